Context: an optimization exercise on an open-source flow, tuned for small area. The choices shown serve that exercise and are no tape-out recipe. At most, simulation tests tie the RTL to the original design; equivalence was not proved. The runs stand in the order in which they began. Some may have run side by side, so a run need not build on the results above it, and the first need not be the original design. Some runs may be left out. An edit can pass the tests and still lose a function that they never use. Only the layout flow was run in runs 3, 7, 10, 12 and 26; the RTL was not checked for function there.

File: flow/design.v
`timescale 1ns / 100ps
module cordic_cell #(
	parameter	VEC_WIDTH = 16,
	parameter	ANG_WIDTH = 16,
	parameter	THETA = 0,
	parameter	N = 0	)(
	input	wire							clk,
	input  	wire	signed	[VEC_WIDTH  :0] x_i,
	input  	wire	signed	[VEC_WIDTH  :0] y_i,
	input  	wire	signed	[ANG_WIDTH-1:0] z_i,
	output	reg 	signed	[VEC_WIDTH  :0] x_o,
	output	reg 	signed	[VEC_WIDTH  :0] y_o,
	output	reg 	signed	[ANG_WIDTH-1:0] z_o
);
always @ (posedge clk)
begin
	if (z_i[ANG_WIDTH-1] == 1'b0)	 
	begin
		x_o <= x_i - (y_i >>> N);
		y_o <= y_i + (x_i >>> N);
		z_o <= z_i - THETA;
	end
	else begin						 
		x_o <= x_i + (y_i >>> N);
		y_o <= y_i - (x_i >>> N);
		z_o <= z_i + THETA;
	end
end
endmodule
`timescale 1ns / 100ps
module cordic_pipelined #(
	parameter	VEC_WIDTH = 16,
	parameter	ANG_WIDTH = 16 )(
	input	wire							clk,
	input	wire		[ANG_WIDTH-1:0]		z_i,
	output	reg	signed	[VEC_WIDTH-1:0]		cos_o,
	output	reg	signed	[VEC_WIDTH-1:0]		sin_o
);
wire signed [VEC_WIDTH  :0] x [0:16];
wire signed [VEC_WIDTH  :0] y [0:16];
wire signed [ANG_WIDTH-1:0] z [0:16];
assign x[0] = 17'sd19898;
assign y[0] = 17'sd0;
wire [ANG_WIDTH-1:0] z_t = z_i - 16'd16384;
assign z[0] = (z_t[ANG_WIDTH-1])? ($signed(z_t) + 16'sd8192) : ($signed(z_t) - 16'sd8192);
reg		sr	[15:0];
integer n;
always @ (posedge clk)
begin
	for (n = 15; n>0; n = n-1)
	begin
		sr[n] <= sr[n-1];
	end
	sr[0] <= z_t[ANG_WIDTH-1];
end
wire sel = sr[15];
cordic_cell #(.THETA(16'sd4096),.N(0)) cell0
(
	.clk(clk),
	.x_i(x[0]),
	.y_i(y[0]), 
	.z_i(z[0]),
	.x_o(x[1]),
	.y_o(y[1]),
	.z_o(z[1])
);
cordic_cell #(.THETA(16'sd2418),.N(1)) cell1
(
	.clk(clk),
	.x_i(x[1]),
	.y_i(y[1]), 
	.z_i(z[1]),
	.x_o(x[2]),
	.y_o(y[2]),
	.z_o(z[2])
);
cordic_cell #(.THETA(16'sd1278),.N(2)) cell2
(
	.clk(clk),
	.x_i(x[2]),
	.y_i(y[2]), 
	.z_i(z[2]),
	.x_o(x[3]),
	.y_o(y[3]),
	.z_o(z[3])
);
cordic_cell #(.THETA(16'sd649),.N(3)) cell3
(
	.clk(clk),
	.x_i(x[3]),
	.y_i(y[3]), 
	.z_i(z[3]),
	.x_o(x[4]),
	.y_o(y[4]),
	.z_o(z[4])
);
cordic_cell #(.THETA(16'sd326),.N(4)) cell4
(
	.clk(clk),
	.x_i(x[4]),
	.y_i(y[4]), 
	.z_i(z[4]),
	.x_o(x[5]),
	.y_o(y[5]),
	.z_o(z[5])
);
cordic_cell #(.THETA(16'sd163),.N(5)) cell5
(
	.clk(clk),
	.x_i(x[5]),
	.y_i(y[5]), 
	.z_i(z[5]),
	.x_o(x[6]),
	.y_o(y[6]),
	.z_o(z[6])
);
cordic_cell #(.THETA(16'sd81),.N(6)) cell6
(
	.clk(clk),
	.x_i(x[6]),
	.y_i(y[6]), 
	.z_i(z[6]),
	.x_o(x[7]),
	.y_o(y[7]),
	.z_o(z[7])
);
cordic_cell #(.THETA(16'sd41),.N(7)) cell7
(
	.clk(clk),
	.x_i(x[7]),
	.y_i(y[7]), 
	.z_i(z[7]),
	.x_o(x[8]),
	.y_o(y[8]),
	.z_o(z[8])
);
cordic_cell #(.THETA(16'sd20),.N(8)) cell8
(
	.clk(clk),
	.x_i(x[8]),
	.y_i(y[8]), 
	.z_i(z[8]),
	.x_o(x[9]),
	.y_o(y[9]),
	.z_o(z[9])
);
cordic_cell #(.THETA(16'sd10),.N(9)) cell9
(
	.clk(clk),
	.x_i(x[9]),
	.y_i(y[9]), 
	.z_i(z[9]),
	.x_o(x[10]),
	.y_o(y[10]),
	.z_o(z[10])
);
cordic_cell #(.THETA(16'sd5),.N(10)) cell10
(
	.clk(clk),
	.x_i(x[10]),
	.y_i(y[10]), 
	.z_i(z[10]),
	.x_o(x[11]),
	.y_o(y[11]),
	.z_o(z[11])
);
cordic_cell #(.THETA(16'sd3),.N(11)) cell11
(
	.clk(clk),
	.x_i(x[11]),
	.y_i(y[11]), 
	.z_i(z[11]),
	.x_o(x[12]),
	.y_o(y[12]),
	.z_o(z[12])
);
cordic_cell #(.THETA(16'sd1),.N(12)) cell12
(
	.clk(clk),
	.x_i(x[12]),
	.y_i(y[12]), 
	.z_i(z[12]),
	.x_o(x[13]),
	.y_o(y[13]),
	.z_o(z[13])
);
cordic_cell #(.THETA(16'sd1),.N(13)) cell13
(
	.clk(clk),
	.x_i(x[13]),
	.y_i(y[13]), 
	.z_i(z[13]),
	.x_o(x[14]),
	.y_o(y[14]),
	.z_o(z[14])
);
cordic_cell #(.THETA(16'sd0),.N(14)) cell14
(
	.clk(clk),
	.x_i(x[14]),
	.y_i(y[14]), 
	.z_i(z[14]),
	.x_o(x[15]),
	.y_o(y[15]),
	.z_o(z[15])
);
cordic_cell #(.THETA(16'sd0),.N(15)) cell15
(
	.clk(clk),
	.x_i(x[15]),
	.y_i(y[15]), 
	.z_i(z[15]),
	.x_o(x[16]),
	.y_o(y[16]),
	.z_o(z[16])
);
wire signed [VEC_WIDTH:0] x_t = (sel) ? -y[16] : y[16];
wire signed [VEC_WIDTH:0] y_t = (sel) ? x[16] : -x[16];
always @ (posedge clk)
begin
	cos_o <= (x_t[VEC_WIDTH]) ? ((x_t[VEC_WIDTH-1]==1'b1) ? x_t[15:0] : 16'h8001) : ((x_t[VEC_WIDTH-1]==1'b0) ?x_t[15:0] : 16'h7FFF);
	sin_o <= (y_t[VEC_WIDTH]) ? ((y_t[VEC_WIDTH-1]==1'b1) ? y_t[15:0] : 16'h8001) : ((y_t[VEC_WIDTH-1]==1'b0) ?y_t[15:0] : 16'h7FFF);
end
endmodule
`timescale 1ns / 100ps
module nco #(
	parameter	VEC_WIDTH = 16,
	parameter	ANG_WIDTH = 16,
	parameter	ACC_WIDTH = 32	)(
	input	wire						clk_i,
	input	wire						rst_n,
	input	wire	[ACC_WIDTH-1:0]		acc_i,
	output	signed	[VEC_WIDTH-1:0]		cos_o,
	output	signed	[VEC_WIDTH-1:0]		sin_o
	);
reg		[ACC_WIDTH-1:0]		acc;
always @ (posedge clk_i, negedge rst_n)
begin
	if (!rst_n)
		acc <= 'd0;
	else
		acc <= acc + acc_i;
end
wire [ANG_WIDTH-1:0] z_i = acc[ACC_WIDTH-1 : ACC_WIDTH-ANG_WIDTH+1];
cordic_pipelined #(
	.VEC_WIDTH		(VEC_WIDTH),
	.ANG_WIDTH		(ANG_WIDTH)
)	cordic_inst (
	.clk			(clk_i),
	.z_i			(z_i),
	.cos_o			(cos_o), 
	.sin_o			(sin_o)
);
endmodule
File: flow/constraint.sdc
create_clock -name core_clock -period 5.0 [get_ports {clk_i}]
set_input_delay 1.0000 -clock core_clock [delete_from_list [all_inputs] [get_ports {clk_i}]]
set_output_delay 1.0000 -clock core_clock [all_outputs]
set_load 0.01 [all_outputs]
File: flow/run.sh
#!/bin/bash
# synth_recipe.tcl (not shown) runs the flow's synth.tcl, then flattens the netlist and writes it again
# the make line also repeats each setting of config.mk as NAME=value (left out here)
make -C /OpenROAD-flow-scripts/flow DESIGN_CONFIG=/design/flow/config.mk WORK_HOME=/design/flow/orfs CLKGATE_MAP_FILE= SYNTH_SCRIPT=/design/flow/synth_recipe.tcl finish
File: flow/config.mk
export PLATFORM = sky130hd
export DESIGN_NAME = nco
export DESIGN_NICKNAME = nco
export VERILOG_FILES = /design/flow/design.v
export SDC_FILE = /design/flow/constraint.sdc
export NUM_CORES = 4
export LEC_CHECK = 0
export CAP_MARGIN = 20
export CORE_MARGIN = 2
export CORE_UTILIZATION = 40
export SLEW_MARGIN = 20
==> flow_metrics.tcl, run 1 <==
set metrics [dict create \
    r2r_setup_slack_ps 1100 \
    drt-total-wl_um 118800 \
    cts.path.max_buffers 3 \
    drt_pre_antenna_iters 6 \
    path_class "flip-flop to flip-flop" \
    drc 0 \
    hold_violations 0 \
    setup_viol 0 \
    die_area_um2 134100 \
    ant_nets 0 \
    start_util_pct 40.43 \
    clock_skew_ps 53.11 \
    clk_root_buffer_cell "clkbuf_16" \
    synthFlopType "dfxtp_1" \
    post_drt_wl_per_cell_um 15.11 \
    critical_path_required_ps 5590 \
    ys_seq_area_share_pct 30.40 \
    via_count 41760 \
    tightest_slew_ps 1076 \
    post-route-period-util_pct 77.97 \
    setup_tns_ps 0 \
    cts_tree "done" \
    io_pins 66 \
    grt_start_max_net_pins 33 \
    grt_use_total_pct 17.40 \
    crit_fanout 4 \
    clock-sinks 789 \
    relSlewSlack_pct 28.17 \
    post-cts-setup-buffers 0 \
    drive_above_1_share_pct 3.908 \
    die_w_um 366.2 \
    final_core_util_pct 44.87 \
    synth_edf_count 0 \
    syn_inst 5953 \
    clk_latency_ps 720 \
    cp-start-kind "flip-flop" \
    clk_pin_slew_ps 60 \
    worst_ep_arrival_time_ps 4490 \
    syn_area_per_cell_um2 8.817 \
    nNetsFinal 6847 \
    synthesis.area_um2 52490 \
    regMostFlops "acc" \
    drtIter0Drc 2338 \
    avgViaCountPerCell 5.315 \
    die_h_um 366.2 \
    grt_pass1_vias 40510 \
    htreeDepth 3 \
    maxSlewViolCount 0 \
    worst_setup_path_end_kind "flip-flop" \
    io_buffer_count 65 \
    diodes 0 \
    maxCapViolCount 0 \
    grt_pass1_wl_um 198300 \
    cts_buffers 90 \
    syn_nets 6759 \
    synth.distinct_cells 89 \
    num_rows 132 \
    fin_area_um2 58250 \
    period_needed_ps 3899 \
    postCtsHoldBufs 0 \
    async_reset_ff_share_pct 4.056 \
    holdCritPathClass "flip-flop to flip-flop" \
    cts_resized 0 \
    area_delta_synth_final_pct 10.98 \
    dp_hpwl_um 94430 \
    largest_reg_flops 32 \
    core_area_um2 129800 \
    max_freq_mhz 256.5 \
    gr-total-overflow 0 \
    gp_congestion 0.8784 \
    placed_cell_area_um2 55100 \
    grt_antenna_before_repair 0 \
    ys_seq_elements 789 \
    ys_warn_count 20 \
    outcome "complete, no violations" \
    grt_setup_unrepaired "false" \
]
-- Yosys cell counts (21+ instances only) --
cell type / count / area [um2]
nand3_1: 107 / 535.5
o41ai_1: 28 / 245.2
o21bai_1: 84 / 630.6
nand2_1: 240 / 900.9
xnor2_1: 496 / 4344
a21o_1: 205 / 1539
fa_1: 43 / 860.8
or4_1: 23 / 172.7
xor2_1: 236 / 2067
dfxtp_1: 757 / 15150
dfrtp_1: 32 / 800.8
o31a_1: 26 / 227.7
mux2i_1: 35 / 350.3
a21oi_1: 555 / 2778
a31oi_1: 78 / 488.0
clkbuf_1: 69 / 259.0
nor2_1: 474 / 1779
nand2b_1: 53 / 331.6
o21ai_0: 268 / 1341
and3_1: 72 / 450.4
inv_1: 403 / 1513
nor4_1: 45 / 281.5
o31ai_1: 33 / 247.7
ha_1: 729 / 9121
nor3_1: 226 / 1131
a2111oi_0: 27 / 236.5
o21a_1: 66 / 495.5
a21boi_0: 21 / 157.7
or3_1: 31 / 193.9
nor2b_1: 62 / 387.9
a211oi_1: 37 / 277.8
o211ai_1: 26 / 195.2
nand4_1: 53 / 331.6
-- cell usage in the layout (no fill, tap or decap), types with 90 or more instances in the layout --
master | Yosys | routed
ha_1 | 729 | 729
a21o_1 | 205 | 205
nor3_1 | 226 | 226
a21oi_1 | 555 | 555
nor2_1 | 474 | 474
dfxtp_1 | 757 | 757
o21ai_0 | 268 | 268
inv_1 | 403 | 403
clkbuf_16 | 0 | 90
xor2_1 | 236 | 236
nand2_1 | 240 | 240
nand3_1 | 107 | 107
xnor2_1 | 496 | 496
-- per-layer routing --
metal	GRT usage (%)	share of wire, %	up-vias
li1	-	-	21630
met1	21.17	45	19290
met2	31.50	49	631
met3	2.409	3.1	210
met4	5.318	2.7	0
met5	0	0	-
-- area by class of cell --
cell class | instances | area [um2]
Tap cell | 1742 | 2180
Timing Repair Buffer | 83 | 785.8
Multi-Input combinational cell | 4670 | 34650
Sequential cell | 789 | 15960
Clock buffer | 122 | 2562
Fill cell | 12760 | 71560
Clock inverter | 44 | 590.6
Inverter | 407 | 1528
-- metrics by stage --
| step | setup WS (ps) | hold WS, ps | cells |
|---|---|---|---|
| 2_1_floorplan | 1643 | 309.6 | 5953 |
| 3_3_place_gp | 899.3 | 314.4 | 7691 |
| 3_5_place_dp | 1023 | 312.1 | 7691 |
| 4_1_cts | 1167 | 318.7 | 7857 |
| 5_1_grt | 800.0 | 322.3 | 7857 |
| 6_report | 1101 | 319.9 | 7857 |
-- worst paths after layout --
path / end / startpoint / cells after the start
min in group asynchronous: acc[27] / rst_n / 2
worst max-delay path: cordic_inst.cell6.y_o[14] / cordic_inst.cell5.x_o[9] / 11
max in group asynchronous: acc[1] / rst_n / 2
worst min-delay path: cordic_inst.sr[6] / cordic_inst.sr[5] / 0
worst max register to register: cordic_inst.cell6.y_o[14] / cordic_inst.cell5.x_o[9] / 11
worst min register to register: cordic_inst.sr[6] / cordic_inst.sr[5] / 0
-- worst max-delay path, cell delays in order, from the launching register on --
cell,delay [ps]
dfxtp_1,350
nor2_1,250
nor4b_1,620
nor2_1,120
xnor2_1,180
ha_1,210
a2111oi_0,630
o21ai_0,290
nor3b_1,260
o31a_1,310
o31ai_1,340
a21boi_0,260
-- cell families after synthesis --
family / count (synthesis) / share of synthesized area (%)
other cells: 1 / 0.007145
simple gates: 1481 / 13.76
buf+inv: 494 / 3.588
compound gates: 1623 / 19.77
mux: 53 / 1.054
flops: 789 / 30.40
xor+xnor: 735 / 12.31
fa+ha+maj: 777 / 19.11
Power of run 1 is not shown: default switching activity piles up to over one toggle a cycle in this logic, so the estimate is an artifact.
==> run 2, diff against run 1 <==
==> flow/design.v (replaced) <==
module nco (
	input  wire        clk_i,
	input  wire        rst_n,
	input  wire [31:0] acc_i,
	output wire [15:0] cos_o,
	output wire [15:0] sin_o
);
reg [31:0] acc;
always @(posedge clk_i, negedge rst_n)
	if (!rst_n) acc <= 32'd0;
	else acc <= acc + acc_i;
wire [14:0] ph1 = acc[31:17];
wire [12:0] zv1 = {~ph1[12], ph1[11:0]};
wire dv2 = ~ph1[12];
wire [12:0] z3 = dv2 ? (zv1[12:0] + 13'd2418) : (zv1[12:0] - 13'd2418);
reg [0:0] r1_sel;
always @(posedge clk_i) r1_sel <= ~ph1[14];
reg [0:0] r1_d0;
always @(posedge clk_i) r1_d0 <= ~ph1[13];
reg [0:0] r1_d1;
always @(posedge clk_i) r1_d1 <= ~ph1[12];
reg [12:0] r1_z2;
always @(posedge clk_i) r1_z2 <= z3;
reg [0:0] r1_d2;
always @(posedge clk_i) r1_d2 <= z3[12];
wire [12:0] zv4 = r1_z2;
wire dv5 = r1_d2;
wire [11:0] z6 = dv5 ? (zv4[11:0] + 12'd1278) : (zv4[11:0] - 12'd1278);
reg [0:0] r2_sel;
always @(posedge clk_i) r2_sel <= r1_sel;
reg [0:0] r2_d0;
always @(posedge clk_i) r2_d0 <= r1_d0;
reg [0:0] r2_d1;
always @(posedge clk_i) r2_d1 <= r1_d1;
reg [0:0] r2_d2;
always @(posedge clk_i) r2_d2 <= r1_d2;
reg [11:0] r2_z3;
always @(posedge clk_i) r2_z3 <= z6;
reg [0:0] r2_d3;
always @(posedge clk_i) r2_d3 <= z6[11];
wire [11:0] zv7 = r2_z3;
wire dv8 = r2_d3;
wire [10:0] z9 = dv8 ? (zv7[10:0] + 11'd649) : (zv7[10:0] - 11'd649);
reg [0:0] r3_sel;
always @(posedge clk_i) r3_sel <= r2_sel;
reg [0:0] r3_d0;
always @(posedge clk_i) r3_d0 <= r2_d0;
reg [0:0] r3_d1;
always @(posedge clk_i) r3_d1 <= r2_d1;
reg [0:0] r3_d2;
always @(posedge clk_i) r3_d2 <= r2_d2;
reg [0:0] r3_d3;
always @(posedge clk_i) r3_d3 <= r2_d3;
reg [10:0] r3_z4;
always @(posedge clk_i) r3_z4 <= z9;
reg [0:0] r3_d4;
always @(posedge clk_i) r3_d4 <= z9[10];
wire [10:0] zv10 = r3_z4;
wire dv11 = r3_d4;
wire [9:0] z12 = dv11 ? (zv10[9:0] + 10'd326) : (zv10[9:0] - 10'd326);
reg [0:0] r4_sel;
always @(posedge clk_i) r4_sel <= r3_sel;
reg [0:0] r4_d0;
always @(posedge clk_i) r4_d0 <= r3_d0;
reg [0:0] r4_d1;
always @(posedge clk_i) r4_d1 <= r3_d1;
reg [0:0] r4_d2;
always @(posedge clk_i) r4_d2 <= r3_d2;
reg [0:0] r4_d3;
always @(posedge clk_i) r4_d3 <= r3_d3;
reg [0:0] r4_d4;
always @(posedge clk_i) r4_d4 <= r3_d4;
reg [9:0] r4_z5;
always @(posedge clk_i) r4_z5 <= z12;
reg [0:0] r4_d5;
always @(posedge clk_i) r4_d5 <= z12[9];
wire [9:0] zv13 = r4_z5;
wire dv14 = r4_d5;
wire [8:0] z15 = dv14 ? (zv13[8:0] + 9'd163) : (zv13[8:0] - 9'd163);
reg [0:0] r5_sel;
always @(posedge clk_i) r5_sel <= r4_sel;
reg [0:0] r5_d0;
always @(posedge clk_i) r5_d0 <= r4_d0;
reg [0:0] r5_d1;
always @(posedge clk_i) r5_d1 <= r4_d1;
reg [0:0] r5_d2;
always @(posedge clk_i) r5_d2 <= r4_d2;
reg [0:0] r5_d3;
always @(posedge clk_i) r5_d3 <= r4_d3;
reg [0:0] r5_d4;
always @(posedge clk_i) r5_d4 <= r4_d4;
reg [0:0] r5_d5;
always @(posedge clk_i) r5_d5 <= r4_d5;
reg [8:0] r5_z6;
always @(posedge clk_i) r5_z6 <= z15;
reg [0:0] r5_d6;
always @(posedge clk_i) r5_d6 <= z15[8];
wire [8:0] zv16 = r5_z6;
wire dv17 = r5_d6;
wire [7:0] z18 = dv17 ? (zv16[7:0] + 8'd81) : (zv16[7:0] - 8'd81);
reg [0:0] r6_sel;
always @(posedge clk_i) r6_sel <= r5_sel;
reg [0:0] r6_d0;
always @(posedge clk_i) r6_d0 <= r5_d0;
reg [0:0] r6_d1;
always @(posedge clk_i) r6_d1 <= r5_d1;
reg [0:0] r6_d2;
always @(posedge clk_i) r6_d2 <= r5_d2;
reg [0:0] r6_d3;
always @(posedge clk_i) r6_d3 <= r5_d3;
reg [0:0] r6_d4;
always @(posedge clk_i) r6_d4 <= r5_d4;
reg [0:0] r6_d5;
always @(posedge clk_i) r6_d5 <= r5_d5;
reg [0:0] r6_d6;
always @(posedge clk_i) r6_d6 <= r5_d6;
reg [7:0] r6_z7;
always @(posedge clk_i) r6_z7 <= z18;
reg [0:0] r6_d7;
always @(posedge clk_i) r6_d7 <= z18[7];
wire [7:0] zv19 = r6_z7;
wire dv20 = r6_d7;
wire [6:0] z21 = dv20 ? (zv19[6:0] + 7'd41) : (zv19[6:0] - 7'd41);
reg [0:0] r7_sel;
always @(posedge clk_i) r7_sel <= r6_sel;
reg [0:0] r7_d0;
always @(posedge clk_i) r7_d0 <= r6_d0;
reg [0:0] r7_d1;
always @(posedge clk_i) r7_d1 <= r6_d1;
reg [0:0] r7_d2;
always @(posedge clk_i) r7_d2 <= r6_d2;
reg [0:0] r7_d3;
always @(posedge clk_i) r7_d3 <= r6_d3;
reg [0:0] r7_d4;
always @(posedge clk_i) r7_d4 <= r6_d4;
reg [0:0] r7_d5;
always @(posedge clk_i) r7_d5 <= r6_d5;
reg [0:0] r7_d6;
always @(posedge clk_i) r7_d6 <= r6_d6;
reg [0:0] r7_d7;
always @(posedge clk_i) r7_d7 <= r6_d7;
reg [6:0] r7_z8;
always @(posedge clk_i) r7_z8 <= z21;
reg [0:0] r7_d8;
always @(posedge clk_i) r7_d8 <= z21[6];
wire [6:0] zv22 = r7_z8;
wire dv23 = r7_d8;
wire [5:0] z24 = dv23 ? (zv22[5:0] + 6'd20) : (zv22[5:0] - 6'd20);
wire [5:0] tix25 = {r7_d5,r7_d4,r7_d3,r7_d2,r7_d1,r7_d0};
reg [16:0] tx26, ty27;
always @* case (tix25)
  6'd0: begin tx26 = 17'h1edfe; ty27 = 17'h07eb2; end
  6'd1: begin tx26 = 17'h07eb5; ty27 = 17'h01202; end
  6'd2: begin tx26 = 17'h05a8f; ty27 = 17'h05a6e; end
  6'd3: begin tx26 = 17'h05a70; ty27 = 17'h1a571; end
  6'd4: begin tx26 = 17'h02bba; ty27 = 17'h07845; end
  6'd5: begin tx26 = 17'h07847; ty27 = 17'h1d445; end
  6'd6: begin tx26 = 17'h07a75; ty27 = 17'h0252d; end
  6'd7: begin tx26 = 17'h0252f; ty27 = 17'h1858a; end
  6'd8: begin tx26 = 17'h00dbb; ty27 = 17'h07f3c; end
  6'd9: begin tx26 = 17'h07f3f; ty27 = 17'h1f245; end
  6'd10: begin tx26 = 17'h06e08; ty27 = 17'h0415b; end
  6'd11: begin tx26 = 17'h0415d; ty27 = 17'h191f8; end
  6'd12: begin tx26 = 17'h047fd; ty27 = 17'h069ce; end
  6'd13: begin tx26 = 17'h069ce; ty27 = 17'h1b803; end
  6'd14: begin tx26 = 17'h07fd8; ty27 = 17'h005e6; end
  6'd15: begin tx26 = 17'h005e6; ty27 = 17'h18029; end
  6'd16: begin tx26 = 17'h1fde8; ty27 = 17'h07ff6; end
  6'd17: begin tx26 = 17'h07ff7; ty27 = 17'h00218; end
  6'd18: begin tx26 = 17'h0651c; ty27 = 17'h04e73; end
  6'd19: begin tx26 = 17'h04e75; ty27 = 17'h19ae4; end
  6'd20: begin tx26 = 17'h03a5d; ty27 = 17'h071e4; end
  6'd21: begin tx26 = 17'h071e4; ty27 = 17'h1c5a2; end
  6'd22: begin tx26 = 17'h07e22; ty27 = 17'h015a5; end
  6'd23: begin tx26 = 17'h015a5; ty27 = 17'h181dd; end
  6'd24: begin tx26 = 17'h01d77; ty27 = 17'h07c89; end
  6'd25: begin tx26 = 17'h07c8a; ty27 = 17'h1e289; end
  6'd26: begin tx26 = 17'h0754f; ty27 = 17'h03326; end
  6'd27: begin tx26 = 17'h03328; ty27 = 17'h18ab1; end
  6'd28: begin tx26 = 17'h0549a; ty27 = 17'h06007; end
  6'd29: begin tx26 = 17'h06005; ty27 = 17'h1ab68; end
  6'd30: begin tx26 = 17'h07f94; ty27 = 17'h1f5f0; end
  6'd31: begin tx26 = 17'h1f5ee; ty27 = 17'h1806d; end
  6'd32: begin tx26 = 17'h1f5f0; ty27 = 17'h07f94; end
  6'd33: begin tx26 = 17'h07f95; ty27 = 17'h00a10; end
  6'd34: begin tx26 = 17'h06007; ty27 = 17'h0549a; end
  6'd35: begin tx26 = 17'h0549a; ty27 = 17'h19ff9; end
  6'd36: begin tx26 = 17'h03326; ty27 = 17'h0754f; end
  6'd37: begin tx26 = 17'h0754f; ty27 = 17'h1ccd9; end
  6'd38: begin tx26 = 17'h07c89; ty27 = 17'h01d77; end
  6'd39: begin tx26 = 17'h01d77; ty27 = 17'h18376; end
  6'd40: begin tx26 = 17'h015a5; ty27 = 17'h07e22; end
  6'd41: begin tx26 = 17'h07e23; ty27 = 17'h1ea5b; end
  6'd42: begin tx26 = 17'h071e4; ty27 = 17'h03a5d; end
  6'd43: begin tx26 = 17'h03a5d; ty27 = 17'h18e1c; end
  6'd44: begin tx26 = 17'h04e73; ty27 = 17'h0651c; end
  6'd45: begin tx26 = 17'h0651a; ty27 = 17'h1b18d; end
  6'd46: begin tx26 = 17'h07ff6; ty27 = 17'h1fde8; end
  6'd47: begin tx26 = 17'h1fde6; ty27 = 17'h1800b; end
  6'd48: begin tx26 = 17'h005e6; ty27 = 17'h07fd8; end
  6'd49: begin tx26 = 17'h07fd7; ty27 = 17'h1fa1a; end
  6'd50: begin tx26 = 17'h069ce; ty27 = 17'h047fd; end
  6'd51: begin tx26 = 17'h047fd; ty27 = 17'h19632; end
  6'd52: begin tx26 = 17'h0415b; ty27 = 17'h06e08; end
  6'd53: begin tx26 = 17'h06e06; ty27 = 17'h1bea4; end
  6'd54: begin tx26 = 17'h07f3c; ty27 = 17'h00dbb; end
  6'd55: begin tx26 = 17'h00db9; ty27 = 17'h180c3; end
  6'd56: begin tx26 = 17'h0252d; ty27 = 17'h07a75; end
  6'd57: begin tx26 = 17'h07a74; ty27 = 17'h1dad3; end
  6'd58: begin tx26 = 17'h07845; ty27 = 17'h02bba; end
  6'd59: begin tx26 = 17'h02bba; ty27 = 17'h187bb; end
  6'd60: begin tx26 = 17'h05a6e; ty27 = 17'h05a8f; end
  6'd61: begin tx26 = 17'h05a8b; ty27 = 17'h1a594; end
  6'd62: begin tx26 = 17'h07eb2; ty27 = 17'h1edfe; end
  6'd63: begin tx26 = 17'h1edfa; ty27 = 17'h1814f; end
  default: begin tx26 = 17'h0; ty27 = 17'h0; end endcase
wire [16:0] xv28 = tx26; wire [16:0] yv29 = ty27; wire dv30 = r7_d6;
wire nd31 = ~dv30;
wire [16:0] s32;
wire [16:0] a33 = {xv28[16],xv28[15],xv28[14],xv28[13],xv28[12],xv28[11],xv28[10],xv28[9],xv28[8],xv28[7],xv28[6],xv28[5],xv28[4],xv28[3],xv28[2],xv28[1],xv28[0]};
wire [16:0] b34 = {(yv29[16] ^ nd31),(yv29[16] ^ nd31),(yv29[16] ^ nd31),(yv29[16] ^ nd31),(yv29[16] ^ nd31),(yv29[16] ^ nd31),(yv29[16] ^ nd31),(yv29[15] ^ nd31),(yv29[14] ^ nd31),(yv29[13] ^ nd31),(yv29[12] ^ nd31),(yv29[11] ^ nd31),(yv29[10] ^ nd31),(yv29[9] ^ nd31),(yv29[8] ^ nd31),(yv29[7] ^ nd31),(yv29[6] ^ nd31)};
assign s32 = a33 + b34 + nd31;
wire [16:0] s35;
wire [16:0] a36 = {yv29[16],yv29[15],yv29[14],yv29[13],yv29[12],yv29[11],yv29[10],yv29[9],yv29[8],yv29[7],yv29[6],yv29[5],yv29[4],yv29[3],yv29[2],yv29[1],yv29[0]};
wire [16:0] b37 = {(xv28[16] ^ dv30),(xv28[16] ^ dv30),(xv28[16] ^ dv30),(xv28[16] ^ dv30),(xv28[16] ^ dv30),(xv28[16] ^ dv30),(xv28[16] ^ dv30),(xv28[15] ^ dv30),(xv28[14] ^ dv30),(xv28[13] ^ dv30),(xv28[12] ^ dv30),(xv28[11] ^ dv30),(xv28[10] ^ dv30),(xv28[9] ^ dv30),(xv28[8] ^ dv30),(xv28[7] ^ dv30),(xv28[6] ^ dv30)};
assign s35 = a36 + b37 + dv30;
reg [0:0] r8_sel;
always @(posedge clk_i) r8_sel <= r7_sel;
reg [0:0] r8_d7;
always @(posedge clk_i) r8_d7 <= r7_d7;
reg [0:0] r8_d8;
always @(posedge clk_i) r8_d8 <= r7_d8;
reg [5:0] r8_z9;
always @(posedge clk_i) r8_z9 <= z24;
reg [0:0] r8_d9;
always @(posedge clk_i) r8_d9 <= z24[5];
reg [16:0] r8_x;
always @(posedge clk_i) r8_x <= s32;
reg [16:0] r8_y;
always @(posedge clk_i) r8_y <= s35;
wire [5:0] zv38 = r8_z9;
wire dv39 = r8_d9;
wire [4:0] z40 = dv39 ? (zv38[4:0] + 5'd10) : (zv38[4:0] - 5'd10);
wire [16:0] xv41 = r8_x; wire [16:0] yv42 = r8_y; wire dv43 = r8_d7;
wire nd44 = ~dv43;
wire [16:0] s45;
wire [16:0] a46 = {xv41[16],xv41[15],xv41[14],xv41[13],xv41[12],xv41[11],xv41[10],xv41[9],xv41[8],xv41[7],xv41[6],xv41[5],xv41[4],xv41[3],xv41[2],xv41[1],xv41[0]};
wire [16:0] b47 = {(yv42[16] ^ nd44),(yv42[16] ^ nd44),(yv42[16] ^ nd44),(yv42[16] ^ nd44),(yv42[16] ^ nd44),(yv42[16] ^ nd44),(yv42[16] ^ nd44),(yv42[16] ^ nd44),(yv42[15] ^ nd44),(yv42[14] ^ nd44),(yv42[13] ^ nd44),(yv42[12] ^ nd44),(yv42[11] ^ nd44),(yv42[10] ^ nd44),(yv42[9] ^ nd44),(yv42[8] ^ nd44),(yv42[7] ^ nd44)};
assign s45 = a46 + b47 + nd44;
wire [16:0] s48;
wire [16:0] a49 = {yv42[16],yv42[15],yv42[14],yv42[13],yv42[12],yv42[11],yv42[10],yv42[9],yv42[8],yv42[7],yv42[6],yv42[5],yv42[4],yv42[3],yv42[2],yv42[1],yv42[0]};
wire [16:0] b50 = {(xv41[16] ^ dv43),(xv41[16] ^ dv43),(xv41[16] ^ dv43),(xv41[16] ^ dv43),(xv41[16] ^ dv43),(xv41[16] ^ dv43),(xv41[16] ^ dv43),(xv41[16] ^ dv43),(xv41[15] ^ dv43),(xv41[14] ^ dv43),(xv41[13] ^ dv43),(xv41[12] ^ dv43),(xv41[11] ^ dv43),(xv41[10] ^ dv43),(xv41[9] ^ dv43),(xv41[8] ^ dv43),(xv41[7] ^ dv43)};
assign s48 = a49 + b50 + dv43;
reg [0:0] r9_sel;
always @(posedge clk_i) r9_sel <= r8_sel;
reg [0:0] r9_d8;
always @(posedge clk_i) r9_d8 <= r8_d8;
reg [0:0] r9_d9;
always @(posedge clk_i) r9_d9 <= r8_d9;
reg [16:0] r9_x;
always @(posedge clk_i) r9_x <= s45;
reg [16:0] r9_y;
always @(posedge clk_i) r9_y <= s48;
reg [4:0] r9_z10;
always @(posedge clk_i) r9_z10 <= z40;
reg [0:0] r9_d10;
always @(posedge clk_i) r9_d10 <= z40[4];
wire [4:0] zv51 = r9_z10;
wire dv52 = r9_d10;
wire [3:0] z53 = dv52 ? (zv51[3:0] + 4'd5) : (zv51[3:0] - 4'd5);
wire [16:0] xv54 = r9_x; wire [16:0] yv55 = r9_y; wire dv56 = r9_d8;
wire nd57 = ~dv56;
wire [16:0] s58;
wire [16:0] a59 = {xv54[16],xv54[15],xv54[14],xv54[13],xv54[12],xv54[11],xv54[10],xv54[9],xv54[8],xv54[7],xv54[6],xv54[5],xv54[4],xv54[3],xv54[2],xv54[1],xv54[0]};
wire [16:0] b60 = {(yv55[16] ^ nd57),(yv55[16] ^ nd57),(yv55[16] ^ nd57),(yv55[16] ^ nd57),(yv55[16] ^ nd57),(yv55[16] ^ nd57),(yv55[16] ^ nd57),(yv55[16] ^ nd57),(yv55[16] ^ nd57),(yv55[15] ^ nd57),(yv55[14] ^ nd57),(yv55[13] ^ nd57),(yv55[12] ^ nd57),(yv55[11] ^ nd57),(yv55[10] ^ nd57),(yv55[9] ^ nd57),(yv55[8] ^ nd57)};
assign s58 = a59 + b60 + nd57;
wire [16:0] s61;
wire [16:0] a62 = {yv55[16],yv55[15],yv55[14],yv55[13],yv55[12],yv55[11],yv55[10],yv55[9],yv55[8],yv55[7],yv55[6],yv55[5],yv55[4],yv55[3],yv55[2],yv55[1],yv55[0]};
wire [16:0] b63 = {(xv54[16] ^ dv56),(xv54[16] ^ dv56),(xv54[16] ^ dv56),(xv54[16] ^ dv56),(xv54[16] ^ dv56),(xv54[16] ^ dv56),(xv54[16] ^ dv56),(xv54[16] ^ dv56),(xv54[16] ^ dv56),(xv54[15] ^ dv56),(xv54[14] ^ dv56),(xv54[13] ^ dv56),(xv54[12] ^ dv56),(xv54[11] ^ dv56),(xv54[10] ^ dv56),(xv54[9] ^ dv56),(xv54[8] ^ dv56)};
assign s61 = a62 + b63 + dv56;
reg [0:0] r10_sel;
always @(posedge clk_i) r10_sel <= r9_sel;
reg [0:0] r10_d9;
always @(posedge clk_i) r10_d9 <= r9_d9;
reg [16:0] r10_x;
always @(posedge clk_i) r10_x <= s58;
reg [16:0] r10_y;
always @(posedge clk_i) r10_y <= s61;
reg [0:0] r10_d10;
always @(posedge clk_i) r10_d10 <= r9_d10;
reg [3:0] r10_z11;
always @(posedge clk_i) r10_z11 <= z53;
reg [0:0] r10_d11;
always @(posedge clk_i) r10_d11 <= z53[3];
wire [3:0] zv64 = r10_z11;
wire dv65 = r10_d11;
wire [2:0] z66 = dv65 ? (zv64[2:0] + 3'd3) : (zv64[2:0] - 3'd3);
wire [16:0] xv67 = r10_x; wire [16:0] yv68 = r10_y; wire dv69 = r10_d9;
wire nd70 = ~dv69;
wire [16:0] s71;
wire [16:0] a72 = {xv67[16],xv67[15],xv67[14],xv67[13],xv67[12],xv67[11],xv67[10],xv67[9],xv67[8],xv67[7],xv67[6],xv67[5],xv67[4],xv67[3],xv67[2],xv67[1],xv67[0]};
wire [16:0] b73 = {(yv68[16] ^ nd70),(yv68[16] ^ nd70),(yv68[16] ^ nd70),(yv68[16] ^ nd70),(yv68[16] ^ nd70),(yv68[16] ^ nd70),(yv68[16] ^ nd70),(yv68[16] ^ nd70),(yv68[16] ^ nd70),(yv68[16] ^ nd70),(yv68[15] ^ nd70),(yv68[14] ^ nd70),(yv68[13] ^ nd70),(yv68[12] ^ nd70),(yv68[11] ^ nd70),(yv68[10] ^ nd70),(yv68[9] ^ nd70)};
assign s71 = a72 + b73 + nd70;
wire [16:0] s74;
wire [16:0] a75 = {yv68[16],yv68[15],yv68[14],yv68[13],yv68[12],yv68[11],yv68[10],yv68[9],yv68[8],yv68[7],yv68[6],yv68[5],yv68[4],yv68[3],yv68[2],yv68[1],yv68[0]};
wire [16:0] b76 = {(xv67[16] ^ dv69),(xv67[16] ^ dv69),(xv67[16] ^ dv69),(xv67[16] ^ dv69),(xv67[16] ^ dv69),(xv67[16] ^ dv69),(xv67[16] ^ dv69),(xv67[16] ^ dv69),(xv67[16] ^ dv69),(xv67[16] ^ dv69),(xv67[15] ^ dv69),(xv67[14] ^ dv69),(xv67[13] ^ dv69),(xv67[12] ^ dv69),(xv67[11] ^ dv69),(xv67[10] ^ dv69),(xv67[9] ^ dv69)};
assign s74 = a75 + b76 + dv69;
reg [0:0] r11_sel;
always @(posedge clk_i) r11_sel <= r10_sel;
reg [16:0] r11_x;
always @(posedge clk_i) r11_x <= s71;
reg [16:0] r11_y;
always @(posedge clk_i) r11_y <= s74;
reg [0:0] r11_d10;
always @(posedge clk_i) r11_d10 <= r10_d10;
reg [0:0] r11_d11;
always @(posedge clk_i) r11_d11 <= r10_d11;
reg [2:0] r11_z12;
always @(posedge clk_i) r11_z12 <= z66;
reg [0:0] r11_d12;
always @(posedge clk_i) r11_d12 <= z66[2];
wire [2:0] zv77 = r11_z12;
wire dv78 = r11_d12;
wire [1:0] z79 = dv78 ? (zv77[1:0] + 2'd1) : (zv77[1:0] - 2'd1);
wire [16:0] xv80 = r11_x; wire [16:0] yv81 = r11_y; wire dv82 = r11_d10;
wire nd83 = ~dv82;
wire [16:0] s84;
wire [16:0] a85 = {xv80[16],xv80[15],xv80[14],xv80[13],xv80[12],xv80[11],xv80[10],xv80[9],xv80[8],xv80[7],xv80[6],xv80[5],xv80[4],xv80[3],xv80[2],xv80[1],xv80[0]};
wire [16:0] b86 = {(yv81[16] ^ nd83),(yv81[16] ^ nd83),(yv81[16] ^ nd83),(yv81[16] ^ nd83),(yv81[16] ^ nd83),(yv81[16] ^ nd83),(yv81[16] ^ nd83),(yv81[16] ^ nd83),(yv81[16] ^ nd83),(yv81[16] ^ nd83),(yv81[16] ^ nd83),(yv81[15] ^ nd83),(yv81[14] ^ nd83),(yv81[13] ^ nd83),(yv81[12] ^ nd83),(yv81[11] ^ nd83),(yv81[10] ^ nd83)};
assign s84 = a85 + b86 + nd83;
wire [16:0] s87;
wire [16:0] a88 = {yv81[16],yv81[15],yv81[14],yv81[13],yv81[12],yv81[11],yv81[10],yv81[9],yv81[8],yv81[7],yv81[6],yv81[5],yv81[4],yv81[3],yv81[2],yv81[1],yv81[0]};
wire [16:0] b89 = {(xv80[16] ^ dv82),(xv80[16] ^ dv82),(xv80[16] ^ dv82),(xv80[16] ^ dv82),(xv80[16] ^ dv82),(xv80[16] ^ dv82),(xv80[16] ^ dv82),(xv80[16] ^ dv82),(xv80[16] ^ dv82),(xv80[16] ^ dv82),(xv80[16] ^ dv82),(xv80[15] ^ dv82),(xv80[14] ^ dv82),(xv80[13] ^ dv82),(xv80[12] ^ dv82),(xv80[11] ^ dv82),(xv80[10] ^ dv82)};
assign s87 = a88 + b89 + dv82;
reg [0:0] r12_sel;
always @(posedge clk_i) r12_sel <= r11_sel;
reg [16:0] r12_x;
always @(posedge clk_i) r12_x <= s84;
reg [16:0] r12_y;
always @(posedge clk_i) r12_y <= s87;
reg [0:0] r12_d11;
always @(posedge clk_i) r12_d11 <= r11_d11;
reg [0:0] r12_d12;
always @(posedge clk_i) r12_d12 <= r11_d12;
reg [1:0] r12_z13;
always @(posedge clk_i) r12_z13 <= z79;
reg [0:0] r12_d13;
always @(posedge clk_i) r12_d13 <= z79[1];
wire [1:0] zv90 = r12_z13;
wire dv91 = r12_d13;
wire [0:0] z92 = dv91 ? (zv90[0:0] + 1'd1) : (zv90[0:0] - 1'd1);
wire [16:0] xv93 = r12_x; wire [16:0] yv94 = r12_y; wire dv95 = r12_d11;
wire nd96 = ~dv95;
wire [16:0] s97;
wire [16:0] a98 = {xv93[16],xv93[15],xv93[14],xv93[13],xv93[12],xv93[11],xv93[10],xv93[9],xv93[8],xv93[7],xv93[6],xv93[5],xv93[4],xv93[3],xv93[2],xv93[1],xv93[0]};
wire [16:0] b99 = {(yv94[16] ^ nd96),(yv94[16] ^ nd96),(yv94[16] ^ nd96),(yv94[16] ^ nd96),(yv94[16] ^ nd96),(yv94[16] ^ nd96),(yv94[16] ^ nd96),(yv94[16] ^ nd96),(yv94[16] ^ nd96),(yv94[16] ^ nd96),(yv94[16] ^ nd96),(yv94[16] ^ nd96),(yv94[15] ^ nd96),(yv94[14] ^ nd96),(yv94[13] ^ nd96),(yv94[12] ^ nd96),(yv94[11] ^ nd96)};
assign s97 = a98 + b99 + nd96;
wire [16:0] s100;
wire [16:0] a101 = {yv94[16],yv94[15],yv94[14],yv94[13],yv94[12],yv94[11],yv94[10],yv94[9],yv94[8],yv94[7],yv94[6],yv94[5],yv94[4],yv94[3],yv94[2],yv94[1],yv94[0]};
wire [16:0] b102 = {(xv93[16] ^ dv95),(xv93[16] ^ dv95),(xv93[16] ^ dv95),(xv93[16] ^ dv95),(xv93[16] ^ dv95),(xv93[16] ^ dv95),(xv93[16] ^ dv95),(xv93[16] ^ dv95),(xv93[16] ^ dv95),(xv93[16] ^ dv95),(xv93[16] ^ dv95),(xv93[16] ^ dv95),(xv93[15] ^ dv95),(xv93[14] ^ dv95),(xv93[13] ^ dv95),(xv93[12] ^ dv95),(xv93[11] ^ dv95)};
assign s100 = a101 + b102 + dv95;
reg [0:0] r13_sel;
always @(posedge clk_i) r13_sel <= r12_sel;
reg [16:0] r13_x;
always @(posedge clk_i) r13_x <= s97;
reg [16:0] r13_y;
always @(posedge clk_i) r13_y <= s100;
reg [0:0] r13_d12;
always @(posedge clk_i) r13_d12 <= r12_d12;
reg [0:0] r13_d13;
always @(posedge clk_i) r13_d13 <= r12_d13;
reg [0:0] r13_d14;
always @(posedge clk_i) r13_d14 <= z92[0];
reg [0:0] r13_d15;
always @(posedge clk_i) r13_d15 <= z92[0];
wire [16:0] xv103 = r13_x; wire [16:0] yv104 = r13_y; wire dv105 = r13_d12;
wire nd106 = ~dv105;
wire [16:0] s107;
wire [16:0] a108 = {xv103[16],xv103[15],xv103[14],xv103[13],xv103[12],xv103[11],xv103[10],xv103[9],xv103[8],xv103[7],xv103[6],xv103[5],xv103[4],xv103[3],xv103[2],xv103[1],xv103[0]};
wire [16:0] b109 = {(yv104[16] ^ nd106),(yv104[16] ^ nd106),(yv104[16] ^ nd106),(yv104[16] ^ nd106),(yv104[16] ^ nd106),(yv104[16] ^ nd106),(yv104[16] ^ nd106),(yv104[16] ^ nd106),(yv104[16] ^ nd106),(yv104[16] ^ nd106),(yv104[16] ^ nd106),(yv104[16] ^ nd106),(yv104[16] ^ nd106),(yv104[15] ^ nd106),(yv104[14] ^ nd106),(yv104[13] ^ nd106),(yv104[12] ^ nd106)};
assign s107 = a108 + b109 + nd106;
wire [16:0] s110;
wire [16:0] a111 = {yv104[16],yv104[15],yv104[14],yv104[13],yv104[12],yv104[11],yv104[10],yv104[9],yv104[8],yv104[7],yv104[6],yv104[5],yv104[4],yv104[3],yv104[2],yv104[1],yv104[0]};
wire [16:0] b112 = {(xv103[16] ^ dv105),(xv103[16] ^ dv105),(xv103[16] ^ dv105),(xv103[16] ^ dv105),(xv103[16] ^ dv105),(xv103[16] ^ dv105),(xv103[16] ^ dv105),(xv103[16] ^ dv105),(xv103[16] ^ dv105),(xv103[16] ^ dv105),(xv103[16] ^ dv105),(xv103[16] ^ dv105),(xv103[16] ^ dv105),(xv103[15] ^ dv105),(xv103[14] ^ dv105),(xv103[13] ^ dv105),(xv103[12] ^ dv105)};
assign s110 = a111 + b112 + dv105;
reg [0:0] r14_sel;
always @(posedge clk_i) r14_sel <= r13_sel;
reg [16:0] r14_x;
always @(posedge clk_i) r14_x <= s107;
reg [16:0] r14_y;
always @(posedge clk_i) r14_y <= s110;
reg [0:0] r14_d13;
always @(posedge clk_i) r14_d13 <= r13_d13;
reg [0:0] r14_d14;
always @(posedge clk_i) r14_d14 <= r13_d14;
reg [0:0] r14_d15;
always @(posedge clk_i) r14_d15 <= r13_d15;
wire [16:0] xv113 = r14_x; wire [16:0] yv114 = r14_y; wire dv115 = r14_d13;
wire nd116 = ~dv115;
wire [16:0] s117;
wire [16:0] a118 = {xv113[16],xv113[15],xv113[14],xv113[13],xv113[12],xv113[11],xv113[10],xv113[9],xv113[8],xv113[7],xv113[6],xv113[5],xv113[4],xv113[3],xv113[2],xv113[1],xv113[0]};
wire [16:0] b119 = {(yv114[16] ^ nd116),(yv114[16] ^ nd116),(yv114[16] ^ nd116),(yv114[16] ^ nd116),(yv114[16] ^ nd116),(yv114[16] ^ nd116),(yv114[16] ^ nd116),(yv114[16] ^ nd116),(yv114[16] ^ nd116),(yv114[16] ^ nd116),(yv114[16] ^ nd116),(yv114[16] ^ nd116),(yv114[16] ^ nd116),(yv114[16] ^ nd116),(yv114[15] ^ nd116),(yv114[14] ^ nd116),(yv114[13] ^ nd116)};
assign s117 = a118 + b119 + nd116;
wire [16:0] s120;
wire [16:0] a121 = {yv114[16],yv114[15],yv114[14],yv114[13],yv114[12],yv114[11],yv114[10],yv114[9],yv114[8],yv114[7],yv114[6],yv114[5],yv114[4],yv114[3],yv114[2],yv114[1],yv114[0]};
wire [16:0] b122 = {(xv113[16] ^ dv115),(xv113[16] ^ dv115),(xv113[16] ^ dv115),(xv113[16] ^ dv115),(xv113[16] ^ dv115),(xv113[16] ^ dv115),(xv113[16] ^ dv115),(xv113[16] ^ dv115),(xv113[16] ^ dv115),(xv113[16] ^ dv115),(xv113[16] ^ dv115),(xv113[16] ^ dv115),(xv113[16] ^ dv115),(xv113[16] ^ dv115),(xv113[15] ^ dv115),(xv113[14] ^ dv115),(xv113[13] ^ dv115)};
assign s120 = a121 + b122 + dv115;
reg [0:0] r15_sel;
always @(posedge clk_i) r15_sel <= r14_sel;
reg [16:0] r15_x;
always @(posedge clk_i) r15_x <= s117;
reg [16:0] r15_y;
always @(posedge clk_i) r15_y <= s120;
reg [0:0] r15_d14;
always @(posedge clk_i) r15_d14 <= r14_d14;
reg [0:0] r15_d15;
always @(posedge clk_i) r15_d15 <= r14_d15;
wire [16:0] xv123 = r15_x; wire [16:0] yv124 = r15_y; wire dv125 = r15_d14;
wire nd126 = ~dv125;
wire [16:0] s127;
wire [16:0] a128 = {xv123[16],xv123[15],xv123[14],xv123[13],xv123[12],xv123[11],xv123[10],xv123[9],xv123[8],xv123[7],xv123[6],xv123[5],xv123[4],xv123[3],xv123[2],xv123[1],xv123[0]};
wire [16:0] b129 = {(yv124[16] ^ nd126),(yv124[16] ^ nd126),(yv124[16] ^ nd126),(yv124[16] ^ nd126),(yv124[16] ^ nd126),(yv124[16] ^ nd126),(yv124[16] ^ nd126),(yv124[16] ^ nd126),(yv124[16] ^ nd126),(yv124[16] ^ nd126),(yv124[16] ^ nd126),(yv124[16] ^ nd126),(yv124[16] ^ nd126),(yv124[16] ^ nd126),(yv124[16] ^ nd126),(yv124[15] ^ nd126),(yv124[14] ^ nd126)};
assign s127 = a128 + b129 + nd126;
wire [16:0] s130;
wire [16:0] a131 = {yv124[16],yv124[15],yv124[14],yv124[13],yv124[12],yv124[11],yv124[10],yv124[9],yv124[8],yv124[7],yv124[6],yv124[5],yv124[4],yv124[3],yv124[2],yv124[1],yv124[0]};
wire [16:0] b132 = {(xv123[16] ^ dv125),(xv123[16] ^ dv125),(xv123[16] ^ dv125),(xv123[16] ^ dv125),(xv123[16] ^ dv125),(xv123[16] ^ dv125),(xv123[16] ^ dv125),(xv123[16] ^ dv125),(xv123[16] ^ dv125),(xv123[16] ^ dv125),(xv123[16] ^ dv125),(xv123[16] ^ dv125),(xv123[16] ^ dv125),(xv123[16] ^ dv125),(xv123[16] ^ dv125),(xv123[15] ^ dv125),(xv123[14] ^ dv125)};
assign s130 = a131 + b132 + dv125;
reg [0:0] r16_sel;
always @(posedge clk_i) r16_sel <= r15_sel;
reg [16:0] r16_x;
always @(posedge clk_i) r16_x <= s127;
reg [16:0] r16_y;
always @(posedge clk_i) r16_y <= s130;
reg [0:0] r16_d15;
always @(posedge clk_i) r16_d15 <= r15_d15;
wire [16:0] xv133 = r16_x; wire [16:0] yv134 = r16_y; wire dv135 = r16_d15;
wire nd136 = ~dv135;
wire [16:0] s137;
wire [16:0] a138 = {xv133[16],xv133[15],xv133[14],xv133[13],xv133[12],xv133[11],xv133[10],xv133[9],xv133[8],xv133[7],xv133[6],xv133[5],xv133[4],xv133[3],xv133[2],xv133[1],xv133[0]};
wire [16:0] b139 = {(yv134[16] ^ nd136),(yv134[16] ^ nd136),(yv134[16] ^ nd136),(yv134[16] ^ nd136),(yv134[16] ^ nd136),(yv134[16] ^ nd136),(yv134[16] ^ nd136),(yv134[16] ^ nd136),(yv134[16] ^ nd136),(yv134[16] ^ nd136),(yv134[16] ^ nd136),(yv134[16] ^ nd136),(yv134[16] ^ nd136),(yv134[16] ^ nd136),(yv134[16] ^ nd136),(yv134[16] ^ nd136),(yv134[15] ^ nd136)};
assign s137 = a138 + b139 + nd136;
wire [16:0] s140;
wire [16:0] a141 = {yv134[16],yv134[15],yv134[14],yv134[13],yv134[12],yv134[11],yv134[10],yv134[9],yv134[8],yv134[7],yv134[6],yv134[5],yv134[4],yv134[3],yv134[2],yv134[1],yv134[0]};
wire [16:0] b142 = {(xv133[16] ^ dv135),(xv133[16] ^ dv135),(xv133[16] ^ dv135),(xv133[16] ^ dv135),(xv133[16] ^ dv135),(xv133[16] ^ dv135),(xv133[16] ^ dv135),(xv133[16] ^ dv135),(xv133[16] ^ dv135),(xv133[16] ^ dv135),(xv133[16] ^ dv135),(xv133[16] ^ dv135),(xv133[16] ^ dv135),(xv133[16] ^ dv135),(xv133[16] ^ dv135),(xv133[16] ^ dv135),(xv133[15] ^ dv135)};
assign s140 = a141 + b142 + dv135;
wire signed [16:0] xo143 = s137; wire signed [16:0] yo144 = s140; wire so145 = r16_sel;
wire signed [16:0] xt_o = so145 ? -yo144 : yo144;
wire signed [16:0] yt_o = so145 ? xo143 : -xo143;
wire [15:0] cos_n = xt_o[16] ? (xt_o[15] ? xt_o[15:0] : 16'h8001) : (xt_o[15] ? 16'h7FFF : xt_o[15:0]);
wire [15:0] sin_n = yt_o[16] ? (yt_o[15] ? yt_o[15:0] : 16'h8001) : (yt_o[15] ? 16'h7FFF : yt_o[15:0]);
reg [15:0] r17_cos;
always @(posedge clk_i) r17_cos <= cos_n;
reg [15:0] r17_sin;
always @(posedge clk_i) r17_sin <= sin_n;
assign cos_o = r17_cos;
assign sin_o = r17_sin;
endmodule
==> run 2 against run 1 <==
Still clean. Clock-buffer cell count is 31 lower. Sequential share of layout area grew 1.8 points. Utilization up 0.55 points. Wire length shrank 36%. Die area shrank 34%. Critical path type unchanged. Highest routed layer is now met5.
==> flow_metrics.tcl, run 2 <==
set metrics [dict create \
    grt_use_total_pct 17.35 \
    async_reset_ff_share_pct 5.776 \
    syn_nets 4275 \
    fin_area_um2 38620 \
    cp.buffers_inverters 0 \
    tightest_slew_ps 1035 \
    io_pins 66 \
    clock_skew_ps 39.22 \
    die_h_um 296.6 \
    ys_warn_count 1 \
    die_w_um 296.6 \
    setup_viol 0 \
    ant_nets 0 \
    grt_pass1_vias 25560 \
    start_util_pct 40.28 \
    wl_met3_um 3893 \
    nNetsFinal 4346 \
    drc 0 \
    synth_area_leaders "dfxtp_1, ha_1, xnor2_1, a21oi_1, xor2_1" \
    outcome "complete, no violations" \
    cts_buffers 67 \
    clk_latency_ps 610 \
    largest_reg_flops 32 \
    grt_start_max_net_pins 89 \
    ys_seq_area_share_pct 32.86 \
    area_delta_synth_final_pct 12.78 \
    worstPathCellList "xnor2_2 > ha_1 > a21oi_1 > o21bai_4 > o2111a_1 > or4_4 > a32oi_2 > nand4bb_1 > or3_1 > nand3_1 > nand3_1 > o211ai_2" \
    synthesis.area_um2 34240 \
    grt_pass1_wl_um 125700 \
    num_rows 107 \
    grt_setup_unrepaired "false" \
    grt_antenna_before_repair 1 \
    postCtsHoldBufs 0 \
    crit_fanout 12 \
    synthFlopType "dfxtp_1" \
    io_buffer_count 65 \
    gp_congestion 0.9206 \
    dp_hpwl_um 58010 \
    slowest_delay_ps 570 \
    synth.top_cells.by_count "dfxtp_1, ha_1, xnor2_1, a21oi_1, nor2_1" \
    worst_ep_arrival_time_ps 5060 \
    period_needed_ps 4534 \
    core_area_um2 85010 \
    diodes 0 \
    path_class "flip-flop to flip-flop" \
    final_common_cell "dfxtp_1" \
    hold_violations 0 \
    maxCapViolCount 0 \
    seq_area_um2 11260 \
    drive_above_1_share_pct 5.377 \
    post-cts-setup-buffers 0 \
    placed_cell_area_um2 36240 \
    syn_inst 3801 \
    htreeDepth 3 \
    regMostFlops "acc" \
    clk_root_buffer_cell "clkbuf_16" \
    cp-start-kind "flip-flop" \
    clk_pin_slew_ps 60 \
    layout_common_cells "dfxtp_1, ha_1, xnor2_1, a21oi_1, nor2_1" \
    max_freq_mhz 220.5 \
    maxSlewViolCount 0 \
    cts_tree "done" \
    cp_common_cell "nand3_1" \
    fill_cells 8253 \
    drt_pre_antenna_iters 5 \
    ys_seq_elements 554 \
    dr.max_layer_used "met5" \
    relSlewSlack_pct 30.49 \
    yosys.area.top_type "dfxtp_1" \
    cts.path.max_buffers 3 \
    syn_area_per_cell_um2 9.009 \
    die_area_um2 87960 \
    multi_input_area_um2 21940 \
    met1_length_um 32760 \
    yosysTopAreaCellShare_pct 30.52 \
    post_drt_wl_per_cell_um 15.07 \
    crit_family "simple AND/OR/NAND/NOR gates" \
    via_count 26660 \
    drt-total-wl_um 76370 \
    wl_met2_um 37140 \
    clock-sinks 554 \
    holdCritPathClass "flip-flop to flip-flop" \
    drtIter0Drc 1607 \
    synth.distinct_cells 86 \
    worst_setup_path_end_kind "flip-flop" \
    synth_most_common_cell "dfxtp_1" \
    avgViaCountPerCell 5.260 \
    gr-total-overflow 0 \
    slowest_stage "xnor2_2" \
    critical_path_required_ps 5530 \
    synth_edf_count 0 \
    setup_tns_ps 0 \
    post-route-period-util_pct 90.69 \
    cts_resized 0 \
]
run 2: routing by layer:
| metal | track usage, % | up-vias |
|---|---|---|
| li1 | - | 13750 |
| met1 | 20.71 | 12120 |
| met2 | 30.85 | 609 |
| met3 | 3.093 | 173 |
| met4 | 6.640 | 2 |
| met5 | 0 | - |
run 2: logic make-up (layout without fill, tap and decap cells):
family / after synthesis / in the layout / share of synthesized area [%]
AO/OA/AOI/OAI: 1021 / 1021 / 19.39
buffers and inverters: 278 / 401 / 3.091
flip-flops: 554 / 554 / 32.86
AND/OR/NAND/NOR: 961 / 961 / 13.64
adder cells (fa/ha/maj): 441 / 441 / 16.81
XOR/XNOR: 518 / 518 / 13.25
multiplexers: 28 / 28 / 0.9683
run 2: path summary, 6_finish.rpt:
path / from / to / slack [ps] / cells after the start
setup / recovery: r16_y[16] / r17_sin[11] / 470 / 12
hold / removal: r7_sel / r8_sel / 290 / 0
setup reg to reg: r16_y[16] / r17_sin[11] / 470 / 12
hold reg to reg: r7_sel / r8_sel / 290 / 0
max in group asynchronous: rst_n / acc[5] / 3890 / 2
min in group asynchronous: rst_n / acc[31] / 780 / 2
run 2: cell type report:
type	instances	area share, %
multi-input cells	2969	56.82
flip-flops and latches	554	29.15
clock buffers	91	5.032
well taps	1144	3.706
repair buffers	107	2.501
inverters	173	1.682
clock inverters	30	1.115
run 2: worst reg2reg max path, cell delays in order (launching register included):
cell and delay (ps):
dfxtp_1 340, xnor2_2 570, ha_1 440, a21oi_1 290, o21bai_4 100, o2111a_1 280
or4_4 500, a32oi_2 220, nand4bb_1 320, or3_1 550, nand3_1 120, nand3_1 410
o211ai_2 320
run 2: per-stage QoR:
stage	hold WS (ps)	std cells	setup slack [ps]	util, %
5_1_grt	318.9	5068	120.7	45.43
3_3_place_gp	311.1	4947	202.1	42.63
2_1_floorplan	309.6	3801	679.9	-
4_1_cts	304.5	5068	84.53	45.42
3_5_place_dp	312.1	4947	87.50	42.63
6_report	294.6	5068	465.6	45.43
Power of run 2 is left out for the same reason.
## Run 3: large edit since run 2, in outline
flow/design.v: 457 -> 1555 lines; modules unchanged: 0
  nco: edited, 457 -> 1555 lines, shown in part
==> module nco, changes in run 3, first 41 of 1911 lines <==
@@ -5,78 +5,182 @@
 	output wire [15:0] cos_o,
 	output wire [15:0] sin_o
 );
-reg [31:0] acc;
+reg [7:0] L0, L1, L2, L3; reg [7:0] D1a, D2a, D2b, D3a, D3b, D3c; reg c0r, c1r, c2r;
+wire [8:0] s1;
+wire [9:0] c2;
+assign c2[0] = 1'b0;
+assign s1[0] = L0[0] ^ acc_i[0] ^ c2[0];
+assign c2[1] = (L0[0] & acc_i[0]) | (c2[0] & (L0[0] ^ acc_i[0]));
+assign s1[1] = L0[1] ^ acc_i[1] ^ c2[1];
+assign c2[2] = (L0[1] & acc_i[1]) | (c2[1] & (L0[1] ^ acc_i[1]));
+assign s1[2] = L0[2] ^ acc_i[2] ^ c2[2];
+assign c2[3] = (L0[2] & acc_i[2]) | (c2[2] & (L0[2] ^ acc_i[2]));
+assign s1[3] = L0[3] ^ acc_i[3] ^ c2[3];
+assign c2[4] = (L0[3] & acc_i[3]) | (c2[3] & (L0[3] ^ acc_i[3]));
+assign s1[4] = L0[4] ^ acc_i[4] ^ c2[4];
+assign c2[5] = (L0[4] & acc_i[4]) | (c2[4] & (L0[4] ^ acc_i[4]));
+assign s1[5] = L0[5] ^ acc_i[5] ^ c2[5];
+assign c2[6] = (L0[5] & acc_i[5]) | (c2[5] & (L0[5] ^ acc_i[5]));
+assign s1[6] = L0[6] ^ acc_i[6] ^ c2[6];
+assign c2[7] = (L0[6] & acc_i[6]) | (c2[6] & (L0[6] ^ acc_i[6]));
+assign s1[7] = L0[7] ^ acc_i[7] ^ c2[7];
+assign c2[8] = (L0[7] & acc_i[7]) | (c2[7] & (L0[7] ^ acc_i[7]));
+assign s1[8] = 1'b0 ^ 1'b0 ^ c2[8];
+assign c2[9] = (1'b0 & 1'b0) | (c2[8] & (1'b0 ^ 1'b0));
+wire [8:0] ch0 = s1;
+wire [8:0] s3;
+wire [9:0] c4;
+assign c4[0] = c0r;
+assign s3[0] = L1[0] ^ D1a[0] ^ c4[0];
+assign c4[1] = (L1[0] & D1a[0]) | (c4[0] & (L1[0] ^ D1a[0]));
+assign s3[1] = L1[1] ^ D1a[1] ^ c4[1];
+assign c4[2] = (L1[1] & D1a[1]) | (c4[1] & (L1[1] ^ D1a[1]));
+assign s3[2] = L1[2] ^ D1a[2] ^ c4[2];
+assign c4[3] = (L1[2] & D1a[2]) | (c4[2] & (L1[2] ^ D1a[2]));
+assign s3[3] = L1[3] ^ D1a[3] ^ c4[3];
+assign c4[4] = (L1[3] & D1a[3]) | (c4[3] & (L1[3] ^ D1a[3]));
+assign s3[4] = L1[4] ^ D1a[4] ^ c4[4];
+assign c4[5] = (L1[4] & D1a[4]) | (c4[4] & (L1[4] ^ D1a[4]));
==> run 3 against run 2 <==
Clock skew fell by 11 ps. Synthesized cell count fell by 17%. Fmax fell by 5.4%. Die area fell by 16%. Non-clock buffer count rose by 89. Largest cell class unchanged.
==> flow_metrics.tcl, run 3 <==
set metrics [dict create \
    syn_inst 3171 \
    outcome "complete, no violations" \
    async_reset_ff_share_pct 17.66 \
    synth_edf_count 0 \
    relSlewSlack_pct 24.77 \
    avgViaCountPerCell 5.518 \
    synth.top_cells.by_count "dfxtp_1, xnor2_1, nor2_1, nand2_1, a21oi_1" \
    clock_skew_ps 27.80 \
    tightest_slew_ps 1124 \
    die_w_um 272.2 \
    worst_ep_arrival_time_ps 5290 \
    place_ws_ps 15.58 \
    fin_area_um2 33010 \
    clk_pin_slew_ps 60 \
    die_h_um 272.2 \
    drc 0 \
    placedCellCount 4150 \
    post-route-period-util_pct 95.89 \
    critical_path_required_ps 5490 \
    drtIter0Drc 2323 \
    num_rows 98 \
    maxCapViolCount 0 \
    drt-total-wl_um 77430 \
    postLayoutSetupSlackWorst_ps 205.5 \
    period_needed_ps 4794 \
    synthFlopType "dfxtp_1" \
    drive_above_1_share_pct 10.12 \
    start_util_pct 40.33 \
    syn_nets 3440 \
    fin_cells 4250 \
    htreeDepth 2 \
    ys_seq_elements 470 \
    hold_violations 0 \
    grt_pass1_vias 22210 \
    synthMuxAreaShare_pct 2.304 \
    synth_compound_area_share_pct 17.08 \
    ys_warn_count 1 \
    die_area_um2 74110 \
    layout_common_cells "dfxtp_1, xnor2_1, nor2_1, nand2_1, a21oi_1" \
    core_area_um2 71360 \
    grt_antenna_before_repair 1 \
    nNetsFinal 3527 \
    io_pins 66 \
    yosysTopAreaCellShare_pct 26.92 \
    postCtsHoldBufs 0 \
    synth_area_leaders "dfxtp_1, xnor2_1, fa_1, dfrtp_1, ha_1" \
    clk_root_buffer_cell "clkbuf_16" \
    ant_nets 0 \
    final_common_cell "dfxtp_1" \
    synth_fa_ha_area_share_pct 13.35 \
    grt_pass1_wl_um 121700 \
    min-delay-start "r15_sel" \
    post_drt_wl_per_cell_um 18.22 \
    grt_start_max_net_pins 170 \
    worst_setup_path_end_kind "flip-flop" \
    maxSlewViolCount 0 \
    ys_seq_area_share_pct 34.13 \
    path_class "flip-flop to flip-flop" \
    clk_latency_ps 600 \
    cts_buffers 51 \
    diodes 0 \
    yosys.area.top_type "dfxtp_1" \
    synth_most_common_cell "dfxtp_1" \
    r2r_start "r14_y[11]" \
    holdCritPathClass "flip-flop to flip-flop" \
    cp-start-kind "flip-flop" \
    grt_use_total_pct 20.48 \
    io_buffer_count 65 \
    area_delta_synth_final_pct 14.69 \
    cts_tree "done" \
    cts.path.max_buffers 3 \
    hold_path_depth 0 \
    via_count 23450 \
    crit_fanout 6 \
    synthesis.area_um2 28780 \
    synth.distinct_cells 101 \
    crit_start "r14_y[11]" \
    yosys.area_share.simple_pct 14.21 \
    dp_hpwl_um 56540 \
    gp_congestion 1.005 \
    synth-xor-area-share_pct 14.26 \
    placed_cell_area_um2 30970 \
    setup_viol 0 \
    max_freq_mhz 208.6 \
    syn_area_per_cell_um2 9.076 \
    synth_top_family_by_area "compound AO/OA/AOI/OAI gates" \
    drt_pre_antenna_iters 6 \
    rr_worst_depth 19 \
    gr-total-overflow 0 \
    clock-sinks 470 \
]
==> run 3: per-stage QoR <==
stage,setup TNS (ps),hold slack (ps),util (%)
after CTS,0,323.6,45.93
final,0,320.3,46.26
after detailed placement,0,312.1,43.40
after floorplan,0,309.6,-
after global routing,-702.4,323.3,46.26
after global placement,0,309.8,43.40
==> run 3: cell families (layout without fill, tap and decap cells) <==
group / Yosys count / count (layout)
AOI/OAI and AO/OA: 756 / 756
and+or+nand+nor: 835 / 835
DFF: 470 / 470
adders and majority gates: 244 / 244
muxes: 55 / 55
xor gates and xnor gates: 458 / 458
buffers and inverters: 353 / 482
==> run 3: path summary, 6_finish.rpt <==
| check | endpoint | slack (ps) |
|---|---|---|
| hold / removal | r16_sel | 320 |
| setup / recovery | r15_y[13] | 210 |
| setup reg to reg | r15_y[13] | 210 |
| min in group asynchronous | D1a[7] | 420 |
| hold reg to reg | r16_sel | 320 |
| max in group asynchronous | D3a[3] | 4060 |
==> run 3: layout make-up <==
cell class	count	area (um2)
fillers	6913	38350
multi-input cells	2348	17810
flip-flops and latches	470	9836
repair buffers	196	1664
clock buffers	74	1515
well taps	950	1189
inverters	191	716.9
clock inverters	21	281.5
==> run 3: repair_timing <==
| action | CTS | global route |
|---|---|---|
| resized for setup | 2 | 39 |
| endpoints found under the hold margin | 0 | 0 |
| buffers inserted | 0 | 5 |
| pin swaps | 0 | 10 |
| cloned | 0 | 0 |
| setup endpoints to repair | 3 | 59 |
==> run 3: layer usage <==
layer	part of all wire (%)	GRT usage, %	up-vias
met5	0.018	0	-
met4	5.0	9.673	2
met3	7.7	3.950	264
met2	46	32.92	954
met1	42	26.51	11000
li1	-	-	11230
==> run 3: critical path: stages (launching register included) <==
cell	delay, ps
dfxtp_1	310
nand2b_1	150
and2_1	180
fa_2	400
a211oi_2	320
o21bai_2	140
a211oi_2	260
a22oi_1	190
xnor2_1	280
xor2_1	110
ha_1	400
nand2_1	120
or3b_2	470
a211oi_2	220
a21oi_1	120
a31o_4	280
nand4b_1	200
o32a_1	260
buf_4	160
xor2_1	130
Power of run 3 is left out for the same reason.
==> run 4, diff against run 3 <==
==> flow/design.v (replaced) <==
module nco (
	input  wire        clk_i,
	input  wire        rst_n,
	input  wire [31:0] acc_i,
	output wire [15:0] cos_o,
	output wire [15:0] sin_o
);
reg [7:0] L0, L1, L2, L3; reg [7:0] D1a, D2a, D2b, D3a, D3b, D3c; reg c0r, c1r, c2r;
wire [8:0] s1;
wire [9:0] c2;
assign c2[0] = 1'b0;
assign s1[0] = L0[0] ^ acc_i[0] ^ c2[0];
assign c2[1] = (L0[0] & acc_i[0]) | (c2[0] & (L0[0] ^ acc_i[0]));
assign s1[1] = L0[1] ^ acc_i[1] ^ c2[1];
assign c2[2] = (L0[1] & acc_i[1]) | (c2[1] & (L0[1] ^ acc_i[1]));
assign s1[2] = L0[2] ^ acc_i[2] ^ c2[2];
assign c2[3] = (L0[2] & acc_i[2]) | (c2[2] & (L0[2] ^ acc_i[2]));
assign s1[3] = L0[3] ^ acc_i[3] ^ c2[3];
assign c2[4] = (L0[3] & acc_i[3]) | (c2[3] & (L0[3] ^ acc_i[3]));
assign s1[4] = L0[4] ^ acc_i[4] ^ c2[4];
assign c2[5] = (L0[4] & acc_i[4]) | (c2[4] & (L0[4] ^ acc_i[4]));
assign s1[5] = L0[5] ^ acc_i[5] ^ c2[5];
assign c2[6] = (L0[5] & acc_i[5]) | (c2[5] & (L0[5] ^ acc_i[5]));
assign s1[6] = L0[6] ^ acc_i[6] ^ c2[6];
assign c2[7] = (L0[6] & acc_i[6]) | (c2[6] & (L0[6] ^ acc_i[6]));
assign s1[7] = L0[7] ^ acc_i[7] ^ c2[7];
assign c2[8] = (L0[7] & acc_i[7]) | (c2[7] & (L0[7] ^ acc_i[7]));
assign s1[8] = 1'b0 ^ 1'b0 ^ c2[8];
assign c2[9] = (1'b0 & 1'b0) | (c2[8] & (1'b0 ^ 1'b0));
wire [8:0] ch0 = s1;
wire [8:0] s3;
wire [9:0] c4;
assign c4[0] = c0r;
assign s3[0] = L1[0] ^ D1a[0] ^ c4[0];
assign c4[1] = (L1[0] & D1a[0]) | (c4[0] & (L1[0] ^ D1a[0]));
assign s3[1] = L1[1] ^ D1a[1] ^ c4[1];
assign c4[2] = (L1[1] & D1a[1]) | (c4[1] & (L1[1] ^ D1a[1]));
assign s3[2] = L1[2] ^ D1a[2] ^ c4[2];
assign c4[3] = (L1[2] & D1a[2]) | (c4[2] & (L1[2] ^ D1a[2]));
assign s3[3] = L1[3] ^ D1a[3] ^ c4[3];
assign c4[4] = (L1[3] & D1a[3]) | (c4[3] & (L1[3] ^ D1a[3]));
assign s3[4] = L1[4] ^ D1a[4] ^ c4[4];
assign c4[5] = (L1[4] & D1a[4]) | (c4[4] & (L1[4] ^ D1a[4]));
assign s3[5] = L1[5] ^ D1a[5] ^ c4[5];
assign c4[6] = (L1[5] & D1a[5]) | (c4[5] & (L1[5] ^ D1a[5]));
assign s3[6] = L1[6] ^ D1a[6] ^ c4[6];
assign c4[7] = (L1[6] & D1a[6]) | (c4[6] & (L1[6] ^ D1a[6]));
assign s3[7] = L1[7] ^ D1a[7] ^ c4[7];
assign c4[8] = (L1[7] & D1a[7]) | (c4[7] & (L1[7] ^ D1a[7]));
assign s3[8] = 1'b0 ^ 1'b0 ^ c4[8];
assign c4[9] = (1'b0 & 1'b0) | (c4[8] & (1'b0 ^ 1'b0));
wire [8:0] ch1 = s3;
wire [8:0] s5;
wire [9:0] c6;
assign c6[0] = c1r;
assign s5[0] = L2[0] ^ D2b[0] ^ c6[0];
assign c6[1] = (L2[0] & D2b[0]) | (c6[0] & (L2[0] ^ D2b[0]));
assign s5[1] = L2[1] ^ D2b[1] ^ c6[1];
assign c6[2] = (L2[1] & D2b[1]) | (c6[1] & (L2[1] ^ D2b[1]));
assign s5[2] = L2[2] ^ D2b[2] ^ c6[2];
assign c6[3] = (L2[2] & D2b[2]) | (c6[2] & (L2[2] ^ D2b[2]));
assign s5[3] = L2[3] ^ D2b[3] ^ c6[3];
assign c6[4] = (L2[3] & D2b[3]) | (c6[3] & (L2[3] ^ D2b[3]));
assign s5[4] = L2[4] ^ D2b[4] ^ c6[4];
assign c6[5] = (L2[4] & D2b[4]) | (c6[4] & (L2[4] ^ D2b[4]));
assign s5[5] = L2[5] ^ D2b[5] ^ c6[5];
assign c6[6] = (L2[5] & D2b[5]) | (c6[5] & (L2[5] ^ D2b[5]));
assign s5[6] = L2[6] ^ D2b[6] ^ c6[6];
assign c6[7] = (L2[6] & D2b[6]) | (c6[6] & (L2[6] ^ D2b[6]));
assign s5[7] = L2[7] ^ D2b[7] ^ c6[7];
assign c6[8] = (L2[7] & D2b[7]) | (c6[7] & (L2[7] ^ D2b[7]));
assign s5[8] = 1'b0 ^ 1'b0 ^ c6[8];
assign c6[9] = (1'b0 & 1'b0) | (c6[8] & (1'b0 ^ 1'b0));
wire [8:0] ch2 = s5;
wire [8:0] s7;
wire [9:0] c8;
assign c8[0] = c2r;
assign s7[0] = L3[0] ^ D3c[0] ^ c8[0];
assign c8[1] = (L3[0] & D3c[0]) | (c8[0] & (L3[0] ^ D3c[0]));
assign s7[1] = L3[1] ^ D3c[1] ^ c8[1];
assign c8[2] = (L3[1] & D3c[1]) | (c8[1] & (L3[1] ^ D3c[1]));
assign s7[2] = L3[2] ^ D3c[2] ^ c8[2];
assign c8[3] = (L3[2] & D3c[2]) | (c8[2] & (L3[2] ^ D3c[2]));
assign s7[3] = L3[3] ^ D3c[3] ^ c8[3];
assign c8[4] = (L3[3] & D3c[3]) | (c8[3] & (L3[3] ^ D3c[3]));
assign s7[4] = L3[4] ^ D3c[4] ^ c8[4];
assign c8[5] = (L3[4] & D3c[4]) | (c8[4] & (L3[4] ^ D3c[4]));
assign s7[5] = L3[5] ^ D3c[5] ^ c8[5];
assign c8[6] = (L3[5] & D3c[5]) | (c8[5] & (L3[5] ^ D3c[5]));
assign s7[6] = L3[6] ^ D3c[6] ^ c8[6];
assign c8[7] = (L3[6] & D3c[6]) | (c8[6] & (L3[6] ^ D3c[6]));
assign s7[7] = L3[7] ^ D3c[7] ^ c8[7];
assign c8[8] = (L3[7] & D3c[7]) | (c8[7] & (L3[7] ^ D3c[7]));
assign s7[8] = 1'b0 ^ 1'b0 ^ c8[8];
assign c8[9] = (1'b0 & 1'b0) | (c8[8] & (1'b0 ^ 1'b0));
wire [8:0] ch3 = s7;
always @(posedge clk_i, negedge rst_n)
	if (!rst_n) begin
		L0 <= 8'd0; L1 <= 8'd0; L2 <= 8'd0; L3 <= 8'd0; c0r <= 1'b0; c1r <= 1'b0; c2r <= 1'b0;
		D1a <= 8'd0; D2a <= 8'd0; D2b <= 8'd0; D3a <= 8'd0; D3b <= 8'd0; D3c <= 8'd0;
	end else begin
		L0 <= ch0[7:0]; c0r <= ch0[8];
		L1 <= ch1[7:0]; c1r <= ch1[8];
		L2 <= ch2[7:0]; c2r <= ch2[8];
		L3 <= ch3[7:0];
		D1a <= acc_i[15:8];
		D2a <= acc_i[23:16]; D2b <= D2a;
		D3a <= acc_i[31:24]; D3b <= D3a; D3c <= D3b;
	end
reg [6:0] L2d; always @(posedge clk_i) L2d <= L2[7:1];
wire [14:0] ph4 = {L3, L2d};
wire [12:0] zv9 = {~ph4[12], ph4[11:0]};
wire dv10 = ~ph4[12];
wire [12:0] s12;
wire [13:0] c13;
assign c13[0] = 1'b0;
assign s12[0] = zv9[0] ^ 1'b0 ^ c13[0];
assign c13[1] = (zv9[0] & 1'b0) | (c13[0] & (zv9[0] ^ 1'b0));
assign s12[1] = zv9[1] ^ 1'b1 ^ c13[1];
assign c13[2] = (zv9[1] & 1'b1) | (c13[1] & (zv9[1] ^ 1'b1));
assign s12[2] = zv9[2] ^ ~dv10 ^ c13[2];
assign c13[3] = (zv9[2] & ~dv10) | (c13[2] & (zv9[2] ^ ~dv10));
assign s12[3] = zv9[3] ^ ~dv10 ^ c13[3];
assign c13[4] = (zv9[3] & ~dv10) | (c13[3] & (zv9[3] ^ ~dv10));
assign s12[4] = zv9[4] ^ dv10 ^ c13[4];
assign c13[5] = (zv9[4] & dv10) | (c13[4] & (zv9[4] ^ dv10));
assign s12[5] = zv9[5] ^ dv10 ^ c13[5];
assign c13[6] = (zv9[5] & dv10) | (c13[5] & (zv9[5] ^ dv10));
assign s12[6] = zv9[6] ^ dv10 ^ c13[6];
assign c13[7] = (zv9[6] & dv10) | (c13[6] & (zv9[6] ^ dv10));
assign s12[7] = zv9[7] ^ ~dv10 ^ c13[7];
assign c13[8] = (zv9[7] & ~dv10) | (c13[7] & (zv9[7] ^ ~dv10));
assign s12[8] = zv9[8] ^ dv10 ^ c13[8];
assign c13[9] = (zv9[8] & dv10) | (c13[8] & (zv9[8] ^ dv10));
assign s12[9] = zv9[9] ^ ~dv10 ^ c13[9];
assign c13[10] = (zv9[9] & ~dv10) | (c13[9] & (zv9[9] ^ ~dv10));
assign s12[10] = zv9[10] ^ ~dv10 ^ c13[10];
assign c13[11] = (zv9[10] & ~dv10) | (c13[10] & (zv9[10] ^ ~dv10));
assign s12[11] = zv9[11] ^ dv10 ^ c13[11];
assign c13[12] = (zv9[11] & dv10) | (c13[11] & (zv9[11] ^ dv10));
assign s12[12] = zv9[12] ^ ~dv10 ^ c13[12];
assign c13[13] = (zv9[12] & ~dv10) | (c13[12] & (zv9[12] ^ ~dv10));
wire [12:0] z11 = s12;
reg [0:0] r4_sel;
always @(posedge clk_i) r4_sel <= ~ph4[14];
reg [0:0] r4_d0;
always @(posedge clk_i) r4_d0 <= ~ph4[13];
reg [0:0] r4_d1;
always @(posedge clk_i) r4_d1 <= ~ph4[12];
reg [12:0] r4_z2;
always @(posedge clk_i) r4_z2 <= z11;
reg [0:0] r4_d2;
always @(posedge clk_i) r4_d2 <= z11[12];
wire [12:0] zv14 = r4_z2;
wire dv15 = r4_d2;
wire [11:0] s17;
wire [12:0] c18;
assign c18[0] = 1'b0;
assign s17[0] = zv14[0] ^ 1'b0 ^ c18[0];
assign c18[1] = (zv14[0] & 1'b0) | (c18[0] & (zv14[0] ^ 1'b0));
assign s17[1] = zv14[1] ^ 1'b1 ^ c18[1];
assign c18[2] = (zv14[1] & 1'b1) | (c18[1] & (zv14[1] ^ 1'b1));
assign s17[2] = zv14[2] ^ dv15 ^ c18[2];
assign c18[3] = (zv14[2] & dv15) | (c18[2] & (zv14[2] ^ dv15));
assign s17[3] = zv14[3] ^ dv15 ^ c18[3];
assign c18[4] = (zv14[3] & dv15) | (c18[3] & (zv14[3] ^ dv15));
assign s17[4] = zv14[4] ^ dv15 ^ c18[4];
assign c18[5] = (zv14[4] & dv15) | (c18[4] & (zv14[4] ^ dv15));
assign s17[5] = zv14[5] ^ dv15 ^ c18[5];
assign c18[6] = (zv14[5] & dv15) | (c18[5] & (zv14[5] ^ dv15));
assign s17[6] = zv14[6] ^ dv15 ^ c18[6];
assign c18[7] = (zv14[6] & dv15) | (c18[6] & (zv14[6] ^ dv15));
assign s17[7] = zv14[7] ^ dv15 ^ c18[7];
assign c18[8] = (zv14[7] & dv15) | (c18[7] & (zv14[7] ^ dv15));
assign s17[8] = zv14[8] ^ ~dv15 ^ c18[8];
assign c18[9] = (zv14[8] & ~dv15) | (c18[8] & (zv14[8] ^ ~dv15));
assign s17[9] = zv14[9] ^ ~dv15 ^ c18[9];
assign c18[10] = (zv14[9] & ~dv15) | (c18[9] & (zv14[9] ^ ~dv15));
assign s17[10] = zv14[10] ^ dv15 ^ c18[10];
assign c18[11] = (zv14[10] & dv15) | (c18[10] & (zv14[10] ^ dv15));
assign s17[11] = zv14[11] ^ ~dv15 ^ c18[11];
assign c18[12] = (zv14[11] & ~dv15) | (c18[11] & (zv14[11] ^ ~dv15));
wire [11:0] z16 = s17;
reg [0:0] r5_sel;
always @(posedge clk_i) r5_sel <= r4_sel;
reg [0:0] r5_d0;
always @(posedge clk_i) r5_d0 <= r4_d0;
reg [0:0] r5_d1;
always @(posedge clk_i) r5_d1 <= r4_d1;
reg [0:0] r5_d2;
always @(posedge clk_i) r5_d2 <= r4_d2;
reg [11:0] r5_z3;
always @(posedge clk_i) r5_z3 <= z16;
reg [0:0] r5_d3;
always @(posedge clk_i) r5_d3 <= z16[11];
wire [11:0] zv19 = r5_z3;
wire dv20 = r5_d3;
wire [10:0] s22;
wire [11:0] c23;
assign c23[0] = 1'b0;
assign s22[0] = zv19[0] ^ 1'b1 ^ c23[0];
assign c23[1] = (zv19[0] & 1'b1) | (c23[0] & (zv19[0] ^ 1'b1));
assign s22[1] = zv19[1] ^ ~dv20 ^ c23[1];
assign c23[2] = (zv19[1] & ~dv20) | (c23[1] & (zv19[1] ^ ~dv20));
assign s22[2] = zv19[2] ^ ~dv20 ^ c23[2];
assign c23[3] = (zv19[2] & ~dv20) | (c23[2] & (zv19[2] ^ ~dv20));
assign s22[3] = zv19[3] ^ dv20 ^ c23[3];
assign c23[4] = (zv19[3] & dv20) | (c23[3] & (zv19[3] ^ dv20));
assign s22[4] = zv19[4] ^ ~dv20 ^ c23[4];
assign c23[5] = (zv19[4] & ~dv20) | (c23[4] & (zv19[4] ^ ~dv20));
assign s22[5] = zv19[5] ^ ~dv20 ^ c23[5];
assign c23[6] = (zv19[5] & ~dv20) | (c23[5] & (zv19[5] ^ ~dv20));
assign s22[6] = zv19[6] ^ ~dv20 ^ c23[6];
assign c23[7] = (zv19[6] & ~dv20) | (c23[6] & (zv19[6] ^ ~dv20));
assign s22[7] = zv19[7] ^ dv20 ^ c23[7];
assign c23[8] = (zv19[7] & dv20) | (c23[7] & (zv19[7] ^ dv20));
assign s22[8] = zv19[8] ^ ~dv20 ^ c23[8];
assign c23[9] = (zv19[8] & ~dv20) | (c23[8] & (zv19[8] ^ ~dv20));
assign s22[9] = zv19[9] ^ dv20 ^ c23[9];
assign c23[10] = (zv19[9] & dv20) | (c23[9] & (zv19[9] ^ dv20));
assign s22[10] = zv19[10] ^ ~dv20 ^ c23[10];
assign c23[11] = (zv19[10] & ~dv20) | (c23[10] & (zv19[10] ^ ~dv20));
wire [10:0] z21 = s22;
reg [0:0] r6_sel;
always @(posedge clk_i) r6_sel <= r5_sel;
reg [0:0] r6_d0;
always @(posedge clk_i) r6_d0 <= r5_d0;
reg [0:0] r6_d1;
always @(posedge clk_i) r6_d1 <= r5_d1;
reg [0:0] r6_d2;
always @(posedge clk_i) r6_d2 <= r5_d2;
reg [0:0] r6_d3;
always @(posedge clk_i) r6_d3 <= r5_d3;
reg [10:0] r6_z4;
always @(posedge clk_i) r6_z4 <= z21;
reg [0:0] r6_d4;
always @(posedge clk_i) r6_d4 <= z21[10];
wire [10:0] zv24 = r6_z4;
wire dv25 = r6_d4;
wire [9:0] s27;
wire [10:0] c28;
assign c28[0] = 1'b0;
assign s27[0] = zv24[0] ^ 1'b0 ^ c28[0];
assign c28[1] = (zv24[0] & 1'b0) | (c28[0] & (zv24[0] ^ 1'b0));
assign s27[1] = zv24[1] ^ 1'b1 ^ c28[1];
assign c28[2] = (zv24[1] & 1'b1) | (c28[1] & (zv24[1] ^ 1'b1));
assign s27[2] = zv24[2] ^ dv25 ^ c28[2];
assign c28[3] = (zv24[2] & dv25) | (c28[2] & (zv24[2] ^ dv25));
assign s27[3] = zv24[3] ^ ~dv25 ^ c28[3];
assign c28[4] = (zv24[3] & ~dv25) | (c28[3] & (zv24[3] ^ ~dv25));
assign s27[4] = zv24[4] ^ ~dv25 ^ c28[4];
assign c28[5] = (zv24[4] & ~dv25) | (c28[4] & (zv24[4] ^ ~dv25));
assign s27[5] = zv24[5] ^ ~dv25 ^ c28[5];
assign c28[6] = (zv24[5] & ~dv25) | (c28[5] & (zv24[5] ^ ~dv25));
assign s27[6] = zv24[6] ^ dv25 ^ c28[6];
assign c28[7] = (zv24[6] & dv25) | (c28[6] & (zv24[6] ^ dv25));
assign s27[7] = zv24[7] ^ ~dv25 ^ c28[7];
assign c28[8] = (zv24[7] & ~dv25) | (c28[7] & (zv24[7] ^ ~dv25));
assign s27[8] = zv24[8] ^ dv25 ^ c28[8];
assign c28[9] = (zv24[8] & dv25) | (c28[8] & (zv24[8] ^ dv25));
assign s27[9] = zv24[9] ^ ~dv25 ^ c28[9];
assign c28[10] = (zv24[9] & ~dv25) | (c28[9] & (zv24[9] ^ ~dv25));
wire [9:0] z26 = s27;
reg [0:0] r7_sel;
always @(posedge clk_i) r7_sel <= r6_sel;
reg [0:0] r7_d0;
always @(posedge clk_i) r7_d0 <= r6_d0;
reg [0:0] r7_d1;
always @(posedge clk_i) r7_d1 <= r6_d1;
reg [0:0] r7_d2;
always @(posedge clk_i) r7_d2 <= r6_d2;
reg [0:0] r7_d3;
always @(posedge clk_i) r7_d3 <= r6_d3;
reg [0:0] r7_d4;
always @(posedge clk_i) r7_d4 <= r6_d4;
reg [9:0] r7_z5;
always @(posedge clk_i) r7_z5 <= z26;
reg [0:0] r7_d5;
always @(posedge clk_i) r7_d5 <= z26[9];
wire [9:0] zv29 = r7_z5;
wire dv30 = r7_d5;
wire [8:0] s32;
wire [9:0] c33;
assign c33[0] = 1'b0;
assign s32[0] = zv29[0] ^ 1'b1 ^ c33[0];
assign c33[1] = (zv29[0] & 1'b1) | (c33[0] & (zv29[0] ^ 1'b1));
assign s32[1] = zv29[1] ^ dv30 ^ c33[1];
assign c33[2] = (zv29[1] & dv30) | (c33[1] & (zv29[1] ^ dv30));
assign s32[2] = zv29[2] ^ ~dv30 ^ c33[2];
assign c33[3] = (zv29[2] & ~dv30) | (c33[2] & (zv29[2] ^ ~dv30));
assign s32[3] = zv29[3] ^ ~dv30 ^ c33[3];
assign c33[4] = (zv29[3] & ~dv30) | (c33[3] & (zv29[3] ^ ~dv30));
assign s32[4] = zv29[4] ^ ~dv30 ^ c33[4];
assign c33[5] = (zv29[4] & ~dv30) | (c33[4] & (zv29[4] ^ ~dv30));
assign s32[5] = zv29[5] ^ dv30 ^ c33[5];
assign c33[6] = (zv29[5] & dv30) | (c33[5] & (zv29[5] ^ dv30));
assign s32[6] = zv29[6] ^ ~dv30 ^ c33[6];
assign c33[7] = (zv29[6] & ~dv30) | (c33[6] & (zv29[6] ^ ~dv30));
assign s32[7] = zv29[7] ^ dv30 ^ c33[7];
assign c33[8] = (zv29[7] & dv30) | (c33[7] & (zv29[7] ^ dv30));
assign s32[8] = zv29[8] ^ ~dv30 ^ c33[8];
assign c33[9] = (zv29[8] & ~dv30) | (c33[8] & (zv29[8] ^ ~dv30));
wire [8:0] z31 = s32;
reg [0:0] r8_sel;
always @(posedge clk_i) r8_sel <= r7_sel;
reg [0:0] r8_d0;
always @(posedge clk_i) r8_d0 <= r7_d0;
reg [0:0] r8_d1;
always @(posedge clk_i) r8_d1 <= r7_d1;
reg [0:0] r8_d2;
always @(posedge clk_i) r8_d2 <= r7_d2;
reg [0:0] r8_d3;
always @(posedge clk_i) r8_d3 <= r7_d3;
reg [0:0] r8_d4;
always @(posedge clk_i) r8_d4 <= r7_d4;
reg [0:0] r8_d5;
always @(posedge clk_i) r8_d5 <= r7_d5;
reg [8:0] r8_z6;
always @(posedge clk_i) r8_z6 <= z31;
reg [0:0] r8_d6;
always @(posedge clk_i) r8_d6 <= z31[8];
wire [8:0] zv34 = r8_z6;
wire dv35 = r8_d6;
wire [7:0] s37;
wire [8:0] c38;
assign c38[0] = 1'b0;
assign s37[0] = zv34[0] ^ 1'b1 ^ c38[0];
assign c38[1] = (zv34[0] & 1'b1) | (c38[0] & (zv34[0] ^ 1'b1));
assign s37[1] = zv34[1] ^ ~dv35 ^ c38[1];
assign c38[2] = (zv34[1] & ~dv35) | (c38[1] & (zv34[1] ^ ~dv35));
assign s37[2] = zv34[2] ^ ~dv35 ^ c38[2];
assign c38[3] = (zv34[2] & ~dv35) | (c38[2] & (zv34[2] ^ ~dv35));
assign s37[3] = zv34[3] ^ ~dv35 ^ c38[3];
assign c38[4] = (zv34[3] & ~dv35) | (c38[3] & (zv34[3] ^ ~dv35));
assign s37[4] = zv34[4] ^ dv35 ^ c38[4];
assign c38[5] = (zv34[4] & dv35) | (c38[4] & (zv34[4] ^ dv35));
assign s37[5] = zv34[5] ^ ~dv35 ^ c38[5];
assign c38[6] = (zv34[5] & ~dv35) | (c38[5] & (zv34[5] ^ ~dv35));
assign s37[6] = zv34[6] ^ dv35 ^ c38[6];
assign c38[7] = (zv34[6] & dv35) | (c38[6] & (zv34[6] ^ dv35));
assign s37[7] = zv34[7] ^ ~dv35 ^ c38[7];
assign c38[8] = (zv34[7] & ~dv35) | (c38[7] & (zv34[7] ^ ~dv35));
wire [7:0] z36 = s37;
reg [0:0] r9_sel;
always @(posedge clk_i) r9_sel <= r8_sel;
reg [0:0] r9_d0;
always @(posedge clk_i) r9_d0 <= r8_d0;
reg [0:0] r9_d1;
always @(posedge clk_i) r9_d1 <= r8_d1;
reg [0:0] r9_d2;
always @(posedge clk_i) r9_d2 <= r8_d2;
reg [0:0] r9_d3;
always @(posedge clk_i) r9_d3 <= r8_d3;
reg [0:0] r9_d4;
always @(posedge clk_i) r9_d4 <= r8_d4;
reg [0:0] r9_d5;
always @(posedge clk_i) r9_d5 <= r8_d5;
reg [0:0] r9_d6;
always @(posedge clk_i) r9_d6 <= r8_d6;
reg [7:0] r9_z7;
always @(posedge clk_i) r9_z7 <= z36;
reg [0:0] r9_d7;
always @(posedge clk_i) r9_d7 <= z36[7];
wire [7:0] zv39 = r9_z7;
wire dv40 = r9_d7;
wire [6:0] s42;
wire [7:0] c43;
assign c43[0] = 1'b0;
assign s42[0] = zv39[0] ^ 1'b1 ^ c43[0];
assign c43[1] = (zv39[0] & 1'b1) | (c43[0] & (zv39[0] ^ 1'b1));
assign s42[1] = zv39[1] ^ ~dv40 ^ c43[1];
assign c43[2] = (zv39[1] & ~dv40) | (c43[1] & (zv39[1] ^ ~dv40));
assign s42[2] = zv39[2] ^ ~dv40 ^ c43[2];
assign c43[3] = (zv39[2] & ~dv40) | (c43[2] & (zv39[2] ^ ~dv40));
assign s42[3] = zv39[3] ^ dv40 ^ c43[3];
assign c43[4] = (zv39[3] & dv40) | (c43[3] & (zv39[3] ^ dv40));
assign s42[4] = zv39[4] ^ ~dv40 ^ c43[4];
assign c43[5] = (zv39[4] & ~dv40) | (c43[4] & (zv39[4] ^ ~dv40));
assign s42[5] = zv39[5] ^ dv40 ^ c43[5];
assign c43[6] = (zv39[5] & dv40) | (c43[5] & (zv39[5] ^ dv40));
assign s42[6] = zv39[6] ^ ~dv40 ^ c43[6];
assign c43[7] = (zv39[6] & ~dv40) | (c43[6] & (zv39[6] ^ ~dv40));
wire [6:0] z41 = s42;
reg [0:0] r10_sel;
always @(posedge clk_i) r10_sel <= r9_sel;
reg [0:0] r10_d0;
always @(posedge clk_i) r10_d0 <= r9_d0;
reg [0:0] r10_d1;
always @(posedge clk_i) r10_d1 <= r9_d1;
reg [0:0] r10_d2;
always @(posedge clk_i) r10_d2 <= r9_d2;
reg [0:0] r10_d3;
always @(posedge clk_i) r10_d3 <= r9_d3;
reg [0:0] r10_d4;
always @(posedge clk_i) r10_d4 <= r9_d4;
reg [0:0] r10_d5;
always @(posedge clk_i) r10_d5 <= r9_d5;
reg [0:0] r10_d6;
always @(posedge clk_i) r10_d6 <= r9_d6;
reg [0:0] r10_d7;
always @(posedge clk_i) r10_d7 <= r9_d7;
reg [6:0] r10_z8;
always @(posedge clk_i) r10_z8 <= z41;
reg [0:0] r10_d8;
always @(posedge clk_i) r10_d8 <= z41[6];
wire [6:0] zv44 = r10_z8;
wire dv45 = r10_d8;
wire [5:0] s47;
wire [6:0] c48;
assign c48[0] = 1'b0;
assign s47[0] = zv44[0] ^ 1'b0 ^ c48[0];
assign c48[1] = (zv44[0] & 1'b0) | (c48[0] & (zv44[0] ^ 1'b0));
assign s47[1] = zv44[1] ^ 1'b0 ^ c48[1];
assign c48[2] = (zv44[1] & 1'b0) | (c48[1] & (zv44[1] ^ 1'b0));
assign s47[2] = zv44[2] ^ 1'b1 ^ c48[2];
assign c48[3] = (zv44[2] & 1'b1) | (c48[2] & (zv44[2] ^ 1'b1));
assign s47[3] = zv44[3] ^ ~dv45 ^ c48[3];
assign c48[4] = (zv44[3] & ~dv45) | (c48[3] & (zv44[3] ^ ~dv45));
assign s47[4] = zv44[4] ^ dv45 ^ c48[4];
assign c48[5] = (zv44[4] & dv45) | (c48[4] & (zv44[4] ^ dv45));
assign s47[5] = zv44[5] ^ ~dv45 ^ c48[5];
assign c48[6] = (zv44[5] & ~dv45) | (c48[5] & (zv44[5] ^ ~dv45));
wire [5:0] z46 = s47;
wire [5:0] tix49 = {r10_d5,r10_d4,r10_d3,r10_d2,r10_d1,r10_d0};
reg [16:0] tx50, ty51;
wire [63:0] dec52 = 64'd1 << tix49;
wire [16:0] tx50_w, ty51_w;
assign tx50_w[0] = |(dec52 & 64'h259a1be6259a1be6);
assign tx50_w[1] = |(dec52 & 64'hf837f2bc9742a3b5);
assign tx50_w[2] = |(dec52 & 64'h176fcdb6e5bebae7);
assign tx50_w[3] = |(dec52 & 64'hb9dc28689e157f95);
assign tx50_w[4] = |(dec52 & 64'hcada788b511e5b5b);
assign tx50_w[5] = |(dec52 & 64'hdbc9d79189eb93db);
assign tx50_w[6] = |(dec52 & 64'h961fdca1853bf869);
assign tx50_w[7] = |(dec52 & 64'he88fc54bd2a3f117);
assign tx50_w[8] = |(dec52 & 64'h89dfe5b3cda7fb91);
assign tx50_w[9] = |(dec52 & 64'h7a6a5a12485a565e);
assign tx50_w[10] = |(dec52 & 64'hc1ebf3ebd7cfd783);
assign tx50_w[11] = |(dec52 & 64'hfee6dac2435b677f);
assign tx50_w[12] = |(dec52 & 64'h7642cffbdff3426e);
assign tx50_w[13] = |(dec52 & 64'hcf66ee77ee7766f3);
assign tx50_w[14] = |(dec52 & 64'hf67ef66ff66f7e6f);
assign tx50_w[15] = |(dec52 & 64'h8000800180010001);
assign tx50_w[16] = |(dec52 & 64'h8000800180010001);
always @* tx50 = tx50_w;
assign ty51_w[0] = |(dec52 & 64'h9bc4a6789bc4a678);
assign ty51_w[1] = |(dec52 & 64'hdeca83d414257487);
assign ty51_w[2] = |(dec52 & 64'hf1243cd194d95374);
assign ty51_w[3] = |(dec52 & 64'hdc57fe3ca3829dc4);
assign ty51_w[4] = |(dec52 & 64'h6f4f1eef48870d09);
assign ty51_w[5] = |(dec52 & 64'h4d6c41c8ec7dc94d);
assign ty51_w[6] = |(dec52 & 64'hc38546f8e09d5e3c);
assign ty51_w[7] = |(dec52 & 64'h7ee5602d4bf95881);
assign ty51_w[8] = |(dec52 & 64'hec4570d964f15dc8);
assign ty51_w[9] = |(dec52 & 64'h1f3f0f8b2e0f0307);
assign ty51_w[10] = |(dec52 & 64'h687d597d416541e9);
assign ty51_w[11] = |(dec52 & 64'h57734f6b290d3115);
assign ty51_w[12] = |(dec52 & 64'h132b655d45592b37);
assign ty51_w[13] = |(dec52 & 64'h6533771177113359);
assign ty51_w[14] = |(dec52 & 64'h5317533553351735);
assign ty51_w[15] = |(dec52 & 64'heaaaeaa8eaa8aaa8);
assign ty51_w[16] = |(dec52 & 64'heaaaeaa8eaa8aaa8);
always @* ty51 = ty51_w;
wire [16:0] xv53 = tx50; wire [16:0] yv54 = ty51; wire dv55 = r10_d6;
wire nd56 = ~dv55;
wire [16:0] s57;
wire [16:0] a58 = {xv53[16],xv53[15],xv53[14],xv53[13],xv53[12],xv53[11],xv53[10],xv53[9],xv53[8],xv53[7],xv53[6],xv53[5],xv53[4],xv53[3],xv53[2],xv53[1],xv53[0]};
wire [16:0] b59 = {(yv54[16] ^ nd56),(yv54[16] ^ nd56),(yv54[16] ^ nd56),(yv54[16] ^ nd56),(yv54[16] ^ nd56),(yv54[16] ^ nd56),(yv54[16] ^ nd56),(yv54[15] ^ nd56),(yv54[14] ^ nd56),(yv54[13] ^ nd56),(yv54[12] ^ nd56),(yv54[11] ^ nd56),(yv54[10] ^ nd56),(yv54[9] ^ nd56),(yv54[8] ^ nd56),(yv54[7] ^ nd56),(yv54[6] ^ nd56)};
assign s57 = a58 + b59 + nd56;
wire [16:0] s60;
wire [16:0] a61 = {yv54[16],yv54[15],yv54[14],yv54[13],yv54[12],yv54[11],yv54[10],yv54[9],yv54[8],yv54[7],yv54[6],yv54[5],yv54[4],yv54[3],yv54[2],yv54[1],yv54[0]};
wire [16:0] b62 = {(xv53[16] ^ dv55),(xv53[16] ^ dv55),(xv53[16] ^ dv55),(xv53[16] ^ dv55),(xv53[16] ^ dv55),(xv53[16] ^ dv55),(xv53[16] ^ dv55),(xv53[15] ^ dv55),(xv53[14] ^ dv55),(xv53[13] ^ dv55),(xv53[12] ^ dv55),(xv53[11] ^ dv55),(xv53[10] ^ dv55),(xv53[9] ^ dv55),(xv53[8] ^ dv55),(xv53[7] ^ dv55),(xv53[6] ^ dv55)};
assign s60 = a61 + b62 + dv55;
reg [0:0] r11_sel;
always @(posedge clk_i) r11_sel <= r10_sel;
reg [0:0] r11_d7;
always @(posedge clk_i) r11_d7 <= r10_d7;
reg [0:0] r11_d8;
always @(posedge clk_i) r11_d8 <= r10_d8;
reg [5:0] r11_z9;
always @(posedge clk_i) r11_z9 <= z46;
reg [0:0] r11_d9;
always @(posedge clk_i) r11_d9 <= z46[5];
reg [16:0] r11_x;
always @(posedge clk_i) r11_x <= s57;
reg [16:0] r11_y;
always @(posedge clk_i) r11_y <= s60;
wire [5:0] zv63 = r11_z9;
wire dv64 = r11_d9;
wire [4:0] s66;
wire [5:0] c67;
assign c67[0] = 1'b0;
assign s66[0] = zv63[0] ^ 1'b0 ^ c67[0];
assign c67[1] = (zv63[0] & 1'b0) | (c67[0] & (zv63[0] ^ 1'b0));
assign s66[1] = zv63[1] ^ 1'b1 ^ c67[1];
assign c67[2] = (zv63[1] & 1'b1) | (c67[1] & (zv63[1] ^ 1'b1));
assign s66[2] = zv63[2] ^ ~dv64 ^ c67[2];
assign c67[3] = (zv63[2] & ~dv64) | (c67[2] & (zv63[2] ^ ~dv64));
assign s66[3] = zv63[3] ^ dv64 ^ c67[3];
assign c67[4] = (zv63[3] & dv64) | (c67[3] & (zv63[3] ^ dv64));
assign s66[4] = zv63[4] ^ ~dv64 ^ c67[4];
assign c67[5] = (zv63[4] & ~dv64) | (c67[4] & (zv63[4] ^ ~dv64));
wire [4:0] z65 = s66;
wire [16:0] xv68 = r11_x; wire [16:0] yv69 = r11_y; wire dv70 = r11_d7;
wire nd71 = ~dv70;
wire [9:0] la72 = {xv68[9],xv68[8],xv68[7],xv68[6],xv68[5],xv68[4],xv68[3],xv68[2],xv68[1],xv68[0]};
wire [9:0] lb73 = {(yv69[16] ^ nd71),(yv69[15] ^ nd71),(yv69[14] ^ nd71),(yv69[13] ^ nd71),(yv69[12] ^ nd71),(yv69[11] ^ nd71),(yv69[10] ^ nd71),(yv69[9] ^ nd71),(yv69[8] ^ nd71),(yv69[7] ^ nd71)};
wire [10:0] lo74 = la72 + lb73 + nd71;
wire bb75 = (yv69[16] ^ nd71);
wire e76 = lo74[10] ^ bb75;
wire [6:0] al77;
assign al77[0] = 1'b1;
wire [6:0] tq78;
assign tq78[0] = xv68[10] ^ bb75;
assign tq78[1] = xv68[11] ^ bb75;
assign tq78[2] = xv68[12] ^ bb75;
assign tq78[3] = xv68[13] ^ bb75;
assign tq78[4] = xv68[14] ^ bb75;
assign tq78[5] = xv68[15] ^ bb75;
assign tq78[6] = xv68[16] ^ bb75;
assign al77[1] = &tq78[0:0];
assign al77[2] = &tq78[1:0];
assign al77[3] = &tq78[2:0];
assign al77[4] = &tq78[3:0];
assign al77[5] = &tq78[4:0];
assign al77[6] = &tq78[5:0];
wire [16:0] sp79;
assign sp79[9:0] = lo74[9:0];
assign sp79[10] = xv68[10] ^ (e76 & al77[0]);
assign sp79[11] = xv68[11] ^ (e76 & al77[1]);
assign sp79[12] = xv68[12] ^ (e76 & al77[2]);
assign sp79[13] = xv68[13] ^ (e76 & al77[3]);
assign sp79[14] = xv68[14] ^ (e76 & al77[4]);
assign sp79[15] = xv68[15] ^ (e76 & al77[5]);
assign sp79[16] = xv68[16] ^ (e76 & al77[6]);
wire [9:0] la80 = {yv69[9],yv69[8],yv69[7],yv69[6],yv69[5],yv69[4],yv69[3],yv69[2],yv69[1],yv69[0]};
wire [9:0] lb81 = {(xv68[16] ^ dv70),(xv68[15] ^ dv70),(xv68[14] ^ dv70),(xv68[13] ^ dv70),(xv68[12] ^ dv70),(xv68[11] ^ dv70),(xv68[10] ^ dv70),(xv68[9] ^ dv70),(xv68[8] ^ dv70),(xv68[7] ^ dv70)};
wire [10:0] lo82 = la80 + lb81 + dv70;
wire bb83 = (xv68[16] ^ dv70);
wire e84 = lo82[10] ^ bb83;
wire [6:0] al85;
assign al85[0] = 1'b1;
wire [6:0] tq86;
assign tq86[0] = yv69[10] ^ bb83;
assign tq86[1] = yv69[11] ^ bb83;
assign tq86[2] = yv69[12] ^ bb83;
assign tq86[3] = yv69[13] ^ bb83;
assign tq86[4] = yv69[14] ^ bb83;
assign tq86[5] = yv69[15] ^ bb83;
assign tq86[6] = yv69[16] ^ bb83;
assign al85[1] = &tq86[0:0];
assign al85[2] = &tq86[1:0];
assign al85[3] = &tq86[2:0];
assign al85[4] = &tq86[3:0];
assign al85[5] = &tq86[4:0];
assign al85[6] = &tq86[5:0];
wire [16:0] sp87;
assign sp87[9:0] = lo82[9:0];
assign sp87[10] = yv69[10] ^ (e84 & al85[0]);
assign sp87[11] = yv69[11] ^ (e84 & al85[1]);
assign sp87[12] = yv69[12] ^ (e84 & al85[2]);
assign sp87[13] = yv69[13] ^ (e84 & al85[3]);
assign sp87[14] = yv69[14] ^ (e84 & al85[4]);
assign sp87[15] = yv69[15] ^ (e84 & al85[5]);
assign sp87[16] = yv69[16] ^ (e84 & al85[6]);
reg [0:0] r12_sel;
always @(posedge clk_i) r12_sel <= r11_sel;
reg [0:0] r12_d8;
always @(posedge clk_i) r12_d8 <= r11_d8;
reg [0:0] r12_d9;
always @(posedge clk_i) r12_d9 <= r11_d9;
reg [16:0] r12_x;
always @(posedge clk_i) r12_x <= sp79;
reg [16:0] r12_y;
always @(posedge clk_i) r12_y <= sp87;
reg [4:0] r12_z10;
always @(posedge clk_i) r12_z10 <= z65;
reg [0:0] r12_d10;
always @(posedge clk_i) r12_d10 <= z65[4];
wire [4:0] zv88 = r12_z10;
wire dv89 = r12_d10;
wire [3:0] s91;
wire [4:0] c92;
assign c92[0] = 1'b0;
assign s91[0] = zv88[0] ^ 1'b1 ^ c92[0];
assign c92[1] = (zv88[0] & 1'b1) | (c92[0] & (zv88[0] ^ 1'b1));
assign s91[1] = zv88[1] ^ ~dv89 ^ c92[1];
assign c92[2] = (zv88[1] & ~dv89) | (c92[1] & (zv88[1] ^ ~dv89));
assign s91[2] = zv88[2] ^ dv89 ^ c92[2];
assign c92[3] = (zv88[2] & dv89) | (c92[2] & (zv88[2] ^ dv89));
assign s91[3] = zv88[3] ^ ~dv89 ^ c92[3];
assign c92[4] = (zv88[3] & ~dv89) | (c92[3] & (zv88[3] ^ ~dv89));
wire [3:0] z90 = s91;
wire [16:0] xv93 = r12_x; wire [16:0] yv94 = r12_y; wire dv95 = r12_d8;
wire nd96 = ~dv95;
wire [8:0] la97 = {xv93[8],xv93[7],xv93[6],xv93[5],xv93[4],xv93[3],xv93[2],xv93[1],xv93[0]};
wire [8:0] lb98 = {(yv94[16] ^ nd96),(yv94[15] ^ nd96),(yv94[14] ^ nd96),(yv94[13] ^ nd96),(yv94[12] ^ nd96),(yv94[11] ^ nd96),(yv94[10] ^ nd96),(yv94[9] ^ nd96),(yv94[8] ^ nd96)};
wire [9:0] lo99 = la97 + lb98 + nd96;
wire bb100 = (yv94[16] ^ nd96);
wire e101 = lo99[9] ^ bb100;
wire [7:0] al102;
assign al102[0] = 1'b1;
wire [7:0] tq103;
assign tq103[0] = xv93[9] ^ bb100;
assign tq103[1] = xv93[10] ^ bb100;
assign tq103[2] = xv93[11] ^ bb100;
assign tq103[3] = xv93[12] ^ bb100;
assign tq103[4] = xv93[13] ^ bb100;
assign tq103[5] = xv93[14] ^ bb100;
assign tq103[6] = xv93[15] ^ bb100;
assign tq103[7] = xv93[16] ^ bb100;
assign al102[1] = &tq103[0:0];
assign al102[2] = &tq103[1:0];
assign al102[3] = &tq103[2:0];
assign al102[4] = &tq103[3:0];
assign al102[5] = &tq103[4:0];
assign al102[6] = &tq103[5:0];
assign al102[7] = &tq103[6:0];
wire [16:0] sp104;
assign sp104[8:0] = lo99[8:0];
assign sp104[9] = xv93[9] ^ (e101 & al102[0]);
assign sp104[10] = xv93[10] ^ (e101 & al102[1]);
assign sp104[11] = xv93[11] ^ (e101 & al102[2]);
assign sp104[12] = xv93[12] ^ (e101 & al102[3]);
assign sp104[13] = xv93[13] ^ (e101 & al102[4]);
assign sp104[14] = xv93[14] ^ (e101 & al102[5]);
assign sp104[15] = xv93[15] ^ (e101 & al102[6]);
assign sp104[16] = xv93[16] ^ (e101 & al102[7]);
wire [8:0] la105 = {yv94[8],yv94[7],yv94[6],yv94[5],yv94[4],yv94[3],yv94[2],yv94[1],yv94[0]};
wire [8:0] lb106 = {(xv93[16] ^ dv95),(xv93[15] ^ dv95),(xv93[14] ^ dv95),(xv93[13] ^ dv95),(xv93[12] ^ dv95),(xv93[11] ^ dv95),(xv93[10] ^ dv95),(xv93[9] ^ dv95),(xv93[8] ^ dv95)};
wire [9:0] lo107 = la105 + lb106 + dv95;
wire bb108 = (xv93[16] ^ dv95);
wire e109 = lo107[9] ^ bb108;
wire [7:0] al110;
assign al110[0] = 1'b1;
wire [7:0] tq111;
assign tq111[0] = yv94[9] ^ bb108;
assign tq111[1] = yv94[10] ^ bb108;
assign tq111[2] = yv94[11] ^ bb108;
assign tq111[3] = yv94[12] ^ bb108;
assign tq111[4] = yv94[13] ^ bb108;
assign tq111[5] = yv94[14] ^ bb108;
assign tq111[6] = yv94[15] ^ bb108;
assign tq111[7] = yv94[16] ^ bb108;
assign al110[1] = &tq111[0:0];
assign al110[2] = &tq111[1:0];
assign al110[3] = &tq111[2:0];
assign al110[4] = &tq111[3:0];
assign al110[5] = &tq111[4:0];
assign al110[6] = &tq111[5:0];
assign al110[7] = &tq111[6:0];
wire [16:0] sp112;
assign sp112[8:0] = lo107[8:0];
assign sp112[9] = yv94[9] ^ (e109 & al110[0]);
assign sp112[10] = yv94[10] ^ (e109 & al110[1]);
assign sp112[11] = yv94[11] ^ (e109 & al110[2]);
assign sp112[12] = yv94[12] ^ (e109 & al110[3]);
assign sp112[13] = yv94[13] ^ (e109 & al110[4]);
assign sp112[14] = yv94[14] ^ (e109 & al110[5]);
assign sp112[15] = yv94[15] ^ (e109 & al110[6]);
assign sp112[16] = yv94[16] ^ (e109 & al110[7]);
reg [0:0] r13_sel;
always @(posedge clk_i) r13_sel <= r12_sel;
reg [0:0] r13_d9;
always @(posedge clk_i) r13_d9 <= r12_d9;
reg [16:0] r13_x;
always @(posedge clk_i) r13_x <= sp104;
reg [16:0] r13_y;
always @(posedge clk_i) r13_y <= sp112;
reg [0:0] r13_d10;
always @(posedge clk_i) r13_d10 <= r12_d10;
reg [3:0] r13_z11;
always @(posedge clk_i) r13_z11 <= z90;
reg [0:0] r13_d11;
always @(posedge clk_i) r13_d11 <= z90[3];
wire [3:0] zv113 = r13_z11;
wire dv114 = r13_d11;
wire [2:0] s116;
wire [3:0] c117;
assign c117[0] = 1'b0;
assign s116[0] = zv113[0] ^ 1'b1 ^ c117[0];
assign c117[1] = (zv113[0] & 1'b1) | (c117[0] & (zv113[0] ^ 1'b1));
assign s116[1] = zv113[1] ^ dv114 ^ c117[1];
assign c117[2] = (zv113[1] & dv114) | (c117[1] & (zv113[1] ^ dv114));
assign s116[2] = zv113[2] ^ ~dv114 ^ c117[2];
assign c117[3] = (zv113[2] & ~dv114) | (c117[2] & (zv113[2] ^ ~dv114));
wire [2:0] z115 = s116;
wire [16:0] xv118 = r13_x; wire [16:0] yv119 = r13_y; wire dv120 = r13_d9;
wire nd121 = ~dv120;
wire [7:0] la122 = {xv118[7],xv118[6],xv118[5],xv118[4],xv118[3],xv118[2],xv118[1],xv118[0]};
wire [7:0] lb123 = {(yv119[16] ^ nd121),(yv119[15] ^ nd121),(yv119[14] ^ nd121),(yv119[13] ^ nd121),(yv119[12] ^ nd121),(yv119[11] ^ nd121),(yv119[10] ^ nd121),(yv119[9] ^ nd121)};
wire [8:0] lo124 = la122 + lb123 + nd121;
wire bb125 = (yv119[16] ^ nd121);
wire e126 = lo124[8] ^ bb125;
wire [8:0] al127;
assign al127[0] = 1'b1;
wire [8:0] tq128;
assign tq128[0] = xv118[8] ^ bb125;
assign tq128[1] = xv118[9] ^ bb125;
assign tq128[2] = xv118[10] ^ bb125;
assign tq128[3] = xv118[11] ^ bb125;
assign tq128[4] = xv118[12] ^ bb125;
assign tq128[5] = xv118[13] ^ bb125;
assign tq128[6] = xv118[14] ^ bb125;
assign tq128[7] = xv118[15] ^ bb125;
assign tq128[8] = xv118[16] ^ bb125;
assign al127[1] = &tq128[0:0];
assign al127[2] = &tq128[1:0];
assign al127[3] = &tq128[2:0];
assign al127[4] = &tq128[3:0];
assign al127[5] = &tq128[4:0];
assign al127[6] = &tq128[5:0];
assign al127[7] = &tq128[6:0];
assign al127[8] = &tq128[7:0];
wire [16:0] sp129;
assign sp129[7:0] = lo124[7:0];
assign sp129[8] = xv118[8] ^ (e126 & al127[0]);
assign sp129[9] = xv118[9] ^ (e126 & al127[1]);
assign sp129[10] = xv118[10] ^ (e126 & al127[2]);
assign sp129[11] = xv118[11] ^ (e126 & al127[3]);
assign sp129[12] = xv118[12] ^ (e126 & al127[4]);
assign sp129[13] = xv118[13] ^ (e126 & al127[5]);
assign sp129[14] = xv118[14] ^ (e126 & al127[6]);
assign sp129[15] = xv118[15] ^ (e126 & al127[7]);
assign sp129[16] = xv118[16] ^ (e126 & al127[8]);
wire [7:0] la130 = {yv119[7],yv119[6],yv119[5],yv119[4],yv119[3],yv119[2],yv119[1],yv119[0]};
wire [7:0] lb131 = {(xv118[16] ^ dv120),(xv118[15] ^ dv120),(xv118[14] ^ dv120),(xv118[13] ^ dv120),(xv118[12] ^ dv120),(xv118[11] ^ dv120),(xv118[10] ^ dv120),(xv118[9] ^ dv120)};
wire [8:0] lo132 = la130 + lb131 + dv120;
wire bb133 = (xv118[16] ^ dv120);
wire e134 = lo132[8] ^ bb133;
wire [8:0] al135;
assign al135[0] = 1'b1;
wire [8:0] tq136;
assign tq136[0] = yv119[8] ^ bb133;
assign tq136[1] = yv119[9] ^ bb133;
assign tq136[2] = yv119[10] ^ bb133;
assign tq136[3] = yv119[11] ^ bb133;
assign tq136[4] = yv119[12] ^ bb133;
assign tq136[5] = yv119[13] ^ bb133;
assign tq136[6] = yv119[14] ^ bb133;
assign tq136[7] = yv119[15] ^ bb133;
assign tq136[8] = yv119[16] ^ bb133;
assign al135[1] = &tq136[0:0];
assign al135[2] = &tq136[1:0];
assign al135[3] = &tq136[2:0];
assign al135[4] = &tq136[3:0];
assign al135[5] = &tq136[4:0];
assign al135[6] = &tq136[5:0];
assign al135[7] = &tq136[6:0];
assign al135[8] = &tq136[7:0];
wire [16:0] sp137;
assign sp137[7:0] = lo132[7:0];
assign sp137[8] = yv119[8] ^ (e134 & al135[0]);
assign sp137[9] = yv119[9] ^ (e134 & al135[1]);
assign sp137[10] = yv119[10] ^ (e134 & al135[2]);
assign sp137[11] = yv119[11] ^ (e134 & al135[3]);
assign sp137[12] = yv119[12] ^ (e134 & al135[4]);
assign sp137[13] = yv119[13] ^ (e134 & al135[5]);
assign sp137[14] = yv119[14] ^ (e134 & al135[6]);
assign sp137[15] = yv119[15] ^ (e134 & al135[7]);
assign sp137[16] = yv119[16] ^ (e134 & al135[8]);
wire [16:0] xv138 = sp129; wire [16:0] yv139 = sp137; wire dv140 = r13_d10;
wire nd141 = ~dv140;
wire [6:0] la142 = {xv138[6],xv138[5],xv138[4],xv138[3],xv138[2],xv138[1],xv138[0]};
wire [6:0] lb143 = {(yv139[16] ^ nd141),(yv139[15] ^ nd141),(yv139[14] ^ nd141),(yv139[13] ^ nd141),(yv139[12] ^ nd141),(yv139[11] ^ nd141),(yv139[10] ^ nd141)};
wire [7:0] lo144 = la142 + lb143 + nd141;
wire bb145 = (yv139[16] ^ nd141);
wire e146 = lo144[7] ^ bb145;
wire [9:0] al147;
assign al147[0] = 1'b1;
wire [9:0] tq148;
assign tq148[0] = xv138[7] ^ bb145;
assign tq148[1] = xv138[8] ^ bb145;
assign tq148[2] = xv138[9] ^ bb145;
assign tq148[3] = xv138[10] ^ bb145;
assign tq148[4] = xv138[11] ^ bb145;
assign tq148[5] = xv138[12] ^ bb145;
assign tq148[6] = xv138[13] ^ bb145;
assign tq148[7] = xv138[14] ^ bb145;
assign tq148[8] = xv138[15] ^ bb145;
assign tq148[9] = xv138[16] ^ bb145;
assign al147[1] = &tq148[0:0];
assign al147[2] = &tq148[1:0];
assign al147[3] = &tq148[2:0];
assign al147[4] = &tq148[3:0];
assign al147[5] = &tq148[4:0];
assign al147[6] = &tq148[5:0];
assign al147[7] = &tq148[6:0];
assign al147[8] = &tq148[7:0];
assign al147[9] = &tq148[8:0];
wire [16:0] sp149;
assign sp149[6:0] = lo144[6:0];
assign sp149[7] = xv138[7] ^ (e146 & al147[0]);
assign sp149[8] = xv138[8] ^ (e146 & al147[1]);
assign sp149[9] = xv138[9] ^ (e146 & al147[2]);
assign sp149[10] = xv138[10] ^ (e146 & al147[3]);
assign sp149[11] = xv138[11] ^ (e146 & al147[4]);
assign sp149[12] = xv138[12] ^ (e146 & al147[5]);
assign sp149[13] = xv138[13] ^ (e146 & al147[6]);
assign sp149[14] = xv138[14] ^ (e146 & al147[7]);
assign sp149[15] = xv138[15] ^ (e146 & al147[8]);
assign sp149[16] = xv138[16] ^ (e146 & al147[9]);
wire [6:0] la150 = {yv139[6],yv139[5],yv139[4],yv139[3],yv139[2],yv139[1],yv139[0]};
wire [6:0] lb151 = {(xv138[16] ^ dv140),(xv138[15] ^ dv140),(xv138[14] ^ dv140),(xv138[13] ^ dv140),(xv138[12] ^ dv140),(xv138[11] ^ dv140),(xv138[10] ^ dv140)};
wire [7:0] lo152 = la150 + lb151 + dv140;
wire bb153 = (xv138[16] ^ dv140);
wire e154 = lo152[7] ^ bb153;
wire [9:0] al155;
assign al155[0] = 1'b1;
wire [9:0] tq156;
assign tq156[0] = yv139[7] ^ bb153;
assign tq156[1] = yv139[8] ^ bb153;
assign tq156[2] = yv139[9] ^ bb153;
assign tq156[3] = yv139[10] ^ bb153;
assign tq156[4] = yv139[11] ^ bb153;
assign tq156[5] = yv139[12] ^ bb153;
assign tq156[6] = yv139[13] ^ bb153;
assign tq156[7] = yv139[14] ^ bb153;
assign tq156[8] = yv139[15] ^ bb153;
assign tq156[9] = yv139[16] ^ bb153;
assign al155[1] = &tq156[0:0];
assign al155[2] = &tq156[1:0];
assign al155[3] = &tq156[2:0];
assign al155[4] = &tq156[3:0];
assign al155[5] = &tq156[4:0];
assign al155[6] = &tq156[5:0];
assign al155[7] = &tq156[6:0];
assign al155[8] = &tq156[7:0];
assign al155[9] = &tq156[8:0];
wire [16:0] sp157;
assign sp157[6:0] = lo152[6:0];
assign sp157[7] = yv139[7] ^ (e154 & al155[0]);
assign sp157[8] = yv139[8] ^ (e154 & al155[1]);
assign sp157[9] = yv139[9] ^ (e154 & al155[2]);
assign sp157[10] = yv139[10] ^ (e154 & al155[3]);
assign sp157[11] = yv139[11] ^ (e154 & al155[4]);
assign sp157[12] = yv139[12] ^ (e154 & al155[5]);
assign sp157[13] = yv139[13] ^ (e154 & al155[6]);
assign sp157[14] = yv139[14] ^ (e154 & al155[7]);
assign sp157[15] = yv139[15] ^ (e154 & al155[8]);
assign sp157[16] = yv139[16] ^ (e154 & al155[9]);
reg [0:0] r14_sel;
always @(posedge clk_i) r14_sel <= r13_sel;
reg [16:0] r14_x;
always @(posedge clk_i) r14_x <= sp149;
reg [16:0] r14_y;
always @(posedge clk_i) r14_y <= sp157;
reg [0:0] r14_d11;
always @(posedge clk_i) r14_d11 <= r13_d11;
reg [2:0] r14_z12;
always @(posedge clk_i) r14_z12 <= z115;
reg [0:0] r14_d12;
always @(posedge clk_i) r14_d12 <= z115[2];
wire [2:0] zv158 = r14_z12;
wire dv159 = r14_d12;
wire [1:0] s161;
wire [2:0] c162;
assign c162[0] = 1'b0;
assign s161[0] = zv158[0] ^ 1'b1 ^ c162[0];
assign c162[1] = (zv158[0] & 1'b1) | (c162[0] & (zv158[0] ^ 1'b1));
assign s161[1] = zv158[1] ^ ~dv159 ^ c162[1];
assign c162[2] = (zv158[1] & ~dv159) | (c162[1] & (zv158[1] ^ ~dv159));
wire [1:0] z160 = s161;
wire [16:0] xv163 = r14_x; wire [16:0] yv164 = r14_y; wire dv165 = r14_d11;
wire nd166 = ~dv165;
wire [5:0] la167 = {xv163[5],xv163[4],xv163[3],xv163[2],xv163[1],xv163[0]};
wire [5:0] lb168 = {(yv164[16] ^ nd166),(yv164[15] ^ nd166),(yv164[14] ^ nd166),(yv164[13] ^ nd166),(yv164[12] ^ nd166),(yv164[11] ^ nd166)};
wire [6:0] lo169 = la167 + lb168 + nd166;
wire bb170 = (yv164[16] ^ nd166);
wire e171 = lo169[6] ^ bb170;
wire [10:0] al172;
assign al172[0] = 1'b1;
wire [10:0] tq173;
assign tq173[0] = xv163[6] ^ bb170;
assign tq173[1] = xv163[7] ^ bb170;
assign tq173[2] = xv163[8] ^ bb170;
assign tq173[3] = xv163[9] ^ bb170;
assign tq173[4] = xv163[10] ^ bb170;
assign tq173[5] = xv163[11] ^ bb170;
assign tq173[6] = xv163[12] ^ bb170;
assign tq173[7] = xv163[13] ^ bb170;
assign tq173[8] = xv163[14] ^ bb170;
assign tq173[9] = xv163[15] ^ bb170;
assign tq173[10] = xv163[16] ^ bb170;
assign al172[1] = &tq173[0:0];
assign al172[2] = &tq173[1:0];
assign al172[3] = &tq173[2:0];
assign al172[4] = &tq173[3:0];
assign al172[5] = &tq173[4:0];
assign al172[6] = &tq173[5:0];
assign al172[7] = &tq173[6:0];
assign al172[8] = &tq173[7:0];
assign al172[9] = &tq173[8:0];
assign al172[10] = &tq173[9:0];
wire [16:0] sp174;
assign sp174[5:0] = lo169[5:0];
assign sp174[6] = xv163[6] ^ (e171 & al172[0]);
assign sp174[7] = xv163[7] ^ (e171 & al172[1]);
assign sp174[8] = xv163[8] ^ (e171 & al172[2]);
assign sp174[9] = xv163[9] ^ (e171 & al172[3]);
assign sp174[10] = xv163[10] ^ (e171 & al172[4]);
assign sp174[11] = xv163[11] ^ (e171 & al172[5]);
assign sp174[12] = xv163[12] ^ (e171 & al172[6]);
assign sp174[13] = xv163[13] ^ (e171 & al172[7]);
assign sp174[14] = xv163[14] ^ (e171 & al172[8]);
assign sp174[15] = xv163[15] ^ (e171 & al172[9]);
assign sp174[16] = xv163[16] ^ (e171 & al172[10]);
wire [5:0] la175 = {yv164[5],yv164[4],yv164[3],yv164[2],yv164[1],yv164[0]};
wire [5:0] lb176 = {(xv163[16] ^ dv165),(xv163[15] ^ dv165),(xv163[14] ^ dv165),(xv163[13] ^ dv165),(xv163[12] ^ dv165),(xv163[11] ^ dv165)};
wire [6:0] lo177 = la175 + lb176 + dv165;
wire bb178 = (xv163[16] ^ dv165);
wire e179 = lo177[6] ^ bb178;
wire [10:0] al180;
assign al180[0] = 1'b1;
wire [10:0] tq181;
assign tq181[0] = yv164[6] ^ bb178;
assign tq181[1] = yv164[7] ^ bb178;
assign tq181[2] = yv164[8] ^ bb178;
assign tq181[3] = yv164[9] ^ bb178;
assign tq181[4] = yv164[10] ^ bb178;
assign tq181[5] = yv164[11] ^ bb178;
assign tq181[6] = yv164[12] ^ bb178;
assign tq181[7] = yv164[13] ^ bb178;
assign tq181[8] = yv164[14] ^ bb178;
assign tq181[9] = yv164[15] ^ bb178;
assign tq181[10] = yv164[16] ^ bb178;
assign al180[1] = &tq181[0:0];
assign al180[2] = &tq181[1:0];
assign al180[3] = &tq181[2:0];
assign al180[4] = &tq181[3:0];
assign al180[5] = &tq181[4:0];
assign al180[6] = &tq181[5:0];
assign al180[7] = &tq181[6:0];
assign al180[8] = &tq181[7:0];
assign al180[9] = &tq181[8:0];
assign al180[10] = &tq181[9:0];
wire [16:0] sp182;
assign sp182[5:0] = lo177[5:0];
assign sp182[6] = yv164[6] ^ (e179 & al180[0]);
assign sp182[7] = yv164[7] ^ (e179 & al180[1]);
assign sp182[8] = yv164[8] ^ (e179 & al180[2]);
assign sp182[9] = yv164[9] ^ (e179 & al180[3]);
assign sp182[10] = yv164[10] ^ (e179 & al180[4]);
assign sp182[11] = yv164[11] ^ (e179 & al180[5]);
assign sp182[12] = yv164[12] ^ (e179 & al180[6]);
assign sp182[13] = yv164[13] ^ (e179 & al180[7]);
assign sp182[14] = yv164[14] ^ (e179 & al180[8]);
assign sp182[15] = yv164[15] ^ (e179 & al180[9]);
assign sp182[16] = yv164[16] ^ (e179 & al180[10]);
wire [16:0] xv183 = sp174; wire [16:0] yv184 = sp182; wire dv185 = r14_d12;
wire nd186 = ~dv185;
wire [4:0] la187 = {xv183[4],xv183[3],xv183[2],xv183[1],xv183[0]};
wire [4:0] lb188 = {(yv184[16] ^ nd186),(yv184[15] ^ nd186),(yv184[14] ^ nd186),(yv184[13] ^ nd186),(yv184[12] ^ nd186)};
wire [5:0] lo189 = la187 + lb188 + nd186;
wire bb190 = (yv184[16] ^ nd186);
wire e191 = lo189[5] ^ bb190;
wire [11:0] al192;
assign al192[0] = 1'b1;
wire [11:0] tq193;
assign tq193[0] = xv183[5] ^ bb190;
assign tq193[1] = xv183[6] ^ bb190;
assign tq193[2] = xv183[7] ^ bb190;
assign tq193[3] = xv183[8] ^ bb190;
assign tq193[4] = xv183[9] ^ bb190;
assign tq193[5] = xv183[10] ^ bb190;
assign tq193[6] = xv183[11] ^ bb190;
assign tq193[7] = xv183[12] ^ bb190;
assign tq193[8] = xv183[13] ^ bb190;
assign tq193[9] = xv183[14] ^ bb190;
assign tq193[10] = xv183[15] ^ bb190;
assign tq193[11] = xv183[16] ^ bb190;
assign al192[1] = &tq193[0:0];
assign al192[2] = &tq193[1:0];
assign al192[3] = &tq193[2:0];
assign al192[4] = &tq193[3:0];
assign al192[5] = &tq193[4:0];
assign al192[6] = &tq193[5:0];
assign al192[7] = &tq193[6:0];
assign al192[8] = &tq193[7:0];
assign al192[9] = &tq193[8:0];
assign al192[10] = &tq193[9:0];
assign al192[11] = &tq193[10:0];
wire [16:0] sp194;
assign sp194[4:0] = lo189[4:0];
assign sp194[5] = xv183[5] ^ (e191 & al192[0]);
assign sp194[6] = xv183[6] ^ (e191 & al192[1]);
assign sp194[7] = xv183[7] ^ (e191 & al192[2]);
assign sp194[8] = xv183[8] ^ (e191 & al192[3]);
assign sp194[9] = xv183[9] ^ (e191 & al192[4]);
assign sp194[10] = xv183[10] ^ (e191 & al192[5]);
assign sp194[11] = xv183[11] ^ (e191 & al192[6]);
assign sp194[12] = xv183[12] ^ (e191 & al192[7]);
assign sp194[13] = xv183[13] ^ (e191 & al192[8]);
assign sp194[14] = xv183[14] ^ (e191 & al192[9]);
assign sp194[15] = xv183[15] ^ (e191 & al192[10]);
assign sp194[16] = xv183[16] ^ (e191 & al192[11]);
wire [4:0] la195 = {yv184[4],yv184[3],yv184[2],yv184[1],yv184[0]};
wire [4:0] lb196 = {(xv183[16] ^ dv185),(xv183[15] ^ dv185),(xv183[14] ^ dv185),(xv183[13] ^ dv185),(xv183[12] ^ dv185)};
wire [5:0] lo197 = la195 + lb196 + dv185;
wire bb198 = (xv183[16] ^ dv185);
wire e199 = lo197[5] ^ bb198;
wire [11:0] al200;
assign al200[0] = 1'b1;
wire [11:0] tq201;
assign tq201[0] = yv184[5] ^ bb198;
assign tq201[1] = yv184[6] ^ bb198;
assign tq201[2] = yv184[7] ^ bb198;
assign tq201[3] = yv184[8] ^ bb198;
assign tq201[4] = yv184[9] ^ bb198;
assign tq201[5] = yv184[10] ^ bb198;
assign tq201[6] = yv184[11] ^ bb198;
assign tq201[7] = yv184[12] ^ bb198;
assign tq201[8] = yv184[13] ^ bb198;
assign tq201[9] = yv184[14] ^ bb198;
assign tq201[10] = yv184[15] ^ bb198;
assign tq201[11] = yv184[16] ^ bb198;
assign al200[1] = &tq201[0:0];
assign al200[2] = &tq201[1:0];
assign al200[3] = &tq201[2:0];
assign al200[4] = &tq201[3:0];
assign al200[5] = &tq201[4:0];
assign al200[6] = &tq201[5:0];
assign al200[7] = &tq201[6:0];
assign al200[8] = &tq201[7:0];
assign al200[9] = &tq201[8:0];
assign al200[10] = &tq201[9:0];
assign al200[11] = &tq201[10:0];
wire [16:0] sp202;
assign sp202[4:0] = lo197[4:0];
assign sp202[5] = yv184[5] ^ (e199 & al200[0]);
assign sp202[6] = yv184[6] ^ (e199 & al200[1]);
assign sp202[7] = yv184[7] ^ (e199 & al200[2]);
assign sp202[8] = yv184[8] ^ (e199 & al200[3]);
assign sp202[9] = yv184[9] ^ (e199 & al200[4]);
assign sp202[10] = yv184[10] ^ (e199 & al200[5]);
assign sp202[11] = yv184[11] ^ (e199 & al200[6]);
assign sp202[12] = yv184[12] ^ (e199 & al200[7]);
assign sp202[13] = yv184[13] ^ (e199 & al200[8]);
assign sp202[14] = yv184[14] ^ (e199 & al200[9]);
assign sp202[15] = yv184[15] ^ (e199 & al200[10]);
assign sp202[16] = yv184[16] ^ (e199 & al200[11]);
reg [0:0] r15_sel;
always @(posedge clk_i) r15_sel <= r14_sel;
reg [16:0] r15_x;
always @(posedge clk_i) r15_x <= sp194;
reg [16:0] r15_y;
always @(posedge clk_i) r15_y <= sp202;
reg [1:0] r15_z13;
always @(posedge clk_i) r15_z13 <= z160;
reg [0:0] r15_d13;
always @(posedge clk_i) r15_d13 <= z160[1];
wire [1:0] zv203 = r15_z13;
wire dv204 = r15_d13;
wire [0:0] s206;
wire [1:0] c207;
assign c207[0] = 1'b0;
assign s206[0] = zv203[0] ^ 1'b1 ^ c207[0];
assign c207[1] = (zv203[0] & 1'b1) | (c207[0] & (zv203[0] ^ 1'b1));
wire [0:0] z205 = s206;
wire [16:0] xv208 = r15_x; wire [16:0] yv209 = r15_y; wire dv210 = r15_d13;
wire nd211 = ~dv210;
wire [3:0] la212 = {xv208[3],xv208[2],xv208[1],xv208[0]};
wire [3:0] lb213 = {(yv209[16] ^ nd211),(yv209[15] ^ nd211),(yv209[14] ^ nd211),(yv209[13] ^ nd211)};
wire [4:0] lo214 = la212 + lb213 + nd211;
wire bb215 = (yv209[16] ^ nd211);
wire e216 = lo214[4] ^ bb215;
wire [12:0] al217;
assign al217[0] = 1'b1;
wire [12:0] tq218;
assign tq218[0] = xv208[4] ^ bb215;
assign tq218[1] = xv208[5] ^ bb215;
assign tq218[2] = xv208[6] ^ bb215;
assign tq218[3] = xv208[7] ^ bb215;
assign tq218[4] = xv208[8] ^ bb215;
assign tq218[5] = xv208[9] ^ bb215;
assign tq218[6] = xv208[10] ^ bb215;
assign tq218[7] = xv208[11] ^ bb215;
assign tq218[8] = xv208[12] ^ bb215;
assign tq218[9] = xv208[13] ^ bb215;
assign tq218[10] = xv208[14] ^ bb215;
assign tq218[11] = xv208[15] ^ bb215;
assign tq218[12] = xv208[16] ^ bb215;
assign al217[1] = &tq218[0:0];
assign al217[2] = &tq218[1:0];
assign al217[3] = &tq218[2:0];
assign al217[4] = &tq218[3:0];
assign al217[5] = &tq218[4:0];
assign al217[6] = &tq218[5:0];
assign al217[7] = &tq218[6:0];
assign al217[8] = &tq218[7:0];
assign al217[9] = &tq218[8:0];
assign al217[10] = &tq218[9:0];
assign al217[11] = &tq218[10:0];
assign al217[12] = &tq218[11:0];
wire [16:0] sp219;
assign sp219[3:0] = lo214[3:0];
assign sp219[4] = xv208[4] ^ (e216 & al217[0]);
assign sp219[5] = xv208[5] ^ (e216 & al217[1]);
assign sp219[6] = xv208[6] ^ (e216 & al217[2]);
assign sp219[7] = xv208[7] ^ (e216 & al217[3]);
assign sp219[8] = xv208[8] ^ (e216 & al217[4]);
assign sp219[9] = xv208[9] ^ (e216 & al217[5]);
assign sp219[10] = xv208[10] ^ (e216 & al217[6]);
assign sp219[11] = xv208[11] ^ (e216 & al217[7]);
assign sp219[12] = xv208[12] ^ (e216 & al217[8]);
assign sp219[13] = xv208[13] ^ (e216 & al217[9]);
assign sp219[14] = xv208[14] ^ (e216 & al217[10]);
assign sp219[15] = xv208[15] ^ (e216 & al217[11]);
assign sp219[16] = xv208[16] ^ (e216 & al217[12]);
wire [3:0] la220 = {yv209[3],yv209[2],yv209[1],yv209[0]};
wire [3:0] lb221 = {(xv208[16] ^ dv210),(xv208[15] ^ dv210),(xv208[14] ^ dv210),(xv208[13] ^ dv210)};
wire [4:0] lo222 = la220 + lb221 + dv210;
wire bb223 = (xv208[16] ^ dv210);
wire e224 = lo222[4] ^ bb223;
wire [12:0] al225;
assign al225[0] = 1'b1;
wire [12:0] tq226;
assign tq226[0] = yv209[4] ^ bb223;
assign tq226[1] = yv209[5] ^ bb223;
assign tq226[2] = yv209[6] ^ bb223;
assign tq226[3] = yv209[7] ^ bb223;
assign tq226[4] = yv209[8] ^ bb223;
assign tq226[5] = yv209[9] ^ bb223;
assign tq226[6] = yv209[10] ^ bb223;
assign tq226[7] = yv209[11] ^ bb223;
assign tq226[8] = yv209[12] ^ bb223;
assign tq226[9] = yv209[13] ^ bb223;
assign tq226[10] = yv209[14] ^ bb223;
assign tq226[11] = yv209[15] ^ bb223;
assign tq226[12] = yv209[16] ^ bb223;
assign al225[1] = &tq226[0:0];
assign al225[2] = &tq226[1:0];
assign al225[3] = &tq226[2:0];
assign al225[4] = &tq226[3:0];
assign al225[5] = &tq226[4:0];
assign al225[6] = &tq226[5:0];
assign al225[7] = &tq226[6:0];
assign al225[8] = &tq226[7:0];
assign al225[9] = &tq226[8:0];
assign al225[10] = &tq226[9:0];
assign al225[11] = &tq226[10:0];
assign al225[12] = &tq226[11:0];
wire [16:0] sp227;
assign sp227[3:0] = lo222[3:0];
assign sp227[4] = yv209[4] ^ (e224 & al225[0]);
assign sp227[5] = yv209[5] ^ (e224 & al225[1]);
assign sp227[6] = yv209[6] ^ (e224 & al225[2]);
assign sp227[7] = yv209[7] ^ (e224 & al225[3]);
assign sp227[8] = yv209[8] ^ (e224 & al225[4]);
assign sp227[9] = yv209[9] ^ (e224 & al225[5]);
assign sp227[10] = yv209[10] ^ (e224 & al225[6]);
assign sp227[11] = yv209[11] ^ (e224 & al225[7]);
assign sp227[12] = yv209[12] ^ (e224 & al225[8]);
assign sp227[13] = yv209[13] ^ (e224 & al225[9]);
assign sp227[14] = yv209[14] ^ (e224 & al225[10]);
assign sp227[15] = yv209[15] ^ (e224 & al225[11]);
assign sp227[16] = yv209[16] ^ (e224 & al225[12]);
wire [16:0] xv228 = sp219; wire [16:0] yv229 = sp227; wire dv230 = z205[0];
wire nd231 = ~dv230;
wire [2:0] la232 = {xv228[2],xv228[1],xv228[0]};
wire [2:0] lb233 = {(yv229[16] ^ nd231),(yv229[15] ^ nd231),(yv229[14] ^ nd231)};
wire [3:0] lo234 = la232 + lb233 + nd231;
wire bb235 = (yv229[16] ^ nd231);
wire e236 = lo234[3] ^ bb235;
wire [13:0] al237;
assign al237[0] = 1'b1;
wire [13:0] tq238;
assign tq238[0] = xv228[3] ^ bb235;
assign tq238[1] = xv228[4] ^ bb235;
assign tq238[2] = xv228[5] ^ bb235;
assign tq238[3] = xv228[6] ^ bb235;
assign tq238[4] = xv228[7] ^ bb235;
assign tq238[5] = xv228[8] ^ bb235;
assign tq238[6] = xv228[9] ^ bb235;
assign tq238[7] = xv228[10] ^ bb235;
assign tq238[8] = xv228[11] ^ bb235;
assign tq238[9] = xv228[12] ^ bb235;
assign tq238[10] = xv228[13] ^ bb235;
assign tq238[11] = xv228[14] ^ bb235;
assign tq238[12] = xv228[15] ^ bb235;
assign tq238[13] = xv228[16] ^ bb235;
assign al237[1] = &tq238[0:0];
assign al237[2] = &tq238[1:0];
assign al237[3] = &tq238[2:0];
assign al237[4] = &tq238[3:0];
assign al237[5] = &tq238[4:0];
assign al237[6] = &tq238[5:0];
assign al237[7] = &tq238[6:0];
assign al237[8] = &tq238[7:0];
assign al237[9] = &tq238[8:0];
assign al237[10] = &tq238[9:0];
assign al237[11] = &tq238[10:0];
assign al237[12] = &tq238[11:0];
assign al237[13] = &tq238[12:0];
wire [16:0] sp239;
assign sp239[2:0] = lo234[2:0];
assign sp239[3] = xv228[3] ^ (e236 & al237[0]);
assign sp239[4] = xv228[4] ^ (e236 & al237[1]);
assign sp239[5] = xv228[5] ^ (e236 & al237[2]);
assign sp239[6] = xv228[6] ^ (e236 & al237[3]);
assign sp239[7] = xv228[7] ^ (e236 & al237[4]);
assign sp239[8] = xv228[8] ^ (e236 & al237[5]);
assign sp239[9] = xv228[9] ^ (e236 & al237[6]);
assign sp239[10] = xv228[10] ^ (e236 & al237[7]);
assign sp239[11] = xv228[11] ^ (e236 & al237[8]);
assign sp239[12] = xv228[12] ^ (e236 & al237[9]);
assign sp239[13] = xv228[13] ^ (e236 & al237[10]);
assign sp239[14] = xv228[14] ^ (e236 & al237[11]);
assign sp239[15] = xv228[15] ^ (e236 & al237[12]);
assign sp239[16] = xv228[16] ^ (e236 & al237[13]);
wire [2:0] la240 = {yv229[2],yv229[1],yv229[0]};
wire [2:0] lb241 = {(xv228[16] ^ dv230),(xv228[15] ^ dv230),(xv228[14] ^ dv230)};
wire [3:0] lo242 = la240 + lb241 + dv230;
wire bb243 = (xv228[16] ^ dv230);
wire e244 = lo242[3] ^ bb243;
wire [13:0] al245;
assign al245[0] = 1'b1;
wire [13:0] tq246;
assign tq246[0] = yv229[3] ^ bb243;
assign tq246[1] = yv229[4] ^ bb243;
assign tq246[2] = yv229[5] ^ bb243;
assign tq246[3] = yv229[6] ^ bb243;
assign tq246[4] = yv229[7] ^ bb243;
assign tq246[5] = yv229[8] ^ bb243;
assign tq246[6] = yv229[9] ^ bb243;
assign tq246[7] = yv229[10] ^ bb243;
assign tq246[8] = yv229[11] ^ bb243;
assign tq246[9] = yv229[12] ^ bb243;
assign tq246[10] = yv229[13] ^ bb243;
assign tq246[11] = yv229[14] ^ bb243;
assign tq246[12] = yv229[15] ^ bb243;
assign tq246[13] = yv229[16] ^ bb243;
assign al245[1] = &tq246[0:0];
assign al245[2] = &tq246[1:0];
assign al245[3] = &tq246[2:0];
assign al245[4] = &tq246[3:0];
assign al245[5] = &tq246[4:0];
assign al245[6] = &tq246[5:0];
assign al245[7] = &tq246[6:0];
assign al245[8] = &tq246[7:0];
assign al245[9] = &tq246[8:0];
assign al245[10] = &tq246[9:0];
assign al245[11] = &tq246[10:0];
assign al245[12] = &tq246[11:0];
assign al245[13] = &tq246[12:0];
wire [16:0] sp247;
assign sp247[2:0] = lo242[2:0];
assign sp247[3] = yv229[3] ^ (e244 & al245[0]);
assign sp247[4] = yv229[4] ^ (e244 & al245[1]);
assign sp247[5] = yv229[5] ^ (e244 & al245[2]);
assign sp247[6] = yv229[6] ^ (e244 & al245[3]);
assign sp247[7] = yv229[7] ^ (e244 & al245[4]);
assign sp247[8] = yv229[8] ^ (e244 & al245[5]);
assign sp247[9] = yv229[9] ^ (e244 & al245[6]);
assign sp247[10] = yv229[10] ^ (e244 & al245[7]);
assign sp247[11] = yv229[11] ^ (e244 & al245[8]);
assign sp247[12] = yv229[12] ^ (e244 & al245[9]);
assign sp247[13] = yv229[13] ^ (e244 & al245[10]);
assign sp247[14] = yv229[14] ^ (e244 & al245[11]);
assign sp247[15] = yv229[15] ^ (e244 & al245[12]);
assign sp247[16] = yv229[16] ^ (e244 & al245[13]);
reg [0:0] r16_sel;
always @(posedge clk_i) r16_sel <= r15_sel;
reg [16:0] r16_x;
always @(posedge clk_i) r16_x <= sp239;
reg [16:0] r16_y;
always @(posedge clk_i) r16_y <= sp247;
reg [0:0] r16_d15;
always @(posedge clk_i) r16_d15 <= z205[0];
wire [16:0] xo248 = r16_x; wire [16:0] yo249 = r16_y; wire so250 = r16_sel; wire dv251 = r16_d15;
wire signed [2:0] xs252 = {1'b0, xo248[16:15]};
wire signed [2:0] ys253 = {yo249[16], yo249[16:15]};
wire signed [2:0] m254 = so250 ? (dv251 ? 3'sd1 + xs252 : 3'sd1 - xs252) : (dv251 ? -xs252 : xs252);
wire signed [3:0] m255 = so250 ? (dv251 ? {ys253[2],ys253} : -{ys253[2],ys253}) : (dv251 ? 4'sd1 - {ys253[2],ys253} : 4'sd1 + {ys253[2],ys253});
wire [2:0] la256 = {(yo249[2] ^ so250),(yo249[1] ^ so250),(yo249[0] ^ so250)};
wire [2:0] lb257 = {m254[2],m254[1],m254[0]};
wire [3:0] lo258 = la256 + lb257 + 1'b0;
wire bb259 = m254[2];
wire e260 = lo258[3] ^ bb259;
wire [13:0] al261;
assign al261[0] = 1'b1;
wire [13:0] tq262;
assign tq262[0] = (yo249[3] ^ so250) ^ bb259;
assign tq262[1] = (yo249[4] ^ so250) ^ bb259;
assign tq262[2] = (yo249[5] ^ so250) ^ bb259;
assign tq262[3] = (yo249[6] ^ so250) ^ bb259;
assign tq262[4] = (yo249[7] ^ so250) ^ bb259;
assign tq262[5] = (yo249[8] ^ so250) ^ bb259;
assign tq262[6] = (yo249[9] ^ so250) ^ bb259;
assign tq262[7] = (yo249[10] ^ so250) ^ bb259;
assign tq262[8] = (yo249[11] ^ so250) ^ bb259;
assign tq262[9] = (yo249[12] ^ so250) ^ bb259;
assign tq262[10] = (yo249[13] ^ so250) ^ bb259;
assign tq262[11] = (yo249[14] ^ so250) ^ bb259;
assign tq262[12] = (yo249[15] ^ so250) ^ bb259;
assign tq262[13] = (yo249[16] ^ so250) ^ bb259;
assign al261[1] = &tq262[0:0];
assign al261[2] = &tq262[1:0];
assign al261[3] = &tq262[2:0];
assign al261[4] = &tq262[3:0];
assign al261[5] = &tq262[4:0];
assign al261[6] = &tq262[5:0];
assign al261[7] = &tq262[6:0];
assign al261[8] = &tq262[7:0];
assign al261[9] = &tq262[8:0];
assign al261[10] = &tq262[9:0];
assign al261[11] = &tq262[10:0];
assign al261[12] = &tq262[11:0];
assign al261[13] = &tq262[12:0];
wire [16:0] sp263;
assign sp263[2:0] = lo258[2:0];
assign sp263[3] = (yo249[3] ^ so250) ^ (e260 & al261[0]);
assign sp263[4] = (yo249[4] ^ so250) ^ (e260 & al261[1]);
assign sp263[5] = (yo249[5] ^ so250) ^ (e260 & al261[2]);
assign sp263[6] = (yo249[6] ^ so250) ^ (e260 & al261[3]);
assign sp263[7] = (yo249[7] ^ so250) ^ (e260 & al261[4]);
assign sp263[8] = (yo249[8] ^ so250) ^ (e260 & al261[5]);
assign sp263[9] = (yo249[9] ^ so250) ^ (e260 & al261[6]);
assign sp263[10] = (yo249[10] ^ so250) ^ (e260 & al261[7]);
assign sp263[11] = (yo249[11] ^ so250) ^ (e260 & al261[8]);
assign sp263[12] = (yo249[12] ^ so250) ^ (e260 & al261[9]);
assign sp263[13] = (yo249[13] ^ so250) ^ (e260 & al261[10]);
assign sp263[14] = (yo249[14] ^ so250) ^ (e260 & al261[11]);
assign sp263[15] = (yo249[15] ^ so250) ^ (e260 & al261[12]);
assign sp263[16] = (yo249[16] ^ so250) ^ (e260 & al261[13]);
wire [3:0] la264 = {(xo248[3] ^ ~so250),(xo248[2] ^ ~so250),(xo248[1] ^ ~so250),(xo248[0] ^ ~so250)};
wire [3:0] lb265 = {m255[3],m255[2],m255[1],m255[0]};
wire [4:0] lo266 = la264 + lb265 + 1'b0;
wire bb267 = m255[3];
wire e268 = lo266[4] ^ bb267;
wire [12:0] al269;
assign al269[0] = 1'b1;
wire [12:0] tq270;
assign tq270[0] = (xo248[4] ^ ~so250) ^ bb267;
assign tq270[1] = (xo248[5] ^ ~so250) ^ bb267;
assign tq270[2] = (xo248[6] ^ ~so250) ^ bb267;
assign tq270[3] = (xo248[7] ^ ~so250) ^ bb267;
assign tq270[4] = (xo248[8] ^ ~so250) ^ bb267;
assign tq270[5] = (xo248[9] ^ ~so250) ^ bb267;
assign tq270[6] = (xo248[10] ^ ~so250) ^ bb267;
assign tq270[7] = (xo248[11] ^ ~so250) ^ bb267;
assign tq270[8] = (xo248[12] ^ ~so250) ^ bb267;
assign tq270[9] = (xo248[13] ^ ~so250) ^ bb267;
assign tq270[10] = (xo248[14] ^ ~so250) ^ bb267;
assign tq270[11] = (xo248[15] ^ ~so250) ^ bb267;
assign tq270[12] = (xo248[16] ^ ~so250) ^ bb267;
assign al269[1] = &tq270[0:0];
assign al269[2] = &tq270[1:0];
assign al269[3] = &tq270[2:0];
assign al269[4] = &tq270[3:0];
assign al269[5] = &tq270[4:0];
assign al269[6] = &tq270[5:0];
assign al269[7] = &tq270[6:0];
assign al269[8] = &tq270[7:0];
assign al269[9] = &tq270[8:0];
assign al269[10] = &tq270[9:0];
assign al269[11] = &tq270[10:0];
assign al269[12] = &tq270[11:0];
wire [16:0] sp271;
assign sp271[3:0] = lo266[3:0];
assign sp271[4] = (xo248[4] ^ ~so250) ^ (e268 & al269[0]);
assign sp271[5] = (xo248[5] ^ ~so250) ^ (e268 & al269[1]);
assign sp271[6] = (xo248[6] ^ ~so250) ^ (e268 & al269[2]);
assign sp271[7] = (xo248[7] ^ ~so250) ^ (e268 & al269[3]);
assign sp271[8] = (xo248[8] ^ ~so250) ^ (e268 & al269[4]);
assign sp271[9] = (xo248[9] ^ ~so250) ^ (e268 & al269[5]);
assign sp271[10] = (xo248[10] ^ ~so250) ^ (e268 & al269[6]);
assign sp271[11] = (xo248[11] ^ ~so250) ^ (e268 & al269[7]);
assign sp271[12] = (xo248[12] ^ ~so250) ^ (e268 & al269[8]);
assign sp271[13] = (xo248[13] ^ ~so250) ^ (e268 & al269[9]);
assign sp271[14] = (xo248[14] ^ ~so250) ^ (e268 & al269[10]);
assign sp271[15] = (xo248[15] ^ ~so250) ^ (e268 & al269[11]);
assign sp271[16] = (xo248[16] ^ ~so250) ^ (e268 & al269[12]);
wire [16:0] xt_o = sp263; wire [16:0] yt_o = sp271;
wire [15:0] cos_n = xt_o[16] ? (xt_o[15] ? xt_o[15:0] : 16'h8001) : (xt_o[15] ? 16'h7FFF : xt_o[15:0]);
wire [15:0] sin_n = yt_o[16] ? (yt_o[15] ? yt_o[15:0] : 16'h8001) : (yt_o[15] ? 16'h7FFF : yt_o[15:0]);
reg [15:0] r17_cos;
always @(posedge clk_i) r17_cos <= cos_n;
reg [15:0] r17_sin;
always @(posedge clk_i) r17_sin <= sin_n;
assign cos_o = r17_cos;
assign sin_o = r17_sin;
endmodule
--- a/flow/config.mk
+++ b/flow/config.mk
@@ -8,4 +8,7 @@
 export CAP_MARGIN = 20
 export CORE_MARGIN = 2
 export CORE_UTILIZATION = 40
+export CTS_BUF_LIST = sky130_fd_sc_hd__clkbuf_8
+export CTS_CLUSTER_DIAMETER = 60
+export CTS_CLUSTER_SIZE = 16
 export SLEW_MARGIN = 20
==> run 4 against run 3 <==
Die area shrank 2.4%. Still clean on timing, DRC and antenna. Clock skew grew 18 ps. Sequential share of layout area grew 1.4 points. Synthesized cell count shrank 3.2%. Final area shrank 4.1%. Non-clock buffer count grew 31. Wire length shrank 18%. Critical path depth grew 1. Fmax grew 2.2%. Register-to-register slack gained 100 ps. Via count shrank 9.7%. Synthesized area shrank 2.5%.
==> flow_metrics.tcl, run 4 <==
set metrics [dict create \
    start_util_pct 40.23 \
    io_pins 66 \
    die_h_um 268.9 \
    slowest_delay_ps 520 \
    grt_setup_unrepaired "false" \
    synth_area_leaders "dfxtp_1, xnor2_1, fa_1, dfrtp_1, ha_1" \
    gr-total-overflow 0 \
    crit_family "compound AO/OA/AOI/OAI gates" \
    drt-total-wl_um 63430 \
    fin_cells 4180 \
    outcome "complete, no violations" \
    drtIter0Drc 1277 \
    relSlewSlack_pct 32.19 \
    yosysTopAreaCellShare_pct 27.74 \
    yosys.area.top_type "dfxtp_1" \
    htreeDepth 2 \
    dp_hpwl_um 49180 \
    slowest_stage "or4b_4" \
    clock_skew_ps 46.03 \
    via_count 21180 \
    post-route-period-util_pct 93.83 \
    clk_latency_ps 650 \
    cts_tree "done" \
    syn_nets 3345 \
    worst_ep_arrival_time_ps 5220 \
    clk_pin_slew_ps 100 \
    max_freq_mhz 213.1 \
    holdCritPathClass "flip-flop to flip-flop" \
    syn_area_per_cell_um2 9.141 \
    core_area_um2 69790 \
    path_class "flip-flop to flip-flop" \
    maxCapViolCount 0 \
    die_area_um2 72320 \
    worst_setup_path_end_kind "flip-flop" \
    clock-sinks 472 \
    grt_pass1_wl_um 103000 \
    hold_violations 0 \
    cts.path.max_buffers 3 \
    maxSlewViolCount 0 \
    area_delta_synth_final_pct 12.80 \
    place_ws_ps -2.049 \
    synth.distinct_cells 94 \
    hold_path_depth 0 \
    post_drt_wl_per_cell_um 15.17 \
    crit_cells 20 \
    ys_seq_elements 472 \
    postLayoutSetupSlackWorst_ps 308.4 \
    worstPathCellList "buf_4 > xor2_1 > ha_1 > nor2b_1 > o21a_1 > or4b_4 > a211oi_4 > xnor2_1 > xnor2_2 > inv_2 > ha_1 > a21oi_1 > nand3_1 > o31ai_2 > a21oi_2 > o311a_1 > a21oi_2 > and2_2 > o21ai_0 > xor2_1" \
    grt_use_total_pct 17.54 \
    syn_inst 3071 \
    ys_seq_area_share_pct 35.14 \
    drt_pre_antenna_iters 6 \
    cp.buffers_inverters 2 \
    grt_start_max_net_pins 93 \
    io_buffer_count 65 \
    postCtsHoldBufs 0 \
    layout_common_cells "dfxtp_1, xnor2_1, inv_1, nor2_1, nand2_1" \
    cts_buffers 41 \
    setup_tns_ps 0 \
    critical_path_required_ps 5530 \
    period_needed_ps 4692 \
    async_reset_ff_share_pct 17.58 \
    ys_warn_count 1 \
    final_common_cell "dfxtp_1" \
    die_w_um 268.9 \
    clk_root_buffer_cell "clkbuf_8" \
    fill_cells 6743 \
    synth_edf_count 0 \
    cp-start-kind "flip-flop" \
    setup_viol 0 \
    placedCellCount 4104 \
    grt_pass1_vias 20050 \
    nNetsFinal 3482 \
    synthFlopType "dfxtp_1" \
    rr_worst_depth 20 \
    gp_congestion 0.9212 \
    synth_most_common_cell "dfxtp_1" \
    grt_antenna_before_repair 1 \
    tightest_slew_ps 1001 \
    crit_fanout 6 \
    drc 0 \
    synth.top_cells.by_count "dfxtp_1, xnor2_1, inv_1, nor2_1" \
    drive_above_1_share_pct 9.914 \
    synthesis.area_um2 28070 \
    num_rows 97 \
    ant_nets 0 \
    avgViaCountPerCell 5.067 \
]
-- run 4: metrics by stage --
stage               hold WS [ps]  util, %  area (um2)
finish                     312.0    45.38       31670
global route               306.4    45.38       31670
CTS                        316.8    45.20       31540
detailed placement         312.1    43.97       30690
global placement           309.6    43.97       30690
floorplan                  309.6        -       28130
-- run 4: final timing paths --
| kind | from | to | slack [ps] |
|---|---|---|---|
| setup / recovery | r15_d13 | r16_x[13] | 310 |
| hold / removal | r9_d0 | r10_d0 | 310 |
| setup reg to reg | r15_d13 | r16_x[13] | 310 |
| hold reg to reg | r9_d0 | r10_d0 | 310 |
| max in group asynchronous | rst_n | D3a[0] | 4150 |
| min in group asynchronous | rst_n | D1a[4] | 370 |
-- run 4: area by class of cell --
class | count | area [um2] | area share [%]
inverters | 241 | 904.6 | 2.857
repair buffers | 227 | 1918 | 6.057
clock buffers | 46 | 633.1 | 1.999
diodes | 2 | 5.005 | 0.01581
flip-flops and latches | 472 | 9883 | 31.21
well taps | 940 | 1176 | 3.714
multi-input cells | 2225 | 16930 | 53.45
clock inverters | 27 | 220.2 | 0.6954
-- run 4: repair_timing --
action | 4_1_cts | 5_1_grt
pin swaps | 0 | 2
gates resized for setup | 1 | 28
buffers inserted | 0 | 1
endpoints found under the setup margin | 2 | 45
-- run 4: kinds of logic after synthesis --
| kind of cell | Yosys count | share of synthesized area, % |
|---|---|---|
| and+or+nand+nor | 770 | 13.48 |
| AOI/OAI and AO/OA | 657 | 14.86 |
| xor gates and xnor gates | 506 | 15.79 |
| DFF | 472 | 35.14 |
| buffers and inverters | 374 | 5.076 |
| adders and majority gates | 240 | 13.64 |
| muxes | 52 | 2.023 |
-- run 4: layer usage --
metal,share of wire [%],GRT usage (%),up-vias
met5,0,0,-
met4,2.9,5.646,0
met1,45,22.72,9959
met3,3.9,2.064,102
met2,49,30.41,421
li1,-,-,10700
Power of run 4 is left out for the same reason.
==> run 5, diff against run 4 <==
--- a/flow/config.mk
+++ b/flow/config.mk
@@ -8,7 +8,7 @@
 export CAP_MARGIN = 20
 export CORE_MARGIN = 2
 export CORE_UTILIZATION = 40
-export CTS_BUF_LIST = sky130_fd_sc_hd__clkbuf_8
-export CTS_CLUSTER_DIAMETER = 60
-export CTS_CLUSTER_SIZE = 16
+export CTS_BUF_LIST = sky130_fd_sc_hd__clkbuf_16
+export CTS_CLUSTER_DIAMETER = 100
+export CTS_CLUSTER_SIZE = 30
 export SLEW_MARGIN = 20
==> run 5 against run 4 <==
Wire length down 0.53%. Clock skew down 17 ps. Clock-buffer cell count shrank 22. Via count fell by 0.25%. Worst hold slack worse by 17 ps. Register-to-register slack got worse by 60 ps. First-iteration DRC count shrank 1.9%. Critical path depth shrank 2. Synthesized cell count did not move. Synthesized area is the same. Fmax decreased by 1.3%. Critical path type unchanged. Largest cell class unchanged. Highest routed layer unchanged.
==> flow_metrics.tcl, run 5 <==
set metrics [dict create \
    die_area_um2 72320 \
    drt-total-wl_um 63090 \
    synth_area_leaders "dfxtp_1, xnor2_1, fa_1, dfrtp_1, ha_1" \
    clk_root_buffer_cell "clkbuf_16" \
    slowest_delay_ps 620 \
    grt_pass1_wl_um 102400 \
    rr_worst_depth 18 \
    clk_pin_slew_ps 100 \
    synth.top_cells.by_count "dfxtp_1, xnor2_1, inv_1, nor2_1" \
    synth_most_common_cell "dfxtp_1" \
    yosys.area.top_type "dfxtp_1" \
    via_count 21130 \
    drive_above_1_share_pct 9.167 \
    worst_setup_path_end_kind "flip-flop" \
    setup_viol 0 \
    fin_cells 4147 \
    outcome "complete, no violations" \
    ant_nets 0 \
    area_delta_synth_final_pct 12.62 \
    multi_input_area_um2 16910 \
    slowest_stage "or4b_2" \
    cp-endpoint "r14_y[10]" \
    nNetsFinal 3465 \
    clk_latency_ps 600 \
    crit_fanout 6 \
    ys_seq_elements 472 \
    clock-sinks 472 \
    tightest_slew_ps 1001 \
    avgViaCountPerCell 5.094 \
    grt_use_total_pct 17.35 \
    timing.rr.end "r14_y[10]" \
    gr-total-overflow 0 \
    critical_path_required_ps 5460 \
    dp_hpwl_um 49180 \
    syn_area_per_cell_um2 9.141 \
    yosysTopAreaCellShare_pct 27.74 \
    grt_start_max_net_pins 93 \
    synth.distinct_cells 94 \
    fill_cells 6734 \
    top_usage_layer "met2" \
    max_freq_mhz 210.4 \
    io_buffer_count 65 \
    core_area_um2 69790 \
    async_reset_ff_share_pct 17.58 \
    final_common_cell "dfxtp_1" \
    cts_tree "done" \
    crit_family "simple AND/OR/NAND/NOR gates" \
    period_needed_ps 4752 \
    path_class "flip-flop to flip-flop" \
    cp-start-kind "flip-flop" \
    final_core_util_pct 45.30 \
    placedCellCount 4104 \
    crit_start "r13_d9" \
    num_rows 97 \
    gp_congestion 0.9212 \
    io_pins 66 \
    diodes 0 \
    die_w_um 268.9 \
    r2r_setup_slack_ps 250 \
    ys_warn_count 1 \
    r2r_start "r13_d9" \
    worst_ep_arrival_time_ps 5210 \
    drtIter0Drc 1253 \
    synthFlopType "dfxtp_1" \
    synthesis.area_um2 28070 \
    drc 0 \
    htreeDepth 1 \
    syn_inst 3071 \
    grt_pass1_vias 19810 \
    seq_area_um2 9883 \
    maxCapViolCount 0 \
    ys_seq_area_share_pct 35.14 \
    grt_antenna_before_repair 0 \
    syn_nets 3345 \
    start_util_pct 40.23 \
    drt_pre_antenna_iters 6 \
    post-route-period-util_pct 95.04 \
    crit_cells 18 \
    grt_util_met1_pct 22.82 \
    synth_edf_count 0 \
    clock_skew_ps 28.59 \
    holdCritPathClass "flip-flop to flip-flop" \
    grtUsageMet3_pct 1.580 \
    min-delay-start "r15_sel" \
    cp.buffers_inverters 0 \
    grt_use_met2_pct 30.42 \
    cts_buffers 24 \
    die_h_um 268.9 \
    cts.path.max_buffers 3 \
    layout_common_cells "dfxtp_1, xnor2_1, inv_1, nor2_1, nand2_1" \
    worstPathCellList "nor2_1 > or2_2 > fa_1 > a21oi_2 > o21bai_1 > nor4_2 > or2_2 > mux2i_2 > a21oi_1 > xnor2_1 > xnor2_1 > ha_1 > a21o_1 > a21o_1 > a221o_1 > or4b_2 > o21ai_0 > xor2_1" \
    hold_violations 0 \
    maxSlewViolCount 0 \
    postCtsHoldBufs 0 \
    relSlewSlack_pct 32.19 \
    post_drt_wl_per_cell_um 15.21 \
]
run 5: cell counts after synthesis:
No cell type changed its count.
run 5: metal layers:
| layer | part of all wire, % | wire, um |
|---|---|---|
| met4 | 2.7 | 1721 |
| met2 | 49 | 30810 |
| met1 | 45 | 28210 |
| met3 | 3.7 | 2345 |
| met5 | 0 | 0 |
run 5: stage by stage:
stage / instance area (um2) / setup slack [ps] / TNS, ps / hold slack, ps
global route: 31620 / -57.74 / -64.59 / 298.2
global placement: 30690 / 151.3 / 0 / 309.6
finish: 31620 / 248.2 / 0 / 295.2
detailed placement: 30690 / -2.049 / -2.049 / 312.1
CTS: 31520 / 75.58 / 0 / 294.1
floorplan: 28130 / -10.15 / -10.15 / 309.6
run 5: layout make-up:
type	count	share of cell area (%)
repair buffers	227	6.067
flip-flops and latches	472	31.26
clock inverters	18	0.7084
multi-input cells	2225	53.48
well taps	940	3.720
inverters	241	2.861
clock buffers	24	1.900
run 5: timing repair:
item,CTS,global route
resized for setup,2,25
pin swaps,0,2
setup endpoints to repair,1,46
endpoints found under the hold margin,0,0
buffers inserted,0,1
run 5: cells by family after synthesis:
kind of cell               count (synthesis)  synth area share, %
AOI/OAI and AO/OA                        657                14.86
xor gates and xnor gates                 506                15.79
adders and majority gates                240                13.64
buffers and inverters                    374                5.076
DFF                                      472                35.14
muxes                                     52                2.023
and+or+nand+nor                          770                13.48
run 5: worst min path at each step:
stage / cells after the start / endpoint
after floorplan: 0 / r10_d0
after global placement: 0 / r7_sel
after detailed placement: 0 / r14_sel
after CTS: 0 / r16_sel
after global routing: 0 / r16_sel
final: 0 / r16_sel
Power of run 5 is left out for the same reason.
==> run 6, diff against run 5 <==
--- a/flow/config.mk
+++ b/flow/config.mk
@@ -7,8 +7,9 @@
 export LEC_CHECK = 0
 export CAP_MARGIN = 20
 export CORE_MARGIN = 2
-export CORE_UTILIZATION = 40
+export CORE_UTILIZATION = 65
 export CTS_BUF_LIST = sky130_fd_sc_hd__clkbuf_16
 export CTS_CLUSTER_DIAMETER = 100
 export CTS_CLUSTER_SIZE = 30
+export GPL_TIMING_DRIVEN = 0
 export SLEW_MARGIN = 20
==> run 6 against run 5 <==
The layout now fails its checks (setup timing). Non-clock buffer count increased by 16. Worst setup slack worse by 250 ps. Clock skew shrank 9.0 ps. Worst hold slack better by 25 ps. Clock-buffer cell count fell by 5.
==> flow_metrics.tcl, run 6 <==
set metrics [dict create \
    outcome "failed layout checks" \
    so_faults "setup timing" \
    clock-sinks 472 \
    cp-start-kind "flip-flop" \
    slowest_delay_ps 460 \
    die_w_um 211.8 \
    async_reset_ff_share_pct 17.58 \
    worst_ep_arrival_time_ps 5440 \
    drt_pre_antenna_iters 12 \
    worstPathCellList "buf_4 > xnor2_1 > buf_2 > inv_1 > ha_1 > nand2_1 > o21ai_4 > mux2i_2 > xor2_2 > xor2_2 > inv_1 > ha_1 > nand2_1 > nor3_1 > o21a_1 > o31a_1 > a221o_2 > o22ai_2 > nand3_2 > xor2_2" \
    grt_antenna_before_repair 0 \
    fill_cells 2839 \
    die_h_um 211.8 \
    cts_tree "done" \
    clk_pin_slew_ps 120 \
    avgViaCountPerCell 6.109 \
    setup_tns_ps -0.1177 \
    synthFlopType "dfxtp_1" \
    clk_root_buffer_cell "clkbuf_16" \
    ant_nets 0 \
    gr-total-overflow 0 \
    r2r_setup_slack_ps -0.1 \
    syn_area_per_cell_um2 9.141 \
    layout_common_cells "dfxtp_1, xnor2_1, inv_1, nand2_1, nor2_1" \
    drive_above_1_share_pct 11.65 \
    multi_input_area_um2 17750 \
    drc 0 \
    cts.path.max_buffers 3 \
    clk_latency_ps 570 \
    timing.rr.end "r14_x[16]" \
    yosys.area.top_type "dfxtp_1" \
    diodes 0 \
    area_delta_synth_final_pct 12.61 \
    post-route-period-util_pct 100.0 \
    core_area_um2 42890 \
    via_count 23180 \
    grt_use_total_pct 34.50 \
    synth_most_common_cell "dfxtp_1" \
    io_buffer_count 65 \
    path_class "flip-flop to flip-flop" \
    worst_setup_path_end_kind "flip-flop" \
    nNetsFinal 3477 \
    io_pins 66 \
    postLayoutSetupSlackWorst_ps -0.1177 \
    fin_cells 3795 \
    post_drt_wl_per_cell_um 20.91 \
    cp_common_cell "xor2_2" \
    num_rows 76 \
    synthesis.area_um2 28070 \
    syn_inst 3071 \
    crit_fanout 10 \
    hold_violations 0 \
    syn_nets 3345 \
    synth_edf_count 0 \
    rr_worst_depth 20 \
    dp_hpwl_um 56800 \
    r2r_start "r13_d9" \
    holdCritPathClass "flip-flop to flip-flop" \
    tightest_slew_ps 977.8 \
    seq_area_um2 9894 \
    synth.distinct_cells 94 \
    critical_path_required_ps 5440 \
    gp_congestion 1.020 \
    grt_start_max_net_pins 58 \
    die_area_um2 44870 \
    final_common_cell "dfxtp_1" \
    setup_viol 1 \
    ys_seq_area_share_pct 35.14 \
    relSlewSlack_pct 34.57 \
    ys_warn_count 1 \
    start_util_pct 65.46 \
    htreeDepth 1 \
    grt_pass1_wl_um 122200 \
    grt_pass1_vias 23600 \
    slowest_stage "a221o_2" \
    max_freq_mhz 200.0 \
    cts_buffers 19 \
    yosysTopAreaCellShare_pct 27.74 \
    drtIter0Drc 2147 \
    synth_area_leaders "dfxtp_1, xnor2_1, fa_1, dfrtp_1, ha_1" \
    placedCellCount 3722 \
    grt_setup_unrepaired "true" \
    hold_path_depth 0 \
    place_ws_ps -1254 \
    synth.top_cells.by_count "dfxtp_1, xnor2_1, inv_1, nor2_1" \
    ys_seq_elements 472 \
    maxSlewViolCount 0 \
    hold_slack_ps 320.2 \
    period_needed_ps 5000 \
    clock_skew_ps 19.64 \
    drt-total-wl_um 79370 \
    min-delay-start "r8_d4" \
    maxCapViolCount 0 \
    holdPathEnd "r9_d4" \
]
==> run 6: cell types whose count changed in the layout (fill, tap and decap cells not counted), sizes merged <==
cell and change:
clkinvlp +1, buf -67, bufinv +1, clkbuf +78, clkinv -5, inv -5
==> run 6: what timing repair did <==
item / in CTS / in global routing
cloned: 0 / 1
setup endpoints to repair: 125 / 88
resized for setup: 181 / 134
buffers inserted: 23 / 39
pin swaps: 23 / 34
hold buffers: 0 / 0
==> run 6: through the flow <==
step                      util (%)  area (um2)
after floorplan                  -       28130
after global placement       68.81       29510
after detailed placement     68.88       29540
after CTS                    72.17       30950
after global routing         73.71       31610
final                        73.71       31610
==> run 6: worst max path at each step <==
stage                         start    endpoint  cells after the start
after global placement       r10_d2   r11_x[16]                     21
after CTS                    r10_d3   r11_x[16]                     22
after global routing      r13_y[16]   r14_y[12]                     19
after floorplan             r16_sel  r17_sin[0]                     20
final                        r13_d9   r14_x[16]                     20
after detailed placement     r10_d2   r11_x[16]                     21
==> run 6: area by class of cell <==
cell class	instances	area share, %
repair buffers	128	3.610
repair inverters	1	0.02375
clock inverters	9	0.2098
flip-flops and latches	472	31.30
clock buffers	19	1.504
plain buffers	115	2.019
multi-input cells	2225	56.15
inverters	241	2.873
well taps	585	2.315
==> run 6: metal layers <==
layer	routed length (um)	part of all wire (%)	up-vias	global-route usage (%)
li1	-	-	10640	-
met2	39540	50	1022	61.79
met4	4397	5.5	0	17.24
met3	5147	6.5	283	4.272
met1	30280	38	11240	40.80
met5	0	0	-	0
==> run 6: worst max-delay path: cells and delay by family, from the launching register on <==
family | cells | cell delay (ps)
AOI/OAI and AO/OA | 5 | 1540
xor gates and xnor gates | 4 | 880
adders and majority gates | 2 | 640
buffers and inverters | 4 | 580
and+or+nand+nor | 4 | 460
DFF | 1 | 400
muxes | 1 | 330
==> run 6: cell families (layout without fill, tap and decap cells) <==
| logic type | Yosys count | in the layout | synth area share, % |
|---|---|---|---|
| muxes | 52 | 52 | 2.023 |
| and+or+nand+nor | 770 | 770 | 13.48 |
| AOI/OAI and AO/OA | 657 | 657 | 14.86 |
| adders and majority gates | 240 | 240 | 13.64 |
| DFF | 472 | 472 | 35.14 |
| buffers and inverters | 374 | 513 | 5.076 |
| xor gates and xnor gates | 506 | 506 | 15.79 |
Power of run 6 is left out for the same reason.
==> run 7: too many edits to list; what changed since run 6 <==
flow/design.v: 1383 -> 1498 lines; modules unchanged: 0
  nco: edited, 1383 -> 1498 lines, shown in part
==> module nco, changes in run 7, first 37 of 2654 lines <==
@@ -5,182 +5,309 @@
 	output wire [15:0] cos_o,
 	output wire [15:0] sin_o
 );
-reg [7:0] L0, L1, L2, L3; reg [7:0] D1a, D2a, D2b, D3a, D3b, D3c; reg c0r, c1r, c2r;
+reg [31:0] acc; reg c0r, c1r, c2r;
 wire [8:0] s1;
 wire [9:0] c2;
 assign c2[0] = 1'b0;
-assign s1[0] = L0[0] ^ acc_i[0] ^ c2[0];
-assign c2[1] = (L0[0] & acc_i[0]) | (c2[0] & (L0[0] ^ acc_i[0]));
-assign s1[1] = L0[1] ^ acc_i[1] ^ c2[1];
-assign c2[2] = (L0[1] & acc_i[1]) | (c2[1] & (L0[1] ^ acc_i[1]));
-assign s1[2] = L0[2] ^ acc_i[2] ^ c2[2];
-assign c2[3] = (L0[2] & acc_i[2]) | (c2[2] & (L0[2] ^ acc_i[2]));
-assign s1[3] = L0[3] ^ acc_i[3] ^ c2[3];
-assign c2[4] = (L0[3] & acc_i[3]) | (c2[3] & (L0[3] ^ acc_i[3]));
-assign s1[4] = L0[4] ^ acc_i[4] ^ c2[4];
-assign c2[5] = (L0[4] & acc_i[4]) | (c2[4] & (L0[4] ^ acc_i[4]));
-assign s1[5] = L0[5] ^ acc_i[5] ^ c2[5];
-assign c2[6] = (L0[5] & acc_i[5]) | (c2[5] & (L0[5] ^ acc_i[5]));
-assign s1[6] = L0[6] ^ acc_i[6] ^ c2[6];
-assign c2[7] = (L0[6] & acc_i[6]) | (c2[6] & (L0[6] ^ acc_i[6]));
-assign s1[7] = L0[7] ^ acc_i[7] ^ c2[7];
-assign c2[8] = (L0[7] & acc_i[7]) | (c2[7] & (L0[7] ^ acc_i[7]));
+assign s1[0] = acc[0] ^ acc_i[0] ^ c2[0];
+assign c2[1] = (acc[0] & acc_i[0]) | (c2[0] & (acc[0] ^ acc_i[0]));
+assign s1[1] = acc[1] ^ acc_i[1] ^ c2[1];
+assign c2[2] = (acc[1] & acc_i[1]) | (c2[1] & (acc[1] ^ acc_i[1]));
+assign s1[2] = acc[2] ^ acc_i[2] ^ c2[2];
+assign c2[3] = (acc[2] & acc_i[2]) | (c2[2] & (acc[2] ^ acc_i[2]));
+assign s1[3] = acc[3] ^ acc_i[3] ^ c2[3];
+assign c2[4] = (acc[3] & acc_i[3]) | (c2[3] & (acc[3] ^ acc_i[3]));
+assign s1[4] = acc[4] ^ acc_i[4] ^ c2[4];
+assign c2[5] = (acc[4] & acc_i[4]) | (c2[4] & (acc[4] ^ acc_i[4]));
+assign s1[5] = acc[5] ^ acc_i[5] ^ c2[5];
+assign c2[6] = (acc[5] & acc_i[5]) | (c2[5] & (acc[5] ^ acc_i[5]));
--- a/flow/config.mk
+++ b/flow/config.mk
@@ -7,9 +7,8 @@
 export LEC_CHECK = 0
 export CAP_MARGIN = 20
 export CORE_MARGIN = 2
-export CORE_UTILIZATION = 65
+export CORE_UTILIZATION = 40
 export CTS_BUF_LIST = sky130_fd_sc_hd__clkbuf_16
 export CTS_CLUSTER_DIAMETER = 100
 export CTS_CLUSTER_SIZE = 30
-export GPL_TIMING_DRIVEN = 0
 export SLEW_MARGIN = 20
==> run 7 against run 6 <==
The run now finishes clean. Synthesized area grew 1.3%. Final cell count rose by 11%. Non-clock buffer count is 44 lower. Sequential share of layout area shrank 1.3 points. Critical path depth rose by 1. Die area is 63% higher.
==> flow_metrics.tcl, run 7 <==
set metrics [dict create \
    drt_pre_antenna_iters 6 \
    worstPathCellList "buf_4 > buf_4 > nand2b_1 > nand2_1 > fa_1 > nor2b_1 > o2111ai_1 > buf_4 > a211o_1 > a21oi_1 > o21ai_0 > xor2_1 > xnor2_1 > ha_1 > nand3_1 > nor4_4 > nor3_2 > nor2_2 > o2111a_2 > a31oi_1 > xor2_1" \
    gr-total-overflow 0 \
    maxCapViolCount 0 \
    drtIter0Drc 1374 \
    place_ws_ps 73.18 \
    syn_nets 3463 \
    area_delta_synth_final_pct 11.05 \
    fin_area_um2 31590 \
    grt_pass1_vias 20880 \
    synth_edf_count 0 \
    syn_inst 3174 \
    largest_reg_flops 32 \
    start_util_pct 40.48 \
    grt_pass1_wl_um 106000 \
    outcome "complete, no violations" \
    core_area_um2 70270 \
    cp-start-kind "flip-flop" \
    placedCellCount 4180 \
    yosys.area.top_type "dfxtp_1" \
    relSlewSlack_pct 34.95 \
    r2r_start "r13_d9" \
    clock-sinks 464 \
    ys_seq_area_share_pct 33.27 \
    num_rows 97 \
    clk_root_buffer_cell "clkbuf_16" \
    grt_setup_unrepaired "false" \
    dp_hpwl_um 50070 \
    crit_start "r13_d9" \
    grt_start_max_net_pins 94 \
    setup_viol 0 \
    holdCritPathClass "flip-flop to flip-flop" \
    grt_antenna_before_repair 0 \
    maxSlewViolCount 0 \
    synth.top_cells.by_count "dfxtp_1, xnor2_1, inv_1, nor2_1, a21oi_1" \
    cts_buffers 22 \
    clk_latency_ps 600 \
    cp-endpoint "r14_y[14]" \
    final_common_cell "dfxtp_1" \
    fin_cells 4219 \
    clock_skew_ps 33.33 \
    die_area_um2 73260 \
    synth_area_leaders "dfxtp_1, xnor2_1, fa_1, ha_1, xor2_1" \
    post-route-period-util_pct 93.21 \
    htreeDepth 1 \
    period_needed_ps 4660 \
    cts_tree "done" \
    slowest_delay_ps 420 \
    critical_path_required_ps 5500 \
    nNetsFinal 3555 \
    r2r_setup_slack_ps 340 \
    drc 0 \
    slowest_stage "fa_1" \
    placed_cell_area_um2 30760 \
    post_drt_wl_per_cell_um 15.09 \
    synthesis.area_um2 28440 \
    cts.path.max_buffers 3 \
    ys_seq_elements 464 \
    die_w_um 270.7 \
    cp_common_cell "buf_4" \
    async_reset_ff_share_pct 7.543 \
    path_class "flip-flop to flip-flop" \
    postLayoutSetupSlackWorst_ps 339.6 \
    timing.rr.end "r14_y[14]" \
    syn_area_per_cell_um2 8.961 \
    crit_fanout 9 \
    io_pins 66 \
    ant_nets 0 \
    drive_above_1_share_pct 7.749 \
    rr_worst_depth 21 \
    die_h_um 270.7 \
    via_count 21680 \
    synth.distinct_cells 108 \
    layout_common_cells "dfxtp_1, xnor2_1, inv_1, nor2_1, a21oi_1" \
    yosysTopAreaCellShare_pct 30.19 \
    gp_congestion 0.9484 \
    worst_ep_arrival_time_ps 5160 \
    hold_violations 0 \
    max_freq_mhz 214.6 \
    synth_most_common_cell "dfxtp_1" \
    ys_warn_count 1 \
    setup_tns_ps 0 \
    worst_setup_path_end_kind "flip-flop" \
    tightest_slew_ps 968.8 \
    postCtsHoldBufs 0 \
    regMostFlops "acc" \
    io_buffer_count 65 \
    drt-total-wl_um 63680 \
    clk_pin_slew_ps 110 \
    avgViaCountPerCell 5.139 \
    grt_use_total_pct 17.31 \
    synthFlopType "dfxtp_1" \
]
run 7: how the worst min path moves through the flow:
stage | startpoint | to | slack (ps) | cells after the start
2_1_floorplan | r9_d0 | r10_d0 | 310 | 0
3_3_place_gp | r5_d2 | r6_d2 | 310 | 0
3_5_place_dp | r7_d3 | r8_d3 | 310 | 0
4_1_cts | r8_d7 | r9_d7 | 320 | 0
5_1_grt | r8_d7 | r9_d7 | 330 | 0
6_report | r8_d7 | r9_d7 | 320 | 0
run 7: metal layers:
layer	track usage, %	routed length (um)
met1	22.43	28440
met2	30.20	30620
met3	1.704	2378
met4	5.554	2245
met5	0	0
run 7: worst max-delay path, delay by kind of cell (launching register included):
| kind | cells | cell delay [ps] |
|---|---|---|
| AO/OA/AOI/OAI | 6 | 1430 |
| AND/OR/NAND/NOR | 7 | 900 |
| adder cells (fa/ha/maj) | 2 | 720 |
| XOR/XNOR | 3 | 620 |
| buffers and inverters | 3 | 510 |
| flip-flops | 1 | 410 |
run 7: kinds of logic (layout without fill, tap and decap cells):
family / after synthesis / count (layout) / share of synthesized area, %
and+or+nand+nor: 833 / 833 / 14.34
adders and majority gates: 255 / 255 / 14.15
xor gates and xnor gates: 507 / 507 / 15.87
other: 0 / 1 / 0
DFF: 464 / 464 / 33.27
muxes: 39 / 39 / 1.474
AOI/OAI and AO/OA: 682 / 682 / 15.58
buffers and inverters: 394 / 498 / 5.314
run 7: repair_timing:
item / 4_1_cts / 5_1_grt
setup endpoints to repair: 0 / 61
gates resized for setup: 0 / 24
buffers inserted: 0 / 2
hold endpoints to repair: 0 / 0
run 7: final cells by class:
| class | instances | area, um2 |
|---|---|---|
| antenna | 1 | 2.502 |
| clock buffer | 22 | 550.5 |
| clock inverter | 14 | 168.9 |
| fill | 6883 | 38690 |
| inverter | 263 | 987.2 |
| multi-input combinational | 2316 | 17550 |
| sequential | 464 | 9478 |
| tap | 940 | 1176 |
| timing repair buffer | 199 | 1677 |
run 7: through the flow:
stage	hold WS (ps)	utilization, %
detailed placement	312.1	43.78
global route	328.8	44.94
global placement	309.8	43.78
CTS	321.3	44.80
floorplan	309.6	-
finish	317.4	44.95
Power of run 7 is left out for the same reason.
==> run 8, diff against run 7 <==
==> flow/design.v: back to that of run 4 <==
--- a/flow/config.mk
+++ b/flow/config.mk
@@ -7,7 +7,7 @@
 export LEC_CHECK = 0
 export CAP_MARGIN = 20
 export CORE_MARGIN = 2
-export CORE_UTILIZATION = 40
+export CORE_UTILIZATION = 60
 export CTS_BUF_LIST = sky130_fd_sc_hd__clkbuf_16
 export CTS_CLUSTER_DIAMETER = 100
 export CTS_CLUSTER_SIZE = 30
==> run 8 against run 7 <==
Wire length up 7.1%. Final area is 0.79% lower. Clock-buffer cell count down 1. Final cell count shrank 9.2%. Sequential cell count up 8. Register-to-register slack worse by 50 ps. First-iteration DRC count is 18% higher. Synthesized area down 1.3%. Die area down 34%. Worst setup slack worse by 52 ps. Synthesized cell count decreased by 3.2%. Utilization rose by 23 points. Critical path type unchanged.
==> flow_metrics.tcl, run 8 <==
set metrics [dict create \
    outcome "complete, no violations" \
    die_h_um 220.3 \
    drt_pre_antenna_iters 5 \
    htreeDepth 1 \
    worst_ep_arrival_time_ps 5220 \
    relSlewSlack_pct 39.39 \
    clock_skew_ps 16.49 \
    final_common_cell "dfxtp_1" \
    holdCritPathClass "flip-flop to flip-flop" \
    start_util_pct 60.56 \
    post_drt_wl_per_cell_um 17.80 \
    multi_input_area_um2 17050 \
    setup_tns_ps 0 \
    hold_path_depth 0 \
    drc 0 \
    ys_seq_elements 472 \
    cts_tree "done" \
    syn_nets 3345 \
    clk_pin_slew_ps 110 \
    maxCapViolCount 0 \
    die_area_um2 48530 \
    grt_antenna_before_repair 0 \
    synth_area_leaders "dfxtp_1, xnor2_1, fa_1, dfrtp_1, ha_1" \
    clock-sinks 472 \
    num_rows 79 \
    io_pins 66 \
    cp-start-kind "flip-flop" \
    grt_pass1_vias 21680 \
    drt-total-wl_um 68170 \
    dp_hpwl_um 52520 \
    path_class "flip-flop to flip-flop" \
    synth.top_cells.by_count "dfxtp_1, xnor2_1, inv_1, nor2_1" \
    synth.distinct_cells 94 \
    crit_fanout 7 \
    ys_warn_count 1 \
    synth_edf_count 0 \
    rr_worst_depth 18 \
    async_reset_ff_share_pct 17.58 \
    die_w_um 220.3 \
    synthesis.area_um2 28070 \
    min-delay-start "r10_z8[1]" \
    grt_use_total_pct 28.15 \
    core_area_um2 46360 \
    maxSlewViolCount 0 \
    crit_start "r13_y[9]" \
    area_delta_synth_final_pct 11.62 \
    syn_inst 3071 \
    worst_setup_path_end_kind "flip-flop" \
    r2r_start "r13_y[9]" \
    r2r_setup_slack_ps 290 \
    avgViaCountPerCell 5.742 \
    holdPathEnd "r11_z9[1]" \
    drtIter0Drc 1621 \
    ant_nets 0 \
    seq_area_um2 9889 \
    layout_common_cells "dfxtp_1, xnor2_1, inv_1, nor2_1, nand2_1" \
    synth_most_common_cell "dfxtp_1" \
    timing.rr.end "r14_y[10]" \
    grt_start_max_net_pins 74 \
    ys_seq_area_share_pct 35.14 \
    via_count 21990 \
    fill_cells 3657 \
    cts.path.max_buffers 3 \
    clk_latency_ps 580 \
    synthFlopType "dfxtp_1" \
    gp_congestion 0.9798 \
    hold_violations 0 \
    yosys.area.top_type "dfxtp_1" \
    hold_slack_ps 323.5 \
    cts_buffers 21 \
    yosysTopAreaCellShare_pct 27.74 \
    io_buffer_count 65 \
    setup_viol 0 \
    post-route-period-util_pct 94.25 \
    syn_area_per_cell_um2 9.141 \
    tightest_slew_ps 904.9 \
    period_needed_ps 4713 \
    critical_path_required_ps 5510 \
    diodes 0 \
    max_freq_mhz 212.2 \
    nNetsFinal 3486 \
    grt_pass1_wl_um 110400 \
    clk_root_buffer_cell "clkbuf_16" \
    gr-total-overflow 0 \
    drive_above_1_share_pct 10.15 \
]
==> run 8: changes by cell type in the layout (fill, tap and decap cells not counted), sizes merged, moves of 9 or more <==
cell    before  now
o21ai      129  149
a211oi      19   31
buf        135  187
dfrtp       35   83
nor2       234  201
a21oi      214  197
nand3       77   57
inv        268  245
ha         144  130
o21a        24   15
dfxtp      429  389
nor4        27   14
==> run 8: how the worst max path moves through the flow <==
| stage | end | depth (start not counted) | slack [ps] |
|---|---|---|---|
| final | r14_y[10] | 18 | 290 |
| after global routing | r16_x[13] | 21 | -20 |
| after CTS | r14_y[12] | 19 | 30 |
| after detailed placement | r15_x[16] | 17 | -80 |
| after global placement | r16_x[13] | 19 | 100 |
| after floorplan | r17_sin[0] | 20 | -10 |
==> run 8: layer usage <==
metal	track usage [%]	up-vias	part of all wire [%]
met4	7.427	0	2.7
met5	0	-	0
li1	-	10680	-
met1	36.04	10650	43
met3	2.900	124	4.4
met2	50.62	545	50
==> run 8: critical path, stage by stage (launching register included) <==
cell and delay, ps:
dfxtp_1 340, and2_1 160, or2_2 290, fa_2 400, a21oi_2 180, o21bai_2 120, nor4_4 310, buf_4 170
nor2_1 110, xnor2_1 270, nor2_1 80, xnor2_1 320, xnor2_1 120, ha_1 350, a21o_1 180, a221o_1 370
or4b_2 650, o21ai_2 80, xor2_1 150
==> run 8: layout make-up <==
type	count	share of cell area [%]
multi-input combinational	2225	54.41
sequential	472	31.56
timing repair buffer	251	6.684
inverter	241	2.887
tap	607	2.424
clock buffer	21	1.677
clock inverter	13	0.3594
==> run 8: through the flow <==
stage / setup slack (ps) / cell area [um2] / cells / utilization, %
finish: 287.3 / 31340 / 3830 / 67.59
floorplan: -10.15 / 28130 / 3071 / -
CTS: 28.47 / 31060 / 3825 / 67.00
detailed placement: -82.44 / 30420 / 3791 / 65.62
global placement: 100.3 / 30420 / 3791 / 65.62
global route: -16.17 / 31340 / 3830 / 67.59
==> run 8: cell families after synthesis <==
kind of cell               Yosys count  share of synthesized area [%]
and+or+nand+nor                    770                          13.48
AOI/OAI and AO/OA                  657                          14.86
xor gates and xnor gates           506                          15.79
DFF                                472                          35.14
buffers and inverters              374                          5.076
adders and majority gates          240                          13.64
muxes                               52                          2.023
==> run 8: timing repair <==
action                                  4_1_cts  5_1_grt
buffers inserted                              0        5
endpoints found under the setup margin        7       56
hold buffers                                  0        0
pin swaps                                     0        5
resized for setup                             2       51
Power of run 8 is left out for the same reason.
==> run 9, diff against run 8 <==
==> flow/config.mk (replaced) <==
export PLATFORM = sky130hd
export DESIGN_NAME = nco
export DESIGN_NICKNAME = nco
export VERILOG_FILES = /design/flow/design.v
export SDC_FILE = /design/flow/constraint.sdc
export NUM_CORES = 4
export LEC_CHECK = 0
export CAP_MARGIN = 0
export CORE_MARGIN = 2
export CORE_UTILIZATION = 40
export CTS_BUF_LIST = sky130_fd_sc_hd__clkbuf_16
export CTS_CLUSTER_DIAMETER = 100
export CTS_CLUSTER_SIZE = 30
export SLEW_MARGIN = 0
==> run 9 against run 8 <==
Still clean. Final area up 0.88%. Critical path depth unchanged. Final cell count increased by 8.3%. Synthesized area unchanged. Largest cell class unchanged.
==> flow_metrics.tcl, run 9 <==
set metrics [dict create \
    synth.distinct_cells 94 \
    grt_pass1_vias 19810 \
    synthFlopType "dfxtp_1" \
    area_delta_synth_final_pct 12.60 \
    cts.path.max_buffers 3 \
    r2r_start "r13_d9" \
    post-route-period-util_pct 95.08 \
    gp_congestion 0.9212 \
    async_reset_ff_share_pct 17.58 \
    slowest_stage "or4b_2" \
    yosys.area.top_type "dfxtp_1" \
    nNetsFinal 3465 \
    setup_tns_ps 0 \
    synth_area_leaders "dfxtp_1, xnor2_1, fa_1, dfrtp_1, ha_1" \
    maxSlewViolCount 0 \
    diodes 0 \
    cts_buffers 24 \
    gr-total-overflow 0 \
    cp.buffers_inverters 0 \
    yosysTopAreaCellShare_pct 27.74 \
    clk_root_buffer_cell "clkbuf_16" \
    die_w_um 268.9 \
    slowest_delay_ps 620 \
    worst_setup_path_end_kind "flip-flop" \
    path_class "flip-flop to flip-flop" \
    final_core_util_pct 45.30 \
    crit_family "simple AND/OR/NAND/NOR gates" \
    ys_seq_elements 472 \
    cts_tree "done" \
    hold_path_depth 0 \
    rr_worst_depth 18 \
    clock-sinks 472 \
    grt_use_total_pct 17.35 \
    layout_common_cells "dfxtp_1, xnor2_1, inv_1, nor2_1, nand2_1" \
    num_rows 97 \
    io_pins 66 \
    avgViaCountPerCell 5.098 \
    synthesis.area_um2 28070 \
    min-delay-start "r15_sel" \
    hold_slack_ps 295.7 \
    htreeDepth 1 \
    start_util_pct 40.23 \
    grt_pass1_wl_um 102400 \
    core_area_um2 69790 \
    crit_fanout 6 \
    relSlewSlack_pct 32.19 \
    synth.top_cells.by_count "dfxtp_1, xnor2_1, inv_1, nor2_1" \
    syn_area_per_cell_um2 9.141 \
    critical_path_required_ps 5460 \
    drtIter0Drc 1255 \
    dp_hpwl_um 49180 \
    clk_pin_slew_ps 100 \
    drc 0 \
    tightest_slew_ps 1001 \
    io_buffer_count 65 \
    setup_viol 0 \
    grt_start_max_net_pins 93 \
    post_drt_wl_per_cell_um 15.22 \
    clk_latency_ps 600 \
    r2r_setup_slack_ps 250 \
    drt_pre_antenna_iters 8 \
    ys_seq_area_share_pct 35.14 \
    syn_inst 3071 \
    drt-total-wl_um 63100 \
    period_needed_ps 4754 \
    worstPathCellList "nor2_1 > or2_2 > fa_1 > a21oi_2 > o21bai_1 > nor4_2 > or2_2 > mux2i_2 > a21oi_1 > xnor2_1 > xnor2_1 > ha_1 > a21o_1 > a21o_1 > a221o_1 > or4b_2 > o21ai_0 > xor2_1" \
    cp-start-kind "flip-flop" \
    synth_most_common_cell "dfxtp_1" \
    maxCapViolCount 0 \
    holdCritPathClass "flip-flop to flip-flop" \
    grt_antenna_before_repair 0 \
    final_common_cell "dfxtp_1" \
    ys_warn_count 1 \
    outcome "complete, no violations" \
    via_count 21140 \
    clock_skew_ps 28.23 \
    die_h_um 268.9 \
    ant_nets 0 \
    syn_nets 3345 \
    holdPathEnd "r16_sel" \
    timing.rr.end "r14_y[10]" \
    drive_above_1_share_pct 9.167 \
    worst_ep_arrival_time_ps 5210 \
    synth_edf_count 0 \
    max_freq_mhz 210.4 \
    die_area_um2 72320 \
    hold_violations 0 \
]
## run 9: cell counts after synthesis
Identical to the previous run, type by type.
## run 9: what timing repair did
action | CTS | global route
hold buffers | 0 | 0
gates cloned | 0 | 0
buffers inserted | 0 | 1
gates resized for setup | 2 | 25
pin swaps | 0 | 2
setup endpoints to repair | 1 | 46
## run 9: area by class of cell
type / instances / area [um2]
inverter: 241 / 904.6
multi-input combinational: 2225 / 16910
clock inverter: 18 / 224.0
clock buffer: 24 / 600.6
fill: 6734 / 38170
tap: 940 / 1176
sequential: 472 / 9883
timing repair buffer: 227 / 1914
## run 9: per-stage QoR
step           instance area [um2]  instances  setup slack (ps)
6_report                     31610       4147             246.2
5_1_grt                      31610       4147            -57.74
4_1_cts                      31520       4146             75.58
3_5_place_dp                 30690       4104            -2.049
3_3_place_gp                 30690       4104             151.3
2_1_floorplan                28130       3071            -10.15
## run 9: logic make-up after synthesis
| logic type | after synthesis | share of synthesized area (%) |
|---|---|---|
| xor gates and xnor gates | 506 | 15.79 |
| buffers and inverters | 374 | 5.076 |
| and+or+nand+nor | 770 | 13.48 |
| adders and majority gates | 240 | 13.64 |
| AOI/OAI and AO/OA | 657 | 14.86 |
| muxes | 52 | 2.023 |
| DFF | 472 | 35.14 |
## run 9: per-layer routing
metal	GRT usage, %	wire length [um]
met1	22.82	28100
met2	30.42	30820
met3	1.580	2405
met4	4.670	1773
met5	0	0
## run 9: worst max path at each step
stage / from / cells after the start / to
2_1_floorplan: r16_sel / 20 / r17_sin[0]
3_3_place_gp: r15_d13 / 20 / r16_x[13]
3_5_place_dp: r15_d13 / 20 / r16_x[13]
4_1_cts: r15_d13 / 20 / r16_x[13]
5_1_grt: r13_d9 / 18 / r14_y[10]
6_report: r13_d9 / 18 / r14_y[10]
Power of run 9 is left out for the same reason.
## Run 10: large edit since run 9, in outline
flow/design.v: 1383 -> 1504 lines; modules unchanged: 0
  nco: edited, 1383 -> 1504 lines, shown in part
==> module nco, changes in run 10, first 37 of 2652 lines <==
@@ -5,182 +5,309 @@
 	output wire [15:0] cos_o,
 	output wire [15:0] sin_o
 );
-reg [7:0] L0, L1, L2, L3; reg [7:0] D1a, D2a, D2b, D3a, D3b, D3c; reg c0r, c1r, c2r;
+reg [31:0] acc; reg c0r, c1r, c2r;
 wire [8:0] s1;
 wire [9:0] c2;
 assign c2[0] = 1'b0;
-assign s1[0] = L0[0] ^ acc_i[0] ^ c2[0];
-assign c2[1] = (L0[0] & acc_i[0]) | (c2[0] & (L0[0] ^ acc_i[0]));
-assign s1[1] = L0[1] ^ acc_i[1] ^ c2[1];
-assign c2[2] = (L0[1] & acc_i[1]) | (c2[1] & (L0[1] ^ acc_i[1]));
-assign s1[2] = L0[2] ^ acc_i[2] ^ c2[2];
-assign c2[3] = (L0[2] & acc_i[2]) | (c2[2] & (L0[2] ^ acc_i[2]));
-assign s1[3] = L0[3] ^ acc_i[3] ^ c2[3];
-assign c2[4] = (L0[3] & acc_i[3]) | (c2[3] & (L0[3] ^ acc_i[3]));
-assign s1[4] = L0[4] ^ acc_i[4] ^ c2[4];
-assign c2[5] = (L0[4] & acc_i[4]) | (c2[4] & (L0[4] ^ acc_i[4]));
-assign s1[5] = L0[5] ^ acc_i[5] ^ c2[5];
-assign c2[6] = (L0[5] & acc_i[5]) | (c2[5] & (L0[5] ^ acc_i[5]));
-assign s1[6] = L0[6] ^ acc_i[6] ^ c2[6];
-assign c2[7] = (L0[6] & acc_i[6]) | (c2[6] & (L0[6] ^ acc_i[6]));
-assign s1[7] = L0[7] ^ acc_i[7] ^ c2[7];
-assign c2[8] = (L0[7] & acc_i[7]) | (c2[7] & (L0[7] ^ acc_i[7]));
+assign s1[0] = acc[0] ^ acc_i[0] ^ c2[0];
+assign c2[1] = (acc[0] & acc_i[0]) | (c2[0] & (acc[0] ^ acc_i[0]));
+assign s1[1] = acc[1] ^ acc_i[1] ^ c2[1];
+assign c2[2] = (acc[1] & acc_i[1]) | (c2[1] & (acc[1] ^ acc_i[1]));
+assign s1[2] = acc[2] ^ acc_i[2] ^ c2[2];
+assign c2[3] = (acc[2] & acc_i[2]) | (c2[2] & (acc[2] ^ acc_i[2]));
+assign s1[3] = acc[3] ^ acc_i[3] ^ c2[3];
+assign c2[4] = (acc[3] & acc_i[3]) | (c2[3] & (acc[3] ^ acc_i[3]));
+assign s1[4] = acc[4] ^ acc_i[4] ^ c2[4];
+assign c2[5] = (acc[4] & acc_i[4]) | (c2[4] & (acc[4] ^ acc_i[4]));
+assign s1[5] = acc[5] ^ acc_i[5] ^ c2[5];
+assign c2[6] = (acc[5] & acc_i[5]) | (c2[5] & (acc[5] ^ acc_i[5]));
--- a/flow/config.mk
+++ b/flow/config.mk
@@ -5,10 +5,10 @@
 export SDC_FILE = /design/flow/constraint.sdc
 export NUM_CORES = 4
 export LEC_CHECK = 0
-export CAP_MARGIN = 0
+export CAP_MARGIN = 20
 export CORE_MARGIN = 2
 export CORE_UTILIZATION = 40
 export CTS_BUF_LIST = sky130_fd_sc_hd__clkbuf_16
 export CTS_CLUSTER_DIAMETER = 100
 export CTS_CLUSTER_SIZE = 30
-export SLEW_MARGIN = 0
+export SLEW_MARGIN = 20
==> run 10 against run 9 <==
Worst setup slack gained 32 ps. Still clean on timing, DRC and antenna. Utilization grew 0.13 points. Global-route usage grew 0.17 points. Register-to-register slack gained 30 ps. Die area shrank 1.6%. Via count shrank 0.44%. Clock skew is essentially flat. Critical endpoint is now r14_x[12]. Final cell count shrank 1.8%.
==> flow_metrics.tcl, run 10 <==
set metrics [dict create \
    period_needed_ps 4722 \
    cts_buffers 23 \
    post-route-period-util_pct 94.43 \
    yosysTopAreaCellShare_pct 30.82 \
    die_h_um 266.7 \
    cts.path.max_buffers 3 \
    synth_most_common_cell "dfxtp_1" \
    via_count 21050 \
    gp_congestion 0.9453 \
    fill_cells 6668 \
    core_area_um2 68470 \
    synth_edf_count 0 \
    dp_hpwl_um 49600 \
    post_drt_wl_per_cell_um 15.45 \
    slowest_delay_ps 360 \
    grt_use_total_pct 17.51 \
    postLayoutSetupSlackWorst_ps 278.4 \
    clock-sinks 460 \
    syn_inst 3052 \
    avgViaCountPerCell 5.167 \
    postCtsHoldBufs 0 \
    place_ws_ps -42.84 \
    clock_skew_ps 28.41 \
    crit_fanout 8 \
    drc 0 \
    drtIter0Drc 1413 \
    final_common_cell "dfxtp_1" \
    async_reset_ff_share_pct 7.609 \
    maxCapViolCount 0 \
    gr-total-overflow 0 \
    ant_nets 0 \
    hold_violations 0 \
    worst_ep_arrival_time_ps 5220 \
    outcome "complete, no violations" \
    synth.distinct_cells 102 \
    io_buffer_count 65 \
    tightest_slew_ps 953.4 \
    drive_above_1_share_pct 9.245 \
    hold_slack_ps 328.6 \
    yosys.area.top_type "dfxtp_1" \
    grt_antenna_before_repair 0 \
    regMostFlops "acc" \
    setup_tns_ps 0 \
    maxSlewViolCount 0 \
    drt_pre_antenna_iters 8 \
    clk_root_buffer_cell "clkbuf_16" \
    start_util_pct 40.33 \
    synth_area_leaders "dfxtp_1, xnor2_1, fa_1, ha_1, xor2_1" \
    die_area_um2 71140 \
    r2r_setup_slack_ps 280 \
    clk_pin_slew_ps 110 \
    syn_nets 3339 \
    synthesis.area_um2 27610 \
    holdCritPathClass "flip-flop to flip-flop" \
    layout_common_cells "dfxtp_1, xnor2_1, inv_1, nor2_1, a21oi_1" \
    syn_area_per_cell_um2 9.046 \
    synthFlopType "dfxtp_1" \
    cp-start-kind "flip-flop" \
    ys_seq_area_share_pct 33.99 \
    synth.top_cells.by_count "dfxtp_1, xnor2_1, inv_1, nor2_1, a21oi_1" \
    path_class "flip-flop to flip-flop" \
    max_freq_mhz 211.8 \
    largest_reg_flops 32 \
    grt_pass1_wl_um 102000 \
    worst_setup_path_end_kind "flip-flop" \
    ys_seq_elements 460 \
    relSlewSlack_pct 36.35 \
    diodes 0 \
    grt_pass1_vias 19920 \
    htreeDepth 1 \
    drt-total-wl_um 62940 \
    setup_viol 0 \
    critical_path_required_ps 5500 \
    nNetsFinal 3463 \
    die_w_um 266.7 \
    ys_warn_count 1 \
    num_rows 96 \
    grt_start_max_net_pins 39 \
    slowest_stage "ha_1" \
    area_delta_synth_final_pct 12.67 \
    cts_tree "done" \
    clk_latency_ps 580 \
    io_pins 66 \
]
==> run 10: cell count changes in the layout (fill, tap and decap cells not counted), sizes merged, moves of 10 or more <==
cell / previous run / this run
a211oi: 31 / 21
a21o: 45 / 33
dfrtp: 83 / 35
dfxtp: 389 / 425
ha: 130 / 142
mux2i: 35 / 25
nand2: 194 / 178
nor2: 201 / 216
o21a: 15 / 33
o21ai: 149 / 165
xor2: 173 / 148
==> run 10: final cells by class <==
class	instances	area [um2]	area share, %
clock buffer	23	575.6	1.850
clock inverter	17	195.2	0.6275
inverter	249	937.1	3.013
multi-input combinational	2221	17020	54.71
sequential	460	9397	30.21
tap	882	1104	3.548
timing repair buffer	221	1879	6.042
==> run 10: worst max-delay path: cells and delay by family, from the launching register on <==
kind            cells  cell delay (ps)
xor+xnor            4              610
flops               1              350
buf+inv             2              280
compound gates      9             1590
fa+ha+maj           2              680
simple gates        8             1140
==> run 10: logic make-up after synthesis <==
family	Yosys count	synth area share (%)
xor gates and xnor gates	482	15.54
DFF	460	33.99
muxes	36	1.396
and+or+nand+nor	786	14.14
adders and majority gates	254	14.52
buffers and inverters	371	5.148
AOI/OAI and AO/OA	663	15.27
==> run 10: worst paths after layout <==
kind                                from        end  cells after the start
worst max-delay path              r13_d9  r14_x[12]                     25
worst min-delay path            r8_z8[1]   r9_z9[1]                      0
worst max register to register    r13_d9  r14_x[12]                     25
worst min register to register  r8_z8[1]   r9_z9[1]                      0
max in group asynchronous          rst_n    acc[19]                      2
min in group asynchronous          rst_n    acc[25]                      2
==> run 10: metrics by stage <==
step	instance area (um2)	utilization [%]	instances
floorplan	27630	-	3052
global placement	30050	43.89	4025
detailed placement	30050	43.89	4025
CTS	30830	45.04	4065
global route	31110	45.43	4073
finish	31110	45.43	4073
==> run 10: layer usage <==
metal | share of wire (%) | vias up | global-route usage, %
li1 | - | 10590 | -
met1 | 43 | 9848 | 21.59
met2 | 51 | 515 | 32.23
met3 | 4.3 | 94 | 1.725
met4 | 2.7 | 0 | 4.950
met5 | 0 | - | 0
==> run 10: what timing repair did <==
action / 4_1_cts / 5_1_grt
setup buffers: 0 / 8
cloned: 0 / 0
resized for setup: 2 / 47
pin swaps: 0 / 9
endpoints found under the setup margin: 4 / 58
Power of run 10 is left out for the same reason.
## Run 11: large edit since run 10, in outline
flow/design.v: 1504 -> 1534 lines; modules unchanged: 0
  nco: edited, 1504 -> 1534 lines, shown in part
==> module nco as of run 11, first 42 of 1534 lines <==
module nco (
	input  wire        clk_i,
	input  wire        rst_n,
	input  wire [31:0] acc_i,
	output wire [15:0] cos_o,
	output wire [15:0] sin_o
);
reg [31:0] acc; reg c0r, c1r, c2r;
wire [8:0] s1;
wire [9:0] c2;
assign c2[0] = 1'b0;
assign s1[0] = acc[0] ^ acc_i[0] ^ c2[0];
assign c2[1] = (acc[0] & acc_i[0]) | (c2[0] & (acc[0] ^ acc_i[0]));
assign s1[1] = acc[1] ^ acc_i[1] ^ c2[1];
assign c2[2] = (acc[1] & acc_i[1]) | (c2[1] & (acc[1] ^ acc_i[1]));
assign s1[2] = acc[2] ^ acc_i[2] ^ c2[2];
assign c2[3] = (acc[2] & acc_i[2]) | (c2[2] & (acc[2] ^ acc_i[2]));
assign s1[3] = acc[3] ^ acc_i[3] ^ c2[3];
assign c2[4] = (acc[3] & acc_i[3]) | (c2[3] & (acc[3] ^ acc_i[3]));
assign s1[4] = acc[4] ^ acc_i[4] ^ c2[4];
assign c2[5] = (acc[4] & acc_i[4]) | (c2[4] & (acc[4] ^ acc_i[4]));
assign s1[5] = acc[5] ^ acc_i[5] ^ c2[5];
assign c2[6] = (acc[5] & acc_i[5]) | (c2[5] & (acc[5] ^ acc_i[5]));
assign s1[6] = acc[6] ^ acc_i[6] ^ c2[6];
assign c2[7] = (acc[6] & acc_i[6]) | (c2[6] & (acc[6] ^ acc_i[6]));
assign s1[7] = acc[7] ^ acc_i[7] ^ c2[7];
assign c2[8] = (acc[7] & acc_i[7]) | (c2[7] & (acc[7] ^ acc_i[7]));
assign s1[8] = 1'b0 ^ 1'b0 ^ c2[8];
assign c2[9] = (1'b0 & 1'b0) | (c2[8] & (1'b0 ^ 1'b0));
wire [8:0] ch0 = s1;
wire [8:0] s3;
wire [9:0] c4;
assign c4[0] = c0r;
assign s3[0] = acc[8] ^ acc_i[8] ^ c4[0];
assign c4[1] = (acc[8] & acc_i[8]) | (c4[0] & (acc[8] ^ acc_i[8]));
assign s3[1] = acc[9] ^ acc_i[9] ^ c4[1];
assign c4[2] = (acc[9] & acc_i[9]) | (c4[1] & (acc[9] ^ acc_i[9]));
assign s3[2] = acc[10] ^ acc_i[10] ^ c4[2];
assign c4[3] = (acc[10] & acc_i[10]) | (c4[2] & (acc[10] ^ acc_i[10]));
assign s3[3] = acc[11] ^ acc_i[11] ^ c4[3];
assign c4[4] = (acc[11] & acc_i[11]) | (c4[3] & (acc[11] ^ acc_i[11]));
assign s3[4] = acc[12] ^ acc_i[12] ^ c4[4];
==> run 11 against run 10 <==
Non-clock buffer count is 2 lower. Final cell count is 2.7% lower. Clock skew is 13 ps higher. Wire length is 4.8% higher. Utilization is 0.36 points higher. Critical path type unchanged. Critical endpoint is now r14_y[16]. Largest cell class unchanged.
==> flow_metrics.tcl, run 11 <==
set metrics [dict create \
    outcome "complete, no violations" \
    gr-total-overflow 0 \
    synth.top_cells.by_count "dfxtp_1, xnor2_1, inv_1, a21oi_1, nor2_1" \
    fill_cells 6350 \
    ys_warn_count 1 \
    yosysTopAreaCellShare_pct 29.71 \
    clock_skew_ps 41.59 \
    final_core_util_pct 45.79 \
    io_buffer_count 65 \
    synthFlopType "dfxtp_1" \
    cts.path.max_buffers 3 \
    crit_start "r13_y[9]" \
    min-delay-start "r11_sel" \
    io_pins 66 \
    drt_pre_antenna_iters 6 \
    max_freq_mhz 209.9 \
    period_needed_ps 4764 \
    post-route-period-util_pct 95.28 \
    die_w_um 263.6 \
    ys_seq_area_share_pct 32.96 \
    gp_congestion 0.8761 \
    holdCritPathClass "flip-flop to flip-flop" \
    grt_util_met1_pct 23.12 \
    async_reset_ff_share_pct 8.046 \
    cts_buffers 26 \
    start_util_pct 40.27 \
    num_rows 95 \
    rr_worst_depth 20 \
    clk_latency_ps 610 \
    relSlewSlack_pct 35.30 \
    clk_pin_slew_ps 100 \
    yosys.area.top_type "dfxtp_1" \
    drtIter0Drc 1349 \
    post_drt_wl_per_cell_um 16.64 \
    synth_area_leaders "dfxtp_1, xnor2_1, fa_1, ha_1, xor2_1" \
    setup_viol 0 \
    synth.distinct_cells 107 \
    critical_path_required_ps 5490 \
    layout_common_cells "dfxtp_1, xnor2_1, inv_1, a21oi_1, nor2_1" \
    drc 0 \
    clk_root_buffer_cell "clkbuf_16" \
    grt_start_max_net_pins 42 \
    final_common_cell "dfxtp_1" \
    cp-start-kind "flip-flop" \
    postCtsHoldBufs 0 \
    drt-total-wl_um 65940 \
    timing.rr.end "r14_y[16]" \
    htreeDepth 1 \
    ant_nets 0 \
    largest_reg_flops 32 \
    synthesis.area_um2 26950 \
    syn_inst 2928 \
    synth_edf_count 0 \
    grt_use_met2_pct 34.60 \
    area_delta_synth_final_pct 13.70 \
    nNetsFinal 3374 \
    top_usage_layer "met2" \
    syn_nets 3231 \
    cp-endpoint "r14_y[16]" \
    die_area_um2 69470 \
    dp_hpwl_um 51660 \
    r2r_start "r13_y[9]" \
    maxSlewViolCount 0 \
    grt_pass1_wl_um 107500 \
    regMostFlops "acc" \
    crit_fanout 5 \
    hold_violations 0 \
    r2r_setup_slack_ps 240 \
    worst_ep_arrival_time_ps 5250 \
    die_h_um 263.6 \
    worst_setup_path_end_kind "flip-flop" \
    multi_input_area_um2 16690 \
    core_area_um2 66920 \
    via_count 20510 \
    clock-sinks 435 \
    avgViaCountPerCell 5.175 \
    grt_use_total_pct 18.86 \
    grt_antenna_before_repair 0 \
    maxCapViolCount 0 \
    diodes 0 \
    grtUsageMet3_pct 1.861 \
    synth_most_common_cell "dfxtp_1" \
    path_class "flip-flop to flip-flop" \
    grt_pass1_vias 20700 \
    ys_seq_elements 435 \
    seq_area_um2 8891 \
    cts_tree "done" \
    drive_above_1_share_pct 9.159 \
    tightest_slew_ps 969.2 \
    syn_area_per_cell_um2 9.205 \
]
==> run 11: metal layers <==
layer / wire length (um) / up-vias
met2: 33390 / 447
met3: 2474 / 125
met4: 2074 / 0
li1: - / 10150
met5: 0 / -
met1: 28000 / 9790
==> run 11: repair_timing <==
action,CTS,global route
setup endpoints to repair,0,30
setup buffers,0,3
gates resized for setup,0,25
==> run 11: per-stage QoR <==
step	setup TNS [ps]	hold WS, ps	setup slack [ps]	cell area (um2)	std cells
floorplan	0	309.6	245.8	26950	2928
global placement	0	309.5	214.5	29500	3913
detailed placement	0	312.0	87.00	29510	3913
CTS	0	318.9	53.76	30500	3960
global route	-192.0	322.5	-83.79	30640	3963
finish	0	317.7	236.0	30640	3963
==> run 11: cells by family (layout without fill, tap and decap cells) <==
kind of cell | count (synthesis) | in the layout | share of synthesized area [%]
AO/OA/AOI/OAI | 621 | 621 | 14.93
XOR/XNOR | 518 | 518 | 17.26
adder cells (fa/ha/maj) | 273 | 273 | 15.95
buffers and inverters | 402 | 564 | 5.692
flip-flops | 435 | 435 | 32.96
multiplexers | 32 | 32 | 1.230
AND/OR/NAND/NOR | 647 | 647 | 11.97
==> run 11: worst min path at each step <==
stage          cells after the start  slack (ps)        to
2_1_floorplan                      0         310    r10_d0
3_3_place_gp                       0         310   r11_sel
3_5_place_dp                       0         310    r11_d0
4_1_cts                            0         320   r12_sel
5_1_grt                            0         320  r9_z9[1]
6_report                           0         320   r12_sel
==> run 11: final cells by class <==
type                       count  area share [%]
clock buffer                  27           2.205
inverter                     298           3.650
clock inverter                20           1.049
sequential                   435           29.02
tap                          873           3.565
timing repair buffer         219           6.060
multi-input combinational   2091           54.45
==> run 11: critical path, stage by stage (launching register included) <==
cell and delay, ps:
dfxtp_1 380, inv_1 70, fa_1 400, fa_1 420, nor2b_1 170, o2111ai_1 180, nand3_1 190, nand4_1 140
or3_1 330, o31ai_1 170, xnor2_1 240, ha_1 380, a21o_1 160, a21o_1 200, a211oi_1 280, buf_4 190
nand4_1 150, nor3_2 210, buf_4 160, nand4_1 110, xnor2_1 150
Power of run 11 is left out for the same reason.
==> run 12: too many edits to list; what changed since run 11 <==
flow/design.v: 1534 -> 1574 lines; modules unchanged: 0
  nco: edited, 1534 -> 1574 lines, shown in part
==> module nco, changes in run 12, first 22 of 1779 lines <==
@@ -628,21 +628,132 @@
 assign ty68_w[15] = |(dec69 & 64'heaaaeaa8eaa8aaa8);
 assign ty68_w[16] = |(dec69 & 64'heaaaeaa8eaa8aaa8);
 always @* ty68 = ty68_w;
-wire [16:0] xv70 = tx67; wire [16:0] yv71 = ty68; wire dv72 = r11_d6;
-wire nd73 = ~dv72;
-wire [16:0] s74;
-wire [16:0] a75 = {xv70[16],xv70[15],xv70[14],xv70[13],xv70[12],xv70[11],xv70[10],xv70[9],xv70[8],xv70[7],xv70[6],xv70[5],xv70[4],xv70[3],xv70[2],xv70[1],xv70[0]};
-wire [16:0] b76 = {(yv71[16] ^ nd73),(yv71[16] ^ nd73),(yv71[16] ^ nd73),(yv71[16] ^ nd73),(yv71[16] ^ nd73),(yv71[16] ^ nd73),(yv71[16] ^ nd73),(yv71[15] ^ nd73),(yv71[14] ^ nd73),(yv71[13] ^ nd73),(yv71[12] ^ nd73),(yv71[11] ^ nd73),(yv71[10] ^ nd73),(yv71[9] ^ nd73),(yv71[8] ^ nd73),(yv71[7] ^ nd73),(yv71[6] ^ nd73)};
-assign s74 = a75 + b76 + nd73;
-wire [16:0] s77;
-wire [16:0] a78 = {yv71[16],yv71[15],yv71[14],yv71[13],yv71[12],yv71[11],yv71[10],yv71[9],yv71[8],yv71[7],yv71[6],yv71[5],yv71[4],yv71[3],yv71[2],yv71[1],yv71[0]};
-wire [16:0] b79 = {(xv70[16] ^ dv72),(xv70[16] ^ dv72),(xv70[16] ^ dv72),(xv70[16] ^ dv72),(xv70[16] ^ dv72),(xv70[16] ^ dv72),(xv70[16] ^ dv72),(xv70[15] ^ dv72),(xv70[14] ^ dv72),(xv70[13] ^ dv72),(xv70[12] ^ dv72),(xv70[11] ^ dv72),(xv70[10] ^ dv72),(xv70[9] ^ dv72),(xv70[8] ^ dv72),(xv70[7] ^ dv72),(xv70[6] ^ dv72)};
-assign s77 = a78 + b79 + dv72;
-wire [16:0] ym80 = s77 ^ {17{~r11_d7}};
+wire [16:0] ym70 = ty68 ^ {17{~r11_d6}};
+wire [16:0] xv71 = tx67; wire [16:0] yv72 = ym70; wire dv73 = r11_d6;
+wire nd74 = ~dv73;
+wire [10:0] la75 = {xv71[10],xv71[9],xv71[8],xv71[7],xv71[6],xv71[5],xv71[4],xv71[3],xv71[2],xv71[1],xv71[0]};
+wire [10:0] lb76 = {yv72[16],yv72[15],yv72[14],yv72[13],yv72[12],yv72[11],yv72[10],yv72[9],yv72[8],yv72[7],yv72[6]};
+wire [11:0] lo77 = la75 + lb76 + nd74;
+wire bb78 = yv72[16];
==> run 12 against run 11 <==
The layout now fails its checks (setup timing). Clock skew shrank 13 ps. Final area up 11%. Wire length up 11%. Worst hold slack better by 12 ps. Synthesized cell count is 0.75% lower. Synthesized area is 0.31% lower. Via count grew 5.8%. Sequential cell count shrank 5. Largest cell class unchanged. Register-to-register slack worse by 950 ps. Die area is 0.30% lower.
==> flow_metrics.tcl, run 12 <==
set metrics [dict create \
    outcome "failed layout checks" \
    so_faults "setup timing" \
    yosys.area_share.simple_pct 12.95 \
    area_delta_synth_final_pct 26.19 \
    ys_warn_count 1 \
    synth_fa_ha_area_share_pct 15.43 \
    maxCapViolCount 0 \
    synth.top_cells.by_count "dfxtp_1, xnor2_1, inv_1, nand2_1, a21oi_1" \
    grt_start_max_net_pins 42 \
    drtIter0Drc 1092 \
    hold_slack_ps 329.8 \
    path_class "flip-flop to flip-flop" \
    synth_area_leaders "dfxtp_1, xnor2_1, fa_1, ha_1, xor2_1" \
    gr-total-overflow 0 \
    cp-start-kind "flip-flop" \
    drc 0 \
    die_area_um2 69260 \
    cts_buffers 20 \
    via_count 21710 \
    die_h_um 263.2 \
    ant_nets 0 \
    hold_path_depth 0 \
    io_buffer_count 65 \
    synthesis.area_um2 26870 \
    clk_latency_ps 560 \
    worst_ep_arrival_time_ps 6160 \
    synth_edf_count 0 \
    async_reset_ff_share_pct 8.140 \
    fill_cells 6179 \
    grt_setup_unrepaired "true" \
    synth_top_family_by_area "XOR/XNOR gates" \
    clk_root_buffer_cell "clkbuf_16" \
    yosysTopAreaCellShare_pct 29.43 \
    syn_inst 2906 \
    multi_input_area_um2 17320 \
    hold_violations 0 \
    cp.buffers_inverters 18 \
    ys_seq_area_share_pct 32.69 \
    core_area_um2 66800 \
    fin_cells 4304 \
    setup_viol 20 \
    holdCritPathClass "flip-flop to flip-flop" \
    cp_common_cell "buf_4" \
    cts.path.max_buffers 3 \
    yosys.area.top_type "dfxtp_1" \
    postCtsHoldBufs 0 \
    synth_compound_area_share_pct 14.32 \
    slowest_delay_ps 380 \
    synth-xor-area-share_pct 16.99 \
    synth_most_common_cell "dfxtp_1" \
    clk_pin_slew_ps 110 \
    syn_nets 3200 \
    grt_use_total_pct 20.73 \
    post_drt_wl_per_cell_um 16.95 \
    r2r_setup_slack_ps -710 \
    dp_hpwl_um 58690 \
    max_freq_mhz 175.0 \
    clock_skew_ps 28.20 \
    place_ws_ps -923.7 \
    critical_path_required_ps 5440 \
    largest_reg_flops 32 \
    crit_fanout 7 \
    htreeDepth 1 \
    drt-total-wl_um 72950 \
    setup_tns_ps -8340 \
    layout_common_cells "buf_4, dfxtp_1, xnor2_1, inv_1, nand2_1" \
    maxSlewViolCount 0 \
    grt_pass1_vias 21940 \
    io_pins 66 \
    final_common_cell "buf_4" \
    synthFlopType "dfxtp_1" \
    nNetsFinal 3716 \
    synthMuxAreaShare_pct 1.560 \
    avgViaCountPerCell 5.043 \
    grt_antenna_before_repair 1 \
    gp_congestion 0.9142 \
    tightest_slew_ps 830.2 \
    grt_pass1_wl_um 115800 \
    drt_pre_antenna_iters 5 \
    start_util_pct 40.22 \
    slowest_stage "dfxtp_4" \
    num_rows 95 \
    post-route-period-util_pct 114.3 \
    die_w_um 263.2 \
    postLayoutSetupSlackWorst_ps -713.1 \
    syn_area_per_cell_um2 9.246 \
    synth.distinct_cells 106 \
    ys_seq_elements 430 \
    relSlewSlack_pct 44.26 \
    crit_cells 39 \
    worst_setup_path_end_kind "flip-flop" \
    clock-sinks 430 \
    seq_area_um2 8801 \
    crit_family "buffers and inverters" \
    placedCellCount 4199 \
    drive_above_1_share_pct 23.52 \
    diodes 0 \
    rr_worst_depth 39 \
    cts_tree "done" \
    period_needed_ps 5713 \
    regMostFlops "acc" \
]
-- run 12: cell types whose count changed after synthesis, moves of 10 or more --
cell / delta
o21ai_0: +33
clkbuf_1: -19
o22ai_1: +11
or2_2: +16
buf_2: +10
o21ai_1: -17
a21oi_1: -36
o211ai_1: -15
xnor2_1: -13
nand2b_1: +32
nor2_1: -30
-- run 12: worst register-to-register path, delay by kind of cell (launching register included) --
family / cells / cell delay (ps)
compound gates: 8 / 1070
fa+ha+maj: 2 / 510
xor+xnor: 4 / 480
flops: 1 / 380
buf+inv: 18 / 2200
simple gates: 7 / 950
-- run 12: final cells by class --
class | instances | share of cell area, %
sequential | 430 | 25.96
inverter | 284 | 3.152
clock buffer | 20 | 1.476
tap | 873 | 3.222
timing repair buffer | 609 | 14.72
clock inverter | 11 | 0.3838
multi-input combinational | 2077 | 51.09
-- run 12: per-stage QoR --
| step | utilization [%] | instance area (um2) |
|---|---|---|
| finish | 50.75 | 33910 |
| global placement | 47.81 | 31940 |
| CTS | 49.67 | 33180 |
| detailed placement | 47.81 | 31940 |
| global route | 50.75 | 33910 |
| floorplan | - | 27100 |
-- run 12: kinds of logic (layout without fill, tap and decap cells) --
family,count (synthesis),after routing
and+or+nand+nor,677,677
AOI/OAI and AO/OA,591,591
xor gates and xnor gates,510,510
DFF,430,430
buffers and inverters,399,924
adders and majority gates,260,260
muxes,39,39
-- run 12: worst paths after layout --
| path | startpoint | end |
|---|---|---|
| max | r11_d1 | r12_x[14] |
| min | r6_d3 | r7_d3 |
| max reg2reg | r11_d1 | r12_x[14] |
| min reg2reg | r6_d3 | r7_d3 |
| max in group asynchronous | rst_n | acc[10] |
| min in group asynchronous | rst_n | c2r |
-- run 12: repair_timing --
| action | CTS | global route |
|---|---|---|
| endpoints found under the setup margin | 32 | 64 |
| cloned | 0 | 2 |
| setup buffers | 46 | 26 |
| gates resized for setup | 73 | 113 |
| pin swaps | 49 | 69 |
-- run 12: per-layer routing --
metal	global-route usage (%)	vias up	part of all wire [%]
met5	0	-	0
met4	5.853	0	3.2
met3	2.077	113	3.7
met2	36.87	452	49
met1	26.65	10390	44
li1	-	10760	-
Power of run 12 is left out for the same reason.
==> run 13, diff against run 12 <==
==> flow/design.v: back to that of run 11 <==
--- a/flow/config.mk
+++ b/flow/config.mk
@@ -9,6 +9,6 @@
 export CORE_MARGIN = 2
 export CORE_UTILIZATION = 40
 export CTS_BUF_LIST = sky130_fd_sc_hd__clkbuf_16
-export CTS_CLUSTER_DIAMETER = 100
+export CTS_CLUSTER_DIAMETER = 150
 export CTS_CLUSTER_SIZE = 30
 export SLEW_MARGIN = 20
==> run 13 against run 12 <==
Utilization down 5.7 points. Now clean on timing, DRC and antenna. Via count down 5.7%. First-iteration DRC count increased by 30%.
==> flow_metrics.tcl, run 13 <==
set metrics [dict create \
    synth_area_leaders "dfxtp_1, xnor2_1, fa_1, ha_1, xor2_1" \
    placedCellCount 3913 \
    io_buffer_count 65 \
    num_rows 95 \
    htreeDepth 1 \
    grt_use_total_pct 18.78 \
    io_pins 66 \
    hold_violations 0 \
    r2r_setup_slack_ps 250 \
    layout_common_cells "dfxtp_1, xnor2_1, inv_1, a21oi_1, nor2_1" \
    gp_congestion 0.8761 \
    crit_family "compound AO/OA/AOI/OAI gates" \
    die_area_um2 69470 \
    cts_buffers 18 \
    setup_tns_ps 0 \
    final_core_util_pct 45.07 \
    worstPathCellList "inv_1 > fa_1 > fa_1 > nor2b_1 > o31a_1 > o211ai_1 > a21oi_1 > buf_4 > o21ai_0 > o31a_1 > xnor2_2 > ha_1 > o21ai_0 > a21boi_1 > o21ai_1 > a21oi_2 > a2111o_1 > nor4_2 > and2b_2 > nand2_1 > xnor2_1" \
    clock-sinks 435 \
    tightest_slew_ps 965.1 \
    drt-total-wl_um 65920 \
    clk_pin_slew_ps 120 \
    drtIter0Drc 1423 \
    holdPathEnd "r14_d13" \
    async_reset_ff_share_pct 8.046 \
    die_w_um 263.6 \
    avgViaCountPerCell 5.197 \
    cts_tree "done" \
    yosysTopAreaCellShare_pct 29.71 \
    cts.path.max_buffers 3 \
    synth.top_cells.by_count "dfxtp_1, xnor2_1, inv_1, a21oi_1, nor2_1" \
    maxCapViolCount 0 \
    drt_pre_antenna_iters 5 \
    area_delta_synth_final_pct 11.91 \
    syn_nets 3231 \
    maxSlewViolCount 0 \
    cp.buffers_inverters 2 \
    clk_root_buffer_cell "clkbuf_16" \
    diodes 0 \
    outcome "complete, no violations" \
    max_freq_mhz 210.7 \
    syn_inst 2928 \
    slowest_delay_ps 460 \
    setup_viol 0 \
    synth_edf_count 0 \
    postCtsHoldBufs 0 \
    nNetsFinal 3366 \
    cp-start-kind "flip-flop" \
    slowest_stage "a2111o_1" \
    core_area_um2 66920 \
    synthFlopType "dfxtp_1" \
    synthesis.area_um2 26950 \
    placed_cell_area_um2 29510 \
    regMostFlops "acc" \
    clk_latency_ps 590 \
    post-route-period-util_pct 94.92 \
    rr_worst_depth 21 \
    clock_skew_ps 52.85 \
    critical_path_required_ps 5440 \
    worst_ep_arrival_time_ps 5180 \
    path_class "flip-flop to flip-flop" \
    post_drt_wl_per_cell_um 16.73 \
    ys_warn_count 1 \
    via_count 20480 \
    largest_reg_flops 32 \
    final_common_cell "dfxtp_1" \
    synth.distinct_cells 107 \
    fin_cells 3940 \
    ys_seq_elements 435 \
    dp_hpwl_um 51660 \
    period_needed_ps 4746 \
    syn_area_per_cell_um2 9.205 \
    synth_most_common_cell "dfxtp_1" \
    fin_area_um2 30160 \
    drive_above_1_share_pct 8.673 \
    min-delay-start "r13_d13" \
    gr-total-overflow 0 \
    yosys.area.top_type "dfxtp_1" \
    r2r_start "r12_y[7]" \
    ys_seq_area_share_pct 32.96 \
    worst_setup_path_end_kind "flip-flop" \
    drc 0 \
    crit_fanout 6 \
    grt_pass1_vias 20590 \
    holdCritPathClass "flip-flop to flip-flop" \
    relSlewSlack_pct 35.57 \
    hold_path_depth 0 \
    ant_nets 0 \
    grt_pass1_wl_um 107100 \
    timing.rr.end "r13_y[14]" \
    die_h_um 263.6 \
    grt_start_max_net_pins 42 \
    start_util_pct 40.27 \
    grt_antenna_before_repair 0 \
]
[run 13: cell count changes in the layout (fill, tap and decap cells not counted), sizes merged, moves of 11 or more]
cell | previous run | this run
buf | 543 | 154
a21oi | 154 | 189
nand2b | 48 | 17
nor2 | 144 | 173
o21ai | 152 | 135
o211ai | 18 | 33
o22ai | 34 | 23
[run 13: what timing repair did]
action                     CTS  global route
resized for setup            0            31
setup buffers                0             3
setup endpoints to repair    0            28
[run 13: final cells by class]
| type | instances | area [um2] |
|---|---|---|
| fill | 6381 | 36760 |
| multi-input combinational | 2091 | 16700 |
| sequential | 435 | 8895 |
| timing repair buffer | 219 | 1857 |
| inverter | 298 | 1119 |
| tap | 873 | 1092 |
| clock buffer | 18 | 450.4 |
| clock inverter | 6 | 47.55 |
[run 13: worst reg2reg max path, stage by stage (launching register included)]
cell and delay [ps]:
dfxtp_1 370, inv_1 60, fa_1 400, fa_1 410, nor2b_1 180, o31a_1 200, o211ai_1 120, a21oi_1 180
buf_4 180, o21ai_0 130, o31a_1 190, xnor2_2 170, ha_1 360, o21ai_0 120, a21boi_1 100, o21ai_1 190
a21oi_2 120, a2111o_1 460, nor4_2 230, and2b_2 240, nand2_1 70, xnor2_1 130
[run 13: routing by layer]
layer / track usage, % / wire length, um / vias up
met3: 1.758 / 2202 / 105
met5: 0 / 0 / -
li1: - / - / 10130
met4: 5.714 / 1968 / 0
met1: 22.98 / 28190 / 9839
met2: 34.65 / 33560 / 406
[run 13: worst max path at each step]
stage | slack, ps | cells after the start | endpoint | start
after floorplan | 250 | 18 | r14_y[16] | r13_d9
after detailed placement | 90 | 19 | r15_x[13] | r14_x[11]
after global routing | -60 | 22 | r14_y[16] | r13_x[0]
after global placement | 210 | 20 | r14_x[15] | r13_x[9]
final | 250 | 21 | r13_y[14] | r12_y[7]
after CTS | 70 | 19 | r15_x[15] | r14_x[11]
[run 13: cell families (layout without fill, tap and decap cells)]
| kind of cell | Yosys count | in the layout | synth area share (%) |
|---|---|---|---|
| simple gates | 647 | 647 | 11.97 |
| compound gates | 621 | 621 | 14.93 |
| xor+xnor | 518 | 518 | 17.26 |
| flops | 435 | 435 | 32.96 |
| buf+inv | 402 | 541 | 5.692 |
| fa+ha+maj | 273 | 273 | 15.95 |
| mux | 32 | 32 | 1.230 |
[run 13: metrics by stage]
step | worst slack (ps) | hold slack [ps]
6_report | 253.9 | 317.4
5_1_grt | -62.19 | 326.4
4_1_cts | 71.94 | 300.3
3_5_place_dp | 87.00 | 312.0
3_3_place_gp | 214.5 | 309.5
2_1_floorplan | 245.8 | 309.6
Power of run 13 is left out for the same reason.
==> run 14, diff against run 13 <==
==> flow/flow/run.sh (new file) <==
#!/bin/bash
# Standard layout, unchanged; keeps its full output in standard.log
bash standard.sh > standard.log 2>&1
==> flow/standard.sh (new file) <==
#!/bin/bash
# synth_recipe.tcl (not shown) runs the flow's synth.tcl, then flattens the netlist and writes it again
# the make line also repeats each setting of config.mk as NAME=value (left out here)
make -C /OpenROAD-flow-scripts/flow DESIGN_CONFIG=/design/flow/config.mk WORK_HOME=/design/flow/orfs CLKGATE_MAP_FILE= SYNTH_SCRIPT=/design/flow/synth_recipe.tcl "${@:-finish}"
--- a/flow/config.mk
+++ b/flow/config.mk
@@ -9,6 +9,6 @@
 export CORE_MARGIN = 2
 export CORE_UTILIZATION = 40
 export CTS_BUF_LIST = sky130_fd_sc_hd__clkbuf_16
-export CTS_CLUSTER_DIAMETER = 150
+export CTS_CLUSTER_DIAMETER = 100
 export CTS_CLUSTER_SIZE = 30
 export SLEW_MARGIN = 20
removed: flow/run.sh
==> run 14 against run 13 <==
Still clean on timing, DRC and antenna. Critical path type unchanged. Utilization up 0.72 points. Sequential cell count unchanged. Wire length is essentially flat. Via count is 0.15% higher. Highest routed layer unchanged. Final area up 1.6%. Clock skew is 11 ps lower. Worst setup slack lost 18 ps. First-iteration DRC count shrank 5.2%. Fmax down 0.37%. Largest cell class unchanged. Non-clock buffer count unchanged.
==> flow_metrics.tcl, run 14 <==
set metrics [dict create \
    path_class "flip-flop to flip-flop" \
    cp-start-kind "flip-flop" \
    grt_pass1_wl_um 107500 \
    ys_seq_area_share_pct 32.96 \
    synthFlopType "dfxtp_1" \
    max_freq_mhz 209.9 \
    dp_hpwl_um 51660 \
    gp_congestion 0.8761 \
    clock_skew_ps 41.59 \
    outcome "complete, no violations" \
    holdPathEnd "r12_sel" \
    layout_common_cells "dfxtp_1, xnor2_1, inv_1, a21oi_1, nor2_1" \
    setup_viol 0 \
    rr_worst_depth 20 \
    crit_fanout 5 \
    yosys.area.top_type "dfxtp_1" \
    final_core_util_pct 45.79 \
    maxSlewViolCount 0 \
    num_rows 95 \
    htreeDepth 1 \
    core_area_um2 66920 \
    syn_nets 3231 \
    timing.rr.end "r14_y[16]" \
    regMostFlops "acc" \
    maxCapViolCount 0 \
    min-delay-start "r11_sel" \
    diodes 0 \
    drc 0 \
    cts.path.max_buffers 3 \
    postLayoutSetupSlackWorst_ps 236.0 \
    nNetsFinal 3374 \
    synth.distinct_cells 107 \
    r2r_start "r13_y[9]" \
    hold_path_depth 0 \
    tightest_slew_ps 969.2 \
    clk_pin_slew_ps 100 \
    critical_path_required_ps 5490 \
    worstPathCellList "inv_1 > fa_1 > fa_1 > nor2b_1 > o2111ai_1 > nand3_1 > nand4_1 > or3_1 > o31ai_1 > xnor2_1 > ha_1 > a21o_1 > a21o_1 > a211oi_1 > buf_4 > nand4_1 > nor3_2 > buf_4 > nand4_1 > xnor2_1" \
    synthesis.area_um2 26950 \
    ys_warn_count 1 \
    worst_setup_path_end_kind "flip-flop" \
    drive_above_1_share_pct 9.159 \
    cp.buffers_inverters 3 \
    avgViaCountPerCell 5.175 \
    clk_latency_ps 610 \
    clock-sinks 435 \
    area_delta_synth_final_pct 13.70 \
    synth_area_leaders "dfxtp_1, xnor2_1, fa_1, ha_1, xor2_1" \
    cts_tree "done" \
    synth_most_common_cell "dfxtp_1" \
    grt_antenna_before_repair 0 \
    r2r_setup_slack_ps 240 \
    drt_pre_antenna_iters 6 \
    synth_edf_count 0 \
    postCtsHoldBufs 0 \
    io_buffer_count 65 \
    setup_tns_ps 0 \
    slowest_delay_ps 420 \
    drt-total-wl_um 65940 \
    post-route-period-util_pct 95.28 \
    via_count 20510 \
    syn_inst 2928 \
    ys_seq_elements 435 \
    hold_slack_ps 317.7 \
    syn_area_per_cell_um2 9.205 \
    final_common_cell "dfxtp_1" \
    grt_use_total_pct 18.86 \
    gr-total-overflow 0 \
    io_pins 66 \
    drtIter0Drc 1349 \
    die_h_um 263.6 \
    relSlewSlack_pct 35.30 \
    die_w_um 263.6 \
    yosysTopAreaCellShare_pct 29.71 \
    grt_start_max_net_pins 42 \
    period_needed_ps 4764 \
    place_ws_ps 87.00 \
    async_reset_ff_share_pct 8.046 \
    slowest_stage "fa_1" \
    crit_family "simple AND/OR/NAND/NOR gates" \
    cp_common_cell "nand4_1" \
    grt_pass1_vias 20700 \
    holdCritPathClass "flip-flop to flip-flop" \
    ant_nets 0 \
    die_area_um2 69470 \
    largest_reg_flops 32 \
    hold_violations 0 \
    worst_ep_arrival_time_ps 5250 \
    synth.top_cells.by_count "dfxtp_1, xnor2_1, inv_1, a21oi_1, nor2_1" \
    start_util_pct 40.27 \
    cts_buffers 26 \
    clk_root_buffer_cell "clkbuf_16" \
    post_drt_wl_per_cell_um 16.64 \
]
-- run 14: cell types whose count changed in the layout (fill, tap and decap cells not counted), sizes merged --
cell,before,now
clkbuf,18,27
clkinv,5,13
inv,299,305
-- run 14: logic make-up (layout without fill, tap and decap cells) --
kind of cell	Yosys count	count (layout)	synth area share (%)
simple gates	647	647	11.97
compound gates	621	621	14.93
xor+xnor	518	518	17.26
flops	435	435	32.96
buf+inv	402	564	5.692
fa+ha+maj	273	273	15.95
mux	32	32	1.230
-- run 14: cell type report --
class | count | area [um2]
Timing Repair Buffer | 219 | 1857
Clock inverter | 20 | 321.6
Sequential cell | 435 | 8891
Inverter | 298 | 1119
Fill cell | 6350 | 36280
Clock buffer | 27 | 675.6
Multi-Input combinational cell | 2091 | 16690
Tap cell | 873 | 1092
-- run 14: metrics by stage --
stage	instances	instance area [um2]
after floorplan	2928	26950
after global placement	3913	29500
after detailed placement	3913	29510
after CTS	3960	30500
after global routing	3963	30640
final	3963	30640
-- run 14: timing repair --
item                                    in CTS  in global routing
endpoints found under the setup margin       0                 30
setup buffers                                0                  3
resized for setup                            0                 25
endpoints found under the hold margin        0                  0
-- run 14: worst max path at each step --
stage | startpoint | end | slack, ps | cells after the start
final | r13_y[9] | r14_y[16] | 240 | 20
after global routing | r13_y[9] | r14_y[16] | -80 | 20
after CTS | r14_x[11] | r15_x[13] | 50 | 19
after detailed placement | r14_x[11] | r15_x[13] | 90 | 19
after global placement | r13_x[9] | r14_x[15] | 210 | 20
after floorplan | r13_d9 | r14_y[16] | 250 | 18
-- run 14: worst register-to-register path: cells and delay by family (launching register included) --
family	cells	cell delay, ps
and+or+nand+nor	7	1300
AOI/OAI and AO/OA	5	990
xor gates and xnor gates	2	390
DFF	1	380
buffers and inverters	3	420
adders and majority gates	3	1200
-- run 14: per-layer routing --
layer	wire length, um	part of all wire [%]	up-vias	track usage [%]
met2	33390	51	447	34.60
met1	28000	42	9790	23.12
met4	2074	3.1	0	5.931
met5	0	0	-	0
li1	-	-	10150	-
met3	2474	3.8	125	1.861
Power of run 14 is left out for the same reason.
==> run 15, diff against run 14 <==
==> flow/flow/run.sh (replaced) <==
#!/bin/bash
# The standard ORFS layout (standard.sh) with these changes passed as make variables:
#  - ports are buffered with sky130_fd_sc_hd__buf_1 (every input and output still gets a buffer)
#  - CTS does not insert dummy load cells
#  - timing-driven global placement does not keep the resizer's buffers (GPL_KEEP_OVERFLOW=0);
#    timing is repaired later by the standard post-CTS and post-route repair steps
# The full output of the run is kept in standard.log; ORFS keeps its per-step logs under orfs/logs.
set -o pipefail
bash standard.sh \
  "BUFFER_PORTS_ARGS=-buffer_cell sky130_fd_sc_hd__buf_1" \
  "CTS_ARGS=-sink_clustering_enable -repair_clock_nets -sink_clustering_size 30 -sink_clustering_max_diameter 100 -buf_list sky130_fd_sc_hd__clkbuf_16 -dont_use_dummy_load" \
  "GPL_KEEP_OVERFLOW=0" \
  finish > standard.log 2>&1
==> run 15 against run 14 <==
Wire length down 11%. Fmax down 0.44%. Final cell count down 3.3%. Clock skew up 25 ps. Critical path type unchanged. Synthesized cell count unchanged. Utilization down 1.7 points. Register-to-register slack worse by 20 ps. Critical endpoint unchanged. Final area down 3.8%. First-iteration DRC count up 3.6%. Sequential cell count unchanged. Highest routed layer unchanged.
==> flow_metrics.tcl, run 15 <==
set metrics [dict create \
    drtIter0Drc 1397 \
    place_ws_ps -653.7 \
    layout_common_cells "dfxtp_1, xnor2_1, inv_1, a21oi_1, nor2_1" \
    grt_pass1_wl_um 95880 \
    diodes 0 \
    drc 0 \
    synth_most_common_cell "dfxtp_1" \
    ys_warn_count 1 \
    placed_cell_area_um2 28130 \
    outcome "complete, no violations" \
    grt_antenna_before_repair 0 \
    clock-sinks 435 \
    via_count 19780 \
    htreeDepth 1 \
    post-route-period-util_pct 95.70 \
    die_h_um 263.6 \
    syn_area_per_cell_um2 9.205 \
    maxSlewViolCount 0 \
    die_area_um2 69470 \
    synth.top_cells.by_count "dfxtp_1, xnor2_1, inv_1, a21oi_1, nor2_1" \
    max_freq_mhz 209.0 \
    nNetsFinal 3263 \
    relSlewSlack_pct 32.68 \
    cts.path.max_buffers 3 \
    post_drt_wl_per_cell_um 15.38 \
    clk_pin_slew_ps 110 \
    avgViaCountPerCell 5.162 \
    final_common_cell "dfxtp_1" \
    syn_nets 3231 \
    num_rows 95 \
    grt_use_total_pct 16.65 \
    dp_hpwl_um 44690 \
    gr-total-overflow 0 \
    syn_inst 2928 \
    critical_path_required_ps 5420 \
    placedCellCount 3770 \
    io_pins 66 \
    fin_area_um2 29480 \
    drt-total-wl_um 58930 \
    area_delta_synth_final_pct 9.369 \
    regMostFlops "acc" \
    period_needed_ps 4785 \
    ant_nets 0 \
    maxCapViolCount 0 \
    start_util_pct 40.27 \
    synthesis.area_um2 26950 \
    setup_viol 0 \
    ys_seq_area_share_pct 32.96 \
    yosysTopAreaCellShare_pct 29.71 \
    drt_pre_antenna_iters 6 \
    cp-start-kind "flip-flop" \
    ys_seq_elements 435 \
    tightest_slew_ps 1008 \
    hold_violations 0 \
    postLayoutSetupSlackWorst_ps 215.1 \
    synth_area_leaders "dfxtp_1, xnor2_1, fa_1, ha_1, xor2_1" \
    core_area_um2 66920 \
    cts_tree "done" \
    gp_congestion 0.9122 \
    grt_pass1_vias 18930 \
    yosys.area.top_type "dfxtp_1" \
    clock_skew_ps 66.86 \
    fin_cells 3831 \
    worst_ep_arrival_time_ps 5210 \
    synth_edf_count 0 \
    final_core_util_pct 44.05 \
    postCtsHoldBufs 0 \
    clk_root_buffer_cell "clkbuf_16" \
    synthFlopType "dfxtp_1" \
    worst_setup_path_end_kind "flip-flop" \
    drive_above_1_share_pct 7.302 \
    path_class "flip-flop to flip-flop" \
    async_reset_ff_share_pct 8.046 \
    holdCritPathClass "input pin to asynchronous set/reset pin" \
    io_buffer_count 65 \
    synth.distinct_cells 107 \
    grt_start_max_net_pins 72 \
    cts_buffers 25 \
    die_w_um 263.6 \
    largest_reg_flops 32 \
    clk_latency_ps 580 \
    crit_fanout 4 \
]
[run 15: cell counts after synthesis]
Identical to the previous run, type by type.
[run 15: final cells by class]
class / instances / area (um2)
Fill cell: 6574 / 37440
Multi-Input combinational cell: 2091 / 17030
Timing Repair Buffer: 107 / 674.4
Clock buffer: 25 / 625.6
Inverter: 298 / 1130
Timing Repair inverter: 2 / 10.01
Sequential cell: 435 / 8919
Tap cell: 873 / 1092
[run 15: per-stage QoR]
stage | hold slack (ps) | setup TNS, ps
finish | 227.8 | 0
global route | 202.4 | -80.21
CTS | 199.0 | 0
detailed placement | 312.1 | -10950
global placement | 309.9 | -82970
floorplan | 309.6 | 0
[run 15: repair_timing]
action | in CTS | in global routing
gates resized for setup | 22 | 75
gates cloned | 1 | 1
buffers inserted | 6 | 28
setup endpoints to repair | 54 | 84
pin swaps | 4 | 13
[run 15: cells by family (layout without fill, tap and decap cells)]
| family | count (synthesis) | after routing | share of synthesized area (%) |
|---|---|---|---|
| adders and majority gates | 273 | 273 | 15.95 |
| AOI/OAI and AO/OA | 621 | 621 | 14.93 |
| buffers and inverters | 402 | 432 | 5.692 |
| muxes | 32 | 32 | 1.230 |
| DFF | 435 | 435 | 32.96 |
| xor gates and xnor gates | 518 | 518 | 17.26 |
| and+or+nand+nor | 647 | 647 | 11.97 |
[run 15: worst paths after layout]
| path | depth (start not counted) | endpoint | from | slack, ps |
|---|---|---|---|---|
| min | 1 | acc[6] | rst_n | 230 |
| max reg2reg | 18 | r14_y[16] | r13_d9 | 220 |
| min in group core_clock | 0 | r13_sel | r12_sel | 260 |
| max | 18 | r14_y[16] | r13_d9 | 220 |
| max in group asynchronous | 2 | acc[27] | rst_n | 4380 |
| min reg2reg | 0 | r13_sel | r12_sel | 260 |
[run 15: critical path: stages, from the launching register on]
cell,delay [ps]
dfxtp_1,400
fa_1,520
fa_1,430
nor2b_1,180
o2111ai_1,180
and3_1,250
o211ai_1,280
a21oi_1,160
xnor2_2,170
ha_1,340
a21o_1,200
a21o_1,170
a21o_1,220
a211oi_4,330
nand4_1,120
buf_4,170
nor3_4,230
nand4_1,140
xnor2_1,150
[run 15: layer usage]
metal / GRT usage [%] / vias to the layer above / part of all wire, %
li1: - / 9898 / -
met1: 20.67 / 9193 / 42
met2: 29.99 / 552 / 50
met3: 2.058 / 132 / 5.0
met4: 5.066 / 0 / 3.1
met5: 0 / - / 0
Power of run 15 is left out for the same reason.
==> run 16, diff against run 15 <==
==> flow/flow/run.sh (replaced) <==
#!/bin/bash
# The standard ORFS layout (standard.sh) with two changes passed as make variables:
#  - ports are buffered with sky130_fd_sc_hd__buf_1 (every input and output still gets a buffer)
#  - CTS does not insert dummy load cells
# The full output of the run is kept in standard.log; ORFS keeps its per-step logs under orfs/logs.
set -o pipefail
bash standard.sh \
  "BUFFER_PORTS_ARGS=-buffer_cell sky130_fd_sc_hd__buf_1" \
  "CTS_ARGS=-sink_clustering_enable -repair_clock_nets -sink_clustering_size 30 -sink_clustering_max_diameter 100 -buf_list sky130_fd_sc_hd__clkbuf_16 -dont_use_dummy_load" \
  finish > standard.log 2>&1
==> run 16 against run 15 <==
Utilization hardly changed. Register-to-register slack better by 130 ps. Worst setup slack better by 130 ps. Via count hardly changed. Largest cell class unchanged. First-iteration DRC count is 2.7% higher. Sequential share of layout area is 0.10 points lower.
==> flow_metrics.tcl, run 16 <==
set metrics [dict create \
    outcome "complete, no violations" \
    grt_pass1_vias 19140 \
    area_delta_synth_final_pct 9.397 \
    gr-total-overflow 0 \
    regMostFlops "acc" \
    synth_edf_count 0 \
    holdPathEnd "r11_d7" \
    num_rows 95 \
    grt_pass1_wl_um 98050 \
    nNetsFinal 3325 \
    yosys.area.top_type "dfxtp_1" \
    cp-start-kind "flip-flop" \
    htreeDepth 1 \
    die_w_um 263.6 \
    layout_common_cells "dfxtp_1, xnor2_1, inv_1, a21oi_1, nor2_1" \
    hold_violations 0 \
    r2r_start "r15_y[13]" \
    setup_tns_ps 0 \
    drt_pre_antenna_iters 5 \
    drive_above_1_share_pct 7.351 \
    final_common_cell "dfxtp_1" \
    cts.path.max_buffers 3 \
    tightest_slew_ps 1028 \
    synth.distinct_cells 107 \
    die_h_um 263.6 \
    synth_most_common_cell "dfxtp_1" \
    via_count 19790 \
    ant_nets 0 \
    maxCapViolCount 0 \
    synth.top_cells.by_count "dfxtp_1, xnor2_1, inv_1, a21oi_1, nor2_1" \
    async_reset_ff_share_pct 8.046 \
    path_class "flip-flop to flip-flop" \
    diodes 0 \
    grt_use_total_pct 17.13 \
    largest_reg_flops 32 \
    io_pins 66 \
    synthesis.area_um2 26950 \
    critical_path_required_ps 5510 \
    avgViaCountPerCell 5.082 \
    synthFlopType "dfxtp_1" \
    hold_path_depth 0 \
    syn_inst 2928 \
    maxSlewViolCount 0 \
    syn_area_per_cell_um2 9.205 \
    grt_setup_unrepaired "false" \
    ys_seq_area_share_pct 32.96 \
    post_drt_wl_per_cell_um 15.46 \
    min-delay-start "r10_d7" \
    period_needed_ps 4657 \
    rr_worst_depth 19 \
    fill_cells 6536 \
    drc 0 \
    yosysTopAreaCellShare_pct 29.71 \
    holdCritPathClass "flip-flop to flip-flop" \
    r2r_setup_slack_ps 340 \
    place_ws_ps 106.0 \
    final_core_util_pct 44.06 \
    crit_fanout 7 \
    start_util_pct 40.27 \
    grt_start_max_net_pins 36 \
    clk_latency_ps 590 \
    clock-sinks 435 \
    postLayoutSetupSlackWorst_ps 342.8 \
    worst_ep_arrival_time_ps 5170 \
    timing.rr.end "r16_y[16]" \
    relSlewSlack_pct 31.34 \
    post-route-period-util_pct 93.14 \
    synth_area_leaders "dfxtp_1, xnor2_1, fa_1, ha_1, xor2_1" \
    ys_seq_elements 435 \
    max_freq_mhz 214.7 \
    grt_antenna_before_repair 0 \
    clk_pin_slew_ps 110 \
    die_area_um2 69470 \
    syn_nets 3231 \
    gp_congestion 0.9342 \
    worst_setup_path_end_kind "flip-flop" \
    setup_viol 0 \
    postCtsHoldBufs 0 \
    drtIter0Drc 1435 \
    core_area_um2 66920 \
    cts_tree "done" \
    cts_buffers 25 \
    drt-total-wl_um 60200 \
    ys_warn_count 1 \
    dp_hpwl_um 47230 \
    clock_skew_ps 59.78 \
    clk_root_buffer_cell "clkbuf_16" \
    io_buffer_count 65 \
]
## run 16: metrics by stage
stage / hold slack, ps / area [um2] / cells
detailed placement: 312.0 / 28680 / 3863
CTS: 276.1 / 29300 / 3888
finish: 275.3 / 29480 / 3893
global route: 272.1 / 29480 / 3893
floorplan: 309.6 / 26950 / 2928
global placement: 309.7 / 28680 / 3863
## run 16: how the worst max path moves through the flow
stage | from | endpoint | slack (ps) | depth (start not counted)
detailed placement | r14_x[11] | r15_x[15] | 110 | 19
CTS | r14_x[11] | r15_x[15] | 100 | 19
global placement | r12_d7 | r13_y[16] | 150 | 20
floorplan | r13_d9 | r14_y[16] | 250 | 18
global route | r12_d7 | r13_y[14] | 9 | 20
finish | r15_y[13] | r16_y[16] | 340 | 19
## run 16: cells by family (layout without fill, tap and decap cells)
| group | after synthesis | in the layout | synth area share, % |
|---|---|---|---|
| AO/OA/AOI/OAI | 621 | 621 | 14.93 |
| XOR/XNOR | 518 | 518 | 17.26 |
| adder cells (fa/ha/maj) | 273 | 273 | 15.95 |
| buffers and inverters | 402 | 494 | 5.692 |
| flip-flops | 435 | 435 | 32.96 |
| multiplexers | 32 | 32 | 1.230 |
| AND/OR/NAND/NOR | 647 | 647 | 11.97 |
## run 16: final cells by class
| class | count | area, um2 | share of cell area [%] |
|---|---|---|---|
| clock buffer | 25 | 625.6 | 2.122 |
| inverter | 298 | 1119 | 3.794 |
| multi-input combinational | 2091 | 16700 | 56.65 |
| sequential | 435 | 8891 | 30.16 |
| tap | 873 | 1092 | 3.705 |
| timing repair buffer | 171 | 1054 | 3.573 |
## run 16: metal layers
| layer | share of wire, % | track usage [%] | up-vias | wire length [um] |
|---|---|---|---|---|
| li1 | - | - | 10020 | - |
| met1 | 43 | 21.43 | 9195 | 25920 |
| met2 | 49 | 30.21 | 469 | 29400 |
| met3 | 4.5 | 2.264 | 106 | 2719 |
| met4 | 3.6 | 5.869 | 0 | 2161 |
| met5 | 0 | 0 | - | 0 |
## run 16: worst max-delay path, cell delays in order, from the launching register on
cell      delay [ps]
dfxtp_2          380
inv_1             90
fa_1             420
fa_1             430
nor2b_1          200
o21ai_2          140
a211oi_2         260
mux2_2           200
nand2_1           90
a21oi_1          190
xnor2_1          160
ha_1             290
a211oi_4         310
o211ai_4         140
nor4b_4          320
nand2b_4         120
a311oi_4         290
nand2_4          120
nor4_4           290
xnor2_1          140
## run 16: repair_timing
| item | CTS | global route |
|---|---|---|
| setup endpoints to repair | 0 | 27 |
| resized for setup | 0 | 31 |
| setup buffers | 0 | 5 |
Power of run 16 is left out for the same reason.
==> run 17, diff against run 16 <==
--- a/flow/flow/run.sh
+++ b/flow/flow/run.sh
@@ -6,5 +6,5 @@
 set -o pipefail
 bash standard.sh \
   "BUFFER_PORTS_ARGS=-buffer_cell sky130_fd_sc_hd__buf_1" \
-  "CTS_ARGS=-sink_clustering_enable -repair_clock_nets -sink_clustering_size 30 -sink_clustering_max_diameter 100 -buf_list sky130_fd_sc_hd__clkbuf_16 -dont_use_dummy_load" \
+  "CTS_ARGS=-sink_clustering_enable -repair_clock_nets -sink_clustering_size 30 -sink_clustering_max_diameter 150 -buf_list sky130_fd_sc_hd__clkbuf_16 -dont_use_dummy_load" \
   finish > standard.log 2>&1
==> run 17 against run 16 <==
First-iteration DRC count fell by 5.9%. Synthesized area did not move. Non-clock buffer count fell by 1. Via count fell by 0.39%. Synthesized cell count did not move. Wire length fell by 0.48%. Clock skew rose by 6.8 ps. Final cell count fell by 0.21%. Worst setup slack got worse by 51 ps. Die area did not move.
==> flow_metrics.tcl, run 17 <==
set metrics [dict create \
    cp-start-kind "flip-flop" \
    grt_use_total_pct 17.11 \
    slowest_delay_ps 490 \
    synthMuxAreaShare_pct 1.230 \
    nNetsFinal 3317 \
    cts.path.max_buffers 3 \
    diodes 0 \
    synth_edf_count 0 \
    io_buffer_count 65 \
    synth_area_leaders "dfxtp_1, xnor2_1, fa_1, ha_1, xor2_1" \
    clk_root_buffer_cell "clkbuf_16" \
    worst_ep_arrival_time_ps 5220 \
    synthesis.area_um2 26950 \
    post_drt_wl_per_cell_um 15.42 \
    dp_hpwl_um 47230 \
    syn_area_per_cell_um2 9.205 \
    cts_buffers 18 \
    synth.top_cells.by_count "dfxtp_1, xnor2_1, inv_1, a21oi_1, nor2_1" \
    async_reset_ff_share_pct 8.046 \
    grt_pass1_wl_um 97830 \
    outcome "complete, no violations" \
    regMostFlops "acc" \
    layout_common_cells "dfxtp_1, xnor2_1, inv_1, a21oi_1, nor2_1" \
    worst_setup_path_end_kind "flip-flop" \
    max_freq_mhz 212.4 \
    cts_tree "done" \
    via_count 19710 \
    path_class "flip-flop to flip-flop" \
    grt_antenna_before_repair 0 \
    drive_above_1_share_pct 7.072 \
    tightest_slew_ps 1013 \
    clk_latency_ps 580 \
    die_area_um2 69470 \
    die_h_um 263.6 \
    worstPathCellList "fa_1 > fa_1 > nor2b_1 > o21ai_1 > a211oi_2 > mux2_2 > nand2_1 > a21oi_1 > xnor2_1 > ha_1 > a211oi_4 > o211ai_4 > nor4b_4 > nand2b_4 > a311oi_4 > nand2_4 > nor4_4 > xnor2_1" \
    ys_seq_elements 435 \
    clk_pin_slew_ps 120 \
    timing.rr.end "r16_y[16]" \
    synth_compound_area_share_pct 14.93 \
    grt_start_max_net_pins 36 \
    drc 0 \
    syn_inst 2928 \
    htreeDepth 1 \
    rr_worst_depth 18 \
    grt_pass1_vias 19080 \
    post-route-period-util_pct 94.17 \
    synth_fa_ha_area_share_pct 15.95 \
    core_area_um2 66920 \
    r2r_start "r15_d13" \
    cp-endpoint "r16_y[16]" \
    maxSlewViolCount 0 \
    setup_viol 0 \
    yosys.area_share.simple_pct 11.97 \
    crit_start "r15_d13" \
    clock_skew_ps 66.57 \
    yosysTopAreaCellShare_pct 29.71 \
    synth_most_common_cell "dfxtp_1" \
    ys_warn_count 1 \
    synth.distinct_cells 107 \
    synthFlopType "dfxtp_1" \
    holdCritPathClass "flip-flop to flip-flop" \
    start_util_pct 40.27 \
    crit_fanout 7 \
    clock-sinks 435 \
    drtIter0Drc 1351 \
    maxCapViolCount 0 \
    critical_path_required_ps 5510 \
    postLayoutSetupSlackWorst_ps 291.5 \
    drt_pre_antenna_iters 7 \
    syn_nets 3231 \
    num_rows 95 \
    avgViaCountPerCell 5.073 \
    gr-total-overflow 0 \
    drt-total-wl_um 59920 \
    io_pins 66 \
    place_ws_ps 106.0 \
    slowest_stage "fa_1" \
    ys_seq_area_share_pct 32.96 \
    largest_reg_flops 32 \
    die_w_um 263.6 \
    ant_nets 0 \
    synth-xor-area-share_pct 17.26 \
    final_common_cell "dfxtp_1" \
    yosys.area.top_type "dfxtp_1" \
    r2r_setup_slack_ps 290 \
    period_needed_ps 4709 \
    synth_top_family_by_area "XOR/XNOR gates" \
    relSlewSlack_pct 32.40 \
    hold_violations 0 \
    area_delta_synth_final_pct 8.672 \
    fill_cells 6561 \
    gp_congestion 0.9342 \
]
==> run 17: worst min path at each step <==
stage / from / end / slack [ps] / cells past startpoint
global route: r10_d0 / r11_d0 / 310 / 0
floorplan: r9_d0 / r10_d0 / 310 / 0
global placement: r14_d15 / r15_d15 / 310 / 0
CTS: r10_d0 / r11_d0 / 310 / 0
detailed placement: r10_d0 / r11_d0 / 310 / 0
finish: r12_d11 / r13_d11 / 310 / 0
==> run 17: worst max-delay path, delay by kind of cell (launching register included) <==
family / cells / cell delay, ps
AO/OA/AOI/OAI: 6 / 1440
adder cells (fa/ha/maj): 3 / 1210
AND/OR/NAND/NOR: 6 / 1110
flip-flops: 1 / 390
XOR/XNOR: 2 / 300
multiplexers: 1 / 200
==> run 17: timing repair <==
| item | in CTS | in global routing |
|---|---|---|
| buffers inserted | 0 | 4 |
| hold buffers | 0 | 0 |
| setup endpoints to repair | 0 | 27 |
| resized for setup | 0 | 30 |
==> run 17: logic make-up (layout without fill, tap and decap cells) <==
group / Yosys count / after routing
and+or+nand+nor: 647 / 647
AOI/OAI and AO/OA: 621 / 621
xor gates and xnor gates: 518 / 518
DFF: 435 / 435
buffers and inverters: 402 / 486
adders and majority gates: 273 / 273
muxes: 32 / 32
==> run 17: metrics by stage <==
| step | hold WS, ps | utilization [%] | std cells | TNS (ps) | cell area (um2) |
|---|---|---|---|---|---|
| detailed placement | 312.0 | 42.86 | 3863 | 0 | 28680 |
| floorplan | 309.6 | - | 2928 | 0 | 26950 |
| global route | 313.2 | 43.77 | 3885 | -27.50 | 29290 |
| CTS | 314.3 | 43.53 | 3881 | 0 | 29130 |
| global placement | 309.7 | 42.86 | 3863 | 0 | 28680 |
| finish | 310.2 | 43.77 | 3885 | 0 | 29290 |
==> run 17: area by class of cell <==
class	count	area, um2	area share, %
multi-input cells	2091	16690	56.98
flip-flops and latches	435	8894	30.37
inverters	298	1119	3.819
well taps	873	1092	3.730
repair buffers	170	1046	3.571
clock buffers	18	450.4	1.538
==> run 17: layer usage <==
layer	wire [um]	track usage [%]
met3	2420	1.908
met5	0	0
met4	2124	6.255
met2	29180	30.11
met1	26190	21.54
Power of run 17 is left out for the same reason.
==> run 18, diff against run 17 <==
==> flow/design.v (replaced) <==
module nco (
	input  wire        clk_i,
	input  wire        rst_n,
	input  wire [31:0] acc_i,
	output wire [15:0] cos_o,
	output wire [15:0] sin_o
);
reg [31:0] acc; reg c0r, c1r, c2r;
wire [8:0] s1;
wire [9:0] c2;
assign c2[0] = 1'b0;
assign s1[0] = acc[0] ^ acc_i[0] ^ c2[0];
assign c2[1] = (acc[0] & acc_i[0]) | (c2[0] & (acc[0] ^ acc_i[0]));
assign s1[1] = acc[1] ^ acc_i[1] ^ c2[1];
assign c2[2] = (acc[1] & acc_i[1]) | (c2[1] & (acc[1] ^ acc_i[1]));
assign s1[2] = acc[2] ^ acc_i[2] ^ c2[2];
assign c2[3] = (acc[2] & acc_i[2]) | (c2[2] & (acc[2] ^ acc_i[2]));
assign s1[3] = acc[3] ^ acc_i[3] ^ c2[3];
assign c2[4] = (acc[3] & acc_i[3]) | (c2[3] & (acc[3] ^ acc_i[3]));
assign s1[4] = acc[4] ^ acc_i[4] ^ c2[4];
assign c2[5] = (acc[4] & acc_i[4]) | (c2[4] & (acc[4] ^ acc_i[4]));
assign s1[5] = acc[5] ^ acc_i[5] ^ c2[5];
assign c2[6] = (acc[5] & acc_i[5]) | (c2[5] & (acc[5] ^ acc_i[5]));
assign s1[6] = acc[6] ^ acc_i[6] ^ c2[6];
assign c2[7] = (acc[6] & acc_i[6]) | (c2[6] & (acc[6] ^ acc_i[6]));
assign s1[7] = acc[7] ^ acc_i[7] ^ c2[7];
assign c2[8] = (acc[7] & acc_i[7]) | (c2[7] & (acc[7] ^ acc_i[7]));
assign s1[8] = 1'b0 ^ 1'b0 ^ c2[8];
assign c2[9] = (1'b0 & 1'b0) | (c2[8] & (1'b0 ^ 1'b0));
wire [8:0] ch0 = s1;
wire [8:0] s3;
wire [9:0] c4;
assign c4[0] = c0r;
assign s3[0] = acc[8] ^ acc_i[8] ^ c4[0];
assign c4[1] = (acc[8] & acc_i[8]) | (c4[0] & (acc[8] ^ acc_i[8]));
assign s3[1] = acc[9] ^ acc_i[9] ^ c4[1];
assign c4[2] = (acc[9] & acc_i[9]) | (c4[1] & (acc[9] ^ acc_i[9]));
assign s3[2] = acc[10] ^ acc_i[10] ^ c4[2];
assign c4[3] = (acc[10] & acc_i[10]) | (c4[2] & (acc[10] ^ acc_i[10]));
assign s3[3] = acc[11] ^ acc_i[11] ^ c4[3];
assign c4[4] = (acc[11] & acc_i[11]) | (c4[3] & (acc[11] ^ acc_i[11]));
assign s3[4] = acc[12] ^ acc_i[12] ^ c4[4];
assign c4[5] = (acc[12] & acc_i[12]) | (c4[4] & (acc[12] ^ acc_i[12]));
assign s3[5] = acc[13] ^ acc_i[13] ^ c4[5];
assign c4[6] = (acc[13] & acc_i[13]) | (c4[5] & (acc[13] ^ acc_i[13]));
assign s3[6] = acc[14] ^ acc_i[14] ^ c4[6];
assign c4[7] = (acc[14] & acc_i[14]) | (c4[6] & (acc[14] ^ acc_i[14]));
assign s3[7] = acc[15] ^ acc_i[15] ^ c4[7];
assign c4[8] = (acc[15] & acc_i[15]) | (c4[7] & (acc[15] ^ acc_i[15]));
assign s3[8] = 1'b0 ^ 1'b0 ^ c4[8];
assign c4[9] = (1'b0 & 1'b0) | (c4[8] & (1'b0 ^ 1'b0));
wire [8:0] ch1 = s3;
wire [8:0] s5;
wire [9:0] c6;
assign c6[0] = c1r;
assign s5[0] = acc[16] ^ acc_i[16] ^ c6[0];
assign c6[1] = (acc[16] & acc_i[16]) | (c6[0] & (acc[16] ^ acc_i[16]));
assign s5[1] = acc[17] ^ acc_i[17] ^ c6[1];
assign c6[2] = (acc[17] & acc_i[17]) | (c6[1] & (acc[17] ^ acc_i[17]));
assign s5[2] = acc[18] ^ acc_i[18] ^ c6[2];
assign c6[3] = (acc[18] & acc_i[18]) | (c6[2] & (acc[18] ^ acc_i[18]));
assign s5[3] = acc[19] ^ acc_i[19] ^ c6[3];
assign c6[4] = (acc[19] & acc_i[19]) | (c6[3] & (acc[19] ^ acc_i[19]));
assign s5[4] = acc[20] ^ acc_i[20] ^ c6[4];
assign c6[5] = (acc[20] & acc_i[20]) | (c6[4] & (acc[20] ^ acc_i[20]));
assign s5[5] = acc[21] ^ acc_i[21] ^ c6[5];
assign c6[6] = (acc[21] & acc_i[21]) | (c6[5] & (acc[21] ^ acc_i[21]));
assign s5[6] = acc[22] ^ acc_i[22] ^ c6[6];
assign c6[7] = (acc[22] & acc_i[22]) | (c6[6] & (acc[22] ^ acc_i[22]));
assign s5[7] = acc[23] ^ acc_i[23] ^ c6[7];
assign c6[8] = (acc[23] & acc_i[23]) | (c6[7] & (acc[23] ^ acc_i[23]));
assign s5[8] = 1'b0 ^ 1'b0 ^ c6[8];
assign c6[9] = (1'b0 & 1'b0) | (c6[8] & (1'b0 ^ 1'b0));
wire [8:0] ch2 = s5;
wire [8:0] s7;
wire [9:0] c8;
assign c8[0] = c2r;
assign s7[0] = acc[24] ^ acc_i[24] ^ c8[0];
assign c8[1] = (acc[24] & acc_i[24]) | (c8[0] & (acc[24] ^ acc_i[24]));
assign s7[1] = acc[25] ^ acc_i[25] ^ c8[1];
assign c8[2] = (acc[25] & acc_i[25]) | (c8[1] & (acc[25] ^ acc_i[25]));
assign s7[2] = acc[26] ^ acc_i[26] ^ c8[2];
assign c8[3] = (acc[26] & acc_i[26]) | (c8[2] & (acc[26] ^ acc_i[26]));
assign s7[3] = acc[27] ^ acc_i[27] ^ c8[3];
assign c8[4] = (acc[27] & acc_i[27]) | (c8[3] & (acc[27] ^ acc_i[27]));
assign s7[4] = acc[28] ^ acc_i[28] ^ c8[4];
assign c8[5] = (acc[28] & acc_i[28]) | (c8[4] & (acc[28] ^ acc_i[28]));
assign s7[5] = acc[29] ^ acc_i[29] ^ c8[5];
assign c8[6] = (acc[29] & acc_i[29]) | (c8[5] & (acc[29] ^ acc_i[29]));
assign s7[6] = acc[30] ^ acc_i[30] ^ c8[6];
assign c8[7] = (acc[30] & acc_i[30]) | (c8[6] & (acc[30] ^ acc_i[30]));
assign s7[7] = acc[31] ^ acc_i[31] ^ c8[7];
assign c8[8] = (acc[31] & acc_i[31]) | (c8[7] & (acc[31] ^ acc_i[31]));
assign s7[8] = 1'b0 ^ 1'b0 ^ c8[8];
assign c8[9] = (1'b0 & 1'b0) | (c8[8] & (1'b0 ^ 1'b0));
wire [8:0] ch3 = s7;
always @(posedge clk_i, negedge rst_n)
	if (!rst_n) begin
		acc <= 32'd0; c0r <= 1'b0; c1r <= 1'b0; c2r <= 1'b0;
	end else begin
		acc <= {ch3[7:0], ch2[7:0], ch1[7:0], ch0[7:0]};
		c0r <= ch0[8]; c1r <= ch1[8]; c2r <= ch2[8];
	end
wire [23:0] s9;
wire [24:0] c10;
assign c10[0] = 1'b0;
assign s9[0] = acc[8] ^ c0r ^ c10[0];
assign c10[1] = (acc[8] & c0r) | (c10[0] & (acc[8] ^ c0r));
assign s9[1] = acc[9] ^ 1'b0 ^ c10[1];
assign c10[2] = (acc[9] & 1'b0) | (c10[1] & (acc[9] ^ 1'b0));
assign s9[2] = acc[10] ^ 1'b0 ^ c10[2];
assign c10[3] = (acc[10] & 1'b0) | (c10[2] & (acc[10] ^ 1'b0));
assign s9[3] = acc[11] ^ 1'b0 ^ c10[3];
assign c10[4] = (acc[11] & 1'b0) | (c10[3] & (acc[11] ^ 1'b0));
assign s9[4] = acc[12] ^ 1'b0 ^ c10[4];
assign c10[5] = (acc[12] & 1'b0) | (c10[4] & (acc[12] ^ 1'b0));
assign s9[5] = acc[13] ^ 1'b0 ^ c10[5];
assign c10[6] = (acc[13] & 1'b0) | (c10[5] & (acc[13] ^ 1'b0));
assign s9[6] = acc[14] ^ 1'b0 ^ c10[6];
assign c10[7] = (acc[14] & 1'b0) | (c10[6] & (acc[14] ^ 1'b0));
assign s9[7] = acc[15] ^ 1'b0 ^ c10[7];
assign c10[8] = (acc[15] & 1'b0) | (c10[7] & (acc[15] ^ 1'b0));
assign s9[8] = acc[16] ^ c1r ^ c10[8];
assign c10[9] = (acc[16] & c1r) | (c10[8] & (acc[16] ^ c1r));
assign s9[9] = acc[17] ^ 1'b0 ^ c10[9];
assign c10[10] = (acc[17] & 1'b0) | (c10[9] & (acc[17] ^ 1'b0));
assign s9[10] = acc[18] ^ 1'b0 ^ c10[10];
assign c10[11] = (acc[18] & 1'b0) | (c10[10] & (acc[18] ^ 1'b0));
assign s9[11] = acc[19] ^ 1'b0 ^ c10[11];
assign c10[12] = (acc[19] & 1'b0) | (c10[11] & (acc[19] ^ 1'b0));
assign s9[12] = acc[20] ^ 1'b0 ^ c10[12];
assign c10[13] = (acc[20] & 1'b0) | (c10[12] & (acc[20] ^ 1'b0));
assign s9[13] = acc[21] ^ 1'b0 ^ c10[13];
assign c10[14] = (acc[21] & 1'b0) | (c10[13] & (acc[21] ^ 1'b0));
assign s9[14] = acc[22] ^ 1'b0 ^ c10[14];
assign c10[15] = (acc[22] & 1'b0) | (c10[14] & (acc[22] ^ 1'b0));
assign s9[15] = acc[23] ^ 1'b0 ^ c10[15];
assign c10[16] = (acc[23] & 1'b0) | (c10[15] & (acc[23] ^ 1'b0));
assign s9[16] = acc[24] ^ c2r ^ c10[16];
assign c10[17] = (acc[24] & c2r) | (c10[16] & (acc[24] ^ c2r));
assign s9[17] = acc[25] ^ 1'b0 ^ c10[17];
assign c10[18] = (acc[25] & 1'b0) | (c10[17] & (acc[25] ^ 1'b0));
assign s9[18] = acc[26] ^ 1'b0 ^ c10[18];
assign c10[19] = (acc[26] & 1'b0) | (c10[18] & (acc[26] ^ 1'b0));
assign s9[19] = acc[27] ^ 1'b0 ^ c10[19];
assign c10[20] = (acc[27] & 1'b0) | (c10[19] & (acc[27] ^ 1'b0));
assign s9[20] = acc[28] ^ 1'b0 ^ c10[20];
assign c10[21] = (acc[28] & 1'b0) | (c10[20] & (acc[28] ^ 1'b0));
assign s9[21] = acc[29] ^ 1'b0 ^ c10[21];
assign c10[22] = (acc[29] & 1'b0) | (c10[21] & (acc[29] ^ 1'b0));
assign s9[22] = acc[30] ^ 1'b0 ^ c10[22];
assign c10[23] = (acc[30] & 1'b0) | (c10[22] & (acc[30] ^ 1'b0));
assign s9[23] = acc[31] ^ 1'b0 ^ c10[23];
assign c10[24] = (acc[31] & 1'b0) | (c10[23] & (acc[31] ^ 1'b0));
wire [23:0] accres = s9;
reg [14:0] r1_p;
always @(posedge clk_i) r1_p <= accres[23:9];
reg [14:0] r2_p;
always @(posedge clk_i) r2_p <= r1_p;
reg [14:0] r3_p;
always @(posedge clk_i) r3_p <= r2_p;
reg [14:0] r4_p;
always @(posedge clk_i) r4_p <= r3_p;
reg [14:0] r5_p;
always @(posedge clk_i) r5_p <= r4_p;
wire [14:0] ph6 = r5_p;
wire [12:0] zv11 = {~ph6[12], ph6[11:0]};
wire dv12 = ~ph6[12];
wire [12:0] s14;
wire [13:0] c15;
assign c15[0] = 1'b0;
assign s14[0] = zv11[0] ^ 1'b0 ^ c15[0];
assign c15[1] = (zv11[0] & 1'b0) | (c15[0] & (zv11[0] ^ 1'b0));
assign s14[1] = zv11[1] ^ 1'b1 ^ c15[1];
assign c15[2] = (zv11[1] & 1'b1) | (c15[1] & (zv11[1] ^ 1'b1));
assign s14[2] = zv11[2] ^ ~dv12 ^ c15[2];
assign c15[3] = (zv11[2] & ~dv12) | (c15[2] & (zv11[2] ^ ~dv12));
assign s14[3] = zv11[3] ^ ~dv12 ^ c15[3];
assign c15[4] = (zv11[3] & ~dv12) | (c15[3] & (zv11[3] ^ ~dv12));
assign s14[4] = zv11[4] ^ dv12 ^ c15[4];
assign c15[5] = (zv11[4] & dv12) | (c15[4] & (zv11[4] ^ dv12));
assign s14[5] = zv11[5] ^ dv12 ^ c15[5];
assign c15[6] = (zv11[5] & dv12) | (c15[5] & (zv11[5] ^ dv12));
assign s14[6] = zv11[6] ^ dv12 ^ c15[6];
assign c15[7] = (zv11[6] & dv12) | (c15[6] & (zv11[6] ^ dv12));
assign s14[7] = zv11[7] ^ ~dv12 ^ c15[7];
assign c15[8] = (zv11[7] & ~dv12) | (c15[7] & (zv11[7] ^ ~dv12));
assign s14[8] = zv11[8] ^ dv12 ^ c15[8];
assign c15[9] = (zv11[8] & dv12) | (c15[8] & (zv11[8] ^ dv12));
assign s14[9] = zv11[9] ^ ~dv12 ^ c15[9];
assign c15[10] = (zv11[9] & ~dv12) | (c15[9] & (zv11[9] ^ ~dv12));
assign s14[10] = zv11[10] ^ ~dv12 ^ c15[10];
assign c15[11] = (zv11[10] & ~dv12) | (c15[10] & (zv11[10] ^ ~dv12));
assign s14[11] = zv11[11] ^ dv12 ^ c15[11];
assign c15[12] = (zv11[11] & dv12) | (c15[11] & (zv11[11] ^ dv12));
assign s14[12] = zv11[12] ^ ~dv12 ^ c15[12];
assign c15[13] = (zv11[12] & ~dv12) | (c15[12] & (zv11[12] ^ ~dv12));
wire [12:0] z13 = s14;
reg [0:0] r6_sel;
always @(posedge clk_i) r6_sel <= ~ph6[14];
reg [0:0] r6_d0;
always @(posedge clk_i) r6_d0 <= ~ph6[13];
reg [0:0] r6_d1;
always @(posedge clk_i) r6_d1 <= ~ph6[12];
reg [12:0] r6_z2;
always @(posedge clk_i) r6_z2 <= z13;
reg [0:0] r6_d2;
always @(posedge clk_i) r6_d2 <= z13[12];
wire [12:0] zv16 = r6_z2;
wire dv17 = r6_d2;
wire [11:0] s19;
wire [12:0] c20;
assign c20[0] = 1'b0;
assign s19[0] = zv16[0] ^ 1'b0 ^ c20[0];
assign c20[1] = (zv16[0] & 1'b0) | (c20[0] & (zv16[0] ^ 1'b0));
assign s19[1] = zv16[1] ^ 1'b1 ^ c20[1];
assign c20[2] = (zv16[1] & 1'b1) | (c20[1] & (zv16[1] ^ 1'b1));
assign s19[2] = zv16[2] ^ dv17 ^ c20[2];
assign c20[3] = (zv16[2] & dv17) | (c20[2] & (zv16[2] ^ dv17));
assign s19[3] = zv16[3] ^ dv17 ^ c20[3];
assign c20[4] = (zv16[3] & dv17) | (c20[3] & (zv16[3] ^ dv17));
assign s19[4] = zv16[4] ^ dv17 ^ c20[4];
assign c20[5] = (zv16[4] & dv17) | (c20[4] & (zv16[4] ^ dv17));
assign s19[5] = zv16[5] ^ dv17 ^ c20[5];
assign c20[6] = (zv16[5] & dv17) | (c20[5] & (zv16[5] ^ dv17));
assign s19[6] = zv16[6] ^ dv17 ^ c20[6];
assign c20[7] = (zv16[6] & dv17) | (c20[6] & (zv16[6] ^ dv17));
assign s19[7] = zv16[7] ^ dv17 ^ c20[7];
assign c20[8] = (zv16[7] & dv17) | (c20[7] & (zv16[7] ^ dv17));
assign s19[8] = zv16[8] ^ ~dv17 ^ c20[8];
assign c20[9] = (zv16[8] & ~dv17) | (c20[8] & (zv16[8] ^ ~dv17));
assign s19[9] = zv16[9] ^ ~dv17 ^ c20[9];
assign c20[10] = (zv16[9] & ~dv17) | (c20[9] & (zv16[9] ^ ~dv17));
assign s19[10] = zv16[10] ^ dv17 ^ c20[10];
assign c20[11] = (zv16[10] & dv17) | (c20[10] & (zv16[10] ^ dv17));
assign s19[11] = zv16[11] ^ ~dv17 ^ c20[11];
assign c20[12] = (zv16[11] & ~dv17) | (c20[11] & (zv16[11] ^ ~dv17));
wire [11:0] z18 = s19;
reg [0:0] r7_sel;
always @(posedge clk_i) r7_sel <= r6_sel;
reg [0:0] r7_d0;
always @(posedge clk_i) r7_d0 <= r6_d0;
reg [0:0] r7_d1;
always @(posedge clk_i) r7_d1 <= r6_d1;
reg [0:0] r7_d2;
always @(posedge clk_i) r7_d2 <= r6_d2;
reg [11:0] r7_z3;
always @(posedge clk_i) r7_z3 <= z18;
reg [0:0] r7_d3;
always @(posedge clk_i) r7_d3 <= z18[11];
wire [11:0] zv21 = r7_z3;
wire dv22 = r7_d3;
wire [10:0] s24;
wire [11:0] c25;
assign c25[0] = 1'b0;
assign s24[0] = zv21[0] ^ 1'b1 ^ c25[0];
assign c25[1] = (zv21[0] & 1'b1) | (c25[0] & (zv21[0] ^ 1'b1));
assign s24[1] = zv21[1] ^ ~dv22 ^ c25[1];
assign c25[2] = (zv21[1] & ~dv22) | (c25[1] & (zv21[1] ^ ~dv22));
assign s24[2] = zv21[2] ^ ~dv22 ^ c25[2];
assign c25[3] = (zv21[2] & ~dv22) | (c25[2] & (zv21[2] ^ ~dv22));
assign s24[3] = zv21[3] ^ dv22 ^ c25[3];
assign c25[4] = (zv21[3] & dv22) | (c25[3] & (zv21[3] ^ dv22));
assign s24[4] = zv21[4] ^ ~dv22 ^ c25[4];
assign c25[5] = (zv21[4] & ~dv22) | (c25[4] & (zv21[4] ^ ~dv22));
assign s24[5] = zv21[5] ^ ~dv22 ^ c25[5];
assign c25[6] = (zv21[5] & ~dv22) | (c25[5] & (zv21[5] ^ ~dv22));
assign s24[6] = zv21[6] ^ ~dv22 ^ c25[6];
assign c25[7] = (zv21[6] & ~dv22) | (c25[6] & (zv21[6] ^ ~dv22));
assign s24[7] = zv21[7] ^ dv22 ^ c25[7];
assign c25[8] = (zv21[7] & dv22) | (c25[7] & (zv21[7] ^ dv22));
assign s24[8] = zv21[8] ^ ~dv22 ^ c25[8];
assign c25[9] = (zv21[8] & ~dv22) | (c25[8] & (zv21[8] ^ ~dv22));
assign s24[9] = zv21[9] ^ dv22 ^ c25[9];
assign c25[10] = (zv21[9] & dv22) | (c25[9] & (zv21[9] ^ dv22));
assign s24[10] = zv21[10] ^ ~dv22 ^ c25[10];
assign c25[11] = (zv21[10] & ~dv22) | (c25[10] & (zv21[10] ^ ~dv22));
wire [10:0] z23 = s24;
reg [0:0] r8_sel;
always @(posedge clk_i) r8_sel <= r7_sel;
reg [0:0] r8_d0;
always @(posedge clk_i) r8_d0 <= r7_d0;
reg [0:0] r8_d1;
always @(posedge clk_i) r8_d1 <= r7_d1;
reg [0:0] r8_d2;
always @(posedge clk_i) r8_d2 <= r7_d2;
reg [0:0] r8_d3;
always @(posedge clk_i) r8_d3 <= r7_d3;
reg [10:0] r8_z4;
always @(posedge clk_i) r8_z4 <= z23;
reg [0:0] r8_d4;
always @(posedge clk_i) r8_d4 <= z23[10];
wire [10:0] zv26 = r8_z4;
wire dv27 = r8_d4;
wire [9:0] s29;
wire [10:0] c30;
assign c30[0] = 1'b0;
assign s29[0] = zv26[0] ^ 1'b0 ^ c30[0];
assign c30[1] = (zv26[0] & 1'b0) | (c30[0] & (zv26[0] ^ 1'b0));
assign s29[1] = zv26[1] ^ 1'b1 ^ c30[1];
assign c30[2] = (zv26[1] & 1'b1) | (c30[1] & (zv26[1] ^ 1'b1));
assign s29[2] = zv26[2] ^ dv27 ^ c30[2];
assign c30[3] = (zv26[2] & dv27) | (c30[2] & (zv26[2] ^ dv27));
assign s29[3] = zv26[3] ^ ~dv27 ^ c30[3];
assign c30[4] = (zv26[3] & ~dv27) | (c30[3] & (zv26[3] ^ ~dv27));
assign s29[4] = zv26[4] ^ ~dv27 ^ c30[4];
assign c30[5] = (zv26[4] & ~dv27) | (c30[4] & (zv26[4] ^ ~dv27));
assign s29[5] = zv26[5] ^ ~dv27 ^ c30[5];
assign c30[6] = (zv26[5] & ~dv27) | (c30[5] & (zv26[5] ^ ~dv27));
assign s29[6] = zv26[6] ^ dv27 ^ c30[6];
assign c30[7] = (zv26[6] & dv27) | (c30[6] & (zv26[6] ^ dv27));
assign s29[7] = zv26[7] ^ ~dv27 ^ c30[7];
assign c30[8] = (zv26[7] & ~dv27) | (c30[7] & (zv26[7] ^ ~dv27));
assign s29[8] = zv26[8] ^ dv27 ^ c30[8];
assign c30[9] = (zv26[8] & dv27) | (c30[8] & (zv26[8] ^ dv27));
assign s29[9] = zv26[9] ^ ~dv27 ^ c30[9];
assign c30[10] = (zv26[9] & ~dv27) | (c30[9] & (zv26[9] ^ ~dv27));
wire [9:0] z28 = s29;
reg [0:0] r9_sel;
always @(posedge clk_i) r9_sel <= r8_sel;
reg [0:0] r9_d0;
always @(posedge clk_i) r9_d0 <= r8_d0;
reg [0:0] r9_d1;
always @(posedge clk_i) r9_d1 <= r8_d1;
reg [0:0] r9_d2;
always @(posedge clk_i) r9_d2 <= r8_d2;
reg [0:0] r9_d3;
always @(posedge clk_i) r9_d3 <= r8_d3;
reg [0:0] r9_d4;
always @(posedge clk_i) r9_d4 <= r8_d4;
reg [9:0] r9_z5;
always @(posedge clk_i) r9_z5 <= z28;
reg [0:0] r9_d5;
always @(posedge clk_i) r9_d5 <= z28[9];
wire [9:0] zv31 = r9_z5;
wire dv32 = r9_d5;
wire [8:0] s34;
wire [9:0] c35;
assign c35[0] = 1'b0;
assign s34[0] = zv31[0] ^ 1'b1 ^ c35[0];
assign c35[1] = (zv31[0] & 1'b1) | (c35[0] & (zv31[0] ^ 1'b1));
assign s34[1] = zv31[1] ^ dv32 ^ c35[1];
assign c35[2] = (zv31[1] & dv32) | (c35[1] & (zv31[1] ^ dv32));
assign s34[2] = zv31[2] ^ ~dv32 ^ c35[2];
assign c35[3] = (zv31[2] & ~dv32) | (c35[2] & (zv31[2] ^ ~dv32));
assign s34[3] = zv31[3] ^ ~dv32 ^ c35[3];
assign c35[4] = (zv31[3] & ~dv32) | (c35[3] & (zv31[3] ^ ~dv32));
assign s34[4] = zv31[4] ^ ~dv32 ^ c35[4];
assign c35[5] = (zv31[4] & ~dv32) | (c35[4] & (zv31[4] ^ ~dv32));
assign s34[5] = zv31[5] ^ dv32 ^ c35[5];
assign c35[6] = (zv31[5] & dv32) | (c35[5] & (zv31[5] ^ dv32));
assign s34[6] = zv31[6] ^ ~dv32 ^ c35[6];
assign c35[7] = (zv31[6] & ~dv32) | (c35[6] & (zv31[6] ^ ~dv32));
assign s34[7] = zv31[7] ^ dv32 ^ c35[7];
assign c35[8] = (zv31[7] & dv32) | (c35[7] & (zv31[7] ^ dv32));
assign s34[8] = zv31[8] ^ ~dv32 ^ c35[8];
assign c35[9] = (zv31[8] & ~dv32) | (c35[8] & (zv31[8] ^ ~dv32));
wire [8:0] z33 = s34;
reg [0:0] r10_sel;
always @(posedge clk_i) r10_sel <= r9_sel;
reg [0:0] r10_d0;
always @(posedge clk_i) r10_d0 <= r9_d0;
reg [0:0] r10_d1;
always @(posedge clk_i) r10_d1 <= r9_d1;
reg [0:0] r10_d2;
always @(posedge clk_i) r10_d2 <= r9_d2;
reg [0:0] r10_d3;
always @(posedge clk_i) r10_d3 <= r9_d3;
reg [0:0] r10_d4;
always @(posedge clk_i) r10_d4 <= r9_d4;
reg [0:0] r10_d5;
always @(posedge clk_i) r10_d5 <= r9_d5;
reg [8:0] r10_z6;
always @(posedge clk_i) r10_z6 <= z33;
reg [0:0] r10_d6;
always @(posedge clk_i) r10_d6 <= z33[8];
wire [8:0] zv36 = r10_z6;
wire dv37 = r10_d6;
wire [7:0] s39;
wire [8:0] c40;
assign c40[0] = 1'b0;
assign s39[0] = zv36[0] ^ 1'b1 ^ c40[0];
assign c40[1] = (zv36[0] & 1'b1) | (c40[0] & (zv36[0] ^ 1'b1));
assign s39[1] = zv36[1] ^ ~dv37 ^ c40[1];
assign c40[2] = (zv36[1] & ~dv37) | (c40[1] & (zv36[1] ^ ~dv37));
assign s39[2] = zv36[2] ^ ~dv37 ^ c40[2];
assign c40[3] = (zv36[2] & ~dv37) | (c40[2] & (zv36[2] ^ ~dv37));
assign s39[3] = zv36[3] ^ ~dv37 ^ c40[3];
assign c40[4] = (zv36[3] & ~dv37) | (c40[3] & (zv36[3] ^ ~dv37));
assign s39[4] = zv36[4] ^ dv37 ^ c40[4];
assign c40[5] = (zv36[4] & dv37) | (c40[4] & (zv36[4] ^ dv37));
assign s39[5] = zv36[5] ^ ~dv37 ^ c40[5];
assign c40[6] = (zv36[5] & ~dv37) | (c40[5] & (zv36[5] ^ ~dv37));
assign s39[6] = zv36[6] ^ dv37 ^ c40[6];
assign c40[7] = (zv36[6] & dv37) | (c40[6] & (zv36[6] ^ dv37));
assign s39[7] = zv36[7] ^ ~dv37 ^ c40[7];
assign c40[8] = (zv36[7] & ~dv37) | (c40[7] & (zv36[7] ^ ~dv37));
wire [7:0] z38 = s39;
reg [0:0] r11_sel;
always @(posedge clk_i) r11_sel <= r10_sel;
reg [0:0] r11_d0;
always @(posedge clk_i) r11_d0 <= r10_d0;
reg [0:0] r11_d1;
always @(posedge clk_i) r11_d1 <= r10_d1;
reg [0:0] r11_d2;
always @(posedge clk_i) r11_d2 <= r10_d2;
reg [0:0] r11_d3;
always @(posedge clk_i) r11_d3 <= r10_d3;
reg [0:0] r11_d4;
always @(posedge clk_i) r11_d4 <= r10_d4;
reg [0:0] r11_d5;
always @(posedge clk_i) r11_d5 <= r10_d5;
reg [0:0] r11_d6;
always @(posedge clk_i) r11_d6 <= r10_d6;
reg [7:0] r11_z7;
always @(posedge clk_i) r11_z7 <= z38;
reg [0:0] r11_d7;
always @(posedge clk_i) r11_d7 <= z38[7];
wire [7:0] zv41 = r11_z7;
wire dv42 = r11_d7;
wire [6:0] s44;
wire [7:0] c45;
assign c45[0] = 1'b0;
assign s44[0] = zv41[0] ^ 1'b1 ^ c45[0];
assign c45[1] = (zv41[0] & 1'b1) | (c45[0] & (zv41[0] ^ 1'b1));
assign s44[1] = zv41[1] ^ ~dv42 ^ c45[1];
assign c45[2] = (zv41[1] & ~dv42) | (c45[1] & (zv41[1] ^ ~dv42));
assign s44[2] = zv41[2] ^ ~dv42 ^ c45[2];
assign c45[3] = (zv41[2] & ~dv42) | (c45[2] & (zv41[2] ^ ~dv42));
assign s44[3] = zv41[3] ^ dv42 ^ c45[3];
assign c45[4] = (zv41[3] & dv42) | (c45[3] & (zv41[3] ^ dv42));
assign s44[4] = zv41[4] ^ ~dv42 ^ c45[4];
assign c45[5] = (zv41[4] & ~dv42) | (c45[4] & (zv41[4] ^ ~dv42));
assign s44[5] = zv41[5] ^ dv42 ^ c45[5];
assign c45[6] = (zv41[5] & dv42) | (c45[5] & (zv41[5] ^ dv42));
assign s44[6] = zv41[6] ^ ~dv42 ^ c45[6];
assign c45[7] = (zv41[6] & ~dv42) | (c45[6] & (zv41[6] ^ ~dv42));
wire [6:0] z43 = s44;
wire [5:0] tix46 = {r11_d5,r11_d4,r11_d3,r11_d2,r11_d1,r11_d0};
reg [16:0] tx47, ty48;
wire [63:0] dec49 = 64'd1 << tix46;
wire [16:0] tx47_w, ty48_w;
assign tx47_w[0] = |(dec49 & 64'h259a1be6259a1be6);
assign tx47_w[1] = |(dec49 & 64'hf837f2bc9742a3b5);
assign tx47_w[2] = |(dec49 & 64'h176fcdb6e5bebae7);
assign tx47_w[3] = |(dec49 & 64'hb9dc28689e157f95);
assign tx47_w[4] = |(dec49 & 64'hcada788b511e5b5b);
assign tx47_w[5] = |(dec49 & 64'hdbc9d79189eb93db);
assign tx47_w[6] = |(dec49 & 64'h961fdca1853bf869);
assign tx47_w[7] = |(dec49 & 64'he88fc54bd2a3f117);
assign tx47_w[8] = |(dec49 & 64'h89dfe5b3cda7fb91);
assign tx47_w[9] = |(dec49 & 64'h7a6a5a12485a565e);
assign tx47_w[10] = |(dec49 & 64'hc1ebf3ebd7cfd783);
assign tx47_w[11] = |(dec49 & 64'hfee6dac2435b677f);
assign tx47_w[12] = |(dec49 & 64'h7642cffbdff3426e);
assign tx47_w[13] = |(dec49 & 64'hcf66ee77ee7766f3);
assign tx47_w[14] = |(dec49 & 64'hf67ef66ff66f7e6f);
assign tx47_w[15] = |(dec49 & 64'h8000800180010001);
assign tx47_w[16] = |(dec49 & 64'h8000800180010001);
always @* tx47 = tx47_w;
assign ty48_w[0] = |(dec49 & 64'h9bc4a6789bc4a678);
assign ty48_w[1] = |(dec49 & 64'hdeca83d414257487);
assign ty48_w[2] = |(dec49 & 64'hf1243cd194d95374);
assign ty48_w[3] = |(dec49 & 64'hdc57fe3ca3829dc4);
assign ty48_w[4] = |(dec49 & 64'h6f4f1eef48870d09);
assign ty48_w[5] = |(dec49 & 64'h4d6c41c8ec7dc94d);
assign ty48_w[6] = |(dec49 & 64'hc38546f8e09d5e3c);
assign ty48_w[7] = |(dec49 & 64'h7ee5602d4bf95881);
assign ty48_w[8] = |(dec49 & 64'hec4570d964f15dc8);
assign ty48_w[9] = |(dec49 & 64'h1f3f0f8b2e0f0307);
assign ty48_w[10] = |(dec49 & 64'h687d597d416541e9);
assign ty48_w[11] = |(dec49 & 64'h57734f6b290d3115);
assign ty48_w[12] = |(dec49 & 64'h132b655d45592b37);
assign ty48_w[13] = |(dec49 & 64'h6533771177113359);
assign ty48_w[14] = |(dec49 & 64'h5317533553351735);
assign ty48_w[15] = |(dec49 & 64'heaaaeaa8eaa8aaa8);
assign ty48_w[16] = |(dec49 & 64'heaaaeaa8eaa8aaa8);
always @* ty48 = ty48_w;
wire [16:0] xv50 = tx47; wire [16:0] yv51 = ty48; wire dv52 = r11_d6;
wire nd53 = ~dv52;
wire [10:0] la54 = {xv50[10],xv50[9],xv50[8],xv50[7],xv50[6],xv50[5],xv50[4],xv50[3],xv50[2],xv50[1],xv50[0]};
wire [10:0] lb55 = {(yv51[16] ^ nd53),(yv51[15] ^ nd53),(yv51[14] ^ nd53),(yv51[13] ^ nd53),(yv51[12] ^ nd53),(yv51[11] ^ nd53),(yv51[10] ^ nd53),(yv51[9] ^ nd53),(yv51[8] ^ nd53),(yv51[7] ^ nd53),(yv51[6] ^ nd53)};
wire [11:0] lo56 = la54 + lb55 + nd53;
wire bb57 = (yv51[16] ^ nd53);
wire e58 = lo56[11] ^ bb57;
wire [5:0] al59;
assign al59[0] = 1'b1;
wire [5:0] tq60;
assign tq60[0] = xv50[11] ^ bb57;
assign tq60[1] = xv50[12] ^ bb57;
assign tq60[2] = xv50[13] ^ bb57;
assign tq60[3] = xv50[14] ^ bb57;
assign tq60[4] = xv50[15] ^ bb57;
assign tq60[5] = xv50[16] ^ bb57;
assign al59[1] = &tq60[0:0];
assign al59[2] = &tq60[1:0];
assign al59[3] = &tq60[2:0];
assign al59[4] = &tq60[3:0];
assign al59[5] = &tq60[4:0];
wire [16:0] sp61;
assign sp61[10:0] = lo56[10:0];
assign sp61[11] = xv50[11] ^ (e58 & al59[0]);
assign sp61[12] = xv50[12] ^ (e58 & al59[1]);
assign sp61[13] = xv50[13] ^ (e58 & al59[2]);
assign sp61[14] = xv50[14] ^ (e58 & al59[3]);
assign sp61[15] = xv50[15] ^ (e58 & al59[4]);
assign sp61[16] = xv50[16] ^ (e58 & al59[5]);
wire [10:0] la62 = {yv51[10],yv51[9],yv51[8],yv51[7],yv51[6],yv51[5],yv51[4],yv51[3],yv51[2],yv51[1],yv51[0]};
wire [10:0] lb63 = {(xv50[16] ^ dv52),(xv50[15] ^ dv52),(xv50[14] ^ dv52),(xv50[13] ^ dv52),(xv50[12] ^ dv52),(xv50[11] ^ dv52),(xv50[10] ^ dv52),(xv50[9] ^ dv52),(xv50[8] ^ dv52),(xv50[7] ^ dv52),(xv50[6] ^ dv52)};
wire [11:0] lo64 = la62 + lb63 + dv52;
wire bb65 = (xv50[16] ^ dv52);
wire e66 = lo64[11] ^ bb65;
wire [5:0] al67;
assign al67[0] = 1'b1;
wire [5:0] tq68;
assign tq68[0] = yv51[11] ^ bb65;
assign tq68[1] = yv51[12] ^ bb65;
assign tq68[2] = yv51[13] ^ bb65;
assign tq68[3] = yv51[14] ^ bb65;
assign tq68[4] = yv51[15] ^ bb65;
assign tq68[5] = yv51[16] ^ bb65;
assign al67[1] = &tq68[0:0];
assign al67[2] = &tq68[1:0];
assign al67[3] = &tq68[2:0];
assign al67[4] = &tq68[3:0];
assign al67[5] = &tq68[4:0];
wire [16:0] sp69;
assign sp69[10:0] = lo64[10:0];
assign sp69[11] = yv51[11] ^ (e66 & al67[0]);
assign sp69[12] = yv51[12] ^ (e66 & al67[1]);
assign sp69[13] = yv51[13] ^ (e66 & al67[2]);
assign sp69[14] = yv51[14] ^ (e66 & al67[3]);
assign sp69[15] = yv51[15] ^ (e66 & al67[4]);
assign sp69[16] = yv51[16] ^ (e66 & al67[5]);
wire [16:0] ym70 = sp69 ^ {17{~r11_d7}};
reg [0:0] r12_sel;
always @(posedge clk_i) r12_sel <= r11_sel;
reg [0:0] r12_d7;
always @(posedge clk_i) r12_d7 <= r11_d7;
reg [6:0] r12_z8;
always @(posedge clk_i) r12_z8 <= z43;
reg [0:0] r12_d8;
always @(posedge clk_i) r12_d8 <= z43[6];
reg [16:0] r12_x;
always @(posedge clk_i) r12_x <= sp61;
reg [16:0] r12_y;
always @(posedge clk_i) r12_y <= ym70;
wire [6:0] zv71 = r12_z8;
wire dv72 = r12_d8;
wire [5:0] s74;
wire [6:0] c75;
assign c75[0] = 1'b0;
assign s74[0] = zv71[0] ^ 1'b0 ^ c75[0];
assign c75[1] = (zv71[0] & 1'b0) | (c75[0] & (zv71[0] ^ 1'b0));
assign s74[1] = zv71[1] ^ 1'b0 ^ c75[1];
assign c75[2] = (zv71[1] & 1'b0) | (c75[1] & (zv71[1] ^ 1'b0));
assign s74[2] = zv71[2] ^ 1'b1 ^ c75[2];
assign c75[3] = (zv71[2] & 1'b1) | (c75[2] & (zv71[2] ^ 1'b1));
assign s74[3] = zv71[3] ^ ~dv72 ^ c75[3];
assign c75[4] = (zv71[3] & ~dv72) | (c75[3] & (zv71[3] ^ ~dv72));
assign s74[4] = zv71[4] ^ dv72 ^ c75[4];
assign c75[5] = (zv71[4] & dv72) | (c75[4] & (zv71[4] ^ dv72));
assign s74[5] = zv71[5] ^ ~dv72 ^ c75[5];
assign c75[6] = (zv71[5] & ~dv72) | (c75[5] & (zv71[5] ^ ~dv72));
wire [5:0] z73 = s74;
wire [5:0] zv76 = z73;
wire dv77 = z73[5];
wire [4:0] s79;
wire [5:0] c80;
assign c80[0] = 1'b0;
assign s79[0] = zv76[0] ^ 1'b0 ^ c80[0];
assign c80[1] = (zv76[0] & 1'b0) | (c80[0] & (zv76[0] ^ 1'b0));
assign s79[1] = zv76[1] ^ 1'b1 ^ c80[1];
assign c80[2] = (zv76[1] & 1'b1) | (c80[1] & (zv76[1] ^ 1'b1));
assign s79[2] = zv76[2] ^ ~dv77 ^ c80[2];
assign c80[3] = (zv76[2] & ~dv77) | (c80[2] & (zv76[2] ^ ~dv77));
assign s79[3] = zv76[3] ^ dv77 ^ c80[3];
assign c80[4] = (zv76[3] & dv77) | (c80[3] & (zv76[3] ^ dv77));
assign s79[4] = zv76[4] ^ ~dv77 ^ c80[4];
assign c80[5] = (zv76[4] & ~dv77) | (c80[4] & (zv76[4] ^ ~dv77));
wire [4:0] z78 = s79;
wire [16:0] xv81 = r12_x; wire [16:0] yv82 = r12_y; wire dv83 = r12_d7;
wire nd84 = ~dv83;
wire [9:0] la85 = {xv81[9],xv81[8],xv81[7],xv81[6],xv81[5],xv81[4],xv81[3],xv81[2],xv81[1],xv81[0]};
wire [9:0] lb86 = {yv82[16],yv82[15],yv82[14],yv82[13],yv82[12],yv82[11],yv82[10],yv82[9],yv82[8],yv82[7]};
wire [10:0] lo87 = la85 + lb86 + nd84;
wire bb88 = yv82[16];
wire e89 = lo87[10] ^ bb88;
wire [6:0] al90;
assign al90[0] = 1'b1;
wire [6:0] tq91;
assign tq91[0] = xv81[10] ^ bb88;
assign tq91[1] = xv81[11] ^ bb88;
assign tq91[2] = xv81[12] ^ bb88;
assign tq91[3] = xv81[13] ^ bb88;
assign tq91[4] = xv81[14] ^ bb88;
assign tq91[5] = xv81[15] ^ bb88;
assign tq91[6] = xv81[16] ^ bb88;
assign al90[1] = &tq91[0:0];
assign al90[2] = &tq91[1:0];
assign al90[3] = &tq91[2:0];
assign al90[4] = &tq91[3:0];
assign al90[5] = &tq91[4:0];
assign al90[6] = &tq91[5:0];
wire [16:0] sp92;
assign sp92[9:0] = lo87[9:0];
assign sp92[10] = xv81[10] ^ (e89 & al90[0]);
assign sp92[11] = xv81[11] ^ (e89 & al90[1]);
assign sp92[12] = xv81[12] ^ (e89 & al90[2]);
assign sp92[13] = xv81[13] ^ (e89 & al90[3]);
assign sp92[14] = xv81[14] ^ (e89 & al90[4]);
assign sp92[15] = xv81[15] ^ (e89 & al90[5]);
assign sp92[16] = xv81[16] ^ (e89 & al90[6]);
wire [9:0] la93 = {yv82[9],yv82[8],yv82[7],yv82[6],yv82[5],yv82[4],yv82[3],yv82[2],yv82[1],yv82[0]};
wire [9:0] lb94 = {~xv81[16],~xv81[15],~xv81[14],~xv81[13],~xv81[12],~xv81[11],~xv81[10],~xv81[9],~xv81[8],~xv81[7]};
wire [10:0] lo95 = la93 + lb94 + 1'b1;
wire bb96 = ~xv81[16];
wire e97 = lo95[10] ^ bb96;
wire [6:0] al98;
assign al98[0] = 1'b1;
wire [6:0] tq99;
assign tq99[0] = yv82[10] ^ bb96;
assign tq99[1] = yv82[11] ^ bb96;
assign tq99[2] = yv82[12] ^ bb96;
assign tq99[3] = yv82[13] ^ bb96;
assign tq99[4] = yv82[14] ^ bb96;
assign tq99[5] = yv82[15] ^ bb96;
assign tq99[6] = yv82[16] ^ bb96;
assign al98[1] = &tq99[0:0];
assign al98[2] = &tq99[1:0];
assign al98[3] = &tq99[2:0];
assign al98[4] = &tq99[3:0];
assign al98[5] = &tq99[4:0];
assign al98[6] = &tq99[5:0];
wire [16:0] sp100;
assign sp100[9:0] = lo95[9:0];
assign sp100[10] = yv82[10] ^ (e97 & al98[0]);
assign sp100[11] = yv82[11] ^ (e97 & al98[1]);
assign sp100[12] = yv82[12] ^ (e97 & al98[2]);
assign sp100[13] = yv82[13] ^ (e97 & al98[3]);
assign sp100[14] = yv82[14] ^ (e97 & al98[4]);
assign sp100[15] = yv82[15] ^ (e97 & al98[5]);
assign sp100[16] = yv82[16] ^ (e97 & al98[6]);
wire [16:0] xp101 = {1'b0, sp92[15:0]};
wire fm102 = dv83 ^ r12_d8;
wire [16:0] ym103 = sp100 ^ {17{fm102}};
wire [16:0] xv104 = xp101; wire [16:0] yv105 = ym103; wire dv106 = r12_d8;
wire nd107 = ~dv106;
wire [8:0] la108 = {xv104[8],xv104[7],xv104[6],xv104[5],xv104[4],xv104[3],xv104[2],xv104[1],xv104[0]};
wire [8:0] lb109 = {yv105[16],yv105[15],yv105[14],yv105[13],yv105[12],yv105[11],yv105[10],yv105[9],yv105[8]};
wire [9:0] lo110 = la108 + lb109 + nd107;
wire bb111 = yv105[16];
wire e112 = lo110[9] ^ bb111;
wire [7:0] al113;
assign al113[0] = 1'b1;
wire [7:0] tq114;
assign tq114[0] = xv104[9] ^ bb111;
assign tq114[1] = xv104[10] ^ bb111;
assign tq114[2] = xv104[11] ^ bb111;
assign tq114[3] = xv104[12] ^ bb111;
assign tq114[4] = xv104[13] ^ bb111;
assign tq114[5] = xv104[14] ^ bb111;
assign tq114[6] = xv104[15] ^ bb111;
assign tq114[7] = xv104[16] ^ bb111;
assign al113[1] = &tq114[0:0];
assign al113[2] = &tq114[1:0];
assign al113[3] = &tq114[2:0];
assign al113[4] = &tq114[3:0];
assign al113[5] = &tq114[4:0];
assign al113[6] = &tq114[5:0];
assign al113[7] = &tq114[6:0];
wire [16:0] sp115;
assign sp115[8:0] = lo110[8:0];
assign sp115[9] = xv104[9] ^ (e112 & al113[0]);
assign sp115[10] = xv104[10] ^ (e112 & al113[1]);
assign sp115[11] = xv104[11] ^ (e112 & al113[2]);
assign sp115[12] = xv104[12] ^ (e112 & al113[3]);
assign sp115[13] = xv104[13] ^ (e112 & al113[4]);
assign sp115[14] = xv104[14] ^ (e112 & al113[5]);
assign sp115[15] = xv104[15] ^ (e112 & al113[6]);
assign sp115[16] = xv104[16] ^ (e112 & al113[7]);
wire [8:0] la116 = {yv105[8],yv105[7],yv105[6],yv105[5],yv105[4],yv105[3],yv105[2],yv105[1],yv105[0]};
wire [8:0] lb117 = {~xv104[16],~xv104[15],~xv104[14],~xv104[13],~xv104[12],~xv104[11],~xv104[10],~xv104[9],~xv104[8]};
wire [9:0] lo118 = la116 + lb117 + 1'b1;
wire bb119 = ~xv104[16];
wire e120 = lo118[9] ^ bb119;
wire [7:0] al121;
assign al121[0] = 1'b1;
wire [7:0] tq122;
assign tq122[0] = yv105[9] ^ bb119;
assign tq122[1] = yv105[10] ^ bb119;
assign tq122[2] = yv105[11] ^ bb119;
assign tq122[3] = yv105[12] ^ bb119;
assign tq122[4] = yv105[13] ^ bb119;
assign tq122[5] = yv105[14] ^ bb119;
assign tq122[6] = yv105[15] ^ bb119;
assign tq122[7] = yv105[16] ^ bb119;
assign al121[1] = &tq122[0:0];
assign al121[2] = &tq122[1:0];
assign al121[3] = &tq122[2:0];
assign al121[4] = &tq122[3:0];
assign al121[5] = &tq122[4:0];
assign al121[6] = &tq122[5:0];
assign al121[7] = &tq122[6:0];
wire [16:0] sp123;
assign sp123[8:0] = lo118[8:0];
assign sp123[9] = yv105[9] ^ (e120 & al121[0]);
assign sp123[10] = yv105[10] ^ (e120 & al121[1]);
assign sp123[11] = yv105[11] ^ (e120 & al121[2]);
assign sp123[12] = yv105[12] ^ (e120 & al121[3]);
assign sp123[13] = yv105[13] ^ (e120 & al121[4]);
assign sp123[14] = yv105[14] ^ (e120 & al121[5]);
assign sp123[15] = yv105[15] ^ (e120 & al121[6]);
assign sp123[16] = yv105[16] ^ (e120 & al121[7]);
wire [16:0] xp124 = {1'b0, sp115[15:0]};
wire fm125 = dv106 ^ z73[5];
wire [16:0] ym126 = sp123 ^ {17{fm125}};
reg [0:0] r13_sel;
always @(posedge clk_i) r13_sel <= r12_sel;
reg [16:0] r13_x;
always @(posedge clk_i) r13_x <= xp124;
reg [16:0] r13_y;
always @(posedge clk_i) r13_y <= ym126;
reg [0:0] r13_d9;
always @(posedge clk_i) r13_d9 <= z73[5];
reg [4:0] r13_z10;
always @(posedge clk_i) r13_z10 <= z78;
reg [0:0] r13_d10;
always @(posedge clk_i) r13_d10 <= z78[4];
wire [4:0] zv127 = r13_z10;
wire dv128 = r13_d10;
wire [3:0] s130;
wire [4:0] c131;
assign c131[0] = 1'b0;
assign s130[0] = zv127[0] ^ 1'b1 ^ c131[0];
assign c131[1] = (zv127[0] & 1'b1) | (c131[0] & (zv127[0] ^ 1'b1));
assign s130[1] = zv127[1] ^ ~dv128 ^ c131[1];
assign c131[2] = (zv127[1] & ~dv128) | (c131[1] & (zv127[1] ^ ~dv128));
assign s130[2] = zv127[2] ^ dv128 ^ c131[2];
assign c131[3] = (zv127[2] & dv128) | (c131[2] & (zv127[2] ^ dv128));
assign s130[3] = zv127[3] ^ ~dv128 ^ c131[3];
assign c131[4] = (zv127[3] & ~dv128) | (c131[3] & (zv127[3] ^ ~dv128));
wire [3:0] z129 = s130;
wire [3:0] zv132 = z129;
wire dv133 = z129[3];
wire [2:0] s135;
wire [3:0] c136;
assign c136[0] = 1'b0;
assign s135[0] = zv132[0] ^ 1'b1 ^ c136[0];
assign c136[1] = (zv132[0] & 1'b1) | (c136[0] & (zv132[0] ^ 1'b1));
assign s135[1] = zv132[1] ^ dv133 ^ c136[1];
assign c136[2] = (zv132[1] & dv133) | (c136[1] & (zv132[1] ^ dv133));
assign s135[2] = zv132[2] ^ ~dv133 ^ c136[2];
assign c136[3] = (zv132[2] & ~dv133) | (c136[2] & (zv132[2] ^ ~dv133));
wire [2:0] z134 = s135;
wire [16:0] xv137 = r13_x; wire [16:0] yv138 = r13_y; wire dv139 = r13_d9;
wire nd140 = ~dv139;
wire [7:0] la141 = {xv137[7],xv137[6],xv137[5],xv137[4],xv137[3],xv137[2],xv137[1],xv137[0]};
wire [7:0] lb142 = {yv138[16],yv138[15],yv138[14],yv138[13],yv138[12],yv138[11],yv138[10],yv138[9]};
wire [8:0] lo143 = la141 + lb142 + nd140;
wire bb144 = yv138[16];
wire e145 = lo143[8] ^ bb144;
wire [8:0] al146;
assign al146[0] = 1'b1;
wire [8:0] tq147;
assign tq147[0] = xv137[8] ^ bb144;
assign tq147[1] = xv137[9] ^ bb144;
assign tq147[2] = xv137[10] ^ bb144;
assign tq147[3] = xv137[11] ^ bb144;
assign tq147[4] = xv137[12] ^ bb144;
assign tq147[5] = xv137[13] ^ bb144;
assign tq147[6] = xv137[14] ^ bb144;
assign tq147[7] = xv137[15] ^ bb144;
assign tq147[8] = xv137[16] ^ bb144;
assign al146[1] = &tq147[0:0];
assign al146[2] = &tq147[1:0];
assign al146[3] = &tq147[2:0];
assign al146[4] = &tq147[3:0];
assign al146[5] = &tq147[4:0];
assign al146[6] = &tq147[5:0];
assign al146[7] = &tq147[6:0];
assign al146[8] = &tq147[7:0];
wire [16:0] sp148;
assign sp148[7:0] = lo143[7:0];
assign sp148[8] = xv137[8] ^ (e145 & al146[0]);
assign sp148[9] = xv137[9] ^ (e145 & al146[1]);
assign sp148[10] = xv137[10] ^ (e145 & al146[2]);
assign sp148[11] = xv137[11] ^ (e145 & al146[3]);
assign sp148[12] = xv137[12] ^ (e145 & al146[4]);
assign sp148[13] = xv137[13] ^ (e145 & al146[5]);
assign sp148[14] = xv137[14] ^ (e145 & al146[6]);
assign sp148[15] = xv137[15] ^ (e145 & al146[7]);
assign sp148[16] = xv137[16] ^ (e145 & al146[8]);
wire [7:0] la149 = {yv138[7],yv138[6],yv138[5],yv138[4],yv138[3],yv138[2],yv138[1],yv138[0]};
wire [7:0] lb150 = {~xv137[16],~xv137[15],~xv137[14],~xv137[13],~xv137[12],~xv137[11],~xv137[10],~xv137[9]};
wire [8:0] lo151 = la149 + lb150 + 1'b1;
wire bb152 = ~xv137[16];
wire e153 = lo151[8] ^ bb152;
wire [8:0] al154;
assign al154[0] = 1'b1;
wire [8:0] tq155;
assign tq155[0] = yv138[8] ^ bb152;
assign tq155[1] = yv138[9] ^ bb152;
assign tq155[2] = yv138[10] ^ bb152;
assign tq155[3] = yv138[11] ^ bb152;
assign tq155[4] = yv138[12] ^ bb152;
assign tq155[5] = yv138[13] ^ bb152;
assign tq155[6] = yv138[14] ^ bb152;
assign tq155[7] = yv138[15] ^ bb152;
assign tq155[8] = yv138[16] ^ bb152;
assign al154[1] = &tq155[0:0];
assign al154[2] = &tq155[1:0];
assign al154[3] = &tq155[2:0];
assign al154[4] = &tq155[3:0];
assign al154[5] = &tq155[4:0];
assign al154[6] = &tq155[5:0];
assign al154[7] = &tq155[6:0];
assign al154[8] = &tq155[7:0];
wire [16:0] sp156;
assign sp156[7:0] = lo151[7:0];
assign sp156[8] = yv138[8] ^ (e153 & al154[0]);
assign sp156[9] = yv138[9] ^ (e153 & al154[1]);
assign sp156[10] = yv138[10] ^ (e153 & al154[2]);
assign sp156[11] = yv138[11] ^ (e153 & al154[3]);
assign sp156[12] = yv138[12] ^ (e153 & al154[4]);
assign sp156[13] = yv138[13] ^ (e153 & al154[5]);
assign sp156[14] = yv138[14] ^ (e153 & al154[6]);
assign sp156[15] = yv138[15] ^ (e153 & al154[7]);
assign sp156[16] = yv138[16] ^ (e153 & al154[8]);
wire [16:0] xp157 = {1'b0, sp148[15:0]};
wire fm158 = dv139 ^ r13_d10;
wire [16:0] ym159 = sp156 ^ {17{fm158}};
wire [16:0] xv160 = xp157; wire [16:0] yv161 = ym159; wire dv162 = r13_d10;
wire nd163 = ~dv162;
wire [6:0] la164 = {xv160[6],xv160[5],xv160[4],xv160[3],xv160[2],xv160[1],xv160[0]};
wire [6:0] lb165 = {yv161[16],yv161[15],yv161[14],yv161[13],yv161[12],yv161[11],yv161[10]};
wire [7:0] lo166 = la164 + lb165 + nd163;
wire bb167 = yv161[16];
wire e168 = lo166[7] ^ bb167;
wire [9:0] al169;
assign al169[0] = 1'b1;
wire [9:0] tq170;
assign tq170[0] = xv160[7] ^ bb167;
assign tq170[1] = xv160[8] ^ bb167;
assign tq170[2] = xv160[9] ^ bb167;
assign tq170[3] = xv160[10] ^ bb167;
assign tq170[4] = xv160[11] ^ bb167;
assign tq170[5] = xv160[12] ^ bb167;
assign tq170[6] = xv160[13] ^ bb167;
assign tq170[7] = xv160[14] ^ bb167;
assign tq170[8] = xv160[15] ^ bb167;
assign tq170[9] = xv160[16] ^ bb167;
assign al169[1] = &tq170[0:0];
assign al169[2] = &tq170[1:0];
assign al169[3] = &tq170[2:0];
assign al169[4] = &tq170[3:0];
assign al169[5] = &tq170[4:0];
assign al169[6] = &tq170[5:0];
assign al169[7] = &tq170[6:0];
assign al169[8] = &tq170[7:0];
assign al169[9] = &tq170[8:0];
wire [16:0] sp171;
assign sp171[6:0] = lo166[6:0];
assign sp171[7] = xv160[7] ^ (e168 & al169[0]);
assign sp171[8] = xv160[8] ^ (e168 & al169[1]);
assign sp171[9] = xv160[9] ^ (e168 & al169[2]);
assign sp171[10] = xv160[10] ^ (e168 & al169[3]);
assign sp171[11] = xv160[11] ^ (e168 & al169[4]);
assign sp171[12] = xv160[12] ^ (e168 & al169[5]);
assign sp171[13] = xv160[13] ^ (e168 & al169[6]);
assign sp171[14] = xv160[14] ^ (e168 & al169[7]);
assign sp171[15] = xv160[15] ^ (e168 & al169[8]);
assign sp171[16] = xv160[16] ^ (e168 & al169[9]);
wire [6:0] la172 = {yv161[6],yv161[5],yv161[4],yv161[3],yv161[2],yv161[1],yv161[0]};
wire [6:0] lb173 = {~xv160[16],~xv160[15],~xv160[14],~xv160[13],~xv160[12],~xv160[11],~xv160[10]};
wire [7:0] lo174 = la172 + lb173 + 1'b1;
wire bb175 = ~xv160[16];
wire e176 = lo174[7] ^ bb175;
wire [9:0] al177;
assign al177[0] = 1'b1;
wire [9:0] tq178;
assign tq178[0] = yv161[7] ^ bb175;
assign tq178[1] = yv161[8] ^ bb175;
assign tq178[2] = yv161[9] ^ bb175;
assign tq178[3] = yv161[10] ^ bb175;
assign tq178[4] = yv161[11] ^ bb175;
assign tq178[5] = yv161[12] ^ bb175;
assign tq178[6] = yv161[13] ^ bb175;
assign tq178[7] = yv161[14] ^ bb175;
assign tq178[8] = yv161[15] ^ bb175;
assign tq178[9] = yv161[16] ^ bb175;
assign al177[1] = &tq178[0:0];
assign al177[2] = &tq178[1:0];
assign al177[3] = &tq178[2:0];
assign al177[4] = &tq178[3:0];
assign al177[5] = &tq178[4:0];
assign al177[6] = &tq178[5:0];
assign al177[7] = &tq178[6:0];
assign al177[8] = &tq178[7:0];
assign al177[9] = &tq178[8:0];
wire [16:0] sp179;
assign sp179[6:0] = lo174[6:0];
assign sp179[7] = yv161[7] ^ (e176 & al177[0]);
assign sp179[8] = yv161[8] ^ (e176 & al177[1]);
assign sp179[9] = yv161[9] ^ (e176 & al177[2]);
assign sp179[10] = yv161[10] ^ (e176 & al177[3]);
assign sp179[11] = yv161[11] ^ (e176 & al177[4]);
assign sp179[12] = yv161[12] ^ (e176 & al177[5]);
assign sp179[13] = yv161[13] ^ (e176 & al177[6]);
assign sp179[14] = yv161[14] ^ (e176 & al177[7]);
assign sp179[15] = yv161[15] ^ (e176 & al177[8]);
assign sp179[16] = yv161[16] ^ (e176 & al177[9]);
wire [16:0] xp180 = {1'b0, sp171[15:0]};
wire fm181 = dv162 ^ z129[3];
wire [16:0] ym182 = sp179 ^ {17{fm181}};
reg [0:0] r14_sel;
always @(posedge clk_i) r14_sel <= r13_sel;
reg [16:0] r14_x;
always @(posedge clk_i) r14_x <= xp180;
reg [16:0] r14_y;
always @(posedge clk_i) r14_y <= ym182;
reg [0:0] r14_d11;
always @(posedge clk_i) r14_d11 <= z129[3];
reg [2:0] r14_z12;
always @(posedge clk_i) r14_z12 <= z134;
reg [0:0] r14_d12;
always @(posedge clk_i) r14_d12 <= z134[2];
wire [2:0] zv183 = r14_z12;
wire dv184 = r14_d12;
wire [1:0] s186;
wire [2:0] c187;
assign c187[0] = 1'b0;
assign s186[0] = zv183[0] ^ 1'b1 ^ c187[0];
assign c187[1] = (zv183[0] & 1'b1) | (c187[0] & (zv183[0] ^ 1'b1));
assign s186[1] = zv183[1] ^ ~dv184 ^ c187[1];
assign c187[2] = (zv183[1] & ~dv184) | (c187[1] & (zv183[1] ^ ~dv184));
wire [1:0] z185 = s186;
wire [1:0] zv188 = z185;
wire dv189 = z185[1];
wire [0:0] s191;
wire [1:0] c192;
assign c192[0] = 1'b0;
assign s191[0] = zv188[0] ^ 1'b1 ^ c192[0];
assign c192[1] = (zv188[0] & 1'b1) | (c192[0] & (zv188[0] ^ 1'b1));
wire [0:0] z190 = s191;
wire [16:0] xv193 = r14_x; wire [16:0] yv194 = r14_y; wire dv195 = r14_d11;
wire nd196 = ~dv195;
wire [5:0] la197 = {xv193[5],xv193[4],xv193[3],xv193[2],xv193[1],xv193[0]};
wire [5:0] lb198 = {yv194[16],yv194[15],yv194[14],yv194[13],yv194[12],yv194[11]};
wire [6:0] lo199 = la197 + lb198 + nd196;
wire bb200 = yv194[16];
wire e201 = lo199[6] ^ bb200;
wire [10:0] al202;
assign al202[0] = 1'b1;
wire [10:0] tq203;
assign tq203[0] = xv193[6] ^ bb200;
assign tq203[1] = xv193[7] ^ bb200;
assign tq203[2] = xv193[8] ^ bb200;
assign tq203[3] = xv193[9] ^ bb200;
assign tq203[4] = xv193[10] ^ bb200;
assign tq203[5] = xv193[11] ^ bb200;
assign tq203[6] = xv193[12] ^ bb200;
assign tq203[7] = xv193[13] ^ bb200;
assign tq203[8] = xv193[14] ^ bb200;
assign tq203[9] = xv193[15] ^ bb200;
assign tq203[10] = xv193[16] ^ bb200;
assign al202[1] = &tq203[0:0];
assign al202[2] = &tq203[1:0];
assign al202[3] = &tq203[2:0];
assign al202[4] = &tq203[3:0];
assign al202[5] = &tq203[4:0];
assign al202[6] = &tq203[5:0];
assign al202[7] = &tq203[6:0];
assign al202[8] = &tq203[7:0];
assign al202[9] = &tq203[8:0];
assign al202[10] = &tq203[9:0];
wire [16:0] sp204;
assign sp204[5:0] = lo199[5:0];
assign sp204[6] = xv193[6] ^ (e201 & al202[0]);
assign sp204[7] = xv193[7] ^ (e201 & al202[1]);
assign sp204[8] = xv193[8] ^ (e201 & al202[2]);
assign sp204[9] = xv193[9] ^ (e201 & al202[3]);
assign sp204[10] = xv193[10] ^ (e201 & al202[4]);
assign sp204[11] = xv193[11] ^ (e201 & al202[5]);
assign sp204[12] = xv193[12] ^ (e201 & al202[6]);
assign sp204[13] = xv193[13] ^ (e201 & al202[7]);
assign sp204[14] = xv193[14] ^ (e201 & al202[8]);
assign sp204[15] = xv193[15] ^ (e201 & al202[9]);
assign sp204[16] = xv193[16] ^ (e201 & al202[10]);
wire [5:0] la205 = {yv194[5],yv194[4],yv194[3],yv194[2],yv194[1],yv194[0]};
wire [5:0] lb206 = {~xv193[16],~xv193[15],~xv193[14],~xv193[13],~xv193[12],~xv193[11]};
wire [6:0] lo207 = la205 + lb206 + 1'b1;
wire bb208 = ~xv193[16];
wire e209 = lo207[6] ^ bb208;
wire [10:0] al210;
assign al210[0] = 1'b1;
wire [10:0] tq211;
assign tq211[0] = yv194[6] ^ bb208;
assign tq211[1] = yv194[7] ^ bb208;
assign tq211[2] = yv194[8] ^ bb208;
assign tq211[3] = yv194[9] ^ bb208;
assign tq211[4] = yv194[10] ^ bb208;
assign tq211[5] = yv194[11] ^ bb208;
assign tq211[6] = yv194[12] ^ bb208;
assign tq211[7] = yv194[13] ^ bb208;
assign tq211[8] = yv194[14] ^ bb208;
assign tq211[9] = yv194[15] ^ bb208;
assign tq211[10] = yv194[16] ^ bb208;
assign al210[1] = &tq211[0:0];
assign al210[2] = &tq211[1:0];
assign al210[3] = &tq211[2:0];
assign al210[4] = &tq211[3:0];
assign al210[5] = &tq211[4:0];
assign al210[6] = &tq211[5:0];
assign al210[7] = &tq211[6:0];
assign al210[8] = &tq211[7:0];
assign al210[9] = &tq211[8:0];
assign al210[10] = &tq211[9:0];
wire [16:0] sp212;
assign sp212[5:0] = lo207[5:0];
assign sp212[6] = yv194[6] ^ (e209 & al210[0]);
assign sp212[7] = yv194[7] ^ (e209 & al210[1]);
assign sp212[8] = yv194[8] ^ (e209 & al210[2]);
assign sp212[9] = yv194[9] ^ (e209 & al210[3]);
assign sp212[10] = yv194[10] ^ (e209 & al210[4]);
assign sp212[11] = yv194[11] ^ (e209 & al210[5]);
assign sp212[12] = yv194[12] ^ (e209 & al210[6]);
assign sp212[13] = yv194[13] ^ (e209 & al210[7]);
assign sp212[14] = yv194[14] ^ (e209 & al210[8]);
assign sp212[15] = yv194[15] ^ (e209 & al210[9]);
assign sp212[16] = yv194[16] ^ (e209 & al210[10]);
wire fm213 = dv195 ^ r14_d12;
wire [16:0] ym214 = sp212 ^ {17{fm213}};
wire [16:0] xv215 = sp204; wire [16:0] yv216 = ym214; wire dv217 = r14_d12;
wire nd218 = ~dv217;
wire [4:0] la219 = {xv215[4],xv215[3],xv215[2],xv215[1],xv215[0]};
wire [4:0] lb220 = {yv216[16],yv216[15],yv216[14],yv216[13],yv216[12]};
wire [5:0] lo221 = la219 + lb220 + nd218;
wire bb222 = yv216[16];
wire e223 = lo221[5] ^ bb222;
wire [11:0] al224;
assign al224[0] = 1'b1;
wire [11:0] tq225;
assign tq225[0] = xv215[5] ^ bb222;
assign tq225[1] = xv215[6] ^ bb222;
assign tq225[2] = xv215[7] ^ bb222;
assign tq225[3] = xv215[8] ^ bb222;
assign tq225[4] = xv215[9] ^ bb222;
assign tq225[5] = xv215[10] ^ bb222;
assign tq225[6] = xv215[11] ^ bb222;
assign tq225[7] = xv215[12] ^ bb222;
assign tq225[8] = xv215[13] ^ bb222;
assign tq225[9] = xv215[14] ^ bb222;
assign tq225[10] = xv215[15] ^ bb222;
assign tq225[11] = xv215[16] ^ bb222;
assign al224[1] = &tq225[0:0];
assign al224[2] = &tq225[1:0];
assign al224[3] = &tq225[2:0];
assign al224[4] = &tq225[3:0];
assign al224[5] = &tq225[4:0];
assign al224[6] = &tq225[5:0];
assign al224[7] = &tq225[6:0];
assign al224[8] = &tq225[7:0];
assign al224[9] = &tq225[8:0];
assign al224[10] = &tq225[9:0];
assign al224[11] = &tq225[10:0];
wire [16:0] sp226;
assign sp226[4:0] = lo221[4:0];
assign sp226[5] = xv215[5] ^ (e223 & al224[0]);
assign sp226[6] = xv215[6] ^ (e223 & al224[1]);
assign sp226[7] = xv215[7] ^ (e223 & al224[2]);
assign sp226[8] = xv215[8] ^ (e223 & al224[3]);
assign sp226[9] = xv215[9] ^ (e223 & al224[4]);
assign sp226[10] = xv215[10] ^ (e223 & al224[5]);
assign sp226[11] = xv215[11] ^ (e223 & al224[6]);
assign sp226[12] = xv215[12] ^ (e223 & al224[7]);
assign sp226[13] = xv215[13] ^ (e223 & al224[8]);
assign sp226[14] = xv215[14] ^ (e223 & al224[9]);
assign sp226[15] = xv215[15] ^ (e223 & al224[10]);
assign sp226[16] = xv215[16] ^ (e223 & al224[11]);
wire [4:0] la227 = {yv216[4],yv216[3],yv216[2],yv216[1],yv216[0]};
wire [4:0] lb228 = {~xv215[16],~xv215[15],~xv215[14],~xv215[13],~xv215[12]};
wire [5:0] lo229 = la227 + lb228 + 1'b1;
wire bb230 = ~xv215[16];
wire e231 = lo229[5] ^ bb230;
wire [11:0] al232;
assign al232[0] = 1'b1;
wire [11:0] tq233;
assign tq233[0] = yv216[5] ^ bb230;
assign tq233[1] = yv216[6] ^ bb230;
assign tq233[2] = yv216[7] ^ bb230;
assign tq233[3] = yv216[8] ^ bb230;
assign tq233[4] = yv216[9] ^ bb230;
assign tq233[5] = yv216[10] ^ bb230;
assign tq233[6] = yv216[11] ^ bb230;
assign tq233[7] = yv216[12] ^ bb230;
assign tq233[8] = yv216[13] ^ bb230;
assign tq233[9] = yv216[14] ^ bb230;
assign tq233[10] = yv216[15] ^ bb230;
assign tq233[11] = yv216[16] ^ bb230;
assign al232[1] = &tq233[0:0];
assign al232[2] = &tq233[1:0];
assign al232[3] = &tq233[2:0];
assign al232[4] = &tq233[3:0];
assign al232[5] = &tq233[4:0];
assign al232[6] = &tq233[5:0];
assign al232[7] = &tq233[6:0];
assign al232[8] = &tq233[7:0];
assign al232[9] = &tq233[8:0];
assign al232[10] = &tq233[9:0];
assign al232[11] = &tq233[10:0];
wire [16:0] sp234;
assign sp234[4:0] = lo229[4:0];
assign sp234[5] = yv216[5] ^ (e231 & al232[0]);
assign sp234[6] = yv216[6] ^ (e231 & al232[1]);
assign sp234[7] = yv216[7] ^ (e231 & al232[2]);
assign sp234[8] = yv216[8] ^ (e231 & al232[3]);
assign sp234[9] = yv216[9] ^ (e231 & al232[4]);
assign sp234[10] = yv216[10] ^ (e231 & al232[5]);
assign sp234[11] = yv216[11] ^ (e231 & al232[6]);
assign sp234[12] = yv216[12] ^ (e231 & al232[7]);
assign sp234[13] = yv216[13] ^ (e231 & al232[8]);
assign sp234[14] = yv216[14] ^ (e231 & al232[9]);
assign sp234[15] = yv216[15] ^ (e231 & al232[10]);
assign sp234[16] = yv216[16] ^ (e231 & al232[11]);
wire fm235 = dv217 ^ z185[1];
wire [16:0] ym236 = sp234 ^ {17{fm235}};
reg [0:0] r15_sel;
always @(posedge clk_i) r15_sel <= r14_sel;
reg [16:0] r15_x;
always @(posedge clk_i) r15_x <= sp226;
reg [16:0] r15_y;
always @(posedge clk_i) r15_y <= ym236;
reg [0:0] r15_d13;
always @(posedge clk_i) r15_d13 <= z185[1];
reg [0:0] r15_d14;
always @(posedge clk_i) r15_d14 <= z190[0];
reg [0:0] r15_d15;
always @(posedge clk_i) r15_d15 <= z190[0];
wire [16:0] xv237 = r15_x; wire [16:0] yv238 = r15_y; wire dv239 = r15_d13;
wire nd240 = ~dv239;
wire [3:0] la241 = {xv237[3],xv237[2],xv237[1],xv237[0]};
wire [3:0] lb242 = {yv238[16],yv238[15],yv238[14],yv238[13]};
wire [4:0] lo243 = la241 + lb242 + nd240;
wire bb244 = yv238[16];
wire e245 = lo243[4] ^ bb244;
wire [12:0] al246;
assign al246[0] = 1'b1;
wire [12:0] tq247;
assign tq247[0] = xv237[4] ^ bb244;
assign tq247[1] = xv237[5] ^ bb244;
assign tq247[2] = xv237[6] ^ bb244;
assign tq247[3] = xv237[7] ^ bb244;
assign tq247[4] = xv237[8] ^ bb244;
assign tq247[5] = xv237[9] ^ bb244;
assign tq247[6] = xv237[10] ^ bb244;
assign tq247[7] = xv237[11] ^ bb244;
assign tq247[8] = xv237[12] ^ bb244;
assign tq247[9] = xv237[13] ^ bb244;
assign tq247[10] = xv237[14] ^ bb244;
assign tq247[11] = xv237[15] ^ bb244;
assign tq247[12] = xv237[16] ^ bb244;
assign al246[1] = &tq247[0:0];
assign al246[2] = &tq247[1:0];
assign al246[3] = &tq247[2:0];
assign al246[4] = &tq247[3:0];
assign al246[5] = &tq247[4:0];
assign al246[6] = &tq247[5:0];
assign al246[7] = &tq247[6:0];
assign al246[8] = &tq247[7:0];
assign al246[9] = &tq247[8:0];
assign al246[10] = &tq247[9:0];
assign al246[11] = &tq247[10:0];
assign al246[12] = &tq247[11:0];
wire [16:0] sp248;
assign sp248[3:0] = lo243[3:0];
assign sp248[4] = xv237[4] ^ (e245 & al246[0]);
assign sp248[5] = xv237[5] ^ (e245 & al246[1]);
assign sp248[6] = xv237[6] ^ (e245 & al246[2]);
assign sp248[7] = xv237[7] ^ (e245 & al246[3]);
assign sp248[8] = xv237[8] ^ (e245 & al246[4]);
assign sp248[9] = xv237[9] ^ (e245 & al246[5]);
assign sp248[10] = xv237[10] ^ (e245 & al246[6]);
assign sp248[11] = xv237[11] ^ (e245 & al246[7]);
assign sp248[12] = xv237[12] ^ (e245 & al246[8]);
assign sp248[13] = xv237[13] ^ (e245 & al246[9]);
assign sp248[14] = xv237[14] ^ (e245 & al246[10]);
assign sp248[15] = xv237[15] ^ (e245 & al246[11]);
assign sp248[16] = xv237[16] ^ (e245 & al246[12]);
wire [3:0] la249 = {yv238[3],yv238[2],yv238[1],yv238[0]};
wire [3:0] lb250 = {~xv237[16],~xv237[15],~xv237[14],~xv237[13]};
wire [4:0] lo251 = la249 + lb250 + 1'b1;
wire bb252 = ~xv237[16];
wire e253 = lo251[4] ^ bb252;
wire [12:0] al254;
assign al254[0] = 1'b1;
wire [12:0] tq255;
assign tq255[0] = yv238[4] ^ bb252;
assign tq255[1] = yv238[5] ^ bb252;
assign tq255[2] = yv238[6] ^ bb252;
assign tq255[3] = yv238[7] ^ bb252;
assign tq255[4] = yv238[8] ^ bb252;
assign tq255[5] = yv238[9] ^ bb252;
assign tq255[6] = yv238[10] ^ bb252;
assign tq255[7] = yv238[11] ^ bb252;
assign tq255[8] = yv238[12] ^ bb252;
assign tq255[9] = yv238[13] ^ bb252;
assign tq255[10] = yv238[14] ^ bb252;
assign tq255[11] = yv238[15] ^ bb252;
assign tq255[12] = yv238[16] ^ bb252;
assign al254[1] = &tq255[0:0];
assign al254[2] = &tq255[1:0];
assign al254[3] = &tq255[2:0];
assign al254[4] = &tq255[3:0];
assign al254[5] = &tq255[4:0];
assign al254[6] = &tq255[5:0];
assign al254[7] = &tq255[6:0];
assign al254[8] = &tq255[7:0];
assign al254[9] = &tq255[8:0];
assign al254[10] = &tq255[9:0];
assign al254[11] = &tq255[10:0];
assign al254[12] = &tq255[11:0];
wire [16:0] sp256;
assign sp256[3:0] = lo251[3:0];
assign sp256[4] = yv238[4] ^ (e253 & al254[0]);
assign sp256[5] = yv238[5] ^ (e253 & al254[1]);
assign sp256[6] = yv238[6] ^ (e253 & al254[2]);
assign sp256[7] = yv238[7] ^ (e253 & al254[3]);
assign sp256[8] = yv238[8] ^ (e253 & al254[4]);
assign sp256[9] = yv238[9] ^ (e253 & al254[5]);
assign sp256[10] = yv238[10] ^ (e253 & al254[6]);
assign sp256[11] = yv238[11] ^ (e253 & al254[7]);
assign sp256[12] = yv238[12] ^ (e253 & al254[8]);
assign sp256[13] = yv238[13] ^ (e253 & al254[9]);
assign sp256[14] = yv238[14] ^ (e253 & al254[10]);
assign sp256[15] = yv238[15] ^ (e253 & al254[11]);
assign sp256[16] = yv238[16] ^ (e253 & al254[12]);
wire [16:0] xp257 = {1'b0, sp248[15:0]};
wire fm258 = dv239 ^ r15_d14;
wire [16:0] ym259 = sp256 ^ {17{fm258}};
wire [16:0] xv260 = xp257; wire [16:0] yv261 = ym259; wire dv262 = r15_d14;
wire nd263 = ~dv262;
wire [2:0] la264 = {xv260[2],xv260[1],xv260[0]};
wire [2:0] lb265 = {yv261[16],yv261[15],yv261[14]};
wire [3:0] lo266 = la264 + lb265 + nd263;
wire bb267 = yv261[16];
wire e268 = lo266[3] ^ bb267;
wire [13:0] al269;
assign al269[0] = 1'b1;
wire [13:0] tq270;
assign tq270[0] = xv260[3] ^ bb267;
assign tq270[1] = xv260[4] ^ bb267;
assign tq270[2] = xv260[5] ^ bb267;
assign tq270[3] = xv260[6] ^ bb267;
assign tq270[4] = xv260[7] ^ bb267;
assign tq270[5] = xv260[8] ^ bb267;
assign tq270[6] = xv260[9] ^ bb267;
assign tq270[7] = xv260[10] ^ bb267;
assign tq270[8] = xv260[11] ^ bb267;
assign tq270[9] = xv260[12] ^ bb267;
assign tq270[10] = xv260[13] ^ bb267;
assign tq270[11] = xv260[14] ^ bb267;
assign tq270[12] = xv260[15] ^ bb267;
assign tq270[13] = xv260[16] ^ bb267;
assign al269[1] = &tq270[0:0];
assign al269[2] = &tq270[1:0];
assign al269[3] = &tq270[2:0];
assign al269[4] = &tq270[3:0];
assign al269[5] = &tq270[4:0];
assign al269[6] = &tq270[5:0];
assign al269[7] = &tq270[6:0];
assign al269[8] = &tq270[7:0];
assign al269[9] = &tq270[8:0];
assign al269[10] = &tq270[9:0];
assign al269[11] = &tq270[10:0];
assign al269[12] = &tq270[11:0];
assign al269[13] = &tq270[12:0];
wire [16:0] sp271;
assign sp271[2:0] = lo266[2:0];
assign sp271[3] = xv260[3] ^ (e268 & al269[0]);
assign sp271[4] = xv260[4] ^ (e268 & al269[1]);
assign sp271[5] = xv260[5] ^ (e268 & al269[2]);
assign sp271[6] = xv260[6] ^ (e268 & al269[3]);
assign sp271[7] = xv260[7] ^ (e268 & al269[4]);
assign sp271[8] = xv260[8] ^ (e268 & al269[5]);
assign sp271[9] = xv260[9] ^ (e268 & al269[6]);
assign sp271[10] = xv260[10] ^ (e268 & al269[7]);
assign sp271[11] = xv260[11] ^ (e268 & al269[8]);
assign sp271[12] = xv260[12] ^ (e268 & al269[9]);
assign sp271[13] = xv260[13] ^ (e268 & al269[10]);
assign sp271[14] = xv260[14] ^ (e268 & al269[11]);
assign sp271[15] = xv260[15] ^ (e268 & al269[12]);
assign sp271[16] = xv260[16] ^ (e268 & al269[13]);
wire [2:0] la272 = {yv261[2],yv261[1],yv261[0]};
wire [2:0] lb273 = {~xv260[16],~xv260[15],~xv260[14]};
wire [3:0] lo274 = la272 + lb273 + 1'b1;
wire bb275 = ~xv260[16];
wire e276 = lo274[3] ^ bb275;
wire [13:0] al277;
assign al277[0] = 1'b1;
wire [13:0] tq278;
assign tq278[0] = yv261[3] ^ bb275;
assign tq278[1] = yv261[4] ^ bb275;
assign tq278[2] = yv261[5] ^ bb275;
assign tq278[3] = yv261[6] ^ bb275;
assign tq278[4] = yv261[7] ^ bb275;
assign tq278[5] = yv261[8] ^ bb275;
assign tq278[6] = yv261[9] ^ bb275;
assign tq278[7] = yv261[10] ^ bb275;
assign tq278[8] = yv261[11] ^ bb275;
assign tq278[9] = yv261[12] ^ bb275;
assign tq278[10] = yv261[13] ^ bb275;
assign tq278[11] = yv261[14] ^ bb275;
assign tq278[12] = yv261[15] ^ bb275;
assign tq278[13] = yv261[16] ^ bb275;
assign al277[1] = &tq278[0:0];
assign al277[2] = &tq278[1:0];
assign al277[3] = &tq278[2:0];
assign al277[4] = &tq278[3:0];
assign al277[5] = &tq278[4:0];
assign al277[6] = &tq278[5:0];
assign al277[7] = &tq278[6:0];
assign al277[8] = &tq278[7:0];
assign al277[9] = &tq278[8:0];
assign al277[10] = &tq278[9:0];
assign al277[11] = &tq278[10:0];
assign al277[12] = &tq278[11:0];
assign al277[13] = &tq278[12:0];
wire [16:0] sp279;
assign sp279[2:0] = lo274[2:0];
assign sp279[3] = yv261[3] ^ (e276 & al277[0]);
assign sp279[4] = yv261[4] ^ (e276 & al277[1]);
assign sp279[5] = yv261[5] ^ (e276 & al277[2]);
assign sp279[6] = yv261[6] ^ (e276 & al277[3]);
assign sp279[7] = yv261[7] ^ (e276 & al277[4]);
assign sp279[8] = yv261[8] ^ (e276 & al277[5]);
assign sp279[9] = yv261[9] ^ (e276 & al277[6]);
assign sp279[10] = yv261[10] ^ (e276 & al277[7]);
assign sp279[11] = yv261[11] ^ (e276 & al277[8]);
assign sp279[12] = yv261[12] ^ (e276 & al277[9]);
assign sp279[13] = yv261[13] ^ (e276 & al277[10]);
assign sp279[14] = yv261[14] ^ (e276 & al277[11]);
assign sp279[15] = yv261[15] ^ (e276 & al277[12]);
assign sp279[16] = yv261[16] ^ (e276 & al277[13]);
wire [16:0] xp280 = {1'b0, sp271[15:0]};
wire fm281 = dv262 ^ r15_d15;
wire [16:0] ym282 = sp279 ^ {17{fm281}};
reg [0:0] r16_sel;
always @(posedge clk_i) r16_sel <= r15_sel;
reg [16:0] r16_x;
always @(posedge clk_i) r16_x <= xp280;
reg [16:0] r16_y;
always @(posedge clk_i) r16_y <= ym282;
reg [0:0] r16_d15;
always @(posedge clk_i) r16_d15 <= r15_d15;
wire [16:0] xo283 = r16_x; wire so285 = r16_sel; wire dv286 = r16_d15;
wire [16:0] yo284 = r16_y ^ {17{~dv286}};
wire signed [2:0] xs287 = {1'b0, xo283[16:15]};
wire signed [2:0] ys288 = {yo284[16], yo284[16:15]};
wire signed [2:0] m289 = so285 ? (dv286 ? 3'sd1 + xs287 : 3'sd1 - xs287) : (dv286 ? -xs287 : xs287);
wire signed [3:0] m290 = so285 ? (dv286 ? {ys288[2],ys288} : -{ys288[2],ys288}) : (dv286 ? 4'sd1 - {ys288[2],ys288} : 4'sd1 + {ys288[2],ys288});
wire [2:0] la291 = {(yo284[2] ^ so285),(yo284[1] ^ so285),(yo284[0] ^ so285)};
wire [2:0] lb292 = {m289[2],m289[1],m289[0]};
wire [3:0] lo293 = la291 + lb292 + 1'b0;
wire bb294 = m289[2];
wire e295 = lo293[3] ^ bb294;
wire [13:0] al296;
assign al296[0] = 1'b1;
wire [13:0] tq297;
assign tq297[0] = (yo284[3] ^ so285) ^ bb294;
assign tq297[1] = (yo284[4] ^ so285) ^ bb294;
assign tq297[2] = (yo284[5] ^ so285) ^ bb294;
assign tq297[3] = (yo284[6] ^ so285) ^ bb294;
assign tq297[4] = (yo284[7] ^ so285) ^ bb294;
assign tq297[5] = (yo284[8] ^ so285) ^ bb294;
assign tq297[6] = (yo284[9] ^ so285) ^ bb294;
assign tq297[7] = (yo284[10] ^ so285) ^ bb294;
assign tq297[8] = (yo284[11] ^ so285) ^ bb294;
assign tq297[9] = (yo284[12] ^ so285) ^ bb294;
assign tq297[10] = (yo284[13] ^ so285) ^ bb294;
assign tq297[11] = (yo284[14] ^ so285) ^ bb294;
assign tq297[12] = (yo284[15] ^ so285) ^ bb294;
assign tq297[13] = (yo284[16] ^ so285) ^ bb294;
assign al296[1] = &tq297[0:0];
assign al296[2] = &tq297[1:0];
assign al296[3] = &tq297[2:0];
assign al296[4] = &tq297[3:0];
assign al296[5] = &tq297[4:0];
assign al296[6] = &tq297[5:0];
assign al296[7] = &tq297[6:0];
assign al296[8] = &tq297[7:0];
assign al296[9] = &tq297[8:0];
assign al296[10] = &tq297[9:0];
assign al296[11] = &tq297[10:0];
assign al296[12] = &tq297[11:0];
assign al296[13] = &tq297[12:0];
wire [16:0] sp298;
assign sp298[2:0] = lo293[2:0];
assign sp298[3] = (yo284[3] ^ so285) ^ (e295 & al296[0]);
assign sp298[4] = (yo284[4] ^ so285) ^ (e295 & al296[1]);
assign sp298[5] = (yo284[5] ^ so285) ^ (e295 & al296[2]);
assign sp298[6] = (yo284[6] ^ so285) ^ (e295 & al296[3]);
assign sp298[7] = (yo284[7] ^ so285) ^ (e295 & al296[4]);
assign sp298[8] = (yo284[8] ^ so285) ^ (e295 & al296[5]);
assign sp298[9] = (yo284[9] ^ so285) ^ (e295 & al296[6]);
assign sp298[10] = (yo284[10] ^ so285) ^ (e295 & al296[7]);
assign sp298[11] = (yo284[11] ^ so285) ^ (e295 & al296[8]);
assign sp298[12] = (yo284[12] ^ so285) ^ (e295 & al296[9]);
assign sp298[13] = (yo284[13] ^ so285) ^ (e295 & al296[10]);
assign sp298[14] = (yo284[14] ^ so285) ^ (e295 & al296[11]);
assign sp298[15] = (yo284[15] ^ so285) ^ (e295 & al296[12]);
assign sp298[16] = (yo284[16] ^ so285) ^ (e295 & al296[13]);
wire [3:0] la299 = {(xo283[3] ^ ~so285),(xo283[2] ^ ~so285),(xo283[1] ^ ~so285),(xo283[0] ^ ~so285)};
wire [3:0] lb300 = {m290[3],m290[2],m290[1],m290[0]};
wire [4:0] lo301 = la299 + lb300 + 1'b0;
wire bb302 = m290[3];
wire e303 = lo301[4] ^ bb302;
wire [12:0] al304;
assign al304[0] = 1'b1;
wire [12:0] tq305;
assign tq305[0] = (xo283[4] ^ ~so285) ^ bb302;
assign tq305[1] = (xo283[5] ^ ~so285) ^ bb302;
assign tq305[2] = (xo283[6] ^ ~so285) ^ bb302;
assign tq305[3] = (xo283[7] ^ ~so285) ^ bb302;
assign tq305[4] = (xo283[8] ^ ~so285) ^ bb302;
assign tq305[5] = (xo283[9] ^ ~so285) ^ bb302;
assign tq305[6] = (xo283[10] ^ ~so285) ^ bb302;
assign tq305[7] = (xo283[11] ^ ~so285) ^ bb302;
assign tq305[8] = (xo283[12] ^ ~so285) ^ bb302;
assign tq305[9] = (xo283[13] ^ ~so285) ^ bb302;
assign tq305[10] = (xo283[14] ^ ~so285) ^ bb302;
assign tq305[11] = (xo283[15] ^ ~so285) ^ bb302;
assign tq305[12] = (xo283[16] ^ ~so285) ^ bb302;
assign al304[1] = &tq305[0:0];
assign al304[2] = &tq305[1:0];
assign al304[3] = &tq305[2:0];
assign al304[4] = &tq305[3:0];
assign al304[5] = &tq305[4:0];
assign al304[6] = &tq305[5:0];
assign al304[7] = &tq305[6:0];
assign al304[8] = &tq305[7:0];
assign al304[9] = &tq305[8:0];
assign al304[10] = &tq305[9:0];
assign al304[11] = &tq305[10:0];
assign al304[12] = &tq305[11:0];
wire [16:0] sp306;
assign sp306[3:0] = lo301[3:0];
assign sp306[4] = (xo283[4] ^ ~so285) ^ (e303 & al304[0]);
assign sp306[5] = (xo283[5] ^ ~so285) ^ (e303 & al304[1]);
assign sp306[6] = (xo283[6] ^ ~so285) ^ (e303 & al304[2]);
assign sp306[7] = (xo283[7] ^ ~so285) ^ (e303 & al304[3]);
assign sp306[8] = (xo283[8] ^ ~so285) ^ (e303 & al304[4]);
assign sp306[9] = (xo283[9] ^ ~so285) ^ (e303 & al304[5]);
assign sp306[10] = (xo283[10] ^ ~so285) ^ (e303 & al304[6]);
assign sp306[11] = (xo283[11] ^ ~so285) ^ (e303 & al304[7]);
assign sp306[12] = (xo283[12] ^ ~so285) ^ (e303 & al304[8]);
assign sp306[13] = (xo283[13] ^ ~so285) ^ (e303 & al304[9]);
assign sp306[14] = (xo283[14] ^ ~so285) ^ (e303 & al304[10]);
assign sp306[15] = (xo283[15] ^ ~so285) ^ (e303 & al304[11]);
assign sp306[16] = (xo283[16] ^ ~so285) ^ (e303 & al304[12]);
wire [16:0] xt_o = sp298; wire [16:0] yt_o = sp306;
wire [15:0] cos_n = xt_o[16] ? (xt_o[15] ? xt_o[15:0] : 16'h8001) : (xt_o[15] ? 16'h7FFF : xt_o[15:0]);
wire [15:0] sin_n = yt_o[16] ? (yt_o[15] ? yt_o[15:0] : 16'h8001) : (yt_o[15] ? 16'h7FFF : yt_o[15:0]);
reg [15:0] r17_cos;
always @(posedge clk_i) r17_cos <= cos_n;
reg [15:0] r17_sin;
always @(posedge clk_i) r17_sin <= sin_n;
assign cos_o = r17_cos;
assign sin_o = r17_sin;
endmodule
--- a/flow/flow/run.sh
+++ b/flow/flow/run.sh
@@ -6,5 +6,5 @@
 set -o pipefail
 bash standard.sh \
   "BUFFER_PORTS_ARGS=-buffer_cell sky130_fd_sc_hd__buf_1" \
-  "CTS_ARGS=-sink_clustering_enable -repair_clock_nets -sink_clustering_size 30 -sink_clustering_max_diameter 150 -buf_list sky130_fd_sc_hd__clkbuf_16 -dont_use_dummy_load" \
+  "CTS_ARGS=-sink_clustering_enable -repair_clock_nets -sink_clustering_size 30 -sink_clustering_max_diameter 100 -buf_list sky130_fd_sc_hd__clkbuf_16 -dont_use_dummy_load" \
   finish > standard.log 2>&1
==> run 18 against run 17 <==
Still clean on timing, DRC and antenna. Utilization is 1.4 points higher. Synthesized cell count shrank 3.0%. Die area decreased by 2.3%. Critical path depth grew 2. Via count rose by 0.44%. Final area grew 0.94%. Sequential share of layout area decreased by 0.54 points. Clock-buffer cell count grew 5. Worst setup slack got worse by 100 ps. Register-to-register slack lost 100 ps. Wire length increased by 4.3%. Critical path type unchanged. Largest cell class unchanged. Highest routed layer is now met5.
==> flow_metrics.tcl, run 18 <==
set metrics [dict create \
    critical_path_required_ps 5480 \
    grt_use_total_pct 18.38 \
    cts_buffers 23 \
    htreeDepth 1 \
    tightest_slew_ps 1007 \
    worstPathCellList "fa_2 > fa_1 > nand2b_1 > a21oi_1 > o21a_2 > buf_4 > o21ai_0 > xnor2_1 > ha_1 > inv_1 > a21o_1 > a21o_1 > a21o_1 > a21o_1 > a21o_1 > a21o_1 > a2111oi_4 > nand4_1 > buf_4 > xnor2_1" \
    timing.rr.end "r13_y[14]" \
    io_buffer_count 65 \
    start_util_pct 40.23 \
    num_rows 94 \
    die_area_um2 67840 \
    synth.distinct_cells 105 \
    cp-start-kind "flip-flop" \
    area_delta_synth_final_pct 12.38 \
    syn_area_per_cell_um2 9.267 \
    largest_reg_flops 32 \
    clk_pin_slew_ps 110 \
    core_area_um2 65390 \
    synth_edf_count 0 \
    grt_start_max_net_pins 49 \
    nNetsFinal 3303 \
    relSlewSlack_pct 32.82 \
    grt_pass1_vias 20100 \
    outcome "complete, no violations" \
    final_core_util_pct 45.21 \
    min-delay-start "r14_sel" \
    postLayoutSetupSlackWorst_ps 189.2 \
    clk_latency_ps 580 \
    avgViaCountPerCell 5.112 \
    seq_area_um2 8818 \
    syn_inst 2839 \
    r2r_setup_slack_ps 190 \
    yosys.area.top_type "dfxtp_1" \
    drtIter0Drc 1022 \
    grt_antenna_before_repair 1 \
    final_common_cell "dfxtp_1" \
    hold_path_depth 0 \
    r2r_start "r12_d7" \
    place_ws_ps -62.90 \
    cp_common_cell "a21o_1" \
    post_drt_wl_per_cell_um 16.15 \
    ant_nets 0 \
    max_freq_mhz 207.9 \
    slowest_delay_ps 430 \
    clk_root_buffer_cell "clkbuf_16" \
    die_h_um 260.5 \
    maxCapViolCount 0 \
    ys_warn_count 1 \
    crit_fanout 3 \
    dp_hpwl_um 49010 \
    path_class "flip-flop to flip-flop" \
    layout_common_cells "dfxtp_1, xnor2_1, inv_1, buf_4, nor2_1" \
    synth_most_common_cell "dfxtp_1" \
    synthesis.area_um2 26310 \
    async_reset_ff_share_pct 8.121 \
    worst_ep_arrival_time_ps 5290 \
    setup_viol 0 \
    synth_area_leaders "dfxtp_1, xnor2_1, fa_1, ha_1, xor2_1" \
    yosysTopAreaCellShare_pct 30.13 \
    syn_nets 3132 \
    multi_input_area_um2 16350 \
    ys_seq_elements 431 \
    synth.top_cells.by_count "dfxtp_1, xnor2_1, inv_1, nor2_1, a21oi_1" \
    via_count 19790 \
    drt_pre_antenna_iters 5 \
    drc 0 \
    rr_worst_depth 20 \
    diodes 0 \
    cts_tree "done" \
    worst_setup_path_end_kind "flip-flop" \
    hold_slack_ps 286.1 \
    grt_pass1_wl_um 102000 \
    die_w_um 260.5 \
    clock-sinks 431 \
    post-route-period-util_pct 96.22 \
    regMostFlops "acc" \
    grt_setup_unrepaired "false" \
    setup_tns_ps 0 \
    period_needed_ps 4811 \
    ys_seq_area_share_pct 33.46 \
    drive_above_1_share_pct 11.77 \
    fill_cells 6320 \
    holdCritPathClass "flip-flop to flip-flop" \
    holdPathEnd "r15_sel" \
    synthFlopType "dfxtp_1" \
    clock_skew_ps 59.79 \
    maxSlewViolCount 0 \
    cts.path.max_buffers 3 \
    gp_congestion 0.8848 \
    gr-total-overflow 0 \
    slowest_stage "fa_2" \
    drt-total-wl_um 62520 \
    hold_violations 0 \
    io_pins 66 \
]
## run 18: changes by cell type after synthesis, sizes merged, moves of 11 or more
cell    delta
a21oi     -18
xnor2     -31
inv       -17
a21o      +11
xor2      +22
o211ai    -19
## run 18: timing repair
action / in CTS / in global routing
hold buffers: 0 / 0
pin swaps: 3 / 27
buffers inserted: 1 / 6
resized for setup: 6 / 72
setup endpoints to repair: 13 / 62
## run 18: how the worst max path moves through the flow
stage / endpoint / startpoint
after floorplan: r15_y[14] / r14_y[11]
after global placement: r15_y[14] / r14_y[11]
after detailed placement: r15_y[14] / r14_y[11]
after CTS: r14_x[15] / r13_x[10]
after global routing: r13_y[14] / r12_d7
final: r13_y[14] / r12_d7
## run 18: worst max-delay path, delay by kind of cell (launching register included)
| family | cells | cell delay [ps] |
|---|---|---|
| xor gates and xnor gates | 2 | 450 |
| buffers and inverters | 3 | 380 |
| and+or+nand+nor | 2 | 410 |
| DFF | 1 | 370 |
| AOI/OAI and AO/OA | 10 | 2070 |
| adders and majority gates | 3 | 1050 |
## run 18: cell families (layout without fill, tap and decap cells)
family / count (synthesis) / count (layout) / synth area share, %
flops: 431 / 431 / 33.46
compound gates: 589 / 589 / 14.49
xor+xnor: 505 / 505 / 17.02
simple gates: 632 / 632 / 12.01
mux: 35 / 35 / 1.422
buf+inv: 384 / 553 / 5.759
fa+ha+maj: 263 / 263 / 15.84
## run 18: metrics by stage
step	std cells	instance area, um2
3_5_place_dp	3842	28610
6_report	3872	29560
2_1_floorplan	2839	26330
5_1_grt	3872	29560
4_1_cts	3866	29220
3_3_place_gp	3842	28610
## run 18: layout make-up
| cell class | count | area share, % |
|---|---|---|
| multi-input combinational | 2024 | 55.30 |
| sequential | 431 | 29.83 |
| timing repair buffer | 248 | 5.688 |
| tap | 864 | 3.657 |
| inverter | 282 | 3.580 |
| clock buffer | 23 | 1.947 |
## run 18: per-layer routing
metal,vias to the layer above,track usage (%),part of all wire [%]
met3,125,1.943,3.0
met5,-,0,0.024
met2,399,33.96,51
met4,2,6.635,3.9
met1,9454,21.93,42
li1,9814,-,-
Power of run 18 is left out for the same reason.
==> run 19, diff against run 18 <==
==> flow/design.v: back to that of run 11 <==
==> flow/flow/run.sh (replaced) <==
#!/bin/bash
# The standard ORFS layout (standard.sh) with two changes passed as make variables:
#  - ports are buffered with sky130_fd_sc_hd__buf_1 (every input and output still gets a buffer)
#  - CTS does not insert dummy load cells
#  - global placement is not timing-driven (timing is repaired by the later standard steps)
# The full output of the run is kept in standard.log; ORFS keeps its per-step logs under orfs/logs.
set -o pipefail
bash standard.sh \
  "BUFFER_PORTS_ARGS=-buffer_cell sky130_fd_sc_hd__buf_1" \
  "CTS_ARGS=-sink_clustering_enable -repair_clock_nets -sink_clustering_size 30 -sink_clustering_max_diameter 100 -buf_list sky130_fd_sc_hd__clkbuf_16 -dont_use_dummy_load" \
  "GPL_TIMING_DRIVEN=0" \
  finish > standard.log 2>&1
==> run 19 against run 18 <==
Synthesized area rose by 2.4%. First-iteration DRC count rose by 27%. Via count rose by 2.4%. Still clean on timing, DRC and antenna. Largest cell class unchanged. Die area rose by 2.4%. Critical endpoint is now r12_x[12]. Final cell count rose by 1.1%.
==> flow_metrics.tcl, run 19 <==
set metrics [dict create \
    ys_seq_elements 435 \
    synth_compound_area_share_pct 14.93 \
    worstPathCellList "clkbuf_2 > clkbuf_4 > nor2_1 > a32oi_1 > nor2_1 > a311o_1 > xnor2_1 > fa_1 > a21o_1 > a21oi_2 > o21bai_1 > a21oi_1 > o21bai_1 > a21oi_1 > o21ai_1 > or3_1 > a31oi_1 > xnor2_1" \
    grt_setup_unrepaired "true" \
    grt_pass1_wl_um 103400 \
    core_area_um2 66920 \
    holdCritPathClass "input pin to asynchronous set/reset pin" \
    synth_fa_ha_area_share_pct 15.95 \
    area_delta_synth_final_pct 9.921 \
    io_pins 66 \
    die_w_um 263.6 \
    synth-xor-area-share_pct 17.26 \
    path_class "flip-flop to flip-flop" \
    tightest_slew_ps 1038 \
    cp-start-kind "flip-flop" \
    die_area_um2 69470 \
    setup_viol 0 \
    die_h_um 263.6 \
    drt-total-wl_um 64720 \
    largest_reg_flops 32 \
    yosys.area_share.simple_pct 11.97 \
    post_drt_wl_per_cell_um 16.53 \
    slowest_stage "nor2_1" \
    max_freq_mhz 208.5 \
    ys_warn_count 1 \
    regMostFlops "acc" \
    grt_pass1_vias 19720 \
    htreeDepth 1 \
    clk_pin_slew_ps 110 \
    post-route-period-util_pct 95.93 \
    grt_use_total_pct 18.36 \
    drc 0 \
    gp_congestion 0.9762 \
    yosysTopAreaCellShare_pct 29.71 \
    io_buffer_count 65 \
    final_core_util_pct 44.27 \
    slowest_delay_ps 660 \
    worst_setup_path_end_kind "flip-flop" \
    synth_area_leaders "dfxtp_1, xnor2_1, fa_1, ha_1, xor2_1" \
    via_count 20270 \
    clk_latency_ps 600 \
    syn_nets 3231 \
    maxSlewViolCount 0 \
    crit_fanout 19 \
    synth.top_cells.by_count "dfxtp_1, xnor2_1, inv_1, a21oi_1, nor2_1" \
    dp_hpwl_um 50400 \
    synth.distinct_cells 107 \
    syn_inst 2928 \
    r2r_start "r11_d2" \
    synthFlopType "dfxtp_1" \
    synth_most_common_cell "dfxtp_1" \
    timing.rr.end "r12_x[12]" \
    relSlewSlack_pct 30.58 \
    final_common_cell "dfxtp_1" \
    syn_area_per_cell_um2 9.205 \
    clock_skew_ps 98.29 \
    period_needed_ps 4796 \
    ant_nets 0 \
    start_util_pct 40.27 \
    clock-sinks 435 \
    cts_tree "done" \
    hold_violations 0 \
    maxCapViolCount 0 \
    synth_top_family_by_area "XOR/XNOR gates" \
    clk_root_buffer_cell "clkbuf_16" \
    synth_edf_count 0 \
    worst_ep_arrival_time_ps 5250 \
    grt_start_max_net_pins 32 \
    drt_pre_antenna_iters 5 \
    ys_seq_area_share_pct 32.96 \
    drtIter0Drc 1302 \
    critical_path_required_ps 5450 \
    fill_cells 6584 \
    synthesis.area_um2 26950 \
    layout_common_cells "dfxtp_1, xnor2_1, inv_1, a21oi_1, nor2_1" \
    grt_antenna_before_repair 1 \
    nNetsFinal 3347 \
    async_reset_ff_share_pct 8.046 \
    cts_buffers 23 \
    cts.path.max_buffers 3 \
    gr-total-overflow 0 \
    synthMuxAreaShare_pct 1.230 \
    avgViaCountPerCell 5.177 \
    rr_worst_depth 18 \
    num_rows 95 \
    yosys.area.top_type "dfxtp_1" \
    r2r_setup_slack_ps 200 \
    outcome "complete, no violations" \
    drive_above_1_share_pct 7.824 \
]
-- run 19: layout make-up --
| cell class | instances | area [um2] | area share (%) |
|---|---|---|---|
| Multi-Input combinational cell | 2091 | 16960 | 57.25 |
| Tap cell | 873 | 1092 | 3.687 |
| Inverter | 298 | 1126 | 3.801 |
| Buffer | 99 | 480.5 | 1.622 |
| Timing Repair Buffer | 96 | 490.5 | 1.656 |
| Clock buffer | 23 | 575.6 | 1.943 |
| Sequential cell | 435 | 8896 | 30.03 |
| Antenna cell | 1 | 2.502 | 0.008447 |
-- run 19: per-stage QoR --
step | hold slack, ps | TNS, ps | instances | area (um2) | worst slack (ps)
global route | 167.1 | -37.08 | 3915 | 29620 | -15.10
CTS | 159.1 | 0 | 3893 | 29100 | 1.718
finish | 198.7 | 0 | 3916 | 29620 | 203.7
floorplan | 309.6 | 0 | 2928 | 26950 | 245.8
detailed placement | 312.1 | -21600 | 3867 | 28310 | -738.2
global placement | 309.5 | -24080 | 3866 | 28290 | -861.7
-- run 19: worst max path at each step --
stage / start / endpoint / slack [ps] / depth (start not counted)
finish: r11_d2 / r12_x[12] / 200 / 18
global route: r13_y[0] / r14_x[14] / -20 / 22
CTS: r13_y[9] / r14_y[16] / 2 / 21
detailed placement: r11_d2 / r12_y[12] / -740 / 20
global placement: r11_d2 / r12_x[12] / -860 / 19
floorplan: r13_d9 / r14_y[16] / 250 / 18
-- run 19: repair_timing --
item / in CTS / in global routing
gates resized for setup: 56 / 111
setup buffers: 6 / 24
setup endpoints to repair: 76 / 81
hold buffers: 0 / 0
pin swaps: 8 / 13
-- run 19: cell families (layout without fill, tap and decap cells) --
logic type / Yosys count / count (layout)
other cells: 0 / 1
flops: 435 / 435
mux: 32 / 32
xor+xnor: 518 / 518
simple gates: 647 / 647
buf+inv: 402 / 516
compound gates: 621 / 621
fa+ha+maj: 273 / 273
-- run 19: critical path, delay by kind of cell (launching register included) --
family | cells | cell delay, ps
and+or+nand+nor | 3 | 1100
buffers and inverters | 2 | 490
DFF | 1 | 360
AOI/OAI and AO/OA | 10 | 1850
adders and majority gates | 1 | 500
xor gates and xnor gates | 2 | 350
-- run 19: layer usage --
metal / track usage [%] / vias up / routed length, um
li1: - / 10060 / -
met1: 22.71 / 9587 / 27710
met2: 32.38 / 488 / 31510
met3: 2.320 / 142 / 2959
met4: 7.166 / 2 / 2518
met5: 0 / - / 16
Power of run 19 is left out for the same reason.
==> run 20, diff against run 19 <==
==> flow/design.v: back to that of run 18 <==
==> flow/flow/run.sh (replaced) <==
#!/bin/bash
# The standard ORFS layout (standard.sh) with two changes passed as make variables:
#  - ports are buffered with sky130_fd_sc_hd__buf_1 (every input and output still gets a buffer)
#  - CTS does not insert dummy load cells
#  - timing-driven global placement does not keep the resizer's buffers (GPL_KEEP_OVERFLOW=0)
#  - the post-CTS and post-route timing repairs aim for 0.15 ns of setup slack
# The full output of the run is kept in standard.log; ORFS keeps its per-step logs under orfs/logs.
set -o pipefail
bash standard.sh \
  "BUFFER_PORTS_ARGS=-buffer_cell sky130_fd_sc_hd__buf_1" \
  "CTS_ARGS=-sink_clustering_enable -repair_clock_nets -sink_clustering_size 18 -sink_clustering_max_diameter 80 -buf_list sky130_fd_sc_hd__clkbuf_8 -dont_use_dummy_load" \
  "GPL_KEEP_OVERFLOW=0" \
  "SETUP_SLACK_MARGIN=0.15" \
  finish > standard.log 2>&1
==> run 20 against run 19 <==
Critical path depth grew 5. Clock skew shrank 46 ps. Synthesized cell count shrank 3.0%. Sequential share of layout area grew 0.071 points. Wire length shrank 3.9%. Worst setup slack lost 46 ps. Synthesized area shrank 2.4%. Global-route usage shrank 0.26 points. Fmax shrank 0.94%. Sequential cell count shrank 4. First-iteration DRC count shrank 21%. Worst hold slack gained 6.4 ps. Critical endpoint is now r15_y[15]. Highest routed layer is now met4.
==> flow_metrics.tcl, run 20 <==
set metrics [dict create \
    holdCritPathClass "input pin to asynchronous set/reset pin" \
    rr_worst_depth 23 \
    relSlewSlack_pct 27.06 \
    num_rows 94 \
    synth_compound_area_share_pct 14.49 \
    clk_latency_ps 610 \
    nNetsFinal 3225 \
    fin_area_um2 29420 \
    synthFlopType "dfxtp_1" \
    ys_seq_elements 431 \
    r2r_setup_slack_ps 160 \
    ys_seq_area_share_pct 33.46 \
    worst_ep_arrival_time_ps 5370 \
    worst_setup_path_end_kind "flip-flop" \
    io_pins 66 \
    path_class "flip-flop to flip-flop" \
    synth.top_cells.by_count "dfxtp_1, xnor2_1, inv_1, nor2_1, a21oi_1" \
    hold_slack_ps 205.1 \
    drt-total-wl_um 62170 \
    final_common_cell "dfxtp_1" \
    via_count 19670 \
    syn_nets 3132 \
    drtIter0Drc 1025 \
    largest_reg_flops 32 \
    synth_most_common_cell "dfxtp_1" \
    area_delta_synth_final_pct 11.84 \
    top_usage_layer "met2" \
    synth.distinct_cells 105 \
    placedCellCount 3674 \
    cts_tree "done" \
    synth-xor-area-share_pct 17.02 \
    clk_pin_slew_ps 100 \
    die_w_um 260.5 \
    period_needed_ps 4842 \
    tightest_slew_ps 1087 \
    placed_cell_area_um2 27510 \
    drive_above_1_share_pct 12.01 \
    die_area_um2 67840 \
    grt_start_max_net_pins 61 \
    start_util_pct 40.23 \
    synth_top_family_by_area "XOR/XNOR gates" \
    avgViaCountPerCell 5.184 \
    synth_area_leaders "dfxtp_1, xnor2_1, fa_1, ha_1, xor2_1" \
    syn_area_per_cell_um2 9.267 \
    ys_warn_count 1 \
    maxSlewViolCount 0 \
    drt_pre_antenna_iters 7 \
    synth_edf_count 0 \
    postCtsHoldBufs 0 \
    grtUsageMet3_pct 2.603 \
    layout_common_cells "dfxtp_1, xnor2_1, inv_1, nor2_1, a21oi_1" \
    setup_viol 0 \
    grt_use_met2_pct 32.59 \
    synthesis.area_um2 26310 \
    cp-start-kind "flip-flop" \
    drc 0 \
    grt_use_total_pct 18.10 \
    io_buffer_count 65 \
    post-route-period-util_pct 96.84 \
    die_h_um 260.5 \
    post_drt_wl_per_cell_um 16.38 \
    yosys.area_share.simple_pct 12.01 \
    max_freq_mhz 206.5 \
    grt_antenna_before_repair 1 \
    cts.path.max_buffers 3 \
    core_area_um2 65390 \
    hold_violations 0 \
    r2r_start "r14_y[11]" \
    grt_pass1_vias 19540 \
    dp_hpwl_um 46230 \
    outcome "complete, no violations" \
    clock-sinks 431 \
    cts_buffers 35 \
    ant_nets 0 \
    timing.rr.end "r15_y[15]" \
    regMostFlops "acc" \
    synthMuxAreaShare_pct 1.422 \
    yosysTopAreaCellShare_pct 30.13 \
    gp_congestion 0.8831 \
    grt_util_met1_pct 21.66 \
    gr-total-overflow 0 \
    fill_cells 6309 \
    grt_setup_unrepaired "true" \
    synth_fa_ha_area_share_pct 15.84 \
    fin_cells 3795 \
    yosys.area.top_type "dfxtp_1" \
    clk_root_buffer_cell "clkbuf_8" \
    critical_path_required_ps 5530 \
    maxCapViolCount 0 \
    crit_fanout 4 \
    syn_inst 2839 \
    clock_skew_ps 51.92 \
    async_reset_ff_share_pct 8.121 \
    htreeDepth 2 \
    grt_pass1_wl_um 99630 \
]
run 20: critical path, stage by stage (launching register included):
cell,delay (ps)
dfxtp_2,340
inv_2,50
fa_2,410
fa_2,400
nand2b_4,160
a21boi_4,160
o21ai_2,90
a211o_1,370
and2_4,220
nor2_4,100
xnor2_2,90
inv_2,100
ha_4,130
inv_2,40
a21o_1,150
a21o_1,170
a21o_1,150
a21o_1,160
or4_4,440
or2_4,240
o22a_1,200
a211o_4,320
nor2_2,130
xnor2_1,140
run 20: routing by layer:
metal	routed length (um)	up-vias	share of wire (%)
met3	2510	145	4.0
met1	25660	9381	41
met4	2357	0	3.8
li1	-	9667	-
met5	0	-	0
met2	31640	479	51
run 20: kinds of logic after synthesis:
family                   count (synthesis)
adder cells (fa/ha/maj)                263
multiplexers                            35
XOR/XNOR                               505
buffers and inverters                  384
AO/OA/AOI/OAI                          589
flip-flops                             431
AND/OR/NAND/NOR                        632
run 20: layout make-up:
cell class	instances	area, um2	share of cell area (%)
multi-input cells	2024	16810	57.12
flip-flops and latches	431	8856	30.10
repair buffers	158	1120	3.806
well taps	864	1081	3.674
inverters	282	1075	3.653
clock buffers	35	481.7	1.637
diodes	1	2.502	0.008505
run 20: repair_timing:
action | 4_1_cts | 5_1_grt
resized for setup | 70 | 109
pin swaps | 35 | 54
buffers inserted | 44 | 41
endpoints found under the setup margin | 92 | 75
run 20: worst max path at each step:
stage,start,to,slack (ps),cells past startpoint
CTS,r12_d7,r13_y[16],60,18
floorplan,r14_y[11],r15_y[14],160,21
global placement,r11_d0,r12_x[15],-3070,17
detailed placement,r12_d7,r13_y[16],-550,18
global route,r14_y[11],r15_y[10],-80,24
finish,r14_y[11],r15_y[15],160,23
run 20: stage by stage:
step / util [%] / worst slack [ps] / setup TNS (ps)
final: 44.99 / 158.1 / 0
after global routing: 44.99 / -83.26 / -184.8
after CTS: 43.82 / 61.40 / 0
after detailed placement: 42.07 / -547.0 / -16580
after global placement: 41.67 / -3072 / -101700
after floorplan: - / 157.7 / 0
Power of run 20 is left out for the same reason.
==> run 21, diff against run 20 <==
==> flow/flow/run.sh (replaced) <==
#!/bin/bash
# The standard ORFS layout (standard.sh) with two changes passed as make variables:
#  - ports are buffered with sky130_fd_sc_hd__buf_1 (every input and output still gets a buffer)
#  - CTS does not insert dummy load cells
# The full output of the run is kept in standard.log; ORFS keeps its per-step logs under orfs/logs.
set -o pipefail
bash standard.sh \
  "BUFFER_PORTS_ARGS=-buffer_cell sky130_fd_sc_hd__buf_1" \
  "CTS_ARGS=-sink_clustering_enable -repair_clock_nets -sink_clustering_size 18 -sink_clustering_max_diameter 80 -buf_list sky130_fd_sc_hd__clkbuf_8 -dont_use_dummy_load" \
  finish > standard.log 2>&1
==> run 21 against run 20 <==
Wire length up 1.2%. Synthesized cell count unchanged. First-iteration DRC count down 2.7%. Worst hold slack better by 97 ps. Worst setup slack better by 42 ps. Via count up 0.80%. Final cell count up 2.4%. Clock-buffer cell count up 1. Global-route usage up 0.54 points. Clock skew up 12 ps. Critical path type unchanged. Die area unchanged.
==> flow_metrics.tcl, run 21 <==
set metrics [dict create \
    synthesis.area_um2 26310 \
    relSlewSlack_pct 32.80 \
    gp_congestion 0.8848 \
    io_buffer_count 65 \
    clock-sinks 431 \
    crit_fanout 5 \
    clk_root_buffer_cell "clkbuf_8" \
    postCtsHoldBufs 0 \
    drc 0 \
    die_h_um 260.5 \
    syn_nets 3132 \
    place_ws_ps -62.90 \
    layout_common_cells "dfxtp_1, xnor2_1, inv_1, buf_4, nor2_1" \
    grt_use_total_pct 18.64 \
    holdCritPathClass "flip-flop to flip-flop" \
    syn_area_per_cell_um2 9.267 \
    async_reset_ff_share_pct 8.121 \
    synth.top_cells.by_count "dfxtp_1, xnor2_1, inv_1, nor2_1, a21oi_1" \
    holdPathEnd "r9_d1" \
    dp_hpwl_um 49010 \
    ys_warn_count 1 \
    synth_edf_count 0 \
    synth.distinct_cells 105 \
    worst_setup_path_end_kind "flip-flop" \
    area_delta_synth_final_pct 11.96 \
    drive_above_1_share_pct 11.98 \
    largest_reg_flops 32 \
    postLayoutSetupSlackWorst_ps 200.0 \
    hold_path_depth 0 \
    io_pins 66 \
    grt_antenna_before_repair 1 \
    num_rows 94 \
    clock_skew_ps 64.05 \
    grt_setup_unrepaired "true" \
    worst_ep_arrival_time_ps 5300 \
    avgViaCountPerCell 5.103 \
    yosys.area.top_type "dfxtp_1" \
    syn_inst 2839 \
    post_drt_wl_per_cell_um 16.19 \
    die_w_um 260.5 \
    clk_latency_ps 610 \
    cp-start-kind "flip-flop" \
    clk_pin_slew_ps 100 \
    via_count 19830 \
    maxSlewViolCount 0 \
    tightest_slew_ps 1007 \
    synthFlopType "dfxtp_1" \
    period_needed_ps 4800 \
    path_class "flip-flop to flip-flop" \
    hold_violations 0 \
    critical_path_required_ps 5500 \
    ant_nets 0 \
    r2r_setup_slack_ps 200 \
    cts.path.max_buffers 3 \
    grt_pass1_wl_um 102500 \
    min-delay-start "r8_d1" \
    gr-total-overflow 0 \
    crit_start "r14_x[12]" \
    core_area_um2 65390 \
    outcome "complete, no violations" \
    grt_pass1_vias 20260 \
    rr_worst_depth 19 \
    ys_seq_area_share_pct 33.46 \
    post-route-period-util_pct 96.00 \
    die_area_um2 67840 \
    cts_tree "done" \
    regMostFlops "acc" \
    synth_area_leaders "dfxtp_1, xnor2_1, fa_1, ha_1, xor2_1" \
    grt_start_max_net_pins 49 \
    maxCapViolCount 0 \
    yosysTopAreaCellShare_pct 30.13 \
    synth_most_common_cell "dfxtp_1" \
    ys_seq_elements 431 \
    start_util_pct 40.23 \
    cts_buffers 36 \
    max_freq_mhz 208.3 \
    drt-total-wl_um 62930 \
    final_common_cell "dfxtp_1" \
    timing.rr.end "r15_x[8]" \
    nNetsFinal 3316 \
    drtIter0Drc 997 \
    r2r_start "r14_x[12]" \
    drt_pre_antenna_iters 5 \
    setup_viol 0 \
    htreeDepth 2 \
]
[run 21: layer usage]
| layer | part of all wire, % | global-route usage, % | vias to the layer above |
|---|---|---|---|
| li1 | - | - | 9828 |
| met2 | 51 | 34.06 | 377 |
| met5 | 0 | 0 | - |
| met3 | 3.7 | 2.467 | 136 |
| met1 | 41 | 21.87 | 9488 |
| met4 | 3.8 | 7.683 | 0 |
[run 21: cell type report]
| type | instances | area [um2] |
|---|---|---|
| Fill cell | 6352 | 35940 |
| Multi-Input combinational cell | 2024 | 16310 |
| Clock buffer | 36 | 495.5 |
| Timing Repair Buffer | 248 | 1685 |
| Sequential cell | 431 | 8818 |
| Inverter | 282 | 1059 |
| Antenna cell | 1 | 2.502 |
| Tap cell | 864 | 1081 |
[run 21: cells by family (layout without fill, tap and decap cells)]
logic type / Yosys count / count (layout) / share of synthesized area [%]
adders and majority gates: 263 / 263 / 15.84
other: 0 / 1 / 0
and+or+nand+nor: 632 / 632 / 12.01
xor gates and xnor gates: 505 / 505 / 17.02
AOI/OAI and AO/OA: 589 / 589 / 14.49
DFF: 431 / 431 / 33.46
buffers and inverters: 384 / 566 / 5.759
muxes: 35 / 35 / 1.422
[run 21: worst max-delay path by stage]
stage | slack, ps | endpoint | cells past startpoint
detailed placement | -60 | r15_y[14] | 23
global route | -140 | r15_x[8] | 19
finish | 200 | r15_x[8] | 19
floorplan | 5 | r15_y[14] | 24
global placement | -3 | r15_y[14] | 23
CTS | 3 | r13_y[16] | 18
[run 21: metrics by stage]
step	TNS [ps]	utilization, %	cells	area, um2	hold WS [ps]
2_1_floorplan	0	-	2839	26330	309.6
3_3_place_gp	-3.128	43.75	3842	28610	309.5
3_5_place_dp	-306.7	43.75	3842	28610	312.1
4_1_cts	0	44.55	3879	29140	306.6
5_1_grt	-269.4	45.04	3886	29450	307.4
6_report	0	45.04	3886	29450	302.2
[run 21: what timing repair did]
action | in CTS | in global routing
setup buffers | 1 | 6
pin swaps | 3 | 25
gates resized for setup | 5 | 68
setup endpoints to repair | 9 | 59
[run 21: critical path: stages, from the launching register on]
cell and delay, ps:
dfxtp_1 410, inv_1 150, fa_1 470, a21o_1 180, a21oi_2 160, o21a_1 160, nand2_1 100, or2_2 340
nor2_1 120, xnor2_1 150, ha_1 260, a21o_1 190, a21oi_2 180, o21bai_1 110, a21oi_2 170, o21ai_1 120
or3b_2 520, mux2_2 290, a221oi_1 400, xor2_1 200
Power of run 21 is left out for the same reason.
==> run 22, diff against run 21 <==
==> flow/flow/run.sh (replaced) <==
#!/bin/bash
# The standard ORFS layout (standard.sh) with two changes passed as make variables:
#  - ports are buffered with sky130_fd_sc_hd__buf_1 (every input and output still gets a buffer)
#  - CTS does not insert dummy load cells
#  - timing-driven global placement does not keep the resizer's buffers (GPL_KEEP_OVERFLOW=0)
# The full output of the run is kept in standard.log; ORFS keeps its per-step logs under orfs/logs.
set -o pipefail
bash standard.sh \
  "BUFFER_PORTS_ARGS=-buffer_cell sky130_fd_sc_hd__buf_1" \
  "CTS_ARGS=-sink_clustering_enable -repair_clock_nets -sink_clustering_size 30 -sink_clustering_max_diameter 100 -buf_list sky130_fd_sc_hd__clkbuf_16 -dont_use_dummy_load" \
  "GPL_KEEP_OVERFLOW=0" \
  finish > standard.log 2>&1
==> run 22 against run 21 <==
Still clean. Worst setup slack worse by 120 ps. Critical path depth is 4 higher. Non-clock buffer count is 120 lower. Via count is 2.0% lower. Die area stayed put. Global-route usage is 0.90 points lower.
==> flow_metrics.tcl, run 22 <==
set metrics [dict create \
    post_drt_wl_per_cell_um 16.19 \
    critical_path_required_ps 5500 \
    maxCapViolCount 0 \
    synth_area_leaders "dfxtp_1, xnor2_1, fa_1, ha_1, xor2_1" \
    synthFlopType "dfxtp_1" \
    synth.distinct_cells 105 \
    crit_fanout 5 \
    clk_pin_slew_ps 100 \
    drtIter0Drc 1146 \
    diodes 0 \
    postLayoutSetupSlackWorst_ps 80.81 \
    grt_antenna_before_repair 0 \
    grt_pass1_vias 19560 \
    die_h_um 260.5 \
    dp_hpwl_um 45830 \
    holdCritPathClass "input pin to asynchronous set/reset pin" \
    maxSlewViolCount 0 \
    outcome "complete, no violations" \
    avgViaCountPerCell 5.182 \
    ys_seq_area_share_pct 33.46 \
    gp_congestion 0.8812 \
    io_buffer_count 65 \
    hold_violations 0 \
    final_common_cell "dfxtp_1" \
    ys_seq_elements 431 \
    core_area_um2 65390 \
    via_count 19430 \
    syn_area_per_cell_um2 9.267 \
    clk_root_buffer_cell "clkbuf_16" \
    ys_warn_count 1 \
    cts_buffers 20 \
    grt_pass1_wl_um 98680 \
    drt_pre_antenna_iters 8 \
    die_area_um2 67840 \
    worst_ep_arrival_time_ps 5420 \
    max_freq_mhz 203.3 \
    setup_viol 0 \
    synth_edf_count 0 \
    hold_slack_ps 265.9 \
    clock_skew_ps 31.60 \
    start_util_pct 40.23 \
    tightest_slew_ps 1130 \
    async_reset_ff_share_pct 8.121 \
    drc 0 \
    synthesis.area_um2 26310 \
    cts.path.max_buffers 3 \
    synth_most_common_cell "dfxtp_1" \
    drt-total-wl_um 60710 \
    htreeDepth 1 \
    relSlewSlack_pct 24.57 \
    yosysTopAreaCellShare_pct 30.13 \
    synth.top_cells.by_count "dfxtp_1, xnor2_1, inv_1, nor2_1, a21oi_1" \
    clock-sinks 431 \
    path_class "flip-flop to flip-flop" \
    io_pins 66 \
    regMostFlops "acc" \
    die_w_um 260.5 \
    place_ws_ps -516.8 \
    final_core_util_pct 44.35 \
    grt_use_total_pct 17.74 \
    area_delta_synth_final_pct 10.24 \
    worst_setup_path_end_kind "flip-flop" \
    layout_common_cells "dfxtp_1, xnor2_1, inv_1, nor2_1, a21oi_1" \
    largest_reg_flops 32 \
    syn_inst 2839 \
    period_needed_ps 4919 \
    post-route-period-util_pct 98.38 \
    yosys.area.top_type "dfxtp_1" \
    clk_latency_ps 560 \
    cp-start-kind "flip-flop" \
    ant_nets 0 \
    num_rows 94 \
    gr-total-overflow 0 \
    grt_start_max_net_pins 81 \
    cts_tree "done" \
    postCtsHoldBufs 0 \
    fill_cells 6378 \
    drive_above_1_share_pct 9.875 \
    nNetsFinal 3181 \
    grt_setup_unrepaired "true" \
    syn_nets 3132 \
]
[run 22: worst paths after layout]
check | from | slack (ps) | cells after the start | end
min in group core_clock | r14_sel | 300 | 0 | r15_sel
worst max-delay path | r14_y[11] | 80 | 23 | r15_y[16]
worst min register to register | r14_sel | 300 | 0 | r15_sel
max in group asynchronous | rst_n | 4340 | 2 | acc[28]
worst min-delay path | rst_n | 270 | 1 | acc[15]
worst max register to register | r14_y[11] | 80 | 23 | r15_y[16]
[run 22: cells by family (layout without fill, tap and decap cells)]
kind of cell	Yosys count	in the layout	share of synthesized area, %
muxes	35	35	1.422
buffers and inverters	384	431	5.759
DFF	431	431	33.46
xor gates and xnor gates	505	505	17.02
adders and majority gates	263	263	15.84
and+or+nand+nor	632	632	12.01
AOI/OAI and AO/OA	589	589	14.49
[run 22: per-stage QoR]
step,setup TNS [ps],instance area (um2),std cells
2_1_floorplan,0,26330,2839
5_1_grt,-454.7,29000,3750
3_3_place_gp,-99260,27200,3666
6_report,0,29000,3750
3_5_place_dp,-16630,27470,3675
4_1_cts,0,28340,3706
[run 22: cell type report]
type	count	area [um2]	share of cell area (%)
multi-input combinational	2024	16660	57.44
clock buffer	20	500.5	1.726
sequential	431	8853	30.53
timing repair inverter	1	5.005	0.01726
timing repair buffer	128	830.8	2.865
tap	864	1081	3.727
inverter	282	1072	3.697
[run 22: repair_timing]
action,CTS,global route
setup endpoints to repair,69,66
endpoints found under the hold margin,0,0
buffers inserted,11,42
gates resized for setup,58,84
pin swaps,19,46
gates cloned,0,1
[run 22: worst max-delay path, cell delays in order, from the launching register on]
cell and delay (ps):
dfxtp_4 370, inv_4 40, fa_2 380, fa_2 410, nand2b_4 160, a21boi_4 190
o21ai_2 90, a211o_1 340, and2_4 190, nor2_4 120, xnor2_2 90, inv_1 80
ha_2 170, inv_2 40, a21o_1 150, a21o_1 170, a21o_1 160, a21o_1 180
or4_4 450, or2_4 240, o22a_1 220, a211o_4 360, a21oi_2 130, xnor2_1 120
[run 22: metal layers]
layer  GRT usage, %  part of all wire (%)
met1          21.02                    42
met2          33.19                    51
met3          1.768                   3.8
met4          6.048                   3.6
met5              0                     0
Power of run 22 is left out for the same reason.
==> run 23, diff against run 22 <==
==> flow/design.v: back to that of run 11 <==
==> flow/flow/run.sh (replaced) <==
#!/bin/bash
# The standard ORFS layout (standard.sh) with two changes passed as make variables:
#  - ports are buffered with sky130_fd_sc_hd__buf_1 (every input and output still gets a buffer)
#  - CTS does not insert dummy load cells
# The full output of the run is kept in standard.log; ORFS keeps its per-step logs under orfs/logs.
set -o pipefail
bash standard.sh \
  "BUFFER_PORTS_ARGS=-buffer_cell sky130_fd_sc_hd__buf_1" \
  "CTS_ARGS=-sink_clustering_enable -repair_clock_nets -sink_clustering_size 18 -sink_clustering_max_diameter 80 -buf_list sky130_fd_sc_hd__clkbuf_8 -dont_use_dummy_load" \
  finish > standard.log 2>&1
==> run 23 against run 22 <==
Register-to-register slack better by 220 ps. Utilization down 0.53 points. Worst setup slack improved by 220 ps. Sequential share of layout area shrank 0.21 points. Worst hold slack better by 49 ps. Fmax increased by 4.8%. Critical path depth fell by 5. Clock-buffer cell count up 14. Highest routed layer unchanged. First-iteration DRC count rose by 33%. Synthesized cell count increased by 3.1%.
==> flow_metrics.tcl, run 23 <==
set metrics [dict create \
    synthMuxAreaShare_pct 1.230 \
    yosys.area_share.simple_pct 11.97 \
    drc 0 \
    num_rows 95 \
    clk_pin_slew_ps 110 \
    core_area_um2 66920 \
    die_area_um2 69470 \
    tightest_slew_ps 1012 \
    period_needed_ps 4694 \
    yosysTopAreaCellShare_pct 29.71 \
    final_common_cell "dfxtp_1" \
    clock_skew_ps 76.57 \
    max_freq_mhz 213.0 \
    htreeDepth 2 \
    timing.rr.end "r16_y[16]" \
    worstPathCellList "fa_1 > fa_1 > nor2b_1 > o21ai_1 > a211oi_2 > mux2_2 > nand2_1 > a21oi_1 > xnor2_1 > ha_1 > a211oi_4 > o211ai_4 > nor4b_4 > nand2b_4 > a311oi_4 > nand2_4 > nor4_4 > xnor2_1" \
    grt_antenna_before_repair 1 \
    area_delta_synth_final_pct 8.802 \
    nNetsFinal 3334 \
    hold_path_depth 0 \
    ys_warn_count 1 \
    fill_cells 6562 \
    via_count 19830 \
    drt_pre_antenna_iters 5 \
    ys_seq_area_share_pct 32.96 \
    dp_hpwl_um 47230 \
    maxSlewViolCount 0 \
    postCtsHoldBufs 0 \
    holdPathEnd "r11_d5" \
    relSlewSlack_pct 32.43 \
    ys_seq_elements 435 \
    multi_input_area_um2 16700 \
    rr_worst_depth 18 \
    r2r_setup_slack_ps 310 \
    clock-sinks 435 \
    regMostFlops "acc" \
    slowest_stage "fa_1" \
    die_w_um 263.6 \
    drtIter0Drc 1523 \
    gp_congestion 0.9342 \
    largest_reg_flops 32 \
    grt_start_max_net_pins 36 \
    synth.distinct_cells 107 \
    avgViaCountPerCell 5.081 \
    grt_pass1_wl_um 98190 \
    synth_area_leaders "dfxtp_1, xnor2_1, fa_1, ha_1, xor2_1" \
    setup_viol 0 \
    r2r_start "r15_d13" \
    path_class "flip-flop to flip-flop" \
    clk_root_buffer_cell "clkbuf_8" \
    hold_violations 0 \
    maxCapViolCount 0 \
    layout_common_cells "dfxtp_1, xnor2_1, inv_1, a21oi_1, nor2_1" \
    synthesis.area_um2 26950 \
    slowest_delay_ps 490 \
    cts_buffers 34 \
    yosys.area.top_type "dfxtp_1" \
    drt-total-wl_um 60030 \
    post_drt_wl_per_cell_um 15.38 \
    synth_fa_ha_area_share_pct 15.95 \
    syn_inst 2928 \
    gr-total-overflow 0 \
    synth_edf_count 0 \
    synth_compound_area_share_pct 14.93 \
    seq_area_um2 8891 \
    io_pins 66 \
    cp-start-kind "flip-flop" \
    drive_above_1_share_pct 7.593 \
    grt_pass1_vias 19260 \
    min-delay-start "r10_d5" \
    die_h_um 263.6 \
    outcome "complete, no violations" \
    cts_tree "done" \
    start_util_pct 40.27 \
    synth.top_cells.by_count "dfxtp_1, xnor2_1, inv_1, a21oi_1, nor2_1" \
    grt_setup_unrepaired "false" \
    ant_nets 0 \
    synth_most_common_cell "dfxtp_1" \
    setup_tns_ps 0 \
    holdCritPathClass "flip-flop to flip-flop" \
    syn_nets 3231 \
    worst_ep_arrival_time_ps 5260 \
    grt_use_total_pct 17.27 \
    synth_top_family_by_area "XOR/XNOR gates" \
    async_reset_ff_share_pct 8.046 \
    crit_fanout 7 \
    io_buffer_count 65 \
    critical_path_required_ps 5560 \
    synth-xor-area-share_pct 17.26 \
    synthFlopType "dfxtp_1" \
    syn_area_per_cell_um2 9.205 \
    clk_latency_ps 630 \
    cts.path.max_buffers 3 \
    worst_setup_path_end_kind "flip-flop" \
    post-route-period-util_pct 93.89 \
]
run 23: per-layer routing:
| layer | vias up | GRT usage [%] | share of wire [%] |
|---|---|---|---|
| met1 | 9201 | 21.34 | 43 |
| met3 | 121 | 2.432 | 4.5 |
| li1 | 10030 | - | - |
| met2 | 481 | 29.95 | 48 |
| met4 | 0 | 7.506 | 4.0 |
| met5 | - | 0 | 0 |
run 23: kinds of logic after synthesis:
kind of cell    Yosys count
mux                      32
compound gates          621
xor+xnor                518
simple gates            647
flops                   435
buf+inv                 402
fa+ha+maj               273
run 23: final cells by class:
| cell class | count | share of cell area [%] |
|---|---|---|
| multi-input cells | 2091 | 56.94 |
| clock buffers | 34 | 1.596 |
| well taps | 873 | 3.725 |
| diodes | 1 | 0.008534 |
| inverters | 298 | 3.815 |
| repair buffers | 171 | 3.593 |
| flip-flops and latches | 435 | 30.32 |
run 23: critical path: cells and delay by family, from the launching register on:
kind	cells	cell delay (ps)
fa+ha+maj	3	1210
compound gates	6	1420
xor+xnor	2	300
flops	1	390
mux	1	200
simple gates	6	1110
run 23: timing repair:
action / 4_1_cts / 5_1_grt
buffers inserted: 0 / 5
setup endpoints to repair: 0 / 27
gates resized for setup: 0 / 30
run 23: worst max-delay path by stage:
stage | end | cells past startpoint | slack [ps] | from
floorplan | r14_y[16] | 18 | 250 | r13_d9
global placement | r13_y[16] | 20 | 150 | r12_d7
detailed placement | r15_x[15] | 19 | 110 | r14_x[11]
CTS | r13_y[14] | 20 | 100 | r12_d7
global route | r16_y[16] | 19 | 0.9 | r15_y[13]
finish | r16_y[16] | 18 | 310 | r15_d13
run 23: metrics by stage:
stage	cell area [um2]	hold WS (ps)	setup WS [ps]	cells	utilization, %
2_1_floorplan	26950	309.6	245.8	2928	-
3_3_place_gp	28680	309.7	149.7	3863	42.86
3_5_place_dp	28680	312.0	106.0	3863	42.86
4_1_cts	29150	318.2	101.6	3897	43.55
5_1_grt	29320	322.4	0.9233	3903	43.82
6_report	29320	314.8	305.6	3903	43.82
Power of run 23 is left out for the same reason.
==> run 24, diff against run 23 <==
==> flow/flow/run.sh (replaced) <==
#!/bin/bash
# The standard ORFS layout (standard.sh) with these changes passed as make variables:
#  - ports are buffered with sky130_fd_sc_hd__buf_1 (every input and output still gets a buffer)
#  - CTS does not insert dummy load cells
#  - global placement is not routability-driven
# The full output of the run is kept in standard.log; ORFS keeps its per-step logs under orfs/logs.
set -o pipefail
bash standard.sh \
  "BUFFER_PORTS_ARGS=-buffer_cell sky130_fd_sc_hd__buf_1" \
  "CTS_ARGS=-sink_clustering_enable -repair_clock_nets -sink_clustering_size 18 -sink_clustering_max_diameter 80 -buf_list sky130_fd_sc_hd__clkbuf_8 -dont_use_dummy_load" \
  "GPL_ROUTABILITY_DRIVEN=0" \
  finish > standard.log 2>&1
==> run 24 against run 23 <==
Still clean. First-iteration DRC count down 12%. Die area unchanged. Worst setup slack worse by 88 ps. Sequential cell count unchanged. Largest cell class unchanged.
==> flow_metrics.tcl, run 24 <==
set metrics [dict create \
    cp-start-kind "flip-flop" \
    gr-total-overflow 0 \
    synth.top_cells.by_count "dfxtp_1, xnor2_1, inv_1, a21oi_1, nor2_1" \
    final_common_cell "dfxtp_1" \
    setup_viol 0 \
    ys_warn_count 1 \
    fin_cells 3901 \
    hold_path_depth 0 \
    ys_seq_area_share_pct 32.96 \
    die_w_um 263.6 \
    syn_inst 2928 \
    start_util_pct 40.27 \
    grt_pass1_wl_um 97880 \
    layout_common_cells "dfxtp_1, xnor2_1, inv_1, a21oi_1, nor2_1" \
    post_drt_wl_per_cell_um 15.28 \
    grt_pass1_vias 19400 \
    placedCellCount 3856 \
    synth_edf_count 0 \
    worst_ep_arrival_time_ps 5260 \
    holdCritPathClass "flip-flop to flip-flop" \
    yosysTopAreaCellShare_pct 29.71 \
    drt_pre_antenna_iters 8 \
    drt-total-wl_um 59620 \
    dp_hpwl_um 46410 \
    crit_fanout 4 \
    place_ws_ps 101.2 \
    critical_path_required_ps 5470 \
    clk_latency_ps 670 \
    cts.path.max_buffers 3 \
    nNetsFinal 3332 \
    path_class "flip-flop to flip-flop" \
    avgViaCountPerCell 5.139 \
    core_area_um2 66920 \
    period_needed_ps 4783 \
    outcome "complete, no violations" \
    maxCapViolCount 0 \
    rr_worst_depth 21 \
    grt_antenna_before_repair 1 \
    grt_use_total_pct 17.08 \
    hold_slack_ps 307.9 \
    post-route-period-util_pct 95.65 \
    synthesis.area_um2 26950 \
    drive_above_1_share_pct 7.367 \
    synth.distinct_cells 107 \
    postLayoutSetupSlackWorst_ps 217.4 \
    fill_cells 6559 \
    async_reset_ff_share_pct 8.046 \
    io_buffer_count 65 \
    tightest_slew_ps 1013 \
    regMostFlops "acc" \
    syn_nets 3231 \
    io_pins 66 \
    relSlewSlack_pct 32.40 \
    max_freq_mhz 209.1 \
    num_rows 95 \
    yosys.area.top_type "dfxtp_1" \
    ant_nets 0 \
    maxSlewViolCount 0 \
    htreeDepth 2 \
    synthFlopType "dfxtp_1" \
    grt_setup_unrepaired "true" \
    clock_skew_ps 117.1 \
    grt_start_max_net_pins 96 \
    worst_setup_path_end_kind "flip-flop" \
    via_count 20050 \
    syn_area_per_cell_um2 9.205 \
    die_h_um 263.6 \
    clk_pin_slew_ps 100 \
    area_delta_synth_final_pct 8.802 \
    clk_root_buffer_cell "clkbuf_8" \
    ys_seq_elements 435 \
    die_area_um2 69470 \
    cts_buffers 37 \
    clock-sinks 435 \
    largest_reg_flops 32 \
    cts_tree "done" \
    synth_most_common_cell "dfxtp_1" \
    drtIter0Drc 1343 \
    hold_violations 0 \
    synth_area_leaders "dfxtp_1, xnor2_1, fa_1, ha_1, xor2_1" \
    drc 0 \
]
==> run 24: cell type report <==
type                            instances  area [um2]  area share, %
Antenna cell                            1       2.502       0.008534
Clock buffer                           37       509.2          1.737
Inverter                              298        1119          3.815
Multi-Input combinational cell       2091       16670          56.84
Sequential cell                       435        8892          30.33
Tap cell                              873        1092          3.725
Timing Repair Buffer                  166        1041          3.550
==> run 24: kinds of logic (layout without fill, tap and decap cells) <==
logic type	Yosys count	after routing	share of synthesized area, %
AO/OA/AOI/OAI	621	621	14.93
AND/OR/NAND/NOR	647	647	11.97
XOR/XNOR	518	518	17.26
adder cells (fa/ha/maj)	273	273	15.95
buffers and inverters	402	501	5.692
flip-flops	435	435	32.96
other	0	1	0
multiplexers	32	32	1.230
==> run 24: through the flow <==
step	utilization (%)	setup TNS, ps	instance area [um2]
after floorplan	-	0	26950
after global placement	42.81	0	28650
after detailed placement	42.81	0	28650
after global routing	43.82	-155.8	29320
final	43.82	0	29320
after CTS	43.57	0	29160
==> run 24: path summary, 6_finish.rpt <==
| check | start | slack [ps] | endpoint |
|---|---|---|---|
| min | r9_d8 | 310 | r10_d8 |
| min in group asynchronous | rst_n | 410 | acc[2] |
| max | r13_y[9] | 220 | r14_y[16] |
| min reg2reg | r9_d8 | 310 | r10_d8 |
| max in group asynchronous | rst_n | 4000 | acc[7] |
| max reg2reg | r13_y[9] | 220 | r14_y[16] |
==> run 24: what timing repair did <==
action | in CTS | in global routing
setup buffers | 0 | 7
gates resized for setup | 0 | 25
setup endpoints to repair | 0 | 28
hold buffers | 0 | 0
endpoints found under the hold margin | 0 | 0
==> run 24: worst max-delay path, cell delays in order, from the launching register on <==
cell	delay, ps
dfxtp_1	380
inv_1	70
fa_1	410
fa_1	430
nor2b_1	170
o2111ai_1	170
and3_1	250
o21ai_2	170
a21oi_1	120
xnor2_1	200
ha_1	260
a21o_1	170
a21o_1	190
a21o_1	180
a21o_1	200
a211oi_2	270
buf_4	170
nand4_1	190
nor3_2	240
buf_4	160
nand4_1	100
xnor2_1	150
==> run 24: per-layer routing <==
layer  track usage (%)  wire (um)  share of wire [%]  vias to the layer above
met5                 0          0                  0                        -
met4             6.625       2198                3.7                        0
met3             2.525       2925                4.9                      126
met2             29.72      29260                 49                      520
met1             21.23      25230                 42                     9382
li1                  -          -                  -                    10020
Power of run 24 is left out for the same reason.
==> run 25, diff against run 24 <==
==> flow/flow/run.sh (replaced) <==
#!/bin/bash
# The standard ORFS layout (standard.sh) with these changes passed as make variables:
#  - ports are buffered with sky130_fd_sc_hd__buf_1 (every input and output still gets a buffer)
#  - CTS does not insert dummy load cells
#  - timing-driven global placement does not keep the resizer's buffers (GPL_KEEP_OVERFLOW=0)
#  - the post-CTS and post-route timing repairs aim for 0.1 ns of setup slack
# The full output of the run is kept in standard.log; ORFS keeps its per-step logs under orfs/logs.
set -o pipefail
bash standard.sh \
  "BUFFER_PORTS_ARGS=-buffer_cell sky130_fd_sc_hd__buf_1" \
  "CTS_ARGS=-sink_clustering_enable -repair_clock_nets -sink_clustering_size 18 -sink_clustering_max_diameter 80 -buf_list sky130_fd_sc_hd__clkbuf_8 -dont_use_dummy_load" \
  "GPL_KEEP_OVERFLOW=0" \
  "SETUP_SLACK_MARGIN=0.1" \
  finish > standard.log 2>&1
==> run 25 against run 24 <==
Die area unchanged. Synthesized cell count unchanged. Register-to-register slack improved by 20 ps. Synthesized area unchanged. Non-clock buffer count decreased by 44. Worst hold slack got worse by 120 ps. Final cell count decreased by 1.1%.
==> flow_metrics.tcl, run 25 <==
set metrics [dict create \
    outcome "complete, no violations" \
    synthFlopType "dfxtp_1" \
    dp_hpwl_um 44690 \
    die_h_um 263.6 \
    ant_nets 0 \
    synth_area_leaders "dfxtp_1, xnor2_1, fa_1, ha_1, xor2_1" \
    slowest_stage "a2111o_1" \
    maxCapViolCount 0 \
    synthesis.area_um2 26950 \
    final_common_cell "dfxtp_1" \
    gr-total-overflow 0 \
    core_area_um2 66920 \
    cts.path.max_buffers 3 \
    async_reset_ff_share_pct 8.046 \
    grt_setup_unrepaired "true" \
    fill_cells 6593 \
    gp_congestion 0.9122 \
    period_needed_ps 4762 \
    grt_start_max_net_pins 72 \
    critical_path_required_ps 5470 \
    clk_root_buffer_cell "clkbuf_8" \
    fin_area_um2 29570 \
    regMostFlops "acc" \
    crit_fanout 4 \
    clock_skew_ps 59.29 \
    yosys.area.top_type "dfxtp_1" \
    slowest_delay_ps 430 \
    worstPathCellList "fa_2 > fa_2 > nor2b_2 > o31a_1 > o211ai_1 > a21oi_2 > buf_4 > o211ai_1 > a21boi_2 > xnor2_2 > ha_1 > a21boi_2 > o21ai_2 > a21oi_2 > a2111o_1 > nor4_4 > and2b_2 > nand3b_1 > xnor2_1" \
    drive_above_1_share_pct 8.917 \
    yosysTopAreaCellShare_pct 29.71 \
    cts_tree "done" \
    setup_viol 0 \
    via_count 19920 \
    grt_antenna_before_repair 2 \
    timing.rr.end "r13_y[16]" \
    rr_worst_depth 19 \
    synth.top_cells.by_count "dfxtp_1, xnor2_1, inv_1, a21oi_1, nor2_1" \
    crit_family "compound AO/OA/AOI/OAI gates" \
    worst_ep_arrival_time_ps 5230 \
    io_pins 66 \
    place_ws_ps -653.7 \
    placed_cell_area_um2 28130 \
    nNetsFinal 3288 \
    relSlewSlack_pct 33.58 \
    clk_latency_ps 630 \
    holdCritPathClass "input pin to asynchronous set/reset pin" \
    tightest_slew_ps 995.0 \
    post_drt_wl_per_cell_um 15.39 \
    ys_seq_area_share_pct 32.96 \
    io_buffer_count 65 \
    max_freq_mhz 210.0 \
    num_rows 95 \
    postLayoutSetupSlackWorst_ps 237.9 \
    grt_pass1_vias 19040 \
    syn_inst 2928 \
    cp.buffers_inverters 1 \
    layout_common_cells "dfxtp_1, xnor2_1, inv_1, a21oi_1, nor2_1" \
    r2r_start "r12_d7" \
    die_area_um2 69470 \
    avgViaCountPerCell 5.163 \
    clock-sinks 435 \
    largest_reg_flops 32 \
    die_w_um 263.6 \
    synth.distinct_cells 107 \
    worst_setup_path_end_kind "flip-flop" \
    grt_use_total_pct 16.86 \
    synth_edf_count 0 \
    htreeDepth 2 \
    syn_nets 3231 \
    r2r_setup_slack_ps 240 \
    drc 0 \
    drt_pre_antenna_iters 6 \
    syn_area_per_cell_um2 9.205 \
    post-route-period-util_pct 95.24 \
    path_class "flip-flop to flip-flop" \
    hold_violations 0 \
    ys_seq_elements 435 \
    start_util_pct 40.27 \
    final_core_util_pct 44.19 \
    synth_most_common_cell "dfxtp_1" \
    drt-total-wl_um 59390 \
    maxSlewViolCount 0 \
    ys_warn_count 1 \
    grt_pass1_wl_um 96400 \
    cp-start-kind "flip-flop" \
    drtIter0Drc 1284 \
    cts_buffers 35 \
    clk_pin_slew_ps 110 \
    area_delta_synth_final_pct 9.717 \
]
run 25: cell families (layout without fill, tap and decap cells):
group / Yosys count / count (layout) / share of synthesized area, %
AOI/OAI and AO/OA: 621 / 621 / 14.93
adders and majority gates: 273 / 273 / 15.95
buffers and inverters: 402 / 457 / 5.692
xor gates and xnor gates: 518 / 518 / 17.26
other: 0 / 2 / 0
DFF: 435 / 435 / 32.96
muxes: 32 / 32 / 1.230
and+or+nand+nor: 647 / 647 / 11.97
run 25: what timing repair did:
| item | CTS | global route |
|---|---|---|
| hold buffers | 0 | 0 |
| setup endpoints to repair | 73 | 87 |
| gates resized for setup | 33 | 94 |
| setup buffers | 9 | 40 |
| pin swaps | 7 | 42 |
| gates cloned | 1 | 1 |
run 25: area by class of cell:
cell class                      instances  area (um2)  area share (%)
Inverter                              298        1127           3.812
Multi-Input combinational cell       2091       17130           57.92
Clock buffer                           35       481.7           1.629
Antenna cell                            2       5.005         0.01693
Sequential cell                       435        8927           30.19
Timing Repair Buffer                  122       799.5           2.704
Timing Repair inverter                  2       10.01         0.03385
Tap cell                              873        1092           3.694
run 25: worst max-delay path by stage:
stage | slack [ps] | cells past startpoint | startpoint | endpoint
floorplan | 250 | 18 | r13_d9 | r14_y[16]
global placement | -2500 | 16 | r11_d0 | r12_x[12]
detailed placement | -650 | 18 | r13_d9 | r14_y[16]
CTS | 90 | 17 | r13_d9 | r14_y[16]
global route | 9 | 19 | r12_d7 | r13_y[16]
finish | 240 | 19 | r12_d7 | r13_y[16]
run 25: stage by stage:
stage / hold WS, ps / TNS (ps) / std cells
floorplan: 309.6 / 0 / 2928
global placement: 309.9 / -82970 / 3762
detailed placement: 312.1 / -10950 / 3770
CTS: 130.6 / 0 / 3815
global route: 140.1 / 0 / 3858
finish: 189.0 / 0 / 3858
run 25: worst reg2reg max path, cell delays in order, from the launching register on:
cell and delay (ps):
dfxtp_4 380, fa_2 410, fa_2 380, nor2b_2 130
o31a_1 200, o211ai_1 150, a21oi_2 280, buf_4 160
o211ai_1 90, a21boi_2 190, xnor2_2 280, ha_1 320
a21boi_2 180, o21ai_2 190, a21oi_2 100, a2111o_1 430
nor4_4 300, and2b_2 230, nand3b_1 100, xnor2_1 130
run 25: metal layers:
metal	GRT usage (%)	vias up	share of wire (%)	routed length [um]
met2	30.05	508	50	29510
met1	20.69	9343	42	25010
met4	5.498	0	3.1	1832
met3	2.638	128	5.1	3036
met5	0	-	0	0
li1	-	9940	-	-
Power of run 25 is left out for the same reason.
--- run 26: outline of the changes from run 25 ---
flow/design.v: 1534 -> 1928 lines; modules unchanged: 0
  nco: edited, 1534 -> 1928 lines, shown in part
==> module nco, changes in run 26, first 60 of 2822 lines <==
@@ -155,9 +155,17 @@
 wire [23:0] accres = s9;
 reg [14:0] r1_p;
 always @(posedge clk_i) r1_p <= accres[23:9];
-wire [14:0] ph2 = r1_p;
-wire [12:0] zv11 = {~ph2[12], ph2[11:0]};
-wire dv12 = ~ph2[12];
+reg [14:0] r2_p;
+always @(posedge clk_i) r2_p <= r1_p;
+reg [14:0] r3_p;
+always @(posedge clk_i) r3_p <= r2_p;
+reg [14:0] r4_p;
+always @(posedge clk_i) r4_p <= r3_p;
+reg [14:0] r5_p;
+always @(posedge clk_i) r5_p <= r4_p;
+wire [14:0] ph6 = r5_p;
+wire [12:0] zv11 = {~ph6[12], ph6[11:0]};
+wire dv12 = ~ph6[12];
 wire [12:0] s14;
 wire [13:0] c15;
 assign c15[0] = 1'b0;
@@ -188,18 +196,18 @@
 assign s14[12] = zv11[12] ^ ~dv12 ^ c15[12];
 assign c15[13] = (zv11[12] & ~dv12) | (c15[12] & (zv11[12] ^ ~dv12));
 wire [12:0] z13 = s14;
-reg [0:0] r2_sel;
-always @(posedge clk_i) r2_sel <= ~ph2[14];
-reg [0:0] r2_d0;
-always @(posedge clk_i) r2_d0 <= ~ph2[13];
-reg [0:0] r2_d1;
-always @(posedge clk_i) r2_d1 <= ~ph2[12];
-reg [12:0] r2_z2;
-always @(posedge clk_i) r2_z2 <= z13;
-reg [0:0] r2_d2;
-always @(posedge clk_i) r2_d2 <= z13[12];
-wire [12:0] zv16 = r2_z2;
-wire dv17 = r2_d2;
+reg [0:0] r6_sel;
+always @(posedge clk_i) r6_sel <= ~ph6[14];
+reg [0:0] r6_d0;
+always @(posedge clk_i) r6_d0 <= ~ph6[13];
+reg [0:0] r6_d1;
+always @(posedge clk_i) r6_d1 <= ~ph6[12];
+reg [12:0] r6_z2;
+always @(posedge clk_i) r6_z2 <= z13;
+reg [0:0] r6_d2;
+always @(posedge clk_i) r6_d2 <= z13[12];
+wire [12:0] zv16 = r6_z2;
+wire dv17 = r6_d2;
 wire [11:0] s19;
 wire [12:0] c20;
 assign c20[0] = 1'b0;
@@ -228,20 +236,20 @@
 assign s19[11] = zv16[11] ^ ~dv17 ^ c20[11];
 assign c20[12] = (zv16[11] & ~dv17) | (c20[11] & (zv16[11] ^ ~dv17));
 wire [11:0] z18 = s19;
-reg [0:0] r3_sel;
-always @(posedge clk_i) r3_sel <= r2_sel;
-reg [0:0] r3_d0;
-always @(posedge clk_i) r3_d0 <= r2_d0;
==> flow/flow/run.sh (replaced) <==
#!/bin/bash
# The standard ORFS layout (standard.sh) with two changes passed as make variables:
#  - ports are buffered with sky130_fd_sc_hd__buf_1 (every input and output still gets a buffer)
#  - CTS does not insert dummy load cells
# The full output of the run is kept in standard.log; ORFS keeps its per-step logs under orfs/logs.
set -o pipefail
bash standard.sh \
  "BUFFER_PORTS_ARGS=-buffer_cell sky130_fd_sc_hd__buf_1" \
  "CTS_ARGS=-sink_clustering_enable -repair_clock_nets -sink_clustering_size 18 -sink_clustering_max_diameter 80 -buf_list sky130_fd_sc_hd__clkbuf_8 -dont_use_dummy_load" \
  finish > standard.log 2>&1
==> run 26 against run 25 <==
Non-clock buffer count increased by 195. Clock-buffer cell count unchanged. Register-to-register slack got worse by 130 ps. Synthesized area decreased by 3.4%. Critical path type unchanged. Synthesized cell count decreased by 7.3%. Sequential cell count decreased by 4. Largest cell class unchanged.
==> flow_metrics.tcl, run 26 <==
set metrics [dict create \
    outcome "complete, no violations" \
    cts_tree "done" \
    nNetsFinal 3296 \
    synth_edf_count 0 \
    slowest_stage "fa_2" \
    grt_pass1_wl_um 99620 \
    place_ws_ps -243.2 \
    area_delta_synth_final_pct 15.06 \
    critical_path_required_ps 5440 \
    ys_seq_elements 431 \
    grt_pass1_vias 19810 \
    ys_warn_count 1 \
    clk_pin_slew_ps 100 \
    period_needed_ps 4892 \
    relSlewSlack_pct 39.43 \
    final_core_util_pct 46.53 \
    htreeDepth 2 \
    clock_skew_ps 111.9 \
    max_freq_mhz 204.4 \
    maxCapViolCount 0 \
    path_class "flip-flop to flip-flop" \
    synth.distinct_cells 86 \
    num_rows 93 \
    gr-total-overflow 0 \
    timing.rr.end "r14_y[15]" \
    die_h_um 259.1 \
    io_buffer_count 65 \
    rr_worst_depth 23 \
    io_pins 66 \
    via_count 19110 \
    holdCritPathClass "flip-flop to flip-flop" \
    setup_viol 0 \
    start_util_pct 40.44 \
    min-delay-start "r10_d0" \
    slowest_delay_ps 450 \
    drive_above_1_share_pct 14.29 \
    grt_use_total_pct 18.18 \
    layout_common_cells "dfxtp_1, xnor2_1, inv_1, buf_4, fa_1" \
    postLayoutSetupSlackWorst_ps 108.2 \
    drt-total-wl_um 60210 \
    crit_fanout 5 \
    regMostFlops "acc" \
    post_drt_wl_per_cell_um 15.75 \
    post-route-period-util_pct 97.84 \
    avgViaCountPerCell 4.999 \
    yosys.area.top_type "dfxtp_1" \
    clk_root_buffer_cell "clkbuf_8" \
    postCtsHoldBufs 0 \
    dp_hpwl_um 47330 \
    async_reset_ff_share_pct 8.121 \
    r2r_setup_slack_ps 110 \
    syn_inst 2715 \
    die_area_um2 67120 \
    largest_reg_flops 32 \
    ant_nets 0 \
    maxSlewViolCount 0 \
    cts.path.max_buffers 3 \
    syn_area_per_cell_um2 9.586 \
    gp_congestion 0.8842 \
    drtIter0Drc 951 \
    tightest_slew_ps 908.6 \
    r2r_start "r13_y[9]" \
    clock-sinks 431 \
    synthFlopType "dfxtp_1" \
    worst_setup_path_end_kind "flip-flop" \
    holdPathEnd "r11_d0" \
    setup_tns_ps 0 \
    final_common_cell "dfxtp_1" \
    syn_nets 3042 \
    hold_violations 0 \
    grt_setup_unrepaired "true" \
    die_w_um 259.1 \
    yosysTopAreaCellShare_pct 30.46 \
    cp-start-kind "flip-flop" \
    synth.top_cells.by_count "dfxtp_1, xnor2_1, inv_1, fa_1, nor2_1" \
    synth_area_leaders "dfxtp_1, fa_1, xnor2_1, ha_1, xor2_1" \
    synth_most_common_cell "dfxtp_1" \
    drt_pre_antenna_iters 7 \
    drc 0 \
    clk_latency_ps 630 \
    cts_buffers 35 \
    hold_slack_ps 296.8 \
    worst_ep_arrival_time_ps 5330 \
    worstPathCellList "inv_2 > fa_2 > nor2b_1 > o21ai_1 > nand2b_1 > a21o_1 > a21oi_2 > o21bai_1 > a21oi_2 > fa_2 > nor4bb_4 > mux2i_2 > xnor2_1 > ha_1 > nor2b_4 > o21a_1 > o21a_1 > o21ai_1 > nand2b_1 > a2111o_1 > nor4_4 > nand2_1 > xnor2_1" \
    hold_path_depth 0 \
    grt_antenna_before_repair 1 \
    grt_start_max_net_pins 56 \
    synthesis.area_um2 26020 \
    ys_seq_area_share_pct 33.83 \
    core_area_um2 64350 \
]
-- run 26: cell count changes after synthesis, moves of 14 or more --
cell and change:
nand2_1 -32, o211ai_1 -21, xnor2_1 -33, o21ai_0 -14
nor2_1 -27, inv_1 +21, o21ai_1 -27, nand3_1 -21
nand2b_1 +14, fa_1 +37, a21oi_1 -57
-- run 26: area by class of cell --
cell class              count  area, um2
fillers                  6125      34400
multi-input cells        1871      16160
flip-flops and latches    431       8820
repair buffers            317       2232
inverters                 313       1175
well taps                 855       1070
clock buffers              35      481.7
diodes                      1      2.502
-- run 26: stage by stage --
| stage | instance area (um2) | cells |
|---|---|---|
| 3_5_place_dp | 28970 | 3768 |
| 5_1_grt | 29940 | 3823 |
| 3_3_place_gp | 28970 | 3768 |
| 2_1_floorplan | 26160 | 2715 |
| 4_1_cts | 29570 | 3806 |
| 6_report | 29940 | 3823 |
-- run 26: worst max-delay path by stage --
| stage | slack, ps | start | cells after the start | endpoint |
|---|---|---|---|---|
| after floorplan | -60 | r15_x[14] | 19 | r16_x[14] |
| after global placement | -50 | r12_d7 | 25 | r13_y[8] |
| after detailed placement | -240 | r12_d7 | 25 | r13_y[8] |
| after CTS | 0.2 | r12_x[8] | 23 | r13_x[12] |
| after global routing | -190 | r13_y[9] | 23 | r14_y[15] |
| final | 110 | r13_y[9] | 23 | r14_y[15] |
-- run 26: per-layer routing --
layer / wire length, um / vias up / global-route usage, %
li1: - / 9440 / -
met1: 24670 / 9183 / 21.33
met2: 31090 / 368 / 33.70
met3: 2273 / 121 / 2.412
met4: 2170 / 0 / 6.503
met5: 0 / - / 0
-- run 26: cells by family (layout without fill, tap and decap cells) --
group | Yosys count | after routing | synth area share, %
compound gates | 473 | 473 | 11.82
xor+xnor | 492 | 492 | 16.80
fa+ha+maj | 298 | 298 | 18.78
buf+inv | 413 | 665 | 6.010
flops | 431 | 431 | 33.83
mux | 43 | 43 | 1.755
other cells | 0 | 1 | 0
simple gates | 565 | 565 | 11.01
-- run 26: timing repair --
item,in CTS,in global routing
setup endpoints to repair,20,44
pin swaps,6,51
cloned,0,0
setup buffers,3,16
gates resized for setup,22,68
-- run 26: worst max-delay path, delay by kind of cell, from the launching register on --
kind / cells / cell delay (ps)
AND/OR/NAND/NOR: 7 / 1220
flip-flops: 1 / 350
adder cells (fa/ha/maj): 3 / 1110
XOR/XNOR: 2 / 360
multiplexers: 1 / 160
buffers and inverters: 1 / 50
AO/OA/AOI/OAI: 9 / 1470
Power of run 26 is left out for the same reason.
==> run 27, diff against run 26 <==
==> flow/design.v: back to that of run 18 <==
==> flow/flow/run.sh (replaced) <==
#!/bin/bash
# The standard ORFS layout (standard.sh) with two changes passed as make variables:
#  - ports are buffered with sky130_fd_sc_hd__buf_1 (every input and output still gets a buffer)
#  - CTS does not insert dummy load cells
#  - timing-driven global placement does not keep the resizer's buffers (GPL_KEEP_OVERFLOW=0)
#  - the post-CTS and post-route timing repairs aim for 0.05 ns of setup slack
# The full output of the run is kept in standard.log; ORFS keeps its per-step logs under orfs/logs.
set -o pipefail
bash standard.sh \
  "BUFFER_PORTS_ARGS=-buffer_cell sky130_fd_sc_hd__buf_1" \
  "CTS_ARGS=-sink_clustering_enable -repair_clock_nets -sink_clustering_size 18 -sink_clustering_max_diameter 80 -buf_list sky130_fd_sc_hd__clkbuf_8 -dont_use_dummy_load" \
  "GPL_KEEP_OVERFLOW=0" \
  "SETUP_SLACK_MARGIN=0.05" \
  finish > standard.log 2>&1
==> run 27 against run 26 <==
The layout now fails its checks (setup timing). Worst hold slack got worse by 67 ps. Wire length is 2.2% higher. Sequential share of layout area grew 0.98 points. Final area fell by 2.8%. Critical path depth did not move. First-iteration DRC count rose by 8.4%. Synthesized cell count grew 4.6%. Utilization is 2.0 points lower. Non-clock buffer count fell by 175. Synthesized area increased by 1.1%. Via count increased by 2.6%. Critical path type unchanged. Largest cell class unchanged.
==> flow_metrics.tcl, run 27 <==
set metrics [dict create \
    so_faults "setup timing" \
    ys_seq_area_share_pct 33.46 \
    fill_cells 6317 \
    syn_area_per_cell_um2 9.267 \
    ys_seq_elements 431 \
    drt_pre_antenna_iters 6 \
    regMostFlops "acc" \
    yosys.area.top_type "dfxtp_1" \
    async_reset_ff_share_pct 8.121 \
    ant_nets 0 \
    post_drt_wl_per_cell_um 16.28 \
    largest_reg_flops 32 \
    relSlewSlack_pct 25.99 \
    final_common_cell "dfxtp_1" \
    hold_violations 0 \
    via_count 19610 \
    synth_most_common_cell "dfxtp_1" \
    tightest_slew_ps 1109 \
    core_area_um2 65390 \
    clk_pin_slew_ps 100 \
    layout_common_cells "dfxtp_1, xnor2_1, inv_1, nor2_1, a21oi_1" \
    crit_fanout 5 \
    syn_nets 3132 \
    start_util_pct 40.23 \
    grt_start_max_net_pins 79 \
    syn_inst 2839 \
    drc 0 \
    drtIter0Drc 1031 \
    io_buffer_count 65 \
    clk_latency_ps 630 \
    critical_path_required_ps 5510 \
    final_core_util_pct 44.50 \
    cp-start-kind "flip-flop" \
    setup_viol 2 \
    grt_antenna_before_repair 1 \
    synthFlopType "dfxtp_1" \
    io_pins 66 \
    holdCritPathClass "input pin to asynchronous set/reset pin" \
    grt_pass1_vias 19600 \
    worst_setup_path_end_kind "flip-flop" \
    grt_setup_unrepaired "true" \
    die_area_um2 67840 \
    maxCapViolCount 0 \
    avgViaCountPerCell 5.189 \
    multi_input_area_um2 16680 \
    clock_skew_ps 84.03 \
    synth_edf_count 0 \
    postLayoutSetupSlackWorst_ps -36.90 \
    dp_hpwl_um 46220 \
    ys_warn_count 1 \
    grt_use_total_pct 17.94 \
    clock-sinks 431 \
    die_w_um 260.5 \
    num_rows 94 \
    yosysTopAreaCellShare_pct 30.13 \
    clk_root_buffer_cell "clkbuf_8" \
    hold_slack_ps 229.6 \
    area_delta_synth_final_pct 10.61 \
    path_class "flip-flop to flip-flop" \
    cts.path.max_buffers 3 \
    outcome "failed layout checks" \
    postCtsHoldBufs 0 \
    maxSlewViolCount 0 \
    synth.distinct_cells 105 \
    grt_pass1_wl_um 98890 \
    max_freq_mhz 198.5 \
    setup_tns_ps -54.58 \
    cts_buffers 35 \
    period_needed_ps 5037 \
    gr-total-overflow 0 \
    cts_tree "done" \
    drt-total-wl_um 61520 \
    synth.top_cells.by_count "dfxtp_1, xnor2_1, inv_1, nor2_1, a21oi_1" \
    synth_area_leaders "dfxtp_1, xnor2_1, fa_1, ha_1, xor2_1" \
    gp_congestion 0.8973 \
    drive_above_1_share_pct 10.81 \
    die_h_um 260.5 \
    synthesis.area_um2 26310 \
    post-route-period-util_pct 100.7 \
    nNetsFinal 3209 \
    htreeDepth 2 \
    seq_area_um2 8856 \
    worst_ep_arrival_time_ps 5540 \
]
==> run 27: cell type report <==
cell class / instances / area share [%]
Tap cell: 864 / 3.715
Antenna cell: 1 / 0.008600
Sequential cell: 431 / 30.44
Multi-Input combinational cell: 2024 / 57.32
Inverter: 282 / 3.685
Timing Repair Buffer: 142 / 3.182
Clock buffer: 35 / 1.655
==> run 27: critical path: stages (launching register included) <==
cell and delay (ps):
dfxtp_4 360, fa_2 410, fa_2 350, nand2b_4 150, a21boi_4 190, o21ai_2 100
a211o_1 340, and2_4 200, nor2_4 110, xnor2_2 90, inv_1 90, ha_2 170
inv_2 40, a21o_1 180, a21o_1 190, a21o_1 150, a21o_1 190, or4_4 550
buf_6 140, mux2i_4 170, and2b_2 240, mux2i_2 270, o31ai_2 110, xnor2_1 130
==> run 27: logic make-up after synthesis <==
kind of cell               count (synthesis)  synth area share, %
and+or+nand+nor                          632                12.01
DFF                                      431                33.46
buffers and inverters                    384                5.759
AOI/OAI and AO/OA                        589                14.49
xor gates and xnor gates                 505                17.02
muxes                                     35                1.422
adders and majority gates                263                15.84
==> run 27: through the flow <==
stage | worst slack (ps) | cells | area [um2]
detailed placement | -496.1 | 3676 | 27490
CTS | 3.788 | 3731 | 28400
floorplan | 57.65 | 2839 | 26350
global placement | -2967 | 3666 | 27220
finish | -36.90 | 3779 | 29100
global route | -199.6 | 3779 | 29100
==> run 27: path summary, 6_finish.rpt <==
check / startpoint / endpoint / slack, ps / depth (start not counted)
max in group asynchronous: rst_n / acc[28] / 4380 / 2
min in group core_clock: r9_d2 / r10_d2 / 310 / 0
setup reg to reg: r14_d11 / r15_y[11] / -40 / 23
setup / recovery: r14_d11 / r15_y[11] / -40 / 23
hold reg to reg: r9_d2 / r10_d2 / 310 / 0
hold / removal: rst_n / acc[15] / 230 / 1
==> run 27: layer usage <==
| layer | wire length (um) | track usage, % | vias to the layer above | share of wire [%] |
|---|---|---|---|---|
| li1 | - | - | 9622 | - |
| met1 | 25710 | 21.52 | 9441 | 42 |
| met2 | 31150 | 32.11 | 423 | 51 |
| met3 | 2303 | 2.214 | 124 | 3.7 |
| met4 | 2346 | 7.873 | 0 | 3.8 |
| met5 | 0 | 0 | - | 0 |
==> run 27: repair_timing <==
item                                    4_1_cts  5_1_grt
pin swaps                                    28       61
setup buffers                                20       47
endpoints found under the setup margin       76       87
endpoints found under the hold margin         0        0
resized for setup                            58       87
Power of run 27 is left out for the same reason.
==> run 28, diff against run 27 <==
==> flow/flow/run.sh (replaced) <==
#!/bin/bash
# The standard ORFS layout (standard.sh) with these changes passed as make variables:
#  - ports are buffered with sky130_fd_sc_hd__buf_1 (every input and output still gets a buffer)
#  - CTS does not insert dummy load cells
#  - timing-driven global placement does not keep the resizer's buffers (GPL_KEEP_OVERFLOW=0)
#  - the post-CTS and post-route timing repairs aim for 0.05 ns of setup slack
# The full output of the run is kept in standard.log; ORFS keeps its per-step logs under orfs/logs.
set -o pipefail
bash standard.sh \
  "BUFFER_PORTS_ARGS=-buffer_cell sky130_fd_sc_hd__buf_1" \
  "CTS_ARGS=-sink_clustering_enable -repair_clock_nets -sink_clustering_size 30 -sink_clustering_max_diameter 100 -buf_list sky130_fd_sc_hd__clkbuf_16 -dont_use_dummy_load" \
  "GPL_KEEP_OVERFLOW=0" \
  "SETUP_SLACK_MARGIN=0.05" \
  finish > standard.log 2>&1
==> run 28 against run 27 <==
Register-to-register slack improved by 230 ps. Sequential cell count did not move. Die area did not move. Synthesized area did not move. Largest cell class unchanged. Via count barely moved. Wire length fell by 0.54%. Synthesized cell count did not move. The run now finishes clean. Sequential share of layout area fell by 0.070 points. Global-route usage fell by 0.15 points. Critical path depth fell by 1. Final area rose by 0.25%.
==> flow_metrics.tcl, run 28 <==
set metrics [dict create \
    grt_antenna_before_repair 0 \
    post_drt_wl_per_cell_um 16.25 \
    postCtsHoldBufs 0 \
    syn_nets 3132 \
    avgViaCountPerCell 5.210 \
    cts_tree "done" \
    diodes 0 \
    ys_seq_area_share_pct 33.46 \
    post-route-period-util_pct 96.23 \
    clk_pin_slew_ps 110 \
    period_needed_ps 4811 \
    drc 0 \
    core_area_um2 65390 \
    hold_slack_ps 254.2 \
    io_pins 66 \
    async_reset_ff_share_pct 8.121 \
    ant_nets 0 \
    grt_setup_unrepaired "true" \
    max_freq_mhz 207.8 \
    die_area_um2 67840 \
    hold_violations 0 \
    nNetsFinal 3197 \
    drt-total-wl_um 61190 \
    cts_buffers 22 \
    holdCritPathClass "input pin to asynchronous set/reset pin" \
    die_w_um 260.5 \
    setup_viol 0 \
    htreeDepth 1 \
    placedCellCount 3676 \
    grt_pass1_wl_um 98730 \
    drtIter0Drc 1111 \
    area_delta_synth_final_pct 10.88 \
    synth_edf_count 0 \
    largest_reg_flops 32 \
    dp_hpwl_um 46220 \
    drt_pre_antenna_iters 7 \
    tightest_slew_ps 1112 \
    syn_inst 2839 \
    critical_path_required_ps 5500 \
    regMostFlops "acc" \
    clock-sinks 431 \
    maxSlewViolCount 0 \
    syn_area_per_cell_um2 9.267 \
    ys_warn_count 1 \
    start_util_pct 40.23 \
    fill_cells 6329 \
    die_h_um 260.5 \
    cts.path.max_buffers 3 \
    clk_root_buffer_cell "clkbuf_16" \
    synth.top_cells.by_count "dfxtp_1, xnor2_1, inv_1, nor2_1, a21oi_1" \
    ys_seq_elements 431 \
    path_class "flip-flop to flip-flop" \
    drive_above_1_share_pct 10.48 \
    yosysTopAreaCellShare_pct 30.13 \
    gp_congestion 0.8973 \
    synth.distinct_cells 105 \
    clock_skew_ps 66.28 \
    io_buffer_count 65 \
    fin_cells 3766 \
    grt_pass1_vias 19500 \
    cp-start-kind "flip-flop" \
    relSlewSlack_pct 25.74 \
    layout_common_cells "dfxtp_1, xnor2_1, inv_1, nor2_1, a21oi_1" \
    worst_setup_path_end_kind "flip-flop" \
    grt_start_max_net_pins 79 \
    worst_ep_arrival_time_ps 5310 \
    outcome "complete, no violations" \
    synthFlopType "dfxtp_1" \
    rr_worst_depth 22 \
    clk_latency_ps 570 \
    via_count 19620 \
    maxCapViolCount 0 \
    num_rows 94 \
    synthesis.area_um2 26310 \
    final_common_cell "dfxtp_1" \
    yosys.area.top_type "dfxtp_1" \
    synth_area_leaders "dfxtp_1, xnor2_1, fa_1, ha_1, xor2_1" \
    crit_fanout 4 \
    grt_use_total_pct 17.78 \
    gr-total-overflow 0 \
    synth_most_common_cell "dfxtp_1" \
]
[run 28: cell counts after synthesis]
No cell type changed its count.
[run 28: per-stage QoR]
stage	area, um2	worst slack (ps)	setup TNS [ps]	util (%)
floorplan	26350	57.65	0	-
global placement	27220	-2967	-102370	41.62
detailed placement	27490	-496.1	-15900	42.04
CTS	28490	21.55	0	43.57
global route	29170	29.05	0	44.61
finish	29170	188.7	0	44.61
[run 28: timing repair]
| item | in CTS | in global routing |
|---|---|---|
| setup endpoints to repair | 75 | 87 |
| gates resized for setup | 55 | 86 |
| pin swaps | 27 | 42 |
| setup buffers | 22 | 46 |
| endpoints found under the hold margin | 0 | 0 |
[run 28: cell families (layout without fill, tap and decap cells)]
logic type,Yosys count,after routing,synth area share [%]
AO/OA/AOI/OAI,589,589,14.49
buffers and inverters,384,447,5.759
adder cells (fa/ha/maj),263,263,15.84
AND/OR/NAND/NOR,632,632,12.01
multiplexers,35,35,1.422
XOR/XNOR,505,505,17.02
flip-flops,431,431,33.46
[run 28: critical path: stages (launching register included)]
cell      delay (ps)
dfxtp_4          360
fa_2             410
fa_2             350
nand2b_4         150
a21boi_4         180
o21ai_2           80
a211o_1          350
and2_4           200
nor2_4           120
xnor2_2           90
inv_2             80
ha_1             140
inv_1             70
a21o_1           170
a21o_1           170
a21o_1           170
a21o_1           180
or4_4            420
or2_2            300
o22a_1           200
a211o_4          300
nor2_2           130
xnor2_1          110
[run 28: final timing paths]
path                          start         to  slack (ps)
max                         r14_d11  r15_y[14]         190
min reg2reg                r2_p[13]   r3_p[13]         290
max reg2reg                 r14_d11  r15_y[14]         190
min in group core_clock    r2_p[13]   r3_p[13]         290
max in group asynchronous     rst_n    acc[28]        4310
min                           rst_n    acc[14]         250
[run 28: final cells by class]
type                    instances  area (um2)  share of cell area (%)
multi-input cells            2024       16670                   57.14
flip-flops and latches        431        8857                   30.37
well taps                     864        1081                   3.706
inverters                     282        1071                   3.672
repair buffers                143       942.2                   3.230
clock buffers                  22       550.5                   1.887
[run 28: per-layer routing]
| layer | vias to the layer above | track usage, % | share of wire, % |
|---|---|---|---|
| li1 | 9604 | - | - |
| met5 | - | 0 | 0 |
| met1 | 9473 | 21.58 | 42 |
| met4 | 0 | 6.841 | 3.6 |
| met2 | 432 | 32.28 | 51 |
| met3 | 112 | 1.807 | 3.6 |
Power of run 28 is left out for the same reason.

## afterwards: timing with drivers on the ports
Ports are ideal in the flow. The routed layouts listed here were re-timed in OpenROAD.
Step 1: set_driving_cell puts a clkbuf_16 on clk_i and a buf_2 on each other input, an assumption about the parent block.
Step 2 times the ports against the registers' clock, not the clock port: input delays grow and output delays shrink by t, the midpoint of the rising clock arrivals with the driver on.
a / b / c = no drivers / after step 1 / after step 2; a / b = the first two.
run | t (ns) | slack for setup (ns) | worst register clock-pin slew, ns
run 1 | 0.762 | 1.101 / 1.101 / 0.980 | 0.07 / 0.07
run 2 | 0.657 | 0.466 / 0.466 / 0.466 | 0.07 / 0.07
run 3 | 0.651 | 0.206 / 0.206 / 0.206 | 0.06 / 0.06
run 4 | 0.682 | 0.308 / 0.308 / 0.308 | 0.10 / 0.10
run 5 | 0.648 | 0.248 / 0.248 / 0.248 | 0.11 / 0.11
run 6 | 0.623 | 0.000 / 0.000 / 0.000 | 0.12 / 0.12
run 7 | 0.647 | 0.340 / 0.340 / 0.340 | 0.11 / 0.11
run 8 | 0.625 | 0.287 / 0.287 / 0.287 | 0.12 / 0.12
run 9 | 0.648 | 0.246 / 0.246 / 0.246 | 0.11 / 0.11
run 10 | 0.635 | 0.278 / 0.278 / 0.278 | 0.11 / 0.11
run 11 | 0.648 | 0.236 / 0.236 / 0.236 | 0.11 / 0.11
run 12 | 0.603 | -0.713 / -0.713 / -0.713 | 0.11 / 0.11
run 13 | 0.629 | 0.254 / 0.254 / 0.254 | 0.12 / 0.12
run 14 | 0.648 | 0.236 / 0.236 / 0.236 | 0.11 / 0.11
run 15 | 0.611 | 0.215 / 0.215 / 0.215 | 0.11 / 0.11
run 16 | 0.619 | 0.343 / 0.343 / 0.343 | 0.11 / 0.11
run 17 | 0.606 | 0.291 / 0.291 / 0.291 | 0.12 / 0.12
run 18 | 0.613 | 0.189 / 0.189 / 0.189 | 0.12 / 0.12
run 19 | 0.614 | 0.204 / 0.204 / 0.204 | 0.11 / 0.11
run 20 | 0.634 | 0.158 / 0.158 / 0.158 | 0.11 / 0.11
run 21 | 0.643 | 0.200 / 0.200 / 0.200 | 0.11 / 0.11
run 22 | 0.607 | 0.081 / 0.081 / 0.081 | 0.11 / 0.11
run 23 | 0.637 | 0.306 / 0.306 / 0.306 | 0.11 / 0.11
run 24 | 0.660 | 0.217 / 0.217 / 0.217 | 0.11 / 0.11
run 25 | 0.660 | 0.238 / 0.238 / 0.238 | 0.11 / 0.11
run 26 | 0.629 | 0.108 / 0.108 / 0.108 | 0.11 / 0.11
run 27 | 0.641 | -0.037 / -0.037 / -0.037 | 0.12 / 0.12
run 28 | 0.605 | 0.189 / 0.189 / 0.189 | 0.11 / 0.11
The setup slack of run 1, which loses most, moves by 0.000 ns with the drivers and by -0.121 ns with both steps.
